Context: an optimization exercise on an open-source flow, tuned for small area and a short achievable clock period. The choices shown serve that exercise and are no tape-out recipe.
RTL that was checked went through simulation tests only; none was proved equivalent to the original.
The runs stand in the order in which they began. Some may have run side by side, so a run need not build on the results above it, and the first need not be the original design.
The series may have gaps, and a smaller design here may also do less where the tests do not look.
Only the layout flow was run in runs 2 to 7, 10 to 14, 17, 19, 22, 24, 26 to 28, 30, 32, 33 and 36; the RTL was not checked for function there.
Power is estimated from default activity; no workload was simulated.

$ cat flow/design.v
module RF_ALU (input clk,
						input RegSet,	 
						input RegWrite,	 
						input [3:0] ALU_control,	 
						input [31:0] instr,	 
						input [31:0] Writedata,	 
						output reg[31:0] rd1,	 
						output reg[31:0] rd2,	 
						output reg[31:0] ALU_result,	 
						output reg  Zero);	 
reg [31:0] registers [31:0];
integer i;
reg [4:0] rs1;
reg [4:0] rs2;
reg [4:0] rd;
always @ (posedge clk) begin
	registers[0] = 0;	 
	rs1 = instr[19:15];	 
	rs2 = instr[24:20];	 
	rd = instr[11:7];		 
	rd1 = registers[rs1];	 
	rd2 = registers[rs2];	 
	if (RegSet)		 
		registers[rd] = Writedata;	 
	registers[0] = 0;	 
	if (ALU_control == 4'b0000)  
		ALU_result = rd1 & rd2;
	if (ALU_control == 4'b0001)	 
		ALU_result = rd1 | rd2;
	if (ALU_control == 4'b0010)	 
		ALU_result = rd1 + rd2;
	if (ALU_control == 4'b0110)	 
		ALU_result = rd1 - rd2;
	if ((rd1 - rd2) == 0)		 
		Zero = 1;
	else
		Zero = 0;
	if (RegWrite)	 
		registers[rd] = ALU_result;
end  
endmodule
$ cat flow/run.sh
#!/bin/bash
# synth_recipe.tcl (not shown) runs the flow's synth.tcl, then flattens the netlist and writes it again
# the make line also repeats each setting of config.mk as NAME=value (left out here)
make -C /OpenROAD-flow-scripts/flow DESIGN_CONFIG=/design/flow/config.mk WORK_HOME=/design/flow/orfs CLKGATE_MAP_FILE= SYNTH_SCRIPT=/design/flow/synth_recipe.tcl finish
$ cat flow/config.mk
export PLATFORM = sky130hd
export DESIGN_NAME = RF_ALU
export DESIGN_NICKNAME = RF_ALU
export VERILOG_FILES = /design/flow/design.v
export SDC_FILE = /design/flow/constraint.sdc
export NUM_CORES = 8
export LEC_CHECK = 0
export CAP_MARGIN = 20
export CORE_MARGIN = 2
export CORE_UTILIZATION = 40
export SLEW_MARGIN = 20
$ cat flow/constraint.sdc
create_clock -name core_clock -period 9.0 [get_ports {clk}]
set_input_delay 1.8000 -clock core_clock [delete_from_list [all_inputs] [get_ports {clk}]]
set_output_delay 1.8000 -clock core_clock [all_outputs]
set_load 0.01 [all_outputs]
==> impl_metrics.ini, run 1 <==
[outcome]
status = finished clean

[placed_design]
gp_congestion = 1.01
hpwl_microns = 215000
place_inst = 8947
io_buffers = 150

[floorplan]
pin_count = 168
initial_core_util_pct = 40.2
coreArea_sq_um = 150000
chipHeight_microns = 392
fp.dieArea_sq_um = 153000
std_cell_rows = 142
die_w_microns = 392

[logic_synthesis]
yosysTopAreaCellShare_pct = 36.3
yosys_warnings = 2
syn-cell-area_sq_um = 60100
synth-main-ff-cell = dfxtp_1
syn_avg_cell_area_sq_um = 8.40
yosysTopAreaCell = dfxtp_1
yosysUniqueCellTypes = 88
yosysSeqAreaShare_pct = 36.3
ys_ff_latch = 1089
synthTopCellsByArea = dfxtp_1, mux2i_1, a22oi_1, mux2_2, a21oi_1
synth_edf_count = 0
syn_inst = 7157
async_reset_ff_share_pct = 0

[timing]
fin_hold_ws_ps = 558
relSlewSlack_pct = 10.2
hold_viol_final = 0
tns_ps = 0
setup_viol = 0
period_minus_slack_ps = 7990
fmax_mhz = 125
worst_pin_slew_ps = 1350
rsz0062_at_grt = no
slew_violations = 0
skew_ps = 45.9
min_period_over_period_pct = 88.8

[drt]
drtIter0Drc = 14000
routed_via_density = 7.17
postRouteAntennaNets = 0
wirelength_microns = 365000
via_count = 66100
avgRoutedWirePerCell_microns = 39.6
drc_errors = 0
firstDrtPassIters = 14

[worst_setup_path]
timing.critical_path.to_type = flip-flop
ff2ff_path_depth = 17
rr_startpoint = registers[16][1]
cp.arrival_ps = 8610
crit_path_cell_trace = clkdlybuf4s50_1, or3b_2, nor2_4, buf_4, a22o_1, a221oi_1, nand3_1, nor4_1, buf_4, ha_1, clkinv_1, a21oi_1, nand2_1, nor3_2, buf_4, o31a_1, a21oi_1, mux2i_1, xnor2_1, a21oi_2, buf_12, o21ai_0
crit_end = registers[4][27]
worstSetupStartpoint = instr[18]
crit_path_start_kind = input pin
crit_path_max_fanout = 32
r2r-end = registers[6][28]
crit_path_top_delay_cell = nor2_4
cp_common_cell = buf_4
crit_type = in2reg
reg2reg_slack_ps = 3350
critPathMaxStageDelay_ps = 940
critPathRequiredTime_ps = 9620

[power_and_ir_drop]
vdd_drop_max_v = 0.000179
p_per_area_nw_per_um2 = 302
p_leak_nw = 29.7

[clock_network]
hold_buffers = 0
clk_pin_slew_worst_paths_ps = 70
cts_resized = 0
cts_htree_levels = 3
clockRootBuffer = clkbuf_16
post_cts_buffers = 0
tritoncts = yes
cts_buffers = 121
max-clock-path-buffers = 3
worstSkewPairLatency_ps = 800
cts.sinks = 1089

[grt]
grt_pass1_vias = 58900
track_usage_pct = 45.7
overflow = 0
grt_pass1_wl_microns = 488000
antenna_found_initial = 34
grt_max_degree = 64

[flow_run]
cap_violations = 0

[cells_and_area]
final_util_pct = 47.0
n_fill_cell = 14300
drive_gt1_share_pct = 16.4
fin_nets = 7228
syn_to_final_growth_pct = 16.9
fin_cells = 9215

[hold_path]
hold_class = reg2reg
-- cells by family (layout without fill, tap and decap cells) --
logic type,after synthesis,after routing,share of synthesized area (%)
adders and majority gates,97,97,2.04
DFF,1089,1089,36.3
buffers and inverters,887,894,5.78
muxes,893,893,15.5
xor gates and xnor gates,42,42,0.612
other,0,35,0
and+or+nand+nor,1747,1747,13.4
AOI/OAI and AO/OA,2402,2402,26.4
-- report_power, final --
group / internal [W] / leakage [nW] / switching, W / total (W)
clock: 0.00302 / 2.09 / 0.00234 / 0.00536
combinational: 0.00308 / 18.5 / 0.00462 / 0.00770
sequential: 0.00655 / 9.15 / 0.00161 / 0.00816
-- registers in the layout, summed over array words and instances (netlist names) --
name / cells
rd2: 32
rd1: 32
ALU_result: 32
Zero: 1
registers: 992
-- how the worst min path moves through the flow --
stage,startpoint,endpoint,cells past startpoint
2_1_floorplan,registers[11][30],registers[11][30],2
3_3_place_gp,registers[23][3],registers[23][3],2
3_5_place_dp,registers[23][3],registers[23][3],2
4_1_cts,registers[7][20],registers[7][20],2
5_1_grt,registers[23][3],registers[23][3],2
6_report,registers[7][20],registers[7][20],2
-- critical path: cells and delay by family --
kind,cells,cell delay (ps)
buf+inv,6,2060
simple gates,6,2400
compound gates,7,1440
mux,1,240
xor+xnor,1,160
fa+ha+maj,1,440
-- cell usage after synthesis (22+ instances only) --
cell      number
a22o_1       144
a211oi_1     191
a222oi_1      64
o211ai_1      22
a22oi_1      612
buf_2         35
o21ai_0      500
nand2_1      584
nor4_1        72
dfxtp_1     1089
buf_1         91
o21ai_1       38
nor3_1        49
inv_1        124
nand4_1       59
mux2i_1      573
ha_1          95
nor2b_1      178
nand3_1      229
a221oi_1     146
mux2_2       320
nor2_1       483
clkbuf_1     617
a21oi_1      578
xnor2_1       37
-- cells in the final DEF, fill, tap and decap left out, drive strengths merged, types with 229 or more instances in the layout --
cell	count
mux2i	573
o21ai	538
dfxtp	1089
a22oi	612
nand3	229
a21oi	581
nand2	584
mux2	320
nor2	483
buf	410
-- area by class of cell --
type	count	area [sq um]	share of cell area, %
sequential	1089	21800	31.0
multi-input combinational	5181	36100	51.4
clock buffer	166	3590	5.11
antenna	35	87.6	0.125
clock inverter	61	626	0.890
inverter	131	497	0.707
tap	2016	2520	3.59
timing repair buffer	536	5060	7.20
-- stage by stage --
| step | worst slack, ps | power [W] | area, sq um |
|---|---|---|---|
| 2_1_floorplan | 2530 | 0.0122 | 60100 |
| 5_1_grt | 911 | 0.0219 | 70200 |
| 3_3_place_gp | 263 | 0.0154 | 65900 |
| 6_report | 1010 | 0.0212 | 70300 |
| 4_1_cts | 1050 | 0.0208 | 70100 |
| 3_5_place_dp | 278 | 0.0155 | 65900 |
-- metal layers --
metal | vias to the layer above | wire length, microns | track usage [%] | part of all wire [%]
met2 | 6573 | 141000 | 62.4 | 39
li1 | 26300 | - | - | -
met1 | 31100 | 126000 | 54.0 | 34
met5 | - | 275 | 0.191 | 0.075
met3 | 2100 | 62600 | 23.0 | 17
met4 | 38 | 35100 | 34.9 | 9.6
==> run 2: changes to the inputs <==
==> flow/design.v (replaced) <==
module RF_ALU (input clk,
               input RegSet,
               input RegWrite,
               input [3:0] ALU_control,
               input [31:0] instr,
               input [31:0] Writedata,
               output reg [31:0] rd1,
               output reg [31:0] rd2,
               output [31:0] ALU_result,
               output reg Zero);
localparam CUT = 3;    
wire [4:0] rs1 = instr[19:15];
wire [4:0] rs2 = instr[24:20];
wire [4:0] rd  = instr[11:7];
reg        pend_v, pend_vn;
reg        pend_alu;
reg [4:0]  pend_rd, pend_rdn;
reg [31:0] pend_wd;
reg [31:0] regs [1:31];
wire [31:0] wdata = pend_alu ? ALU_result : pend_wd;
wire [31:0] stale;         
assign stale[0] = 1'b0;
wire [32*32-1:0] rows;     
assign rows[31:0] = wdata;
genvar r, k;
generate
    for (r = 1; r < 32; r = r + 1) begin : row
        wire we   = pend_v && (pend_rd == r);
        wire hold = pend_vn || (pend_rdn != ~r[4:0]);
        wire [31:0] d;
        assign stale[r] = we;
        assign rows[32*r +: 32] = regs[r];
        for (k = 0; k < 32; k = k + 1) begin : bt
            g_ao22 wc (.a1(regs[r][k]), .a2(hold), .b1(wdata[k]), .b2(we), .y(d[k]));
        end
        always @(posedge clk) regs[r] <= d;
    end
endgenerate
function [31:0] selects(input [4:0] rs, input [31:0] stl, input pv, input [4:0] prd);
    integer j;
    begin
        selects[0] = pv && (rs == prd) && (rs != 5'd0);
        for (j = 1; j < 32; j = j + 1)
            selects[j] = (rs == j) && !stl[j];
    end
endfunction
wire [31:0] sel1 = selects(rs1, stale, pend_v, pend_rd);
wire [31:0] sel2 = selects(rs2, stale, pend_v, pend_rd);
wire [31:0] a, b;
generate
    for (k = 0; k < 32; k = k + 1) begin : rdbit
        wire [31:0] col;
        for (r = 0; r < 32; r = r + 1) begin : c
            assign col[r] = rows[32*r + k];
        end
        rf_mux32 m1 (.sel(sel1), .d(col), .q(a[k]));
        rf_mux32 m2 (.sel(sel2), .d(col), .q(b[k]));
    end
endgenerate
wire op_and   = (ALU_control == 4'b0000);
wire op_or    = (ALU_control == 4'b0001);
wire op_sub   = (ALU_control == 4'b0110);
wire op_arith = (ALU_control == 4'b0010) || op_sub;
wire [31:0] bb, g0, p0;
generate
    for (k = 0; k < 32; k = k + 1) begin : pg
        g_xor2 x1 (.a(b[k]), .b(op_sub), .y(bb[k]));
        g_and2 ga (.a(a[k]), .b(bb[k]), .y(g0[k]));
        g_xor2 x2 (.a(a[k]), .b(bb[k]), .y(p0[k]));
    end
endgenerate
wire g0c;
g_ao21 cin0 (.a1(p0[0]), .a2(op_sub), .b1(g0[0]), .y(g0c));
wire [32*6-1:0] gv, tv;
assign gv[31:0] = {g0[31:1], g0c};
assign tv[31:0] = p0;
reg [31:0] alu_p;            
reg [31:0] alu_gn, alu_tn;   
genvar l;
generate
    for (l = 0; l < 5; l = l + 1) begin : lvl
        wire [31:0] gi = (l == CUT) ? ~alu_gn : gv[32*l +: 32];
        wire [31:0] ti = (l == CUT) ? ~alu_tn : tv[32*l +: 32];
        wire [31:0] giv = (l == CUT) ? alu_gn : gv[32*l +: 32];
        wire [31:0] tiv = (l == CUT) ? alu_tn : tv[32*l +: 32];
        ks_level #(.L(l), .INV_IN(l % 2)) u (.gi(giv), .ti(tiv),
            .go(gv[32*(l+1) +: 32]), .to(tv[32*(l+1) +: 32]));
    end
endgenerate
wire [31:0] cn = {gv[32*5 +: 31], 1'b1};    
generate
    for (k = 0; k < 32; k = k + 1) begin : sm
        g_xnor2 s (.a(alu_p[k]), .b(cn[k]), .y(ALU_result[k]));
    end
endgenerate
always @(posedge clk) begin
    rd1 <= a;
    rd2 <= b;
    Zero <= (a == b);
    if (op_arith) begin
        alu_p  <= {p0[31:1], p0[0] ^ op_sub};    
        alu_gn <= gv[32*CUT +: 32];
        alu_tn <= tv[32*CUT +: 32];
    end else begin
        alu_p  <= op_and ? (a & b) : op_or ? (a | b) : ALU_result;
        alu_gn <= 32'hffffffff;    
        alu_tn <= 32'hffffffff;
    end
    pend_v   <= (RegWrite || RegSet) && (rd != 5'd0);
    pend_vn  <= !((RegWrite || RegSet) && (rd != 5'd0));
    pend_alu <= RegWrite;
    pend_rd  <= rd;
    pend_rdn <= ~rd;
    pend_wd  <= Writedata;
end
endmodule
module rf_mux32 (input [31:0] sel, input [31:0] d, output q);
wire [15:0] t;
wire [3:0] u;
wire [1:0] v;
genvar j;
generate
    for (j = 0; j < 16; j = j + 1) begin : l1
        g_aoi22 x (.a1(sel[2*j]), .a2(d[2*j]), .b1(sel[2*j+1]), .b2(d[2*j+1]), .y(t[j]));
    end
    for (j = 0; j < 4; j = j + 1) begin : l2
        g_nand4 x (.a(t[4*j]), .b(t[4*j+1]), .c(t[4*j+2]), .d(t[4*j+3]), .y(u[j]));
    end
endgenerate
g_nor2 v0 (.a(u[0]), .b(u[1]), .y(v[0]));
g_nor2 v1 (.a(u[2]), .b(u[3]), .y(v[1]));
g_nand2 o (.a(v[0]), .b(v[1]), .y(q));
endmodule
module ks_level #(parameter L = 0, parameter INV_IN = 0)
                 (input [31:0] gi, input [31:0] ti, output [31:0] go, output [31:0] to);
genvar k;
generate
    for (k = 0; k < 32; k = k + 1) begin : bt
        if (k >= (1 << L)) begin : m
            if (INV_IN == 0) begin : p
                g_aoi21 g (.a1(ti[k]), .a2(gi[k-(1<<L)]), .b1(gi[k]), .y(go[k]));
                g_nand2 t (.a(ti[k]), .b(ti[k-(1<<L)]), .y(to[k]));
            end else begin : n
                g_oai21 g (.a1(ti[k]), .a2(gi[k-(1<<L)]), .b1(gi[k]), .y(go[k]));
                g_nor2 t (.a(ti[k]), .b(ti[k-(1<<L)]), .y(to[k]));
            end
        end else begin : t
            g_inv g (.a(gi[k]), .y(go[k]));
            g_inv t (.a(ti[k]), .y(to[k]));
        end
    end
endgenerate
endmodule
module g_aoi22 (input a1, input a2, input b1, input b2, output y);
assign y = ~((a1 & a2) | (b1 & b2));
endmodule
module g_ao22 (input a1, input a2, input b1, input b2, output y);
assign y = (a1 & a2) | (b1 & b2);
endmodule
module g_aoi21 (input a1, input a2, input b1, output y);
assign y = ~((a1 & a2) | b1);
endmodule
module g_oai21 (input a1, input a2, input b1, output y);
assign y = ~((a1 | a2) & b1);
endmodule
module g_ao21 (input a1, input a2, input b1, output y);
assign y = (a1 & a2) | b1;
endmodule
module g_nand4 (input a, input b, input c, input d, output y);
assign y = ~(a & b & c & d);
endmodule
module g_nand2 (input a, input b, output y);
assign y = ~(a & b);
endmodule
module g_nor2 (input a, input b, output y);
assign y = ~(a | b);
endmodule
module g_and2 (input a, input b, output y);
assign y = a & b;
endmodule
module g_xor2 (input a, input b, output y);
assign y = a ^ b;
endmodule
module g_xnor2 (input a, input b, output y);
assign y = ~(a ^ b);
endmodule
module g_inv (input a, output y);
assign y = ~a;
endmodule
--- a/flow/config.mk
+++ b/flow/config.mk
@@ -9,3 +9,5 @@
 export CORE_MARGIN = 2
 export CORE_UTILIZATION = 40
+export SETUP_SLACK_MARGIN = 5
 export SLEW_MARGIN = 20
+export SYNTH_HIERARCHICAL = 1
==> run 2 against run 1 <==
Against the previous run: maximum frequency is 88% higher; global-route usage down 12 points; clock skew fell by 3.7 ps; critical path depth shrank 3; first-iteration DRC count shrank 57%; critical endpoint is now alu_gn[13]; synthesized cell count shrank 35%; largest power group unchanged; count of clock-buffer cells in the layout increased by 26; largest cell class unchanged; final cell count down 22%; sequential power up 2%; core utilization rose by 5.7 points.
==> impl_metrics.ini, run 2 <==
[worst_setup_path]
worstSetupStartpoint = instr[21]
crit_path_max_fanout = 8
critPathRequiredTime_ps = 9620
cpLargestDelayFamily = simple AND/OR/NAND/NOR gates
crit_type = in2reg
crit_buf_inv = 6
cp.arrival_ps = 4870
crit_path_start_kind = input pin
timing.critical_path.to_type = flip-flop
crit_path_top_delay_cell = nand4_1
critPathMaxStageDelay_ps = 350
rr_startpoint = pend_rd[4]
crit_path_cell_trace = buf_16, nand2b_4, or2_4, nor4_4, buf_6, buf_8, buf_12, buf_16, a22oi_2, nand4_1, nor2_2, nand2_2, xor2_2, xor2_2, buf_6, a21oi_4, o21ai_4, a21oi_2, nand2b_1

[timing]
worst_pin_slew_ps = 1150
slew_violations = 0
setup_viol = 0
fmax_mhz = 235
tns_ps = 0
rsz0062_at_grt = yes
hold_viol_final = 0
period_minus_slack_ps = 4260
relSlewSlack_pct = 23.5
fin_ws_ps = 4740
skew_ps = 42.2
min_period_over_period_pct = 47.3

[floorplan]
pin_count = 168
fp.dieArea_sq_um = 138000
die_w_microns = 371
coreArea_sq_um = 134000
std_cell_rows = 134
initial_core_util_pct = 40.4
chipHeight_microns = 371

[drt]
via_count = 48600
wirelength_microns = 242000
routed_via_density = 6.79
wl_met2_microns = 104000
avgRoutedWirePerCell_microns = 33.8
drtIter0Drc = 6059
drc_errors = 0
met3_length_microns = 25400
dr.max_layer_used = met4
firstDrtPassIters = 6
postRouteAntennaNets = 0
wl_met1_microns = 96300

[clock_network]
cts_htree_levels = 4
max-clock-path-buffers = 3
cts_buffers = 132
hold_buffers = 0
tritoncts = yes
clk_pin_slew_worst_paths_ps = 60
clockRootBuffer = clkbuf_16
cts.sinks = 1188
worstSkewPairLatency_ps = 790

[grt]
grt_pass1_vias = 45900
overflow = 0
track_usage_pct = 33.5
grt_max_degree = 74
grt_pass1_wl_microns = 337000
antenna_found_initial = 1

[cells_and_area]
seqCellArea_sq_um = 23800
n_fill_cell = 11300
layout_commonest_cell = dfxtp_1
final_cell_mix = dfxtp_1, a22oi_2, a22o_1
fin_cells = 7157
drive_gt1_share_pct = 41.6
multi_input_area_sq_um = 33500
syn_to_final_growth_pct = 30.5
largest_reg_flops = 992
fin_nets = 5425

[power_and_ir_drop]
p_leak_nw = 24.5
p_per_area_nw_per_um2 = 277
vdd_drop_max_v = 0.000202

[logic_synthesis]
syn_avg_cell_area_sq_um = 11.6
syn_inst = 4651
syn-cell-area_sq_um = 54000
yosys_warnings = 9

[placed_design]
place_inst = 6692
place_ws_ps = 1990
hpwl_microns = 139000
io_buffers = 150
gp_congestion = 0.920

[flow_run]
cap_violations = 0

[hold_path]
hp-start = regs[23][22]
hold_class = reg2reg

[outcome]
status = finished clean
-- run 2: cell type report --
class	count	share of cell area, %
clock buffers	192	5.54
flip-flops and latches	1188	33.8
inverters	101	0.538
well taps	1768	3.14
diodes	2	0.00710
repair buffers	551	8.66
clock inverters	39	0.793
multi-input cells	3316	47.6
-- run 2: repair_timing --
item	CTS	global route
cloned	19	3
endpoints found under the setup margin	182	76
setup buffers	172	38
pin swaps	223	92
gates resized for setup	781	147
-- run 2: final timing paths --
kind	slack (ps)	depth (start not counted)	to
max reg2reg	4820	15	Zero
min	550	1	regs[23][22]
max	4740	19	alu_gn[13]
min reg2reg	550	1	regs[23][22]
-- run 2: routing by layer --
layer / vias up / track usage, %
li1: 20300 / -
met4: 0 / 21.1
met2: 2984 / 49.4
met1: 24600 / 43.4
met3: 632 / 8.75
met5: - / 0
-- run 2: report_power, final --
group,switching [W],internal [W],total [W]
logic,0.00293,0.00264,0.00557
registers,0.00154,0.00675,0.00830
clock network,0.00232,0.00333,0.00566
-- run 2: worst register-to-register path: stages, from the launching register on --
cell and delay, ps:
dfxtp_2 490, nand4b_1 190, buf_4 200, nor2_4 230, buf_4 350, nor4_4 110
bufbuf_16 330, a22oi_2 220, nand4_1 430, nor2_2 400, nand2_2 160, inv_1 130
ha_4 230, nor4_2 210, nand4_1 270, nor2_1 160
-- run 2: per-stage QoR --
step           utilization, %  instance area [sq um]  power [W]  hold slack (ps)
3_5_place_dp             44.6                  59700     0.0126              533
2_1_floorplan               -                  54300     0.0108              514
3_3_place_gp             44.6                  59700     0.0124              524
5_1_grt                  52.7                  70500     0.0201              556
4_1_cts                  51.8                  69300     0.0190              548
6_report                 52.7                  70500     0.0195              547
==> run 3: changes to the inputs <==
--- a/flow/config.mk
+++ b/flow/config.mk
@@ -9,5 +9,5 @@
 export CORE_MARGIN = 2
 export CORE_UTILIZATION = 40
-export SETUP_SLACK_MARGIN = 5
+export SETUP_SLACK_MARGIN = 4.6
 export SLEW_MARGIN = 20
 export SYNTH_HIERARCHICAL = 1
==> run 3 against run 2 <==
Against the previous run: synthesized cell count did not move; die area is the same; highest routed layer is now met5; maximum frequency decreased by 5.0%; critical path depth shrank 3; global-route usage shrank 1.3 points; setup slack lost 220 ps; still clean on timing, DRC and antenna.
==> impl_metrics.ini, run 3 <==
[cells_and_area]
largest_reg_flops = 992
drive_gt1_share_pct = 37.9
fin_nets = 5279
final_cell_mix = dfxtp_1, a22oi_2, a22o_1
layout_commonest_cell = dfxtp_1
syn_to_final_growth_pct = 23.8
fin_area_sq_um = 66900

[timing]
hold_viol_final = 0
skew_ps = 34.5
tns_ps = 0
slew_violations = 0
worst_pin_slew_ps = 1140
rsz0062_at_grt = no
fmax_mhz = 223
relSlewSlack_pct = 24.3
period_minus_slack_ps = 4480
min_period_over_period_pct = 49.8
setup_viol = 0

[clock_network]
worstSkewPairLatency_ps = 790
clk_pin_slew_worst_paths_ps = 60
cts_buffers = 132
max-clock-path-buffers = 3
cts_htree_levels = 4
cts.sinks = 1188
tritoncts = yes
clockRootBuffer = clkbuf_16

[power_and_ir_drop]
p_total_w = 0.0187
vdd_drop_max_v = 0.000207
p_leak_nw = 22.9
p_per_area_nw_per_um2 = 280

[floorplan]
chipHeight_microns = 371
pin_count = 168
die_w_microns = 371
coreArea_sq_um = 134000
fp.dieArea_sq_um = 138000
std_cell_rows = 134
initial_core_util_pct = 40.4

[worst_setup_path]
critPathMaxStageDelay_ps = 320
cp.arrival_ps = 5110
r2r-end = alu_gn[13]
crit_path_start_kind = input pin
critPathRequiredTime_ps = 9620
reg2reg_slack_ps = 4580
crit_path_cell_trace = buf_4, nand2b_2, or2_4, nor4_4, buf_4, buf_12, a22oi_2, nand4_1, nor2_1, nand2_2, xor2_2, buf_4, nand2_2, nor2_2, a21oi_2, nand2b_1
rr_startpoint = pend_rd[3]
crit_type = in2reg
crit_path_top_delay_cell = or2_4
ff2ff_path_depth = 15
cp_common_cell = buf_4
timing.critical_path.to_type = flip-flop
crit_path_max_fanout = 16

[placed_design]
hpwl_microns = 139000
io_buffers = 150
dpl-instance-area_sq_um = 59700
gp_congestion = 0.920

[hold_path]
whs_endpoint = regs[21][20]
hp-start = regs[21][20]
hold_class = reg2reg
whs_path_depth = 1

[logic_synthesis]
syn_inst = 4651
yosys_warnings = 9
syn_avg_cell_area_sq_um = 11.6
syn-cell-area_sq_um = 54000

[outcome]
status = finished clean

[drt]
via_count = 47500
avgRoutedWirePerCell_microns = 33.2
firstDrtPassIters = 11
drtIter0Drc = 5930
routed_via_density = 6.77
postRouteAntennaNets = 0
wirelength_microns = 233000
drc_errors = 0

[grt]
grt_pass1_wl_microns = 325000
overflow = 0
grt_max_degree = 74
track_usage_pct = 32.2
antenna_found_initial = 6
grt_pass1_vias = 44300

[flow_run]
cap_violations = 0
[run 3: repair_timing]
item | CTS | global route
resized for setup | 328 | 176
hold buffers | 0 | 0
buffers inserted | 39 | 36
pin swaps | 49 | 54
cloned | 6 | 5
endpoints found under the hold margin | 0 | 0
endpoints found under the setup margin | 147 | 63
[run 3: worst max-delay path, delay by kind of cell]
family | cells | cell delay (ps)
xor gates and xnor gates | 1 | 300
buffers and inverters | 4 | 880
AOI/OAI and AO/OA | 2 | 140
and+or+nand+nor | 9 | 1980
[run 3: worst max path at each step]
stage                     from          to  slack [ps]
finish               instr[16]  alu_gn[13]        4520
global route         instr[16]  alu_gn[11]        4560
CTS                 pend_rd[4]  alu_tn[25]        4580
detailed placement   instr[17]  alu_gn[15]        1990
global placement     instr[16]        Zero        2010
floorplan            instr[20]  alu_gn[28]         850
[run 3: per-layer routing]
layer  global-route usage, %  vias up  wire length, microns  part of all wire, %
met5                       0        -                    31                0.013
met1                    42.9    24100                 95600                   41
met4                    18.7        6                 14400                  6.2
li1                        -    20000                     -                    -
met2                    47.7     2771                100000                   43
met3                    7.46      557                 22900                  9.8
[run 3: report_power, final]
group	internal [W]	switching, W	total, W
logic	0.00223	0.00257	0.00480
registers	0.00675	0.00151	0.00826
clock network	0.00333	0.00231	0.00565
total	0.0123	0.00639	0.0187
[run 3: per-stage QoR]
stage | std cells | hold WS, ps | utilization [%] | setup WS (ps)
after CTS | 6968 | 548 | 49.2 | 4580
after global placement | 6690 | 524 | 44.6 | 2010
final | 7013 | 546 | 50.0 | 4520
after floorplan | 4651 | 514 | - | 852
after global routing | 7010 | 556 | 50.0 | 4560
after detailed placement | 6692 | 533 | 44.6 | 1990
[run 3: area by class of cell]
type | count | area [sq um]
inverter | 101 | 379
clock buffer | 192 | 3910
antenna | 4 | 10.0
sequential | 1188 | 23800
multi-input combinational | 3316 | 31800
fill | 11900 | 66900
timing repair buffer | 405 | 4220
clock inverter | 39 | 559
tap | 1768 | 2210
==> run 4: changes to the inputs <==
--- a/flow/config.mk
+++ b/flow/config.mk
@@ -9,5 +9,5 @@
 export CORE_MARGIN = 2
 export CORE_UTILIZATION = 40
-export SETUP_SLACK_MARGIN = 4.6
+export SETUP_SLACK_MARGIN = 4.0
 export SLEW_MARGIN = 20
 export SYNTH_HIERARCHICAL = 1
==> run 4 against run 3 <==
Against the previous run: non-clock buffer count fell by 68; maximum frequency fell by 10%; first-iteration DRC count fell by 4.7%; design area fell by 2.9%; still clean; global-route usage fell by 0.38 points; area after synthesis did not move; sequential share of layout area rose by 1.1 points; critical path depth fell by 3; setup slack got worse by 520 ps.
==> impl_metrics.ini, run 4 <==
[outcome]
status = finished clean

[worst_setup_path]
crit_path_cell_trace = clkdlybuf4s15_1, or2_2, nor4_2, bufbuf_16, a22oi_2, nand4_1, nor2_1, nand2_1, inv_1, ha_1, nor4_1, nand4_1, nor2_1
crit_type = in2reg
crit_path_start_kind = input pin
timing.critical_path.to_type = flip-flop
cp.arrival_ps = 5700
crit_path_top_delay_cell = or2_2
critPathRequiredTime_ps = 9700
critPathMaxStageDelay_ps = 550
crit_path_max_fanout = 32

[clock_network]
clk_pin_slew_worst_paths_ps = 60
cts.sinks = 1188
clockRootBuffer = clkbuf_16
cts_buffers = 132
worstSkewPairLatency_ps = 790
max-clock-path-buffers = 3
cts_htree_levels = 4
tritoncts = yes
hold_buffers = 0

[grt]
overflow = 0
track_usage_pct = 31.8
grt_pass1_vias = 44100
grt_pass1_wl_microns = 322000
antenna_found_initial = 8
grt_max_degree = 74

[timing]
tns_ps = 0
rsz0062_at_grt = yes
setup_viol = 0
skew_ps = 34.5
fmax_mhz = 200
period_minus_slack_ps = 5000
slew_violations = 0
fin_hold_ws_ps = 545
relSlewSlack_pct = 25.0
worst_pin_slew_ps = 1120
hold_viol_final = 0
min_period_over_period_pct = 55.6

[floorplan]
fp.dieArea_sq_um = 138000
die_w_microns = 371
pin_count = 168
std_cell_rows = 134
initial_core_util_pct = 40.4
coreArea_sq_um = 134000
chipHeight_microns = 371

[drt]
firstDrtPassIters = 9
wirelength_microns = 229000
via_count = 46800
routed_via_density = 6.74
postRouteAntennaNets = 0
drc_errors = 0
drtIter0Drc = 5650
avgRoutedWirePerCell_microns = 33.0

[placed_design]
gp_congestion = 0.920
io_buffers = 150
place_inst = 6692
dpl-instance-area_sq_um = 59700
hpwl_microns = 139000

[cells_and_area]
n_fill_cell = 12100
largest_reg_flops = 992
fin_nets = 5211
layout_commonest_cell = dfxtp_1
fin_area_sq_um = 64900
final_util_pct = 48.5
syn_to_final_growth_pct = 20.2
final_cell_mix = dfxtp_1, a22oi_2, a22o_1
drive_gt1_share_pct = 34.0
fin_cells = 6945

[power_and_ir_drop]
p_leak_nw = 22.2
vdd_drop_max_v = 0.000203
p_per_area_nw_per_um2 = 283

[logic_synthesis]
yosys_warnings = 9
syn-cell-area_sq_um = 54000
syn_inst = 4651
syn_avg_cell_area_sq_um = 11.6

[hold_path]
hold_class = reg2reg

[flow_run]
cap_violations = 0
[run 4: cell count changes in the layout (fill, tap and decap cells not counted), moves of 10 or more]
cell | before | now
xor2_2 | 46 | 25
buf_6 | 47 | 28
nor2_1 | 116 | 146
buf_12 | 28 | 12
buf_4 | 164 | 139
xnor2_1 | 30 | 40
nand2_1 | 86 | 149
nand2_2 | 77 | 23
nor2_4 | 71 | 48
xor2_1 | 11 | 40
[run 4: final timing paths]
| kind | from | to | slack, ps | cells after the start |
|---|---|---|---|---|
| max | instr[19] | Zero | 4000 | 13 |
| min | regs[13][2] | regs[13][2] | 550 | 1 |
| max reg2reg | pend_v | Zero | 4130 | 14 |
| min reg2reg | regs[13][2] | regs[13][2] | 550 | 1 |
[run 4: worst max-delay path: cells and delay by family]
family                     cells  cell delay (ps)
and+or+nand+nor                8             2370
buffers and inverters          3             1010
adders and majority gates      1              340
AOI/OAI and AO/OA              1               90
[run 4: cell type report]
class	count	area (sq um)	area share [%]
antenna	4	10.0	0.0154
clock buffer	192	3910	6.02
clock inverter	39	559	0.861
inverter	101	379	0.584
multi-input combinational	3316	30900	47.5
sequential	1188	23800	36.6
tap	1768	2210	3.41
timing repair buffer	337	3210	4.95
[run 4: metrics by stage]
stage / total power, W / setup slack [ps]
final: 0.0184 / 4000
after global routing: 0.0190 / 3950
after CTS: 0.0182 / 4040
after detailed placement: 0.0126 / 1990
after global placement: 0.0124 / 2010
after floorplan: 0.0108 / 852
[run 4: timing repair]
item,4_1_cts,5_1_grt
cloned,0,1
resized for setup,100,91
endpoints found under the setup margin,91,55
buffers inserted,13,4
pin swaps,8,7
[run 4: metal layers]
metal / GRT usage, % / part of all wire [%]
met5: 0 / 0.0066
met4: 18.0 / 5.8
met3: 7.99 / 9.8
met2: 46.9 / 43
met1: 42.3 / 42
[run 4: where the power goes]
group | internal, W | switching, W | leakage [nW]
Sequential | 0.00675 | 0.00150 | 9.89
Clock | 0.00333 | 0.00231 | 2.19
Combinational | 0.00204 | 0.00242 | 10.2
Total | 0.0121 | 0.00623 | 22.2
==> run 5: changes to the inputs <==
==> flow/design.v (replaced) <==
module RF_ALU (input clk,
               input RegSet,
               input RegWrite,
               input [3:0] ALU_control,
               input [31:0] instr,
               input [31:0] Writedata,
               output reg [31:0] rd1,
               output reg [31:0] rd2,
               output [31:0] ALU_result,
               output reg Zero);
wire [4:0] rs1 = instr[19:15];
wire [4:0] rs2 = instr[24:20];
wire [4:0] rd  = instr[11:7];
reg        pend_v;
reg        pend_alu;
reg [4:0]  pend_rd;
reg [31:0] pend_wd;
reg [31:0] regs [1:31];
wire [31:0] wdata = pend_alu ? ALU_result : pend_wd;
wire [31:0] stale;         
assign stale[0] = 1'b0;
wire [32*32-1:0] rows;     
assign rows[31:0] = wdata;
genvar r, k;
generate
    for (r = 1; r < 32; r = r + 1) begin : row
        wire we   = pend_v && (pend_rd == r);
        wire hold = !we;
        wire [31:0] d;
        assign stale[r] = we;
        assign rows[32*r +: 32] = regs[r];
        for (k = 0; k < 32; k = k + 1) begin : bt
            g_ao22 wc (.a1(regs[r][k]), .a2(hold), .b1(wdata[k]), .b2(we), .y(d[k]));
        end
        always @(posedge clk) regs[r] <= d;
    end
endgenerate
function [31:0] selects(input [4:0] rs, input [31:0] stl, input pv, input [4:0] prd);
    integer j;
    begin
        selects[0] = pv && (rs == prd) && (rs != 5'd0);
        for (j = 1; j < 32; j = j + 1)
            selects[j] = (rs == j) && !stl[j];
    end
endfunction
wire [31:0] sel1 = selects(rs1, stale, pend_v, pend_rd);
wire [31:0] sel2 = selects(rs2, stale, pend_v, pend_rd);
wire [31:0] a, b;
generate
    for (k = 0; k < 32; k = k + 1) begin : rdbit
        wire [31:0] col;
        for (r = 0; r < 32; r = r + 1) begin : c
            assign col[r] = rows[32*r + k];
        end
        rf_mux32 m1 (.sel(sel1), .d(col), .q(a[k]));
        rf_mux32 m2 (.sel(sel2), .d(col), .q(b[k]));
    end
endgenerate
wire op_and   = (ALU_control == 4'b0000);
wire op_or    = (ALU_control == 4'b0001);
wire op_sub   = (ALU_control == 4'b0110);
wire op_arith = (ALU_control == 4'b0010) || op_sub;
wire [31:0] aa, g0n, t0n;
generate
    for (k = 0; k < 32; k = k + 1) begin : pg
        g_xor2  x (.a(a[k]), .b(op_sub), .y(aa[k]));
        g_nand3 g (.a(aa[k]), .b(b[k]), .c(op_arith), .y(g0n[k]));
        g_nor2  t (.a(aa[k]), .b(b[k]), .y(t0n[k]));
    end
endgenerate
reg [31:0] alu_p;    
reg [31:0] alu_g;    
reg [31:8] alu_t;    
wire l1g_1;
wire l1g_2;
wire l1t_2;
wire l1g_3;
wire l1t_3;
wire l1g_4;
wire l1t_4;
wire l1g_5;
wire l1t_5;
wire l1g_6;
wire l1t_6;
wire l1g_7;
wire l1t_7;
wire l1g_8;
wire l1t_8;
wire l1g_9;
wire l1t_9;
wire l1g_10;
wire l1t_10;
wire l1g_11;
wire l1t_11;
wire l1g_12;
wire l1t_12;
wire l1g_13;
wire l1t_13;
wire l1g_14;
wire l1t_14;
wire l1g_15;
wire l1t_15;
wire l1g_16;
wire l1t_16;
wire l1g_17;
wire l1t_17;
wire l1g_18;
wire l1t_18;
wire l1g_19;
wire l1t_19;
wire l1g_20;
wire l1t_20;
wire l1g_21;
wire l1t_21;
wire l1g_22;
wire l1t_22;
wire l1g_23;
wire l1t_23;
wire l1g_24;
wire l1t_24;
wire l1g_25;
wire l1t_25;
wire l1g_26;
wire l1t_26;
wire l1g_27;
wire l1t_27;
wire l1g_28;
wire l1t_28;
wire l1g_29;
wire l1t_29;
wire l1g_30;
wire l1t_30;
wire l1g_31;
wire l1t_31;
wire n_g0n_0;
wire l2g_2;
wire l2g_3;
wire l2g_4;
wire l2t_4;
wire l2g_5;
wire l2t_5;
wire l2g_6;
wire l2t_6;
wire l2g_7;
wire l2t_7;
wire l2g_8;
wire l2t_8;
wire l2g_9;
wire l2t_9;
wire l2g_10;
wire l2t_10;
wire l2g_11;
wire l2t_11;
wire l2g_12;
wire l2t_12;
wire l2g_13;
wire l2t_13;
wire l2g_14;
wire l2t_14;
wire l2g_15;
wire l2t_15;
wire l2g_16;
wire l2t_16;
wire l2g_17;
wire l2t_17;
wire l2g_18;
wire l2t_18;
wire l2g_19;
wire l2t_19;
wire l2g_20;
wire l2t_20;
wire l2g_21;
wire l2t_21;
wire l2g_22;
wire l2t_22;
wire l2g_23;
wire l2t_23;
wire l2g_24;
wire l2t_24;
wire l2g_25;
wire l2t_25;
wire l2g_26;
wire l2t_26;
wire l2g_27;
wire l2t_27;
wire l2g_28;
wire l2t_28;
wire l2g_29;
wire l2t_29;
wire l2g_30;
wire l2t_30;
wire l2g_31;
wire l2t_31;
wire l3g_4;
wire n_l1g_1;
wire l3g_5;
wire l3g_6;
wire l3g_7;
wire l3g_8;
wire l3t_8;
wire l3g_9;
wire l3t_9;
wire l3g_10;
wire l3t_10;
wire l3g_11;
wire l3t_11;
wire l3g_12;
wire l3t_12;
wire l3g_13;
wire l3t_13;
wire l3g_14;
wire l3t_14;
wire l3g_15;
wire l3t_15;
wire l3g_16;
wire l3t_16;
wire l3g_17;
wire l3t_17;
wire l3g_18;
wire l3t_18;
wire l3g_19;
wire l3t_19;
wire l3g_20;
wire l3t_20;
wire l3g_21;
wire l3t_21;
wire l3g_22;
wire l3t_22;
wire l3g_23;
wire l3t_23;
wire l3g_24;
wire l3t_24;
wire l3g_25;
wire l3t_25;
wire l3g_26;
wire l3t_26;
wire l3g_27;
wire l3t_27;
wire l3g_28;
wire l3t_28;
wire l3g_29;
wire l3t_29;
wire l3g_30;
wire l3t_30;
wire l3g_31;
wire l3t_31;
wire n_alu_g_0;
wire l4g_8;
wire l4g_9;
wire n_alu_g_2;
wire l4g_10;
wire n_alu_g_3;
wire l4g_11;
wire l4g_12;
wire l4g_13;
wire l4g_14;
wire l4g_15;
wire l4g_16;
wire l4t_16;
wire l4g_17;
wire l4t_17;
wire l4g_18;
wire l4t_18;
wire l4g_19;
wire l4t_19;
wire l4g_20;
wire l4t_20;
wire l4g_21;
wire l4t_21;
wire l4g_22;
wire l4t_22;
wire l4g_23;
wire l4t_23;
wire l4g_24;
wire l4t_24;
wire l4g_25;
wire l4t_25;
wire l4g_26;
wire l4t_26;
wire l4g_27;
wire l4t_27;
wire l4g_28;
wire l4t_28;
wire l4g_29;
wire l4t_29;
wire l4g_30;
wire l4t_30;
wire l4g_31;
wire l4t_31;
wire l5g_16;
wire n_alu_g_1;
wire l5g_17;
wire l5g_18;
wire l5g_19;
wire n_alu_g_4;
wire l5g_20;
wire n_alu_g_5;
wire l5g_21;
wire n_alu_g_6;
wire l5g_22;
wire n_alu_g_7;
wire l5g_23;
wire l5g_24;
wire l5g_25;
wire l5g_26;
wire l5g_27;
wire l5g_28;
wire l5g_29;
wire l5g_30;
wire l5g_31;
g_oai21 p0g1 (.a1(t0n[1]), .a2(g0n[0]), .b1(g0n[1]), .y(l1g_1));
g_oai21 p0g2 (.a1(t0n[2]), .a2(g0n[1]), .b1(g0n[2]), .y(l1g_2));
g_nor2 p0t2 (.a(t0n[2]), .b(t0n[1]), .y(l1t_2));
g_oai21 p0g3 (.a1(t0n[3]), .a2(g0n[2]), .b1(g0n[3]), .y(l1g_3));
g_nor2 p0t3 (.a(t0n[3]), .b(t0n[2]), .y(l1t_3));
g_oai21 p0g4 (.a1(t0n[4]), .a2(g0n[3]), .b1(g0n[4]), .y(l1g_4));
g_nor2 p0t4 (.a(t0n[4]), .b(t0n[3]), .y(l1t_4));
g_oai21 p0g5 (.a1(t0n[5]), .a2(g0n[4]), .b1(g0n[5]), .y(l1g_5));
g_nor2 p0t5 (.a(t0n[5]), .b(t0n[4]), .y(l1t_5));
g_oai21 p0g6 (.a1(t0n[6]), .a2(g0n[5]), .b1(g0n[6]), .y(l1g_6));
g_nor2 p0t6 (.a(t0n[6]), .b(t0n[5]), .y(l1t_6));
g_oai21 p0g7 (.a1(t0n[7]), .a2(g0n[6]), .b1(g0n[7]), .y(l1g_7));
g_nor2 p0t7 (.a(t0n[7]), .b(t0n[6]), .y(l1t_7));
g_oai21 p0g8 (.a1(t0n[8]), .a2(g0n[7]), .b1(g0n[8]), .y(l1g_8));
g_nor2 p0t8 (.a(t0n[8]), .b(t0n[7]), .y(l1t_8));
g_oai21 p0g9 (.a1(t0n[9]), .a2(g0n[8]), .b1(g0n[9]), .y(l1g_9));
g_nor2 p0t9 (.a(t0n[9]), .b(t0n[8]), .y(l1t_9));
g_oai21 p0g10 (.a1(t0n[10]), .a2(g0n[9]), .b1(g0n[10]), .y(l1g_10));
g_nor2 p0t10 (.a(t0n[10]), .b(t0n[9]), .y(l1t_10));
g_oai21 p0g11 (.a1(t0n[11]), .a2(g0n[10]), .b1(g0n[11]), .y(l1g_11));
g_nor2 p0t11 (.a(t0n[11]), .b(t0n[10]), .y(l1t_11));
g_oai21 p0g12 (.a1(t0n[12]), .a2(g0n[11]), .b1(g0n[12]), .y(l1g_12));
g_nor2 p0t12 (.a(t0n[12]), .b(t0n[11]), .y(l1t_12));
g_oai21 p0g13 (.a1(t0n[13]), .a2(g0n[12]), .b1(g0n[13]), .y(l1g_13));
g_nor2 p0t13 (.a(t0n[13]), .b(t0n[12]), .y(l1t_13));
g_oai21 p0g14 (.a1(t0n[14]), .a2(g0n[13]), .b1(g0n[14]), .y(l1g_14));
g_nor2 p0t14 (.a(t0n[14]), .b(t0n[13]), .y(l1t_14));
g_oai21 p0g15 (.a1(t0n[15]), .a2(g0n[14]), .b1(g0n[15]), .y(l1g_15));
g_nor2 p0t15 (.a(t0n[15]), .b(t0n[14]), .y(l1t_15));
g_oai21 p0g16 (.a1(t0n[16]), .a2(g0n[15]), .b1(g0n[16]), .y(l1g_16));
g_nor2 p0t16 (.a(t0n[16]), .b(t0n[15]), .y(l1t_16));
g_oai21 p0g17 (.a1(t0n[17]), .a2(g0n[16]), .b1(g0n[17]), .y(l1g_17));
g_nor2 p0t17 (.a(t0n[17]), .b(t0n[16]), .y(l1t_17));
g_oai21 p0g18 (.a1(t0n[18]), .a2(g0n[17]), .b1(g0n[18]), .y(l1g_18));
g_nor2 p0t18 (.a(t0n[18]), .b(t0n[17]), .y(l1t_18));
g_oai21 p0g19 (.a1(t0n[19]), .a2(g0n[18]), .b1(g0n[19]), .y(l1g_19));
g_nor2 p0t19 (.a(t0n[19]), .b(t0n[18]), .y(l1t_19));
g_oai21 p0g20 (.a1(t0n[20]), .a2(g0n[19]), .b1(g0n[20]), .y(l1g_20));
g_nor2 p0t20 (.a(t0n[20]), .b(t0n[19]), .y(l1t_20));
g_oai21 p0g21 (.a1(t0n[21]), .a2(g0n[20]), .b1(g0n[21]), .y(l1g_21));
g_nor2 p0t21 (.a(t0n[21]), .b(t0n[20]), .y(l1t_21));
g_oai21 p0g22 (.a1(t0n[22]), .a2(g0n[21]), .b1(g0n[22]), .y(l1g_22));
g_nor2 p0t22 (.a(t0n[22]), .b(t0n[21]), .y(l1t_22));
g_oai21 p0g23 (.a1(t0n[23]), .a2(g0n[22]), .b1(g0n[23]), .y(l1g_23));
g_nor2 p0t23 (.a(t0n[23]), .b(t0n[22]), .y(l1t_23));
g_oai21 p0g24 (.a1(t0n[24]), .a2(g0n[23]), .b1(g0n[24]), .y(l1g_24));
g_nor2 p0t24 (.a(t0n[24]), .b(t0n[23]), .y(l1t_24));
g_oai21 p0g25 (.a1(t0n[25]), .a2(g0n[24]), .b1(g0n[25]), .y(l1g_25));
g_nor2 p0t25 (.a(t0n[25]), .b(t0n[24]), .y(l1t_25));
g_oai21 p0g26 (.a1(t0n[26]), .a2(g0n[25]), .b1(g0n[26]), .y(l1g_26));
g_nor2 p0t26 (.a(t0n[26]), .b(t0n[25]), .y(l1t_26));
g_oai21 p0g27 (.a1(t0n[27]), .a2(g0n[26]), .b1(g0n[27]), .y(l1g_27));
g_nor2 p0t27 (.a(t0n[27]), .b(t0n[26]), .y(l1t_27));
g_oai21 p0g28 (.a1(t0n[28]), .a2(g0n[27]), .b1(g0n[28]), .y(l1g_28));
g_nor2 p0t28 (.a(t0n[28]), .b(t0n[27]), .y(l1t_28));
g_oai21 p0g29 (.a1(t0n[29]), .a2(g0n[28]), .b1(g0n[29]), .y(l1g_29));
g_nor2 p0t29 (.a(t0n[29]), .b(t0n[28]), .y(l1t_29));
g_oai21 p0g30 (.a1(t0n[30]), .a2(g0n[29]), .b1(g0n[30]), .y(l1g_30));
g_nor2 p0t30 (.a(t0n[30]), .b(t0n[29]), .y(l1t_30));
g_oai21 p0g31 (.a1(t0n[31]), .a2(g0n[30]), .b1(g0n[31]), .y(l1g_31));
g_nor2 p0t31 (.a(t0n[31]), .b(t0n[30]), .y(l1t_31));
g_inv i_n_g0n_0 (.a(g0n[0]), .y(n_g0n_0));
g_aoi21 p1g2 (.a1(l1t_2), .a2(n_g0n_0), .b1(l1g_2), .y(l2g_2));
g_aoi21 p1g3 (.a1(l1t_3), .a2(l1g_1), .b1(l1g_3), .y(l2g_3));
g_aoi21 p1g4 (.a1(l1t_4), .a2(l1g_2), .b1(l1g_4), .y(l2g_4));
g_nand2 p1t4 (.a(l1t_4), .b(l1t_2), .y(l2t_4));
g_aoi21 p1g5 (.a1(l1t_5), .a2(l1g_3), .b1(l1g_5), .y(l2g_5));
g_nand2 p1t5 (.a(l1t_5), .b(l1t_3), .y(l2t_5));
g_aoi21 p1g6 (.a1(l1t_6), .a2(l1g_4), .b1(l1g_6), .y(l2g_6));
g_nand2 p1t6 (.a(l1t_6), .b(l1t_4), .y(l2t_6));
g_aoi21 p1g7 (.a1(l1t_7), .a2(l1g_5), .b1(l1g_7), .y(l2g_7));
g_nand2 p1t7 (.a(l1t_7), .b(l1t_5), .y(l2t_7));
g_aoi21 p1g8 (.a1(l1t_8), .a2(l1g_6), .b1(l1g_8), .y(l2g_8));
g_nand2 p1t8 (.a(l1t_8), .b(l1t_6), .y(l2t_8));
g_aoi21 p1g9 (.a1(l1t_9), .a2(l1g_7), .b1(l1g_9), .y(l2g_9));
g_nand2 p1t9 (.a(l1t_9), .b(l1t_7), .y(l2t_9));
g_aoi21 p1g10 (.a1(l1t_10), .a2(l1g_8), .b1(l1g_10), .y(l2g_10));
g_nand2 p1t10 (.a(l1t_10), .b(l1t_8), .y(l2t_10));
g_aoi21 p1g11 (.a1(l1t_11), .a2(l1g_9), .b1(l1g_11), .y(l2g_11));
g_nand2 p1t11 (.a(l1t_11), .b(l1t_9), .y(l2t_11));
g_aoi21 p1g12 (.a1(l1t_12), .a2(l1g_10), .b1(l1g_12), .y(l2g_12));
g_nand2 p1t12 (.a(l1t_12), .b(l1t_10), .y(l2t_12));
g_aoi21 p1g13 (.a1(l1t_13), .a2(l1g_11), .b1(l1g_13), .y(l2g_13));
g_nand2 p1t13 (.a(l1t_13), .b(l1t_11), .y(l2t_13));
g_aoi21 p1g14 (.a1(l1t_14), .a2(l1g_12), .b1(l1g_14), .y(l2g_14));
g_nand2 p1t14 (.a(l1t_14), .b(l1t_12), .y(l2t_14));
g_aoi21 p1g15 (.a1(l1t_15), .a2(l1g_13), .b1(l1g_15), .y(l2g_15));
g_nand2 p1t15 (.a(l1t_15), .b(l1t_13), .y(l2t_15));
g_aoi21 p1g16 (.a1(l1t_16), .a2(l1g_14), .b1(l1g_16), .y(l2g_16));
g_nand2 p1t16 (.a(l1t_16), .b(l1t_14), .y(l2t_16));
g_aoi21 p1g17 (.a1(l1t_17), .a2(l1g_15), .b1(l1g_17), .y(l2g_17));
g_nand2 p1t17 (.a(l1t_17), .b(l1t_15), .y(l2t_17));
g_aoi21 p1g18 (.a1(l1t_18), .a2(l1g_16), .b1(l1g_18), .y(l2g_18));
g_nand2 p1t18 (.a(l1t_18), .b(l1t_16), .y(l2t_18));
g_aoi21 p1g19 (.a1(l1t_19), .a2(l1g_17), .b1(l1g_19), .y(l2g_19));
g_nand2 p1t19 (.a(l1t_19), .b(l1t_17), .y(l2t_19));
g_aoi21 p1g20 (.a1(l1t_20), .a2(l1g_18), .b1(l1g_20), .y(l2g_20));
g_nand2 p1t20 (.a(l1t_20), .b(l1t_18), .y(l2t_20));
g_aoi21 p1g21 (.a1(l1t_21), .a2(l1g_19), .b1(l1g_21), .y(l2g_21));
g_nand2 p1t21 (.a(l1t_21), .b(l1t_19), .y(l2t_21));
g_aoi21 p1g22 (.a1(l1t_22), .a2(l1g_20), .b1(l1g_22), .y(l2g_22));
g_nand2 p1t22 (.a(l1t_22), .b(l1t_20), .y(l2t_22));
g_aoi21 p1g23 (.a1(l1t_23), .a2(l1g_21), .b1(l1g_23), .y(l2g_23));
g_nand2 p1t23 (.a(l1t_23), .b(l1t_21), .y(l2t_23));
g_aoi21 p1g24 (.a1(l1t_24), .a2(l1g_22), .b1(l1g_24), .y(l2g_24));
g_nand2 p1t24 (.a(l1t_24), .b(l1t_22), .y(l2t_24));
g_aoi21 p1g25 (.a1(l1t_25), .a2(l1g_23), .b1(l1g_25), .y(l2g_25));
g_nand2 p1t25 (.a(l1t_25), .b(l1t_23), .y(l2t_25));
g_aoi21 p1g26 (.a1(l1t_26), .a2(l1g_24), .b1(l1g_26), .y(l2g_26));
g_nand2 p1t26 (.a(l1t_26), .b(l1t_24), .y(l2t_26));
g_aoi21 p1g27 (.a1(l1t_27), .a2(l1g_25), .b1(l1g_27), .y(l2g_27));
g_nand2 p1t27 (.a(l1t_27), .b(l1t_25), .y(l2t_27));
g_aoi21 p1g28 (.a1(l1t_28), .a2(l1g_26), .b1(l1g_28), .y(l2g_28));
g_nand2 p1t28 (.a(l1t_28), .b(l1t_26), .y(l2t_28));
g_aoi21 p1g29 (.a1(l1t_29), .a2(l1g_27), .b1(l1g_29), .y(l2g_29));
g_nand2 p1t29 (.a(l1t_29), .b(l1t_27), .y(l2t_29));
g_aoi21 p1g30 (.a1(l1t_30), .a2(l1g_28), .b1(l1g_30), .y(l2g_30));
g_nand2 p1t30 (.a(l1t_30), .b(l1t_28), .y(l2t_30));
g_aoi21 p1g31 (.a1(l1t_31), .a2(l1g_29), .b1(l1g_31), .y(l2g_31));
g_nand2 p1t31 (.a(l1t_31), .b(l1t_29), .y(l2t_31));
g_oai21 p2g4 (.a1(l2t_4), .a2(g0n[0]), .b1(l2g_4), .y(l3g_4));
g_inv i_n_l1g_1 (.a(l1g_1), .y(n_l1g_1));
g_oai21 p2g5 (.a1(l2t_5), .a2(n_l1g_1), .b1(l2g_5), .y(l3g_5));
g_oai21 p2g6 (.a1(l2t_6), .a2(l2g_2), .b1(l2g_6), .y(l3g_6));
g_oai21 p2g7 (.a1(l2t_7), .a2(l2g_3), .b1(l2g_7), .y(l3g_7));
g_oai21 p2g8 (.a1(l2t_8), .a2(l2g_4), .b1(l2g_8), .y(l3g_8));
g_nor2 p2t8 (.a(l2t_8), .b(l2t_4), .y(l3t_8));
g_oai21 p2g9 (.a1(l2t_9), .a2(l2g_5), .b1(l2g_9), .y(l3g_9));
g_nor2 p2t9 (.a(l2t_9), .b(l2t_5), .y(l3t_9));
g_oai21 p2g10 (.a1(l2t_10), .a2(l2g_6), .b1(l2g_10), .y(l3g_10));
g_nor2 p2t10 (.a(l2t_10), .b(l2t_6), .y(l3t_10));
g_oai21 p2g11 (.a1(l2t_11), .a2(l2g_7), .b1(l2g_11), .y(l3g_11));
g_nor2 p2t11 (.a(l2t_11), .b(l2t_7), .y(l3t_11));
g_oai21 p2g12 (.a1(l2t_12), .a2(l2g_8), .b1(l2g_12), .y(l3g_12));
g_nor2 p2t12 (.a(l2t_12), .b(l2t_8), .y(l3t_12));
g_oai21 p2g13 (.a1(l2t_13), .a2(l2g_9), .b1(l2g_13), .y(l3g_13));
g_nor2 p2t13 (.a(l2t_13), .b(l2t_9), .y(l3t_13));
g_oai21 p2g14 (.a1(l2t_14), .a2(l2g_10), .b1(l2g_14), .y(l3g_14));
g_nor2 p2t14 (.a(l2t_14), .b(l2t_10), .y(l3t_14));
g_oai21 p2g15 (.a1(l2t_15), .a2(l2g_11), .b1(l2g_15), .y(l3g_15));
g_nor2 p2t15 (.a(l2t_15), .b(l2t_11), .y(l3t_15));
g_oai21 p2g16 (.a1(l2t_16), .a2(l2g_12), .b1(l2g_16), .y(l3g_16));
g_nor2 p2t16 (.a(l2t_16), .b(l2t_12), .y(l3t_16));
g_oai21 p2g17 (.a1(l2t_17), .a2(l2g_13), .b1(l2g_17), .y(l3g_17));
g_nor2 p2t17 (.a(l2t_17), .b(l2t_13), .y(l3t_17));
g_oai21 p2g18 (.a1(l2t_18), .a2(l2g_14), .b1(l2g_18), .y(l3g_18));
g_nor2 p2t18 (.a(l2t_18), .b(l2t_14), .y(l3t_18));
g_oai21 p2g19 (.a1(l2t_19), .a2(l2g_15), .b1(l2g_19), .y(l3g_19));
g_nor2 p2t19 (.a(l2t_19), .b(l2t_15), .y(l3t_19));
g_oai21 p2g20 (.a1(l2t_20), .a2(l2g_16), .b1(l2g_20), .y(l3g_20));
g_nor2 p2t20 (.a(l2t_20), .b(l2t_16), .y(l3t_20));
g_oai21 p2g21 (.a1(l2t_21), .a2(l2g_17), .b1(l2g_21), .y(l3g_21));
g_nor2 p2t21 (.a(l2t_21), .b(l2t_17), .y(l3t_21));
g_oai21 p2g22 (.a1(l2t_22), .a2(l2g_18), .b1(l2g_22), .y(l3g_22));
g_nor2 p2t22 (.a(l2t_22), .b(l2t_18), .y(l3t_22));
g_oai21 p2g23 (.a1(l2t_23), .a2(l2g_19), .b1(l2g_23), .y(l3g_23));
g_nor2 p2t23 (.a(l2t_23), .b(l2t_19), .y(l3t_23));
g_oai21 p2g24 (.a1(l2t_24), .a2(l2g_20), .b1(l2g_24), .y(l3g_24));
g_nor2 p2t24 (.a(l2t_24), .b(l2t_20), .y(l3t_24));
g_oai21 p2g25 (.a1(l2t_25), .a2(l2g_21), .b1(l2g_25), .y(l3g_25));
g_nor2 p2t25 (.a(l2t_25), .b(l2t_21), .y(l3t_25));
g_oai21 p2g26 (.a1(l2t_26), .a2(l2g_22), .b1(l2g_26), .y(l3g_26));
g_nor2 p2t26 (.a(l2t_26), .b(l2t_22), .y(l3t_26));
g_oai21 p2g27 (.a1(l2t_27), .a2(l2g_23), .b1(l2g_27), .y(l3g_27));
g_nor2 p2t27 (.a(l2t_27), .b(l2t_23), .y(l3t_27));
g_oai21 p2g28 (.a1(l2t_28), .a2(l2g_24), .b1(l2g_28), .y(l3g_28));
g_nor2 p2t28 (.a(l2t_28), .b(l2t_24), .y(l3t_28));
g_oai21 p2g29 (.a1(l2t_29), .a2(l2g_25), .b1(l2g_29), .y(l3g_29));
g_nor2 p2t29 (.a(l2t_29), .b(l2t_25), .y(l3t_29));
g_oai21 p2g30 (.a1(l2t_30), .a2(l2g_26), .b1(l2g_30), .y(l3g_30));
g_nor2 p2t30 (.a(l2t_30), .b(l2t_26), .y(l3t_30));
g_oai21 p2g31 (.a1(l2t_31), .a2(l2g_27), .b1(l2g_31), .y(l3g_31));
g_nor2 p2t31 (.a(l2t_31), .b(l2t_27), .y(l3t_31));
g_inv i_n_alu_g_0 (.a(alu_g[0]), .y(n_alu_g_0));
g_aoi21 p3g8 (.a1(alu_t[8]), .a2(n_alu_g_0), .b1(alu_g[8]), .y(l4g_8));
g_aoi21 p3g9 (.a1(alu_t[9]), .a2(alu_g[1]), .b1(alu_g[9]), .y(l4g_9));
g_inv i_n_alu_g_2 (.a(alu_g[2]), .y(n_alu_g_2));
g_aoi21 p3g10 (.a1(alu_t[10]), .a2(n_alu_g_2), .b1(alu_g[10]), .y(l4g_10));
g_inv i_n_alu_g_3 (.a(alu_g[3]), .y(n_alu_g_3));
g_aoi21 p3g11 (.a1(alu_t[11]), .a2(n_alu_g_3), .b1(alu_g[11]), .y(l4g_11));
g_aoi21 p3g12 (.a1(alu_t[12]), .a2(alu_g[4]), .b1(alu_g[12]), .y(l4g_12));
g_aoi21 p3g13 (.a1(alu_t[13]), .a2(alu_g[5]), .b1(alu_g[13]), .y(l4g_13));
g_aoi21 p3g14 (.a1(alu_t[14]), .a2(alu_g[6]), .b1(alu_g[14]), .y(l4g_14));
g_aoi21 p3g15 (.a1(alu_t[15]), .a2(alu_g[7]), .b1(alu_g[15]), .y(l4g_15));
g_aoi21 p3g16 (.a1(alu_t[16]), .a2(alu_g[8]), .b1(alu_g[16]), .y(l4g_16));
g_nand2 p3t16 (.a(alu_t[16]), .b(alu_t[8]), .y(l4t_16));
g_aoi21 p3g17 (.a1(alu_t[17]), .a2(alu_g[9]), .b1(alu_g[17]), .y(l4g_17));
g_nand2 p3t17 (.a(alu_t[17]), .b(alu_t[9]), .y(l4t_17));
g_aoi21 p3g18 (.a1(alu_t[18]), .a2(alu_g[10]), .b1(alu_g[18]), .y(l4g_18));
g_nand2 p3t18 (.a(alu_t[18]), .b(alu_t[10]), .y(l4t_18));
g_aoi21 p3g19 (.a1(alu_t[19]), .a2(alu_g[11]), .b1(alu_g[19]), .y(l4g_19));
g_nand2 p3t19 (.a(alu_t[19]), .b(alu_t[11]), .y(l4t_19));
g_aoi21 p3g20 (.a1(alu_t[20]), .a2(alu_g[12]), .b1(alu_g[20]), .y(l4g_20));
g_nand2 p3t20 (.a(alu_t[20]), .b(alu_t[12]), .y(l4t_20));
g_aoi21 p3g21 (.a1(alu_t[21]), .a2(alu_g[13]), .b1(alu_g[21]), .y(l4g_21));
g_nand2 p3t21 (.a(alu_t[21]), .b(alu_t[13]), .y(l4t_21));
g_aoi21 p3g22 (.a1(alu_t[22]), .a2(alu_g[14]), .b1(alu_g[22]), .y(l4g_22));
g_nand2 p3t22 (.a(alu_t[22]), .b(alu_t[14]), .y(l4t_22));
g_aoi21 p3g23 (.a1(alu_t[23]), .a2(alu_g[15]), .b1(alu_g[23]), .y(l4g_23));
g_nand2 p3t23 (.a(alu_t[23]), .b(alu_t[15]), .y(l4t_23));
g_aoi21 p3g24 (.a1(alu_t[24]), .a2(alu_g[16]), .b1(alu_g[24]), .y(l4g_24));
g_nand2 p3t24 (.a(alu_t[24]), .b(alu_t[16]), .y(l4t_24));
g_aoi21 p3g25 (.a1(alu_t[25]), .a2(alu_g[17]), .b1(alu_g[25]), .y(l4g_25));
g_nand2 p3t25 (.a(alu_t[25]), .b(alu_t[17]), .y(l4t_25));
g_aoi21 p3g26 (.a1(alu_t[26]), .a2(alu_g[18]), .b1(alu_g[26]), .y(l4g_26));
g_nand2 p3t26 (.a(alu_t[26]), .b(alu_t[18]), .y(l4t_26));
g_aoi21 p3g27 (.a1(alu_t[27]), .a2(alu_g[19]), .b1(alu_g[27]), .y(l4g_27));
g_nand2 p3t27 (.a(alu_t[27]), .b(alu_t[19]), .y(l4t_27));
g_aoi21 p3g28 (.a1(alu_t[28]), .a2(alu_g[20]), .b1(alu_g[28]), .y(l4g_28));
g_nand2 p3t28 (.a(alu_t[28]), .b(alu_t[20]), .y(l4t_28));
g_aoi21 p3g29 (.a1(alu_t[29]), .a2(alu_g[21]), .b1(alu_g[29]), .y(l4g_29));
g_nand2 p3t29 (.a(alu_t[29]), .b(alu_t[21]), .y(l4t_29));
g_aoi21 p3g30 (.a1(alu_t[30]), .a2(alu_g[22]), .b1(alu_g[30]), .y(l4g_30));
g_nand2 p3t30 (.a(alu_t[30]), .b(alu_t[22]), .y(l4t_30));
g_aoi21 p3g31 (.a1(alu_t[31]), .a2(alu_g[23]), .b1(alu_g[31]), .y(l4g_31));
g_nand2 p3t31 (.a(alu_t[31]), .b(alu_t[23]), .y(l4t_31));
g_oai21 p4g16 (.a1(l4t_16), .a2(alu_g[0]), .b1(l4g_16), .y(l5g_16));
g_inv i_n_alu_g_1 (.a(alu_g[1]), .y(n_alu_g_1));
g_oai21 p4g17 (.a1(l4t_17), .a2(n_alu_g_1), .b1(l4g_17), .y(l5g_17));
g_oai21 p4g18 (.a1(l4t_18), .a2(alu_g[2]), .b1(l4g_18), .y(l5g_18));
g_oai21 p4g19 (.a1(l4t_19), .a2(alu_g[3]), .b1(l4g_19), .y(l5g_19));
g_inv i_n_alu_g_4 (.a(alu_g[4]), .y(n_alu_g_4));
g_oai21 p4g20 (.a1(l4t_20), .a2(n_alu_g_4), .b1(l4g_20), .y(l5g_20));
g_inv i_n_alu_g_5 (.a(alu_g[5]), .y(n_alu_g_5));
g_oai21 p4g21 (.a1(l4t_21), .a2(n_alu_g_5), .b1(l4g_21), .y(l5g_21));
g_inv i_n_alu_g_6 (.a(alu_g[6]), .y(n_alu_g_6));
g_oai21 p4g22 (.a1(l4t_22), .a2(n_alu_g_6), .b1(l4g_22), .y(l5g_22));
g_inv i_n_alu_g_7 (.a(alu_g[7]), .y(n_alu_g_7));
g_oai21 p4g23 (.a1(l4t_23), .a2(n_alu_g_7), .b1(l4g_23), .y(l5g_23));
g_oai21 p4g24 (.a1(l4t_24), .a2(l4g_8), .b1(l4g_24), .y(l5g_24));
g_oai21 p4g25 (.a1(l4t_25), .a2(l4g_9), .b1(l4g_25), .y(l5g_25));
g_oai21 p4g26 (.a1(l4t_26), .a2(l4g_10), .b1(l4g_26), .y(l5g_26));
g_oai21 p4g27 (.a1(l4t_27), .a2(l4g_11), .b1(l4g_27), .y(l5g_27));
g_oai21 p4g28 (.a1(l4t_28), .a2(l4g_12), .b1(l4g_28), .y(l5g_28));
g_oai21 p4g29 (.a1(l4t_29), .a2(l4g_13), .b1(l4g_29), .y(l5g_29));
g_oai21 p4g30 (.a1(l4t_30), .a2(l4g_14), .b1(l4g_30), .y(l5g_30));
g_oai21 p4g31 (.a1(l4t_31), .a2(l4g_15), .b1(l4g_31), .y(l5g_31));
assign ALU_result[0] = alu_p[0];
g_xnor2 s1 (.a(alu_p[1]), .b(alu_g[0]), .y(ALU_result[1]));
g_xor2 s2 (.a(alu_p[2]), .b(alu_g[1]), .y(ALU_result[2]));
g_xnor2 s3 (.a(alu_p[3]), .b(alu_g[2]), .y(ALU_result[3]));
g_xnor2 s4 (.a(alu_p[4]), .b(alu_g[3]), .y(ALU_result[4]));
g_xor2 s5 (.a(alu_p[5]), .b(alu_g[4]), .y(ALU_result[5]));
g_xor2 s6 (.a(alu_p[6]), .b(alu_g[5]), .y(ALU_result[6]));
g_xor2 s7 (.a(alu_p[7]), .b(alu_g[6]), .y(ALU_result[7]));
g_xor2 s8 (.a(alu_p[8]), .b(alu_g[7]), .y(ALU_result[8]));
g_xnor2 s9 (.a(alu_p[9]), .b(l4g_8), .y(ALU_result[9]));
g_xnor2 s10 (.a(alu_p[10]), .b(l4g_9), .y(ALU_result[10]));
g_xnor2 s11 (.a(alu_p[11]), .b(l4g_10), .y(ALU_result[11]));
g_xnor2 s12 (.a(alu_p[12]), .b(l4g_11), .y(ALU_result[12]));
g_xnor2 s13 (.a(alu_p[13]), .b(l4g_12), .y(ALU_result[13]));
g_xnor2 s14 (.a(alu_p[14]), .b(l4g_13), .y(ALU_result[14]));
g_xnor2 s15 (.a(alu_p[15]), .b(l4g_14), .y(ALU_result[15]));
g_xnor2 s16 (.a(alu_p[16]), .b(l4g_15), .y(ALU_result[16]));
g_xor2 s17 (.a(alu_p[17]), .b(l5g_16), .y(ALU_result[17]));
g_xor2 s18 (.a(alu_p[18]), .b(l5g_17), .y(ALU_result[18]));
g_xor2 s19 (.a(alu_p[19]), .b(l5g_18), .y(ALU_result[19]));
g_xor2 s20 (.a(alu_p[20]), .b(l5g_19), .y(ALU_result[20]));
g_xor2 s21 (.a(alu_p[21]), .b(l5g_20), .y(ALU_result[21]));
g_xor2 s22 (.a(alu_p[22]), .b(l5g_21), .y(ALU_result[22]));
g_xor2 s23 (.a(alu_p[23]), .b(l5g_22), .y(ALU_result[23]));
g_xor2 s24 (.a(alu_p[24]), .b(l5g_23), .y(ALU_result[24]));
g_xor2 s25 (.a(alu_p[25]), .b(l5g_24), .y(ALU_result[25]));
g_xor2 s26 (.a(alu_p[26]), .b(l5g_25), .y(ALU_result[26]));
g_xor2 s27 (.a(alu_p[27]), .b(l5g_26), .y(ALU_result[27]));
g_xor2 s28 (.a(alu_p[28]), .b(l5g_27), .y(ALU_result[28]));
g_xor2 s29 (.a(alu_p[29]), .b(l5g_28), .y(ALU_result[29]));
g_xor2 s30 (.a(alu_p[30]), .b(l5g_29), .y(ALU_result[30]));
g_xor2 s31 (.a(alu_p[31]), .b(l5g_30), .y(ALU_result[31]));
always @(posedge clk) begin
    rd1 <= a;
    rd2 <= b;
    Zero <= (a == b);
    alu_p <= op_arith ? (a ^ b) : op_and ? (a & b) : op_or ? (a | b) : ALU_result;
    alu_g[0] <= g0n[0];
    alu_g[1] <= l1g_1;
    alu_g[2] <= l2g_2;
    alu_g[3] <= l2g_3;
    alu_g[4] <= l3g_4;
    alu_g[5] <= l3g_5;
    alu_g[6] <= l3g_6;
    alu_g[7] <= l3g_7;
    alu_g[8] <= l3g_8;
    alu_g[9] <= l3g_9;
    alu_g[10] <= l3g_10;
    alu_g[11] <= l3g_11;
    alu_g[12] <= l3g_12;
    alu_g[13] <= l3g_13;
    alu_g[14] <= l3g_14;
    alu_g[15] <= l3g_15;
    alu_g[16] <= l3g_16;
    alu_g[17] <= l3g_17;
    alu_g[18] <= l3g_18;
    alu_g[19] <= l3g_19;
    alu_g[20] <= l3g_20;
    alu_g[21] <= l3g_21;
    alu_g[22] <= l3g_22;
    alu_g[23] <= l3g_23;
    alu_g[24] <= l3g_24;
    alu_g[25] <= l3g_25;
    alu_g[26] <= l3g_26;
    alu_g[27] <= l3g_27;
    alu_g[28] <= l3g_28;
    alu_g[29] <= l3g_29;
    alu_g[30] <= l3g_30;
    alu_g[31] <= l3g_31;
    alu_t[8] <= l3t_8;
    alu_t[9] <= l3t_9;
    alu_t[10] <= l3t_10;
    alu_t[11] <= l3t_11;
    alu_t[12] <= l3t_12;
    alu_t[13] <= l3t_13;
    alu_t[14] <= l3t_14;
    alu_t[15] <= l3t_15;
    alu_t[16] <= l3t_16;
    alu_t[17] <= l3t_17;
    alu_t[18] <= l3t_18;
    alu_t[19] <= l3t_19;
    alu_t[20] <= l3t_20;
    alu_t[21] <= l3t_21;
    alu_t[22] <= l3t_22;
    alu_t[23] <= l3t_23;
    alu_t[24] <= l3t_24;
    alu_t[25] <= l3t_25;
    alu_t[26] <= l3t_26;
    alu_t[27] <= l3t_27;
    alu_t[28] <= l3t_28;
    alu_t[29] <= l3t_29;
    alu_t[30] <= l3t_30;
    alu_t[31] <= l3t_31;
    pend_v   <= (RegWrite || RegSet) && (rd != 5'd0);
    pend_alu <= RegWrite;
    pend_rd  <= rd;
    pend_wd  <= Writedata;
end
endmodule
module rf_mux32 (input [31:0] sel, input [31:0] d, output q);
wire [15:0] t;
wire [3:0] u;
wire [1:0] v;
genvar j;
generate
    for (j = 0; j < 16; j = j + 1) begin : l1
        g_aoi22 x (.a1(sel[2*j]), .a2(d[2*j]), .b1(sel[2*j+1]), .b2(d[2*j+1]), .y(t[j]));
    end
    for (j = 0; j < 4; j = j + 1) begin : l2
        g_nand4 x (.a(t[4*j]), .b(t[4*j+1]), .c(t[4*j+2]), .d(t[4*j+3]), .y(u[j]));
    end
endgenerate
g_nor2 v0 (.a(u[0]), .b(u[1]), .y(v[0]));
g_nor2 v1 (.a(u[2]), .b(u[3]), .y(v[1]));
g_nand2 o (.a(v[0]), .b(v[1]), .y(q));
endmodule
module g_aoi22 (input a1, input a2, input b1, input b2, output y);
assign y = ~((a1 & a2) | (b1 & b2));
endmodule
module g_ao22 (input a1, input a2, input b1, input b2, output y);
assign y = (a1 & a2) | (b1 & b2);
endmodule
module g_aoi21 (input a1, input a2, input b1, output y);
assign y = ~((a1 & a2) | b1);
endmodule
module g_oai21 (input a1, input a2, input b1, output y);
assign y = ~((a1 | a2) & b1);
endmodule
module g_nand4 (input a, input b, input c, input d, output y);
assign y = ~(a & b & c & d);
endmodule
module g_nand3 (input a, input b, input c, output y);
assign y = ~(a & b & c);
endmodule
module g_nand2 (input a, input b, output y);
assign y = ~(a & b);
endmodule
module g_nor2 (input a, input b, output y);
assign y = ~(a | b);
endmodule
module g_xor2 (input a, input b, output y);
assign y = a ^ b;
endmodule
module g_inv (input a, output y);
assign y = ~a;
endmodule
module g_xnor2 (input a, input b, output y);
assign y = ~(a ^ b);
endmodule
--- a/flow/config.mk
+++ b/flow/config.mk
@@ -9,5 +9,5 @@
 export CORE_MARGIN = 2
 export CORE_UTILIZATION = 40
-export SETUP_SLACK_MARGIN = 4.0
+export SETUP_SLACK_MARGIN = 4.6
 export SLEW_MARGIN = 20
 export SYNTH_HIERARCHICAL = 1
==> run 5 against run 4 <==
Against the previous run: sequential power about the same; die area decreased by 1.5%; clock skew decreased by 6.7 ps; area after synthesis decreased by 1.6%; register-to-register slack improved by 250 ps; core utilization increased by 2.2 points.
==> impl_metrics.ini, run 5 <==
[timing]
slew_violations = 0
fmax_mhz = 210
worst_pin_slew_ps = 1080
tns_ps = 0
setup_viol = 0
skew_ps = 27.8
period_minus_slack_ps = 4750
rsz0062_at_grt = yes
min_period_over_period_pct = 52.8
hold_viol_final = 0
fin_hold_ws_ps = 547
fin_ws_ps = 4250
relSlewSlack_pct = 28.0

[clock_network]
hold_buffers = 0
tritoncts = yes
clockRootBuffer = clkbuf_16
clk_pin_slew_worst_paths_ps = 60
max-clock-path-buffers = 3
worstSkewPairLatency_ps = 750
cts.sinks = 1182
cts_buffers = 121
cts_htree_levels = 3

[grt]
grt_pass1_vias = 44700
grt_pass1_wl_microns = 331000
grt_max_degree = 41
antenna_found_initial = 5
overflow = 0
track_usage_pct = 33.2

[logic_synthesis]
synth_most_common_cell = dfxtp_1
async_reset_ff_share_pct = 0
yosysSeqAreaShare_pct = 44.5
synth_edf_count = 1
synthTopCellsByCount = dfxtp_1, a22oi_2, a22o_1
ys_ff_latch = 1182
syn-cell-area_sq_um = 53200
synth-main-ff-cell = dfxtp_1
yosysTopAreaCell = dfxtp_1
yosysUniqueCellTypes = 50
syn_inst = 4533
synthTopCellsByArea = dfxtp_1, a22oi_2, a22o_1, nand4_1, nor2_1
syn_avg_cell_area_sq_um = 11.7
yosysTopAreaCellShare_pct = 44.5
yosys_warnings = 9

[floorplan]
coreArea_sq_um = 132000
initial_core_util_pct = 40.4
die_w_microns = 369
fp.dieArea_sq_um = 136000
std_cell_rows = 133
chipHeight_microns = 369
pin_count = 168

[placed_design]
place_ws_ps = 2260
gp_congestion = 0.968
dpl-instance-area_sq_um = 59000
hpwl_microns = 144000
io_buffers = 150

[worst_setup_path]
crit_buf_inv = 5
critPathRequiredTime_ps = 9670
crit_path_max_fanout = 8
reg2reg_slack_ps = 4380
critPathMaxStageDelay_ps = 500
crit_path_start_kind = input pin
timing.critical_path.to_type = flip-flop
crit_path_cell_trace = clkdlybuf4s50_1, buf_8, nand2b_4, or2_4, nor4_4, buf_4, clkbuf_16, a22oi_2, nand4_1, nor2_4, nand2_4, inv_2, ha_4, nor4_4, nand4_1, nor2_1
cpLargestDelayFamily = simple AND/OR/NAND/NOR gates
crit_type = in2reg
cp.arrival_ps = 5420
crit_path_top_delay_cell = clkdlybuf4s50_1

[drt]
wirelength_microns = 239000
firstDrtPassIters = 13
routed_via_density = 6.85
postRouteAntennaNets = 0
drc_errors = 0
avgRoutedWirePerCell_microns = 34.3
drtIter0Drc = 5917
via_count = 47700

[hold_path]
hold_class = reg2reg

[outcome]
status = finished clean

[power_and_ir_drop]
p_per_area_nw_per_um2 = 274
vdd_drop_max_v = 0.000198
p_leak_nw = 23.0

[cells_and_area]
largest_reg_flops = 992
final_cell_mix = dfxtp_1, a22oi_2, a22o_1
drive_gt1_share_pct = 39.4
syn_to_final_growth_pct = 25.5
n_fill_cell = 11700
final_util_pct = 50.7
fin_nets = 5246
fin_area_sq_um = 66700
layout_commonest_cell = dfxtp_1

[flow_run]
cap_violations = 0
run 5: layout make-up:
cell class / instances / area [sq um] / share of cell area, %
tap: 1755 / 2200 / 3.29
timing repair buffer: 490 / 5230 / 7.84
sequential: 1182 / 23700 / 35.5
multi-input combinational: 3209 / 31000 / 46.5
clock buffer: 183 / 3640 / 5.46
inverter: 107 / 403 / 0.604
clock inverter: 37 / 532 / 0.797
antenna: 1 / 2.50 / 0.00375
run 5: cells by family (layout without fill, tap and decap cells):
| group | count (synthesis) | count (layout) | share of synthesized area (%) |
|---|---|---|---|
| buf+inv | 145 | 817 | 1.17 |
| other cells | 0 | 1 | 0 |
| simple gates | 830 | 833 | 7.85 |
| fa+ha+maj | 64 | 64 | 1.51 |
| xor+xnor | 70 | 70 | 1.15 |
| mux | 33 | 33 | 0.697 |
| flops | 1182 | 1182 | 44.5 |
| compound gates | 2209 | 2209 | 43.1 |
run 5: metal layers:
layer	track usage, %	vias up	part of all wire, %
met2	48.8	3051	42
met4	16.9	8	6.2
met1	43.5	24000	40
met3	10.6	673	12
li1	-	19900	-
met5	0	-	0.027
run 5: per-module statistics from Yosys, one instance, submodules excluded, a selection:
module | cell area, sq um | flops+latches | cells inside
g_nand2 | 3.75 | 0 | 1
g_inv | 3.75 | 0 | 1
g_aoi21 | 8.76 | 0 | 1
RF_ALU | 27300 | 1182 | 1718
g_nand3 | 5.00 | 0 | 1
g_xor2 | 8.76 | 0 | 1
g_nor2 | 3.75 | 0 | 1
g_xnor2 | 8.76 | 0 | 1
g_aoi22 | 12.5 | 0 | 1
g_nand4 | 6.26 | 0 | 1
g_ao22 | 8.76 | 0 | 1
g_oai21 | 5.00 | 0 | 1
run 5: metrics by stage:
stage / total power [W] / std cells
after floorplan: 0.0107 / 4533
after global placement: 0.0123 / 6595
after detailed placement: 0.0125 / 6595
after CTS: 0.0179 / 6891
after global routing: 0.0188 / 6963
final: 0.0183 / 6964
run 5: power breakdown:
part           internal (W)  leakage [nW]  switching [W]
registers           0.00674          9.85        0.00152
clock network       0.00314          2.05        0.00222
logic               0.00217          11.1        0.00246
run 5: worst register-to-register path, cell delays in order, from the launching register on:
cell,delay [ps]
dfxtp_1,490
nand4bb_2,720
nor2_4,620
nor3_2,110
buf_6,280
a22oi_2,270
nand4_1,490
nor2_4,370
nand2_1,230
inv_1,160
ha_4,230
nor4_4,350
nand4_1,130
nor2_1,120
run 5: final timing paths:
check	end	depth (start not counted)	start
worst min register to register	regs[6][6]	1	regs[6][6]
worst max register to register	Zero	13	pend_rd[4]
worst min-delay path	regs[6][6]	1	regs[6][6]
worst max-delay path	Zero	16	instr[21]
run 5: timing repair:
| item | in CTS | in global routing |
|---|---|---|
| buffers inserted | 53 | 62 |
| pin swaps | 61 | 72 |
| cloned | 23 | 9 |
| resized for setup | 329 | 187 |
| endpoints found under the setup margin | 134 | 69 |
==> run 6: changes to the inputs <==
--- a/flow/config.mk
+++ b/flow/config.mk
@@ -9,5 +9,5 @@
 export CORE_MARGIN = 2
 export CORE_UTILIZATION = 40
-export SETUP_SLACK_MARGIN = 4.6
+export SETUP_SLACK_MARGIN = 5
 export SLEW_MARGIN = 20
 export SYNTH_HIERARCHICAL = 1
==> run 6 against run 5 <==
Against the previous run: area after synthesis is the same; first-iteration DRC count rose by 12%; synthesized cell count unchanged; critical path type unchanged; critical endpoint unchanged.
==> impl_metrics.ini, run 6 <==
[outcome]
status = finished clean

[power_and_ir_drop]
p_total_w = 0.0186
p_sw_share_pct = 34.4
vdd_drop_max_v = 0.000199
p_leak_nw = 24.0
pwr-share-seq_pct = 44.6
p_int_w = 0.0122
p_per_area_nw_per_um2 = 269
combPwrFrac_pct = 26.4
power.switching_w = 0.00640
p_clk_share_pct = 29.0

[logic_synthesis]
syn_avg_cell_area_sq_um = 11.7
yosys_warnings = 9
yosysUniqueCellTypes = 50
synthTopCellsByArea = dfxtp_1, a22oi_2, a22o_1, nand4_1, nor2_1
async_reset_ff_share_pct = 0
synth-main-ff-cell = dfxtp_1
yosysSeqAreaShare_pct = 44.5
ys_ff_latch = 1182
synthTopCellsByCount = dfxtp_1, a22oi_2, a22o_1
yosysTopAreaCell = dfxtp_1
syn-cell-area_sq_um = 53200
synth_most_common_cell = dfxtp_1
yosysTopAreaCellShare_pct = 44.5
synth_edf_count = 1
syn_inst = 4533

[worst_setup_path]
crit_path_start_kind = input pin
crit_buf_inv = 6
crit_type = in2reg
crit_path_max_fanout = 16
critPathRequiredTime_ps = 9670
timing.critical_path.to_type = flip-flop
cp.arrival_ps = 5080
crit_path_top_delay_cell = nand4_1
cpLargestDelayFamily = simple AND/OR/NAND/NOR gates
crit_path_cell_trace = buf_6, buf_12, buf_4, xnor2_1, nand3_1, a211oi_4, buf_4, buf_8, a22oi_2, nand4_1, nor2_4, nand2_2, inv_2, ha_4, nor4_4, nand4_1, nor2_1
critPathMaxStageDelay_ps = 420

[timing]
slew_violations = 0
period_minus_slack_ps = 4410
rsz0062_at_grt = yes
tns_ps = 0
hold_viol_final = 0
skew_ps = 36.4
fmax_mhz = 227
setup_viol = 0
worst_pin_slew_ps = 1230
min_period_over_period_pct = 48.9
relSlewSlack_pct = 18.0

[floorplan]
initial_core_util_pct = 40.4
std_cell_rows = 133
chipHeight_microns = 369
die_w_microns = 369
fp.dieArea_sq_um = 136000
pin_count = 168
coreArea_sq_um = 132000

[clock_network]
cts_buffers = 121
tritoncts = yes
worstSkewPairLatency_ps = 770
cts.sinks = 1182
max-clock-path-buffers = 3
clk_pin_slew_worst_paths_ps = 60
clockRootBuffer = clkbuf_16
cts_htree_levels = 3

[grt]
track_usage_pct = 34.4
overflow = 0
grt_max_degree = 41
grt_pass1_wl_microns = 341000
antenna_found_initial = 1
grt_pass1_vias = 45800

[hold_path]
hold_class = reg2reg

[cells_and_area]
final_cell_mix = dfxtp_1, a22oi_2, a22o_1
final_util_pct = 52.5
layout_commonest_cell = dfxtp_1
fin_nets = 5345
drive_gt1_share_pct = 42.2
largest_reg_flops = 992
syn_to_final_growth_pct = 29.9

[flow_run]
cap_violations = 0

[drt]
drc_errors = 0
wirelength_microns = 247000
postRouteAntennaNets = 0
avgRoutedWirePerCell_microns = 35.0
drtIter0Drc = 6612
firstDrtPassIters = 6
routed_via_density = 6.90
via_count = 48800

[placed_design]
hpwl_microns = 144000
gp_congestion = 0.968
io_buffers = 150
run 6: path summary, 6_finish.rpt:
check	start	endpoint	slack, ps	cells past startpoint
hold reg to reg	regs[17][28]	regs[17][28]	550	1
setup / recovery	instr[21]	Zero	4590	17
setup reg to reg	pend_rd[1]	Zero	4730	16
hold / removal	regs[17][28]	regs[17][28]	550	1
run 6: final cells by class:
type                            count  area (sq um)
Antenna cell                        1          2.50
Multi-Input combinational cell   3210         31900
Tap cell                         1755          2200
Timing Repair Buffer              588          6670
Fill cell                       11300         62600
Inverter                          107           403
Sequential cell                  1182         23700
Clock buffer                      183          3640
Clock inverter                     37           532
run 6: cell families (layout without fill, tap and decap cells):
group | Yosys count | after routing | share of synthesized area (%)
adder cells (fa/ha/maj) | 64 | 64 | 1.51
other | 0 | 1 | 0
multiplexers | 33 | 33 | 0.697
flip-flops | 1182 | 1182 | 44.5
XOR/XNOR | 70 | 70 | 1.15
buffers and inverters | 145 | 915 | 1.17
AO/OA/AOI/OAI | 2209 | 2209 | 43.1
AND/OR/NAND/NOR | 830 | 834 | 7.85
run 6: worst reg2reg max path, cell delays in order (launching register included):
cell      delay, ps
dfxtp_1         550
nand2_2         210
buf_4           300
nor2_4          150
clkbuf_8        400
nor3_4          120
buf_4           220
buf_12          190
a22oi_2         200
nand4_1         260
nor2_2          330
nand2_1         200
inv_1           130
ha_4            220
nor4_4          300
nand4_1         280
nor2_1          160
run 6: per-stage QoR:
step | area [sq um] | hold slack [ps] | std cells | setup WS [ps]
floorplan | 53500 | 514 | 4533 | 1100
global placement | 59000 | 525 | 6595 | 2310
detailed placement | 59000 | 533 | 6595 | 2260
finish | 69100 | 546 | 7063 | 4590
global route | 69100 | 559 | 7062 | 4640
CTS | 67500 | 549 | 6982 | 4780
run 6: routing by layer:
layer | GRT usage (%) | part of all wire (%) | up-vias
li1 | - | - | 20100
met1 | 44.5 | 39 | 24500
met2 | 51.0 | 42 | 3371
met5 | 0 | 0 | -
met4 | 18.1 | 6.4 | 0
met3 | 11.0 | 12 | 752
run 6: per-module statistics from Yosys, one instance, submodules excluded, a selection:
module   cells  copies in the design
g_nor2       1                   210
RF_ALU    1718                     1
g_nand3      1                    31
g_nand2      1                   106
g_ao22       1                   992
g_oai21      1                    72
g_xor2       1                    51
g_aoi22      1                  1024
g_aoi21      1                    52
g_inv        1                    10
g_xnor2      1                    11
g_nand4      1                   256
run 6: what timing repair did:
item,4_1_cts,5_1_grt
hold buffers,0,0
gates resized for setup,614,191
buffers inserted,128,72
pin swaps,145,122
setup endpoints to repair,179,83
cloned,39,8
run 6: power groups by stage:
stage | Sequential [W] | Clock, W | Combinational (W)
detailed placement | 0.00831 | 0 | 0.00417
CTS | 0.00822 | 0.00539 | 0.00456
finish | 0.00829 | 0.00538 | 0.00491
global route | 0.00845 | 0.00560 | 0.00507
floorplan | 0.00809 | 0 | 0.00263
global placement | 0.00824 | 0 | 0.00411
==> run 7: changes to the inputs <==
--- a/flow/design.v
+++ b/flow/design.v
@@ -646,14 +646,10 @@
 endmodule
 module rf_mux32 (input [31:0] sel, input [31:0] d, output q);
-wire [15:0] t;
 wire [3:0] u;
 wire [1:0] v;
 genvar j;
 generate
-    for (j = 0; j < 16; j = j + 1) begin : l1
-        g_aoi22 x (.a1(sel[2*j]), .a2(d[2*j]), .b1(sel[2*j+1]), .b2(d[2*j+1]), .y(t[j]));
-    end
-    for (j = 0; j < 4; j = j + 1) begin : l2
-        g_nand4 x (.a(t[4*j]), .b(t[4*j+1]), .c(t[4*j+2]), .d(t[4*j+3]), .y(u[j]));
+    for (j = 0; j < 4; j = j + 1) begin : l1
+        rf_mux8 x (.sel(sel[8*j +: 8]), .d(d[8*j +: 8]), .y(u[j]));
     end
 endgenerate
@@ -662,6 +658,6 @@
 g_nand2 o (.a(v[0]), .b(v[1]), .y(q));
 endmodule
-module g_aoi22 (input a1, input a2, input b1, input b2, output y);
-assign y = ~((a1 & a2) | (b1 & b2));
+module rf_mux8 (input [7:0] sel, input [7:0] d, output y);
+assign y = |(sel & d);
 endmodule
 module g_ao22 (input a1, input a2, input b1, input b2, output y);
==> run 7 against run 6 <==
Against the previous run: still clean; routed wire length shrank 6.2%; clock skew is 17 ps lower; clock power is 2% higher; global-route usage is 1.1 points higher; power is 2.0% lower; design area shrank 9.2%; die area fell by 9.5%; maximum frequency increased by 3.2%; final cell count down 3.6%; core utilization about the same; sequential share of layout area grew 3.5 points; non-clock buffer count decreased by 120.
==> impl_metrics.ini, run 7 <==
[drt]
via_count = 47600
firstDrtPassIters = 7
drc_errors = 0
drtIter0Drc = 7544
wirelength_microns = 231000
postRouteAntennaNets = 0
avgRoutedWirePerCell_microns = 34.0
routed_via_density = 6.99

[logic_synthesis]
synth_edf_count = 1
yosys_warnings = 9
synthTopCellsByCount = dfxtp_1, a22oi_1, a22o_1
yosysTopAreaCell = dfxtp_1
synth_most_common_cell = dfxtp_1
synth-main-ff-cell = dfxtp_1
syn_avg_cell_area_sq_um = 10.6
synthTopCellsByArea = dfxtp_1, a22o_1, a22oi_1, nand4_1, nor2_1
ys_ff_latch = 1182
async_reset_ff_share_pct = 0
syn-cell-area_sq_um = 48000
yosysUniqueCellTypes = 49
yosysSeqAreaShare_pct = 49.3
syn_inst = 4533
yosysTopAreaCellShare_pct = 49.2

[cells_and_area]
drive_gt1_share_pct = 22.4
fin_nets = 5231
fin_cells = 6809
fin_area_sq_um = 62700
final_cell_mix = dfxtp_1, a22oi_1, a22o_1
syn_to_final_growth_pct = 30.6
largest_reg_flops = 992
layout_commonest_cell = dfxtp_1

[placed_design]
dpl-instance-area_sq_um = 53500
hpwl_microns = 133000
gp_congestion = 0.971
io_buffers = 150
place_inst = 6424

[clock_network]
cts_htree_levels = 4
max-clock-path-buffers = 3
clk_pin_slew_worst_paths_ps = 60
clockRootBuffer = clkbuf_16
cts.sinks = 1182
tritoncts = yes
cts_buffers = 130
hold_buffers = 0
worstSkewPairLatency_ps = 770

[worst_setup_path]
rr_startpoint = pend_v
crit_path_start_kind = input pin
crit_path_max_fanout = 16
timing.critical_path.to_type = flip-flop
r2r-end = Zero
crit_type = in2reg
cp.arrival_ps = 4960
critPathRequiredTime_ps = 9690
worstSetupStartpoint = instr[22]
ff2ff_path_depth = 15
reg2reg_slack_ps = 4780

[power_and_ir_drop]
p_leak_nw = 23.0
vdd_drop_max_v = 0.000180
p_total_w = 0.0182
p_per_area_nw_per_um2 = 290

[grt]
grt_pass1_vias = 43500
grt_max_degree = 44
grt.busiest_layer = met2
use_met2_pct = 49.9
use_met3_pct = 14.1
grt_pass1_wl_microns = 318000
track_usage_pct = 35.5
use_met1_pct = 46.4
overflow = 0
antenna_found_initial = 4

[hold_path]
hp-start = regs[19][6]
whs_endpoint = regs[19][6]
whs_path_depth = 1
hold_class = reg2reg

[timing]
period_minus_slack_ps = 4270
skew_ps = 19.4
relSlewSlack_pct = 27.2
hold_viol_final = 0
rsz0062_at_grt = yes
slew_violations = 0
min_period_over_period_pct = 47.4
tns_ps = 0
fmax_mhz = 234
worst_pin_slew_ps = 1090
fin_hold_ws_ps = 511
setup_viol = 0

[floorplan]
coreArea_sq_um = 119000
fp.dieArea_sq_um = 123000
pin_count = 168
std_cell_rows = 127
initial_core_util_pct = 40.2
die_w_microns = 351
chipHeight_microns = 351

[flow_run]
cap_violations = 0

[outcome]
status = finished clean
[run 7: cell types whose count changed in the layout (fill, tap and decap cells not counted), sizes merged]
cell           delta
clkdlybuf4s50     -2
bufinv            -8
dlymetal6s2s      +1
bufbuf           -10
inv               -6
dlygate4sd2       -1
clkinv            +6
nor2              -3
buf             -113
clkdlybuf4s15     +2
clkbuf           +23
[run 7: area by class of cell]
| cell class | count | area (sq um) |
|---|---|---|
| tap | 1612 | 2020 |
| fill | 10500 | 56800 |
| antenna | 1 | 2.50 |
| inverter | 107 | 422 |
| multi-input combinational | 3207 | 27200 |
| clock inverter | 29 | 295 |
| timing repair buffer | 468 | 5080 |
| sequential | 1182 | 23700 |
| clock buffer | 203 | 4060 |
[run 7: modules after synthesis (local to each module, per instance), a selection]
module / copies in the design / flip-flops and latches / area, sq um / cells inside
g_nand3: 31 / 0 / 5.00 / 1
g_xnor2: 11 / 0 / 8.76 / 1
g_ao22: 992 / 0 / 8.76 / 1
rf_mux8: 256 / 0 / 36.3 / 5
g_aoi21: 52 / 0 / 8.76 / 1
g_nand2: 106 / 0 / 3.75 / 1
g_xor2: 51 / 0 / 8.76 / 1
g_inv: 10 / 0 / 3.75 / 1
g_oai21: 72 / 0 / 5.00 / 1
g_nor2: 210 / 0 / 3.75 / 1
RF_ALU: 1 / 1182 / 27300 / 1718
[run 7: where the power goes]
group | internal, W | switching [W]
Sequential | 0.00675 | 0.00116
Clock | 0.00324 | 0.00225
Combinational | 0.00219 | 0.00263
Total | 0.0122 | 0.00604
[run 7: per-stage QoR]
step	worst slack (ps)	util (%)
2_1_floorplan	2860	-
3_3_place_gp	2070	44.8
3_5_place_dp	2290	44.8
4_1_cts	4650	50.9
5_1_grt	4820	52.5
6_report	4730	52.5
[run 7: critical path, cell delays in order]
cell,delay [ps]
buf_6,150
nor2_2,150
a211o_1,180
a211oi_4,70
buf_4,170
clkbuf_16,200
a22oi_1,190
nand4_1,280
nor2_1,520
nand2_2,300
inv_1,130
ha_1,280
nor4_4,200
nand4_1,160
nor2_1,150
[run 7: how the worst max path moves through the flow]
stage	to	slack (ps)	cells after the start
3_5_place_dp	Zero	2290	14
4_1_cts	Zero	4650	14
2_1_floorplan	Zero	2860	13
5_1_grt	Zero	4820	16
6_report	Zero	4730	15
3_3_place_gp	Zero	2070	14
[run 7: metal layers]
metal  part of all wire [%]  routed length [microns]
met4                    6.1                    14100
met1                     39                    90600
met3                     14                    32300
met5                   0.13                      300
met2                     41                    94200
[run 7: timing repair]
item | CTS | global route
hold endpoints to repair | 0 | 0
buffers inserted | 86 | 48
pin swaps | 128 | 137
endpoints found under the setup margin | 177 | 92
gates resized for setup | 509 | 310
cloned | 11 | 7
[run 7: logic make-up after synthesis]
family                   count (synthesis)  share of synthesized area, %
XOR/XNOR                                70                          1.28
adder cells (fa/ha/maj)                 64                          1.67
buffers and inverters                  145                          1.30
flip-flops                            1182                          49.3
AO/OA/AOI/OAI                         2209                          37.0
multiplexers                            33                         0.771
AND/OR/NAND/NOR                        830                          8.69
==> run 8: changes to the inputs <==
--- a/flow/design.v
+++ b/flow/design.v
@@ -8,5 +8,5 @@
                output reg [31:0] rd2,
                output [31:0] ALU_result,
-               output reg Zero);
+               output Zero);
 wire [4:0] rs1 = instr[19:15];
 wire [4:0] rs2 = instr[24:20];
@@ -546,4 +546,5 @@
 g_oai21 p4g30 (.a1(l4t_30), .a2(l4g_14), .b1(l4g_30), .y(l5g_30));
 g_oai21 p4g31 (.a1(l4t_31), .a2(l4g_15), .b1(l4g_31), .y(l5g_31));
+assign Zero = (rd1 == rd2);
 assign ALU_result[0] = alu_p[0];
 g_xnor2 s1 (.a(alu_p[1]), .b(alu_g[0]), .y(ALU_result[1]));
@@ -581,5 +582,4 @@
     rd1 <= a;
     rd2 <= b;
-    Zero <= (a == b);
     alu_p <= op_arith ? (a ^ b) : op_and ? (a & b) : op_or ? (a | b) : ALU_result;
     alu_g[0] <= g0n[0];
==> run 8 against run 7 <==
Against the previous run: sequential share of layout area increased by 1.3 points; global-route usage decreased by 0.93 points; via count is 1.5% lower; power fell by 5.4%; final cell count decreased by 0.34%; count of clock-buffer cells in the layout is 20 lower; routed wire length shrank 2.6%; sequential cell count fell by 1; critical endpoint is now alu_g[30]; die area is 0.45% higher.
==> impl_metrics.ini, run 8 <==
[logic_synthesis]
synth-main-ff-cell = dfxtp_1
yosysTopAreaCell = dfxtp_1
yosysSeqAreaShare_pct = 49.0
synthTopCellsByCount = dfxtp_1, a22oi_1, a22o_1
yosysUniqueCellTypes = 35
synth_most_common_cell = dfxtp_1
async_reset_ff_share_pct = 0
syn_avg_cell_area_sq_um = 10.4
yosys_warnings = 9
synth_edf_count = 1
syn-cell-area_sq_um = 48300
synthTopCellsByArea = dfxtp_1, a22o_1, a22oi_1, nand4_1, nor2_1
ys_ff_latch = 1181
yosysTopAreaCellShare_pct = 48.9
syn_inst = 4621

[floorplan]
initial_core_util_pct = 40.3
pin_count = 168
die_w_microns = 351
chipHeight_microns = 351
coreArea_sq_um = 120000
std_cell_rows = 127
fp.dieArea_sq_um = 123000

[cells_and_area]
fin_cells = 6786
drive_gt1_share_pct = 19.0
largest_reg_flops = 992
layout_commonest_cell = dfxtp_1
final_cell_mix = dfxtp_1, a22oi_1, a22o_1
fin_nets = 5204
syn_to_final_growth_pct = 25.5
final_util_pct = 50.6

[clock_network]
max-clock-path-buffers = 3
cts_buffers = 121
cts.sinks = 1181
hold_buffers = 0
cts_htree_levels = 3
clk_pin_slew_worst_paths_ps = 60
worstSkewPairLatency_ps = 730
clockRootBuffer = clkbuf_16
tritoncts = yes

[timing]
slew_violations = 0
setup_viol = 0
min_period_over_period_pct = 45.4
fin_hold_ws_ps = 512
rsz0062_at_grt = yes
fmax_mhz = 245
hold_viol_final = 0
tns_ps = 0
period_minus_slack_ps = 4080
relSlewSlack_pct = 22.3
skew_ps = 24.9
worst_pin_slew_ps = 1160

[grt]
grt_pass1_vias = 42900
overflow = 0
grt_max_degree = 66
grt_pass1_wl_microns = 312000
antenna_found_initial = 10
track_usage_pct = 34.5

[worst_setup_path]
reg2reg_slack_ps = 4920
crit_path_top_delay_cell = nand4_1
crit_path_start_kind = flip-flop
ff2ff_path_depth = 16
critPathMaxStageDelay_ps = 490
crit_buf_inv = 3
cpLargestDelayFamily = simple AND/OR/NAND/NOR gates
timing.critical_path.to_type = flip-flop
crit_path_cell_trace = nor2b_2, nand3_2, nor2_4, buf_8, nor3_4, buf_6, buf_6, a22oi_1, nand4_1, nor2_4, nand2_4, xor2_1, nor2_2, o21ai_2, a21oi_2, o21ai_1
critPathRequiredTime_ps = 9610
crit_type = reg2reg
cp.arrival_ps = 4700
crit_path_max_fanout = 25
cp.depth = 16

[hold_path]
hold_class = reg2reg
whs_path_depth = 1

[drt]
via_count = 46900
firstDrtPassIters = 6
avgRoutedWirePerCell_microns = 33.2
wirelength_microns = 225000
drtIter0Drc = 7417
routed_via_density = 6.91
drc_errors = 0
postRouteAntennaNets = 0

[power_and_ir_drop]
p_per_area_nw_per_um2 = 284
pwr-share-seq_pct = 44.6
p_clk_share_pct = 30.6
p_sw_share_pct = 33.3
combPwrFrac_pct = 24.8
power.switching_w = 0.00573
p_int_w = 0.0115
p_leak_nw = 22.2
vdd_drop_max_v = 0.000194

[placed_design]
place_inst = 6498
io_buffers = 150
hpwl_microns = 132000
gp_congestion = 0.984

[outcome]
status = finished clean

[flow_run]
cap_violations = 0
-- run 8: logic make-up after synthesis --
family	count (synthesis)	synth area share, %
AO/OA/AOI/OAI	2238	36.7
flip-flops	1181	49.0
AND/OR/NAND/NOR	855	8.76
buffers and inverters	148	1.21
XOR/XNOR	102	1.85
adder cells (fa/ha/maj)	64	1.66
multiplexers	33	0.767
-- run 8: path summary, 6_finish.rpt --
path | start | endpoint
min | regs[25][25] | regs[25][25]
max | pend_rd[4] | alu_g[30]
min reg2reg | regs[25][25] | regs[25][25]
max reg2reg | pend_rd[4] | alu_g[30]
-- run 8: area by class of cell --
| cell class | count | area [sq um] |
|---|---|---|
| fill | 10900 | 59200 |
| multi-input combinational | 3293 | 26700 |
| sequential | 1181 | 23700 |
| timing repair buffer | 365 | 3660 |
| clock buffer | 183 | 3620 |
| tap | 1612 | 2020 |
| clock inverter | 42 | 502 |
| inverter | 107 | 404 |
| antenna | 3 | 7.51 |
-- run 8: modules after synthesis (local to each module, per instance), a selection --
module	times used	flip-flops and latches	area, sq um	cells inside
g_xor2	51	0	8.76	1
g_oai21	72	0	5.00	1
rf_mux8	256	0	36.3	5
g_nor2	210	0	3.75	1
g_xnor2	11	0	8.76	1
g_nand2	106	0	3.75	1
g_aoi21	52	0	8.76	1
-- run 8: timing repair --
action                                 CTS  global route
endpoints found under the hold margin    0             0
cloned                                   2             6
buffers inserted                        28            24
setup endpoints to repair              175            90
pin swaps                              102           122
resized for setup                      402           242
-- run 8: stage by stage --
stage / worst slack (ps) / cell area [sq um] / power [W]
2_1_floorplan: 2940 / 48500 / 0.00978
3_3_place_gp: 2520 / 53600 / 0.0114
3_5_place_dp: 2680 / 53600 / 0.0115
4_1_cts: 4810 / 59300 / 0.0169
5_1_grt: 4860 / 60600 / 0.0178
6_report: 4920 / 60600 / 0.0172
-- run 8: layer usage --
| metal | share of wire (%) | routed length [microns] | track usage [%] | vias up |
|---|---|---|---|---|
| met5 | 0.10 | 226 | 1.02 | - |
| met4 | 5.8 | 13100 | 18.4 | 10 |
| met3 | 14 | 31000 | 12.4 | 494 |
| met2 | 41 | 93500 | 49.9 | 3278 |
| met1 | 39 | 87600 | 44.7 | 23300 |
| li1 | - | - | - | 19800 |
-- run 8: power by group through the flow --
stage          logic [W]  clock network (W)  registers [W]
2_1_floorplan    0.00229                  0        0.00749
3_5_place_dp     0.00381                  0        0.00770
3_3_place_gp     0.00374                  0        0.00765
4_1_cts          0.00398            0.00527        0.00762
5_1_grt          0.00444            0.00549        0.00783
6_report         0.00427            0.00526        0.00769
==> run 9: changes to the inputs <==
--- a/flow/config.mk
+++ b/flow/config.mk
@@ -8,5 +8,5 @@
 export CAP_MARGIN = 20
 export CORE_MARGIN = 2
-export CORE_UTILIZATION = 40
+export CORE_UTILIZATION = 60
 export SETUP_SLACK_MARGIN = 5
 export SLEW_MARGIN = 20
==> run 9 against run 8 <==
Against the previous run: worst hold slack got worse by 0.59 ps; critical path type is now in2reg; highest routed layer unchanged; still clean; maximum frequency decreased by 1.7%; via count increased by 2.7%; critical endpoint is now alu_g[14].
==> impl_metrics.ini, run 9 <==
[floorplan]
chipHeight_microns = 288
pin_count = 168
die_w_microns = 288
fp.dieArea_sq_um = 82700
std_cell_rows = 104
initial_core_util_pct = 60.3
coreArea_sq_um = 80000

[timing]
period_minus_slack_ps = 4160
tns_ps = 0
setup_viol = 0
fmax_mhz = 241
hold_viol_final = 0
worst_pin_slew_ps = 1180
slew_violations = 0
relSlewSlack_pct = 21.7
skew_ps = 25.7
rsz0062_at_grt = yes
min_period_over_period_pct = 46.2

[logic_synthesis]
synth_most_common_cell = dfxtp_1
synth-main-ff-cell = dfxtp_1
syn_inst = 4621
yosysSeqAreaShare_pct = 49.0
synth_edf_count = 1
yosysTopAreaCell = dfxtp_1
synthTopCellsByCount = dfxtp_1, a22oi_1, a22o_1
yosysTopAreaCellShare_pct = 48.9
yosys_warnings = 9
async_reset_ff_share_pct = 0
syn-cell-area_sq_um = 48300
yosysUniqueCellTypes = 35
syn_avg_cell_area_sq_um = 10.4
ys_ff_latch = 1181
synthTopCellsByArea = dfxtp_1, a22o_1, a22oi_1, nand4_1, nor2_1

[clock_network]
cts_buffers = 121
worstSkewPairLatency_ps = 720
max-clock-path-buffers = 3
cts_htree_levels = 3
cts.sinks = 1181
clockRootBuffer = clkbuf_16
clk_pin_slew_worst_paths_ps = 60
tritoncts = yes

[worst_setup_path]
crit_path_max_fanout = 15
rr_startpoint = pend_rd[1]
critPathMaxStageDelay_ps = 460
crit_buf_inv = 4
crit_path_cell_trace = buf_8, nand3b_1, buf_4, nor4_4, buf_6, buf_12, a22oi_1, nand4_1, nor2_4, nand2_2, xor2_1, nand3_2, o21ai_2, a21oi_2, o21ai_1
crit_path_top_delay_cell = nand4_1
critPathRequiredTime_ps = 9630
cp.arrival_ps = 4790
reg2reg_slack_ps = 4930
cpLargestDelayFamily = simple AND/OR/NAND/NOR gates
worstSetupStartpoint = instr[18]
crit_path_start_kind = input pin
crit_end = alu_g[14]
timing.critical_path.to_type = flip-flop
ff2ff_path_depth = 14
cp.depth = 15
r2r-end = alu_g[14]
crit_type = in2reg

[drt]
postRouteAntennaNets = 0
via_count = 48200
drtIter0Drc = 8564
drc_errors = 0
routed_via_density = 7.74
wirelength_microns = 215000
avgRoutedWirePerCell_microns = 34.5
firstDrtPassIters = 10

[placed_design]
hpwl_microns = 122000
place_inst = 5955
io_buffers = 150
dpl-instance-area_sq_um = 53000
gp_congestion = 1.02

[cells_and_area]
final_cell_mix = dfxtp_1, a22oi_1, a22o_1
layout_commonest_cell = dfxtp_1
fin_cells = 6224
fin_nets = 5197
seqCellArea_sq_um = 23700
syn_to_final_growth_pct = 24.0
multi_input_area_sq_um = 26400
drive_gt1_share_pct = 18.4
n_fill_cell = 5705
fin_area_sq_um = 59900
largest_reg_flops = 992

[power_and_ir_drop]
p_int_w = 0.0118
pwr-share-seq_pct = 44.1
p_leak_nw = 22.3
p_clk_share_pct = 31.8
vdd_drop_max_v = 0.000203
p_sw_share_pct = 32.5
power.switching_w = 0.00568
p_per_area_nw_per_um2 = 292
combPwrFrac_pct = 24.1

[flow_run]
cap_violations = 0

[hold_path]
hp-start = regs[1][17]
hold_class = reg2reg

[outcome]
status = finished clean

[grt]
grt_pass1_wl_microns = 298000
antenna_found_initial = 2
grt_max_degree = 66
overflow = 0
grt_pass1_vias = 44000
track_usage_pct = 48.7
## run 9: kinds of logic (layout without fill, tap and decap cells)
group,after synthesis,count (layout),share of synthesized area [%]
other,0,2,0
buffers and inverters,148,689,1.21
flip-flops,1181,1181,49.0
multiplexers,33,33,0.767
AO/OA/AOI/OAI,2238,2238,36.7
XOR/XNOR,102,102,1.85
adder cells (fa/ha/maj),64,64,1.66
AND/OR/NAND/NOR,855,855,8.76
## run 9: how the worst min path moves through the flow
stage / endpoint / slack (ps) / cells after the start
finish: regs[1][17] / 510 / 1
global route: regs[6][27] / 520 / 1
CTS: regs[19][24] / 510 / 1
detailed placement: regs[9][8] / 500 / 1
global placement: regs[13][15] / 490 / 1
floorplan: regs[10][0] / 480 / 1
## run 9: layer usage
layer / GRT usage, % / routed length [microns]
met2: 66.1 / 84400
met3: 22.6 / 36500
met4: 29.7 / 16200
met1: 62.4 / 77700
met5: 0.640 / 205
## run 9: through the flow
stage          util [%]  hold slack [ps]  total power (W)  worst slack [ps]
3_3_place_gp       66.2              488           0.0113              2560
6_report           74.8              511           0.0175              4840
5_1_grt            74.8              523           0.0179              4750
4_1_cts            73.3              509           0.0170              4900
2_1_floorplan         -              478          0.00978              2940
3_5_place_dp       66.2              495           0.0114              2850
## run 9: final cells by class
class | count | share of cell area (%)
antenna | 2 | 0.00836
clock inverter | 58 | 1.59
inverter | 107 | 0.671
clock buffer | 165 | 5.75
timing repair buffer | 359 | 6.12
sequential | 1181 | 39.5
tap | 1060 | 2.22
multi-input combinational | 3292 | 44.1
## run 9: repair_timing
item	in CTS	in global routing
pin swaps	66	103
cloned	0	6
hold buffers	0	0
gates resized for setup	337	240
setup endpoints to repair	171	95
setup buffers	24	14
## run 9: worst register-to-register path: stages (launching register included)
cell and delay, ps:
dfxtp_1 500, nand2_2 370, nor2_4 220, buf_8 310, nor3_2 110, buf_6 240, a22oi_1 240, nand4_1 460
nor2_4 400, nand2_2 190, xor2_1 310, nand3_2 160, o21ai_2 220, a21oi_2 120, o21ai_1 140
## run 9: power groups by stage
| stage | registers [W] | clock network, W | logic, W |
|---|---|---|---|
| after floorplan | 0.00749 | 0 | 0.00229 |
| after global placement | 0.00765 | 0 | 0.00362 |
| after detailed placement | 0.00771 | 0 | 0.00370 |
| after CTS | 0.00763 | 0.00552 | 0.00385 |
| after global routing | 0.00783 | 0.00574 | 0.00434 |
| final | 0.00771 | 0.00555 | 0.00422 |
## run 9: per-module statistics from Yosys, one instance, submodules excluded, a selection
module,times used,cells inside
RF_ALU,1,1806
rf_mux8,256,5
g_ao22,992,1
g_aoi21,52,1
g_xnor2,11,1
g_xor2,51,1
g_nand3,31,1
g_oai21,72,1
g_inv,10,1
g_nand2,106,1
g_nor2,210,1
==> run 10: changes to the inputs <==
--- a/flow/design.v
+++ b/flow/design.v
@@ -36,14 +36,8 @@
     end
 endgenerate
-function [31:0] selects(input [4:0] rs, input [31:0] stl, input pv, input [4:0] prd);
-    integer j;
-    begin
-        selects[0] = pv && (rs == prd) && (rs != 5'd0);
-        for (j = 1; j < 32; j = j + 1)
-            selects[j] = (rs == j) && !stl[j];
-    end
-endfunction
-wire [31:0] sel1 = selects(rs1, stale, pend_v, pend_rd);
-wire [31:0] sel2 = selects(rs2, stale, pend_v, pend_rd);
+wire pend_nz = pend_v && (pend_rd != 5'd0);
+wire [31:0] sel1, sel2;
+rf_dec dec1 (.rs(rs1), .stale(stale), .pv(pend_nz), .prd(pend_rd), .sel(sel1));
+rf_dec dec2 (.rs(rs2), .stale(stale), .pv(pend_nz), .prd(pend_rd), .sel(sel2));
 wire [31:0] a, b;
 generate
@@ -645,4 +639,32 @@
 end
 endmodule
+module rf_dec (input [4:0] rs, input [31:0] stale, input pv, input [4:0] prd,
+               output [31:0] sel);
+wire [4:0] rn;
+wire [3:0] lo_n;
+wire [7:0] hi_n;
+wire [4:0] x;
+wire e0, e1;
+genvar j;
+generate
+    for (j = 0; j < 5; j = j + 1) begin : iv
+        g_inv i (.a(rs[j]), .y(rn[j]));
+        g_xnor2 c (.a(rs[j]), .b(prd[j]), .y(x[j]));
+    end
+    for (j = 0; j < 4; j = j + 1) begin : lo
+        g_nand2 n (.a(j & 1 ? rs[0] : rn[0]), .b(j & 2 ? rs[1] : rn[1]), .y(lo_n[j]));
+    end
+    for (j = 0; j < 8; j = j + 1) begin : hi
+        g_nand3 n (.a(j & 1 ? rs[2] : rn[2]), .b(j & 2 ? rs[3] : rn[3]),
+                   .c(j & 4 ? rs[4] : rn[4]), .y(hi_n[j]));
+    end
+    for (j = 1; j < 32; j = j + 1) begin : s
+        g_nor3 n (.a(lo_n[j % 4]), .b(hi_n[j / 4]), .c(stale[j]), .y(sel[j]));
+    end
+endgenerate
+g_nand3 c0 (.a(x[0]), .b(x[1]), .c(x[2]), .y(e0));
+g_nand3 c1 (.a(x[3]), .b(x[4]), .c(pv), .y(e1));
+g_nor2 c2 (.a(e0), .b(e1), .y(sel[0]));
+endmodule
 module rf_mux32 (input [31:0] sel, input [31:0] d, output q);
 wire [3:0] u;
@@ -676,4 +698,7 @@
 assign y = ~(a & b & c);
 endmodule
+module g_nor3 (input a, input b, input c, output y);
+assign y = ~(a | b | c);
+endmodule
 module g_nand2 (input a, input b, output y);
 assign y = ~(a & b);
--- a/flow/config.mk
+++ b/flow/config.mk
@@ -8,5 +8,5 @@
 export CAP_MARGIN = 20
 export CORE_MARGIN = 2
-export CORE_UTILIZATION = 60
+export CORE_UTILIZATION = 40
 export SETUP_SLACK_MARGIN = 5
 export SLEW_MARGIN = 20
==> run 10 against run 9 <==
Against the previous run: non-clock buffer count grew 79; critical path depth grew 3; critical path type unchanged; sequential share of layout area shrank 1.5 points; largest cell class unchanged; first-iteration DRC count shrank 5.7%; synthesized cell count shrank 0.22%; register-to-register slack lost 110 ps; still clean; final cell count grew 10%; core utilization shrank 23 points; largest power group unchanged; design area grew 4.1%.
==> impl_metrics.ini, run 10 <==
[outcome]
status = finished clean

[grt]
grt_max_degree = 66
antenna_found_initial = 4
track_usage_pct = 35.1
grt_pass1_wl_microns = 321000
overflow = 0
grt_pass1_vias = 43700

[worst_setup_path]
cp.arrival_ps = 4850
critPathRequiredTime_ps = 9610
timing.critical_path.to_type = flip-flop
rr_startpoint = pend_rd[1]
worstSetupStartpoint = instr[18]
crit_type = in2reg
crit_path_max_fanout = 8
crit_path_start_kind = input pin

[timing]
fin_ws_ps = 4770
hold_viol_final = 0
period_minus_slack_ps = 4230
skew_ps = 23.2
min_period_over_period_pct = 47.1
rsz0062_at_grt = yes
fin_hold_ws_ps = 512
worst_pin_slew_ps = 1110
tns_ps = 0
fmax_mhz = 236
slew_violations = 0
relSlewSlack_pct = 26.1
setup_viol = 0

[cells_and_area]
layout_commonest_cell = dfxtp_1
syn_to_final_growth_pct = 28.5
multi_input_area_sq_um = 27000
final_cell_mix = dfxtp_1, a22oi_1, a22o_1
drive_gt1_share_pct = 20.7
fin_area_sq_um = 62300
fin_nets = 5279
largest_reg_flops = 992
n_fill_cell = 10700
fin_cells = 6858
seqCellArea_sq_um = 23700

[clock_network]
max-clock-path-buffers = 3
tritoncts = yes
cts.sinks = 1181
hold_buffers = 0
clk_pin_slew_worst_paths_ps = 60
worstSkewPairLatency_ps = 750
cts_buffers = 119
cts_htree_levels = 3
clockRootBuffer = clkbuf_16

[placed_design]
dpl-instance-area_sq_um = 53900
place_ws_ps = 2540
place_inst = 6507
gp_congestion = 0.930
hpwl_microns = 132000
io_buffers = 150

[drt]
wirelength_microns = 232000
drc_errors = 0
via_count = 47800
drtIter0Drc = 8079
firstDrtPassIters = 9
avgRoutedWirePerCell_microns = 33.8
routed_via_density = 6.97
postRouteAntennaNets = 0

[logic_synthesis]
syn-cell-area_sq_um = 48500
syn_avg_cell_area_sq_um = 10.5
syn_inst = 4611
yosys_warnings = 9

[hold_path]
hp-start = regs[3][17]
hold_class = reg2reg

[power_and_ir_drop]
vdd_drop_max_v = 0.000194
p_leak_nw = 23.0
p_per_area_nw_per_um2 = 279

[floorplan]
coreArea_sq_um = 120000
std_cell_rows = 127
chipHeight_microns = 352
pin_count = 168
initial_core_util_pct = 40.4
fp.dieArea_sq_um = 124000
die_w_microns = 352

[flow_run]
cap_violations = 0
run 10: worst max-delay path, cell delays in order:
cell        delay, ps
buf_6              70
buf_8             120
clkinvlp_4        110
buf_6             130
nand3_4           100
buf_12            120
nor3_4             40
buf_6             160
buf_16            170
a22oi_2           180
nand4_1           450
nor2_4            440
nand2_4           140
xor2_2            190
nor2_2            230
o21ai_2           100
a21oi_2           170
o21ai_1            90
run 10: timing repair:
action,CTS,global route
buffers inserted,83,30
endpoints found under the setup margin,175,89
pin swaps,138,123
gates cloned,12,3
gates resized for setup,570,280
run 10: power breakdown:
part           switching [W]  total, W  internal [W]
Combinational        0.00247   0.00438       0.00191
Sequential           0.00111   0.00772       0.00661
Clock                0.00220   0.00531       0.00311
run 10: cell type report:
cell class / instances / share of cell area (%)
Multi-Input combinational cell: 3285 / 43.3
Sequential cell: 1181 / 38.0
Timing Repair Buffer: 438 / 7.88
Clock buffer: 176 / 5.69
Tap cell: 1612 / 3.24
Clock inverter: 45 / 0.950
Inverter: 117 / 0.892
Timing Repair inverter: 2 / 0.0161
Antenna cell: 2 / 0.00803
run 10: worst paths after layout:
| kind | slack [ps] | endpoint | depth (start not counted) |
|---|---|---|---|
| setup reg to reg | 4820 | alu_g[9] | 17 |
| setup / recovery | 4770 | alu_g[13] | 18 |
| hold reg to reg | 510 | regs[3][17] | 1 |
| hold / removal | 510 | regs[3][17] | 1 |
run 10: through the flow:
step                      power, W  util [%]
after floorplan            0.00978         -
after CTS                   0.0170      50.7
after detailed placement    0.0115      44.8
after global routing        0.0179      51.9
after global placement      0.0114      44.8
final                       0.0174      51.9
run 10: routing by layer:
layer / track usage, % / up-vias / part of all wire [%]
met2: 49.4 / 3582 / 41
met4: 21.4 / 6 / 6.7
li1: - / 20000 / -
met3: 12.5 / 600 / 14
met1: 45.7 / 23700 / 38
met5: 0 / - / 0.014
==> run 11: changes to the inputs <==
--- a/flow/design.v
+++ b/flow/design.v
@@ -13,4 +13,6 @@
 wire [4:0] rd  = instr[11:7];
 reg        pend_v;
+reg [3:0]  pend_lo;     
+reg [7:0]  pend_hi;     
 reg        pend_alu;
 reg [4:0]  pend_rd;
@@ -25,6 +27,7 @@
 generate
     for (r = 1; r < 32; r = r + 1) begin : row
-        wire we   = pend_v && (pend_rd == r);
-        wire hold = !we;
+        wire we, hold;
+        g_and2 w (.a(pend_lo[r % 4]), .b(pend_hi[r / 4]), .y(we));
+        g_inv h (.a(we), .y(hold));
         wire [31:0] d;
         assign stale[r] = we;
@@ -65,5 +68,5 @@
 reg [31:0] alu_p;    
 reg [31:0] alu_g;    
-reg [31:8] alu_t;    
+reg [31:4] alu_t;    
 wire l1g_1;
 wire l1g_2;
@@ -187,5 +190,5 @@
 wire l2t_31;
 wire l3g_4;
-wire n_l1g_1;
+wire n_alu_g_1;
 wire l3g_5;
 wire l3g_6;
@@ -283,15 +286,14 @@
 wire l4t_31;
 wire l5g_16;
-wire n_alu_g_1;
 wire l5g_17;
 wire l5g_18;
 wire l5g_19;
-wire n_alu_g_4;
+wire n_l3g_4;
 wire l5g_20;
-wire n_alu_g_5;
+wire n_l3g_5;
 wire l5g_21;
-wire n_alu_g_6;
+wire n_l3g_6;
 wire l5g_22;
-wire n_alu_g_7;
+wire n_l3g_7;
 wire l5g_23;
 wire l5g_24;
@@ -423,113 +425,112 @@
 g_aoi21 p1g31 (.a1(l1t_31), .a2(l1g_29), .b1(l1g_31), .y(l2g_31));
 g_nand2 p1t31 (.a(l1t_31), .b(l1t_29), .y(l2t_31));
-g_oai21 p2g4 (.a1(l2t_4), .a2(g0n[0]), .b1(l2g_4), .y(l3g_4));
-g_inv i_n_l1g_1 (.a(l1g_1), .y(n_l1g_1));
-g_oai21 p2g5 (.a1(l2t_5), .a2(n_l1g_1), .b1(l2g_5), .y(l3g_5));
-g_oai21 p2g6 (.a1(l2t_6), .a2(l2g_2), .b1(l2g_6), .y(l3g_6));
-g_oai21 p2g7 (.a1(l2t_7), .a2(l2g_3), .b1(l2g_7), .y(l3g_7));
-g_oai21 p2g8 (.a1(l2t_8), .a2(l2g_4), .b1(l2g_8), .y(l3g_8));
-g_nor2 p2t8 (.a(l2t_8), .b(l2t_4), .y(l3t_8));
-g_oai21 p2g9 (.a1(l2t_9), .a2(l2g_5), .b1(l2g_9), .y(l3g_9));
-g_nor2 p2t9 (.a(l2t_9), .b(l2t_5), .y(l3t_9));
-g_oai21 p2g10 (.a1(l2t_10), .a2(l2g_6), .b1(l2g_10), .y(l3g_10));
-g_nor2 p2t10 (.a(l2t_10), .b(l2t_6), .y(l3t_10));
-g_oai21 p2g11 (.a1(l2t_11), .a2(l2g_7), .b1(l2g_11), .y(l3g_11));
-g_nor2 p2t11 (.a(l2t_11), .b(l2t_7), .y(l3t_11));
-g_oai21 p2g12 (.a1(l2t_12), .a2(l2g_8), .b1(l2g_12), .y(l3g_12));
-g_nor2 p2t12 (.a(l2t_12), .b(l2t_8), .y(l3t_12));
-g_oai21 p2g13 (.a1(l2t_13), .a2(l2g_9), .b1(l2g_13), .y(l3g_13));
-g_nor2 p2t13 (.a(l2t_13), .b(l2t_9), .y(l3t_13));
-g_oai21 p2g14 (.a1(l2t_14), .a2(l2g_10), .b1(l2g_14), .y(l3g_14));
-g_nor2 p2t14 (.a(l2t_14), .b(l2t_10), .y(l3t_14));
-g_oai21 p2g15 (.a1(l2t_15), .a2(l2g_11), .b1(l2g_15), .y(l3g_15));
-g_nor2 p2t15 (.a(l2t_15), .b(l2t_11), .y(l3t_15));
-g_oai21 p2g16 (.a1(l2t_16), .a2(l2g_12), .b1(l2g_16), .y(l3g_16));
-g_nor2 p2t16 (.a(l2t_16), .b(l2t_12), .y(l3t_16));
-g_oai21 p2g17 (.a1(l2t_17), .a2(l2g_13), .b1(l2g_17), .y(l3g_17));
-g_nor2 p2t17 (.a(l2t_17), .b(l2t_13), .y(l3t_17));
-g_oai21 p2g18 (.a1(l2t_18), .a2(l2g_14), .b1(l2g_18), .y(l3g_18));
-g_nor2 p2t18 (.a(l2t_18), .b(l2t_14), .y(l3t_18));
-g_oai21 p2g19 (.a1(l2t_19), .a2(l2g_15), .b1(l2g_19), .y(l3g_19));
-g_nor2 p2t19 (.a(l2t_19), .b(l2t_15), .y(l3t_19));
-g_oai21 p2g20 (.a1(l2t_20), .a2(l2g_16), .b1(l2g_20), .y(l3g_20));
-g_nor2 p2t20 (.a(l2t_20), .b(l2t_16), .y(l3t_20));
-g_oai21 p2g21 (.a1(l2t_21), .a2(l2g_17), .b1(l2g_21), .y(l3g_21));
-g_nor2 p2t21 (.a(l2t_21), .b(l2t_17), .y(l3t_21));
-g_oai21 p2g22 (.a1(l2t_22), .a2(l2g_18), .b1(l2g_22), .y(l3g_22));
-g_nor2 p2t22 (.a(l2t_22), .b(l2t_18), .y(l3t_22));
-g_oai21 p2g23 (.a1(l2t_23), .a2(l2g_19), .b1(l2g_23), .y(l3g_23));
-g_nor2 p2t23 (.a(l2t_23), .b(l2t_19), .y(l3t_23));
-g_oai21 p2g24 (.a1(l2t_24), .a2(l2g_20), .b1(l2g_24), .y(l3g_24));
-g_nor2 p2t24 (.a(l2t_24), .b(l2t_20), .y(l3t_24));
-g_oai21 p2g25 (.a1(l2t_25), .a2(l2g_21), .b1(l2g_25), .y(l3g_25));
-g_nor2 p2t25 (.a(l2t_25), .b(l2t_21), .y(l3t_25));
-g_oai21 p2g26 (.a1(l2t_26), .a2(l2g_22), .b1(l2g_26), .y(l3g_26));
-g_nor2 p2t26 (.a(l2t_26), .b(l2t_22), .y(l3t_26));
-g_oai21 p2g27 (.a1(l2t_27), .a2(l2g_23), .b1(l2g_27), .y(l3g_27));
-g_nor2 p2t27 (.a(l2t_27), .b(l2t_23), .y(l3t_27));
-g_oai21 p2g28 (.a1(l2t_28), .a2(l2g_24), .b1(l2g_28), .y(l3g_28));
-g_nor2 p2t28 (.a(l2t_28), .b(l2t_24), .y(l3t_28));
-g_oai21 p2g29 (.a1(l2t_29), .a2(l2g_25), .b1(l2g_29), .y(l3g_29));
-g_nor2 p2t29 (.a(l2t_29), .b(l2t_25), .y(l3t_29));
-g_oai21 p2g30 (.a1(l2t_30), .a2(l2g_26), .b1(l2g_30), .y(l3g_30));
-g_nor2 p2t30 (.a(l2t_30), .b(l2t_26), .y(l3t_30));
-g_oai21 p2g31 (.a1(l2t_31), .a2(l2g_27), .b1(l2g_31), .y(l3g_31));
-g_nor2 p2t31 (.a(l2t_31), .b(l2t_27), .y(l3t_31));
+g_oai21 p2g4 (.a1(alu_t[4]), .a2(alu_g[0]), .b1(alu_g[4]), .y(l3g_4));
+g_inv i_n_alu_g_1 (.a(alu_g[1]), .y(n_alu_g_1));
+g_oai21 p2g5 (.a1(alu_t[5]), .a2(n_alu_g_1), .b1(alu_g[5]), .y(l3g_5));
+g_oai21 p2g6 (.a1(alu_t[6]), .a2(alu_g[2]), .b1(alu_g[6]), .y(l3g_6));
+g_oai21 p2g7 (.a1(alu_t[7]), .a2(alu_g[3]), .b1(alu_g[7]), .y(l3g_7));
+g_oai21 p2g8 (.a1(alu_t[8]), .a2(alu_g[4]), .b1(alu_g[8]), .y(l3g_8));
+g_nor2 p2t8 (.a(alu_t[8]), .b(alu_t[4]), .y(l3t_8));
+g_oai21 p2g9 (.a1(alu_t[9]), .a2(alu_g[5]), .b1(alu_g[9]), .y(l3g_9));
+g_nor2 p2t9 (.a(alu_t[9]), .b(alu_t[5]), .y(l3t_9));
+g_oai21 p2g10 (.a1(alu_t[10]), .a2(alu_g[6]), .b1(alu_g[10]), .y(l3g_10));
+g_nor2 p2t10 (.a(alu_t[10]), .b(alu_t[6]), .y(l3t_10));
+g_oai21 p2g11 (.a1(alu_t[11]), .a2(alu_g[7]), .b1(alu_g[11]), .y(l3g_11));
+g_nor2 p2t11 (.a(alu_t[11]), .b(alu_t[7]), .y(l3t_11));
+g_oai21 p2g12 (.a1(alu_t[12]), .a2(alu_g[8]), .b1(alu_g[12]), .y(l3g_12));
+g_nor2 p2t12 (.a(alu_t[12]), .b(alu_t[8]), .y(l3t_12));
+g_oai21 p2g13 (.a1(alu_t[13]), .a2(alu_g[9]), .b1(alu_g[13]), .y(l3g_13));
+g_nor2 p2t13 (.a(alu_t[13]), .b(alu_t[9]), .y(l3t_13));
+g_oai21 p2g14 (.a1(alu_t[14]), .a2(alu_g[10]), .b1(alu_g[14]), .y(l3g_14));
+g_nor2 p2t14 (.a(alu_t[14]), .b(alu_t[10]), .y(l3t_14));
+g_oai21 p2g15 (.a1(alu_t[15]), .a2(alu_g[11]), .b1(alu_g[15]), .y(l3g_15));
+g_nor2 p2t15 (.a(alu_t[15]), .b(alu_t[11]), .y(l3t_15));
+g_oai21 p2g16 (.a1(alu_t[16]), .a2(alu_g[12]), .b1(alu_g[16]), .y(l3g_16));
+g_nor2 p2t16 (.a(alu_t[16]), .b(alu_t[12]), .y(l3t_16));
+g_oai21 p2g17 (.a1(alu_t[17]), .a2(alu_g[13]), .b1(alu_g[17]), .y(l3g_17));
+g_nor2 p2t17 (.a(alu_t[17]), .b(alu_t[13]), .y(l3t_17));
+g_oai21 p2g18 (.a1(alu_t[18]), .a2(alu_g[14]), .b1(alu_g[18]), .y(l3g_18));
+g_nor2 p2t18 (.a(alu_t[18]), .b(alu_t[14]), .y(l3t_18));
+g_oai21 p2g19 (.a1(alu_t[19]), .a2(alu_g[15]), .b1(alu_g[19]), .y(l3g_19));
+g_nor2 p2t19 (.a(alu_t[19]), .b(alu_t[15]), .y(l3t_19));
+g_oai21 p2g20 (.a1(alu_t[20]), .a2(alu_g[16]), .b1(alu_g[20]), .y(l3g_20));
+g_nor2 p2t20 (.a(alu_t[20]), .b(alu_t[16]), .y(l3t_20));
+g_oai21 p2g21 (.a1(alu_t[21]), .a2(alu_g[17]), .b1(alu_g[21]), .y(l3g_21));
+g_nor2 p2t21 (.a(alu_t[21]), .b(alu_t[17]), .y(l3t_21));
+g_oai21 p2g22 (.a1(alu_t[22]), .a2(alu_g[18]), .b1(alu_g[22]), .y(l3g_22));
+g_nor2 p2t22 (.a(alu_t[22]), .b(alu_t[18]), .y(l3t_22));
+g_oai21 p2g23 (.a1(alu_t[23]), .a2(alu_g[19]), .b1(alu_g[23]), .y(l3g_23));
+g_nor2 p2t23 (.a(alu_t[23]), .b(alu_t[19]), .y(l3t_23));
+g_oai21 p2g24 (.a1(alu_t[24]), .a2(alu_g[20]), .b1(alu_g[24]), .y(l3g_24));
+g_nor2 p2t24 (.a(alu_t[24]), .b(alu_t[20]), .y(l3t_24));
+g_oai21 p2g25 (.a1(alu_t[25]), .a2(alu_g[21]), .b1(alu_g[25]), .y(l3g_25));
+g_nor2 p2t25 (.a(alu_t[25]), .b(alu_t[21]), .y(l3t_25));
+g_oai21 p2g26 (.a1(alu_t[26]), .a2(alu_g[22]), .b1(alu_g[26]), .y(l3g_26));
+g_nor2 p2t26 (.a(alu_t[26]), .b(alu_t[22]), .y(l3t_26));
+g_oai21 p2g27 (.a1(alu_t[27]), .a2(alu_g[23]), .b1(alu_g[27]), .y(l3g_27));
+g_nor2 p2t27 (.a(alu_t[27]), .b(alu_t[23]), .y(l3t_27));
+g_oai21 p2g28 (.a1(alu_t[28]), .a2(alu_g[24]), .b1(alu_g[28]), .y(l3g_28));
+g_nor2 p2t28 (.a(alu_t[28]), .b(alu_t[24]), .y(l3t_28));
+g_oai21 p2g29 (.a1(alu_t[29]), .a2(alu_g[25]), .b1(alu_g[29]), .y(l3g_29));
+g_nor2 p2t29 (.a(alu_t[29]), .b(alu_t[25]), .y(l3t_29));
+g_oai21 p2g30 (.a1(alu_t[30]), .a2(alu_g[26]), .b1(alu_g[30]), .y(l3g_30));
+g_nor2 p2t30 (.a(alu_t[30]), .b(alu_t[26]), .y(l3t_30));
+g_oai21 p2g31 (.a1(alu_t[31]), .a2(alu_g[27]), .b1(alu_g[31]), .y(l3g_31));
+g_nor2 p2t31 (.a(alu_t[31]), .b(alu_t[27]), .y(l3t_31));
 g_inv i_n_alu_g_0 (.a(alu_g[0]), .y(n_alu_g_0));
-g_aoi21 p3g8 (.a1(alu_t[8]), .a2(n_alu_g_0), .b1(alu_g[8]), .y(l4g_8));
-g_aoi21 p3g9 (.a1(alu_t[9]), .a2(alu_g[1]), .b1(alu_g[9]), .y(l4g_9));
+g_aoi21 p3g8 (.a1(l3t_8), .a2(n_alu_g_0), .b1(l3g_8), .y(l4g_8));
+g_aoi21 p3g9 (.a1(l3t_9), .a2(alu_g[1]), .b1(l3g_9), .y(l4g_9));
 g_inv i_n_alu_g_2 (.a(alu_g[2]), .y(n_alu_g_2));
-g_aoi21 p3g10 (.a1(alu_t[10]), .a2(n_alu_g_2), .b1(alu_g[10]), .y(l4g_10));
+g_aoi21 p3g10 (.a1(l3t_10), .a2(n_alu_g_2), .b1(l3g_10), .y(l4g_10));
 g_inv i_n_alu_g_3 (.a(alu_g[3]), .y(n_alu_g_3));
-g_aoi21 p3g11 (.a1(alu_t[11]), .a2(n_alu_g_3), .b1(alu_g[11]), .y(l4g_11));
-g_aoi21 p3g12 (.a1(alu_t[12]), .a2(alu_g[4]), .b1(alu_g[12]), .y(l4g_12));
-g_aoi21 p3g13 (.a1(alu_t[13]), .a2(alu_g[5]), .b1(alu_g[13]), .y(l4g_13));
-g_aoi21 p3g14 (.a1(alu_t[14]), .a2(alu_g[6]), .b1(alu_g[14]), .y(l4g_14));
-g_aoi21 p3g15 (.a1(alu_t[15]), .a2(alu_g[7]), .b1(alu_g[15]), .y(l4g_15));
-g_aoi21 p3g16 (.a1(alu_t[16]), .a2(alu_g[8]), .b1(alu_g[16]), .y(l4g_16));
-g_nand2 p3t16 (.a(alu_t[16]), .b(alu_t[8]), .y(l4t_16));
-g_aoi21 p3g17 (.a1(alu_t[17]), .a2(alu_g[9]), .b1(alu_g[17]), .y(l4g_17));
-g_nand2 p3t17 (.a(alu_t[17]), .b(alu_t[9]), .y(l4t_17));
-g_aoi21 p3g18 (.a1(alu_t[18]), .a2(alu_g[10]), .b1(alu_g[18]), .y(l4g_18));
-g_nand2 p3t18 (.a(alu_t[18]), .b(alu_t[10]), .y(l4t_18));
-g_aoi21 p3g19 (.a1(alu_t[19]), .a2(alu_g[11]), .b1(alu_g[19]), .y(l4g_19));
-g_nand2 p3t19 (.a(alu_t[19]), .b(alu_t[11]), .y(l4t_19));
-g_aoi21 p3g20 (.a1(alu_t[20]), .a2(alu_g[12]), .b1(alu_g[20]), .y(l4g_20));
-g_nand2 p3t20 (.a(alu_t[20]), .b(alu_t[12]), .y(l4t_20));
-g_aoi21 p3g21 (.a1(alu_t[21]), .a2(alu_g[13]), .b1(alu_g[21]), .y(l4g_21));
-g_nand2 p3t21 (.a(alu_t[21]), .b(alu_t[13]), .y(l4t_21));
-g_aoi21 p3g22 (.a1(alu_t[22]), .a2(alu_g[14]), .b1(alu_g[22]), .y(l4g_22));
-g_nand2 p3t22 (.a(alu_t[22]), .b(alu_t[14]), .y(l4t_22));
-g_aoi21 p3g23 (.a1(alu_t[23]), .a2(alu_g[15]), .b1(alu_g[23]), .y(l4g_23));
-g_nand2 p3t23 (.a(alu_t[23]), .b(alu_t[15]), .y(l4t_23));
-g_aoi21 p3g24 (.a1(alu_t[24]), .a2(alu_g[16]), .b1(alu_g[24]), .y(l4g_24));
-g_nand2 p3t24 (.a(alu_t[24]), .b(alu_t[16]), .y(l4t_24));
-g_aoi21 p3g25 (.a1(alu_t[25]), .a2(alu_g[17]), .b1(alu_g[25]), .y(l4g_25));
-g_nand2 p3t25 (.a(alu_t[25]), .b(alu_t[17]), .y(l4t_25));
-g_aoi21 p3g26 (.a1(alu_t[26]), .a2(alu_g[18]), .b1(alu_g[26]), .y(l4g_26));
-g_nand2 p3t26 (.a(alu_t[26]), .b(alu_t[18]), .y(l4t_26));
-g_aoi21 p3g27 (.a1(alu_t[27]), .a2(alu_g[19]), .b1(alu_g[27]), .y(l4g_27));
-g_nand2 p3t27 (.a(alu_t[27]), .b(alu_t[19]), .y(l4t_27));
-g_aoi21 p3g28 (.a1(alu_t[28]), .a2(alu_g[20]), .b1(alu_g[28]), .y(l4g_28));
-g_nand2 p3t28 (.a(alu_t[28]), .b(alu_t[20]), .y(l4t_28));
-g_aoi21 p3g29 (.a1(alu_t[29]), .a2(alu_g[21]), .b1(alu_g[29]), .y(l4g_29));
-g_nand2 p3t29 (.a(alu_t[29]), .b(alu_t[21]), .y(l4t_29));
-g_aoi21 p3g30 (.a1(alu_t[30]), .a2(alu_g[22]), .b1(alu_g[30]), .y(l4g_30));
-g_nand2 p3t30 (.a(alu_t[30]), .b(alu_t[22]), .y(l4t_30));
-g_aoi21 p3g31 (.a1(alu_t[31]), .a2(alu_g[23]), .b1(alu_g[31]), .y(l4g_31));
-g_nand2 p3t31 (.a(alu_t[31]), .b(alu_t[23]), .y(l4t_31));
+g_aoi21 p3g11 (.a1(l3t_11), .a2(n_alu_g_3), .b1(l3g_11), .y(l4g_11));
+g_aoi21 p3g12 (.a1(l3t_12), .a2(l3g_4), .b1(l3g_12), .y(l4g_12));
+g_aoi21 p3g13 (.a1(l3t_13), .a2(l3g_5), .b1(l3g_13), .y(l4g_13));
+g_aoi21 p3g14 (.a1(l3t_14), .a2(l3g_6), .b1(l3g_14), .y(l4g_14));
+g_aoi21 p3g15 (.a1(l3t_15), .a2(l3g_7), .b1(l3g_15), .y(l4g_15));
+g_aoi21 p3g16 (.a1(l3t_16), .a2(l3g_8), .b1(l3g_16), .y(l4g_16));
+g_nand2 p3t16 (.a(l3t_16), .b(l3t_8), .y(l4t_16));
+g_aoi21 p3g17 (.a1(l3t_17), .a2(l3g_9), .b1(l3g_17), .y(l4g_17));
+g_nand2 p3t17 (.a(l3t_17), .b(l3t_9), .y(l4t_17));
+g_aoi21 p3g18 (.a1(l3t_18), .a2(l3g_10), .b1(l3g_18), .y(l4g_18));
+g_nand2 p3t18 (.a(l3t_18), .b(l3t_10), .y(l4t_18));
+g_aoi21 p3g19 (.a1(l3t_19), .a2(l3g_11), .b1(l3g_19), .y(l4g_19));
+g_nand2 p3t19 (.a(l3t_19), .b(l3t_11), .y(l4t_19));
+g_aoi21 p3g20 (.a1(l3t_20), .a2(l3g_12), .b1(l3g_20), .y(l4g_20));
+g_nand2 p3t20 (.a(l3t_20), .b(l3t_12), .y(l4t_20));
+g_aoi21 p3g21 (.a1(l3t_21), .a2(l3g_13), .b1(l3g_21), .y(l4g_21));
+g_nand2 p3t21 (.a(l3t_21), .b(l3t_13), .y(l4t_21));
+g_aoi21 p3g22 (.a1(l3t_22), .a2(l3g_14), .b1(l3g_22), .y(l4g_22));
+g_nand2 p3t22 (.a(l3t_22), .b(l3t_14), .y(l4t_22));
+g_aoi21 p3g23 (.a1(l3t_23), .a2(l3g_15), .b1(l3g_23), .y(l4g_23));
+g_nand2 p3t23 (.a(l3t_23), .b(l3t_15), .y(l4t_23));
+g_aoi21 p3g24 (.a1(l3t_24), .a2(l3g_16), .b1(l3g_24), .y(l4g_24));
+g_nand2 p3t24 (.a(l3t_24), .b(l3t_16), .y(l4t_24));
+g_aoi21 p3g25 (.a1(l3t_25), .a2(l3g_17), .b1(l3g_25), .y(l4g_25));
+g_nand2 p3t25 (.a(l3t_25), .b(l3t_17), .y(l4t_25));
+g_aoi21 p3g26 (.a1(l3t_26), .a2(l3g_18), .b1(l3g_26), .y(l4g_26));
+g_nand2 p3t26 (.a(l3t_26), .b(l3t_18), .y(l4t_26));
+g_aoi21 p3g27 (.a1(l3t_27), .a2(l3g_19), .b1(l3g_27), .y(l4g_27));
+g_nand2 p3t27 (.a(l3t_27), .b(l3t_19), .y(l4t_27));
+g_aoi21 p3g28 (.a1(l3t_28), .a2(l3g_20), .b1(l3g_28), .y(l4g_28));
+g_nand2 p3t28 (.a(l3t_28), .b(l3t_20), .y(l4t_28));
+g_aoi21 p3g29 (.a1(l3t_29), .a2(l3g_21), .b1(l3g_29), .y(l4g_29));
+g_nand2 p3t29 (.a(l3t_29), .b(l3t_21), .y(l4t_29));
+g_aoi21 p3g30 (.a1(l3t_30), .a2(l3g_22), .b1(l3g_30), .y(l4g_30));
+g_nand2 p3t30 (.a(l3t_30), .b(l3t_22), .y(l4t_30));
+g_aoi21 p3g31 (.a1(l3t_31), .a2(l3g_23), .b1(l3g_31), .y(l4g_31));
+g_nand2 p3t31 (.a(l3t_31), .b(l3t_23), .y(l4t_31));
 g_oai21 p4g16 (.a1(l4t_16), .a2(alu_g[0]), .b1(l4g_16), .y(l5g_16));
-g_inv i_n_alu_g_1 (.a(alu_g[1]), .y(n_alu_g_1));
 g_oai21 p4g17 (.a1(l4t_17), .a2(n_alu_g_1), .b1(l4g_17), .y(l5g_17));
 g_oai21 p4g18 (.a1(l4t_18), .a2(alu_g[2]), .b1(l4g_18), .y(l5g_18));
 g_oai21 p4g19 (.a1(l4t_19), .a2(alu_g[3]), .b1(l4g_19), .y(l5g_19));
-g_inv i_n_alu_g_4 (.a(alu_g[4]), .y(n_alu_g_4));
-g_oai21 p4g20 (.a1(l4t_20), .a2(n_alu_g_4), .b1(l4g_20), .y(l5g_20));
-g_inv i_n_alu_g_5 (.a(alu_g[5]), .y(n_alu_g_5));
-g_oai21 p4g21 (.a1(l4t_21), .a2(n_alu_g_5), .b1(l4g_21), .y(l5g_21));
-g_inv i_n_alu_g_6 (.a(alu_g[6]), .y(n_alu_g_6));
-g_oai21 p4g22 (.a1(l4t_22), .a2(n_alu_g_6), .b1(l4g_22), .y(l5g_22));
-g_inv i_n_alu_g_7 (.a(alu_g[7]), .y(n_alu_g_7));
-g_oai21 p4g23 (.a1(l4t_23), .a2(n_alu_g_7), .b1(l4g_23), .y(l5g_23));
+g_inv i_n_l3g_4 (.a(l3g_4), .y(n_l3g_4));
+g_oai21 p4g20 (.a1(l4t_20), .a2(n_l3g_4), .b1(l4g_20), .y(l5g_20));
+g_inv i_n_l3g_5 (.a(l3g_5), .y(n_l3g_5));
+g_oai21 p4g21 (.a1(l4t_21), .a2(n_l3g_5), .b1(l4g_21), .y(l5g_21));
+g_inv i_n_l3g_6 (.a(l3g_6), .y(n_l3g_6));
+g_oai21 p4g22 (.a1(l4t_22), .a2(n_l3g_6), .b1(l4g_22), .y(l5g_22));
+g_inv i_n_l3g_7 (.a(l3g_7), .y(n_l3g_7));
+g_oai21 p4g23 (.a1(l4t_23), .a2(n_l3g_7), .b1(l4g_23), .y(l5g_23));
 g_oai21 p4g24 (.a1(l4t_24), .a2(l4g_8), .b1(l4g_24), .y(l5g_24));
 g_oai21 p4g25 (.a1(l4t_25), .a2(l4g_9), .b1(l4g_25), .y(l5g_25));
@@ -546,8 +547,8 @@
 g_xnor2 s3 (.a(alu_p[3]), .b(alu_g[2]), .y(ALU_result[3]));
 g_xnor2 s4 (.a(alu_p[4]), .b(alu_g[3]), .y(ALU_result[4]));
-g_xor2 s5 (.a(alu_p[5]), .b(alu_g[4]), .y(ALU_result[5]));
-g_xor2 s6 (.a(alu_p[6]), .b(alu_g[5]), .y(ALU_result[6]));
-g_xor2 s7 (.a(alu_p[7]), .b(alu_g[6]), .y(ALU_result[7]));
-g_xor2 s8 (.a(alu_p[8]), .b(alu_g[7]), .y(ALU_result[8]));
+g_xor2 s5 (.a(alu_p[5]), .b(l3g_4), .y(ALU_result[5]));
+g_xor2 s6 (.a(alu_p[6]), .b(l3g_5), .y(ALU_result[6]));
+g_xor2 s7 (.a(alu_p[7]), .b(l3g_6), .y(ALU_result[7]));
+g_xor2 s8 (.a(alu_p[8]), .b(l3g_7), .y(ALU_result[8]));
 g_xnor2 s9 (.a(alu_p[9]), .b(l4g_8), .y(ALU_result[9]));
 g_xnor2 s10 (.a(alu_p[10]), .b(l4g_9), .y(ALU_result[10]));
@@ -581,57 +582,63 @@
     alu_g[2] <= l2g_2;
     alu_g[3] <= l2g_3;
-    alu_g[4] <= l3g_4;
-    alu_g[5] <= l3g_5;
-    alu_g[6] <= l3g_6;
-    alu_g[7] <= l3g_7;
-    alu_g[8] <= l3g_8;
-    alu_g[9] <= l3g_9;
-    alu_g[10] <= l3g_10;
-    alu_g[11] <= l3g_11;
-    alu_g[12] <= l3g_12;
-    alu_g[13] <= l3g_13;
-    alu_g[14] <= l3g_14;
-    alu_g[15] <= l3g_15;
-    alu_g[16] <= l3g_16;
-    alu_g[17] <= l3g_17;
-    alu_g[18] <= l3g_18;
-    alu_g[19] <= l3g_19;
-    alu_g[20] <= l3g_20;
-    alu_g[21] <= l3g_21;
-    alu_g[22] <= l3g_22;
-    alu_g[23] <= l3g_23;
-    alu_g[24] <= l3g_24;
-    alu_g[25] <= l3g_25;
-    alu_g[26] <= l3g_26;
-    alu_g[27] <= l3g_27;
-    alu_g[28] <= l3g_28;
-    alu_g[29] <= l3g_29;
-    alu_g[30] <= l3g_30;
-    alu_g[31] <= l3g_31;
-    alu_t[8] <= l3t_8;
-    alu_t[9] <= l3t_9;
-    alu_t[10] <= l3t_10;
-    alu_t[11] <= l3t_11;
-    alu_t[12] <= l3t_12;
-    alu_t[13] <= l3t_13;
-    alu_t[14] <= l3t_14;
-    alu_t[15] <= l3t_15;
-    alu_t[16] <= l3t_16;
-    alu_t[17] <= l3t_17;
-    alu_t[18] <= l3t_18;
-    alu_t[19] <= l3t_19;
-    alu_t[20] <= l3t_20;
-    alu_t[21] <= l3t_21;
-    alu_t[22] <= l3t_22;
-    alu_t[23] <= l3t_23;
-    alu_t[24] <= l3t_24;
-    alu_t[25] <= l3t_25;
-    alu_t[26] <= l3t_26;
-    alu_t[27] <= l3t_27;
-    alu_t[28] <= l3t_28;
-    alu_t[29] <= l3t_29;
-    alu_t[30] <= l3t_30;
-    alu_t[31] <= l3t_31;
+    alu_g[4] <= l2g_4;
+    alu_g[5] <= l2g_5;
+    alu_g[6] <= l2g_6;
+    alu_g[7] <= l2g_7;
+    alu_g[8] <= l2g_8;
+    alu_g[9] <= l2g_9;
+    alu_g[10] <= l2g_10;
+    alu_g[11] <= l2g_11;
+    alu_g[12] <= l2g_12;
+    alu_g[13] <= l2g_13;
+    alu_g[14] <= l2g_14;
+    alu_g[15] <= l2g_15;
+    alu_g[16] <= l2g_16;
+    alu_g[17] <= l2g_17;
+    alu_g[18] <= l2g_18;
+    alu_g[19] <= l2g_19;
+    alu_g[20] <= l2g_20;
+    alu_g[21] <= l2g_21;
+    alu_g[22] <= l2g_22;
+    alu_g[23] <= l2g_23;
+    alu_g[24] <= l2g_24;
+    alu_g[25] <= l2g_25;
+    alu_g[26] <= l2g_26;
+    alu_g[27] <= l2g_27;
+    alu_g[28] <= l2g_28;
+    alu_g[29] <= l2g_29;
+    alu_g[30] <= l2g_30;
+    alu_g[31] <= l2g_31;
+    alu_t[4] <= l2t_4;
+    alu_t[5] <= l2t_5;
+    alu_t[6] <= l2t_6;
+    alu_t[7] <= l2t_7;
+    alu_t[8] <= l2t_8;
+    alu_t[9] <= l2t_9;
+    alu_t[10] <= l2t_10;
+    alu_t[11] <= l2t_11;
+    alu_t[12] <= l2t_12;
+    alu_t[13] <= l2t_13;
+    alu_t[14] <= l2t_14;
+    alu_t[15] <= l2t_15;
+    alu_t[16] <= l2t_16;
+    alu_t[17] <= l2t_17;
+    alu_t[18] <= l2t_18;
+    alu_t[19] <= l2t_19;
+    alu_t[20] <= l2t_20;
+    alu_t[21] <= l2t_21;
+    alu_t[22] <= l2t_22;
+    alu_t[23] <= l2t_23;
+    alu_t[24] <= l2t_24;
+    alu_t[25] <= l2t_25;
+    alu_t[26] <= l2t_26;
+    alu_t[27] <= l2t_27;
+    alu_t[28] <= l2t_28;
+    alu_t[29] <= l2t_29;
+    alu_t[30] <= l2t_30;
+    alu_t[31] <= l2t_31;
     pend_v   <= (RegWrite || RegSet) && (rd != 5'd0);
+    pend_lo  <= ((RegWrite || RegSet) && (rd != 5'd0)) ? (4'd1 << rd[1:0]) : 4'd0;
+    pend_hi  <= 8'd1 << rd[4:2];
     pend_alu <= RegWrite;
     pend_rd  <= rd;
@@ -701,4 +708,7 @@
 assign y = ~(a | b | c);
 endmodule
+module g_and2 (input a, input b, output y);
+assign y = a & b;
+endmodule
 module g_nand2 (input a, input b, output y);
 assign y = ~(a & b);
==> run 11 against run 10 <==
Against the previous run: worst hold slack got worse by 2.4 ps; critical endpoint is now alu_g[15]; still clean on timing, DRC and antenna; clock power rose by 11%; design area fell by 0.87%; combinational power fell by 1%; first-iteration DRC count fell by 11%; die area rose by 0.78%; count of clock-buffer cells in the layout rose by 11; area after synthesis rose by 0.79%; critical path depth fell by 3; largest cell class unchanged; critical path type unchanged.
==> impl_metrics.ini, run 11 <==
[worst_setup_path]
timing.critical_path.to_type = flip-flop
crit_path_max_fanout = 13
crit_path_cell_trace = buf_6, clkinvlp_4, buf_4, nand3_4, nor3_4, buf_4, buf_4, a22oi_1, nand4_1, nor2_2, nand2_4, xor2_2, nand3_1, o21ai_2, a21oi_2
critPathMaxStageDelay_ps = 500
cp_common_cell = buf_4
crit_type = in2reg
critPathRequiredTime_ps = 9650
cp.arrival_ps = 4830
crit_path_start_kind = input pin
crit_path_top_delay_cell = nand4_1

[logic_synthesis]
yosys_warnings = 9
syn_avg_cell_area_sq_um = 10.6
syn_inst = 4620
syn-cell-area_sq_um = 48900

[placed_design]
place_inst = 6528
gp_congestion = 0.968
hpwl_microns = 141000
io_buffers = 150
dpl-instance-area_sq_um = 54300

[clock_network]
hold_buffers = 0
tritoncts = yes
worstSkewPairLatency_ps = 790
cts_htree_levels = 4
clk_pin_slew_worst_paths_ps = 60
cts.sinks = 1197
clockRootBuffer = clkbuf_16
cts_buffers = 130
max-clock-path-buffers = 3

[drt]
firstDrtPassIters = 8
drtIter0Drc = 7162
wirelength_microns = 233000
routed_via_density = 6.90
postRouteAntennaNets = 0
drc_errors = 0
via_count = 47300
avgRoutedWirePerCell_microns = 34.0

[timing]
period_minus_slack_ps = 4180
setup_viol = 0
worst_pin_slew_ps = 1310
rsz0062_at_grt = yes
hold_viol_final = 0
skew_ps = 32.1
tns_ps = 0
fmax_mhz = 239
min_period_over_period_pct = 46.5
slew_violations = 0
relSlewSlack_pct = 12.5

[cells_and_area]
layout_commonest_cell = dfxtp_1
fin_area_sq_um = 61800
fin_nets = 5267
drive_gt1_share_pct = 19.4
final_cell_mix = dfxtp_1, a22oi_1, a22o_1
n_fill_cell = 11000
syn_to_final_growth_pct = 26.4
largest_reg_flops = 992
fin_cells = 6864
final_util_pct = 50.8

[hold_path]
hold_class = reg2reg

[grt]
antenna_found_initial = 6
grt_max_degree = 66
grt_pass1_wl_microns = 326000
track_usage_pct = 35.7
grt_pass1_vias = 44500
overflow = 0

[flow_run]
cap_violations = 0

[power_and_ir_drop]
pwr-share-seq_pct = 43.3
p_sw_share_pct = 33.0
p_int_w = 0.0121
p_clk_share_pct = 32.7
combPwrFrac_pct = 24.0
power.switching_w = 0.00594
p_per_area_nw_per_um2 = 291
p_leak_nw = 23.0
vdd_drop_max_v = 0.000222

[floorplan]
pin_count = 168
coreArea_sq_um = 122000
initial_core_util_pct = 40.2
chipHeight_microns = 354
std_cell_rows = 128
die_w_microns = 354
fp.dieArea_sq_um = 125000

[outcome]
status = finished clean
run 11: cell types whose count changed in the layout (fill, tap and decap cells not counted), moves of 21 or more:
cell / before / now
a22oi_1: 996 / 1018
buf_4: 139 / 199
nand2_1: 105 / 74
nor2_2: 71 / 50
clkinvlp_4: 34 / 9
and2_2: 1 / 31
nor2_1: 87 / 114
a22oi_2: 28 / 6
buf_12: 46 / 10
buf_6: 75 / 35
run 11: power by group through the flow:
stage	Clock, W	Sequential, W	Combinational [W]
floorplan	0	0.00758	0.00226
global route	0.00613	0.00794	0.00449
detailed placement	0	0.00778	0.00390
finish	0.00589	0.00778	0.00432
CTS	0.00592	0.00772	0.00405
global placement	0	0.00773	0.00384
run 11: final timing paths:
check        cells after the start  slack (ps)        start          end
max                             15        4820    instr[17]    alu_g[15]
min                              1         510  regs[22][3]  regs[22][3]
max reg2reg                     16        4950     alu_t[0]    alu_g[20]
min reg2reg                      1         510  regs[22][3]  regs[22][3]
run 11: layout make-up:
type	count	area (sq um)	area share, %
timing repair buffer	402	3690	5.98
clock buffer	187	3870	6.27
sequential	1197	24000	38.9
antenna	2	5.00	0.00810
multi-input combinational	3285	26900	43.5
clock inverter	50	817	1.32
tap	1625	2030	3.29
inverter	116	465	0.754
run 11: stage by stage:
step / hold slack, ps / total power, W / setup WS, ps
2_1_floorplan: 478 / 0.00984 / 4990
3_3_place_gp: 488 / 0.0116 / 2540
3_5_place_dp: 495 / 0.0117 / 2530
4_1_cts: 510 / 0.0177 / 4770
5_1_grt: 515 / 0.0186 / 4800
6_report: 509 / 0.0180 / 4820
run 11: critical path, delay by kind of cell:
| family | cells | cell delay (ps) |
|---|---|---|
| XOR/XNOR | 1 | 190 |
| buffers and inverters | 5 | 870 |
| AND/OR/NAND/NOR | 6 | 1330 |
| AO/OA/AOI/OAI | 3 | 600 |
run 11: timing repair:
item                       4_1_cts  5_1_grt
setup buffers                   62       32
pin swaps                      102      130
resized for setup              421      217
setup endpoints to repair      184      110
gates cloned                     3        0
run 11: layer usage:
| metal | part of all wire, % | vias to the layer above | global-route usage, % |
|---|---|---|---|
| met3 | 13 | 650 | 14.1 |
| li1 | - | 20000 | - |
| met5 | 0.041 | - | 0 |
| met1 | 37 | 23400 | 43.7 |
| met2 | 41 | 3325 | 50.7 |
| met4 | 8.3 | 6 | 26.0 |
==> run 12: too many edits to list; what changed since run 11 <==
flow/design.v: 727 -> 727 lines; modules unchanged: 15
  RF_ALU: edited, 647 -> 647 lines, not shown
==> run 12 against run 11 <==
Against the previous run: still clean on timing, DRC and antenna; maximum frequency increased by 1.2%; clock power decreased by 7.5%; via count increased by 0.83%; final cell count decreased by 0.32%; routed wire length decreased by 4.4%; sequential power increased by 1%; register-to-register slack improved by 190 ps; design area decreased by 1.0%; non-clock buffer count decreased by 6; power decreased by 3.9%; clock skew decreased by 1.4 ps; critical path type is now reg2out; critical endpoint is now Zero; highest routed layer unchanged.
==> impl_metrics.ini, run 12 <==
[outcome]
status = finished clean

[placed_design]
io_buffers = 150
hpwl_microns = 131000
gp_congestion = 0.910

[logic_synthesis]
yosys_warnings = 9
syn_avg_cell_area_sq_um = 10.6
syn-cell-area_sq_um = 48900
syn_inst = 4621

[floorplan]
fp.dieArea_sq_um = 125000
chipHeight_microns = 354
pin_count = 168
coreArea_sq_um = 122000
die_w_microns = 354
std_cell_rows = 128
initial_core_util_pct = 40.2

[clock_network]
cts_htree_levels = 3
tritoncts = yes
clk_pin_slew_worst_paths_ps = 60
hold_buffers = 0
worstSkewPairLatency_ps = 740
max-clock-path-buffers = 3
clockRootBuffer = clkbuf_16
cts.sinks = 1199
cts_buffers = 121

[power_and_ir_drop]
p_clk_share_pct = 31.5
p_per_area_nw_per_um2 = 283
p_int_w = 0.0118
combPwrFrac_pct = 22.9
p_sw_share_pct = 32.0
p_leak_nw = 22.7
pwr-share-seq_pct = 45.6
power.switching_w = 0.00554
p_total_w = 0.0173
vdd_drop_max_v = 0.000173

[drt]
routed_via_density = 6.98
via_count = 47700
avgRoutedWirePerCell_microns = 32.6
drc_errors = 0
postRouteAntennaNets = 0
wirelength_microns = 223000
firstDrtPassIters = 9
drtIter0Drc = 6739

[worst_setup_path]
crit_path_start_kind = flip-flop
crit_path_max_fanout = 2
crit_type = reg2out
cp.arrival_ps = 2330
timing.critical_path.to_type = output port
critPathRequiredTime_ps = 7200

[cells_and_area]
largest_reg_flops = 992
layout_commonest_cell = dfxtp_1
fin_nets = 5250
syn_to_final_growth_pct = 25.0
final_cell_mix = dfxtp_1, a22oi_1, a22o_1
drive_gt1_share_pct = 18.9

[timing]
fmax_mhz = 242
worst_pin_slew_ps = 1110
relSlewSlack_pct = 26.0
period_minus_slack_ps = 4130
rsz0062_at_grt = yes
slew_violations = 0
setup_viol = 0
min_period_over_period_pct = 45.9
skew_ps = 30.7
tns_ps = 0
hold_viol_final = 0

[grt]
overflow = 0
grt_pass1_vias = 44800
grt_max_degree = 79
track_usage_pct = 33.7
antenna_found_initial = 4
grt_pass1_wl_microns = 314000

[flow_run]
cap_violations = 0

[hold_path]
hold_class = reg2reg
-- run 12: critical path, cell delays in order (launching register included) --
cell,delay (ps)
dfxtp_1,310
xor2_1,180
nor4_4,470
nand4_1,280
nor2_2,190
buf_2,170
-- run 12: final cells by class --
type | count | area, sq um
Timing Repair Buffer | 396 | 3700
Clock buffer | 175 | 3560
Multi-Input combinational cell | 3282 | 26600
Fill cell | 10900 | 60400
Inverter | 115 | 460
Tap cell | 1625 | 2030
Sequential cell | 1199 | 24100
Antenna cell | 1 | 2.50
Clock inverter | 49 | 691
-- run 12: repair_timing --
item | 4_1_cts | 5_1_grt
pin swaps | 79 | 84
buffers inserted | 74 | 29
cloned | 0 | 1
resized for setup | 498 | 172
setup endpoints to repair | 186 | 108
-- run 12: power groups by stage --
stage                     clock network [W]  registers (W)  logic [W]
after floorplan                           0        0.00765    0.00222
after global placement                    0        0.00781    0.00356
after detailed placement                  0        0.00786    0.00362
after CTS                           0.00547        0.00780    0.00379
after global routing                0.00568        0.00803    0.00417
final                               0.00545        0.00788    0.00397
-- run 12: layer usage --
layer | share of wire [%] | global-route usage (%)
met1 | 39 | 43.8
met3 | 13 | 10.3
met2 | 43 | 50.7
met4 | 5.0 | 16.5
met5 | 0.081 | 0
-- run 12: path summary, 6_finish.rpt --
path / to / start / slack [ps] / cells past startpoint
worst max-delay path: Zero / rd2[27] / 4870 / 5
worst max register to register: alu_p[31] / alu_g[0] / 5140 / 19
worst min register to register: regs[7][29] / regs[7][29] / 510 / 1
worst min-delay path: regs[7][29] / regs[7][29] / 510 / 1
-- run 12: through the flow --
stage	area [sq um]	instances	setup WS (ps)	hold slack [ps]	util (%)
2_1_floorplan	49500	4621	5010	478	-
3_3_place_gp	54100	6512	2630	489	44.5
3_5_place_dp	54100	6512	2570	495	44.5
4_1_cts	60300	6810	4810	509	49.6
5_1_grt	61100	6841	4850	523	50.3
6_report	61100	6842	4870	510	50.3
==> run 13: changes to the inputs <==
--- a/flow/design.v
+++ b/flow/design.v
@@ -539,5 +539,6 @@
 g_oai21 p4g30 (.a1(l4t_30), .a2(l4g_14), .b1(l4g_30), .y(l5g_30));
 g_oai21 p4g31 (.a1(l4t_31), .a2(l4g_15), .b1(l4g_31), .y(l5g_31));
-assign Zero = (rd1 == rd2);
+reg [1:0] zq;
+assign Zero = zq[0] & zq[1];
 assign ALU_result[0] = alu_p[0];
 g_xnor2 s1 (.a(alu_p[1]), .b(alu_g[0]), .y(ALU_result[1]));
@@ -575,4 +576,6 @@
     rd1 <= a;
     rd2 <= b;
+    zq[0] <= (a[15:0] == b[15:0]);
+    zq[1] <= (a[31:16] == b[31:16]);
     alu_p <= op_arith ? (a ^ b) : op_and ? (a & b) : op_or ? (a | b) : ALU_result;
     alu_g[0] <= g0n[0];
==> run 13 against run 12 <==
Against the previous run: largest power group unchanged; sequential cell count grew 2; synthesized cell count shrank 1.2%; final cell count shrank 0.54%; still clean; core utilization grew 0.63 points; count of clock-buffer cells in the layout grew 19; highest routed layer unchanged; largest cell class unchanged; maximum frequency grew 1.2%; register-to-register slack lost 230 ps; global-route usage shrank 0.56 points; design area grew 0.20%; die area shrank 0.44%; area after synthesis shrank 0.45%; sequential share of layout area is essentially flat.
==> impl_metrics.ini, run 13 <==
[drt]
drc_errors = 0
routed_via_density = 6.90
avgRoutedWirePerCell_microns = 32.1
via_count = 47000
wirelength_microns = 218000
drtIter0Drc = 7667
firstDrtPassIters = 6
postRouteAntennaNets = 0

[hold_path]
hold_class = reg2reg
whs_path_depth = 1
whs_endpoint = regs[5][20]
hp-start = regs[5][20]

[cells_and_area]
layout_commonest_cell = dfxtp_1
fin_area_sq_um = 61300
drive_gt1_share_pct = 19.6
largest_reg_flops = 992
final_cell_mix = dfxtp_1, a22oi_1, a22o_1
syn_to_final_growth_pct = 25.8
fin_nets = 5220

[grt]
grt_pass1_vias = 43400
grt_max_degree = 96
antenna_found_initial = 7
grt_pass1_wl_microns = 308000
track_usage_pct = 33.2
overflow = 0

[timing]
setup_viol = 0
worst_pin_slew_ps = 1010
fmax_mhz = 245
relSlewSlack_pct = 32.5
hold_viol_final = 0
tns_ps = 0
skew_ps = 35.7
period_minus_slack_ps = 4090
min_period_over_period_pct = 45.4
slew_violations = 0
fin_ws_ps = 4910
rsz0062_at_grt = yes

[power_and_ir_drop]
combPwrFrac_pct = 23.3
power.switching_w = 0.00569
p_leak_nw = 22.9
p_sw_share_pct = 32.3
p_int_w = 0.0119
pwr-share-seq_pct = 45.6
vdd_drop_max_v = 0.000184
p_per_area_nw_per_um2 = 288
p_clk_share_pct = 31.2

[placed_design]
gp_congestion = 0.929
dpl-instance-area_sq_um = 53900
place_ws_ps = 2420
hpwl_microns = 129000
io_buffers = 150

[floorplan]
initial_core_util_pct = 40.5
coreArea_sq_um = 120000
fp.dieArea_sq_um = 125000
chipHeight_microns = 353
std_cell_rows = 127
die_w_microns = 353
pin_count = 168

[logic_synthesis]
yosys_warnings = 9
syn_avg_cell_area_sq_um = 10.7
syn-cell-area_sq_um = 48700
syn_inst = 4565

[worst_setup_path]
crit_path_start_kind = flip-flop
cpLargestDelayFamily = simple AND/OR/NAND/NOR gates
r2r-end = zq[1]
cp.arrival_ps = 4780
rr_startpoint = alu_g[3]
crit_path_max_fanout = 33
reg2reg_slack_ps = 4910
crit_path_cell_trace = a21oi_4, buf_6, o21ai_4, a21oi_4, o21ai_4, xor2_4, buf_4, mux2_1, buf_4, a22oi_1, nand4_1, nor2_2, nand2_2, inv_1, ha_1, nor4_2, and4_1
worstSetupStartpoint = alu_g[3]
crit_buf_inv = 4
timing.critical_path.to_type = flip-flop
critPathMaxStageDelay_ps = 350
crit_path_top_delay_cell = dfxtp_2
ff2ff_path_depth = 17
critPathRequiredTime_ps = 9700
crit_type = reg2reg

[clock_network]
max-clock-path-buffers = 3
cts.sinks = 1201
worstSkewPairLatency_ps = 780
clk_pin_slew_worst_paths_ps = 60
cts_buffers = 133
clockRootBuffer = clkbuf_16
cts_htree_levels = 4
tritoncts = yes
hold_buffers = 0

[flow_run]
cap_violations = 0

[outcome]
status = finished clean
run 13: power by group through the flow:
stage | logic (W) | registers, W | clock network (W)
6_report | 0.00410 | 0.00803 | 0.00550
5_1_grt | 0.00427 | 0.00819 | 0.00575
3_5_place_dp | 0.00367 | 0.00800 | 0
4_1_cts | 0.00386 | 0.00795 | 0.00553
3_3_place_gp | 0.00360 | 0.00795 | 0
2_1_floorplan | 0.00228 | 0.00779 | 0
run 13: what timing repair did:
item / 4_1_cts / 5_1_grt
pin swaps: 96 / 101
gates cloned: 0 / 1
endpoints found under the setup margin: 188 / 59
resized for setup: 505 / 187
setup buffers: 81 / 27
run 13: worst reg2reg max path: stages, from the launching register on:
cell     delay, ps
dfxtp_2        350
a21oi_4        210
buf_6          130
o21ai_4         60
a21oi_4        230
o21ai_4        110
xor2_4         190
buf_4          180
mux2_1         290
buf_4          280
a22oi_1        280
nand4_1        280
nor2_2         360
nand2_2        210
inv_1          100
ha_1           250
nor4_2         280
and4_1         200
run 13: area by class of cell:
type	count	area, sq um
Sequential cell	1201	24100
Antenna cell	4	10.0
Fill cell	10700	59000
Multi-Input combinational cell	3225	26400
Clock inverter	45	410
Inverter	114	468
Timing Repair Buffer	410	3880
Clock buffer	194	3980
Tap cell	1612	2020
run 13: per-layer routing:
layer	global-route usage [%]	part of all wire, %	up-vias
li1	-	-	19900
met1	43.8	40	23300
met2	48.1	42	3255
met3	10.3	12	561
met4	18.1	6.1	6
met5	0	0.068	-
run 13: worst max path at each step:
stage                                 to  slack, ps  cells after the start
after floorplan                    zq[0]       4940                     11
after global placement             zq[1]       2440                     13
after detailed placement           zq[1]       2420                     13
after CTS                 ALU_result[30]       4800                      6
after global routing      ALU_result[24]       4860                      6
final                              zq[1]       4910                     17
run 13: through the flow:
stage / hold slack (ps) / instances / utilization [%] / power, W
4_1_cts: 509 / 6773 / 50.2 / 0.0173
3_5_place_dp: 495 / 6453 / 44.8 / 0.0117
5_1_grt: 524 / 6803 / 50.9 / 0.0182
2_1_floorplan: 478 / 4565 / - / 0.0101
6_report: 509 / 6805 / 50.9 / 0.0176
3_3_place_gp: 489 / 6453 / 44.8 / 0.0116
==> run 14: changes to the inputs <==
==> flow/flow/run.sh (new file) <==
#!/bin/bash
set -euo pipefail
export SETUP_SLACK_MARGIN=6
# let timing repair change a cell's footprint (drive strength) in every step
sed 's|"\${@:-finish}"|MATCH_CELL_FOOTPRINT=0 "${@:-finish}"|' standard.sh > standard_own.sh
grep -q 'MATCH_CELL_FOOTPRINT=0' standard_own.sh
bash standard_own.sh > standard_flow.log 2>&1
==> flow/standard.sh (new file) <==
#!/bin/bash
# synth_recipe.tcl (not shown) runs the flow's synth.tcl, then flattens the netlist and writes it again
# the make line also repeats each setting of config.mk as NAME=value (left out here)
make -C /OpenROAD-flow-scripts/flow DESIGN_CONFIG=/design/flow/config.mk WORK_HOME=/design/flow/orfs CLKGATE_MAP_FILE= SYNTH_SCRIPT=/design/flow/synth_recipe.tcl "${@:-finish}"
--- a/flow/config.mk
+++ b/flow/config.mk
@@ -9,5 +9,4 @@
 export CORE_MARGIN = 2
 export CORE_UTILIZATION = 40
-export SETUP_SLACK_MARGIN = 5
 export SLEW_MARGIN = 20
 export SYNTH_HIERARCHICAL = 1
removed: flow/run.sh
==> run 14 against run 13 <==
Against the previous run: critical path type is now reg2out; largest power group unchanged; highest routed layer unchanged; maximum frequency is 6.5% lower; worst hold slack improved by 4.0 ps; via count rose by 12%; sequential share of layout area down 4.7 points; design area grew 14%; sequential cell count unchanged.
==> impl_metrics.ini, run 14 <==
[worst_setup_path]
rr_startpoint = alu_t[5]
r2r-end = zq[1]
cp_common_cell = nand2_1
cp.arrival_ps = 2570
critPathMaxStageDelay_ps = 390
crit_path_start_kind = flip-flop
crit_path_top_delay_cell = dfxtp_1
critPathRequiredTime_ps = 7200
timing.critical_path.to_type = output port
crit_path_cell_trace = nand2_1, nor2_1, nand2_1, o21ai_4, xor2_2, buf_2
reg2reg_slack_ps = 4890
ff2ff_path_depth = 16
crit_type = reg2out
crit_path_max_fanout = 2

[clock_network]
hold_buffers = 0
cts.sinks = 1201
clockRootBuffer = clkbuf_16
cts_buffers = 132
clk_pin_slew_worst_paths_ps = 70
cts_htree_levels = 4
tritoncts = yes
worstSkewPairLatency_ps = 800
max-clock-path-buffers = 3

[timing]
skew_ps = 39.1
rsz0062_at_grt = yes
tns_ps = 0
hold_viol_final = 0
min_period_over_period_pct = 48.6
fin_hold_ws_ps = 513
setup_viol = 0
period_minus_slack_ps = 4370
relSlewSlack_pct = 23.1
worst_pin_slew_ps = 1150
fmax_mhz = 229
fin_ws_ps = 4630
slew_violations = 0

[logic_synthesis]
syn_avg_cell_area_sq_um = 10.7
syn_inst = 4565
syn-cell-area_sq_um = 48700
yosys_warnings = 9

[power_and_ir_drop]
p_sw_share_pct = 34.2
p_leak_nw = 26.0
combPwrFrac_pct = 28.1
pwr-share-seq_pct = 42.8
vdd_drop_max_v = 0.000205
p_clk_share_pct = 29.1
p_per_area_nw_per_um2 = 274
p_int_w = 0.0126
power.switching_w = 0.00656

[drt]
met3_length_microns = 42200
firstDrtPassIters = 9
drtIter0Drc = 9564
via_count = 52700
wirelength_microns = 269000
drc_errors = 0
avgRoutedWirePerCell_microns = 37.7
postRouteAntennaNets = 0
routed_via_density = 7.39
wl_met2_microns = 107000
dr.max_layer_used = met5
wl_met1_microns = 95500

[placed_design]
hpwl_microns = 127000
gp_congestion = 0.894
place_ws_ps = 2410
io_buffers = 150

[floorplan]
chipHeight_microns = 353
coreArea_sq_um = 120000
die_w_microns = 353
pin_count = 168
fp.dieArea_sq_um = 125000
std_cell_rows = 127
initial_core_util_pct = 40.5

[grt]
grt_max_degree = 93
overflow = 0
track_usage_pct = 38.4
antenna_found_initial = 7
grt_pass1_wl_microns = 351000
grt_pass1_vias = 48100

[cells_and_area]
layout_commonest_cell = dfxtp_1
drive_gt1_share_pct = 35.9
fin_nets = 5552
largest_reg_flops = 992
final_cell_mix = dfxtp_1, a22o_1, a22oi_1
syn_to_final_growth_pct = 43.5

[hold_path]
whs_path_depth = 1
whs_endpoint = regs[7][11]
hp-start = regs[7][11]
hold_class = reg2reg

[outcome]
status = finished clean

[flow_run]
cap_violations = 0
## run 14: cell count changes in the layout (fill, tap and decap cells not counted), moves of 48 or more
| cell | change |
|---|---|
| buf_6 | +190 |
| a22oi_1 | -170 |
| a22oi_2 | +170 |
| nor2_1 | -107 |
| buf_12 | +98 |
| nor2_4 | +80 |
| clkdlybuf4s50_1 | -68 |
| ha_1 | -56 |
| dfxtp_1 | -52 |
| buf_4 | +50 |
| inv_1 | -50 |
| inv_2 | +50 |
| nand2_4 | +48 |
## run 14: final cells by class
| class | instances | area, sq um |
|---|---|---|
| Fill cell | 9329 | 50400 |
| Sequential cell | 1201 | 24200 |
| Antenna cell | 4 | 10.0 |
| Timing Repair Buffer | 740 | 8790 |
| Inverter | 114 | 483 |
| Tap cell | 1612 | 2020 |
| Clock buffer | 195 | 3930 |
| Multi-Input combinational cell | 3228 | 29900 |
| Clock inverter | 42 | 485 |
## run 14: worst max-delay path by stage
stage,from,to,slack (ps),cells after the start
6_report,alu_t[27],ALU_result[30],4630,6
3_3_place_gp,instr[22],zq[1],2440,13
5_1_grt,alu_g[5],ALU_result[28],4590,6
2_1_floorplan,instr[17],zq[0],4940,11
4_1_cts,alu_t[3],ALU_result[30],4970,7
3_5_place_dp,instr[22],zq[1],2410,13
## run 14: per-layer routing
| metal | vias up | GRT usage (%) |
|---|---|---|
| met4 | 10 | 26.3 |
| met5 | - | 0.792 |
| li1 | 20500 | - |
| met3 | 1385 | 14.9 |
| met1 | 25600 | 48.5 |
| met2 | 5146 | 53.7 |
## run 14: timing repair
action,CTS,global route
setup buffers,275,141
pin swaps,427,402
endpoints found under the setup margin,255,250
gates cloned,39,17
resized for setup,1512,527
## run 14: per-stage QoR
| stage | instance area (sq um) | cells | util [%] | power, W |
|---|---|---|---|---|
| floorplan | 49400 | 4565 | - | 0.0101 |
| global placement | 53800 | 6423 | 44.7 | 0.0115 |
| detailed placement | 53800 | 6423 | 44.7 | 0.0116 |
| CTS | 65800 | 6974 | 54.7 | 0.0179 |
| global route | 69800 | 7133 | 58.1 | 0.0196 |
| finish | 69900 | 7136 | 58.1 | 0.0192 |
## run 14: power groups by stage
stage / Combinational [W] / Clock (W) / Sequential (W)
CTS: 0.00439 / 0.00552 / 0.00801
floorplan: 0.00228 / 0 / 0.00779
global placement: 0.00356 / 0 / 0.00794
global route: 0.00548 / 0.00578 / 0.00835
finish: 0.00539 / 0.00557 / 0.00820
detailed placement: 0.00363 / 0 / 0.00799
## run 14: critical path: cells and delay by family (launching register included)
kind / cells / cell delay, ps
AO/OA/AOI/OAI: 1 / 270
XOR/XNOR: 1 / 230
AND/OR/NAND/NOR: 3 / 730
flip-flops: 1 / 390
buffers and inverters: 1 / 170
==> run 15: changes to the inputs <==
==> flow/design.v: back to that of run 8 <==
==> flow/run.sh (new file) <==
#!/bin/bash
# synth_recipe.tcl (not shown) runs the flow's synth.tcl, then flattens the netlist and writes it again
# the make line also repeats each setting of config.mk as NAME=value (left out here)
make -C /OpenROAD-flow-scripts/flow DESIGN_CONFIG=/design/flow/config.mk WORK_HOME=/design/flow/orfs CLKGATE_MAP_FILE= SYNTH_SCRIPT=/design/flow/synth_recipe.tcl finish
--- a/flow/config.mk
+++ b/flow/config.mk
@@ -9,4 +9,7 @@
 export CORE_MARGIN = 2
 export CORE_UTILIZATION = 40
+export CTS_CLUSTER_DIAMETER = 100
+export CTS_CLUSTER_SIZE = 30
+export SETUP_SLACK_MARGIN = 5
 export SLEW_MARGIN = 20
 export SYNTH_HIERARCHICAL = 1
removed: flow/flow/run.sh
removed: flow/standard.sh
==> run 15 against run 14 <==
Against the previous run: register-to-register slack improved by 70 ps; worst hold slack improved by 8.6 ps; count of clock-buffer cells in the layout is 144 lower; largest power group unchanged.
==> impl_metrics.ini, run 15 <==
[cells_and_area]
multi_input_area_sq_um = 26800
largest_reg_flops = 992
fin_nets = 5139
n_fill_cell = 11100
seqCellArea_sq_um = 23700
drive_gt1_share_pct = 17.0
final_cell_mix = dfxtp_1, a22oi_1, a22o_1
layout_commonest_cell = dfxtp_1
syn_to_final_growth_pct = 20.3

[timing]
min_period_over_period_pct = 45.4
rsz0062_at_grt = yes
fmax_mhz = 245
fin_ws_ps = 4910
skew_ps = 41.7
tns_ps = 0
slew_violations = 0
hold_viol_final = 0
worst_pin_slew_ps = 1160
setup_viol = 0
period_minus_slack_ps = 4090
relSlewSlack_pct = 22.5

[drt]
drc_errors = 0
via_count = 46500
routed_via_density = 7.02
avgRoutedWirePerCell_microns = 33.8
firstDrtPassIters = 13
postRouteAntennaNets = 0
wirelength_microns = 224000
drtIter0Drc = 7316

[floorplan]
die_w_microns = 351
chipHeight_microns = 351
pin_count = 168
fp.dieArea_sq_um = 123000
std_cell_rows = 127
initial_core_util_pct = 40.3
coreArea_sq_um = 120000

[logic_synthesis]
synth_most_common_cell = dfxtp_1
synth-main-ff-cell = dfxtp_1
synthTopCellsByArea = dfxtp_1, a22o_1, a22oi_1, nand4_1, nor2_1
yosysSeqAreaShare_pct = 49.0
yosys_warnings = 9
yosysTopAreaCellShare_pct = 48.9
ys_ff_latch = 1181
syn-cell-area_sq_um = 48300
yosysUniqueCellTypes = 35
syn_avg_cell_area_sq_um = 10.4
synth_edf_count = 1
yosysTopAreaCell = dfxtp_1
syn_inst = 4621
async_reset_ff_share_pct = 0
synthTopCellsByCount = dfxtp_1, a22oi_1, a22o_1

[grt]
overflow = 0
grt_pass1_wl_microns = 310000
grt_pass1_vias = 42100
track_usage_pct = 34.3
grt_max_degree = 66
antenna_found_initial = 5

[clock_network]
clockRootBuffer = clkbuf_16
max-clock-path-buffers = 3
tritoncts = yes
cts_htree_levels = 2
clk_pin_slew_worst_paths_ps = 110
cts_buffers = 46
cts.sinks = 1181
worstSkewPairLatency_ps = 710

[flow_run]
cap_violations = 0

[worst_setup_path]
ff2ff_path_depth = 16
critPathRequiredTime_ps = 9630
crit_path_start_kind = input pin
crit_type = in2reg
timing.critical_path.to_type = flip-flop
cp.arrival_ps = 4720
crit_path_max_fanout = 16

[placed_design]
hpwl_microns = 132000
gp_congestion = 0.984
place_ws_ps = 2680
io_buffers = 150

[power_and_ir_drop]
p_leak_nw = 20.9
p_per_area_nw_per_um2 = 254
vdd_drop_max_v = 0.000145

[hold_path]
hold_class = reg2reg
whs_path_depth = 1

[outcome]
status = finished clean
run 15: cell type report:
type	instances	area share, %
Multi-Input combinational cell	3293	46.1
Sequential cell	1181	40.8
Timing Repair Buffer	375	6.66
Tap cell	1612	3.48
Clock buffer	51	2.05
Inverter	107	0.696
Clock inverter	8	0.201
Antenna cell	2	0.00862
run 15: repair_timing:
| action | CTS | global route |
|---|---|---|
| pin swaps | 117 | 138 |
| setup buffers | 32 | 28 |
| hold buffers | 0 | 0 |
| cloned | 3 | 7 |
| setup endpoints to repair | 173 | 90 |
| resized for setup | 432 | 244 |
run 15: cell families (layout without fill, tap and decap cells):
group | Yosys count | in the layout | share of synthesized area, %
xor+xnor | 102 | 102 | 1.85
fa+ha+maj | 64 | 64 | 1.66
simple gates | 855 | 856 | 8.76
other cells | 0 | 2 | 0
buf+inv | 148 | 541 | 1.21
mux | 33 | 33 | 0.767
flops | 1181 | 1181 | 49.0
compound gates | 2238 | 2238 | 36.7
run 15: worst paths after layout:
check             slack, ps   startpoint          end
setup / recovery       4910    instr[18]    alu_g[21]
hold / removal          520  regs[22][1]  regs[22][1]
setup reg to reg       4960   pend_rd[4]    alu_g[30]
hold reg to reg         520  regs[22][1]  regs[22][1]
run 15: worst max-delay path, cell delays in order:
cell       delay (ps)
buf_8             140
nand3b_1          140
buf_6             150
nor4_4             60
bufbuf_16         320
a22oi_1           180
nand4_1           420
nor2_4            420
nand2_4           170
xor2_1            230
nand3_1           170
o21ai_2           260
a21oi_2           100
o21ai_1           140
run 15: metal layers:
metal	wire length, microns	global-route usage [%]	up-vias
met5	34	0	-
met4	13300	17.1	4
met3	29300	10.5	493
met2	93900	50.3	3201
met1	87700	45.6	23200
li1	-	-	19600
run 15: through the flow:
step	util (%)	power [W]	hold WS (ps)	cells	area, sq um
6_report	48.4	0.0147	522	6629	58000
5_1_grt	48.4	0.0152	536	6628	58000
4_1_cts	47.3	0.0144	521	6592	56700
3_5_place_dp	44.7	0.0115	495	6498	53600
3_3_place_gp	44.7	0.0114	489	6497	53600
2_1_floorplan	-	0.00978	478	4621	48500
run 15: Yosys stat by module, one instance, submodules excluded, a selection:
module / times used / flops+latches
g_inv: 10 / 0
g_nand2: 106 / 0
g_xnor2: 11 / 0
g_xor2: 51 / 0
RF_ALU: 1 / 1181
g_oai21: 72 / 0
g_ao22: 992 / 0
g_aoi21: 52 / 0
run 15: power by group:
part           total, W  leakage, nW  internal [W]  switching, W
Sequential      0.00767         9.80       0.00659       0.00108
Clock           0.00275        0.641       0.00103       0.00173
Combinational   0.00429         10.5       0.00187       0.00243
Total            0.0147         20.9       0.00949       0.00523
==> run 16: changes to the inputs <==
--- a/flow/config.mk
+++ b/flow/config.mk
@@ -9,6 +9,6 @@
 export CORE_MARGIN = 2
 export CORE_UTILIZATION = 40
-export CTS_CLUSTER_DIAMETER = 100
-export CTS_CLUSTER_SIZE = 30
+export CTS_BUF_LIST = sky130_fd_sc_hd__clkbuf_8
+export CTS_CLUSTER_SIZE = 20
 export SETUP_SLACK_MARGIN = 5
 export SLEW_MARGIN = 20
==> run 16 against run 15 <==
Against the previous run: largest power group unchanged; critical path depth fell by 9; routed wire length rose by 0.57%; core utilization rose by 1.7 points; highest routed layer unchanged.
==> impl_metrics.ini, run 16 <==
[placed_design]
io_buffers = 150
hpwl_microns = 132000
gp_congestion = 0.984

[timing]
hold_viol_final = 0
period_minus_slack_ps = 4200
tns_ps = 0
skew_ps = 49.5
fmax_mhz = 238
min_period_over_period_pct = 46.7
relSlewSlack_pct = 11.7
fin_hold_ws_ps = 510
rsz0062_at_grt = yes
worst_pin_slew_ps = 1320
slew_violations = 0
setup_viol = 0

[floorplan]
pin_count = 168
chipHeight_microns = 351
coreArea_sq_um = 120000
fp.dieArea_sq_um = 123000
die_w_microns = 351
std_cell_rows = 127
initial_core_util_pct = 40.3

[worst_setup_path]
crit_path_max_fanout = 2
r2r-end = alu_g[25]
rr_startpoint = pend_v
reg2reg_slack_ps = 4970
crit_type = reg2out
crit_path_start_kind = flip-flop
cp.arrival_ps = 2400
critPathRequiredTime_ps = 7200
timing.critical_path.to_type = output port
ff2ff_path_depth = 15

[logic_synthesis]
yosysTopAreaCell = dfxtp_1
yosysUniqueCellTypes = 35
synthTopCellsByArea = dfxtp_1, a22o_1, a22oi_1, nand4_1, nor2_1
syn-cell-area_sq_um = 48300
yosysTopAreaCellShare_pct = 48.9
synth_most_common_cell = dfxtp_1
async_reset_ff_share_pct = 0
yosysSeqAreaShare_pct = 49.0
syn_avg_cell_area_sq_um = 10.4
synth_edf_count = 1
syn_inst = 4621
synthTopCellsByCount = dfxtp_1, a22oi_1, a22o_1
ys_ff_latch = 1181
synth-main-ff-cell = dfxtp_1
yosys_warnings = 9

[drt]
routed_via_density = 6.88
wirelength_microns = 226000
via_count = 47400
avgRoutedWirePerCell_microns = 32.7
drc_errors = 0
postRouteAntennaNets = 0
firstDrtPassIters = 7
drtIter0Drc = 7252

[clock_network]
cts_htree_levels = 4
tritoncts = yes
clockRootBuffer = clkbuf_8
cts_buffers = 195
clk_pin_slew_worst_paths_ps = 60
max-clock-path-buffers = 3
hold_buffers = 0
worstSkewPairLatency_ps = 950
cts.sinks = 1181

[power_and_ir_drop]
vdd_drop_max_v = 0.000131
p_leak_nw = 22.4
p_total_w = 0.0169
p_per_area_nw_per_um2 = 281

[grt]
track_usage_pct = 34.8
overflow = 0
antenna_found_initial = 11
grt_pass1_wl_microns = 313000
grt_pass1_vias = 43800
grt_max_degree = 66

[hold_path]
hp-start = regs[25][25]
whs_endpoint = regs[25][25]
hold_class = reg2reg
whs_path_depth = 1

[cells_and_area]
final_cell_mix = dfxtp_1, a22oi_1, a22o_1
n_fill_cell = 10900
fin_nets = 5261
layout_commonest_cell = dfxtp_1
drive_gt1_share_pct = 19.3
largest_reg_flops = 992
syn_to_final_growth_pct = 24.4

[flow_run]
cap_violations = 0

[outcome]
status = finished clean
run 16: stage by stage:
stage,worst slack (ps),instances,area [sq um],util [%]
after floorplan,2940,4621,48500,-
after global placement,2520,6497,53600,44.7
after detailed placement,2680,6498,53600,44.7
after CTS,4730,6875,59300,49.5
after global routing,4740,6891,60000,50.1
final,4800,6891,60000,50.1
run 16: logic make-up (layout without fill, tap and decap cells):
family | Yosys count | count (layout) | synth area share, %
AO/OA/AOI/OAI | 2238 | 2238 | 36.7
XOR/XNOR | 102 | 102 | 1.85
adder cells (fa/ha/maj) | 64 | 64 | 1.66
buffers and inverters | 148 | 803 | 1.21
flip-flops | 1181 | 1181 | 49.0
multiplexers | 33 | 33 | 0.767
other | 0 | 2 | 0
AND/OR/NAND/NOR | 855 | 856 | 8.76
run 16: what timing repair did:
item	4_1_cts	5_1_grt
setup buffers	28	11
endpoints found under the setup margin	182	98
pin swaps	91	79
resized for setup	413	164
cloned	1	3
run 16: per-module statistics from Yosys, one instance, submodules excluded, excerpt:
module	cell area (sq um)	cells	flops+latches	copies in the design
RF_ALU	27500	1806	1181	1
g_ao22	8.76	1	0	992
g_aoi21	8.76	1	0	52
g_inv	3.75	1	0	10
g_nand2	3.75	1	0	106
g_oai21	5.00	1	0	72
g_xnor2	8.76	1	0	11
g_xor2	8.76	1	0	51
run 16: metal layers:
| layer | wire length [microns] | global-route usage [%] |
|---|---|---|
| met1 | 87300 | 44.6 |
| met2 | 93400 | 49.5 |
| met4 | 14200 | 20.6 |
| met5 | 287 | 1.22 |
| met3 | 30300 | 13.0 |
run 16: area by class of cell:
class	instances	area, sq um	share of cell area (%)
clock buffers	254	3500	5.82
multi-input cells	3293	26300	43.9
diodes	2	5.00	0.00834
well taps	1612	2020	3.36
clock inverters	94	618	1.03
inverters	107	404	0.673
flip-flops and latches	1181	23700	39.5
repair buffers	348	3430	5.72
run 16: how the worst max path moves through the flow:
| stage | startpoint | endpoint | slack, ps | cells past startpoint |
|---|---|---|---|---|
| final | rd1[25] | Zero | 4800 | 5 |
| after global placement | instr[15] | alu_g[23] | 2520 | 14 |
| after CTS | rd2[0] | Zero | 4730 | 6 |
| after global routing | rd2[0] | Zero | 4740 | 6 |
| after floorplan | instr[15] | alu_g[14] | 2940 | 13 |
| after detailed placement | instr[21] | alu_p[9] | 2680 | 14 |
run 16: critical path, cell delays in order, from the launching register on:
cell and delay, ps:
dfxtp_1 380, xor2_1 640, nor4_1 150, nand4_1 110, nor2_1 60, buf_2 140
run 16: report_power, final:
group          leakage [nW]  switching [W]  internal [W]  total, W
sequential             9.80        0.00109       0.00661   0.00770
clock                  2.35        0.00231       0.00270   0.00500
combinational          10.2        0.00237       0.00181   0.00418
## Run 17: large edit since run 16, in outline
flow/design.v: 692 -> 740 lines; modules unchanged: 12
  RF_ALU: edited, 646 -> 657 lines, shown in part
  rf_dec: new, 28 lines, not shown
  g_nor3: new, 3 lines
  g_mux2: new, 3 lines
  g_and2: new, 3 lines
==> module RF_ALU, changes in run 17, first 14 of 498 lines <==
@@ -13,18 +13,28 @@
 wire [4:0] rd  = instr[11:7];
 reg        pend_v;
+reg [3:0]  pend_lo;     
+reg [7:0]  pend_hi;     
 reg        pend_alu;
 reg [4:0]  pend_rd;
 reg [31:0] pend_wd;
 reg [31:0] regs [1:31];
-wire [31:0] wdata = pend_alu ? ALU_result : pend_wd;
+wire [31:0] wdata, fwd;
+genvar m;
+generate
+    for (m = 0; m < 32; m = m + 1) begin : wd
==> module g_nor3 as of run 17 <==
module g_nor3 (input a, input b, input c, output y);
assign y = ~(a | b | c);
endmodule
==> module g_mux2 as of run 17 <==
module g_mux2 (input s, input a, input b, output y);
assign y = s ? b : a;
endmodule
==> module g_and2 as of run 17 <==
module g_and2 (input a, input b, output y);
assign y = a & b;
endmodule
==> run 17 against run 16 <==
Against the previous run: design area is 2.4% higher; via count is 0.78% higher; setup slack worse by 43 ps; area after synthesis is 2.1% higher; global-route usage is 0.25 points lower; synthesized cell count is 0.61% lower; sequential share of layout area is 0.23 points lower.
==> impl_metrics.ini, run 17 <==
[grt]
grt_max_degree = 96
grt_pass1_wl_microns = 320000
grt_pass1_vias = 44200
overflow = 0
track_usage_pct = 34.6
antenna_found_initial = 9

[logic_synthesis]
yosys_warnings = 9
syn-cell-area_sq_um = 49300
syn_inst = 4593
syn_avg_cell_area_sq_um = 10.7

[timing]
min_period_over_period_pct = 47.2
setup_viol = 0
fmax_mhz = 236
worst_pin_slew_ps = 1030
slew_violations = 0
relSlewSlack_pct = 31.2
period_minus_slack_ps = 4240
skew_ps = 47.3
rsz0062_at_grt = yes
hold_viol_final = 0
tns_ps = 0

[worst_setup_path]
timing.critical_path.to_type = flip-flop
crit_path_cell_trace = clkbuf_4, clkinvlp_4, nand2_8, nor3_4, buf_6, a22oi_1, nand4_1, nor2_2, nand2_1, inv_1, ha_1, nor4_2, and4_1
crit_type = in2reg
crit_path_top_delay_cell = nor2_2
cp.arrival_ps = 5090
crit_path_start_kind = input pin
critPathMaxStageDelay_ps = 440
crit_path_max_fanout = 32
critPathRequiredTime_ps = 9840

[drt]
drc_errors = 0
firstDrtPassIters = 7
drtIter0Drc = 7324
met3_length_microns = 32000
postRouteAntennaNets = 0
wl_met2_microns = 93200
routed_via_density = 6.87
wl_met1_microns = 89600
via_count = 47800
dr.max_layer_used = met5
avgRoutedWirePerCell_microns = 32.8
wirelength_microns = 228000

[floorplan]
pin_count = 168
fp.dieArea_sq_um = 126000
chipHeight_microns = 355
coreArea_sq_um = 122000
initial_core_util_pct = 40.4
die_w_microns = 355
std_cell_rows = 128

[outcome]
status = finished clean

[cells_and_area]
multi_input_area_sq_um = 27000
largest_reg_flops = 992
fin_nets = 5314
layout_commonest_cell = dfxtp_1
drive_gt1_share_pct = 20.6
n_fill_cell = 11000
seqCellArea_sq_um = 24100
syn_to_final_growth_pct = 24.8
final_cell_mix = dfxtp_1, a22oi_1, a22o_1
final_util_pct = 50.4

[clock_network]
max-clock-path-buffers = 3
worstSkewPairLatency_ps = 920
clk_pin_slew_worst_paths_ps = 60
cts_htree_levels = 4
hold_buffers = 0
tritoncts = yes
cts.sinks = 1201
clockRootBuffer = clkbuf_8
cts_buffers = 200

[placed_design]
io_buffers = 150
gp_congestion = 0.991
hpwl_microns = 134000

[power_and_ir_drop]
vdd_drop_max_v = 0.000168
p_per_area_nw_per_um2 = 283
p_total_w = 0.0174
p_leak_nw = 23.5

[hold_path]
hold_class = reg2reg

[flow_run]
cap_violations = 0
-- run 17: worst paths after layout --
kind / startpoint / to / slack, ps / cells after the start
max reg2reg: pend_lo[0] / zq[1] / 4900 / 13
min: regs[23][27] / regs[23][27] / 510 / 1
max: instr[21] / zq[1] / 4760 / 13
min reg2reg: regs[23][27] / regs[23][27] / 510 / 1
-- run 17: report_power, final --
| part | switching [W] | leakage (nW) | internal, W | total, W |
|---|---|---|---|---|
| Combinational | 0.00229 | 11.1 | 0.00197 | 0.00426 |
| Sequential | 0.00121 | 10.0 | 0.00685 | 0.00806 |
| Clock | 0.00233 | 2.34 | 0.00272 | 0.00506 |
| Total | 0.00582 | 23.5 | 0.0115 | 0.0174 |
-- run 17: stage by stage --
stage               instances  setup slack (ps)  hold WS, ps  cell area (sq um)
CTS                      6911              4740          509              60700
floorplan                4593              4940          478              49900
global placement         6485              2420          489              54400
finish                   6957              4760          510              61500
detailed placement       6485              2340          495              54400
global route             6954              4690          523              61500
-- run 17: area by class of cell --
| cell class | count | area share [%] |
|---|---|---|
| tap | 1625 | 3.31 |
| sequential | 1201 | 39.3 |
| inverter | 114 | 0.770 |
| multi-input combinational | 3257 | 43.9 |
| timing repair buffer | 405 | 5.99 |
| clock inverter | 103 | 1.19 |
| antenna | 5 | 0.0204 |
| clock buffer | 247 | 5.53 |
-- run 17: worst max-delay path: cells and delay by family --
family / cells / cell delay, ps
adder cells (fa/ha/maj): 1 / 260
AND/OR/NAND/NOR: 7 / 1920
buffers and inverters: 4 / 810
AO/OA/AOI/OAI: 1 / 250
-- run 17: routing by layer --
| metal | vias up | global-route usage, % |
|---|---|---|
| met1 | 23700 | 45.2 |
| met4 | 2 | 19.5 |
| li1 | 20200 | - |
| met2 | 3349 | 48.0 |
| met3 | 591 | 14.0 |
| met5 | - | 0 |
-- run 17: repair_timing --
item	CTS	global route
resized for setup	564	102
buffers inserted	76	41
setup endpoints to repair	189	113
pin swaps	108	82
==> run 18: changes to the inputs <==
==> flow/design.v: back to that of run 8 <==
--- a/flow/config.mk
+++ b/flow/config.mk
@@ -9,6 +9,6 @@
 export CORE_MARGIN = 2
 export CORE_UTILIZATION = 40
-export CTS_BUF_LIST = sky130_fd_sc_hd__clkbuf_8
-export CTS_CLUSTER_SIZE = 20
+export CTS_CLUSTER_DIAMETER = 80
+export CTS_CLUSTER_SIZE = 24
 export SETUP_SLACK_MARGIN = 5
 export SLEW_MARGIN = 20
==> run 18 against run 17 <==
Against the previous run: still clean on timing, DRC and antenna; worst hold slack improved by 9.0 ps; design area down 5.0%; register-to-register slack improved by 40 ps; count of clock-buffer cells in the layout fell by 180; area after synthesis fell by 2.0%; power decreased by 13%; first-iteration DRC count is 7.9% higher; sequential cell count decreased by 20; largest cell class unchanged; highest routed layer unchanged.
==> impl_metrics.ini, run 18 <==
[outcome]
status = finished clean

[grt]
grt_pass1_vias = 42100
overflow = 0
grt_pass1_wl_microns = 309000
grt_max_degree = 66
antenna_found_initial = 7
track_usage_pct = 34.2

[cells_and_area]
drive_gt1_share_pct = 17.3
fin_nets = 5151
fin_cells = 6650
final_cell_mix = dfxtp_1, a22oi_1, a22o_1
final_util_pct = 48.7
layout_commonest_cell = dfxtp_1
syn_to_final_growth_pct = 21.0
fin_area_sq_um = 58400
largest_reg_flops = 992
n_fill_cell = 11000

[clock_network]
max-clock-path-buffers = 3
clockRootBuffer = clkbuf_16
cts_htree_levels = 2
clk_pin_slew_worst_paths_ps = 100
cts.sinks = 1181
cts_buffers = 58
tritoncts = yes
hold_buffers = 0
worstSkewPairLatency_ps = 740

[logic_synthesis]
yosysTopAreaCell = dfxtp_1
ys_ff_latch = 1181
yosysSeqAreaShare_pct = 49.0
yosys_warnings = 9
yosysTopAreaCellShare_pct = 48.9
synthTopCellsByArea = dfxtp_1, a22o_1, a22oi_1, nand4_1, nor2_1
async_reset_ff_share_pct = 0
yosysUniqueCellTypes = 35
syn_avg_cell_area_sq_um = 10.4
syn-cell-area_sq_um = 48300
syn_inst = 4621
synthTopCellsByCount = dfxtp_1, a22oi_1, a22o_1
synth_most_common_cell = dfxtp_1
synth_edf_count = 1
synth-main-ff-cell = dfxtp_1

[worst_setup_path]
crit_path_start_kind = input pin
cp.arrival_ps = 4760
critPathRequiredTime_ps = 9670
crit_type = in2reg
reg2reg_slack_ps = 4940
crit_path_max_fanout = 16
ff2ff_path_depth = 16
timing.critical_path.to_type = flip-flop

[floorplan]
chipHeight_microns = 351
fp.dieArea_sq_um = 123000
coreArea_sq_um = 120000
pin_count = 168
std_cell_rows = 127
initial_core_util_pct = 40.3
die_w_microns = 351

[power_and_ir_drop]
p_leak_nw = 21.1
p_per_area_nw_per_um2 = 259
vdd_drop_max_v = 0.000154
p_total_w = 0.0151

[placed_design]
hpwl_microns = 132000
io_buffers = 150
dpl-instance-area_sq_um = 53600
place_inst = 6498
gp_congestion = 0.984

[timing]
worst_pin_slew_ps = 1140
relSlewSlack_pct = 24.0
tns_ps = 0
setup_viol = 0
fmax_mhz = 245
rsz0062_at_grt = yes
skew_ps = 37.2
min_period_over_period_pct = 45.4
hold_viol_final = 0
period_minus_slack_ps = 4090
slew_violations = 0

[hold_path]
whs_path_depth = 1
hold_class = reg2reg

[drt]
avgRoutedWirePerCell_microns = 33.8
postRouteAntennaNets = 0
drc_errors = 0
firstDrtPassIters = 7
wirelength_microns = 225000
routed_via_density = 7.03
via_count = 46700
drtIter0Drc = 7900

[flow_run]
cap_violations = 0
==> run 18: per-layer routing <==
metal	GRT usage, %	part of all wire (%)	up-vias
li1	-	-	19600
met1	44.8	39	23200
met2	49.2	42	3368
met3	11.5	14	529
met4	18.4	6.0	10
met5	1.81	0.16	-
==> run 18: kinds of logic (layout without fill, tap and decap cells) <==
| group | count (synthesis) | count (layout) | share of synthesized area [%] |
|---|---|---|---|
| AO/OA/AOI/OAI | 2238 | 2238 | 36.7 |
| flip-flops | 1181 | 1181 | 49.0 |
| AND/OR/NAND/NOR | 855 | 856 | 8.76 |
| buffers and inverters | 148 | 561 | 1.21 |
| XOR/XNOR | 102 | 102 | 1.85 |
| adder cells (fa/ha/maj) | 64 | 64 | 1.66 |
| multiplexers | 33 | 33 | 0.767 |
| other | 0 | 3 | 0 |
==> run 18: worst paths after layout <==
path                     start            to
hold / removal    regs[20][19]  regs[20][19]
setup reg to reg    pend_rd[4]     alu_g[30]
hold reg to reg   regs[20][19]  regs[20][19]
setup / recovery     instr[16]     alu_g[30]
==> run 18: area by class of cell <==
class | instances | area [sq um] | area share (%)
Clock inverter | 12 | 183 | 0.313
Sequential cell | 1181 | 23700 | 40.5
Multi-Input combinational cell | 3293 | 26700 | 45.7
Antenna cell | 3 | 7.51 | 0.0129
Inverter | 107 | 404 | 0.692
Tap cell | 1612 | 2020 | 3.45
Timing Repair Buffer | 375 | 3870 | 6.63
Clock buffer | 67 | 1550 | 2.65
==> run 18: what timing repair did <==
item                       4_1_cts  5_1_grt
buffers inserted                33       26
setup endpoints to repair      173       90
gates resized for setup        427      237
pin swaps                      118      115
cloned                           2        9
==> run 18: power by group <==
| part | switching, W | internal [W] |
|---|---|---|
| clock network | 0.00182 | 0.00132 |
| registers | 0.00108 | 0.00659 |
| logic | 0.00242 | 0.00186 |
| total | 0.00532 | 0.00978 |
==> run 18: per-stage QoR <==
stage / setup WS (ps) / hold WS (ps)
detailed placement: 2680 / 495
CTS: 4960 / 518
finish: 4910 / 519
global placement: 2520 / 489
floorplan: 2940 / 478
global route: 4820 / 531
==> run 18: Yosys stat by module (local to each module, per instance), a selection <==
module | flip-flops and latches | area [sq um] | cells
g_nor2 | 0 | 3.75 | 1
rf_mux8 | 0 | 36.3 | 5
g_nand3 | 0 | 5.00 | 1
g_ao22 | 0 | 8.76 | 1
g_oai21 | 0 | 5.00 | 1
g_aoi21 | 0 | 8.76 | 1
==> run 18: worst max-delay path, cell delays in order <==
cell and delay [ps]:
buf_6 180, nand2b_4 230, or2_4 190, nor4_4 50, buf_4 180, buf_6 190
a22oi_1 190, nand4_1 400, nor2_2 280, nand2_4 120, xor2_2 240, nand3_1 190
o21ai_2 240, a21oi_2 110, o21ai_1 140
==> run 19: changes to the inputs <==
--- a/flow/design.v
+++ b/flow/design.v
@@ -13,18 +13,28 @@
 wire [4:0] rd  = instr[11:7];
 reg        pend_v;
+reg [3:0]  pend_lo;     
+reg [7:0]  pend_hi;     
 reg        pend_alu;
 reg [4:0]  pend_rd;
 reg [31:0] pend_wd;
 reg [31:0] regs [1:31];
-wire [31:0] wdata = pend_alu ? ALU_result : pend_wd;
+wire [31:0] wdata, fwd;
+genvar m;
+generate
+    for (m = 0; m < 32; m = m + 1) begin : wd
+        g_mux2 w (.s(pend_alu), .a(pend_wd[m]), .b(ALU_result[m]), .y(wdata[m]));
+        g_mux2 f (.s(pend_alu), .a(pend_wd[m]), .b(ALU_result[m]), .y(fwd[m]));
+    end
+endgenerate
 wire [31:0] stale;         
 assign stale[0] = 1'b0;
 wire [32*32-1:0] rows;     
-assign rows[31:0] = wdata;
+assign rows[31:0] = fwd;
 genvar r, k;
 generate
     for (r = 1; r < 32; r = r + 1) begin : row
-        wire we   = pend_v && (pend_rd == r);
-        wire hold = !we;
+        wire we, hold;
+        g_and2 w (.a(pend_lo[r % 4]), .b(pend_hi[r / 4]), .y(we));
+        g_inv h (.a(we), .y(hold));
         wire [31:0] d;
         assign stale[r] = we;
@@ -36,14 +46,8 @@
     end
 endgenerate
-function [31:0] selects(input [4:0] rs, input [31:0] stl, input pv, input [4:0] prd);
-    integer j;
-    begin
-        selects[0] = pv && (rs == prd) && (rs != 5'd0);
-        for (j = 1; j < 32; j = j + 1)
-            selects[j] = (rs == j) && !stl[j];
-    end
-endfunction
-wire [31:0] sel1 = selects(rs1, stale, pend_v, pend_rd);
-wire [31:0] sel2 = selects(rs2, stale, pend_v, pend_rd);
+wire pend_nz = pend_v && (pend_rd != 5'd0);
+wire [31:0] sel1, sel2;
+rf_dec dec1 (.rs(rs1), .stale(stale), .pv(pend_nz), .prd(pend_rd), .sel(sel1));
+rf_dec dec2 (.rs(rs2), .stale(stale), .pv(pend_nz), .prd(pend_rd), .sel(sel2));
 wire [31:0] a, b;
 generate
@@ -546,5 +550,27 @@
 g_oai21 p4g30 (.a1(l4t_30), .a2(l4g_14), .b1(l4g_30), .y(l5g_30));
 g_oai21 p4g31 (.a1(l4t_31), .a2(l4g_15), .b1(l4g_31), .y(l5g_31));
-assign Zero = (rd1 == rd2);
+reg [1:0] nzq;
+g_nor2 zr (.a(nzq[0]), .b(nzq[1]), .y(Zero));
+wire [31:0] ab_x;
+wire [15:0] ab_o1;
+wire [7:0] ab_o2;
+wire [3:0] ab_o3;
+wire ne_lo, ne_hi;
+generate
+    for (k = 0; k < 32; k = k + 1) begin : zx
+        g_xor2 x (.a(a[k]), .b(b[k]), .y(ab_x[k]));
+    end
+    for (k = 0; k < 16; k = k + 1) begin : z1
+        g_nor2 o (.a(ab_x[2*k]), .b(ab_x[2*k+1]), .y(ab_o1[k]));
+    end
+    for (k = 0; k < 8; k = k + 1) begin : z2
+        g_nand2 o (.a(ab_o1[2*k]), .b(ab_o1[2*k+1]), .y(ab_o2[k]));
+    end
+    for (k = 0; k < 4; k = k + 1) begin : z3
+        g_nor2 o (.a(ab_o2[2*k]), .b(ab_o2[2*k+1]), .y(ab_o3[k]));
+    end
+endgenerate
+g_nand2 z4l (.a(ab_o3[0]), .b(ab_o3[1]), .y(ne_lo));
+g_nand2 z4h (.a(ab_o3[2]), .b(ab_o3[3]), .y(ne_hi));
 assign ALU_result[0] = alu_p[0];
 g_xnor2 s1 (.a(alu_p[1]), .b(alu_g[0]), .y(ALU_result[1]));
@@ -582,4 +608,5 @@
     rd1 <= a;
     rd2 <= b;
+    nzq <= {ne_hi, ne_lo};
     alu_p <= op_arith ? (a ^ b) : op_and ? (a & b) : op_or ? (a | b) : ALU_result;
     alu_g[0] <= g0n[0];
@@ -640,4 +667,6 @@
     alu_t[31] <= l3t_31;
     pend_v   <= (RegWrite || RegSet) && (rd != 5'd0);
+    pend_lo  <= ((RegWrite || RegSet) && (rd != 5'd0)) ? (4'd1 << rd[1:0]) : 4'd0;
+    pend_hi  <= 8'd1 << rd[4:2];
     pend_alu <= RegWrite;
     pend_rd  <= rd;
@@ -645,4 +674,32 @@
 end
 endmodule
+module rf_dec (input [4:0] rs, input [31:0] stale, input pv, input [4:0] prd,
+               output [31:0] sel);
+wire [4:0] rn;
+wire [3:0] lo_n;
+wire [7:0] hi_n;
+wire [4:0] x;
+wire e0, e1;
+genvar j;
+generate
+    for (j = 0; j < 5; j = j + 1) begin : iv
+        g_inv i (.a(rs[j]), .y(rn[j]));
+        g_xnor2 c (.a(rs[j]), .b(prd[j]), .y(x[j]));
+    end
+    for (j = 0; j < 4; j = j + 1) begin : lo
+        g_nand2 n (.a(j & 1 ? rs[0] : rn[0]), .b(j & 2 ? rs[1] : rn[1]), .y(lo_n[j]));
+    end
+    for (j = 0; j < 8; j = j + 1) begin : hi
+        g_nand3 n (.a(j & 1 ? rs[2] : rn[2]), .b(j & 2 ? rs[3] : rn[3]),
+                   .c(j & 4 ? rs[4] : rn[4]), .y(hi_n[j]));
+    end
+    for (j = 1; j < 32; j = j + 1) begin : s
+        g_nor3 n (.a(lo_n[j % 4]), .b(hi_n[j / 4]), .c(stale[j]), .y(sel[j]));
+    end
+endgenerate
+g_nand3 c0 (.a(x[0]), .b(x[1]), .c(x[2]), .y(e0));
+g_nand3 c1 (.a(x[3]), .b(x[4]), .c(pv), .y(e1));
+g_nor2 c2 (.a(e0), .b(e1), .y(sel[0]));
+endmodule
 module rf_mux32 (input [31:0] sel, input [31:0] d, output q);
 wire [3:0] u;
@@ -676,4 +733,13 @@
 assign y = ~(a & b & c);
 endmodule
+module g_nor3 (input a, input b, input c, output y);
+assign y = ~(a | b | c);
+endmodule
+module g_mux2 (input s, input a, input b, output y);
+assign y = s ? b : a;
+endmodule
+module g_and2 (input a, input b, output y);
+assign y = a & b;
+endmodule
 module g_nand2 (input a, input b, output y);
 assign y = ~(a & b);
--- a/flow/config.mk
+++ b/flow/config.mk
@@ -9,6 +9,6 @@
 export CORE_MARGIN = 2
 export CORE_UTILIZATION = 40
-export CTS_CLUSTER_DIAMETER = 80
-export CTS_CLUSTER_SIZE = 24
+export CTS_CLUSTER_DIAMETER = 100
+export CTS_CLUSTER_SIZE = 30
 export SETUP_SLACK_MARGIN = 5
 export SLEW_MARGIN = 20
==> run 19 against run 18 <==
Against the previous run: via count barely moved; final cell count up 0.96%; core utilization rose by 0.11 points; routed wire length rose by 1.3%; count of clock-buffer cells in the layout decreased by 13; worst hold slack better by 5.8 ps; global-route usage fell by 0.33 points; non-clock buffer count grew 17; sequential cell count up 14; critical endpoint unchanged; sequential share of layout area decreased by 0.70 points; setup slack got worse by 17 ps.
==> impl_metrics.ini, run 19 <==
[drt]
avgRoutedWirePerCell_microns = 33.9
postRouteAntennaNets = 0
via_count = 46800
routed_via_density = 6.96
drtIter0Drc = 6739
drc_errors = 0
firstDrtPassIters = 7
wirelength_microns = 228000

[cells_and_area]
syn_to_final_growth_pct = 21.6
fin_cells = 6714
drive_gt1_share_pct = 18.3
fin_nets = 5198
antenna_cells = 0
layout_commonest_cell = dfxtp_1
largest_reg_flops = 992
final_cell_mix = dfxtp_1, a22oi_1, a22o_1

[logic_synthesis]
syn_inst = 4641
syn-cell-area_sq_um = 49500
syn_avg_cell_area_sq_um = 10.7
yosys_warnings = 9

[timing]
slew_violations = 0
rsz0062_at_grt = yes
tns_ps = 0
worst_pin_slew_ps = 1210
skew_ps = 30.5
setup_viol = 0
fmax_mhz = 244
min_period_over_period_pct = 45.6
relSlewSlack_pct = 19.6
hold_viol_final = 0
period_minus_slack_ps = 4110

[placed_design]
gp_congestion = 0.926
io_buffers = 150
hpwl_microns = 129000
place_inst = 6538

[hold_path]
hp-start = regs[17][5]
hold_class = reg2reg
whs_path_depth = 1
whs_endpoint = regs[17][5]

[floorplan]
std_cell_rows = 129
coreArea_sq_um = 123000
initial_core_util_pct = 40.2
chipHeight_microns = 356
die_w_microns = 356
pin_count = 168
fp.dieArea_sq_um = 127000

[clock_network]
cts_htree_levels = 2
tritoncts = yes
hold_buffers = 0
max-clock-path-buffers = 3
worstSkewPairLatency_ps = 710
clockRootBuffer = clkbuf_16
cts_buffers = 48
clk_pin_slew_worst_paths_ps = 110
cts.sinks = 1195

[grt]
grt.busiest_layer = met2
use_met1_pct = 45.4
track_usage_pct = 33.9
grt_pass1_wl_microns = 315000
use_met2_pct = 47.2
grt_max_degree = 73
use_met3_pct = 11.9
grt_pass1_vias = 42900
overflow = 0
antenna_found_initial = 4

[worst_setup_path]
r2r-end = alu_g[30]
crit_type = in2reg
timing.critical_path.to_type = flip-flop
critPathRequiredTime_ps = 9640
crit_path_cell_trace = buf_12, clkinvlp_4, nand2_8, buf_12, nor3_4, clkbuf_16, a22oi_1, nand4_1, nor2_4, nand2_4, xor2_4, nand3_1, o21ai_2, a21oi_2, o21ai_1
reg2reg_slack_ps = 5030
crit_path_top_delay_cell = nor2_4
cp.arrival_ps = 4740
ff2ff_path_depth = 13
crit_path_max_fanout = 16
crit_path_start_kind = input pin
critPathMaxStageDelay_ps = 440
rr_startpoint = pend_lo[3]
cp_common_cell = buf_12

[power_and_ir_drop]
p_per_area_nw_per_um2 = 254
p_leak_nw = 22.2
vdd_drop_max_v = 0.000151

[outcome]
status = finished clean

[flow_run]
cap_violations = 0
[run 19: worst max path at each step]
stage | startpoint | end | slack (ps) | depth (start not counted)
3_3_place_gp | instr[17] | alu_g[21] | 2600 | 14
5_1_grt | instr[15] | alu_g[20] | 4870 | 15
3_5_place_dp | instr[17] | alu_g[21] | 2560 | 14
6_report | instr[15] | alu_g[30] | 4890 | 15
4_1_cts | alu_g[6] | ALU_result[15] | 4930 | 3
2_1_floorplan | instr[24] | alu_p[0] | 4990 | 10
[run 19: layer usage]
metal / wire length [microns] / up-vias
met5: 44 / -
met4: 14400 / 6
met3: 30200 / 537
met2: 92000 / 3184
met1: 90900 / 23200
li1: - / 19800
[run 19: worst max-delay path: cells and delay by family]
kind            cells  cell delay (ps)
compound gates      4              620
xor+xnor            1              210
buf+inv             4              640
simple gates        6             1430
[run 19: metrics by stage]
stage               utilization (%)  hold WS (ps)  instance area (sq um)  total power, W  setup slack, ps
finish                         48.9           524                  60200          0.0153             4890
global route                   48.9           535                  60200          0.0158             4870
CTS                            47.5           522                  58500          0.0149             4930
detailed placement             44.5           495                  54800          0.0118             2560
global placement               44.5           489                  54800          0.0117             2600
floorplan                         -           478                  50400          0.0102             4990
[run 19: where the power goes]
group	leakage [nW]	internal (W)	switching, W
clock network	0.683	0.00106	0.00180
registers	9.95	0.00675	0.00112
logic	11.6	0.00205	0.00253
total	22.2	0.00986	0.00545
[run 19: repair_timing]
action / CTS / global route
pin swaps: 143 / 133
buffers inserted: 48 / 45
setup endpoints to repair: 181 / 91
gates resized for setup: 505 / 182
gates cloned: 4 / 15
[run 19: layout make-up]
type | instances | area [sq um]
fillers | 11100 | 63000
multi-input cells | 3310 | 28100
flip-flops and latches | 1195 | 24000
repair buffers | 392 | 4240
well taps | 1637 | 2050
clock buffers | 54 | 1250
inverters | 116 | 473
clock inverters | 10 | 140
==> run 20: changes to the inputs <==
==> flow/design.v: back to that of run 8 <==
--- a/flow/config.mk
+++ b/flow/config.mk
@@ -9,7 +9,8 @@
 export CORE_MARGIN = 2
 export CORE_UTILIZATION = 40
-export CTS_CLUSTER_DIAMETER = 100
-export CTS_CLUSTER_SIZE = 30
+export CTS_CLUSTER_DIAMETER = 80
+export CTS_CLUSTER_SIZE = 24
 export SETUP_SLACK_MARGIN = 5
 export SLEW_MARGIN = 20
 export SYNTH_HIERARCHICAL = 1
+export TNS_END_PERCENT = 10
==> run 20 against run 19 <==
Against the previous run: critical path type unchanged; largest power group unchanged; core utilization increased by 0.56 points; register-to-register slack got worse by 220 ps; sequential share of layout area increased by 0.13 points; non-clock buffer count increased by 27; highest routed layer unchanged; global-route usage increased by 2.1 points; setup slack got worse by 170 ps.
==> impl_metrics.ini, run 20 <==
[worst_setup_path]
reg2reg_slack_ps = 4810
crit_path_start_kind = input pin
rr_startpoint = pend_rd[4]
crit_path_cell_trace = buf_16, buf_4, nor4_4, nor3_2, a21oi_2, nor3_4, clkbuf_16, a22oi_1, nand4_1, nor2_4, nand2_4, xor2_1, nor2_2, nor2_1, nand2_1, nor2_1
critPathMaxStageDelay_ps = 520
crit_path_top_delay_cell = nor3_4
crit_type = in2reg
ff2ff_path_depth = 15
timing.critical_path.to_type = flip-flop
cp_common_cell = nor2_1
crit_path_max_fanout = 8
critPathRequiredTime_ps = 9600
r2r-end = alu_g[9]
cp.arrival_ps = 4880

[clock_network]
cts_buffers = 66
hold_buffers = 0
max-clock-path-buffers = 3
clockRootBuffer = clkbuf_16
clk_pin_slew_worst_paths_ps = 80
worstSkewPairLatency_ps = 700
tritoncts = yes
cts_htree_levels = 3
cts.sinks = 1181

[power_and_ir_drop]
p_sw_share_pct = 35.6
p_clk_share_pct = 22.5
combPwrFrac_pct = 28.4
p_int_w = 0.0101
power.switching_w = 0.00556
vdd_drop_max_v = 0.000190
p_leak_nw = 21.5
pwr-share-seq_pct = 49.0
p_per_area_nw_per_um2 = 264

[hold_path]
whs_endpoint = regs[16][12]
whs_path_depth = 1
hold_class = reg2reg
hp-start = regs[16][12]

[logic_synthesis]
syn_avg_cell_area_sq_um = 10.4
syn_inst = 4621
yosysTopAreaCellShare_pct = 48.9
synth-main-ff-cell = dfxtp_1
synthTopCellsByArea = dfxtp_1, a22o_1, a22oi_1, nand4_1, nor2_1
yosys_warnings = 9
synth_most_common_cell = dfxtp_1
synth_edf_count = 1
async_reset_ff_share_pct = 0
yosysTopAreaCell = dfxtp_1
ys_ff_latch = 1181
yosysSeqAreaShare_pct = 49.0
syn-cell-area_sq_um = 48300
synthTopCellsByCount = dfxtp_1, a22oi_1, a22o_1
yosysUniqueCellTypes = 35

[flow_run]
cap_violations = 0

[cells_and_area]
largest_reg_flops = 992
fin_area_sq_um = 59200
drive_gt1_share_pct = 17.4
layout_commonest_cell = dfxtp_1
syn_to_final_growth_pct = 22.7
fin_nets = 5205
final_cell_mix = dfxtp_1, a22oi_1, a22o_1

[timing]
period_minus_slack_ps = 4270
fin_hold_ws_ps = 517
skew_ps = 42.6
rsz0062_at_grt = yes
min_period_over_period_pct = 47.5
hold_viol_final = 0
fin_ws_ps = 4730
slew_violations = 0
tns_ps = 0
worst_pin_slew_ps = 1120
setup_viol = 0
relSlewSlack_pct = 25.4
fmax_mhz = 234

[placed_design]
hpwl_microns = 138000
io_buffers = 150
place_ws_ps = 2370
gp_congestion = 0.989
dpl-instance-area_sq_um = 53500

[floorplan]
fp.dieArea_sq_um = 123000
std_cell_rows = 127
pin_count = 168
initial_core_util_pct = 40.3
coreArea_sq_um = 120000
die_w_microns = 351
chipHeight_microns = 351

[grt]
grt_pass1_vias = 42900
antenna_found_initial = 4
grt_max_degree = 66
overflow = 0
track_usage_pct = 36.0
grt_pass1_wl_microns = 320000

[drt]
drtIter0Drc = 7220
wirelength_microns = 235000
avgRoutedWirePerCell_microns = 34.9
firstDrtPassIters = 7
drc_errors = 0
postRouteAntennaNets = 0
via_count = 46900
routed_via_density = 6.98

[outcome]
status = finished clean
run 20: per-stage QoR:
step / util (%) / instances / total power [W]
detailed placement: 44.7 / 6508 / 0.0116
global placement: 44.7 / 6508 / 0.0115
floorplan: - / 4621 / 0.00974
global route: 49.4 / 6712 / 0.0161
finish: 49.4 / 6716 / 0.0156
CTS: 48.0 / 6654 / 0.0152
run 20: cell families after synthesis:
| group | count (synthesis) | synth area share [%] |
|---|---|---|
| buf+inv | 148 | 1.21 |
| compound gates | 2238 | 36.7 |
| mux | 33 | 0.767 |
| xor+xnor | 102 | 1.85 |
| flops | 1181 | 49.0 |
| simple gates | 855 | 8.76 |
| fa+ha+maj | 64 | 1.66 |
run 20: metal layers:
layer	GRT usage (%)	part of all wire, %	up-vias
li1	-	-	19800
met1	44.2	37	23200
met2	51.7	41	3243
met3	13.4	14	668
met4	25.2	8.3	4
met5	0.0785	0.012	-
run 20: how the worst max path moves through the flow:
stage / start / endpoint / slack [ps]
2_1_floorplan: instr[15] / alu_g[14] / 2930
3_3_place_gp: instr[20] / alu_p[20] / 2180
3_5_place_dp: instr[20] / alu_p[20] / 2370
4_1_cts: alu_g[1] / ALU_result[26] / 4780
5_1_grt: instr[16] / alu_g[9] / 4750
6_report: instr[15] / alu_t[9] / 4730
run 20: per-module statistics from Yosys, one instance, submodules excluded, a selection:
module   cell area, sq um  flip-flops and latches
RF_ALU              27500                    1181
rf_mux8              36.3                       0
g_ao22               8.76                       0
g_aoi21              8.76                       0
g_xnor2              8.76                       0
g_xor2               8.76                       0
g_nand3              5.00                       0
g_oai21              5.00                       0
g_inv                3.75                       0
g_nand2              3.75                       0
g_nor2               3.75                       0
run 20: worst max-delay path, delay by kind of cell:
family / cells / cell delay (ps)
AO/OA/AOI/OAI: 2 / 180
XOR/XNOR: 1 / 250
buffers and inverters: 3 / 550
AND/OR/NAND/NOR: 10 / 2070
run 20: power by group through the flow:
stage / Combinational (W) / Sequential, W / Clock (W)
final: 0.00444 / 0.00766 / 0.00352
after global routing: 0.00461 / 0.00781 / 0.00372
after CTS: 0.00410 / 0.00759 / 0.00354
after detailed placement: 0.00390 / 0.00769 / 0
after global placement: 0.00383 / 0.00764 / 0
after floorplan: 0.00225 / 0.00749 / 0
run 20: area by class of cell:
type	count	area, sq um
repair buffers	419	4270
flip-flops and latches	1181	23700
clock inverters	22	309
multi-input cells	3295	26700
well taps	1612	2020
fillers	10900	60600
clock buffers	76	1820
inverters	107	402
diodes	4	10.0
run 20: what timing repair did:
item	in CTS	in global routing
buffers inserted	43	47
gates resized for setup	425	256
endpoints found under the setup margin	175	107
pin swaps	132	109
cloned	5	11
==> run 21: changes to the inputs <==
--- a/flow/config.mk
+++ b/flow/config.mk
@@ -11,6 +11,5 @@
 export CTS_CLUSTER_DIAMETER = 80
 export CTS_CLUSTER_SIZE = 24
-export SETUP_SLACK_MARGIN = 5
+export SETUP_SLACK_MARGIN = 4.8
 export SLEW_MARGIN = 20
 export SYNTH_HIERARCHICAL = 1
-export TNS_END_PERCENT = 10
==> run 21 against run 20 <==
Against the previous run: still clean on timing, DRC and antenna; die area did not move; synthesized cell count did not move; sequential cell count did not move; area after synthesis did not move; largest power group unchanged.
==> impl_metrics.ini, run 21 <==
[drt]
avgRoutedWirePerCell_microns = 33.6
drtIter0Drc = 7356
firstDrtPassIters = 7
wirelength_microns = 222000
via_count = 46400
drc_errors = 0
postRouteAntennaNets = 0
routed_via_density = 7.01

[cells_and_area]
multi_input_area_sq_um = 26000
drive_gt1_share_pct = 15.1
syn_to_final_growth_pct = 18.5
n_fill_cell = 11200
final_util_pct = 47.7
final_cell_mix = dfxtp_1, a22oi_1, a22o_1
fin_nets = 5119
seqCellArea_sq_um = 23700
largest_reg_flops = 992
fin_cells = 6619
layout_commonest_cell = dfxtp_1

[timing]
setup_viol = 0
relSlewSlack_pct = 10.7
tns_ps = 0
hold_viol_final = 0
fin_ws_ps = 4750
worst_pin_slew_ps = 1340
period_minus_slack_ps = 4250
skew_ps = 34.4
rsz0062_at_grt = yes
fmax_mhz = 235
slew_violations = 0
min_period_over_period_pct = 47.2

[clock_network]
hold_buffers = 0
clockRootBuffer = clkbuf_16
tritoncts = yes
max-clock-path-buffers = 3
worstSkewPairLatency_ps = 730
cts_htree_levels = 2
cts_buffers = 58
clk_pin_slew_worst_paths_ps = 100
cts.sinks = 1181

[logic_synthesis]
syn_avg_cell_area_sq_um = 10.4
yosysUniqueCellTypes = 35
synthTopCellsByCount = dfxtp_1, a22oi_1, a22o_1
yosys_warnings = 9
async_reset_ff_share_pct = 0
yosysTopAreaCell = dfxtp_1
synthTopCellsByArea = dfxtp_1, a22o_1, a22oi_1, nand4_1, nor2_1
yosysTopAreaCellShare_pct = 48.9
syn-cell-area_sq_um = 48300
ys_ff_latch = 1181
syn_inst = 4621
yosysSeqAreaShare_pct = 49.0
synth_edf_count = 1
synth-main-ff-cell = dfxtp_1
synth_most_common_cell = dfxtp_1

[floorplan]
die_w_microns = 351
fp.dieArea_sq_um = 123000
std_cell_rows = 127
pin_count = 168
chipHeight_microns = 351
initial_core_util_pct = 40.3
coreArea_sq_um = 120000

[worst_setup_path]
crit_path_max_fanout = 25
crit_path_start_kind = flip-flop
crit_type = reg2reg
critPathRequiredTime_ps = 9610
critPathMaxStageDelay_ps = 490
crit_path_cell_trace = nor2b_2, nand3_2, nor2_4, buf_6, nor3_4, buf_6, buf_4, a22oi_1, nand4_1, nor2_4, nand2_4, xor2_2, nor2_2, nor2_1, a21oi_2, o21ai_1
crit_path_top_delay_cell = dfxtp_1
timing.critical_path.to_type = flip-flop
cpLargestDelayFamily = simple AND/OR/NAND/NOR gates
crit_buf_inv = 3
cp.arrival_ps = 4860

[power_and_ir_drop]
p_sw_share_pct = 35.0
p_int_w = 0.00972
power.switching_w = 0.00524
combPwrFrac_pct = 27.8
vdd_drop_max_v = 0.000154
p_total_w = 0.0150
p_per_area_nw_per_um2 = 262
p_leak_nw = 20.7
pwr-share-seq_pct = 51.2
p_clk_share_pct = 21.0

[outcome]
status = finished clean

[hold_path]
hold_class = reg2reg

[placed_design]
gp_congestion = 0.984
io_buffers = 150
place_inst = 6498
place_ws_ps = 2680
hpwl_microns = 132000

[flow_run]
cap_violations = 0

[grt]
grt_max_degree = 66
antenna_found_initial = 9
track_usage_pct = 34.1
grt_pass1_wl_microns = 307000
grt_pass1_vias = 41900
overflow = 0
==> run 21: cell type report <==
cell class                      count  area share (%)
Sequential cell                  1181            41.4
Clock inverter                     12           0.320
Clock buffer                       67            2.71
Antenna cell                        4          0.0175
Inverter                          107           0.707
Tap cell                         1612            3.53
Timing Repair Buffer              343            5.81
Multi-Input combinational cell   3293            45.5
==> run 21: worst paths after layout <==
check | startpoint | end | slack [ps] | depth (start not counted)
worst max-delay path | pend_rd[3] | alu_g[10] | 4750 | 16
worst max register to register | pend_rd[3] | alu_g[10] | 4750 | 16
worst min register to register | regs[12][3] | regs[12][3] | 520 | 1
worst min-delay path | regs[12][3] | regs[12][3] | 520 | 1
==> run 21: cell families after synthesis <==
family	count (synthesis)	share of synthesized area, %
AO/OA/AOI/OAI	2238	36.7
adder cells (fa/ha/maj)	64	1.66
multiplexers	33	0.767
flip-flops	1181	49.0
buffers and inverters	148	1.21
AND/OR/NAND/NOR	855	8.76
XOR/XNOR	102	1.85
==> run 21: worst register-to-register path, cell delays in order, from the launching register on <==
cell     delay, ps
dfxtp_1        490
nor2b_2        250
nand3_2        240
nor2_4         260
buf_6          310
nor3_4         100
buf_6          180
buf_4          230
a22oi_1        230
nand4_1        440
nor2_4         420
nand2_4        150
xor2_2         190
nor2_2         250
nor2_1         120
a21oi_2        200
o21ai_1         90
==> run 21: modules after synthesis, one instance, submodules excluded, excerpt <==
module | cell area, sq um | flops+latches | times used
g_oai21 | 5.00 | 0 | 72
g_inv | 3.75 | 0 | 10
g_nor2 | 3.75 | 0 | 210
g_xor2 | 8.76 | 0 | 51
g_xnor2 | 8.76 | 0 | 11
g_nand3 | 5.00 | 0 | 31
g_nand2 | 3.75 | 0 | 106
rf_mux8 | 36.3 | 0 | 256
g_ao22 | 8.76 | 0 | 992
RF_ALU | 27500 | 1181 | 1
==> run 21: power groups by stage <==
stage | registers, W | logic (W) | clock network, W
final | 0.00767 | 0.00416 | 0.00314
after floorplan | 0.00749 | 0.00229 | 0
after detailed placement | 0.00770 | 0.00381 | 0
after global placement | 0.00765 | 0.00374 | 0
after global routing | 0.00781 | 0.00432 | 0.00333
after CTS | 0.00760 | 0.00395 | 0.00316
==> run 21: what timing repair did <==
action / CTS / global route
endpoints found under the setup margin: 169 / 96
gates resized for setup: 288 / 143
pin swaps: 69 / 71
cloned: 1 / 4
setup buffers: 19 / 14
==> run 21: per-stage QoR <==
step                cell area (sq um)  hold slack, ps
floorplan                       48500             478
detailed placement              53600             495
global route                    57200             531
global placement                53600             489
CTS                             56500             518
finish                          57200             521
==> run 21: per-layer routing <==
layer | wire length, microns | vias to the layer above | track usage (%)
li1 | - | 19600 | -
met1 | 86400 | 23100 | 44.7
met2 | 92400 | 3270 | 49.2
met3 | 29900 | 456 | 11.7
met4 | 13100 | 12 | 17.7
met5 | 257 | - | 1.02
## Run 22: large edit since run 21, in outline
flow/design.v: 692 -> 718 lines; modules unchanged: 12
  RF_ALU: edited, 646 -> 672 lines, not shown
--- a/flow/config.mk
+++ b/flow/config.mk
@@ -11,5 +11,5 @@
 export CTS_CLUSTER_DIAMETER = 80
 export CTS_CLUSTER_SIZE = 24
-export SETUP_SLACK_MARGIN = 4.8
+export SETUP_SLACK_MARGIN = 5
 export SLEW_MARGIN = 20
 export SYNTH_HIERARCHICAL = 1
==> run 22 against run 21 <==
Against the previous run: routed wire length is 2.4% higher; core utilization is 1.4 points higher; power is 4.5% higher; first-iteration DRC count is 4.6% higher; maximum frequency is 0.78% higher; global-route usage is 0.25 points lower; critical path type is now reg2out; highest routed layer unchanged.
==> impl_metrics.ini, run 22 <==
[grt]
grt.busiest_layer = met2
use_met2_pct = 47.1
grt_pass1_vias = 42800
grt_max_degree = 95
grt_pass1_wl_microns = 312000
overflow = 0
use_met3_pct = 12.7
use_met1_pct = 44.9
track_usage_pct = 33.8
antenna_found_initial = 5

[drt]
via_count = 47100
drc_errors = 0
postRouteAntennaNets = 0
firstDrtPassIters = 7
drtIter0Drc = 7697
wirelength_microns = 227000
avgRoutedWirePerCell_microns = 33.9
routed_via_density = 7.02

[timing]
min_period_over_period_pct = 46.9
relSlewSlack_pct = 23.0
fin_hold_ws_ps = 520
hold_viol_final = 0
setup_viol = 0
tns_ps = 0
slew_violations = 0
period_minus_slack_ps = 4220
fmax_mhz = 237
worst_pin_slew_ps = 1160
rsz0062_at_grt = yes
skew_ps = 26.6

[logic_synthesis]
synthTopCellsByArea = dfxtp_1, a22o_1, a22oi_1, nand4_1, nor2_1
ys_ff_latch = 1190
syn-cell-area_sq_um = 48500
synth_most_common_cell = dfxtp_1
synth_edf_count = 1
synthTopCellsByCount = dfxtp_1, a22oi_1, a22o_1
yosysTopAreaCellShare_pct = 49.0
syn_inst = 4621
yosysSeqAreaShare_pct = 49.1
yosys_warnings = 9
synth-main-ff-cell = dfxtp_1
async_reset_ff_share_pct = 0
yosysUniqueCellTypes = 43
yosysTopAreaCell = dfxtp_1
syn_avg_cell_area_sq_um = 10.5

[worst_setup_path]
crit_path_top_delay_cell = dfxtp_4
cp.arrival_ps = 2420
r2r-end = nzq[1]
crit_type = reg2out
crit_buf_inv = 1
timing.critical_path.to_type = output port
critPathRequiredTime_ps = 7200
critPathMaxStageDelay_ps = 380
cp_common_cell = nor2_4
crit_path_cell_trace = nor2_4, nand2_4, nor2_4, nand2_1, o21ai_4, xor2_2, buf_2
reg2reg_slack_ps = 4940
crit_path_start_kind = flip-flop
rr_startpoint = alu_t[6]
crit_path_max_fanout = 3
cpLargestDelayFamily = simple AND/OR/NAND/NOR gates
ff2ff_path_depth = 19

[power_and_ir_drop]
vdd_drop_max_v = 0.000184
p_total_w = 0.0156
p_per_area_nw_per_um2 = 265
p_leak_nw = 21.7

[clock_network]
cts_buffers = 61
hold_buffers = 0
tritoncts = yes
clk_pin_slew_worst_paths_ps = 100
cts.sinks = 1190
max-clock-path-buffers = 3
cts_htree_levels = 2
clockRootBuffer = clkbuf_16
worstSkewPairLatency_ps = 740

[hold_path]
hp-start = regs[21][27]
whs_endpoint = regs[21][27]
hold_class = reg2reg
whs_path_depth = 1

[cells_and_area]
fin_cells = 6706
largest_reg_flops = 992
drive_gt1_share_pct = 19.6
syn_to_final_growth_pct = 21.6
layout_commonest_cell = dfxtp_1
multi_input_area_sq_um = 26700
seqCellArea_sq_um = 23900
fin_area_sq_um = 59000
final_cell_mix = dfxtp_1, a22oi_1, a22o_1
n_fill_cell = 11000
fin_nets = 5202

[outcome]
status = finished clean

[floorplan]
fp.dieArea_sq_um = 124000
initial_core_util_pct = 40.4
pin_count = 168
chipHeight_microns = 352
die_w_microns = 352
std_cell_rows = 127
coreArea_sq_um = 120000

[placed_design]
gp_congestion = 0.952
io_buffers = 150
hpwl_microns = 130000
dpl-instance-area_sq_um = 53900
place_inst = 6497

[flow_run]
cap_violations = 0
==> run 22: cell count changes in the layout (fill, tap and decap cells not counted), moves of 24 or more <==
cell / previous run / this run
a21oi_1: 64 / 0
and3_1: 0 / 24
buf_4: 134 / 195
clkdlybuf4s50_1: 134 / 110
inv_1: 96 / 55
inv_2: 1 / 35
nand2_2: 40 / 72
nand2b_1: 50 / 7
nor2_1: 108 / 175
o21ai_4: 5 / 31
==> run 22: logic make-up after synthesis <==
logic type                 count (synthesis)  share of synthesized area (%)
adders and majority gates                 64                           1.65
xor gates and xnor gates                 102                           1.84
and+or+nand+nor                          909                           9.16
DFF                                     1190                           49.1
muxes                                     33                          0.763
buffers and inverters                    145                           1.28
AOI/OAI and AO/OA                       2178                           36.2
==> run 22: layout make-up <==
type	count	share of cell area [%]
multi-input combinational	3286	45.2
sequential	1190	40.5
timing repair buffer	424	6.88
tap	1612	3.42
clock buffer	68	2.75
inverter	104	0.678
clock inverter	19	0.471
antenna	3	0.0127
==> run 22: layer usage <==
layer  wire length, microns  up-vias
met1                  88500    23400
met2                  92800     3342
li1                       -    19800
met4                  13700        6
met3                  32200      562
met5                    166        -
==> run 22: metrics by stage <==
| step | setup slack (ps) | util (%) |
|---|---|---|
| finish | 4780 | 49.1 |
| global route | 4720 | 49.1 |
| CTS | 4770 | 48.1 |
| detailed placement | 2820 | 44.9 |
| global placement | 2900 | 44.9 |
| floorplan | 2940 | - |
==> run 22: how the worst max path moves through the flow <==
stage	end	depth (start not counted)	slack (ps)	startpoint
final	ALU_result[17]	7	4780	alu_t[8]
after global routing	ALU_result[28]	7	4720	alu_t[11]
after CTS	ALU_result[22]	8	4770	alu_t[0]
after detailed placement	alu_p[31]	12	2820	instr[20]
after global placement	alu_p[31]	13	2900	instr[17]
after floorplan	alu_p[0]	11	2940	instr[15]
==> run 22: where the power goes <==
part / internal, W / switching, W / leakage (nW) / total, W
clock network: 0.00141 / 0.00190 / 0.929 / 0.00331
logic: 0.00196 / 0.00230 / 10.9 / 0.00426
registers: 0.00682 / 0.00125 / 9.91 / 0.00807
==> run 22: what timing repair did <==
action                     4_1_cts  5_1_grt
gates resized for setup        537      210
gates cloned                     1       10
pin swaps                       84      117
setup buffers                   57       50
setup endpoints to repair      189       85
==> run 22: modules after synthesis (local to each module, per instance), a selection <==
| module | flops+latches | area, sq um | times used | cells inside |
|---|---|---|---|---|
| RF_ALU | 1190 | 27400 | 1 | 1745 |
| g_ao22 | 0 | 8.76 | 992 | 1 |
| g_inv | 0 | 3.75 | 8 | 1 |
| g_nand2 | 0 | 3.75 | 116 | 1 |
| g_nand3 | 0 | 5.00 | 31 | 1 |
| g_nor2 | 0 | 3.75 | 231 | 1 |
## Run 23: large edit since run 22, in outline
flow/design.v: 718 -> 717 lines; modules unchanged: 12
  RF_ALU: edited, 672 -> 671 lines, not shown
removed: flow/run.sh
==> flow/flow/run.sh (new file) <==
#!/bin/bash
set -euo pipefail
export SETUP_SLACK_MARGIN=5
# let timing repair change a cell's footprint (drive strength) in every step
sed 's|"\${@:-finish}"|MATCH_CELL_FOOTPRINT=0 "${@:-finish}"|' standard.sh > standard_own.sh
grep -q 'MATCH_CELL_FOOTPRINT=0' standard_own.sh
bash standard_own.sh > standard_flow.log 2>&1
==> flow/standard.sh (new file) <==
#!/bin/bash
# synth_recipe.tcl (not shown) runs the flow's synth.tcl, then flattens the netlist and writes it again
# the make line also repeats each setting of config.mk as NAME=value (left out here)
make -C /OpenROAD-flow-scripts/flow DESIGN_CONFIG=/design/flow/config.mk WORK_HOME=/design/flow/orfs CLKGATE_MAP_FILE= SYNTH_SCRIPT=/design/flow/synth_recipe.tcl "${@:-finish}"
--- a/flow/config.mk
+++ b/flow/config.mk
@@ -11,5 +11,4 @@
 export CTS_CLUSTER_DIAMETER = 80
 export CTS_CLUSTER_SIZE = 24
-export SETUP_SLACK_MARGIN = 5
 export SLEW_MARGIN = 20
 export SYNTH_HIERARCHICAL = 1
==> run 23 against run 22 <==
Against the previous run: still clean on timing, DRC and antenna; via count fell by 0.87%; synthesized cell count barely moved; core utilization fell by 1.0 points; routed wire length fell by 1.6%; sequential power fell by 1%; sequential share of layout area rose by 0.78 points; clock skew rose by 29 ps; highest routed layer unchanged; clock power fell by 6%.
==> impl_metrics.ini, run 23 <==
[outcome]
status = finished clean

[drt]
firstDrtPassIters = 7
routed_via_density = 7.01
drc_errors = 0
via_count = 46700
postRouteAntennaNets = 0
drtIter0Drc = 7866
wirelength_microns = 224000
avgRoutedWirePerCell_microns = 33.6

[timing]
skew_ps = 55.9
relSlewSlack_pct = 23.3
min_period_over_period_pct = 45.5
slew_violations = 0
setup_viol = 0
tns_ps = 0
worst_pin_slew_ps = 1150
fmax_mhz = 244
rsz0062_at_grt = yes
period_minus_slack_ps = 4090
hold_viol_final = 0

[worst_setup_path]
crit_path_start_kind = flip-flop
cpLargestDelayFamily = compound AO/OA/AOI/OAI gates
crit_path_top_delay_cell = dfxtp_2
critPathRequiredTime_ps = 7200
crit_path_max_fanout = 3
crit_type = reg2out
cp_common_cell = o21ai_4
timing.critical_path.to_type = output port
crit_path_cell_trace = nand2_4, o21ai_4, a21oi_4, buf_6, o21ai_4, xor2_2, buf_2
crit_buf_inv = 2
cp.arrival_ps = 2290
critPathMaxStageDelay_ps = 410

[cells_and_area]
drive_gt1_share_pct = 17.3
layout_commonest_cell = dfxtp_1
n_fill_cell = 11200
largest_reg_flops = 992
final_cell_mix = dfxtp_1, a22oi_1, a22o_1
syn_to_final_growth_pct = 19.1
fin_area_sq_um = 57800
fin_nets = 5161

[placed_design]
dpl-instance-area_sq_um = 53900
gp_congestion = 0.943
io_buffers = 150
hpwl_microns = 131000

[logic_synthesis]
synth_most_common_cell = dfxtp_1
yosysTopAreaCellShare_pct = 49.0
synthTopCellsByCount = dfxtp_1, a22oi_1, a22o_1
synth_edf_count = 1
syn-cell-area_sq_um = 48500
yosys_warnings = 9
syn_inst = 4620
synth-main-ff-cell = dfxtp_1
synthTopCellsByArea = dfxtp_1, a22o_1, a22oi_1, nand4_1, nor2_1
yosysTopAreaCell = dfxtp_1
ys_ff_latch = 1189
yosysSeqAreaShare_pct = 49.1
yosysUniqueCellTypes = 43
syn_avg_cell_area_sq_um = 10.5
async_reset_ff_share_pct = 0

[grt]
overflow = 0
grt_max_degree = 95
grt_pass1_wl_microns = 311000
track_usage_pct = 33.8
antenna_found_initial = 10
grt_pass1_vias = 42200

[power_and_ir_drop]
p_per_area_nw_per_um2 = 263
p_leak_nw = 21.3
vdd_drop_max_v = 0.000179

[floorplan]
chipHeight_microns = 352
std_cell_rows = 127
die_w_microns = 352
fp.dieArea_sq_um = 124000
initial_core_util_pct = 40.4
coreArea_sq_um = 120000
pin_count = 168

[clock_network]
worstSkewPairLatency_ps = 740
cts_htree_levels = 2
clockRootBuffer = clkbuf_16
max-clock-path-buffers = 3
tritoncts = yes
cts_buffers = 59
cts.sinks = 1189
clk_pin_slew_worst_paths_ps = 90

[flow_run]
cap_violations = 0

[hold_path]
hold_class = reg2reg
[run 23: layout make-up]
class                      instances  area, sq um  share of cell area (%)
inverter                         104          395                   0.684
tap                             1612         2020                    3.49
multi-input combinational       3288        26200                    45.3
clock inverter                    14          186                   0.323
antenna                            5         12.5                  0.0217
sequential                      1189        23900                    41.3
timing repair buffer             384         3600                    6.23
clock buffer                      64         1500                    2.59
[run 23: what timing repair did]
item,CTS,global route
buffers inserted,40,33
resized for setup,300,199
endpoints found under the hold margin,0,0
cloned,3,3
hold buffers,0,0
endpoints found under the setup margin,188,114
pin swaps,48,80
[run 23: cells by family after synthesis]
group | Yosys count | share of synthesized area (%)
AOI/OAI and AO/OA | 2178 | 36.2
xor gates and xnor gates | 102 | 1.84
adders and majority gates | 64 | 1.65
buffers and inverters | 145 | 1.28
DFF | 1189 | 49.1
muxes | 33 | 0.763
and+or+nand+nor | 909 | 9.16
[run 23: Yosys stat by module, one instance, submodules excluded, a selection]
module	area, sq um	flops+latches	copies in the design	cells
RF_ALU	27400	1189	1	1744
g_ao22	8.76	0	992	1
g_aoi21	8.76	0	52	1
g_inv	3.75	0	8	1
g_nand2	3.75	0	116	1
g_nand3	5.00	0	31	1
g_nor2	3.75	0	231	1
g_oai21	5.00	0	72	1
g_xnor2	8.76	0	11	1
g_xor2	8.76	0	83	1
rf_mux8	36.3	0	256	5
[run 23: stage by stage]
stage / utilization [%] / std cells / hold WS, ps / setup slack [ps] / total power [W]
global placement: 44.9 / 6498 / 488 / 3070 / 0.0117
finish: 48.1 / 6660 / 514 / 4910 / 0.0152
CTS: 47.3 / 6619 / 517 / 4810 / 0.0149
detailed placement: 44.9 / 6498 / 495 / 3070 / 0.0118
floorplan: - / 4620 / 478 / 2940 / 0.0101
global route: 48.1 / 6656 / 530 / 4820 / 0.0158
[run 23: power breakdown]
group	switching (W)	internal [W]	total, W
sequential	0.00119	0.00679	0.00797
clock	0.00185	0.00127	0.00312
combinational	0.00223	0.00187	0.00410
total	0.00527	0.00993	0.0152
[run 23: worst paths after layout]
kind | start | to | slack [ps] | cells past startpoint
min | regs[5][3] | regs[5][3] | 510 | 1
max | alu_t[0] | ALU_result[29] | 4910 | 7
min reg2reg | regs[5][3] | regs[5][3] | 510 | 1
max reg2reg | pend_rd[0] | nzq[0] | 4920 | 15
[run 23: per-layer routing]
metal | global-route usage, % | wire [microns]
met5 | 0 | 186
met3 | 11.5 | 30000
met4 | 17.2 | 12900
met2 | 46.2 | 89800
met1 | 46.7 | 90700
==> run 24: changes to the inputs <==
--- a/flow/design.v
+++ b/flow/design.v
@@ -36,14 +36,9 @@
     end
 endgenerate
-function [31:0] selects(input [4:0] rs, input [31:0] stl, input pv, input [4:0] prd);
-    integer j;
-    begin
-        selects[0] = pv && (rs == prd) && (rs != 5'd0);
-        for (j = 1; j < 32; j = j + 1)
-            selects[j] = (rs == j) && !stl[j];
-    end
-endfunction
-wire [31:0] sel1 = selects(rs1, stale, pend_v, pend_rd);
-wire [31:0] sel2 = selects(rs2, stale, pend_v, pend_rd);
+wire [31:0] sel1l, sel1h, sel2l, sel2h;
+rf_dec d1l (.rs(rs1), .stale(stale), .pv(pend_v), .prd(pend_rd), .sel(sel1l));
+rf_dec d1h (.rs(rs1), .stale(stale), .pv(pend_v), .prd(pend_rd), .sel(sel1h));
+rf_dec d2l (.rs(rs2), .stale(stale), .pv(pend_v), .prd(pend_rd), .sel(sel2l));
+rf_dec d2h (.rs(rs2), .stale(stale), .pv(pend_v), .prd(pend_rd), .sel(sel2h));
 wire [31:0] a, b;
 generate
@@ -53,6 +48,6 @@
             assign col[r] = rows[32*r + k];
         end
-        rf_mux32 m1 (.sel(sel1), .d(col), .q(a[k]));
-        rf_mux32 m2 (.sel(sel2), .d(col), .q(b[k]));
+        rf_mux32 m1 (.sel(k < 16 ? sel1l : sel1h), .d(col), .q(a[k]));
+        rf_mux32 m2 (.sel(k < 16 ? sel2l : sel2h), .d(col), .q(b[k]));
     end
 endgenerate
@@ -565,4 +560,16 @@
 g_nand2 z4l (.a(ab_o3[0]), .b(ab_o3[1]), .y(ne_lo));
 g_nand2 z4h (.a(ab_o3[2]), .b(ab_o3[3]), .y(ne_hi));
+wire sp_x = op_arith || op_or;
+wire sp_t = op_and || op_or;
+wire sp_h = !(op_arith || op_and || op_or);
+wire [31:0] alu_pd;
+generate
+    for (k = 0; k < 32; k = k + 1) begin : pn
+        wire x, tn;
+        g_xor2 x0 (.a(a[k]), .b(b[k]), .y(x));
+        g_nand2 t0 (.a(a[k]), .b(b[k]), .y(tn));
+        g_psel s (.x(x), .tn(tn), .r(ALU_result[k]), .sx(sp_x), .st(sp_t), .sh(sp_h), .y(alu_pd[k]));
+    end
+endgenerate
 assign ALU_result[0] = alu_p[0];
 g_xnor2 s1 (.a(alu_p[1]), .b(alu_g[0]), .y(ALU_result[1]));
@@ -601,5 +608,5 @@
     rd2 <= b;
     nzq <= {ne_hi, ne_lo};
-    alu_p <= op_arith ? (a ^ b) : op_and ? (a & b) : op_or ? (a | b) : ALU_result;
+    alu_p <= alu_pd;
     alu_g[0] <= g0n[0];
     alu_g[1] <= l1g_1;
@@ -670,4 +677,16 @@
 end
 endmodule
+module rf_dec (input [4:0] rs, input [31:0] stale, input pv, input [4:0] prd,
+               output reg [31:0] sel);
+integer j;
+always @* begin
+    sel[0] = pv && (rs == prd) && (rs != 5'd0);
+    for (j = 1; j < 32; j = j + 1)
+        sel[j] = (rs == j) && !stale[j];
+end
+endmodule
+module g_psel (input x, input tn, input r, input sx, input st, input sh, output y);
+assign y = (x & sx) | (~tn & st) | (r & sh);
+endmodule
 module rf_mux32 (input [31:0] sel, input [31:0] d, output q);
 wire [3:0] u;
==> flow/run.sh (new file) <==
#!/bin/bash
# synth_recipe.tcl (not shown) runs the flow's synth.tcl, then flattens the netlist and writes it again
# the make line also repeats each setting of config.mk as NAME=value (left out here)
make -C /OpenROAD-flow-scripts/flow DESIGN_CONFIG=/design/flow/config.mk WORK_HOME=/design/flow/orfs CLKGATE_MAP_FILE= SYNTH_SCRIPT=/design/flow/synth_recipe.tcl finish
--- a/flow/config.mk
+++ b/flow/config.mk
@@ -11,4 +11,5 @@
 export CTS_CLUSTER_DIAMETER = 80
 export CTS_CLUSTER_SIZE = 24
+export SETUP_SLACK_MARGIN = 5
 export SLEW_MARGIN = 20
 export SYNTH_HIERARCHICAL = 1
removed: flow/flow/run.sh
removed: flow/standard.sh
==> run 24 against run 23 <==
Against the previous run: clock power grew 2%; sequential share of layout area shrank 0.85 points; still clean; die area shrank 0.24%; sequential cell count is the same; setup slack lost 78 ps; highest routed layer unchanged; core utilization grew 1.1 points; maximum frequency shrank 1.9%; register-to-register slack lost 40 ps; synthesized cell count shrank 0.32%; non-clock buffer count grew 93.
==> impl_metrics.ini, run 24 <==
[drt]
drtIter0Drc = 7107
via_count = 46900
wirelength_microns = 222000
drc_errors = 0
avgRoutedWirePerCell_microns = 32.9
postRouteAntennaNets = 0
firstDrtPassIters = 6
routed_via_density = 6.96

[worst_setup_path]
crit_type = reg2out
crit_path_cell_trace = nand2_4, nor2_2, buf_4, a21oi_4, buf_6, o21ai_4, xor2_2, buf_2
crit_path_max_fanout = 3
crit_path_start_kind = flip-flop
crit_path_top_delay_cell = dfxtp_4
cp.arrival_ps = 2370
critPathMaxStageDelay_ps = 390
timing.critical_path.to_type = output port
critPathRequiredTime_ps = 7200
reg2reg_slack_ps = 4880

[cells_and_area]
seqCellArea_sq_um = 23900
n_fill_cell = 11000
layout_commonest_cell = dfxtp_1
largest_reg_flops = 992
fin_nets = 5176
drive_gt1_share_pct = 20.3
final_cell_mix = dfxtp_1, a22oi_1, a22o_1
syn_to_final_growth_pct = 21.9
multi_input_area_sq_um = 26900

[logic_synthesis]
syn-cell-area_sq_um = 48400
syn_inst = 4605
yosys_warnings = 10
syn_avg_cell_area_sq_um = 10.5

[clock_network]
worstSkewPairLatency_ps = 740
cts_htree_levels = 2
tritoncts = yes
clockRootBuffer = clkbuf_16
max-clock-path-buffers = 3
cts.sinks = 1189
cts_buffers = 60
hold_buffers = 0
clk_pin_slew_worst_paths_ps = 110

[floorplan]
fp.dieArea_sq_um = 124000
coreArea_sq_um = 120000
die_w_microns = 352
initial_core_util_pct = 40.3
std_cell_rows = 127
pin_count = 168
chipHeight_microns = 352

[grt]
track_usage_pct = 34.0
grt_pass1_vias = 42900
grt_pass1_wl_microns = 309000
grt_max_degree = 37
antenna_found_initial = 8
overflow = 0

[timing]
relSlewSlack_pct = 18.8
rsz0062_at_grt = yes
skew_ps = 32.7
hold_viol_final = 0
period_minus_slack_ps = 4170
tns_ps = 0
fmax_mhz = 240
setup_viol = 0
min_period_over_period_pct = 46.4
slew_violations = 0
worst_pin_slew_ps = 1210

[placed_design]
hpwl_microns = 133000
gp_congestion = 0.983
io_buffers = 150

[power_and_ir_drop]
p_leak_nw = 21.4
vdd_drop_max_v = 0.000179
p_total_w = 0.0151
p_per_area_nw_per_um2 = 257

[flow_run]
cap_violations = 0

[outcome]
status = finished clean

[hold_path]
hold_class = reg2reg
[run 24: path summary, 6_finish.rpt]
check / startpoint / to / depth (start not counted)
hold reg to reg: regs[5][18] / regs[5][18] / 1
setup / recovery: alu_t[9] / ALU_result[28] / 8
setup reg to reg: pend_rd[0] / nzq[1] / 14
hold / removal: regs[5][18] / regs[5][18] / 1
[run 24: final cells by class]
| cell class | count | share of cell area [%] |
|---|---|---|
| Multi-Input combinational cell | 3337 | 45.5 |
| Antenna cell | 2 | 0.00848 |
| Timing Repair Buffer | 477 | 7.31 |
| Inverter | 40 | 0.267 |
| Tap cell | 1612 | 3.42 |
| Clock inverter | 14 | 0.257 |
| Sequential cell | 1189 | 40.5 |
| Clock buffer | 68 | 2.73 |
[run 24: routing by layer]
layer,global-route usage [%],up-vias,routed length [microns]
met1,45.5,23100,88600
met5,0,-,61
met2,50.0,3296,93900
met4,17.4,10,11700
met3,9.38,535,27400
li1,-,19900,-
[run 24: power breakdown]
group | total, W | internal, W | switching, W
logic | 0.00414 | 0.00187 | 0.00227
clock network | 0.00318 | 0.00130 | 0.00188
registers | 0.00783 | 0.00668 | 0.00115
[run 24: metrics by stage]
step,worst slack [ps],cell area (sq um),utilization (%),hold WS [ps],instances
final,4830,59000,49.2,519,6739
after detailed placement,3100,54100,45.1,495,6526
after CTS,4780,57900,48.2,518,6692
after global placement,3110,54100,45.1,489,6526
after floorplan,4880,48600,-,472,4605
after global routing,4810,59000,49.2,532,6738
[run 24: worst max-delay path: cells and delay by family, from the launching register on]
family / cells / cell delay (ps)
AOI/OAI and AO/OA: 2 / 340
xor gates and xnor gates: 1 / 250
buffers and inverters: 3 / 430
DFF: 1 / 390
and+or+nand+nor: 2 / 200
[run 24: timing repair]
action	in CTS	in global routing
pin swaps	70	97
setup endpoints to repair	184	120
gates resized for setup	411	234
cloned	0	1
setup buffers	84	44
==> run 25: changes to the inputs <==
==> flow/design.v: back to that of run 23 <==
==> flow/flow/run.sh (new file) <==
#!/bin/bash
# Own layout flow: the standard flow (standard.sh, standard synthesis
# unchanged) with two changes to how the layout is made:
#  - port buffers are sky130_fd_sc_hd__buf_2 (timing repair resizes them),
#  - timing repair may change a cell's footprint in every step.
set -euo pipefail
export SETUP_SLACK_MARGIN=5
export BUFFER_PORTS_ARGS="-buffer_cell sky130_fd_sc_hd__buf_2"
sed 's|"\${@:-finish}"|MATCH_CELL_FOOTPRINT=0 "${@:-finish}"|' standard.sh > standard_own.sh
grep -q 'MATCH_CELL_FOOTPRINT=0' standard_own.sh
bash standard_own.sh > standard_flow.log 2>&1
==> flow/standard.sh (new file) <==
#!/bin/bash
# synth_recipe.tcl (not shown) runs the flow's synth.tcl, then flattens the netlist and writes it again
# the make line also repeats each setting of config.mk as NAME=value (left out here)
make -C /OpenROAD-flow-scripts/flow DESIGN_CONFIG=/design/flow/config.mk WORK_HOME=/design/flow/orfs CLKGATE_MAP_FILE= SYNTH_SCRIPT=/design/flow/synth_recipe.tcl "${@:-finish}"
--- a/flow/config.mk
+++ b/flow/config.mk
@@ -11,5 +11,4 @@
 export CTS_CLUSTER_DIAMETER = 80
 export CTS_CLUSTER_SIZE = 24
-export SETUP_SLACK_MARGIN = 5
 export SLEW_MARGIN = 20
 export SYNTH_HIERARCHICAL = 1
removed: flow/run.sh
==> run 25 against run 24 <==
Against the previous run: first-iteration DRC count is 8.5% higher; area after synthesis grew 0.25%; clock power grew 3%; die area increased by 0.24%; largest power group unchanged.
==> impl_metrics.ini, run 25 <==
[floorplan]
initial_core_util_pct = 40.4
chipHeight_microns = 352
pin_count = 168
fp.dieArea_sq_um = 124000
std_cell_rows = 127
coreArea_sq_um = 120000
die_w_microns = 352

[cells_and_area]
n_fill_cell = 11100
largest_reg_flops = 992
layout_commonest_cell = dfxtp_1
final_cell_mix = dfxtp_1, a22oi_1, a22o_1
drive_gt1_share_pct = 19.7
syn_to_final_growth_pct = 17.8
fin_nets = 5150
fin_area_sq_um = 57200

[grt]
antenna_found_initial = 8
grt_max_degree = 72
track_usage_pct = 33.1
grt_pass1_wl_microns = 306000
grt_pass1_vias = 42700
overflow = 0

[timing]
period_minus_slack_ps = 4090
fmax_mhz = 245
relSlewSlack_pct = 23.7
rsz0062_at_grt = yes
worst_pin_slew_ps = 1140
min_period_over_period_pct = 45.4
hold_viol_final = 0
setup_viol = 0
slew_violations = 0
skew_ps = 47.5
tns_ps = 0

[hold_path]
whs_path_depth = 1
hp-start = regs[23][7]
hold_class = reg2reg
whs_endpoint = regs[23][7]

[power_and_ir_drop]
p_leak_nw = 21.3
vdd_drop_max_v = 0.000187
p_per_area_nw_per_um2 = 265

[clock_network]
cts.sinks = 1189
cts_htree_levels = 2
worstSkewPairLatency_ps = 740
cts_buffers = 61
tritoncts = yes
max-clock-path-buffers = 3
clk_pin_slew_worst_paths_ps = 90
clockRootBuffer = clkbuf_16

[worst_setup_path]
timing.critical_path.to_type = flip-flop
critPathRequiredTime_ps = 9630
cpLargestDelayFamily = simple AND/OR/NAND/NOR gates
critPathMaxStageDelay_ps = 400
cp.arrival_ps = 4720
crit_path_start_kind = input pin
r2r-end = nzq[1]
rr_startpoint = alu_g[0]
crit_path_top_delay_cell = nand4_1
crit_buf_inv = 4
ff2ff_path_depth = 19
crit_path_max_fanout = 16
crit_type = in2reg
reg2reg_slack_ps = 4950
crit_path_cell_trace = clkbuf_4, nand2b_4, or2_4, nor4_4, buf_4, buf_12, a22oi_1, nand4_1, nor2_1, nand2_2, inv_2, ha_2, and3_1, o41ai_1

[logic_synthesis]
ys_ff_latch = 1189
syn-cell-area_sq_um = 48500
syn_inst = 4620
synthTopCellsByArea = dfxtp_1, a22o_1, a22oi_1, nand4_1, nor2_1
yosysTopAreaCellShare_pct = 49.0
synthTopCellsByCount = dfxtp_1, a22oi_1, a22o_1
yosysTopAreaCell = dfxtp_1
yosysUniqueCellTypes = 43
synth_most_common_cell = dfxtp_1
async_reset_ff_share_pct = 0
synth_edf_count = 1
syn_avg_cell_area_sq_um = 10.5
synth-main-ff-cell = dfxtp_1
yosysSeqAreaShare_pct = 49.1
yosys_warnings = 9

[flow_run]
cap_violations = 0

[placed_design]
gp_congestion = 0.946
io_buffers = 150
hpwl_microns = 128000
dpl-instance-area_sq_um = 53200

[drt]
wirelength_microns = 221000
avgRoutedWirePerCell_microns = 33.2
drc_errors = 0
routed_via_density = 6.97
via_count = 46400
postRouteAntennaNets = 0
firstDrtPassIters = 9
drtIter0Drc = 7708

[outcome]
status = finished clean
run 25: cell types whose count changed in the layout (fill, tap and decap cells not counted), sizes merged, moves of 31 or more:
cell,change
ha,+64
nand2,-37
a22oi,-32
inv,+59
nor2,+49
o41ai,+31
nor3,-69
and3,+31
clkdlybuf4s50,-112
o21ai,-36
xor2,-32
run 25: cell type report:
cell class	count	area, sq um	share of cell area, %
clock inverters	20	248	0.433
diodes	1	2.50	0.00438
inverters	104	393	0.687
multi-input cells	3286	26100	45.7
clock buffers	66	1610	2.81
repair buffers	373	2900	5.07
flip-flops and latches	1189	23900	41.8
well taps	1612	2020	3.53
run 25: worst reg2reg max path, cell delays in order (launching register included):
cell and delay (ps):
dfxtp_4 390, inv_4 40, a21oi_4 260, inv_2 80, a21oi_4 250, o21ai_4 100
xor2_2 160, buf_4 160, mux2_2 300, buf_8 220, a22oi_1 240, nand4_1 520
nor2_1 300, nand2_2 210, buf_4 200, xor2_1 150, nor2_1 110, nand2_1 70
nor2_1 120, nand2_1 60
run 25: worst max path at each step:
stage / slack (ps) / cells after the start / startpoint / endpoint
after global placement: 3990 / 14 / instr[17] / nzq[1]
after global routing: 4930 / 7 / alu_g[0] / ALU_result[31]
final: 4910 / 14 / instr[16] / alu_p[22]
after detailed placement: 3940 / 13 / instr[15] / alu_p[30]
after floorplan: 2940 / 11 / instr[15] / alu_p[0]
after CTS: 4890 / 6 / alu_g[8] / ALU_result[31]
run 25: kinds of logic after synthesis:
logic type | share of synthesized area [%]
adders and majority gates | 1.65
buffers and inverters | 1.28
and+or+nand+nor | 9.16
DFF | 49.1
AOI/OAI and AO/OA | 36.2
muxes | 0.763
xor gates and xnor gates | 1.84
run 25: power by group:
part | total (W) | internal, W | switching, W
logic | 0.00395 | 0.00175 | 0.00220
registers | 0.00796 | 0.00679 | 0.00117
clock network | 0.00326 | 0.00137 | 0.00189
run 25: modules after synthesis, one instance, submodules excluded, excerpt:
module   cell area, sq um  cells  times used
g_ao22               8.76      1         992
RF_ALU              27400   1744           1
g_oai21              5.00      1          72
rf_mux8              36.3      5         256
g_aoi21              8.76      1          52
g_nor2               3.75      1         231
run 25: repair_timing:
item / 4_1_cts / 5_1_grt
hold buffers: 0 / 0
gates resized for setup: 228 / 178
buffers inserted: 27 / 29
setup endpoints to repair: 176 / 113
cloned: 0 / 8
pin swaps: 39 / 84
run 25: metal layers:
metal | global-route usage [%] | vias to the layer above | share of wire, %
met5 | 0 | - | 0.027
met4 | 18.3 | 10 | 5.8
met3 | 13.7 | 512 | 14
met2 | 45.0 | 3152 | 40
met1 | 43.7 | 23000 | 40
li1 | - | 19600 | -
run 25: per-stage QoR:
step | setup WS [ps] | cells | total power [W] | hold slack (ps) | util (%)
after floorplan | 2940 | 4620 | 0.0101 | 478 | -
after global placement | 3990 | 6500 | 0.0115 | 489 | 44.2
after detailed placement | 3940 | 6500 | 0.0116 | 495 | 44.2
after CTS | 4890 | 6613 | 0.0149 | 517 | 46.7
after global routing | 4930 | 6650 | 0.0157 | 530 | 47.6
final | 4910 | 6651 | 0.0152 | 515 | 47.6
==> run 26: changes to the inputs <==
==> flow/design.v: back to that of run 24 <==
==> run 26 against run 25 <==
Against the previous run: still clean on timing, DRC and antenna; global-route usage rose by 0.27 points; clock skew fell by 19 ps; design area barely moved; synthesized cell count fell by 0.32%; register-to-register slack got worse by 40 ps; setup slack got worse by 63 ps; highest routed layer is now met4.
==> impl_metrics.ini, run 26 <==
[power_and_ir_drop]
vdd_drop_max_v = 0.000245
p_total_w = 0.0147
p_per_area_nw_per_um2 = 258
p_leak_nw = 21.1

[cells_and_area]
seqCellArea_sq_um = 23900
fin_area_sq_um = 57200
syn_to_final_growth_pct = 18.2
fin_cells = 6721
multi_input_area_sq_um = 26200
layout_commonest_cell = dfxtp_1
largest_reg_flops = 992
fin_nets = 5157
drive_gt1_share_pct = 20.7
final_cell_mix = dfxtp_1, a22oi_1, a22o_1
n_fill_cell = 11200

[clock_network]
clockRootBuffer = clkbuf_16
hold_buffers = 0
worstSkewPairLatency_ps = 720
cts.sinks = 1189
tritoncts = yes
max-clock-path-buffers = 3
clk_pin_slew_worst_paths_ps = 90
cts_buffers = 57
cts_htree_levels = 2

[drt]
routed_via_density = 6.93
drtIter0Drc = 7617
drc_errors = 0
avgRoutedWirePerCell_microns = 32.3
postRouteAntennaNets = 0
via_count = 46600
wirelength_microns = 217000
firstDrtPassIters = 10

[worst_setup_path]
crit_type = in2reg
cp.arrival_ps = 4740
critPathRequiredTime_ps = 9590
rr_startpoint = alu_g[1]
crit_path_start_kind = input pin
crit_path_max_fanout = 18
timing.critical_path.to_type = flip-flop
worstSetupStartpoint = instr[20]

[floorplan]
die_w_microns = 352
coreArea_sq_um = 120000
chipHeight_microns = 352
fp.dieArea_sq_um = 124000
initial_core_util_pct = 40.3
pin_count = 168
std_cell_rows = 127

[grt]
grt_pass1_wl_microns = 304000
antenna_found_initial = 6
grt_pass1_vias = 42100
overflow = 0
grt_max_degree = 37
track_usage_pct = 33.3

[timing]
min_period_over_period_pct = 46.1
relSlewSlack_pct = 19.6
tns_ps = 0
setup_viol = 0
rsz0062_at_grt = yes
fmax_mhz = 241
slew_violations = 0
period_minus_slack_ps = 4150
worst_pin_slew_ps = 1200
skew_ps = 29.0
hold_viol_final = 0

[placed_design]
hpwl_microns = 133000
dpl-instance-area_sq_um = 53400
gp_congestion = 1.01
place_inst = 6538
io_buffers = 150

[flow_run]
cap_violations = 0

[outcome]
status = finished clean

[logic_synthesis]
syn_avg_cell_area_sq_um = 10.5
syn-cell-area_sq_um = 48400
yosys_warnings = 10
syn_inst = 4605

[hold_path]
hp-start = regs[6][6]
hold_class = reg2reg
## run 26: power breakdown
part           internal (W)  switching (W)  leakage, nW
Sequential          0.00668        0.00113         9.86
Clock               0.00122        0.00180        0.783
Combinational       0.00171        0.00220         10.4
Total               0.00961        0.00513         21.1
## run 26: path summary, 6_finish.rpt
| kind | endpoint | slack, ps | cells after the start |
|---|---|---|---|
| worst max-delay path | nzq[0] | 4850 | 13 |
| worst min-delay path | regs[6][6] | 520 | 1 |
| worst max register to register | nzq[1] | 4910 | 17 |
| worst min register to register | regs[6][6] | 520 | 1 |
## run 26: routing by layer
| metal | part of all wire [%] | GRT usage (%) |
|---|---|---|
| met5 | 0 | 0 |
| met2 | 42 | 48.4 |
| met1 | 40 | 45.6 |
| met3 | 13 | 8.94 |
| met4 | 5.3 | 15.9 |
## run 26: metrics by stage
stage	util (%)	hold WS (ps)	worst slack [ps]
after floorplan	-	472	4880
after global placement	44.5	488	3920
after detailed placement	44.5	495	3890
after CTS	47.0	518	4920
after global routing	47.7	535	4880
final	47.7	520	4850
## run 26: repair_timing
| item | 4_1_cts | 5_1_grt |
|---|---|---|
| setup endpoints to repair | 180 | 101 |
| gates resized for setup | 224 | 114 |
| buffers inserted | 59 | 42 |
| pin swaps | 71 | 53 |
## run 26: cell type report
type	instances	share of cell area [%]
well taps	1612	3.53
multi-input cells	3337	45.8
clock buffers	66	2.64
diodes	7	0.0306
clock inverters	9	0.151
inverters	40	0.271
repair buffers	461	5.83
flip-flops and latches	1189	41.8
## run 26: worst max-delay path, cell delays in order
cell and delay (ps):
clkbuf_4 280, nand3b_1 460, nor3_2 80, buf_4 220
a22oi_1 240, nand4_1 250, nor2_1 440, nand2_2 230
xor2_1 210, nor2_1 90, nand2_1 60, nor2_1 240
nand2_1 100
==> run 27: changes to the inputs <==
--- a/flow/design.v
+++ b/flow/design.v
@@ -36,9 +36,14 @@
     end
 endgenerate
-wire [31:0] sel1l, sel1h, sel2l, sel2h;
-rf_dec d1l (.rs(rs1), .stale(stale), .pv(pend_v), .prd(pend_rd), .sel(sel1l));
-rf_dec d1h (.rs(rs1), .stale(stale), .pv(pend_v), .prd(pend_rd), .sel(sel1h));
-rf_dec d2l (.rs(rs2), .stale(stale), .pv(pend_v), .prd(pend_rd), .sel(sel2l));
-rf_dec d2h (.rs(rs2), .stale(stale), .pv(pend_v), .prd(pend_rd), .sel(sel2h));
+function [31:0] selects(input [4:0] rs, input [31:0] stl, input pv, input [4:0] prd);
+    integer j;
+    begin
+        selects[0] = pv && (rs == prd) && (rs != 5'd0);
+        for (j = 1; j < 32; j = j + 1)
+            selects[j] = (rs == j) && !stl[j];
+    end
+endfunction
+wire [31:0] sel1 = selects(rs1, stale, pend_v, pend_rd);
+wire [31:0] sel2 = selects(rs2, stale, pend_v, pend_rd);
 wire [31:0] a, b;
 generate
@@ -48,6 +53,6 @@
             assign col[r] = rows[32*r + k];
         end
-        rf_mux32 m1 (.sel(k < 16 ? sel1l : sel1h), .d(col), .q(a[k]));
-        rf_mux32 m2 (.sel(k < 16 ? sel2l : sel2h), .d(col), .q(b[k]));
+        rf_mux32 m1 (.sel(sel1), .d(col), .q(a[k]));
+        rf_mux32 m2 (.sel(sel2), .d(col), .q(b[k]));
     end
 endgenerate
@@ -560,16 +565,4 @@
 g_nand2 z4l (.a(ab_o3[0]), .b(ab_o3[1]), .y(ne_lo));
 g_nand2 z4h (.a(ab_o3[2]), .b(ab_o3[3]), .y(ne_hi));
-wire sp_x = op_arith || op_or;
-wire sp_t = op_and || op_or;
-wire sp_h = !(op_arith || op_and || op_or);
-wire [31:0] alu_pd;
-generate
-    for (k = 0; k < 32; k = k + 1) begin : pn
-        wire x, tn;
-        g_xor2 x0 (.a(a[k]), .b(b[k]), .y(x));
-        g_nand2 t0 (.a(a[k]), .b(b[k]), .y(tn));
-        g_psel s (.x(x), .tn(tn), .r(ALU_result[k]), .sx(sp_x), .st(sp_t), .sh(sp_h), .y(alu_pd[k]));
-    end
-endgenerate
 assign ALU_result[0] = alu_p[0];
 g_xnor2 s1 (.a(alu_p[1]), .b(alu_g[0]), .y(ALU_result[1]));
@@ -608,5 +601,5 @@
     rd2 <= b;
     nzq <= {ne_hi, ne_lo};
-    alu_p <= alu_pd;
+    alu_p <= op_arith ? (a ^ b) : op_and ? (a & b) : op_or ? (a | b) : ALU_result;
     alu_g[0] <= g0n[0];
     alu_g[1] <= l1g_1;
@@ -677,30 +670,26 @@
 end
 endmodule
-module rf_dec (input [4:0] rs, input [31:0] stale, input pv, input [4:0] prd,
-               output reg [31:0] sel);
-integer j;
-always @* begin
-    sel[0] = pv && (rs == prd) && (rs != 5'd0);
-    for (j = 1; j < 32; j = j + 1)
-        sel[j] = (rs == j) && !stale[j];
-end
-endmodule
-module g_psel (input x, input tn, input r, input sx, input st, input sh, output y);
-assign y = (x & sx) | (~tn & st) | (r & sh);
-endmodule
 module rf_mux32 (input [31:0] sel, input [31:0] d, output q);
-wire [3:0] u;
-wire [1:0] v;
+wire [15:0] t;
+wire [7:0] u;
+wire [3:0] v;
+wire [1:0] w;
+wire qn;
 genvar j;
 generate
-    for (j = 0; j < 4; j = j + 1) begin : l1
-        rf_mux8 x (.sel(sel[8*j +: 8]), .d(d[8*j +: 8]), .y(u[j]));
+    for (j = 0; j < 8; j = j + 1) begin : l1
+        rf_mux4 x (.sel(sel[4*j +: 4]), .d(d[4*j +: 4]), .y(u[j]));
+    end
+    for (j = 0; j < 4; j = j + 1) begin : l2
+        g_nor2 x (.a(u[2*j]), .b(u[2*j+1]), .y(v[j]));
+    end
+    for (j = 0; j < 2; j = j + 1) begin : l3
+        g_nand2 x (.a(v[2*j]), .b(v[2*j+1]), .y(w[j]));
     end
 endgenerate
-g_nor2 v0 (.a(u[0]), .b(u[1]), .y(v[0]));
-g_nor2 v1 (.a(u[2]), .b(u[3]), .y(v[1]));
-g_nand2 o (.a(v[0]), .b(v[1]), .y(q));
+g_nor2 o (.a(w[0]), .b(w[1]), .y(qn));
+g_inv i (.a(qn), .y(q));
 endmodule
-module rf_mux8 (input [7:0] sel, input [7:0] d, output y);
+module rf_mux4 (input [3:0] sel, input [3:0] d, output y);
 assign y = |(sel & d);
 endmodule
==> run 27 against run 26 <==
Against the previous run: still clean; via count rose by 2.0%; register-to-register slack improved by 20 ps; sequential power rose by 2%; design area rose by 1.8%; sequential share of layout area fell by 0.73 points; sequential cell count did not move; synthesized cell count rose by 13%; global-route usage fell by 1.5 points; core utilization fell by 0.70 points; die area rose by 3.4%; critical path depth rose by 3; largest cell class unchanged; highest routed layer is now met5.
==> impl_metrics.ini, run 27 <==
[outcome]
status = finished clean

[placed_design]
dpl-instance-area_sq_um = 54500
gp_congestion = 0.907
place_ws_ps = 3470
place_inst = 7104
hpwl_microns = 134000
io_buffers = 150

[cells_and_area]
layout_commonest_cell = dfxtp_1
syn_to_final_growth_pct = 16.4
final_cell_mix = dfxtp_1, a22oi_1, a22o_1
n_fill_cell = 11800
fin_nets = 5712
largest_reg_flops = 992
fin_area_sq_um = 58200
fin_cells = 7244
drive_gt1_share_pct = 18.3

[logic_synthesis]
synthSimpleGateAreaFrac_pct = 11.4
async_reset_ff_share_pct = 0
yosysUniqueCellTypes = 43
ys_ff_latch = 1189
synthTopCellsByArea = dfxtp_1, a22o_1, a22oi_1, nand2_1, nor2_1
synthAdderAreaFrac_pct = 1.60
synth_edf_count = 1
synthTopCellsByCount = dfxtp_1, a22oi_1, a22o_1
synth_most_common_cell = dfxtp_1
syn_avg_cell_area_sq_um = 9.63
syn_inst = 5196
synth.area.mux_share_pct = 0.740
yosysSeqAreaShare_pct = 47.6
yosysTopAreaCell = dfxtp_1
synth-xor-area-share_pct = 1.79
yosysTopAreaCellShare_pct = 47.5
synth_compound_gate_area_share_pct = 35.1
yosys_warnings = 9
synth_top_family_by_area = compound AO/OA/AOI/OAI gates
synth-main-ff-cell = dfxtp_1
syn-cell-area_sq_um = 50000

[timing]
fin_ws_ps = 4880
relSlewSlack_pct = 23.8
fin_hold_ws_ps = 517
rsz0062_at_grt = yes
skew_ps = 59.0
worst_pin_slew_ps = 1140
setup_viol = 0
hold_viol_final = 0
slew_violations = 0
period_minus_slack_ps = 4120
tns_ps = 0
min_period_over_period_pct = 45.7
fmax_mhz = 243

[power_and_ir_drop]
p_clk_share_pct = 21.7
power.switching_w = 0.00525
pwr-share-seq_pct = 52.5
combPwrFrac_pct = 25.9
p_int_w = 0.00990
p_sw_share_pct = 34.7
vdd_drop_max_v = 0.000175
p_leak_nw = 24.6
p_per_area_nw_per_um2 = 260

[grt]
grt_pass1_wl_microns = 302000
antenna_found_initial = 11
grt_max_degree = 64
overflow = 0
track_usage_pct = 31.8
grt_pass1_vias = 42600

[floorplan]
initial_core_util_pct = 40.4
std_cell_rows = 129
chipHeight_microns = 358
fp.dieArea_sq_um = 128000
coreArea_sq_um = 124000
pin_count = 168
die_w_microns = 358

[drt]
routed_via_density = 6.56
wirelength_microns = 216000
avgRoutedWirePerCell_microns = 29.8
via_count = 47500
drc_errors = 0
drtIter0Drc = 7027
firstDrtPassIters = 6
postRouteAntennaNets = 0

[clock_network]
cts.sinks = 1189
hold_buffers = 0
worstSkewPairLatency_ps = 740
cts_buffers = 60
clockRootBuffer = clkbuf_16
cts_htree_levels = 2
tritoncts = yes
clk_pin_slew_worst_paths_ps = 100
max-clock-path-buffers = 3

[worst_setup_path]
critPathRequiredTime_ps = 9640
crit_type = in2reg
timing.critical_path.to_type = flip-flop
crit_path_max_fanout = 32
cp.arrival_ps = 4750
crit_path_start_kind = input pin

[hold_path]
hold_class = reg2reg

[flow_run]
cap_violations = 0
run 27: cell types whose count changed in the layout (fill, tap and decap cells not counted), sizes merged, moves of 32 or more:
| cell | delta |
|---|---|
| nand2 | +539 |
| nor2 | +241 |
| a22oi | -32 |
| ha | +64 |
| nor3 | -69 |
| o21ai | -36 |
| nand4 | -256 |
| xor2 | -32 |
| inv | +127 |
| buf | -107 |
run 27: cells by family (layout without fill, tap and decap cells):
group                      Yosys count  after routing
DFF                               1189           1189
other                                0              3
buffers and inverters              209            617
and+or+nand+nor                   1421           1421
muxes                               33             33
adders and majority gates           64             64
AOI/OAI and AO/OA                 2178           2178
xor gates and xnor gates           102            102
run 27: routing by layer:
| layer | GRT usage [%] | share of wire [%] |
|---|---|---|
| met1 | 44.3 | 41 |
| met2 | 46.0 | 42 |
| met3 | 8.11 | 11 |
| met4 | 14.3 | 5.1 |
| met5 | 0 | 0.045 |
run 27: modules after synthesis (local to each module, per instance), excerpt:
module,flops+latches,cells
g_inv,0,1
g_nor2,0,1
g_xor2,0,1
rf_mux4,0,3
g_oai21,0,1
g_ao22,0,1
g_xnor2,0,1
run 27: path summary, 6_finish.rpt:
check	from	end	slack (ps)	depth (start not counted)
setup / recovery	instr[18]	nzq[0]	4880	16
hold / removal	regs[18][8]	regs[18][8]	520	1
setup reg to reg	pend_v	nzq[0]	4930	16
hold reg to reg	regs[18][8]	regs[18][8]	520	1
run 27: per-stage QoR:
step	utilization (%)	total power [W]
4_1_cts	46.2	0.0149
3_3_place_gp	44.0	0.0115
2_1_floorplan	-	0.0101
5_1_grt	47.0	0.0157
3_5_place_dp	44.0	0.0116
6_report	47.0	0.0152
run 27: cell type report:
type | instances | area, sq um | share of cell area (%)
diodes | 3 | 7.51 | 0.0129
clock buffers | 72 | 1630 | 2.80
clock inverters | 17 | 240 | 0.413
inverters | 168 | 633 | 1.09
multi-input cells | 3798 | 27000 | 46.4
flip-flops and latches | 1189 | 23900 | 41.0
well taps | 1637 | 2050 | 3.52
repair buffers | 360 | 2760 | 4.74
run 27: timing repair:
action / CTS / global route
setup endpoints to repair: 132 / 116
gates cloned: 0 / 3
buffers inserted: 26 / 19
pin swaps: 38 / 39
gates resized for setup: 158 / 219
run 27: worst max-delay path, stage by stage:
cell	delay [ps]
buf_2	290
nor2_1	110
nand2_2	170
nor3_2	50
buf_4	280
a22oi_1	230
nand2_1	230
nor2_2	290
nand2_1	240
nor2_1	300
inv_2	150
xor2_1	170
nor2_1	90
nand2_1	150
nor2_1	120
nand2_1	50
run 27: power by group through the flow:
| stage | Clock (W) | Combinational (W) | Sequential, W |
|---|---|---|---|
| CTS | 0.00331 | 0.00375 | 0.00788 |
| global route | 0.00348 | 0.00413 | 0.00811 |
| global placement | 0 | 0.00359 | 0.00790 |
| floorplan | 0 | 0.00240 | 0.00772 |
| detailed placement | 0 | 0.00367 | 0.00796 |
| finish | 0.00328 | 0.00392 | 0.00795 |
==> run 28: changes to the inputs <==
--- a/flow/design.v
+++ b/flow/design.v
@@ -71,5 +71,5 @@
 reg [31:0] alu_p;    
 reg [31:0] alu_g;    
-reg [31:2] alu_t;    
+reg [31:4] alu_t;    
 wire l1g_1;
 wire l1g_2;
@@ -133,5 +133,5 @@
 wire l1g_31;
 wire l1t_31;
-wire n_alu_g_0;
+wire n_g0n_0;
 wire l2g_2;
 wire l2g_3;
@@ -245,9 +245,10 @@
 wire l3g_31;
 wire l3t_31;
+wire n_alu_g_0;
 wire l4g_8;
 wire l4g_9;
-wire n_l2g_2;
+wire n_alu_g_2;
 wire l4g_10;
-wire n_l2g_3;
+wire n_alu_g_3;
 wire l4g_11;
 wire l4g_12;
@@ -368,122 +369,123 @@
 g_oai21 p0g31 (.a1(t0n[31]), .a2(g0n[30]), .b1(g0n[31]), .y(l1g_31));
 g_nor2 p0t31 (.a(t0n[31]), .b(t0n[30]), .y(l1t_31));
-g_inv i_n_alu_g_0 (.a(alu_g[0]), .y(n_alu_g_0));
-g_aoi21 p1g2 (.a1(alu_t[2]), .a2(n_alu_g_0), .b1(alu_g[2]), .y(l2g_2));
-g_aoi21 p1g3 (.a1(alu_t[3]), .a2(alu_g[1]), .b1(alu_g[3]), .y(l2g_3));
-g_aoi21 p1g4 (.a1(alu_t[4]), .a2(alu_g[2]), .b1(alu_g[4]), .y(l2g_4));
-g_nand2 p1t4 (.a(alu_t[4]), .b(alu_t[2]), .y(l2t_4));
-g_aoi21 p1g5 (.a1(alu_t[5]), .a2(alu_g[3]), .b1(alu_g[5]), .y(l2g_5));
-g_nand2 p1t5 (.a(alu_t[5]), .b(alu_t[3]), .y(l2t_5));
-g_aoi21 p1g6 (.a1(alu_t[6]), .a2(alu_g[4]), .b1(alu_g[6]), .y(l2g_6));
-g_nand2 p1t6 (.a(alu_t[6]), .b(alu_t[4]), .y(l2t_6));
-g_aoi21 p1g7 (.a1(alu_t[7]), .a2(alu_g[5]), .b1(alu_g[7]), .y(l2g_7));
-g_nand2 p1t7 (.a(alu_t[7]), .b(alu_t[5]), .y(l2t_7));
-g_aoi21 p1g8 (.a1(alu_t[8]), .a2(alu_g[6]), .b1(alu_g[8]), .y(l2g_8));
-g_nand2 p1t8 (.a(alu_t[8]), .b(alu_t[6]), .y(l2t_8));
-g_aoi21 p1g9 (.a1(alu_t[9]), .a2(alu_g[7]), .b1(alu_g[9]), .y(l2g_9));
-g_nand2 p1t9 (.a(alu_t[9]), .b(alu_t[7]), .y(l2t_9));
-g_aoi21 p1g10 (.a1(alu_t[10]), .a2(alu_g[8]), .b1(alu_g[10]), .y(l2g_10));
-g_nand2 p1t10 (.a(alu_t[10]), .b(alu_t[8]), .y(l2t_10));
-g_aoi21 p1g11 (.a1(alu_t[11]), .a2(alu_g[9]), .b1(alu_g[11]), .y(l2g_11));
-g_nand2 p1t11 (.a(alu_t[11]), .b(alu_t[9]), .y(l2t_11));
-g_aoi21 p1g12 (.a1(alu_t[12]), .a2(alu_g[10]), .b1(alu_g[12]), .y(l2g_12));
-g_nand2 p1t12 (.a(alu_t[12]), .b(alu_t[10]), .y(l2t_12));
-g_aoi21 p1g13 (.a1(alu_t[13]), .a2(alu_g[11]), .b1(alu_g[13]), .y(l2g_13));
-g_nand2 p1t13 (.a(alu_t[13]), .b(alu_t[11]), .y(l2t_13));
-g_aoi21 p1g14 (.a1(alu_t[14]), .a2(alu_g[12]), .b1(alu_g[14]), .y(l2g_14));
-g_nand2 p1t14 (.a(alu_t[14]), .b(alu_t[12]), .y(l2t_14));
-g_aoi21 p1g15 (.a1(alu_t[15]), .a2(alu_g[13]), .b1(alu_g[15]), .y(l2g_15));
-g_nand2 p1t15 (.a(alu_t[15]), .b(alu_t[13]), .y(l2t_15));
-g_aoi21 p1g16 (.a1(alu_t[16]), .a2(alu_g[14]), .b1(alu_g[16]), .y(l2g_16));
-g_nand2 p1t16 (.a(alu_t[16]), .b(alu_t[14]), .y(l2t_16));
-g_aoi21 p1g17 (.a1(alu_t[17]), .a2(alu_g[15]), .b1(alu_g[17]), .y(l2g_17));
-g_nand2 p1t17 (.a(alu_t[17]), .b(alu_t[15]), .y(l2t_17));
-g_aoi21 p1g18 (.a1(alu_t[18]), .a2(alu_g[16]), .b1(alu_g[18]), .y(l2g_18));
-g_nand2 p1t18 (.a(alu_t[18]), .b(alu_t[16]), .y(l2t_18));
-g_aoi21 p1g19 (.a1(alu_t[19]), .a2(alu_g[17]), .b1(alu_g[19]), .y(l2g_19));
-g_nand2 p1t19 (.a(alu_t[19]), .b(alu_t[17]), .y(l2t_19));
-g_aoi21 p1g20 (.a1(alu_t[20]), .a2(alu_g[18]), .b1(alu_g[20]), .y(l2g_20));
-g_nand2 p1t20 (.a(alu_t[20]), .b(alu_t[18]), .y(l2t_20));
-g_aoi21 p1g21 (.a1(alu_t[21]), .a2(alu_g[19]), .b1(alu_g[21]), .y(l2g_21));
-g_nand2 p1t21 (.a(alu_t[21]), .b(alu_t[19]), .y(l2t_21));
-g_aoi21 p1g22 (.a1(alu_t[22]), .a2(alu_g[20]), .b1(alu_g[22]), .y(l2g_22));
-g_nand2 p1t22 (.a(alu_t[22]), .b(alu_t[20]), .y(l2t_22));
-g_aoi21 p1g23 (.a1(alu_t[23]), .a2(alu_g[21]), .b1(alu_g[23]), .y(l2g_23));
-g_nand2 p1t23 (.a(alu_t[23]), .b(alu_t[21]), .y(l2t_23));
-g_aoi21 p1g24 (.a1(alu_t[24]), .a2(alu_g[22]), .b1(alu_g[24]), .y(l2g_24));
-g_nand2 p1t24 (.a(alu_t[24]), .b(alu_t[22]), .y(l2t_24));
-g_aoi21 p1g25 (.a1(alu_t[25]), .a2(alu_g[23]), .b1(alu_g[25]), .y(l2g_25));
-g_nand2 p1t25 (.a(alu_t[25]), .b(alu_t[23]), .y(l2t_25));
-g_aoi21 p1g26 (.a1(alu_t[26]), .a2(alu_g[24]), .b1(alu_g[26]), .y(l2g_26));
-g_nand2 p1t26 (.a(alu_t[26]), .b(alu_t[24]), .y(l2t_26));
-g_aoi21 p1g27 (.a1(alu_t[27]), .a2(alu_g[25]), .b1(alu_g[27]), .y(l2g_27));
-g_nand2 p1t27 (.a(alu_t[27]), .b(alu_t[25]), .y(l2t_27));
-g_aoi21 p1g28 (.a1(alu_t[28]), .a2(alu_g[26]), .b1(alu_g[28]), .y(l2g_28));
-g_nand2 p1t28 (.a(alu_t[28]), .b(alu_t[26]), .y(l2t_28));
-g_aoi21 p1g29 (.a1(alu_t[29]), .a2(alu_g[27]), .b1(alu_g[29]), .y(l2g_29));
-g_nand2 p1t29 (.a(alu_t[29]), .b(alu_t[27]), .y(l2t_29));
-g_aoi21 p1g30 (.a1(alu_t[30]), .a2(alu_g[28]), .b1(alu_g[30]), .y(l2g_30));
-g_nand2 p1t30 (.a(alu_t[30]), .b(alu_t[28]), .y(l2t_30));
-g_aoi21 p1g31 (.a1(alu_t[31]), .a2(alu_g[29]), .b1(alu_g[31]), .y(l2g_31));
-g_nand2 p1t31 (.a(alu_t[31]), .b(alu_t[29]), .y(l2t_31));
-g_oai21 p2g4 (.a1(l2t_4), .a2(alu_g[0]), .b1(l2g_4), .y(l3g_4));
+g_inv i_n_g0n_0 (.a(g0n[0]), .y(n_g0n_0));
+g_aoi21 p1g2 (.a1(l1t_2), .a2(n_g0n_0), .b1(l1g_2), .y(l2g_2));
+g_aoi21 p1g3 (.a1(l1t_3), .a2(l1g_1), .b1(l1g_3), .y(l2g_3));
+g_aoi21 p1g4 (.a1(l1t_4), .a2(l1g_2), .b1(l1g_4), .y(l2g_4));
+g_nand2 p1t4 (.a(l1t_4), .b(l1t_2), .y(l2t_4));
+g_aoi21 p1g5 (.a1(l1t_5), .a2(l1g_3), .b1(l1g_5), .y(l2g_5));
+g_nand2 p1t5 (.a(l1t_5), .b(l1t_3), .y(l2t_5));
+g_aoi21 p1g6 (.a1(l1t_6), .a2(l1g_4), .b1(l1g_6), .y(l2g_6));
+g_nand2 p1t6 (.a(l1t_6), .b(l1t_4), .y(l2t_6));
+g_aoi21 p1g7 (.a1(l1t_7), .a2(l1g_5), .b1(l1g_7), .y(l2g_7));
+g_nand2 p1t7 (.a(l1t_7), .b(l1t_5), .y(l2t_7));
+g_aoi21 p1g8 (.a1(l1t_8), .a2(l1g_6), .b1(l1g_8), .y(l2g_8));
+g_nand2 p1t8 (.a(l1t_8), .b(l1t_6), .y(l2t_8));
+g_aoi21 p1g9 (.a1(l1t_9), .a2(l1g_7), .b1(l1g_9), .y(l2g_9));
+g_nand2 p1t9 (.a(l1t_9), .b(l1t_7), .y(l2t_9));
+g_aoi21 p1g10 (.a1(l1t_10), .a2(l1g_8), .b1(l1g_10), .y(l2g_10));
+g_nand2 p1t10 (.a(l1t_10), .b(l1t_8), .y(l2t_10));
+g_aoi21 p1g11 (.a1(l1t_11), .a2(l1g_9), .b1(l1g_11), .y(l2g_11));
+g_nand2 p1t11 (.a(l1t_11), .b(l1t_9), .y(l2t_11));
+g_aoi21 p1g12 (.a1(l1t_12), .a2(l1g_10), .b1(l1g_12), .y(l2g_12));
+g_nand2 p1t12 (.a(l1t_12), .b(l1t_10), .y(l2t_12));
+g_aoi21 p1g13 (.a1(l1t_13), .a2(l1g_11), .b1(l1g_13), .y(l2g_13));
+g_nand2 p1t13 (.a(l1t_13), .b(l1t_11), .y(l2t_13));
+g_aoi21 p1g14 (.a1(l1t_14), .a2(l1g_12), .b1(l1g_14), .y(l2g_14));
+g_nand2 p1t14 (.a(l1t_14), .b(l1t_12), .y(l2t_14));
+g_aoi21 p1g15 (.a1(l1t_15), .a2(l1g_13), .b1(l1g_15), .y(l2g_15));
+g_nand2 p1t15 (.a(l1t_15), .b(l1t_13), .y(l2t_15));
+g_aoi21 p1g16 (.a1(l1t_16), .a2(l1g_14), .b1(l1g_16), .y(l2g_16));
+g_nand2 p1t16 (.a(l1t_16), .b(l1t_14), .y(l2t_16));
+g_aoi21 p1g17 (.a1(l1t_17), .a2(l1g_15), .b1(l1g_17), .y(l2g_17));
+g_nand2 p1t17 (.a(l1t_17), .b(l1t_15), .y(l2t_17));
+g_aoi21 p1g18 (.a1(l1t_18), .a2(l1g_16), .b1(l1g_18), .y(l2g_18));
+g_nand2 p1t18 (.a(l1t_18), .b(l1t_16), .y(l2t_18));
+g_aoi21 p1g19 (.a1(l1t_19), .a2(l1g_17), .b1(l1g_19), .y(l2g_19));
+g_nand2 p1t19 (.a(l1t_19), .b(l1t_17), .y(l2t_19));
+g_aoi21 p1g20 (.a1(l1t_20), .a2(l1g_18), .b1(l1g_20), .y(l2g_20));
+g_nand2 p1t20 (.a(l1t_20), .b(l1t_18), .y(l2t_20));
+g_aoi21 p1g21 (.a1(l1t_21), .a2(l1g_19), .b1(l1g_21), .y(l2g_21));
+g_nand2 p1t21 (.a(l1t_21), .b(l1t_19), .y(l2t_21));
+g_aoi21 p1g22 (.a1(l1t_22), .a2(l1g_20), .b1(l1g_22), .y(l2g_22));
+g_nand2 p1t22 (.a(l1t_22), .b(l1t_20), .y(l2t_22));
+g_aoi21 p1g23 (.a1(l1t_23), .a2(l1g_21), .b1(l1g_23), .y(l2g_23));
+g_nand2 p1t23 (.a(l1t_23), .b(l1t_21), .y(l2t_23));
+g_aoi21 p1g24 (.a1(l1t_24), .a2(l1g_22), .b1(l1g_24), .y(l2g_24));
+g_nand2 p1t24 (.a(l1t_24), .b(l1t_22), .y(l2t_24));
+g_aoi21 p1g25 (.a1(l1t_25), .a2(l1g_23), .b1(l1g_25), .y(l2g_25));
+g_nand2 p1t25 (.a(l1t_25), .b(l1t_23), .y(l2t_25));
+g_aoi21 p1g26 (.a1(l1t_26), .a2(l1g_24), .b1(l1g_26), .y(l2g_26));
+g_nand2 p1t26 (.a(l1t_26), .b(l1t_24), .y(l2t_26));
+g_aoi21 p1g27 (.a1(l1t_27), .a2(l1g_25), .b1(l1g_27), .y(l2g_27));
+g_nand2 p1t27 (.a(l1t_27), .b(l1t_25), .y(l2t_27));
+g_aoi21 p1g28 (.a1(l1t_28), .a2(l1g_26), .b1(l1g_28), .y(l2g_28));
+g_nand2 p1t28 (.a(l1t_28), .b(l1t_26), .y(l2t_28));
+g_aoi21 p1g29 (.a1(l1t_29), .a2(l1g_27), .b1(l1g_29), .y(l2g_29));
+g_nand2 p1t29 (.a(l1t_29), .b(l1t_27), .y(l2t_29));
+g_aoi21 p1g30 (.a1(l1t_30), .a2(l1g_28), .b1(l1g_30), .y(l2g_30));
+g_nand2 p1t30 (.a(l1t_30), .b(l1t_28), .y(l2t_30));
+g_aoi21 p1g31 (.a1(l1t_31), .a2(l1g_29), .b1(l1g_31), .y(l2g_31));
+g_nand2 p1t31 (.a(l1t_31), .b(l1t_29), .y(l2t_31));
+g_oai21 p2g4 (.a1(alu_t[4]), .a2(alu_g[0]), .b1(alu_g[4]), .y(l3g_4));
 g_inv i_n_alu_g_1 (.a(alu_g[1]), .y(n_alu_g_1));
-g_oai21 p2g5 (.a1(l2t_5), .a2(n_alu_g_1), .b1(l2g_5), .y(l3g_5));
-g_oai21 p2g6 (.a1(l2t_6), .a2(l2g_2), .b1(l2g_6), .y(l3g_6));
-g_oai21 p2g7 (.a1(l2t_7), .a2(l2g_3), .b1(l2g_7), .y(l3g_7));
-g_oai21 p2g8 (.a1(l2t_8), .a2(l2g_4), .b1(l2g_8), .y(l3g_8));
-g_nor2 p2t8 (.a(l2t_8), .b(l2t_4), .y(l3t_8));
-g_oai21 p2g9 (.a1(l2t_9), .a2(l2g_5), .b1(l2g_9), .y(l3g_9));
-g_nor2 p2t9 (.a(l2t_9), .b(l2t_5), .y(l3t_9));
-g_oai21 p2g10 (.a1(l2t_10), .a2(l2g_6), .b1(l2g_10), .y(l3g_10));
-g_nor2 p2t10 (.a(l2t_10), .b(l2t_6), .y(l3t_10));
-g_oai21 p2g11 (.a1(l2t_11), .a2(l2g_7), .b1(l2g_11), .y(l3g_11));
-g_nor2 p2t11 (.a(l2t_11), .b(l2t_7), .y(l3t_11));
-g_oai21 p2g12 (.a1(l2t_12), .a2(l2g_8), .b1(l2g_12), .y(l3g_12));
-g_nor2 p2t12 (.a(l2t_12), .b(l2t_8), .y(l3t_12));
-g_oai21 p2g13 (.a1(l2t_13), .a2(l2g_9), .b1(l2g_13), .y(l3g_13));
-g_nor2 p2t13 (.a(l2t_13), .b(l2t_9), .y(l3t_13));
-g_oai21 p2g14 (.a1(l2t_14), .a2(l2g_10), .b1(l2g_14), .y(l3g_14));
-g_nor2 p2t14 (.a(l2t_14), .b(l2t_10), .y(l3t_14));
-g_oai21 p2g15 (.a1(l2t_15), .a2(l2g_11), .b1(l2g_15), .y(l3g_15));
-g_nor2 p2t15 (.a(l2t_15), .b(l2t_11), .y(l3t_15));
-g_oai21 p2g16 (.a1(l2t_16), .a2(l2g_12), .b1(l2g_16), .y(l3g_16));
-g_nor2 p2t16 (.a(l2t_16), .b(l2t_12), .y(l3t_16));
-g_oai21 p2g17 (.a1(l2t_17), .a2(l2g_13), .b1(l2g_17), .y(l3g_17));
-g_nor2 p2t17 (.a(l2t_17), .b(l2t_13), .y(l3t_17));
-g_oai21 p2g18 (.a1(l2t_18), .a2(l2g_14), .b1(l2g_18), .y(l3g_18));
-g_nor2 p2t18 (.a(l2t_18), .b(l2t_14), .y(l3t_18));
-g_oai21 p2g19 (.a1(l2t_19), .a2(l2g_15), .b1(l2g_19), .y(l3g_19));
-g_nor2 p2t19 (.a(l2t_19), .b(l2t_15), .y(l3t_19));
-g_oai21 p2g20 (.a1(l2t_20), .a2(l2g_16), .b1(l2g_20), .y(l3g_20));
-g_nor2 p2t20 (.a(l2t_20), .b(l2t_16), .y(l3t_20));
-g_oai21 p2g21 (.a1(l2t_21), .a2(l2g_17), .b1(l2g_21), .y(l3g_21));
-g_nor2 p2t21 (.a(l2t_21), .b(l2t_17), .y(l3t_21));
-g_oai21 p2g22 (.a1(l2t_22), .a2(l2g_18), .b1(l2g_22), .y(l3g_22));
-g_nor2 p2t22 (.a(l2t_22), .b(l2t_18), .y(l3t_22));
-g_oai21 p2g23 (.a1(l2t_23), .a2(l2g_19), .b1(l2g_23), .y(l3g_23));
-g_nor2 p2t23 (.a(l2t_23), .b(l2t_19), .y(l3t_23));
-g_oai21 p2g24 (.a1(l2t_24), .a2(l2g_20), .b1(l2g_24), .y(l3g_24));
-g_nor2 p2t24 (.a(l2t_24), .b(l2t_20), .y(l3t_24));
-g_oai21 p2g25 (.a1(l2t_25), .a2(l2g_21), .b1(l2g_25), .y(l3g_25));
-g_nor2 p2t25 (.a(l2t_25), .b(l2t_21), .y(l3t_25));
-g_oai21 p2g26 (.a1(l2t_26), .a2(l2g_22), .b1(l2g_26), .y(l3g_26));
-g_nor2 p2t26 (.a(l2t_26), .b(l2t_22), .y(l3t_26));
-g_oai21 p2g27 (.a1(l2t_27), .a2(l2g_23), .b1(l2g_27), .y(l3g_27));
-g_nor2 p2t27 (.a(l2t_27), .b(l2t_23), .y(l3t_27));
-g_oai21 p2g28 (.a1(l2t_28), .a2(l2g_24), .b1(l2g_28), .y(l3g_28));
-g_nor2 p2t28 (.a(l2t_28), .b(l2t_24), .y(l3t_28));
-g_oai21 p2g29 (.a1(l2t_29), .a2(l2g_25), .b1(l2g_29), .y(l3g_29));
-g_nor2 p2t29 (.a(l2t_29), .b(l2t_25), .y(l3t_29));
-g_oai21 p2g30 (.a1(l2t_30), .a2(l2g_26), .b1(l2g_30), .y(l3g_30));
-g_nor2 p2t30 (.a(l2t_30), .b(l2t_26), .y(l3t_30));
-g_oai21 p2g31 (.a1(l2t_31), .a2(l2g_27), .b1(l2g_31), .y(l3g_31));
-g_nor2 p2t31 (.a(l2t_31), .b(l2t_27), .y(l3t_31));
+g_oai21 p2g5 (.a1(alu_t[5]), .a2(n_alu_g_1), .b1(alu_g[5]), .y(l3g_5));
+g_oai21 p2g6 (.a1(alu_t[6]), .a2(alu_g[2]), .b1(alu_g[6]), .y(l3g_6));
+g_oai21 p2g7 (.a1(alu_t[7]), .a2(alu_g[3]), .b1(alu_g[7]), .y(l3g_7));
+g_oai21 p2g8 (.a1(alu_t[8]), .a2(alu_g[4]), .b1(alu_g[8]), .y(l3g_8));
+g_nor2 p2t8 (.a(alu_t[8]), .b(alu_t[4]), .y(l3t_8));
+g_oai21 p2g9 (.a1(alu_t[9]), .a2(alu_g[5]), .b1(alu_g[9]), .y(l3g_9));
+g_nor2 p2t9 (.a(alu_t[9]), .b(alu_t[5]), .y(l3t_9));
+g_oai21 p2g10 (.a1(alu_t[10]), .a2(alu_g[6]), .b1(alu_g[10]), .y(l3g_10));
+g_nor2 p2t10 (.a(alu_t[10]), .b(alu_t[6]), .y(l3t_10));
+g_oai21 p2g11 (.a1(alu_t[11]), .a2(alu_g[7]), .b1(alu_g[11]), .y(l3g_11));
+g_nor2 p2t11 (.a(alu_t[11]), .b(alu_t[7]), .y(l3t_11));
+g_oai21 p2g12 (.a1(alu_t[12]), .a2(alu_g[8]), .b1(alu_g[12]), .y(l3g_12));
+g_nor2 p2t12 (.a(alu_t[12]), .b(alu_t[8]), .y(l3t_12));
+g_oai21 p2g13 (.a1(alu_t[13]), .a2(alu_g[9]), .b1(alu_g[13]), .y(l3g_13));
+g_nor2 p2t13 (.a(alu_t[13]), .b(alu_t[9]), .y(l3t_13));
+g_oai21 p2g14 (.a1(alu_t[14]), .a2(alu_g[10]), .b1(alu_g[14]), .y(l3g_14));
+g_nor2 p2t14 (.a(alu_t[14]), .b(alu_t[10]), .y(l3t_14));
+g_oai21 p2g15 (.a1(alu_t[15]), .a2(alu_g[11]), .b1(alu_g[15]), .y(l3g_15));
+g_nor2 p2t15 (.a(alu_t[15]), .b(alu_t[11]), .y(l3t_15));
+g_oai21 p2g16 (.a1(alu_t[16]), .a2(alu_g[12]), .b1(alu_g[16]), .y(l3g_16));
+g_nor2 p2t16 (.a(alu_t[16]), .b(alu_t[12]), .y(l3t_16));
+g_oai21 p2g17 (.a1(alu_t[17]), .a2(alu_g[13]), .b1(alu_g[17]), .y(l3g_17));
+g_nor2 p2t17 (.a(alu_t[17]), .b(alu_t[13]), .y(l3t_17));
+g_oai21 p2g18 (.a1(alu_t[18]), .a2(alu_g[14]), .b1(alu_g[18]), .y(l3g_18));
+g_nor2 p2t18 (.a(alu_t[18]), .b(alu_t[14]), .y(l3t_18));
+g_oai21 p2g19 (.a1(alu_t[19]), .a2(alu_g[15]), .b1(alu_g[19]), .y(l3g_19));
+g_nor2 p2t19 (.a(alu_t[19]), .b(alu_t[15]), .y(l3t_19));
+g_oai21 p2g20 (.a1(alu_t[20]), .a2(alu_g[16]), .b1(alu_g[20]), .y(l3g_20));
+g_nor2 p2t20 (.a(alu_t[20]), .b(alu_t[16]), .y(l3t_20));
+g_oai21 p2g21 (.a1(alu_t[21]), .a2(alu_g[17]), .b1(alu_g[21]), .y(l3g_21));
+g_nor2 p2t21 (.a(alu_t[21]), .b(alu_t[17]), .y(l3t_21));
+g_oai21 p2g22 (.a1(alu_t[22]), .a2(alu_g[18]), .b1(alu_g[22]), .y(l3g_22));
+g_nor2 p2t22 (.a(alu_t[22]), .b(alu_t[18]), .y(l3t_22));
+g_oai21 p2g23 (.a1(alu_t[23]), .a2(alu_g[19]), .b1(alu_g[23]), .y(l3g_23));
+g_nor2 p2t23 (.a(alu_t[23]), .b(alu_t[19]), .y(l3t_23));
+g_oai21 p2g24 (.a1(alu_t[24]), .a2(alu_g[20]), .b1(alu_g[24]), .y(l3g_24));
+g_nor2 p2t24 (.a(alu_t[24]), .b(alu_t[20]), .y(l3t_24));
+g_oai21 p2g25 (.a1(alu_t[25]), .a2(alu_g[21]), .b1(alu_g[25]), .y(l3g_25));
+g_nor2 p2t25 (.a(alu_t[25]), .b(alu_t[21]), .y(l3t_25));
+g_oai21 p2g26 (.a1(alu_t[26]), .a2(alu_g[22]), .b1(alu_g[26]), .y(l3g_26));
+g_nor2 p2t26 (.a(alu_t[26]), .b(alu_t[22]), .y(l3t_26));
+g_oai21 p2g27 (.a1(alu_t[27]), .a2(alu_g[23]), .b1(alu_g[27]), .y(l3g_27));
+g_nor2 p2t27 (.a(alu_t[27]), .b(alu_t[23]), .y(l3t_27));
+g_oai21 p2g28 (.a1(alu_t[28]), .a2(alu_g[24]), .b1(alu_g[28]), .y(l3g_28));
+g_nor2 p2t28 (.a(alu_t[28]), .b(alu_t[24]), .y(l3t_28));
+g_oai21 p2g29 (.a1(alu_t[29]), .a2(alu_g[25]), .b1(alu_g[29]), .y(l3g_29));
+g_nor2 p2t29 (.a(alu_t[29]), .b(alu_t[25]), .y(l3t_29));
+g_oai21 p2g30 (.a1(alu_t[30]), .a2(alu_g[26]), .b1(alu_g[30]), .y(l3g_30));
+g_nor2 p2t30 (.a(alu_t[30]), .b(alu_t[26]), .y(l3t_30));
+g_oai21 p2g31 (.a1(alu_t[31]), .a2(alu_g[27]), .b1(alu_g[31]), .y(l3g_31));
+g_nor2 p2t31 (.a(alu_t[31]), .b(alu_t[27]), .y(l3t_31));
+g_inv i_n_alu_g_0 (.a(alu_g[0]), .y(n_alu_g_0));
 g_aoi21 p3g8 (.a1(l3t_8), .a2(n_alu_g_0), .b1(l3g_8), .y(l4g_8));
 g_aoi21 p3g9 (.a1(l3t_9), .a2(alu_g[1]), .b1(l3g_9), .y(l4g_9));
-g_inv i_n_l2g_2 (.a(l2g_2), .y(n_l2g_2));
-g_aoi21 p3g10 (.a1(l3t_10), .a2(n_l2g_2), .b1(l3g_10), .y(l4g_10));
-g_inv i_n_l2g_3 (.a(l2g_3), .y(n_l2g_3));
-g_aoi21 p3g11 (.a1(l3t_11), .a2(n_l2g_3), .b1(l3g_11), .y(l4g_11));
+g_inv i_n_alu_g_2 (.a(alu_g[2]), .y(n_alu_g_2));
+g_aoi21 p3g10 (.a1(l3t_10), .a2(n_alu_g_2), .b1(l3g_10), .y(l4g_10));
+g_inv i_n_alu_g_3 (.a(alu_g[3]), .y(n_alu_g_3));
+g_aoi21 p3g11 (.a1(l3t_11), .a2(n_alu_g_3), .b1(l3g_11), .y(l4g_11));
 g_aoi21 p3g12 (.a1(l3t_12), .a2(l3g_4), .b1(l3g_12), .y(l4g_12));
 g_aoi21 p3g13 (.a1(l3t_13), .a2(l3g_5), .b1(l3g_13), .y(l4g_13));
@@ -524,6 +526,6 @@
 g_oai21 p4g16 (.a1(l4t_16), .a2(alu_g[0]), .b1(l4g_16), .y(l5g_16));
 g_oai21 p4g17 (.a1(l4t_17), .a2(n_alu_g_1), .b1(l4g_17), .y(l5g_17));
-g_oai21 p4g18 (.a1(l4t_18), .a2(l2g_2), .b1(l4g_18), .y(l5g_18));
-g_oai21 p4g19 (.a1(l4t_19), .a2(l2g_3), .b1(l4g_19), .y(l5g_19));
+g_oai21 p4g18 (.a1(l4t_18), .a2(alu_g[2]), .b1(l4g_18), .y(l5g_18));
+g_oai21 p4g19 (.a1(l4t_19), .a2(alu_g[3]), .b1(l4g_19), .y(l5g_19));
 g_inv i_n_l3g_4 (.a(l3g_4), .y(n_l3g_4));
 g_oai21 p4g20 (.a1(l4t_20), .a2(n_l3g_4), .b1(l4g_20), .y(l5g_20));
@@ -568,6 +570,6 @@
 g_xnor2 s1 (.a(alu_p[1]), .b(alu_g[0]), .y(ALU_result[1]));
 g_xor2 s2 (.a(alu_p[2]), .b(alu_g[1]), .y(ALU_result[2]));
-g_xnor2 s3 (.a(alu_p[3]), .b(l2g_2), .y(ALU_result[3]));
-g_xnor2 s4 (.a(alu_p[4]), .b(l2g_3), .y(ALU_result[4]));
+g_xnor2 s3 (.a(alu_p[3]), .b(alu_g[2]), .y(ALU_result[3]));
+g_xnor2 s4 (.a(alu_p[4]), .b(alu_g[3]), .y(ALU_result[4]));
 g_xor2 s5 (.a(alu_p[5]), .b(l3g_4), .y(ALU_result[5]));
 g_xor2 s6 (.a(alu_p[6]), .b(l3g_5), .y(ALU_result[6]));
@@ -604,64 +606,62 @@
     alu_g[0] <= g0n[0];
     alu_g[1] <= l1g_1;
-    alu_g[2] <= l1g_2;
-    alu_g[3] <= l1g_3;
-    alu_g[4] <= l1g_4;
-    alu_g[5] <= l1g_5;
-    alu_g[6] <= l1g_6;
-    alu_g[7] <= l1g_7;
-    alu_g[8] <= l1g_8;
-    alu_g[9] <= l1g_9;
-    alu_g[10] <= l1g_10;
-    alu_g[11] <= l1g_11;
-    alu_g[12] <= l1g_12;
-    alu_g[13] <= l1g_13;
-    alu_g[14] <= l1g_14;
-    alu_g[15] <= l1g_15;
-    alu_g[16] <= l1g_16;
-    alu_g[17] <= l1g_17;
-    alu_g[18] <= l1g_18;
-    alu_g[19] <= l1g_19;
-    alu_g[20] <= l1g_20;
-    alu_g[21] <= l1g_21;
-    alu_g[22] <= l1g_22;
-    alu_g[23] <= l1g_23;
-    alu_g[24] <= l1g_24;
-    alu_g[25] <= l1g_25;
-    alu_g[26] <= l1g_26;
-    alu_g[27] <= l1g_27;
-    alu_g[28] <= l1g_28;
-    alu_g[29] <= l1g_29;
-    alu_g[30] <= l1g_30;
-    alu_g[31] <= l1g_31;
-    alu_t[2] <= l1t_2;
-    alu_t[3] <= l1t_3;
-    alu_t[4] <= l1t_4;
-    alu_t[5] <= l1t_5;
-    alu_t[6] <= l1t_6;
-    alu_t[7] <= l1t_7;
-    alu_t[8] <= l1t_8;
-    alu_t[9] <= l1t_9;
-    alu_t[10] <= l1t_10;
-    alu_t[11] <= l1t_11;
-    alu_t[12] <= l1t_12;
-    alu_t[13] <= l1t_13;
-    alu_t[14] <= l1t_14;
-    alu_t[15] <= l1t_15;
-    alu_t[16] <= l1t_16;
-    alu_t[17] <= l1t_17;
-    alu_t[18] <= l1t_18;
-    alu_t[19] <= l1t_19;
-    alu_t[20] <= l1t_20;
-    alu_t[21] <= l1t_21;
-    alu_t[22] <= l1t_22;
-    alu_t[23] <= l1t_23;
-    alu_t[24] <= l1t_24;
-    alu_t[25] <= l1t_25;
-    alu_t[26] <= l1t_26;
-    alu_t[27] <= l1t_27;
-    alu_t[28] <= l1t_28;
-    alu_t[29] <= l1t_29;
-    alu_t[30] <= l1t_30;
-    alu_t[31] <= l1t_31;
+    alu_g[2] <= l2g_2;
+    alu_g[3] <= l2g_3;
+    alu_g[4] <= l2g_4;
+    alu_g[5] <= l2g_5;
+    alu_g[6] <= l2g_6;
+    alu_g[7] <= l2g_7;
+    alu_g[8] <= l2g_8;
+    alu_g[9] <= l2g_9;
+    alu_g[10] <= l2g_10;
+    alu_g[11] <= l2g_11;
+    alu_g[12] <= l2g_12;
+    alu_g[13] <= l2g_13;
+    alu_g[14] <= l2g_14;
+    alu_g[15] <= l2g_15;
+    alu_g[16] <= l2g_16;
+    alu_g[17] <= l2g_17;
+    alu_g[18] <= l2g_18;
+    alu_g[19] <= l2g_19;
+    alu_g[20] <= l2g_20;
+    alu_g[21] <= l2g_21;
+    alu_g[22] <= l2g_22;
+    alu_g[23] <= l2g_23;
+    alu_g[24] <= l2g_24;
+    alu_g[25] <= l2g_25;
+    alu_g[26] <= l2g_26;
+    alu_g[27] <= l2g_27;
+    alu_g[28] <= l2g_28;
+    alu_g[29] <= l2g_29;
+    alu_g[30] <= l2g_30;
+    alu_g[31] <= l2g_31;
+    alu_t[4] <= l2t_4;
+    alu_t[5] <= l2t_5;
+    alu_t[6] <= l2t_6;
+    alu_t[7] <= l2t_7;
+    alu_t[8] <= l2t_8;
+    alu_t[9] <= l2t_9;
+    alu_t[10] <= l2t_10;
+    alu_t[11] <= l2t_11;
+    alu_t[12] <= l2t_12;
+    alu_t[13] <= l2t_13;
+    alu_t[14] <= l2t_14;
+    alu_t[15] <= l2t_15;
+    alu_t[16] <= l2t_16;
+    alu_t[17] <= l2t_17;
+    alu_t[18] <= l2t_18;
+    alu_t[19] <= l2t_19;
+    alu_t[20] <= l2t_20;
+    alu_t[21] <= l2t_21;
+    alu_t[22] <= l2t_22;
+    alu_t[23] <= l2t_23;
+    alu_t[24] <= l2t_24;
+    alu_t[25] <= l2t_25;
+    alu_t[26] <= l2t_26;
+    alu_t[27] <= l2t_27;
+    alu_t[28] <= l2t_28;
+    alu_t[29] <= l2t_29;
+    alu_t[30] <= l2t_30;
+    alu_t[31] <= l2t_31;
     pend_v   <= (RegWrite || RegSet) && (rd != 5'd0);
     pend_alu <= RegWrite;
==> run 28 against run 27 <==
Against the previous run: critical path depth fell by 1; synthesized cell count barely moved; worst hold slack improved by 1.1 ps; die area barely moved; via count rose by 0.26%; first-iteration DRC count fell by 2.9%; combinational power rose by 3%; routed wire length rose by 2.8%; register-to-register slack improved by 70 ps; design area barely moved.
==> impl_metrics.ini, run 28 <==
[grt]
grt_pass1_wl_microns = 309000
antenna_found_initial = 15
grt_max_degree = 96
overflow = 0
grt_pass1_vias = 42800
track_usage_pct = 32.8

[worst_setup_path]
cp_common_cell = nand2_1
crit_type = in2reg
cp.arrival_ps = 4690
crit_buf_inv = 3
cpLargestDelayFamily = simple AND/OR/NAND/NOR gates
critPathRequiredTime_ps = 9610
crit_path_max_fanout = 32
crit_path_start_kind = input pin
rr_startpoint = pend_rd[2]
crit_path_top_delay_cell = or2_4
critPathMaxStageDelay_ps = 320
ff2ff_path_depth = 16
timing.critical_path.to_type = flip-flop
crit_path_cell_trace = clkbuf_4, nand2b_4, or2_4, nor3_2, buf_12, a22oi_1, nand2_1, nor2_2, nand2_1, nor2_1, inv_2, xor2_2, nand3_1, o21ai_2, a21oi_2
r2r-end = alu_g[15]
reg2reg_slack_ps = 5000

[timing]
tns_ps = 0
relSlewSlack_pct = 40.6
rsz0062_at_grt = yes
worst_pin_slew_ps = 890
period_minus_slack_ps = 4090
setup_viol = 0
min_period_over_period_pct = 45.4
slew_violations = 0
hold_viol_final = 0
fmax_mhz = 245
skew_ps = 40.0

[logic_synthesis]
yosysTopAreaCellShare_pct = 47.5
synth_most_common_cell = dfxtp_1
synth_edf_count = 1
yosysUniqueCellTypes = 43
syn-cell-area_sq_um = 50000
yosysTopAreaCell = dfxtp_1
yosys_warnings = 9
yosysSeqAreaShare_pct = 47.5
syn_inst = 5195
synthTopCellsByCount = dfxtp_1, a22oi_1, a22o_1
syn_avg_cell_area_sq_um = 9.62
synthTopCellsByArea = dfxtp_1, a22o_1, a22oi_1, nand2_1, nor2_1
ys_ff_latch = 1187
async_reset_ff_share_pct = 0
synth-main-ff-cell = dfxtp_1

[clock_network]
clk_pin_slew_worst_paths_ps = 100
max-clock-path-buffers = 3
tritoncts = yes
hold_buffers = 0
worstSkewPairLatency_ps = 750
clockRootBuffer = clkbuf_16
cts_buffers = 59
cts_htree_levels = 2
cts.sinks = 1187

[placed_design]
place_inst = 7102
gp_congestion = 0.961
io_buffers = 150
hpwl_microns = 132000

[floorplan]
initial_core_util_pct = 40.4
chipHeight_microns = 358
fp.dieArea_sq_um = 128000
die_w_microns = 358
std_cell_rows = 129
pin_count = 168
coreArea_sq_um = 124000

[outcome]
status = finished clean

[drt]
wirelength_microns = 222000
wl_met2_microns = 94800
met3_length_microns = 24600
wl_met1_microns = 86500
postRouteAntennaNets = 0
dr.max_layer_used = met5
avgRoutedWirePerCell_microns = 30.8
routed_via_density = 6.60
firstDrtPassIters = 9
via_count = 47600
drtIter0Drc = 6823
drc_errors = 0

[cells_and_area]
n_fill_cell = 11700
final_util_pct = 47.1
layout_commonest_cell = dfxtp_1
drive_gt1_share_pct = 19.3
fin_nets = 5697
final_cell_mix = dfxtp_1, a22oi_1, a22o_1
fin_cells = 7222
syn_to_final_growth_pct = 16.6
largest_reg_flops = 992

[hold_path]
whs_endpoint = regs[5][21]
hp-start = regs[5][21]
whs_path_depth = 1
hold_class = reg2reg

[power_and_ir_drop]
p_total_w = 0.0150
p_leak_nw = 24.4
p_per_area_nw_per_um2 = 257
vdd_drop_max_v = 0.000164

[flow_run]
cap_violations = 0
==> run 28: changes by cell type after synthesis, sizes merged <==
cell | before | now
dfxtp | 1188 | 1186
inv | 168 | 169
==> run 28: modules after synthesis, one instance, submodules excluded, excerpt <==
module,copies in the design,flip-flops and latches,cell area (sq um)
g_xor2,83,0,8.76
RF_ALU,1,1187,27400
g_nand3,31,0,5.00
rf_mux4,512,0,18.8
g_oai21,72,0,5.00
g_nor2,423,0,3.75
g_ao22,992,0,8.76
g_xnor2,11,0,8.76
g_nand2,180,0,3.75
g_aoi21,52,0,8.76
==> run 28: worst max-delay path by stage <==
stage / slack [ps] / from / endpoint / depth (start not counted)
after global routing: 4920 / instr[15] / alu_g[15] / 15
after detailed placement: 3660 / instr[21] / alu_p[14] / 15
final: 4910 / instr[15] / alu_g[15] / 15
after global placement: 3720 / instr[21] / alu_p[14] / 15
after floorplan: 2930 / instr[20] / alu_p[0] / 13
after CTS: 4990 / instr[20] / alu_p[14] / 15
==> run 28: layout make-up <==
type / instances / area [sq um] / share of cell area, %
Tap cell: 1637 / 2050 / 3.51
Inverter: 169 / 634 / 1.09
Timing Repair Buffer: 347 / 2730 / 4.69
Clock inverter: 15 / 158 / 0.270
Sequential cell: 1187 / 23800 / 40.8
Clock buffer: 65 / 1500 / 2.57
Antenna cell: 4 / 10.0 / 0.0172
Multi-Input combinational cell: 3798 / 27400 / 47.0
==> run 28: power breakdown <==
group	total [W]	internal [W]	leakage (nW)	switching (W)
logic	0.00405	0.00173	13.8	0.00232
registers	0.00783	0.00672	9.88	0.00111
clock network	0.00308	0.00122	0.813	0.00186
total	0.0150	0.00968	24.4	0.00529
==> run 28: repair_timing <==
| item | 4_1_cts | 5_1_grt |
|---|---|---|
| endpoints found under the setup margin | 122 | 99 |
| cloned | 2 | 7 |
| setup buffers | 10 | 17 |
| pin swaps | 19 | 17 |
| resized for setup | 212 | 224 |
==> run 28: metrics by stage <==
stage          instance area (sq um)  setup slack [ps]  hold slack (ps)
6_report                       58300              4910              518
5_1_grt                        58300              4920              529
4_1_cts                        57200              4990              517
3_5_place_dp                   54700              3660              495
3_3_place_gp                   54700              3720              489
2_1_floorplan                  50400              2930              478
==> run 28: kinds of logic after synthesis <==
group	share of synthesized area (%)
adders and majority gates	1.60
buffers and inverters	1.73
AOI/OAI and AO/OA	35.1
DFF	47.5
and+or+nand+nor	11.5
xor gates and xnor gates	1.79
muxes	0.741
==> run 28: per-layer routing <==
metal  GRT usage (%)  vias to the layer above
met2            48.2                     2780
met1            42.0                    23600
met3            9.44                      542
met4            21.3                       12
li1                -                    20800
met5               0                        -
==> run 29: changes to the inputs <==
==> flow/design.v: back to that of run 23 <==
==> flow/run.sh (new file) <==
#!/bin/bash
# synth_recipe.tcl (not shown) runs the flow's synth.tcl, then flattens the netlist and writes it again
# the make line also repeats each setting of config.mk as NAME=value (left out here)
make -C /OpenROAD-flow-scripts/flow DESIGN_CONFIG=/design/flow/config.mk WORK_HOME=/design/flow/orfs CLKGATE_MAP_FILE= SYNTH_SCRIPT=/design/flow/synth_recipe.tcl finish
--- a/flow/config.mk
+++ b/flow/config.mk
@@ -11,4 +11,5 @@
 export CTS_CLUSTER_DIAMETER = 80
 export CTS_CLUSTER_SIZE = 24
+export SETUP_SLACK_MARGIN = 5
 export SLEW_MARGIN = 20
 export SYNTH_HIERARCHICAL = 1
removed: flow/flow/run.sh
removed: flow/standard.sh
==> run 29 against run 28 <==
Against the previous run: still clean; count of clock-buffer cells in the layout rose by 6; area after synthesis fell by 3.0%; design area barely moved; routed wire length rose by 1.3%; critical path depth shrank 6; first-iteration DRC count up 10%; core utilization increased by 1.4 points; global-route usage grew 1.2 points; clock skew fell by 9.1 ps; setup slack improved by 32 ps; die area shrank 2.9%; sequential share of layout area rose by 0.21 points; critical path type is now reg2out; critical endpoint is now ALU_result[24].
==> impl_metrics.ini, run 29 <==
[timing]
tns_ps = 0
setup_viol = 0
period_minus_slack_ps = 4050
fin_ws_ps = 4950
fmax_mhz = 247
skew_ps = 30.9
min_period_over_period_pct = 45.0
hold_viol_final = 0
worst_pin_slew_ps = 1130
rsz0062_at_grt = yes
slew_violations = 0
fin_hold_ws_ps = 513
relSlewSlack_pct = 24.7

[logic_synthesis]
synthTopCellsByArea = dfxtp_1, a22o_1, a22oi_1, nand4_1, nor2_1
yosysUniqueCellTypes = 43
syn_inst = 4620
synth_edf_count = 1
syn_avg_cell_area_sq_um = 10.5
ys_ff_latch = 1189
yosysSeqAreaShare_pct = 49.1
synth_most_common_cell = dfxtp_1
synth-main-ff-cell = dfxtp_1
syn-cell-area_sq_um = 48500
yosysTopAreaCell = dfxtp_1
async_reset_ff_share_pct = 0
yosys_warnings = 9
yosysTopAreaCellShare_pct = 49.0
synthTopCellsByCount = dfxtp_1, a22oi_1, a22o_1

[clock_network]
cts_buffers = 59
cts.sinks = 1189
worstSkewPairLatency_ps = 730
clockRootBuffer = clkbuf_16
tritoncts = yes
cts_htree_levels = 2
max-clock-path-buffers = 3
clk_pin_slew_worst_paths_ps = 100

[worst_setup_path]
rr_startpoint = pend_rd[2]
crit_path_max_fanout = 3
ff2ff_path_depth = 12
crit_path_start_kind = flip-flop
crit_path_cell_trace = a21oi_4, buf_6, o21ai_4, buf_6, buf_6, inv_4, o21ai_4, xor2_2, buf_2
cp_common_cell = buf_6
timing.critical_path.to_type = output port
crit_path_top_delay_cell = dfxtp_2
r2r-end = alu_g[10]
crit_type = reg2out
reg2reg_slack_ps = 4950
critPathMaxStageDelay_ps = 390
critPathRequiredTime_ps = 7200
cp.arrival_ps = 2250

[hold_path]
whs_endpoint = regs[21][2]
whs_path_depth = 1
hold_class = reg2reg
hp-start = regs[21][2]

[drt]
via_count = 46900
avgRoutedWirePerCell_microns = 33.6
postRouteAntennaNets = 0
drtIter0Drc = 7538
firstDrtPassIters = 9
drc_errors = 0
wirelength_microns = 225000
routed_via_density = 7.01

[grt]
antenna_found_initial = 9
grt_pass1_vias = 43300
grt_max_degree = 96
grt_pass1_wl_microns = 313000
track_usage_pct = 34.0
overflow = 0

[outcome]
status = finished clean

[floorplan]
coreArea_sq_um = 120000
std_cell_rows = 127
die_w_microns = 352
pin_count = 168
fp.dieArea_sq_um = 124000
initial_core_util_pct = 40.4
chipHeight_microns = 352

[power_and_ir_drop]
vdd_drop_max_v = 0.000185
p_total_w = 0.0153
p_leak_nw = 21.5
p_per_area_nw_per_um2 = 263

[placed_design]
place_ws_ps = 3030
place_inst = 6497
gp_congestion = 0.945
hpwl_microns = 131000
io_buffers = 150

[cells_and_area]
fin_nets = 5188
layout_commonest_cell = dfxtp_1
fin_cells = 6690
drive_gt1_share_pct = 18.0
final_cell_mix = dfxtp_1, a22oi_1, a22o_1
syn_to_final_growth_pct = 20.0
largest_reg_flops = 992

[flow_run]
cap_violations = 0
-- run 29: cell types whose count changed after synthesis, sizes merged --
cell / delta
nand2: -576
nand4: +256
nor2: -192
inv: -65
dfxtp: +2
-- run 29: cells by family after synthesis --
group	synth area share [%]
AOI/OAI and AO/OA	36.2
DFF	49.1
and+or+nand+nor	9.16
buffers and inverters	1.28
xor gates and xnor gates	1.84
adders and majority gates	1.65
muxes	0.763
-- run 29: final cells by class --
| class | count | area, sq um |
|---|---|---|
| fill | 11100 | 61900 |
| multi-input combinational | 3288 | 26300 |
| sequential | 1189 | 23900 |
| timing repair buffer | 411 | 3870 |
| tap | 1612 | 2020 |
| clock buffer | 71 | 1590 |
| inverter | 104 | 400 |
| clock inverter | 12 | 168 |
| antenna | 3 | 7.51 |
-- run 29: where the power goes --
part           total, W  switching [W]  internal, W
sequential      0.00798        0.00119      0.00679
clock           0.00319        0.00186      0.00133
combinational   0.00412        0.00224      0.00187
total            0.0153        0.00530       0.0100
-- run 29: metal layers --
| layer | vias to the layer above | part of all wire (%) | track usage [%] |
|---|---|---|---|
| met2 | 3327 | 41 | 47.4 |
| met1 | 23300 | 39 | 44.6 |
| met3 | 535 | 14 | 12.6 |
| met4 | 12 | 6.3 | 20.0 |
| li1 | 19800 | - | - |
| met5 | - | 0.19 | 0 |
-- run 29: stage by stage --
| step | utilization (%) | instance area, sq um |
|---|---|---|
| 6_report | 48.5 | 58200 |
| 5_1_grt | 48.5 | 58200 |
| 4_1_cts | 47.7 | 57400 |
| 3_5_place_dp | 44.9 | 53900 |
| 3_3_place_gp | 44.8 | 53900 |
| 2_1_floorplan | - | 48900 |
-- run 29: worst max path at each step --
stage          slack [ps]              to  cells past startpoint      start
2_1_floorplan        2940        alu_p[0]                     11  instr[15]
3_3_place_gp         2690        alu_p[0]                     11  instr[23]
3_5_place_dp         3030        alu_p[0]                     11  instr[23]
4_1_cts              4800  ALU_result[31]                      6   alu_g[8]
5_1_grt              4890  ALU_result[24]                      9   alu_g[1]
6_report             4950  ALU_result[24]                      9   alu_t[1]
-- run 29: modules after synthesis (local to each module, per instance), excerpt --
| module | copies in the design | flops+latches |
|---|---|---|
| g_ao22 | 992 | 0 |
| g_nand2 | 116 | 0 |
| g_nand3 | 31 | 0 |
| g_nor2 | 231 | 0 |
| g_oai21 | 72 | 0 |
| rf_mux8 | 256 | 0 |
-- run 29: repair_timing --
item / 4_1_cts / 5_1_grt
endpoints found under the setup margin: 187 / 117
cloned: 4 / 5
gates resized for setup: 424 / 167
hold buffers: 0 / 0
buffers inserted: 66 / 32
pin swaps: 76 / 84
-- run 29: worst max-delay path: cells and delay by family (launching register included) --
kind            cells  cell delay, ps
buf+inv             5             530
flops               1             390
xor+xnor            1             160
compound gates      3             460
==> run 30: changes to the inputs <==
--- a/flow/design.v
+++ b/flow/design.v
@@ -71,5 +71,5 @@
 reg [31:0] alu_p;    
 reg [31:0] alu_g;    
-reg [31:2] alu_t;    
+reg [31:4] alu_t;    
 wire l1g_1;
 wire l1g_2;
@@ -133,5 +133,5 @@
 wire l1g_31;
 wire l1t_31;
-wire n_alu_g_0;
+wire n_g0n_0;
 wire l2g_2;
 wire l2g_3;
@@ -245,9 +245,10 @@
 wire l3g_31;
 wire l3t_31;
+wire n_alu_g_0;
 wire l4g_8;
 wire l4g_9;
-wire n_l2g_2;
+wire n_alu_g_2;
 wire l4g_10;
-wire n_l2g_3;
+wire n_alu_g_3;
 wire l4g_11;
 wire l4g_12;
@@ -368,122 +369,123 @@
 g_oai21 p0g31 (.a1(t0n[31]), .a2(g0n[30]), .b1(g0n[31]), .y(l1g_31));
 g_nor2 p0t31 (.a(t0n[31]), .b(t0n[30]), .y(l1t_31));
-g_inv i_n_alu_g_0 (.a(alu_g[0]), .y(n_alu_g_0));
-g_aoi21 p1g2 (.a1(alu_t[2]), .a2(n_alu_g_0), .b1(alu_g[2]), .y(l2g_2));
-g_aoi21 p1g3 (.a1(alu_t[3]), .a2(alu_g[1]), .b1(alu_g[3]), .y(l2g_3));
-g_aoi21 p1g4 (.a1(alu_t[4]), .a2(alu_g[2]), .b1(alu_g[4]), .y(l2g_4));
-g_nand2 p1t4 (.a(alu_t[4]), .b(alu_t[2]), .y(l2t_4));
-g_aoi21 p1g5 (.a1(alu_t[5]), .a2(alu_g[3]), .b1(alu_g[5]), .y(l2g_5));
-g_nand2 p1t5 (.a(alu_t[5]), .b(alu_t[3]), .y(l2t_5));
-g_aoi21 p1g6 (.a1(alu_t[6]), .a2(alu_g[4]), .b1(alu_g[6]), .y(l2g_6));
-g_nand2 p1t6 (.a(alu_t[6]), .b(alu_t[4]), .y(l2t_6));
-g_aoi21 p1g7 (.a1(alu_t[7]), .a2(alu_g[5]), .b1(alu_g[7]), .y(l2g_7));
-g_nand2 p1t7 (.a(alu_t[7]), .b(alu_t[5]), .y(l2t_7));
-g_aoi21 p1g8 (.a1(alu_t[8]), .a2(alu_g[6]), .b1(alu_g[8]), .y(l2g_8));
-g_nand2 p1t8 (.a(alu_t[8]), .b(alu_t[6]), .y(l2t_8));
-g_aoi21 p1g9 (.a1(alu_t[9]), .a2(alu_g[7]), .b1(alu_g[9]), .y(l2g_9));
-g_nand2 p1t9 (.a(alu_t[9]), .b(alu_t[7]), .y(l2t_9));
-g_aoi21 p1g10 (.a1(alu_t[10]), .a2(alu_g[8]), .b1(alu_g[10]), .y(l2g_10));
-g_nand2 p1t10 (.a(alu_t[10]), .b(alu_t[8]), .y(l2t_10));
-g_aoi21 p1g11 (.a1(alu_t[11]), .a2(alu_g[9]), .b1(alu_g[11]), .y(l2g_11));
-g_nand2 p1t11 (.a(alu_t[11]), .b(alu_t[9]), .y(l2t_11));
-g_aoi21 p1g12 (.a1(alu_t[12]), .a2(alu_g[10]), .b1(alu_g[12]), .y(l2g_12));
-g_nand2 p1t12 (.a(alu_t[12]), .b(alu_t[10]), .y(l2t_12));
-g_aoi21 p1g13 (.a1(alu_t[13]), .a2(alu_g[11]), .b1(alu_g[13]), .y(l2g_13));
-g_nand2 p1t13 (.a(alu_t[13]), .b(alu_t[11]), .y(l2t_13));
-g_aoi21 p1g14 (.a1(alu_t[14]), .a2(alu_g[12]), .b1(alu_g[14]), .y(l2g_14));
-g_nand2 p1t14 (.a(alu_t[14]), .b(alu_t[12]), .y(l2t_14));
-g_aoi21 p1g15 (.a1(alu_t[15]), .a2(alu_g[13]), .b1(alu_g[15]), .y(l2g_15));
-g_nand2 p1t15 (.a(alu_t[15]), .b(alu_t[13]), .y(l2t_15));
-g_aoi21 p1g16 (.a1(alu_t[16]), .a2(alu_g[14]), .b1(alu_g[16]), .y(l2g_16));
-g_nand2 p1t16 (.a(alu_t[16]), .b(alu_t[14]), .y(l2t_16));
-g_aoi21 p1g17 (.a1(alu_t[17]), .a2(alu_g[15]), .b1(alu_g[17]), .y(l2g_17));
-g_nand2 p1t17 (.a(alu_t[17]), .b(alu_t[15]), .y(l2t_17));
-g_aoi21 p1g18 (.a1(alu_t[18]), .a2(alu_g[16]), .b1(alu_g[18]), .y(l2g_18));
-g_nand2 p1t18 (.a(alu_t[18]), .b(alu_t[16]), .y(l2t_18));
-g_aoi21 p1g19 (.a1(alu_t[19]), .a2(alu_g[17]), .b1(alu_g[19]), .y(l2g_19));
-g_nand2 p1t19 (.a(alu_t[19]), .b(alu_t[17]), .y(l2t_19));
-g_aoi21 p1g20 (.a1(alu_t[20]), .a2(alu_g[18]), .b1(alu_g[20]), .y(l2g_20));
-g_nand2 p1t20 (.a(alu_t[20]), .b(alu_t[18]), .y(l2t_20));
-g_aoi21 p1g21 (.a1(alu_t[21]), .a2(alu_g[19]), .b1(alu_g[21]), .y(l2g_21));
-g_nand2 p1t21 (.a(alu_t[21]), .b(alu_t[19]), .y(l2t_21));
-g_aoi21 p1g22 (.a1(alu_t[22]), .a2(alu_g[20]), .b1(alu_g[22]), .y(l2g_22));
-g_nand2 p1t22 (.a(alu_t[22]), .b(alu_t[20]), .y(l2t_22));
-g_aoi21 p1g23 (.a1(alu_t[23]), .a2(alu_g[21]), .b1(alu_g[23]), .y(l2g_23));
-g_nand2 p1t23 (.a(alu_t[23]), .b(alu_t[21]), .y(l2t_23));
-g_aoi21 p1g24 (.a1(alu_t[24]), .a2(alu_g[22]), .b1(alu_g[24]), .y(l2g_24));
-g_nand2 p1t24 (.a(alu_t[24]), .b(alu_t[22]), .y(l2t_24));
-g_aoi21 p1g25 (.a1(alu_t[25]), .a2(alu_g[23]), .b1(alu_g[25]), .y(l2g_25));
-g_nand2 p1t25 (.a(alu_t[25]), .b(alu_t[23]), .y(l2t_25));
-g_aoi21 p1g26 (.a1(alu_t[26]), .a2(alu_g[24]), .b1(alu_g[26]), .y(l2g_26));
-g_nand2 p1t26 (.a(alu_t[26]), .b(alu_t[24]), .y(l2t_26));
-g_aoi21 p1g27 (.a1(alu_t[27]), .a2(alu_g[25]), .b1(alu_g[27]), .y(l2g_27));
-g_nand2 p1t27 (.a(alu_t[27]), .b(alu_t[25]), .y(l2t_27));
-g_aoi21 p1g28 (.a1(alu_t[28]), .a2(alu_g[26]), .b1(alu_g[28]), .y(l2g_28));
-g_nand2 p1t28 (.a(alu_t[28]), .b(alu_t[26]), .y(l2t_28));
-g_aoi21 p1g29 (.a1(alu_t[29]), .a2(alu_g[27]), .b1(alu_g[29]), .y(l2g_29));
-g_nand2 p1t29 (.a(alu_t[29]), .b(alu_t[27]), .y(l2t_29));
-g_aoi21 p1g30 (.a1(alu_t[30]), .a2(alu_g[28]), .b1(alu_g[30]), .y(l2g_30));
-g_nand2 p1t30 (.a(alu_t[30]), .b(alu_t[28]), .y(l2t_30));
-g_aoi21 p1g31 (.a1(alu_t[31]), .a2(alu_g[29]), .b1(alu_g[31]), .y(l2g_31));
-g_nand2 p1t31 (.a(alu_t[31]), .b(alu_t[29]), .y(l2t_31));
-g_oai21 p2g4 (.a1(l2t_4), .a2(alu_g[0]), .b1(l2g_4), .y(l3g_4));
+g_inv i_n_g0n_0 (.a(g0n[0]), .y(n_g0n_0));
+g_aoi21 p1g2 (.a1(l1t_2), .a2(n_g0n_0), .b1(l1g_2), .y(l2g_2));
+g_aoi21 p1g3 (.a1(l1t_3), .a2(l1g_1), .b1(l1g_3), .y(l2g_3));
+g_aoi21 p1g4 (.a1(l1t_4), .a2(l1g_2), .b1(l1g_4), .y(l2g_4));
+g_nand2 p1t4 (.a(l1t_4), .b(l1t_2), .y(l2t_4));
+g_aoi21 p1g5 (.a1(l1t_5), .a2(l1g_3), .b1(l1g_5), .y(l2g_5));
+g_nand2 p1t5 (.a(l1t_5), .b(l1t_3), .y(l2t_5));
+g_aoi21 p1g6 (.a1(l1t_6), .a2(l1g_4), .b1(l1g_6), .y(l2g_6));
+g_nand2 p1t6 (.a(l1t_6), .b(l1t_4), .y(l2t_6));
+g_aoi21 p1g7 (.a1(l1t_7), .a2(l1g_5), .b1(l1g_7), .y(l2g_7));
+g_nand2 p1t7 (.a(l1t_7), .b(l1t_5), .y(l2t_7));
+g_aoi21 p1g8 (.a1(l1t_8), .a2(l1g_6), .b1(l1g_8), .y(l2g_8));
+g_nand2 p1t8 (.a(l1t_8), .b(l1t_6), .y(l2t_8));
+g_aoi21 p1g9 (.a1(l1t_9), .a2(l1g_7), .b1(l1g_9), .y(l2g_9));
+g_nand2 p1t9 (.a(l1t_9), .b(l1t_7), .y(l2t_9));
+g_aoi21 p1g10 (.a1(l1t_10), .a2(l1g_8), .b1(l1g_10), .y(l2g_10));
+g_nand2 p1t10 (.a(l1t_10), .b(l1t_8), .y(l2t_10));
+g_aoi21 p1g11 (.a1(l1t_11), .a2(l1g_9), .b1(l1g_11), .y(l2g_11));
+g_nand2 p1t11 (.a(l1t_11), .b(l1t_9), .y(l2t_11));
+g_aoi21 p1g12 (.a1(l1t_12), .a2(l1g_10), .b1(l1g_12), .y(l2g_12));
+g_nand2 p1t12 (.a(l1t_12), .b(l1t_10), .y(l2t_12));
+g_aoi21 p1g13 (.a1(l1t_13), .a2(l1g_11), .b1(l1g_13), .y(l2g_13));
+g_nand2 p1t13 (.a(l1t_13), .b(l1t_11), .y(l2t_13));
+g_aoi21 p1g14 (.a1(l1t_14), .a2(l1g_12), .b1(l1g_14), .y(l2g_14));
+g_nand2 p1t14 (.a(l1t_14), .b(l1t_12), .y(l2t_14));
+g_aoi21 p1g15 (.a1(l1t_15), .a2(l1g_13), .b1(l1g_15), .y(l2g_15));
+g_nand2 p1t15 (.a(l1t_15), .b(l1t_13), .y(l2t_15));
+g_aoi21 p1g16 (.a1(l1t_16), .a2(l1g_14), .b1(l1g_16), .y(l2g_16));
+g_nand2 p1t16 (.a(l1t_16), .b(l1t_14), .y(l2t_16));
+g_aoi21 p1g17 (.a1(l1t_17), .a2(l1g_15), .b1(l1g_17), .y(l2g_17));
+g_nand2 p1t17 (.a(l1t_17), .b(l1t_15), .y(l2t_17));
+g_aoi21 p1g18 (.a1(l1t_18), .a2(l1g_16), .b1(l1g_18), .y(l2g_18));
+g_nand2 p1t18 (.a(l1t_18), .b(l1t_16), .y(l2t_18));
+g_aoi21 p1g19 (.a1(l1t_19), .a2(l1g_17), .b1(l1g_19), .y(l2g_19));
+g_nand2 p1t19 (.a(l1t_19), .b(l1t_17), .y(l2t_19));
+g_aoi21 p1g20 (.a1(l1t_20), .a2(l1g_18), .b1(l1g_20), .y(l2g_20));
+g_nand2 p1t20 (.a(l1t_20), .b(l1t_18), .y(l2t_20));
+g_aoi21 p1g21 (.a1(l1t_21), .a2(l1g_19), .b1(l1g_21), .y(l2g_21));
+g_nand2 p1t21 (.a(l1t_21), .b(l1t_19), .y(l2t_21));
+g_aoi21 p1g22 (.a1(l1t_22), .a2(l1g_20), .b1(l1g_22), .y(l2g_22));
+g_nand2 p1t22 (.a(l1t_22), .b(l1t_20), .y(l2t_22));
+g_aoi21 p1g23 (.a1(l1t_23), .a2(l1g_21), .b1(l1g_23), .y(l2g_23));
+g_nand2 p1t23 (.a(l1t_23), .b(l1t_21), .y(l2t_23));
+g_aoi21 p1g24 (.a1(l1t_24), .a2(l1g_22), .b1(l1g_24), .y(l2g_24));
+g_nand2 p1t24 (.a(l1t_24), .b(l1t_22), .y(l2t_24));
+g_aoi21 p1g25 (.a1(l1t_25), .a2(l1g_23), .b1(l1g_25), .y(l2g_25));
+g_nand2 p1t25 (.a(l1t_25), .b(l1t_23), .y(l2t_25));
+g_aoi21 p1g26 (.a1(l1t_26), .a2(l1g_24), .b1(l1g_26), .y(l2g_26));
+g_nand2 p1t26 (.a(l1t_26), .b(l1t_24), .y(l2t_26));
+g_aoi21 p1g27 (.a1(l1t_27), .a2(l1g_25), .b1(l1g_27), .y(l2g_27));
+g_nand2 p1t27 (.a(l1t_27), .b(l1t_25), .y(l2t_27));
+g_aoi21 p1g28 (.a1(l1t_28), .a2(l1g_26), .b1(l1g_28), .y(l2g_28));
+g_nand2 p1t28 (.a(l1t_28), .b(l1t_26), .y(l2t_28));
+g_aoi21 p1g29 (.a1(l1t_29), .a2(l1g_27), .b1(l1g_29), .y(l2g_29));
+g_nand2 p1t29 (.a(l1t_29), .b(l1t_27), .y(l2t_29));
+g_aoi21 p1g30 (.a1(l1t_30), .a2(l1g_28), .b1(l1g_30), .y(l2g_30));
+g_nand2 p1t30 (.a(l1t_30), .b(l1t_28), .y(l2t_30));
+g_aoi21 p1g31 (.a1(l1t_31), .a2(l1g_29), .b1(l1g_31), .y(l2g_31));
+g_nand2 p1t31 (.a(l1t_31), .b(l1t_29), .y(l2t_31));
+g_oai21 p2g4 (.a1(alu_t[4]), .a2(alu_g[0]), .b1(alu_g[4]), .y(l3g_4));
 g_inv i_n_alu_g_1 (.a(alu_g[1]), .y(n_alu_g_1));
-g_oai21 p2g5 (.a1(l2t_5), .a2(n_alu_g_1), .b1(l2g_5), .y(l3g_5));
-g_oai21 p2g6 (.a1(l2t_6), .a2(l2g_2), .b1(l2g_6), .y(l3g_6));
-g_oai21 p2g7 (.a1(l2t_7), .a2(l2g_3), .b1(l2g_7), .y(l3g_7));
-g_oai21 p2g8 (.a1(l2t_8), .a2(l2g_4), .b1(l2g_8), .y(l3g_8));
-g_nor2 p2t8 (.a(l2t_8), .b(l2t_4), .y(l3t_8));
-g_oai21 p2g9 (.a1(l2t_9), .a2(l2g_5), .b1(l2g_9), .y(l3g_9));
-g_nor2 p2t9 (.a(l2t_9), .b(l2t_5), .y(l3t_9));
-g_oai21 p2g10 (.a1(l2t_10), .a2(l2g_6), .b1(l2g_10), .y(l3g_10));
-g_nor2 p2t10 (.a(l2t_10), .b(l2t_6), .y(l3t_10));
-g_oai21 p2g11 (.a1(l2t_11), .a2(l2g_7), .b1(l2g_11), .y(l3g_11));
-g_nor2 p2t11 (.a(l2t_11), .b(l2t_7), .y(l3t_11));
-g_oai21 p2g12 (.a1(l2t_12), .a2(l2g_8), .b1(l2g_12), .y(l3g_12));
-g_nor2 p2t12 (.a(l2t_12), .b(l2t_8), .y(l3t_12));
-g_oai21 p2g13 (.a1(l2t_13), .a2(l2g_9), .b1(l2g_13), .y(l3g_13));
-g_nor2 p2t13 (.a(l2t_13), .b(l2t_9), .y(l3t_13));
-g_oai21 p2g14 (.a1(l2t_14), .a2(l2g_10), .b1(l2g_14), .y(l3g_14));
-g_nor2 p2t14 (.a(l2t_14), .b(l2t_10), .y(l3t_14));
-g_oai21 p2g15 (.a1(l2t_15), .a2(l2g_11), .b1(l2g_15), .y(l3g_15));
-g_nor2 p2t15 (.a(l2t_15), .b(l2t_11), .y(l3t_15));
-g_oai21 p2g16 (.a1(l2t_16), .a2(l2g_12), .b1(l2g_16), .y(l3g_16));
-g_nor2 p2t16 (.a(l2t_16), .b(l2t_12), .y(l3t_16));
-g_oai21 p2g17 (.a1(l2t_17), .a2(l2g_13), .b1(l2g_17), .y(l3g_17));
-g_nor2 p2t17 (.a(l2t_17), .b(l2t_13), .y(l3t_17));
-g_oai21 p2g18 (.a1(l2t_18), .a2(l2g_14), .b1(l2g_18), .y(l3g_18));
-g_nor2 p2t18 (.a(l2t_18), .b(l2t_14), .y(l3t_18));
-g_oai21 p2g19 (.a1(l2t_19), .a2(l2g_15), .b1(l2g_19), .y(l3g_19));
-g_nor2 p2t19 (.a(l2t_19), .b(l2t_15), .y(l3t_19));
-g_oai21 p2g20 (.a1(l2t_20), .a2(l2g_16), .b1(l2g_20), .y(l3g_20));
-g_nor2 p2t20 (.a(l2t_20), .b(l2t_16), .y(l3t_20));
-g_oai21 p2g21 (.a1(l2t_21), .a2(l2g_17), .b1(l2g_21), .y(l3g_21));
-g_nor2 p2t21 (.a(l2t_21), .b(l2t_17), .y(l3t_21));
-g_oai21 p2g22 (.a1(l2t_22), .a2(l2g_18), .b1(l2g_22), .y(l3g_22));
-g_nor2 p2t22 (.a(l2t_22), .b(l2t_18), .y(l3t_22));
-g_oai21 p2g23 (.a1(l2t_23), .a2(l2g_19), .b1(l2g_23), .y(l3g_23));
-g_nor2 p2t23 (.a(l2t_23), .b(l2t_19), .y(l3t_23));
-g_oai21 p2g24 (.a1(l2t_24), .a2(l2g_20), .b1(l2g_24), .y(l3g_24));
-g_nor2 p2t24 (.a(l2t_24), .b(l2t_20), .y(l3t_24));
-g_oai21 p2g25 (.a1(l2t_25), .a2(l2g_21), .b1(l2g_25), .y(l3g_25));
-g_nor2 p2t25 (.a(l2t_25), .b(l2t_21), .y(l3t_25));
-g_oai21 p2g26 (.a1(l2t_26), .a2(l2g_22), .b1(l2g_26), .y(l3g_26));
-g_nor2 p2t26 (.a(l2t_26), .b(l2t_22), .y(l3t_26));
-g_oai21 p2g27 (.a1(l2t_27), .a2(l2g_23), .b1(l2g_27), .y(l3g_27));
-g_nor2 p2t27 (.a(l2t_27), .b(l2t_23), .y(l3t_27));
-g_oai21 p2g28 (.a1(l2t_28), .a2(l2g_24), .b1(l2g_28), .y(l3g_28));
-g_nor2 p2t28 (.a(l2t_28), .b(l2t_24), .y(l3t_28));
-g_oai21 p2g29 (.a1(l2t_29), .a2(l2g_25), .b1(l2g_29), .y(l3g_29));
-g_nor2 p2t29 (.a(l2t_29), .b(l2t_25), .y(l3t_29));
-g_oai21 p2g30 (.a1(l2t_30), .a2(l2g_26), .b1(l2g_30), .y(l3g_30));
-g_nor2 p2t30 (.a(l2t_30), .b(l2t_26), .y(l3t_30));
-g_oai21 p2g31 (.a1(l2t_31), .a2(l2g_27), .b1(l2g_31), .y(l3g_31));
-g_nor2 p2t31 (.a(l2t_31), .b(l2t_27), .y(l3t_31));
+g_oai21 p2g5 (.a1(alu_t[5]), .a2(n_alu_g_1), .b1(alu_g[5]), .y(l3g_5));
+g_oai21 p2g6 (.a1(alu_t[6]), .a2(alu_g[2]), .b1(alu_g[6]), .y(l3g_6));
+g_oai21 p2g7 (.a1(alu_t[7]), .a2(alu_g[3]), .b1(alu_g[7]), .y(l3g_7));
+g_oai21 p2g8 (.a1(alu_t[8]), .a2(alu_g[4]), .b1(alu_g[8]), .y(l3g_8));
+g_nor2 p2t8 (.a(alu_t[8]), .b(alu_t[4]), .y(l3t_8));
+g_oai21 p2g9 (.a1(alu_t[9]), .a2(alu_g[5]), .b1(alu_g[9]), .y(l3g_9));
+g_nor2 p2t9 (.a(alu_t[9]), .b(alu_t[5]), .y(l3t_9));
+g_oai21 p2g10 (.a1(alu_t[10]), .a2(alu_g[6]), .b1(alu_g[10]), .y(l3g_10));
+g_nor2 p2t10 (.a(alu_t[10]), .b(alu_t[6]), .y(l3t_10));
+g_oai21 p2g11 (.a1(alu_t[11]), .a2(alu_g[7]), .b1(alu_g[11]), .y(l3g_11));
+g_nor2 p2t11 (.a(alu_t[11]), .b(alu_t[7]), .y(l3t_11));
+g_oai21 p2g12 (.a1(alu_t[12]), .a2(alu_g[8]), .b1(alu_g[12]), .y(l3g_12));
+g_nor2 p2t12 (.a(alu_t[12]), .b(alu_t[8]), .y(l3t_12));
+g_oai21 p2g13 (.a1(alu_t[13]), .a2(alu_g[9]), .b1(alu_g[13]), .y(l3g_13));
+g_nor2 p2t13 (.a(alu_t[13]), .b(alu_t[9]), .y(l3t_13));
+g_oai21 p2g14 (.a1(alu_t[14]), .a2(alu_g[10]), .b1(alu_g[14]), .y(l3g_14));
+g_nor2 p2t14 (.a(alu_t[14]), .b(alu_t[10]), .y(l3t_14));
+g_oai21 p2g15 (.a1(alu_t[15]), .a2(alu_g[11]), .b1(alu_g[15]), .y(l3g_15));
+g_nor2 p2t15 (.a(alu_t[15]), .b(alu_t[11]), .y(l3t_15));
+g_oai21 p2g16 (.a1(alu_t[16]), .a2(alu_g[12]), .b1(alu_g[16]), .y(l3g_16));
+g_nor2 p2t16 (.a(alu_t[16]), .b(alu_t[12]), .y(l3t_16));
+g_oai21 p2g17 (.a1(alu_t[17]), .a2(alu_g[13]), .b1(alu_g[17]), .y(l3g_17));
+g_nor2 p2t17 (.a(alu_t[17]), .b(alu_t[13]), .y(l3t_17));
+g_oai21 p2g18 (.a1(alu_t[18]), .a2(alu_g[14]), .b1(alu_g[18]), .y(l3g_18));
+g_nor2 p2t18 (.a(alu_t[18]), .b(alu_t[14]), .y(l3t_18));
+g_oai21 p2g19 (.a1(alu_t[19]), .a2(alu_g[15]), .b1(alu_g[19]), .y(l3g_19));
+g_nor2 p2t19 (.a(alu_t[19]), .b(alu_t[15]), .y(l3t_19));
+g_oai21 p2g20 (.a1(alu_t[20]), .a2(alu_g[16]), .b1(alu_g[20]), .y(l3g_20));
+g_nor2 p2t20 (.a(alu_t[20]), .b(alu_t[16]), .y(l3t_20));
+g_oai21 p2g21 (.a1(alu_t[21]), .a2(alu_g[17]), .b1(alu_g[21]), .y(l3g_21));
+g_nor2 p2t21 (.a(alu_t[21]), .b(alu_t[17]), .y(l3t_21));
+g_oai21 p2g22 (.a1(alu_t[22]), .a2(alu_g[18]), .b1(alu_g[22]), .y(l3g_22));
+g_nor2 p2t22 (.a(alu_t[22]), .b(alu_t[18]), .y(l3t_22));
+g_oai21 p2g23 (.a1(alu_t[23]), .a2(alu_g[19]), .b1(alu_g[23]), .y(l3g_23));
+g_nor2 p2t23 (.a(alu_t[23]), .b(alu_t[19]), .y(l3t_23));
+g_oai21 p2g24 (.a1(alu_t[24]), .a2(alu_g[20]), .b1(alu_g[24]), .y(l3g_24));
+g_nor2 p2t24 (.a(alu_t[24]), .b(alu_t[20]), .y(l3t_24));
+g_oai21 p2g25 (.a1(alu_t[25]), .a2(alu_g[21]), .b1(alu_g[25]), .y(l3g_25));
+g_nor2 p2t25 (.a(alu_t[25]), .b(alu_t[21]), .y(l3t_25));
+g_oai21 p2g26 (.a1(alu_t[26]), .a2(alu_g[22]), .b1(alu_g[26]), .y(l3g_26));
+g_nor2 p2t26 (.a(alu_t[26]), .b(alu_t[22]), .y(l3t_26));
+g_oai21 p2g27 (.a1(alu_t[27]), .a2(alu_g[23]), .b1(alu_g[27]), .y(l3g_27));
+g_nor2 p2t27 (.a(alu_t[27]), .b(alu_t[23]), .y(l3t_27));
+g_oai21 p2g28 (.a1(alu_t[28]), .a2(alu_g[24]), .b1(alu_g[28]), .y(l3g_28));
+g_nor2 p2t28 (.a(alu_t[28]), .b(alu_t[24]), .y(l3t_28));
+g_oai21 p2g29 (.a1(alu_t[29]), .a2(alu_g[25]), .b1(alu_g[29]), .y(l3g_29));
+g_nor2 p2t29 (.a(alu_t[29]), .b(alu_t[25]), .y(l3t_29));
+g_oai21 p2g30 (.a1(alu_t[30]), .a2(alu_g[26]), .b1(alu_g[30]), .y(l3g_30));
+g_nor2 p2t30 (.a(alu_t[30]), .b(alu_t[26]), .y(l3t_30));
+g_oai21 p2g31 (.a1(alu_t[31]), .a2(alu_g[27]), .b1(alu_g[31]), .y(l3g_31));
+g_nor2 p2t31 (.a(alu_t[31]), .b(alu_t[27]), .y(l3t_31));
+g_inv i_n_alu_g_0 (.a(alu_g[0]), .y(n_alu_g_0));
 g_aoi21 p3g8 (.a1(l3t_8), .a2(n_alu_g_0), .b1(l3g_8), .y(l4g_8));
 g_aoi21 p3g9 (.a1(l3t_9), .a2(alu_g[1]), .b1(l3g_9), .y(l4g_9));
-g_inv i_n_l2g_2 (.a(l2g_2), .y(n_l2g_2));
-g_aoi21 p3g10 (.a1(l3t_10), .a2(n_l2g_2), .b1(l3g_10), .y(l4g_10));
-g_inv i_n_l2g_3 (.a(l2g_3), .y(n_l2g_3));
-g_aoi21 p3g11 (.a1(l3t_11), .a2(n_l2g_3), .b1(l3g_11), .y(l4g_11));
+g_inv i_n_alu_g_2 (.a(alu_g[2]), .y(n_alu_g_2));
+g_aoi21 p3g10 (.a1(l3t_10), .a2(n_alu_g_2), .b1(l3g_10), .y(l4g_10));
+g_inv i_n_alu_g_3 (.a(alu_g[3]), .y(n_alu_g_3));
+g_aoi21 p3g11 (.a1(l3t_11), .a2(n_alu_g_3), .b1(l3g_11), .y(l4g_11));
 g_aoi21 p3g12 (.a1(l3t_12), .a2(l3g_4), .b1(l3g_12), .y(l4g_12));
 g_aoi21 p3g13 (.a1(l3t_13), .a2(l3g_5), .b1(l3g_13), .y(l4g_13));
@@ -524,6 +526,6 @@
 g_oai21 p4g16 (.a1(l4t_16), .a2(alu_g[0]), .b1(l4g_16), .y(l5g_16));
 g_oai21 p4g17 (.a1(l4t_17), .a2(n_alu_g_1), .b1(l4g_17), .y(l5g_17));
-g_oai21 p4g18 (.a1(l4t_18), .a2(l2g_2), .b1(l4g_18), .y(l5g_18));
-g_oai21 p4g19 (.a1(l4t_19), .a2(l2g_3), .b1(l4g_19), .y(l5g_19));
+g_oai21 p4g18 (.a1(l4t_18), .a2(alu_g[2]), .b1(l4g_18), .y(l5g_18));
+g_oai21 p4g19 (.a1(l4t_19), .a2(alu_g[3]), .b1(l4g_19), .y(l5g_19));
 g_inv i_n_l3g_4 (.a(l3g_4), .y(n_l3g_4));
 g_oai21 p4g20 (.a1(l4t_20), .a2(n_l3g_4), .b1(l4g_20), .y(l5g_20));
@@ -568,6 +570,6 @@
 g_xnor2 s1 (.a(alu_p[1]), .b(alu_g[0]), .y(ALU_result[1]));
 g_xor2 s2 (.a(alu_p[2]), .b(alu_g[1]), .y(ALU_result[2]));
-g_xnor2 s3 (.a(alu_p[3]), .b(l2g_2), .y(ALU_result[3]));
-g_xnor2 s4 (.a(alu_p[4]), .b(l2g_3), .y(ALU_result[4]));
+g_xnor2 s3 (.a(alu_p[3]), .b(alu_g[2]), .y(ALU_result[3]));
+g_xnor2 s4 (.a(alu_p[4]), .b(alu_g[3]), .y(ALU_result[4]));
 g_xor2 s5 (.a(alu_p[5]), .b(l3g_4), .y(ALU_result[5]));
 g_xor2 s6 (.a(alu_p[6]), .b(l3g_5), .y(ALU_result[6]));
@@ -604,64 +606,62 @@
     alu_g[0] <= g0n[0];
     alu_g[1] <= l1g_1;
-    alu_g[2] <= l1g_2;
-    alu_g[3] <= l1g_3;
-    alu_g[4] <= l1g_4;
-    alu_g[5] <= l1g_5;
-    alu_g[6] <= l1g_6;
-    alu_g[7] <= l1g_7;
-    alu_g[8] <= l1g_8;
-    alu_g[9] <= l1g_9;
-    alu_g[10] <= l1g_10;
-    alu_g[11] <= l1g_11;
-    alu_g[12] <= l1g_12;
-    alu_g[13] <= l1g_13;
-    alu_g[14] <= l1g_14;
-    alu_g[15] <= l1g_15;
-    alu_g[16] <= l1g_16;
-    alu_g[17] <= l1g_17;
-    alu_g[18] <= l1g_18;
-    alu_g[19] <= l1g_19;
-    alu_g[20] <= l1g_20;
-    alu_g[21] <= l1g_21;
-    alu_g[22] <= l1g_22;
-    alu_g[23] <= l1g_23;
-    alu_g[24] <= l1g_24;
-    alu_g[25] <= l1g_25;
-    alu_g[26] <= l1g_26;
-    alu_g[27] <= l1g_27;
-    alu_g[28] <= l1g_28;
-    alu_g[29] <= l1g_29;
-    alu_g[30] <= l1g_30;
-    alu_g[31] <= l1g_31;
-    alu_t[2] <= l1t_2;
-    alu_t[3] <= l1t_3;
-    alu_t[4] <= l1t_4;
-    alu_t[5] <= l1t_5;
-    alu_t[6] <= l1t_6;
-    alu_t[7] <= l1t_7;
-    alu_t[8] <= l1t_8;
-    alu_t[9] <= l1t_9;
-    alu_t[10] <= l1t_10;
-    alu_t[11] <= l1t_11;
-    alu_t[12] <= l1t_12;
-    alu_t[13] <= l1t_13;
-    alu_t[14] <= l1t_14;
-    alu_t[15] <= l1t_15;
-    alu_t[16] <= l1t_16;
-    alu_t[17] <= l1t_17;
-    alu_t[18] <= l1t_18;
-    alu_t[19] <= l1t_19;
-    alu_t[20] <= l1t_20;
-    alu_t[21] <= l1t_21;
-    alu_t[22] <= l1t_22;
-    alu_t[23] <= l1t_23;
-    alu_t[24] <= l1t_24;
-    alu_t[25] <= l1t_25;
-    alu_t[26] <= l1t_26;
-    alu_t[27] <= l1t_27;
-    alu_t[28] <= l1t_28;
-    alu_t[29] <= l1t_29;
-    alu_t[30] <= l1t_30;
-    alu_t[31] <= l1t_31;
+    alu_g[2] <= l2g_2;
+    alu_g[3] <= l2g_3;
+    alu_g[4] <= l2g_4;
+    alu_g[5] <= l2g_5;
+    alu_g[6] <= l2g_6;
+    alu_g[7] <= l2g_7;
+    alu_g[8] <= l2g_8;
+    alu_g[9] <= l2g_9;
+    alu_g[10] <= l2g_10;
+    alu_g[11] <= l2g_11;
+    alu_g[12] <= l2g_12;
+    alu_g[13] <= l2g_13;
+    alu_g[14] <= l2g_14;
+    alu_g[15] <= l2g_15;
+    alu_g[16] <= l2g_16;
+    alu_g[17] <= l2g_17;
+    alu_g[18] <= l2g_18;
+    alu_g[19] <= l2g_19;
+    alu_g[20] <= l2g_20;
+    alu_g[21] <= l2g_21;
+    alu_g[22] <= l2g_22;
+    alu_g[23] <= l2g_23;
+    alu_g[24] <= l2g_24;
+    alu_g[25] <= l2g_25;
+    alu_g[26] <= l2g_26;
+    alu_g[27] <= l2g_27;
+    alu_g[28] <= l2g_28;
+    alu_g[29] <= l2g_29;
+    alu_g[30] <= l2g_30;
+    alu_g[31] <= l2g_31;
+    alu_t[4] <= l2t_4;
+    alu_t[5] <= l2t_5;
+    alu_t[6] <= l2t_6;
+    alu_t[7] <= l2t_7;
+    alu_t[8] <= l2t_8;
+    alu_t[9] <= l2t_9;
+    alu_t[10] <= l2t_10;
+    alu_t[11] <= l2t_11;
+    alu_t[12] <= l2t_12;
+    alu_t[13] <= l2t_13;
+    alu_t[14] <= l2t_14;
+    alu_t[15] <= l2t_15;
+    alu_t[16] <= l2t_16;
+    alu_t[17] <= l2t_17;
+    alu_t[18] <= l2t_18;
+    alu_t[19] <= l2t_19;
+    alu_t[20] <= l2t_20;
+    alu_t[21] <= l2t_21;
+    alu_t[22] <= l2t_22;
+    alu_t[23] <= l2t_23;
+    alu_t[24] <= l2t_24;
+    alu_t[25] <= l2t_25;
+    alu_t[26] <= l2t_26;
+    alu_t[27] <= l2t_27;
+    alu_t[28] <= l2t_28;
+    alu_t[29] <= l2t_29;
+    alu_t[30] <= l2t_30;
+    alu_t[31] <= l2t_31;
     pend_v   <= (RegWrite || RegSet) && (rd != 5'd0);
     pend_alu <= RegWrite;
==> run 30 against run 29 <==
Against the previous run: sequential cell count shrank 2; setup slack lost 37 ps; clock power shrank 1%; die area is essentially flat; synthesized cell count is essentially flat; global-route usage grew 0.48 points; highest routed layer unchanged.
==> impl_metrics.ini, run 30 <==
[outcome]
status = finished clean

[drt]
routed_via_density = 7.00
drc_errors = 0
drtIter0Drc = 7629
via_count = 46600
wirelength_microns = 227000
postRouteAntennaNets = 0
firstDrtPassIters = 6
avgRoutedWirePerCell_microns = 34.1

[clock_network]
max-clock-path-buffers = 3
cts_buffers = 59
worstSkewPairLatency_ps = 750
cts.sinks = 1187
clk_pin_slew_worst_paths_ps = 100
cts_htree_levels = 2
tritoncts = yes
clockRootBuffer = clkbuf_16

[logic_synthesis]
syn-cell-area_sq_um = 48500
yosysSeqAreaShare_pct = 49.0
yosys_warnings = 9
synth_edf_count = 1
synth-main-ff-cell = dfxtp_1
yosysTopAreaCell = dfxtp_1
synthTopCellsByCount = dfxtp_1, a22oi_1, a22o_1
synthTopCellsByArea = dfxtp_1, a22o_1, a22oi_1, nand4_1, nor2_1
async_reset_ff_share_pct = 0
ys_ff_latch = 1187
yosysTopAreaCellShare_pct = 49.0
yosysUniqueCellTypes = 43
synth_most_common_cell = dfxtp_1
syn_avg_cell_area_sq_um = 10.5
syn_inst = 4619

[power_and_ir_drop]
power.switching_w = 0.00534
p_total_w = 0.0153
p_int_w = 0.00992
p_sw_share_pct = 35.0
p_per_area_nw_per_um2 = 262
p_clk_share_pct = 20.6
p_leak_nw = 21.3
pwr-share-seq_pct = 51.6
combPwrFrac_pct = 27.8
vdd_drop_max_v = 0.000169

[timing]
tns_ps = 0
relSlewSlack_pct = 27.0
period_minus_slack_ps = 4090
rsz0062_at_grt = yes
min_period_over_period_pct = 45.5
worst_pin_slew_ps = 1090
slew_violations = 0
fin_hold_ws_ps = 515
skew_ps = 62.6
setup_viol = 0
hold_viol_final = 0
fmax_mhz = 244

[grt]
overflow = 0
grt_max_degree = 73
track_usage_pct = 34.5
antenna_found_initial = 7
grt_pass1_vias = 42900
grt_pass1_wl_microns = 317000

[worst_setup_path]
crit_path_start_kind = input pin
timing.critical_path.to_type = flip-flop
critPathRequiredTime_ps = 9630
crit_type = in2reg
crit_path_max_fanout = 16
reg2reg_slack_ps = 5000
cp.arrival_ps = 4720

[cells_and_area]
antenna_cells = 0
seqCellArea_sq_um = 23800
syn_to_final_growth_pct = 19.9
n_fill_cell = 11100
layout_commonest_cell = dfxtp_1
largest_reg_flops = 992
multi_input_area_sq_um = 26400
drive_gt1_share_pct = 18.4
final_cell_mix = dfxtp_1, a22oi_1, a22o_1
fin_nets = 5157

[floorplan]
fp.dieArea_sq_um = 124000
pin_count = 168
die_w_microns = 352
coreArea_sq_um = 120000
initial_core_util_pct = 40.4
std_cell_rows = 127
chipHeight_microns = 352

[placed_design]
hpwl_microns = 130000
gp_congestion = 0.945
io_buffers = 150

[flow_run]
cap_violations = 0

[hold_path]
hold_class = reg2reg
## run 30: what timing repair did
| action | in CTS | in global routing |
|---|---|---|
| endpoints found under the setup margin | 184 | 101 |
| pin swaps | 61 | 72 |
| hold endpoints to repair | 0 | 0 |
| buffers inserted | 43 | 30 |
| gates cloned | 4 | 6 |
| hold buffers | 0 | 0 |
| resized for setup | 325 | 159 |
## run 30: area by class of cell
class / count / area share, %
clock buffer: 66 / 2.66
inverter: 105 / 0.678
timing repair buffer: 382 / 6.49
sequential: 1187 / 41.0
multi-input combinational: 3287 / 45.5
tap: 1612 / 3.47
clock inverter: 14 / 0.299
## run 30: critical path, cell delays in order
cell,delay [ps]
buf_4,230
nor2_2,90
a211o_1,330
a211oi_4,270
buf_4,160
buf_12,170
a22oi_1,110
nand4_1,520
nor2_1,130
nand2_2,270
inv_1,80
ha_2,180
and3_1,140
o41ai_1,220
## run 30: worst paths after layout
| check | endpoint | cells after the start | from |
|---|---|---|---|
| min | regs[17][12] | 1 | regs[17][12] |
| min reg2reg | regs[17][12] | 1 | regs[17][12] |
| max | alu_p[23] | 14 | instr[22] |
| max reg2reg | alu_g[24] | 14 | alu_t[0] |
## run 30: kinds of logic after synthesis
kind of cell / Yosys count / share of synthesized area [%]
AOI/OAI and AO/OA: 2178 / 36.2
DFF: 1187 / 49.0
and+or+nand+nor: 909 / 9.17
buffers and inverters: 146 / 1.29
xor gates and xnor gates: 102 / 1.84
adders and majority gates: 64 / 1.65
muxes: 33 / 0.764
## run 30: modules after synthesis, one instance, submodules excluded, a selection
module / cells / area [sq um] / copies in the design / flip-flops and latches
RF_ALU: 1742 / 27400 / 1 / 1187
g_ao22: 1 / 8.76 / 992 / 0
g_aoi21: 1 / 8.76 / 52 / 0
g_inv: 1 / 3.75 / 9 / 0
g_nand2: 1 / 3.75 / 116 / 0
g_nand3: 1 / 5.00 / 31 / 0
g_nor2: 1 / 3.75 / 231 / 0
g_oai21: 1 / 5.00 / 72 / 0
g_xnor2: 1 / 8.76 / 11 / 0
g_xor2: 1 / 8.76 / 83 / 0
rf_mux8: 5 / 36.3 / 256 / 0
## run 30: power groups by stage
stage          clock network, W  logic [W]  registers, W
6_report                0.00315    0.00424       0.00787
3_3_place_gp                  0    0.00387       0.00783
3_5_place_dp                  0    0.00393       0.00789
4_1_cts                 0.00315    0.00403       0.00780
2_1_floorplan                 0    0.00249       0.00767
5_1_grt                 0.00333    0.00445       0.00804
## run 30: through the flow
step                      utilization, %  setup WS, ps  instance area (sq um)  cells
final                               48.4          4910                  58100   6653
after floorplan                        -          2940                  49100   4619
after global routing                48.4          4900                  58100   6653
after CTS                           47.6          4910                  57100   6617
after global placement              45.0          3000                  54100   6490
after detailed placement            45.0          3060                  54100   6490
## run 30: metal layers
layer  global-route usage, %  wire length (microns)
met5                    1.19                    276
met4                    18.5                  13200
met3                    13.6                  32100
met2                    47.5                  91600
met1                    45.7                  89900
==> run 31: changes to the inputs <==
==> flow/design.v: back to that of run 23 <==
--- a/flow/config.mk
+++ b/flow/config.mk
@@ -8,5 +8,5 @@
 export CAP_MARGIN = 20
 export CORE_MARGIN = 2
-export CORE_UTILIZATION = 40
+export CORE_UTILIZATION = 55
 export CTS_CLUSTER_DIAMETER = 80
 export CTS_CLUSTER_SIZE = 24
==> run 31 against run 30 <==
Against the previous run: sequential share of layout area is 0.84 points higher; sequential power is 1% higher; clock skew is 16 ps lower; maximum frequency is 1.7% lower; via count is 1.9% higher; global-route usage is 11 points higher; sequential cell count is 2 higher; highest routed layer unchanged; register-to-register slack worse by 160 ps; clock power is 6.3% lower; core utilization is 17 points higher; setup slack worse by 70 ps.
==> impl_metrics.ini, run 31 <==
[drt]
firstDrtPassIters = 7
via_count = 47500
postRouteAntennaNets = 0
routed_via_density = 7.65
drtIter0Drc = 8132
wirelength_microns = 220000
avgRoutedWirePerCell_microns = 35.4
drc_errors = 0

[grt]
antenna_found_initial = 7
grt_pass1_wl_microns = 303000
grt_max_degree = 96
track_usage_pct = 45.5
grt_pass1_vias = 43100
overflow = 0

[timing]
relSlewSlack_pct = 18.3
slew_violations = 0
hold_viol_final = 0
fmax_mhz = 240
setup_viol = 0
rsz0062_at_grt = yes
skew_ps = 46.7
period_minus_slack_ps = 4160
min_period_over_period_pct = 46.2
tns_ps = 0
worst_pin_slew_ps = 1230

[clock_network]
clockRootBuffer = clkbuf_16
hold_buffers = 0
cts.sinks = 1189
max-clock-path-buffers = 3
clk_pin_slew_worst_paths_ps = 100
tritoncts = yes
cts_htree_levels = 2
worstSkewPairLatency_ps = 720
cts_buffers = 56

[cells_and_area]
drive_gt1_share_pct = 17.4
fin_area_sq_um = 57100
fin_nets = 5166
syn_to_final_growth_pct = 17.8
largest_reg_flops = 992
layout_commonest_cell = dfxtp_1
fin_cells = 6204
final_cell_mix = dfxtp_1, a22oi_1, a22o_1

[logic_synthesis]
synth-main-ff-cell = dfxtp_1
syn-cell-area_sq_um = 48500
synth_edf_count = 1
yosysTopAreaCell = dfxtp_1
async_reset_ff_share_pct = 0
ys_ff_latch = 1189
yosys_warnings = 9
yosysTopAreaCellShare_pct = 49.0
synth_most_common_cell = dfxtp_1
yosysUniqueCellTypes = 43
syn_inst = 4620
yosysSeqAreaShare_pct = 49.1
synthTopCellsByArea = dfxtp_1, a22o_1, a22oi_1, nand4_1, nor2_1
synthTopCellsByCount = dfxtp_1, a22oi_1, a22o_1
syn_avg_cell_area_sq_um = 10.5

[power_and_ir_drop]
p_int_w = 0.00985
p_leak_nw = 21.2
combPwrFrac_pct = 27.3
pwr-share-seq_pct = 53.1
vdd_drop_max_v = 0.000222
p_clk_share_pct = 19.6
power.switching_w = 0.00519
p_per_area_nw_per_um2 = 263
p_sw_share_pct = 34.5

[floorplan]
initial_core_util_pct = 55.7
coreArea_sq_um = 87200
chipHeight_microns = 301
std_cell_rows = 108
pin_count = 168
fp.dieArea_sq_um = 90600
die_w_microns = 301

[placed_design]
hpwl_microns = 126000
io_buffers = 150
dpl-instance-area_sq_um = 53300
place_inst = 6041
gp_congestion = 0.966

[worst_setup_path]
cp_common_cell = buf_4
crit_path_cell_trace = nand2_1, o21ai_4, buf_4, inv_1, o21ai_2, xor2_2, buf_4, buf_4, mux2_1, buf_6, a22oi_1, nand4_1, nor2_1, nand2_2, inv_1, ha_2, nand2_1, o41ai_2
timing.critical_path.to_type = flip-flop
critPathMaxStageDelay_ps = 490
crit_path_max_fanout = 33
crit_path_top_delay_cell = nand4_1
crit_buf_inv = 6
crit_type = reg2reg
crit_path_start_kind = flip-flop
critPathRequiredTime_ps = 9560
cp.arrival_ps = 4720
cpLargestDelayFamily = simple AND/OR/NAND/NOR gates

[flow_run]
cap_violations = 0

[hold_path]
hold_class = reg2reg

[outcome]
status = finished clean
run 31: layer usage:
| layer | GRT usage, % | share of wire, % | vias to the layer above |
|---|---|---|---|
| met1 | 59.5 | 37 | 23300 |
| met3 | 20.1 | 16 | 667 |
| met5 | 0.582 | 0.061 | - |
| met2 | 61.2 | 39 | 3825 |
| li1 | - | - | 19700 |
| met4 | 27.4 | 7.2 | 8 |
run 31: area by class of cell:
| class | instances | area, sq um |
|---|---|---|
| Tap cell | 1155 | 1450 |
| Antenna cell | 4 | 10.0 |
| Clock buffer | 64 | 1480 |
| Sequential cell | 1189 | 23900 |
| Clock inverter | 8 | 82.6 |
| Fill cell | 7074 | 30000 |
| Timing Repair Buffer | 393 | 3740 |
| Inverter | 104 | 395 |
| Multi-Input combinational cell | 3287 | 26100 |
run 31: Yosys stat by module, one instance, submodules excluded, excerpt:
module	cell area (sq um)	flip-flops and latches	cells
g_xnor2	8.76	0	1
g_nand2	3.75	0	1
g_ao22	8.76	0	1
g_oai21	5.00	0	1
g_xor2	8.76	0	1
rf_mux8	36.3	0	5
g_inv	3.75	0	1
RF_ALU	27400	1189	1744
g_nor2	3.75	0	1
g_nand3	5.00	0	1
g_aoi21	8.76	0	1
run 31: final timing paths:
check	end	slack (ps)	cells past startpoint	start
min reg2reg	regs[23][9]	520	1	regs[23][9]
max	alu_p[21]	4840	18	alu_t[2]
max reg2reg	alu_p[21]	4840	18	alu_t[2]
min	regs[23][9]	520	1	regs[23][9]
run 31: kinds of logic after synthesis:
| logic type | share of synthesized area, % |
|---|---|
| compound gates | 36.2 |
| xor+xnor | 1.84 |
| fa+ha+maj | 1.65 |
| buf+inv | 1.28 |
| flops | 49.1 |
| mux | 0.763 |
| simple gates | 9.16 |
run 31: power by group through the flow:
stage | sequential (W) | clock, W | combinational [W]
after floorplan | 0.00775 | 0 | 0.00240
after global routing | 0.00814 | 0.00312 | 0.00426
after detailed placement | 0.00796 | 0 | 0.00380
after global placement | 0.00791 | 0 | 0.00372
after CTS | 0.00789 | 0.00294 | 0.00387
final | 0.00798 | 0.00295 | 0.00410
run 31: what timing repair did:
| item | in CTS | in global routing |
|---|---|---|
| pin swaps | 53 | 69 |
| cloned | 2 | 6 |
| buffers inserted | 40 | 39 |
| endpoints found under the hold margin | 0 | 0 |
| gates resized for setup | 383 | 175 |
| endpoints found under the setup margin | 187 | 119 |
run 31: per-stage QoR:
| step | total power (W) | setup WS, ps | util [%] | hold slack, ps |
|---|---|---|---|---|
| after floorplan | 0.0101 | 2940 | - | 478 |
| after global placement | 0.0116 | 3020 | 61.2 | 489 |
| after detailed placement | 0.0118 | 2980 | 61.2 | 495 |
| after CTS | 0.0147 | 4910 | 64.5 | 518 |
| after global routing | 0.0155 | 4890 | 65.6 | 531 |
| final | 0.0150 | 4840 | 65.6 | 518 |
run 31: worst register-to-register path: cells and delay by family, from the launching register on:
kind            cells  cell delay, ps
mux                 1             310
compound gates      4             780
flops               1             390
xor+xnor            1             160
buf+inv             6             890
simple gates        5            1220
fa+ha+maj           1             260
==> run 32: changes to the inputs <==
--- a/flow/design.v
+++ b/flow/design.v
@@ -671,18 +671,27 @@
 endmodule
 module rf_mux32 (input [31:0] sel, input [31:0] d, output q);
-wire [3:0] u;
-wire [1:0] v;
+wire [32:0] s = {1'b0, sel};
+wire [32:0] e = {1'b0, d};
+wire [10:0] t;
+wire [2:0] u;
+wire qn;
 genvar j;
 generate
-    for (j = 0; j < 4; j = j + 1) begin : l1
-        rf_mux8 x (.sel(sel[8*j +: 8]), .d(d[8*j +: 8]), .y(u[j]));
+    for (j = 0; j < 11; j = j + 1) begin : l1
+        g_aoi222 x (.a1(s[3*j]), .a2(e[3*j]), .b1(s[3*j+1]), .b2(e[3*j+1]),
+                    .c1(s[3*j+2]), .c2(e[3*j+2]), .y(t[j]));
     end
 endgenerate
-g_nor2 v0 (.a(u[0]), .b(u[1]), .y(v[0]));
-g_nor2 v1 (.a(u[2]), .b(u[3]), .y(v[1]));
-g_nand2 o (.a(v[0]), .b(v[1]), .y(q));
+g_nand4 n0 (.a(t[0]), .b(t[1]), .c(t[2]), .d(t[3]), .y(u[0]));
+g_nand4 n1 (.a(t[4]), .b(t[5]), .c(t[6]), .d(t[7]), .y(u[1]));
+g_nand3 n2 (.a(t[8]), .b(t[9]), .c(t[10]), .y(u[2]));
+g_nor3 o (.a(u[0]), .b(u[1]), .c(u[2]), .y(qn));
+g_inv i (.a(qn), .y(q));
 endmodule
-module rf_mux8 (input [7:0] sel, input [7:0] d, output y);
-assign y = |(sel & d);
+module g_aoi222 (input a1, input a2, input b1, input b2, input c1, input c2, output y);
+assign y = ~((a1 & a2) | (b1 & b2) | (c1 & c2));
+endmodule
+module g_nor3 (input a, input b, input c, output y);
+assign y = ~(a | b | c);
 endmodule
 module g_ao22 (input a1, input a2, input b1, input b2, output y);
--- a/flow/config.mk
+++ b/flow/config.mk
@@ -8,5 +8,5 @@
 export CAP_MARGIN = 20
 export CORE_MARGIN = 2
-export CORE_UTILIZATION = 55
+export CORE_UTILIZATION = 40
 export CTS_CLUSTER_DIAMETER = 80
 export CTS_CLUSTER_SIZE = 24
==> run 32 against run 31 <==
Against the previous run: still clean on timing, DRC and antenna; register-to-register slack about the same; power increased by 10%; via count decreased by 2.3%; non-clock buffer count increased by 80; sequential share of layout area decreased by 1.1 points; critical path type is now in2reg; largest cell class unchanged.
==> impl_metrics.ini, run 32 <==
[outcome]
status = finished clean

[worst_setup_path]
critPathRequiredTime_ps = 9630
cp.depth = 16
critPathMaxStageDelay_ps = 520
timing.critical_path.to_type = flip-flop
crit_path_start_kind = input pin
reg2reg_slack_ps = 4850
rr_startpoint = pend_rd[0]
crit_path_max_fanout = 9
cpLargestDelayFamily = simple AND/OR/NAND/NOR gates
r2r-end = nzq[1]
crit_buf_inv = 5
crit_type = in2reg
cp_common_cell = nand2_1
crit_path_top_delay_cell = nand4_1
crit_path_cell_trace = buf_16, buf_4, xnor2_1, nand2_1, a211oi_4, buf_12, buf_6, a222oi_1, nand4_1, nor3_2, inv_2, xor2_1, nor2_1, nand2_1, nor2_2, nand2_1
ff2ff_path_depth = 14
cp.arrival_ps = 4790

[timing]
relSlewSlack_pct = 15.6
fin_hold_ws_ps = 517
worst_pin_slew_ps = 1270
period_minus_slack_ps = 4160
slew_violations = 0
skew_ps = 49.1
fmax_mhz = 241
fin_ws_ps = 4840
min_period_over_period_pct = 46.2
hold_viol_final = 0
setup_viol = 0
rsz0062_at_grt = yes
tns_ps = 0

[drt]
drtIter0Drc = 10200
drc_errors = 0
via_count = 46400
firstDrtPassIters = 22
routed_via_density = 7.30
postRouteAntennaNets = 0
avgRoutedWirePerCell_microns = 35.3
wirelength_microns = 224000

[power_and_ir_drop]
vdd_drop_max_v = 0.000192
p_clk_share_pct = 19.2
p_per_area_nw_per_um2 = 283
p_int_w = 0.0107
combPwrFrac_pct = 30.0
pwr-share-seq_pct = 50.8
p_leak_nw = 22.2
p_sw_share_pct = 35.8
power.switching_w = 0.00594

[floorplan]
coreArea_sq_um = 118000
initial_core_util_pct = 40.4
chipHeight_microns = 350
die_w_microns = 350
std_cell_rows = 126
pin_count = 168
fp.dieArea_sq_um = 122000

[grt]
track_usage_pct = 34.1
overflow = 0
grt_max_degree = 95
antenna_found_initial = 4
grt_pass1_wl_microns = 306000
grt_pass1_vias = 42600

[flow_run]
cap_violations = 0

[logic_synthesis]
yosysTopAreaCellShare_pct = 49.8
syn_inst = 4236
yosysTopAreaCell = dfxtp_1
ys_ff_latch = 1189
async_reset_ff_share_pct = 0
yosys_warnings = 9
synthTopCellsByCount = dfxtp_1, a22o_1, a222oi_1
synth-main-ff-cell = dfxtp_1
syn-cell-area_sq_um = 47800
synthTopCellsByArea = dfxtp_1, a22o_1, a222oi_1, nand4_1, ha_1
synth_most_common_cell = dfxtp_1
yosysSeqAreaShare_pct = 49.8
syn_avg_cell_area_sq_um = 11.3
yosysUniqueCellTypes = 45
synth_edf_count = 1

[hold_path]
whs_path_depth = 1
hp-start = regs[25][0]
hold_class = reg2reg
whs_endpoint = regs[25][0]

[cells_and_area]
fin_nets = 4930
drive_gt1_share_pct = 21.5
final_util_pct = 49.7
final_cell_mix = dfxtp_1, a22o_1, a222oi_1
n_fill_cell = 10500
largest_reg_flops = 992
layout_commonest_cell = dfxtp_1
fin_area_sq_um = 58800
syn_to_final_growth_pct = 22.9

[clock_network]
clockRootBuffer = clkbuf_16
cts_htree_levels = 2
max-clock-path-buffers = 3
clk_pin_slew_worst_paths_ps = 100
tritoncts = yes
cts.sinks = 1189
worstSkewPairLatency_ps = 750
cts_buffers = 60

[placed_design]
place_ws_ps = 2470
hpwl_microns = 127000
gp_congestion = 0.968
io_buffers = 150
dpl-instance-area_sq_um = 53200
## run 32: layout make-up
cell class	count	area [sq um]	share of cell area, %
antenna	3	7.51	0.0128
clock buffer	65	1560	2.66
clock inverter	17	206	0.351
inverter	168	677	1.15
multi-input combinational	2903	25600	43.5
sequential	1189	23900	40.7
tap	1536	1920	3.27
timing repair buffer	473	4910	8.35
## run 32: power by group through the flow
stage / Clock (W) / Sequential (W) / Combinational (W)
5_1_grt: 0.00336 / 0.00861 / 0.00520
6_report: 0.00318 / 0.00843 / 0.00499
2_1_floorplan: 0 / 0.00810 / 0.00284
3_3_place_gp: 0 / 0.00832 / 0.00432
4_1_cts: 0.00319 / 0.00834 / 0.00460
3_5_place_dp: 0 / 0.00839 / 0.00440
## run 32: through the flow
| stage | std cells | power, W |
|---|---|---|
| global route | 6351 | 0.0172 |
| global placement | 6100 | 0.0126 |
| floorplan | 4300 | 0.0109 |
| CTS | 6276 | 0.0161 |
| finish | 6354 | 0.0166 |
| detailed placement | 6100 | 0.0128 |
## run 32: cell families (layout without fill, tap and decap cells)
group,Yosys count,count (layout),synth area share [%]
AND/OR/NAND/NOR,717,717,8.13
flip-flops,1189,1189,49.8
other,64,131,0.503
buffers and inverters,209,723,1.80
XOR/XNOR,102,102,1.87
AO/OA/AOI/OAI,1858,1858,35.4
multiplexers,33,34,0.775
adder cells (fa/ha/maj),64,64,1.68
## run 32: modules after synthesis, one instance, submodules excluded, a selection
module | cell area [sq um] | copies in the design | flops+latches
RF_ALU | 27400 | 1 | 1189
g_aoi21 | 8.76 | 52 | 0
g_aoi222 | 10.0 | 704 | 0
g_inv | 3.75 | 72 | 0
g_nand2 | 3.75 | 52 | 0
g_nand3 | 5.00 | 95 | 0
g_nand4 | 6.26 | 128 | 0
g_nor2 | 3.75 | 103 | 0
g_nor3 | 10.0 | 64 | 0
g_oai21 | 5.00 | 72 | 0
g_xnor2 | 8.76 | 11 | 0
rf_mux32 | 3.75 | 64 | 0
## run 32: worst max path at each step
stage | start | endpoint | slack, ps
2_1_floorplan | instr[21] | alu_p[0] | 3030
3_3_place_gp | instr[21] | alu_p[0] | 2530
3_5_place_dp | instr[20] | alu_p[0] | 2470
4_1_cts | alu_g[7] | ALU_result[30] | 4910
5_1_grt | alu_g[2] | nzq[1] | 4810
6_report | instr[20] | nzq[1] | 4840
## run 32: routing by layer
layer	routed length (microns)	share of wire, %	global-route usage, %	vias up
met5	362	0.16	0	-
met4	15700	7.0	21.6	10
met3	31000	14	10.8	659
met2	92700	41	49.6	3678
met1	84700	38	43.5	22800
li1	-	-	-	19300
## run 32: timing repair
item | CTS | global route
resized for setup | 427 | 266
setup endpoints to repair | 188 | 109
hold buffers | 0 | 0
pin swaps | 103 | 170
gates cloned | 7 | 11
setup buffers | 87 | 64
==> run 33: changes to the inputs <==
--- a/flow/design.v
+++ b/flow/design.v
@@ -71,5 +71,5 @@
 reg [31:0] alu_p;    
 reg [31:0] alu_g;    
-reg [31:2] alu_t;    
+reg [31:4] alu_t;    
 wire l1g_1;
 wire l1g_2;
@@ -133,5 +133,5 @@
 wire l1g_31;
 wire l1t_31;
-wire n_alu_g_0;
+wire n_g0n_0;
 wire l2g_2;
 wire l2g_3;
@@ -245,9 +245,10 @@
 wire l3g_31;
 wire l3t_31;
+wire n_alu_g_0;
 wire l4g_8;
 wire l4g_9;
-wire n_l2g_2;
+wire n_alu_g_2;
 wire l4g_10;
-wire n_l2g_3;
+wire n_alu_g_3;
 wire l4g_11;
 wire l4g_12;
@@ -368,122 +369,123 @@
 g_oai21 p0g31 (.a1(t0n[31]), .a2(g0n[30]), .b1(g0n[31]), .y(l1g_31));
 g_nor2 p0t31 (.a(t0n[31]), .b(t0n[30]), .y(l1t_31));
-g_inv i_n_alu_g_0 (.a(alu_g[0]), .y(n_alu_g_0));
-g_aoi21 p1g2 (.a1(alu_t[2]), .a2(n_alu_g_0), .b1(alu_g[2]), .y(l2g_2));
-g_aoi21 p1g3 (.a1(alu_t[3]), .a2(alu_g[1]), .b1(alu_g[3]), .y(l2g_3));
-g_aoi21 p1g4 (.a1(alu_t[4]), .a2(alu_g[2]), .b1(alu_g[4]), .y(l2g_4));
-g_nand2 p1t4 (.a(alu_t[4]), .b(alu_t[2]), .y(l2t_4));
-g_aoi21 p1g5 (.a1(alu_t[5]), .a2(alu_g[3]), .b1(alu_g[5]), .y(l2g_5));
-g_nand2 p1t5 (.a(alu_t[5]), .b(alu_t[3]), .y(l2t_5));
-g_aoi21 p1g6 (.a1(alu_t[6]), .a2(alu_g[4]), .b1(alu_g[6]), .y(l2g_6));
-g_nand2 p1t6 (.a(alu_t[6]), .b(alu_t[4]), .y(l2t_6));
-g_aoi21 p1g7 (.a1(alu_t[7]), .a2(alu_g[5]), .b1(alu_g[7]), .y(l2g_7));
-g_nand2 p1t7 (.a(alu_t[7]), .b(alu_t[5]), .y(l2t_7));
-g_aoi21 p1g8 (.a1(alu_t[8]), .a2(alu_g[6]), .b1(alu_g[8]), .y(l2g_8));
-g_nand2 p1t8 (.a(alu_t[8]), .b(alu_t[6]), .y(l2t_8));
-g_aoi21 p1g9 (.a1(alu_t[9]), .a2(alu_g[7]), .b1(alu_g[9]), .y(l2g_9));
-g_nand2 p1t9 (.a(alu_t[9]), .b(alu_t[7]), .y(l2t_9));
-g_aoi21 p1g10 (.a1(alu_t[10]), .a2(alu_g[8]), .b1(alu_g[10]), .y(l2g_10));
-g_nand2 p1t10 (.a(alu_t[10]), .b(alu_t[8]), .y(l2t_10));
-g_aoi21 p1g11 (.a1(alu_t[11]), .a2(alu_g[9]), .b1(alu_g[11]), .y(l2g_11));
-g_nand2 p1t11 (.a(alu_t[11]), .b(alu_t[9]), .y(l2t_11));
-g_aoi21 p1g12 (.a1(alu_t[12]), .a2(alu_g[10]), .b1(alu_g[12]), .y(l2g_12));
-g_nand2 p1t12 (.a(alu_t[12]), .b(alu_t[10]), .y(l2t_12));
-g_aoi21 p1g13 (.a1(alu_t[13]), .a2(alu_g[11]), .b1(alu_g[13]), .y(l2g_13));
-g_nand2 p1t13 (.a(alu_t[13]), .b(alu_t[11]), .y(l2t_13));
-g_aoi21 p1g14 (.a1(alu_t[14]), .a2(alu_g[12]), .b1(alu_g[14]), .y(l2g_14));
-g_nand2 p1t14 (.a(alu_t[14]), .b(alu_t[12]), .y(l2t_14));
-g_aoi21 p1g15 (.a1(alu_t[15]), .a2(alu_g[13]), .b1(alu_g[15]), .y(l2g_15));
-g_nand2 p1t15 (.a(alu_t[15]), .b(alu_t[13]), .y(l2t_15));
-g_aoi21 p1g16 (.a1(alu_t[16]), .a2(alu_g[14]), .b1(alu_g[16]), .y(l2g_16));
-g_nand2 p1t16 (.a(alu_t[16]), .b(alu_t[14]), .y(l2t_16));
-g_aoi21 p1g17 (.a1(alu_t[17]), .a2(alu_g[15]), .b1(alu_g[17]), .y(l2g_17));
-g_nand2 p1t17 (.a(alu_t[17]), .b(alu_t[15]), .y(l2t_17));
-g_aoi21 p1g18 (.a1(alu_t[18]), .a2(alu_g[16]), .b1(alu_g[18]), .y(l2g_18));
-g_nand2 p1t18 (.a(alu_t[18]), .b(alu_t[16]), .y(l2t_18));
-g_aoi21 p1g19 (.a1(alu_t[19]), .a2(alu_g[17]), .b1(alu_g[19]), .y(l2g_19));
-g_nand2 p1t19 (.a(alu_t[19]), .b(alu_t[17]), .y(l2t_19));
-g_aoi21 p1g20 (.a1(alu_t[20]), .a2(alu_g[18]), .b1(alu_g[20]), .y(l2g_20));
-g_nand2 p1t20 (.a(alu_t[20]), .b(alu_t[18]), .y(l2t_20));
-g_aoi21 p1g21 (.a1(alu_t[21]), .a2(alu_g[19]), .b1(alu_g[21]), .y(l2g_21));
-g_nand2 p1t21 (.a(alu_t[21]), .b(alu_t[19]), .y(l2t_21));
-g_aoi21 p1g22 (.a1(alu_t[22]), .a2(alu_g[20]), .b1(alu_g[22]), .y(l2g_22));
-g_nand2 p1t22 (.a(alu_t[22]), .b(alu_t[20]), .y(l2t_22));
-g_aoi21 p1g23 (.a1(alu_t[23]), .a2(alu_g[21]), .b1(alu_g[23]), .y(l2g_23));
-g_nand2 p1t23 (.a(alu_t[23]), .b(alu_t[21]), .y(l2t_23));
-g_aoi21 p1g24 (.a1(alu_t[24]), .a2(alu_g[22]), .b1(alu_g[24]), .y(l2g_24));
-g_nand2 p1t24 (.a(alu_t[24]), .b(alu_t[22]), .y(l2t_24));
-g_aoi21 p1g25 (.a1(alu_t[25]), .a2(alu_g[23]), .b1(alu_g[25]), .y(l2g_25));
-g_nand2 p1t25 (.a(alu_t[25]), .b(alu_t[23]), .y(l2t_25));
-g_aoi21 p1g26 (.a1(alu_t[26]), .a2(alu_g[24]), .b1(alu_g[26]), .y(l2g_26));
-g_nand2 p1t26 (.a(alu_t[26]), .b(alu_t[24]), .y(l2t_26));
-g_aoi21 p1g27 (.a1(alu_t[27]), .a2(alu_g[25]), .b1(alu_g[27]), .y(l2g_27));
-g_nand2 p1t27 (.a(alu_t[27]), .b(alu_t[25]), .y(l2t_27));
-g_aoi21 p1g28 (.a1(alu_t[28]), .a2(alu_g[26]), .b1(alu_g[28]), .y(l2g_28));
-g_nand2 p1t28 (.a(alu_t[28]), .b(alu_t[26]), .y(l2t_28));
-g_aoi21 p1g29 (.a1(alu_t[29]), .a2(alu_g[27]), .b1(alu_g[29]), .y(l2g_29));
-g_nand2 p1t29 (.a(alu_t[29]), .b(alu_t[27]), .y(l2t_29));
-g_aoi21 p1g30 (.a1(alu_t[30]), .a2(alu_g[28]), .b1(alu_g[30]), .y(l2g_30));
-g_nand2 p1t30 (.a(alu_t[30]), .b(alu_t[28]), .y(l2t_30));
-g_aoi21 p1g31 (.a1(alu_t[31]), .a2(alu_g[29]), .b1(alu_g[31]), .y(l2g_31));
-g_nand2 p1t31 (.a(alu_t[31]), .b(alu_t[29]), .y(l2t_31));
-g_oai21 p2g4 (.a1(l2t_4), .a2(alu_g[0]), .b1(l2g_4), .y(l3g_4));
+g_inv i_n_g0n_0 (.a(g0n[0]), .y(n_g0n_0));
+g_aoi21 p1g2 (.a1(l1t_2), .a2(n_g0n_0), .b1(l1g_2), .y(l2g_2));
+g_aoi21 p1g3 (.a1(l1t_3), .a2(l1g_1), .b1(l1g_3), .y(l2g_3));
+g_aoi21 p1g4 (.a1(l1t_4), .a2(l1g_2), .b1(l1g_4), .y(l2g_4));
+g_nand2 p1t4 (.a(l1t_4), .b(l1t_2), .y(l2t_4));
+g_aoi21 p1g5 (.a1(l1t_5), .a2(l1g_3), .b1(l1g_5), .y(l2g_5));
+g_nand2 p1t5 (.a(l1t_5), .b(l1t_3), .y(l2t_5));
+g_aoi21 p1g6 (.a1(l1t_6), .a2(l1g_4), .b1(l1g_6), .y(l2g_6));
+g_nand2 p1t6 (.a(l1t_6), .b(l1t_4), .y(l2t_6));
+g_aoi21 p1g7 (.a1(l1t_7), .a2(l1g_5), .b1(l1g_7), .y(l2g_7));
+g_nand2 p1t7 (.a(l1t_7), .b(l1t_5), .y(l2t_7));
+g_aoi21 p1g8 (.a1(l1t_8), .a2(l1g_6), .b1(l1g_8), .y(l2g_8));
+g_nand2 p1t8 (.a(l1t_8), .b(l1t_6), .y(l2t_8));
+g_aoi21 p1g9 (.a1(l1t_9), .a2(l1g_7), .b1(l1g_9), .y(l2g_9));
+g_nand2 p1t9 (.a(l1t_9), .b(l1t_7), .y(l2t_9));
+g_aoi21 p1g10 (.a1(l1t_10), .a2(l1g_8), .b1(l1g_10), .y(l2g_10));
+g_nand2 p1t10 (.a(l1t_10), .b(l1t_8), .y(l2t_10));
+g_aoi21 p1g11 (.a1(l1t_11), .a2(l1g_9), .b1(l1g_11), .y(l2g_11));
+g_nand2 p1t11 (.a(l1t_11), .b(l1t_9), .y(l2t_11));
+g_aoi21 p1g12 (.a1(l1t_12), .a2(l1g_10), .b1(l1g_12), .y(l2g_12));
+g_nand2 p1t12 (.a(l1t_12), .b(l1t_10), .y(l2t_12));
+g_aoi21 p1g13 (.a1(l1t_13), .a2(l1g_11), .b1(l1g_13), .y(l2g_13));
+g_nand2 p1t13 (.a(l1t_13), .b(l1t_11), .y(l2t_13));
+g_aoi21 p1g14 (.a1(l1t_14), .a2(l1g_12), .b1(l1g_14), .y(l2g_14));
+g_nand2 p1t14 (.a(l1t_14), .b(l1t_12), .y(l2t_14));
+g_aoi21 p1g15 (.a1(l1t_15), .a2(l1g_13), .b1(l1g_15), .y(l2g_15));
+g_nand2 p1t15 (.a(l1t_15), .b(l1t_13), .y(l2t_15));
+g_aoi21 p1g16 (.a1(l1t_16), .a2(l1g_14), .b1(l1g_16), .y(l2g_16));
+g_nand2 p1t16 (.a(l1t_16), .b(l1t_14), .y(l2t_16));
+g_aoi21 p1g17 (.a1(l1t_17), .a2(l1g_15), .b1(l1g_17), .y(l2g_17));
+g_nand2 p1t17 (.a(l1t_17), .b(l1t_15), .y(l2t_17));
+g_aoi21 p1g18 (.a1(l1t_18), .a2(l1g_16), .b1(l1g_18), .y(l2g_18));
+g_nand2 p1t18 (.a(l1t_18), .b(l1t_16), .y(l2t_18));
+g_aoi21 p1g19 (.a1(l1t_19), .a2(l1g_17), .b1(l1g_19), .y(l2g_19));
+g_nand2 p1t19 (.a(l1t_19), .b(l1t_17), .y(l2t_19));
+g_aoi21 p1g20 (.a1(l1t_20), .a2(l1g_18), .b1(l1g_20), .y(l2g_20));
+g_nand2 p1t20 (.a(l1t_20), .b(l1t_18), .y(l2t_20));
+g_aoi21 p1g21 (.a1(l1t_21), .a2(l1g_19), .b1(l1g_21), .y(l2g_21));
+g_nand2 p1t21 (.a(l1t_21), .b(l1t_19), .y(l2t_21));
+g_aoi21 p1g22 (.a1(l1t_22), .a2(l1g_20), .b1(l1g_22), .y(l2g_22));
+g_nand2 p1t22 (.a(l1t_22), .b(l1t_20), .y(l2t_22));
+g_aoi21 p1g23 (.a1(l1t_23), .a2(l1g_21), .b1(l1g_23), .y(l2g_23));
+g_nand2 p1t23 (.a(l1t_23), .b(l1t_21), .y(l2t_23));
+g_aoi21 p1g24 (.a1(l1t_24), .a2(l1g_22), .b1(l1g_24), .y(l2g_24));
+g_nand2 p1t24 (.a(l1t_24), .b(l1t_22), .y(l2t_24));
+g_aoi21 p1g25 (.a1(l1t_25), .a2(l1g_23), .b1(l1g_25), .y(l2g_25));
+g_nand2 p1t25 (.a(l1t_25), .b(l1t_23), .y(l2t_25));
+g_aoi21 p1g26 (.a1(l1t_26), .a2(l1g_24), .b1(l1g_26), .y(l2g_26));
+g_nand2 p1t26 (.a(l1t_26), .b(l1t_24), .y(l2t_26));
+g_aoi21 p1g27 (.a1(l1t_27), .a2(l1g_25), .b1(l1g_27), .y(l2g_27));
+g_nand2 p1t27 (.a(l1t_27), .b(l1t_25), .y(l2t_27));
+g_aoi21 p1g28 (.a1(l1t_28), .a2(l1g_26), .b1(l1g_28), .y(l2g_28));
+g_nand2 p1t28 (.a(l1t_28), .b(l1t_26), .y(l2t_28));
+g_aoi21 p1g29 (.a1(l1t_29), .a2(l1g_27), .b1(l1g_29), .y(l2g_29));
+g_nand2 p1t29 (.a(l1t_29), .b(l1t_27), .y(l2t_29));
+g_aoi21 p1g30 (.a1(l1t_30), .a2(l1g_28), .b1(l1g_30), .y(l2g_30));
+g_nand2 p1t30 (.a(l1t_30), .b(l1t_28), .y(l2t_30));
+g_aoi21 p1g31 (.a1(l1t_31), .a2(l1g_29), .b1(l1g_31), .y(l2g_31));
+g_nand2 p1t31 (.a(l1t_31), .b(l1t_29), .y(l2t_31));
+g_oai21 p2g4 (.a1(alu_t[4]), .a2(alu_g[0]), .b1(alu_g[4]), .y(l3g_4));
 g_inv i_n_alu_g_1 (.a(alu_g[1]), .y(n_alu_g_1));
-g_oai21 p2g5 (.a1(l2t_5), .a2(n_alu_g_1), .b1(l2g_5), .y(l3g_5));
-g_oai21 p2g6 (.a1(l2t_6), .a2(l2g_2), .b1(l2g_6), .y(l3g_6));
-g_oai21 p2g7 (.a1(l2t_7), .a2(l2g_3), .b1(l2g_7), .y(l3g_7));
-g_oai21 p2g8 (.a1(l2t_8), .a2(l2g_4), .b1(l2g_8), .y(l3g_8));
-g_nor2 p2t8 (.a(l2t_8), .b(l2t_4), .y(l3t_8));
-g_oai21 p2g9 (.a1(l2t_9), .a2(l2g_5), .b1(l2g_9), .y(l3g_9));
-g_nor2 p2t9 (.a(l2t_9), .b(l2t_5), .y(l3t_9));
-g_oai21 p2g10 (.a1(l2t_10), .a2(l2g_6), .b1(l2g_10), .y(l3g_10));
-g_nor2 p2t10 (.a(l2t_10), .b(l2t_6), .y(l3t_10));
-g_oai21 p2g11 (.a1(l2t_11), .a2(l2g_7), .b1(l2g_11), .y(l3g_11));
-g_nor2 p2t11 (.a(l2t_11), .b(l2t_7), .y(l3t_11));
-g_oai21 p2g12 (.a1(l2t_12), .a2(l2g_8), .b1(l2g_12), .y(l3g_12));
-g_nor2 p2t12 (.a(l2t_12), .b(l2t_8), .y(l3t_12));
-g_oai21 p2g13 (.a1(l2t_13), .a2(l2g_9), .b1(l2g_13), .y(l3g_13));
-g_nor2 p2t13 (.a(l2t_13), .b(l2t_9), .y(l3t_13));
-g_oai21 p2g14 (.a1(l2t_14), .a2(l2g_10), .b1(l2g_14), .y(l3g_14));
-g_nor2 p2t14 (.a(l2t_14), .b(l2t_10), .y(l3t_14));
-g_oai21 p2g15 (.a1(l2t_15), .a2(l2g_11), .b1(l2g_15), .y(l3g_15));
-g_nor2 p2t15 (.a(l2t_15), .b(l2t_11), .y(l3t_15));
-g_oai21 p2g16 (.a1(l2t_16), .a2(l2g_12), .b1(l2g_16), .y(l3g_16));
-g_nor2 p2t16 (.a(l2t_16), .b(l2t_12), .y(l3t_16));
-g_oai21 p2g17 (.a1(l2t_17), .a2(l2g_13), .b1(l2g_17), .y(l3g_17));
-g_nor2 p2t17 (.a(l2t_17), .b(l2t_13), .y(l3t_17));
-g_oai21 p2g18 (.a1(l2t_18), .a2(l2g_14), .b1(l2g_18), .y(l3g_18));
-g_nor2 p2t18 (.a(l2t_18), .b(l2t_14), .y(l3t_18));
-g_oai21 p2g19 (.a1(l2t_19), .a2(l2g_15), .b1(l2g_19), .y(l3g_19));
-g_nor2 p2t19 (.a(l2t_19), .b(l2t_15), .y(l3t_19));
-g_oai21 p2g20 (.a1(l2t_20), .a2(l2g_16), .b1(l2g_20), .y(l3g_20));
-g_nor2 p2t20 (.a(l2t_20), .b(l2t_16), .y(l3t_20));
-g_oai21 p2g21 (.a1(l2t_21), .a2(l2g_17), .b1(l2g_21), .y(l3g_21));
-g_nor2 p2t21 (.a(l2t_21), .b(l2t_17), .y(l3t_21));
-g_oai21 p2g22 (.a1(l2t_22), .a2(l2g_18), .b1(l2g_22), .y(l3g_22));
-g_nor2 p2t22 (.a(l2t_22), .b(l2t_18), .y(l3t_22));
-g_oai21 p2g23 (.a1(l2t_23), .a2(l2g_19), .b1(l2g_23), .y(l3g_23));
-g_nor2 p2t23 (.a(l2t_23), .b(l2t_19), .y(l3t_23));
-g_oai21 p2g24 (.a1(l2t_24), .a2(l2g_20), .b1(l2g_24), .y(l3g_24));
-g_nor2 p2t24 (.a(l2t_24), .b(l2t_20), .y(l3t_24));
-g_oai21 p2g25 (.a1(l2t_25), .a2(l2g_21), .b1(l2g_25), .y(l3g_25));
-g_nor2 p2t25 (.a(l2t_25), .b(l2t_21), .y(l3t_25));
-g_oai21 p2g26 (.a1(l2t_26), .a2(l2g_22), .b1(l2g_26), .y(l3g_26));
-g_nor2 p2t26 (.a(l2t_26), .b(l2t_22), .y(l3t_26));
-g_oai21 p2g27 (.a1(l2t_27), .a2(l2g_23), .b1(l2g_27), .y(l3g_27));
-g_nor2 p2t27 (.a(l2t_27), .b(l2t_23), .y(l3t_27));
-g_oai21 p2g28 (.a1(l2t_28), .a2(l2g_24), .b1(l2g_28), .y(l3g_28));
-g_nor2 p2t28 (.a(l2t_28), .b(l2t_24), .y(l3t_28));
-g_oai21 p2g29 (.a1(l2t_29), .a2(l2g_25), .b1(l2g_29), .y(l3g_29));
-g_nor2 p2t29 (.a(l2t_29), .b(l2t_25), .y(l3t_29));
-g_oai21 p2g30 (.a1(l2t_30), .a2(l2g_26), .b1(l2g_30), .y(l3g_30));
-g_nor2 p2t30 (.a(l2t_30), .b(l2t_26), .y(l3t_30));
-g_oai21 p2g31 (.a1(l2t_31), .a2(l2g_27), .b1(l2g_31), .y(l3g_31));
-g_nor2 p2t31 (.a(l2t_31), .b(l2t_27), .y(l3t_31));
+g_oai21 p2g5 (.a1(alu_t[5]), .a2(n_alu_g_1), .b1(alu_g[5]), .y(l3g_5));
+g_oai21 p2g6 (.a1(alu_t[6]), .a2(alu_g[2]), .b1(alu_g[6]), .y(l3g_6));
+g_oai21 p2g7 (.a1(alu_t[7]), .a2(alu_g[3]), .b1(alu_g[7]), .y(l3g_7));
+g_oai21 p2g8 (.a1(alu_t[8]), .a2(alu_g[4]), .b1(alu_g[8]), .y(l3g_8));
+g_nor2 p2t8 (.a(alu_t[8]), .b(alu_t[4]), .y(l3t_8));
+g_oai21 p2g9 (.a1(alu_t[9]), .a2(alu_g[5]), .b1(alu_g[9]), .y(l3g_9));
+g_nor2 p2t9 (.a(alu_t[9]), .b(alu_t[5]), .y(l3t_9));
+g_oai21 p2g10 (.a1(alu_t[10]), .a2(alu_g[6]), .b1(alu_g[10]), .y(l3g_10));
+g_nor2 p2t10 (.a(alu_t[10]), .b(alu_t[6]), .y(l3t_10));
+g_oai21 p2g11 (.a1(alu_t[11]), .a2(alu_g[7]), .b1(alu_g[11]), .y(l3g_11));
+g_nor2 p2t11 (.a(alu_t[11]), .b(alu_t[7]), .y(l3t_11));
+g_oai21 p2g12 (.a1(alu_t[12]), .a2(alu_g[8]), .b1(alu_g[12]), .y(l3g_12));
+g_nor2 p2t12 (.a(alu_t[12]), .b(alu_t[8]), .y(l3t_12));
+g_oai21 p2g13 (.a1(alu_t[13]), .a2(alu_g[9]), .b1(alu_g[13]), .y(l3g_13));
+g_nor2 p2t13 (.a(alu_t[13]), .b(alu_t[9]), .y(l3t_13));
+g_oai21 p2g14 (.a1(alu_t[14]), .a2(alu_g[10]), .b1(alu_g[14]), .y(l3g_14));
+g_nor2 p2t14 (.a(alu_t[14]), .b(alu_t[10]), .y(l3t_14));
+g_oai21 p2g15 (.a1(alu_t[15]), .a2(alu_g[11]), .b1(alu_g[15]), .y(l3g_15));
+g_nor2 p2t15 (.a(alu_t[15]), .b(alu_t[11]), .y(l3t_15));
+g_oai21 p2g16 (.a1(alu_t[16]), .a2(alu_g[12]), .b1(alu_g[16]), .y(l3g_16));
+g_nor2 p2t16 (.a(alu_t[16]), .b(alu_t[12]), .y(l3t_16));
+g_oai21 p2g17 (.a1(alu_t[17]), .a2(alu_g[13]), .b1(alu_g[17]), .y(l3g_17));
+g_nor2 p2t17 (.a(alu_t[17]), .b(alu_t[13]), .y(l3t_17));
+g_oai21 p2g18 (.a1(alu_t[18]), .a2(alu_g[14]), .b1(alu_g[18]), .y(l3g_18));
+g_nor2 p2t18 (.a(alu_t[18]), .b(alu_t[14]), .y(l3t_18));
+g_oai21 p2g19 (.a1(alu_t[19]), .a2(alu_g[15]), .b1(alu_g[19]), .y(l3g_19));
+g_nor2 p2t19 (.a(alu_t[19]), .b(alu_t[15]), .y(l3t_19));
+g_oai21 p2g20 (.a1(alu_t[20]), .a2(alu_g[16]), .b1(alu_g[20]), .y(l3g_20));
+g_nor2 p2t20 (.a(alu_t[20]), .b(alu_t[16]), .y(l3t_20));
+g_oai21 p2g21 (.a1(alu_t[21]), .a2(alu_g[17]), .b1(alu_g[21]), .y(l3g_21));
+g_nor2 p2t21 (.a(alu_t[21]), .b(alu_t[17]), .y(l3t_21));
+g_oai21 p2g22 (.a1(alu_t[22]), .a2(alu_g[18]), .b1(alu_g[22]), .y(l3g_22));
+g_nor2 p2t22 (.a(alu_t[22]), .b(alu_t[18]), .y(l3t_22));
+g_oai21 p2g23 (.a1(alu_t[23]), .a2(alu_g[19]), .b1(alu_g[23]), .y(l3g_23));
+g_nor2 p2t23 (.a(alu_t[23]), .b(alu_t[19]), .y(l3t_23));
+g_oai21 p2g24 (.a1(alu_t[24]), .a2(alu_g[20]), .b1(alu_g[24]), .y(l3g_24));
+g_nor2 p2t24 (.a(alu_t[24]), .b(alu_t[20]), .y(l3t_24));
+g_oai21 p2g25 (.a1(alu_t[25]), .a2(alu_g[21]), .b1(alu_g[25]), .y(l3g_25));
+g_nor2 p2t25 (.a(alu_t[25]), .b(alu_t[21]), .y(l3t_25));
+g_oai21 p2g26 (.a1(alu_t[26]), .a2(alu_g[22]), .b1(alu_g[26]), .y(l3g_26));
+g_nor2 p2t26 (.a(alu_t[26]), .b(alu_t[22]), .y(l3t_26));
+g_oai21 p2g27 (.a1(alu_t[27]), .a2(alu_g[23]), .b1(alu_g[27]), .y(l3g_27));
+g_nor2 p2t27 (.a(alu_t[27]), .b(alu_t[23]), .y(l3t_27));
+g_oai21 p2g28 (.a1(alu_t[28]), .a2(alu_g[24]), .b1(alu_g[28]), .y(l3g_28));
+g_nor2 p2t28 (.a(alu_t[28]), .b(alu_t[24]), .y(l3t_28));
+g_oai21 p2g29 (.a1(alu_t[29]), .a2(alu_g[25]), .b1(alu_g[29]), .y(l3g_29));
+g_nor2 p2t29 (.a(alu_t[29]), .b(alu_t[25]), .y(l3t_29));
+g_oai21 p2g30 (.a1(alu_t[30]), .a2(alu_g[26]), .b1(alu_g[30]), .y(l3g_30));
+g_nor2 p2t30 (.a(alu_t[30]), .b(alu_t[26]), .y(l3t_30));
+g_oai21 p2g31 (.a1(alu_t[31]), .a2(alu_g[27]), .b1(alu_g[31]), .y(l3g_31));
+g_nor2 p2t31 (.a(alu_t[31]), .b(alu_t[27]), .y(l3t_31));
+g_inv i_n_alu_g_0 (.a(alu_g[0]), .y(n_alu_g_0));
 g_aoi21 p3g8 (.a1(l3t_8), .a2(n_alu_g_0), .b1(l3g_8), .y(l4g_8));
 g_aoi21 p3g9 (.a1(l3t_9), .a2(alu_g[1]), .b1(l3g_9), .y(l4g_9));
-g_inv i_n_l2g_2 (.a(l2g_2), .y(n_l2g_2));
-g_aoi21 p3g10 (.a1(l3t_10), .a2(n_l2g_2), .b1(l3g_10), .y(l4g_10));
-g_inv i_n_l2g_3 (.a(l2g_3), .y(n_l2g_3));
-g_aoi21 p3g11 (.a1(l3t_11), .a2(n_l2g_3), .b1(l3g_11), .y(l4g_11));
+g_inv i_n_alu_g_2 (.a(alu_g[2]), .y(n_alu_g_2));
+g_aoi21 p3g10 (.a1(l3t_10), .a2(n_alu_g_2), .b1(l3g_10), .y(l4g_10));
+g_inv i_n_alu_g_3 (.a(alu_g[3]), .y(n_alu_g_3));
+g_aoi21 p3g11 (.a1(l3t_11), .a2(n_alu_g_3), .b1(l3g_11), .y(l4g_11));
 g_aoi21 p3g12 (.a1(l3t_12), .a2(l3g_4), .b1(l3g_12), .y(l4g_12));
 g_aoi21 p3g13 (.a1(l3t_13), .a2(l3g_5), .b1(l3g_13), .y(l4g_13));
@@ -524,6 +526,6 @@
 g_oai21 p4g16 (.a1(l4t_16), .a2(alu_g[0]), .b1(l4g_16), .y(l5g_16));
 g_oai21 p4g17 (.a1(l4t_17), .a2(n_alu_g_1), .b1(l4g_17), .y(l5g_17));
-g_oai21 p4g18 (.a1(l4t_18), .a2(l2g_2), .b1(l4g_18), .y(l5g_18));
-g_oai21 p4g19 (.a1(l4t_19), .a2(l2g_3), .b1(l4g_19), .y(l5g_19));
+g_oai21 p4g18 (.a1(l4t_18), .a2(alu_g[2]), .b1(l4g_18), .y(l5g_18));
+g_oai21 p4g19 (.a1(l4t_19), .a2(alu_g[3]), .b1(l4g_19), .y(l5g_19));
 g_inv i_n_l3g_4 (.a(l3g_4), .y(n_l3g_4));
 g_oai21 p4g20 (.a1(l4t_20), .a2(n_l3g_4), .b1(l4g_20), .y(l5g_20));
@@ -568,6 +570,6 @@
 g_xnor2 s1 (.a(alu_p[1]), .b(alu_g[0]), .y(ALU_result[1]));
 g_xor2 s2 (.a(alu_p[2]), .b(alu_g[1]), .y(ALU_result[2]));
-g_xnor2 s3 (.a(alu_p[3]), .b(l2g_2), .y(ALU_result[3]));
-g_xnor2 s4 (.a(alu_p[4]), .b(l2g_3), .y(ALU_result[4]));
+g_xnor2 s3 (.a(alu_p[3]), .b(alu_g[2]), .y(ALU_result[3]));
+g_xnor2 s4 (.a(alu_p[4]), .b(alu_g[3]), .y(ALU_result[4]));
 g_xor2 s5 (.a(alu_p[5]), .b(l3g_4), .y(ALU_result[5]));
 g_xor2 s6 (.a(alu_p[6]), .b(l3g_5), .y(ALU_result[6]));
@@ -604,64 +606,62 @@
     alu_g[0] <= g0n[0];
     alu_g[1] <= l1g_1;
-    alu_g[2] <= l1g_2;
-    alu_g[3] <= l1g_3;
-    alu_g[4] <= l1g_4;
-    alu_g[5] <= l1g_5;
-    alu_g[6] <= l1g_6;
-    alu_g[7] <= l1g_7;
-    alu_g[8] <= l1g_8;
-    alu_g[9] <= l1g_9;
-    alu_g[10] <= l1g_10;
-    alu_g[11] <= l1g_11;
-    alu_g[12] <= l1g_12;
-    alu_g[13] <= l1g_13;
-    alu_g[14] <= l1g_14;
-    alu_g[15] <= l1g_15;
-    alu_g[16] <= l1g_16;
-    alu_g[17] <= l1g_17;
-    alu_g[18] <= l1g_18;
-    alu_g[19] <= l1g_19;
-    alu_g[20] <= l1g_20;
-    alu_g[21] <= l1g_21;
-    alu_g[22] <= l1g_22;
-    alu_g[23] <= l1g_23;
-    alu_g[24] <= l1g_24;
-    alu_g[25] <= l1g_25;
-    alu_g[26] <= l1g_26;
-    alu_g[27] <= l1g_27;
-    alu_g[28] <= l1g_28;
-    alu_g[29] <= l1g_29;
-    alu_g[30] <= l1g_30;
-    alu_g[31] <= l1g_31;
-    alu_t[2] <= l1t_2;
-    alu_t[3] <= l1t_3;
-    alu_t[4] <= l1t_4;
-    alu_t[5] <= l1t_5;
-    alu_t[6] <= l1t_6;
-    alu_t[7] <= l1t_7;
-    alu_t[8] <= l1t_8;
-    alu_t[9] <= l1t_9;
-    alu_t[10] <= l1t_10;
-    alu_t[11] <= l1t_11;
-    alu_t[12] <= l1t_12;
-    alu_t[13] <= l1t_13;
-    alu_t[14] <= l1t_14;
-    alu_t[15] <= l1t_15;
-    alu_t[16] <= l1t_16;
-    alu_t[17] <= l1t_17;
-    alu_t[18] <= l1t_18;
-    alu_t[19] <= l1t_19;
-    alu_t[20] <= l1t_20;
-    alu_t[21] <= l1t_21;
-    alu_t[22] <= l1t_22;
-    alu_t[23] <= l1t_23;
-    alu_t[24] <= l1t_24;
-    alu_t[25] <= l1t_25;
-    alu_t[26] <= l1t_26;
-    alu_t[27] <= l1t_27;
-    alu_t[28] <= l1t_28;
-    alu_t[29] <= l1t_29;
-    alu_t[30] <= l1t_30;
-    alu_t[31] <= l1t_31;
+    alu_g[2] <= l2g_2;
+    alu_g[3] <= l2g_3;
+    alu_g[4] <= l2g_4;
+    alu_g[5] <= l2g_5;
+    alu_g[6] <= l2g_6;
+    alu_g[7] <= l2g_7;
+    alu_g[8] <= l2g_8;
+    alu_g[9] <= l2g_9;
+    alu_g[10] <= l2g_10;
+    alu_g[11] <= l2g_11;
+    alu_g[12] <= l2g_12;
+    alu_g[13] <= l2g_13;
+    alu_g[14] <= l2g_14;
+    alu_g[15] <= l2g_15;
+    alu_g[16] <= l2g_16;
+    alu_g[17] <= l2g_17;
+    alu_g[18] <= l2g_18;
+    alu_g[19] <= l2g_19;
+    alu_g[20] <= l2g_20;
+    alu_g[21] <= l2g_21;
+    alu_g[22] <= l2g_22;
+    alu_g[23] <= l2g_23;
+    alu_g[24] <= l2g_24;
+    alu_g[25] <= l2g_25;
+    alu_g[26] <= l2g_26;
+    alu_g[27] <= l2g_27;
+    alu_g[28] <= l2g_28;
+    alu_g[29] <= l2g_29;
+    alu_g[30] <= l2g_30;
+    alu_g[31] <= l2g_31;
+    alu_t[4] <= l2t_4;
+    alu_t[5] <= l2t_5;
+    alu_t[6] <= l2t_6;
+    alu_t[7] <= l2t_7;
+    alu_t[8] <= l2t_8;
+    alu_t[9] <= l2t_9;
+    alu_t[10] <= l2t_10;
+    alu_t[11] <= l2t_11;
+    alu_t[12] <= l2t_12;
+    alu_t[13] <= l2t_13;
+    alu_t[14] <= l2t_14;
+    alu_t[15] <= l2t_15;
+    alu_t[16] <= l2t_16;
+    alu_t[17] <= l2t_17;
+    alu_t[18] <= l2t_18;
+    alu_t[19] <= l2t_19;
+    alu_t[20] <= l2t_20;
+    alu_t[21] <= l2t_21;
+    alu_t[22] <= l2t_22;
+    alu_t[23] <= l2t_23;
+    alu_t[24] <= l2t_24;
+    alu_t[25] <= l2t_25;
+    alu_t[26] <= l2t_26;
+    alu_t[27] <= l2t_27;
+    alu_t[28] <= l2t_28;
+    alu_t[29] <= l2t_29;
+    alu_t[30] <= l2t_30;
+    alu_t[31] <= l2t_31;
     pend_v   <= (RegWrite || RegSet) && (rd != 5'd0);
     pend_alu <= RegWrite;
==> run 33 against run 32 <==
Against the previous run: core utilization rose by 1.5 points; maximum frequency down 4.0%; critical path depth shrank 1; count of clock-buffer cells in the layout rose by 4; non-clock buffer count up 44; sequential share of layout area shrank 1.3 points; clock power grew 3%; routed wire length increased by 2.5%; first-iteration DRC count rose by 6.6%; sequential power fell by 0.7%; area after synthesis hardly changed; setup slack worse by 170 ps; largest power group unchanged.
==> impl_metrics.ini, run 33 <==
[floorplan]
die_w_microns = 350
coreArea_sq_um = 118000
initial_core_util_pct = 40.4
chipHeight_microns = 350
fp.dieArea_sq_um = 122000
std_cell_rows = 126
pin_count = 168

[placed_design]
hpwl_microns = 128000
io_buffers = 150
place_inst = 6099
gp_congestion = 1.00
place_ws_ps = 2720

[drt]
routed_via_density = 7.36
drc_errors = 0
via_count = 47200
firstDrtPassIters = 15
wirelength_microns = 230000
drtIter0Drc = 10900
postRouteAntennaNets = 0
avgRoutedWirePerCell_microns = 35.9

[outcome]
status = finished clean

[clock_network]
clockRootBuffer = clkbuf_16
worstSkewPairLatency_ps = 750
tritoncts = yes
cts.sinks = 1187
hold_buffers = 0
cts_htree_levels = 2
clk_pin_slew_worst_paths_ps = 100
max-clock-path-buffers = 3
cts_buffers = 60

[logic_synthesis]
synth_most_common_cell = dfxtp_1
yosysUniqueCellTypes = 45
synth-main-ff-cell = dfxtp_1
synth_edf_count = 1
async_reset_ff_share_pct = 0
yosys_warnings = 9
syn-cell-area_sq_um = 47800
synthTopCellsByCount = dfxtp_1, a22o_1, a222oi_1
syn_inst = 4235
syn_avg_cell_area_sq_um = 11.3
yosysTopAreaCellShare_pct = 49.7
yosysTopAreaCell = dfxtp_1
yosysSeqAreaShare_pct = 49.8
synthTopCellsByArea = dfxtp_1, a22o_1, a222oi_1, nand4_1, ha_1
ys_ff_latch = 1187

[flow_run]
cap_violations = 0

[timing]
fmax_mhz = 231
slew_violations = 0
relSlewSlack_pct = 28.8
min_period_over_period_pct = 48.1
skew_ps = 47.1
hold_viol_final = 0
rsz0062_at_grt = yes
fin_hold_ws_ps = 515
fin_ws_ps = 4670
period_minus_slack_ps = 4330
setup_viol = 0
tns_ps = 0
worst_pin_slew_ps = 1070

[worst_setup_path]
crit_path_max_fanout = 8
timing.critical_path.to_type = flip-flop
crit_path_start_kind = input pin
crit_type = in2reg
critPathRequiredTime_ps = 9620
cp.arrival_ps = 4950

[cells_and_area]
drive_gt1_share_pct = 24.5
largest_reg_flops = 992
n_fill_cell = 10300
layout_commonest_cell = dfxtp_1
syn_to_final_growth_pct = 26.7
final_cell_mix = dfxtp_1, a22o_1, a222oi_1
fin_cells = 6404
fin_nets = 4975

[grt]
antenna_found_initial = 1
track_usage_pct = 34.4
grt_max_degree = 81
grt_pass1_wl_microns = 309000
grt_pass1_vias = 43000
overflow = 0

[power_and_ir_drop]
p_per_area_nw_per_um2 = 278
p_total_w = 0.0168
p_leak_nw = 22.7
vdd_drop_max_v = 0.000193

[hold_path]
hold_class = reg2reg
run 33: cell types whose count changed after synthesis:
cell / before / now
dfxtp_1: 1188 / 1186
inv_1: 168 / 169
run 33: metrics by stage:
stage	util [%]	instance area, sq um
CTS	48.8	57600
finish	51.2	60500
floorplan	-	48400
global placement	45.1	53300
detailed placement	45.1	53400
global route	51.2	60500
run 33: Yosys stat by module (local to each module, per instance), a selection:
module    cells  copies in the design
g_oai21       1                    72
g_xnor2       1                    11
g_nand3       1                    95
RF_ALU     1742                     1
g_nand4       1                   128
g_ao22        1                   992
g_aoi222      1                   704
rf_mux32      1                    64
run 33: worst paths after layout:
kind / slack [ps] / end / depth (start not counted) / startpoint
max reg2reg: 4740 / alu_g[5] / 15 / pend_rd[3]
max: 4670 / alu_g[30] / 15 / instr[16]
min: 520 / regs[13][2] / 1 / regs[13][2]
min reg2reg: 520 / regs[13][2] / 1 / regs[13][2]
run 33: kinds of logic after synthesis:
kind of cell / Yosys count / share of synthesized area [%]
DFF: 1187 / 49.8
buffers and inverters: 210 / 1.81
xor gates and xnor gates: 102 / 1.87
muxes: 33 / 0.775
AOI/OAI and AO/OA: 1858 / 35.5
other: 64 / 0.503
adders and majority gates: 64 / 1.68
and+or+nand+nor: 717 / 8.13
run 33: area by class of cell:
cell class	count	area (sq um)	area share [%]
diodes	1	2.50	0.00414
clock buffers	69	1590	2.62
clock inverters	20	262	0.432
inverters	169	707	1.17
multi-input cells	2905	26700	44.1
flip-flops and latches	1187	23800	39.4
well taps	1536	1920	3.18
repair buffers	517	5530	9.14
run 33: per-layer routing:
layer | share of wire [%] | track usage (%) | vias up
li1 | - | - | 19300
met2 | 41 | 49.9 | 3758
met3 | 14 | 11.5 | 735
met1 | 37 | 44.4 | 23400
met5 | 0 | 0 | -
met4 | 7.0 | 20.0 | 0
run 33: where the power goes:
group / internal [W] / total [W] / switching, W
sequential: 0.00701 / 0.00837 / 0.00136
clock: 0.00137 / 0.00326 / 0.00189
combinational: 0.00241 / 0.00522 / 0.00281
run 33: what timing repair did:
| action | CTS | global route |
|---|---|---|
| endpoints found under the setup margin | 183 | 103 |
| resized for setup | 432 | 377 |
| setup buffers | 85 | 102 |
| pin swaps | 163 | 264 |
| hold endpoints to repair | 0 | 0 |
| gates cloned | 12 | 16 |
run 33: critical path, stage by stage:
cell and delay [ps]:
buf_16 130, nand2b_4 160, buf_4 110, buf_6 90, buf_6 90, nor3_4 60, clkbuf_16 190, a222oi_1 460
nand4_1 490, nor3_4 520, inv_4 130, xor2_4 210, nand3_2 140, o21ai_2 250, a21oi_2 70
--- run 34: outline of the changes from run 33 ---
flow/design.v: 726 -> 742 lines; modules unchanged: 11
  RF_ALU: edited, 671 -> 665 lines, not shown
  rf_dec: new, 28 lines, not shown
  rf_mux32: edited, 19 -> 13 lines, not shown
  rf_mux8: new, 3 lines, not shown
  removed: g_aoi222
removed: flow/run.sh
==> flow/flow/run.sh (new file) <==
#!/bin/bash
# Own layout flow: the standard flow (standard.sh, standard synthesis
# unchanged) with two changes to how the layout is made:
#  - port buffers are sky130_fd_sc_hd__buf_2 (timing repair resizes them),
#  - timing repair may change a cell's footprint in every step.
set -euo pipefail
export SETUP_SLACK_MARGIN=5
export BUFFER_PORTS_ARGS="-buffer_cell sky130_fd_sc_hd__buf_2"
sed 's|"\${@:-finish}"|MATCH_CELL_FOOTPRINT=0 "${@:-finish}"|' standard.sh > standard_own.sh
grep -q 'MATCH_CELL_FOOTPRINT=0' standard_own.sh
bash standard_own.sh > standard_flow.log 2>&1
==> flow/standard.sh (new file) <==
#!/bin/bash
# synth_recipe.tcl (not shown) runs the flow's synth.tcl, then flattens the netlist and writes it again
# the make line also repeats each setting of config.mk as NAME=value (left out here)
make -C /OpenROAD-flow-scripts/flow DESIGN_CONFIG=/design/flow/config.mk WORK_HOME=/design/flow/orfs CLKGATE_MAP_FILE= SYNTH_SCRIPT=/design/flow/synth_recipe.tcl "${@:-finish}"
--- a/flow/config.mk
+++ b/flow/config.mk
@@ -11,5 +11,4 @@
 export CTS_CLUSTER_DIAMETER = 80
 export CTS_CLUSTER_SIZE = 24
-export SETUP_SLACK_MARGIN = 5
 export SLEW_MARGIN = 20
 export SYNTH_HIERARCHICAL = 1
==> run 34 against run 33 <==
Against the previous run: clock power down 5%; setup slack gained 250 ps; clock skew decreased by 6.9 ps; combinational power is 27% lower; critical path type unchanged; worst hold slack about the same; synthesized cell count grew 9.3%; sequential power down 4.9%; register-to-register slack improved by 220 ps; maximum frequency rose by 6.2%; count of clock-buffer cells in the layout decreased by 4; global-route usage decreased by 0.17 points; largest power group unchanged; design area shrank 5.1%.
==> impl_metrics.ini, run 34 <==
[timing]
worst_pin_slew_ps = 1190
period_minus_slack_ps = 4080
fin_ws_ps = 4920
relSlewSlack_pct = 20.7
min_period_over_period_pct = 45.3
hold_viol_final = 0
tns_ps = 0
skew_ps = 40.2
setup_viol = 0
slew_violations = 0
rsz0062_at_grt = yes
fmax_mhz = 245

[worst_setup_path]
ff2ff_path_depth = 14
r2r-end = alu_p[23]
crit_path_start_kind = input pin
reg2reg_slack_ps = 4960
crit_path_max_fanout = 27
crit_type = in2reg
timing.critical_path.to_type = flip-flop
rr_startpoint = pend_v
critPathRequiredTime_ps = 9550
worstSetupStartpoint = instr[15]
cp.arrival_ps = 4630

[hold_path]
hold_class = reg2reg
whs_path_depth = 1
whs_endpoint = regs[4][2]
hp-start = regs[4][2]

[clock_network]
max-clock-path-buffers = 3
clk_pin_slew_worst_paths_ps = 90
cts.sinks = 1189
worstSkewPairLatency_ps = 740
cts_htree_levels = 2
clockRootBuffer = clkbuf_16
hold_buffers = 0
cts_buffers = 58
tritoncts = yes

[cells_and_area]
n_fill_cell = 11400
multi_input_area_sq_um = 26400
seqCellArea_sq_um = 23900
layout_commonest_cell = dfxtp_1
syn_to_final_growth_pct = 17.7
drive_gt1_share_pct = 18.6
final_cell_mix = dfxtp_1, a22oi_1, a22o_1
largest_reg_flops = 992
fin_nets = 5180

[placed_design]
gp_congestion = 0.909
hpwl_microns = 128000
io_buffers = 150
place_ws_ps = 3560

[power_and_ir_drop]
combPwrFrac_pct = 25.7
p_clk_share_pct = 20.8
p_per_area_nw_per_um2 = 259
p_sw_share_pct = 34.4
pwr-share-seq_pct = 53.5
vdd_drop_max_v = 0.000186
p_leak_nw = 21.4
p_int_w = 0.00977
power.switching_w = 0.00512

[logic_synthesis]
syn_inst = 4629
syn_avg_cell_area_sq_um = 10.5
yosys_warnings = 9
syn-cell-area_sq_um = 48800

[drt]
routed_via_density = 7.14
wirelength_microns = 226000
drtIter0Drc = 7583
postRouteAntennaNets = 0
via_count = 47800
drc_errors = 0
avgRoutedWirePerCell_microns = 33.7
firstDrtPassIters = 7

[flow_run]
cap_violations = 0

[floorplan]
initial_core_util_pct = 40.2
chipHeight_microns = 353
die_w_microns = 353
pin_count = 168
fp.dieArea_sq_um = 125000
std_cell_rows = 128
coreArea_sq_um = 121000

[grt]
grt_pass1_wl_microns = 317000
track_usage_pct = 34.2
overflow = 0
grt_max_degree = 95
antenna_found_initial = 6
grt_pass1_vias = 44800

[outcome]
status = finished clean
-- run 34: metrics by stage --
step,hold WS (ps),utilization [%],power (W),instances,instance area (sq um)
2_1_floorplan,478,-,0.0101,4629,49100
3_3_place_gp,489,44.1,0.0114,6531,53500
3_5_place_dp,495,44.1,0.0115,6531,53500
4_1_cts,518,46.5,0.0146,6664,56500
5_1_grt,534,47.3,0.0154,6685,57400
6_report,515,47.3,0.0149,6689,57400
-- run 34: metal layers --
| metal | GRT usage, % | up-vias | wire length, microns |
|---|---|---|---|
| met1 | 44.7 | 23500 | 87100 |
| met5 | 0.189 | - | 241 |
| met4 | 16.9 | 12 | 11900 |
| met2 | 49.8 | 3745 | 94600 |
| li1 | - | 19700 | - |
| met3 | 12.3 | 817 | 31800 |
-- run 34: area by class of cell --
cell class,count,area share (%)
flip-flops and latches,1189,41.6
clock buffers,65,2.74
clock inverters,10,0.179
repair buffers,387,5.37
well taps,1625,3.54
diodes,4,0.0174
multi-input cells,3322,45.9
inverters,87,0.639
-- run 34: what timing repair did --
item                                    in CTS  in global routing
pin swaps                                   55                 46
endpoints found under the setup margin     182                114
resized for setup                          199                194
buffers inserted                            58                 21
-- run 34: how the worst max path moves through the flow --
stage	end
3_3_place_gp	alu_p[11]
6_report	alu_p[23]
4_1_cts	nzq[1]
5_1_grt	nzq[1]
3_5_place_dp	alu_p[11]
2_1_floorplan	alu_p[0]
-- run 34: critical path, stage by stage --
cell	delay [ps]
buf_2	280
clkinvlp_4	250
nand2_4	260
nor3_4	100
buf_8	220
a22oi_1	190
nand4_1	250
nor2_2	500
nand2_2	250
inv_1	110
ha_1	230
nand2_1	60
o41ai_1	100
-- run 34: power groups by stage --
stage,registers [W],clock network [W],logic [W]
2_1_floorplan,0.00775,0,0.00238
3_3_place_gp,0.00791,0,0.00350
3_5_place_dp,0.00796,0,0.00357
4_1_cts,0.00787,0.00309,0.00366
5_1_grt,0.00812,0.00327,0.00404
6_report,0.00796,0.00310,0.00383
==> run 35: changes to the inputs <==
==> flow/run.sh (new file) <==
#!/bin/bash
# synth_recipe.tcl (not shown) runs the flow's synth.tcl, then flattens the netlist and writes it again
# the make line also repeats each setting of config.mk as NAME=value (left out here)
make -C /OpenROAD-flow-scripts/flow DESIGN_CONFIG=/design/flow/config.mk WORK_HOME=/design/flow/orfs CLKGATE_MAP_FILE= SYNTH_SCRIPT=/design/flow/synth_recipe.tcl finish
--- a/flow/config.mk
+++ b/flow/config.mk
@@ -11,4 +11,5 @@
 export CTS_CLUSTER_DIAMETER = 80
 export CTS_CLUSTER_SIZE = 24
+export SETUP_SLACK_MARGIN = 5
 export SLEW_MARGIN = 20
 export SYNTH_HIERARCHICAL = 1
removed: flow/flow/run.sh
removed: flow/standard.sh
==> run 35 against run 34 <==
Against the previous run: register-to-register slack better by 90 ps; power rose by 1.2%; critical path depth down 7; maximum frequency grew 0.60%; sequential power about the same.
==> impl_metrics.ini, run 35 <==
[cells_and_area]
final_cell_mix = dfxtp_1, a22oi_1, a22o_1
layout_commonest_cell = dfxtp_1
drive_gt1_share_pct = 16.5
syn_to_final_growth_pct = 19.5
largest_reg_flops = 992
antenna_cells = 0
n_fill_cell = 11400
fin_nets = 5177

[worst_setup_path]
crit_type = reg2out
ff2ff_path_depth = 14
critPathRequiredTime_ps = 7200
cp_common_cell = buf_4
cp.arrival_ps = 2260
critPathMaxStageDelay_ps = 400
crit_path_max_fanout = 4
cp.depth = 6
crit_path_top_delay_cell = xnor2_1
crit_path_start_kind = flip-flop
crit_path_cell_trace = inv_4, a21oi_4, buf_4, buf_4, xnor2_1, dlygate4sd2_1
cpLargestDelayFamily = buffers and inverters
crit_buf_inv = 4
timing.critical_path.to_type = output port

[timing]
worst_pin_slew_ps = 1100
skew_ps = 42.1
relSlewSlack_pct = 26.7
slew_violations = 0
rsz0062_at_grt = yes
tns_ps = 0
fmax_mhz = 247
hold_viol_final = 0
period_minus_slack_ps = 4060
setup_viol = 0
min_period_over_period_pct = 45.1

[placed_design]
hpwl_microns = 129000
gp_congestion = 0.930
io_buffers = 150

[clock_network]
worstSkewPairLatency_ps = 730
cts_buffers = 59
clockRootBuffer = clkbuf_16
cts.sinks = 1189
max-clock-path-buffers = 3
tritoncts = yes
cts_htree_levels = 2
clk_pin_slew_worst_paths_ps = 100

[drt]
avgRoutedWirePerCell_microns = 33.6
drtIter0Drc = 7003
wirelength_microns = 224000
firstDrtPassIters = 7
drc_errors = 0
via_count = 47500
postRouteAntennaNets = 0
routed_via_density = 7.11

[logic_synthesis]
yosys_warnings = 9
syn-cell-area_sq_um = 48800
syn_inst = 4629
syn_avg_cell_area_sq_um = 10.5

[grt]
grt_max_degree = 75
overflow = 0
antenna_found_initial = 2
use_met3_pct = 10.7
grt.busiest_layer = met2
grt_pass1_wl_microns = 317000
use_met2_pct = 50.9
use_met1_pct = 44.7
track_usage_pct = 34.1
grt_pass1_vias = 45100

[hold_path]
hold_class = reg2reg
whs_path_depth = 1

[power_and_ir_drop]
p_per_area_nw_per_um2 = 259
vdd_drop_max_v = 0.000185
p_leak_nw = 21.4
p_total_w = 0.0151

[floorplan]
die_w_microns = 353
std_cell_rows = 128
initial_core_util_pct = 40.2
coreArea_sq_um = 121000
chipHeight_microns = 353
pin_count = 168
fp.dieArea_sq_um = 125000

[outcome]
status = finished clean

[flow_run]
cap_violations = 0
## run 35: final timing paths
check                   start             to  slack (ps)
setup / recovery     alu_g[0]  ALU_result[3]        4940
hold reg to reg   regs[7][14]    regs[7][14]         520
setup reg to reg   pend_rd[0]       alu_p[0]        5050
hold / removal    regs[7][14]    regs[7][14]         520
## run 35: where the power goes
part	leakage (nW)	total (W)	internal [W]	switching, W
registers	9.91	0.00798	0.00679	0.00119
clock network	0.817	0.00310	0.00124	0.00185
logic	10.7	0.00400	0.00187	0.00213
total	21.4	0.0151	0.00990	0.00517
## run 35: per-layer routing
metal  wire length, microns  up-vias
met2                  96200     3548
met4                   9990        0
met3                  29900      705
li1                       -    19800
met5                      0        -
met1                  88300    23500
## run 35: through the flow
stage / area [sq um] / util [%] / worst slack (ps) / hold slack (ps) / cells
6_report: 58300 / 48.0 / 4940 / 519 / 6680
5_1_grt: 58300 / 48.0 / 4910 / 532 / 6680
4_1_cts: 57600 / 47.5 / 4870 / 518 / 6666
3_5_place_dp: 54300 / 44.7 / 2800 / 495 / 6532
3_3_place_gp: 54300 / 44.7 / 2810 / 489 / 6532
2_1_floorplan: 49100 / - / 4680 / 478 / 4629
## run 35: timing repair
action	4_1_cts	5_1_grt
gates resized for setup	424	173
setup buffers	60	14
endpoints found under the setup margin	189	113
pin swaps	75	44
hold buffers	0	0
gates cloned	0	0
## run 35: area by class of cell
class,instances,area [sq um],share of cell area [%]
clock inverter,10,136,0.234
multi-input combinational,3322,26700,45.8
sequential,1189,23900,41.0
inverter,87,367,0.629
clock buffer,64,1540,2.64
timing repair buffer,383,3640,6.25
tap,1625,2030,3.49
==> run 36: changes to the inputs <==
--- a/flow/design.v
+++ b/flow/design.v
@@ -666,5 +666,4 @@
 module rf_dec (input [4:0] rs, input [31:0] stale, input pv, input [4:0] prd,
                output [31:0] sel);
-wire [4:0] rn;
 wire [3:0] lo_n;
 wire [7:0] hi_n;
@@ -674,13 +673,11 @@
 generate
     for (j = 0; j < 5; j = j + 1) begin : iv
-        g_inv i (.a(rs[j]), .y(rn[j]));
         g_xnor2 c (.a(rs[j]), .b(prd[j]), .y(x[j]));
     end
     for (j = 0; j < 4; j = j + 1) begin : lo
-        g_nand2 n (.a(j & 1 ? rs[0] : rn[0]), .b(j & 2 ? rs[1] : rn[1]), .y(lo_n[j]));
+        g_ndec2 #(.V(j)) n (.x(rs[1:0]), .y(lo_n[j]));
     end
     for (j = 0; j < 8; j = j + 1) begin : hi
-        g_nand3 n (.a(j & 1 ? rs[2] : rn[2]), .b(j & 2 ? rs[3] : rn[3]),
-                   .c(j & 4 ? rs[4] : rn[4]), .y(hi_n[j]));
+        g_ndec3 #(.V(j)) n (.x(rs[4:2]), .y(hi_n[j]));
     end
     for (j = 1; j < 32; j = j + 1) begin : s
@@ -692,4 +689,10 @@
 g_nor2 c2 (.a(e0), .b(e1), .y(sel[0]));
 endmodule
+module g_ndec2 #(parameter V = 0) (input [1:0] x, output y);
+assign y = ~(x == V);
+endmodule
+module g_ndec3 #(parameter V = 0) (input [2:0] x, output y);
+assign y = ~(x == V);
+endmodule
 module rf_mux32 (input [31:0] sel, input [31:0] d, output q);
 wire [3:0] u;
==> run 36 against run 35 <==
Against the previous run: power up 0.88%; count of clock-buffer cells in the layout is the same; combinational power up 3%; maximum frequency fell by 0.18%; critical path depth up 7; routed wire length decreased by 0.95%; design area grew 0.21%; final cell count rose by 0.37%; still clean; critical endpoint is now alu_g[27]; synthesized cell count down 0.22%; sequential power is essentially flat; via count decreased by 1.9%; highest routed layer is now met5; largest power group unchanged; global-route usage is 0.36 points lower; largest cell class unchanged.
==> impl_metrics.ini, run 36 <==
[placed_design]
dpl-instance-area_sq_um = 54200
io_buffers = 150
hpwl_microns = 127000
place_ws_ps = 2640
gp_congestion = 1.01

[drt]
drc_errors = 0
avgRoutedWirePerCell_microns = 33.1
via_count = 46600
postRouteAntennaNets = 0
drtIter0Drc = 6910
routed_via_density = 6.95
wirelength_microns = 222000
firstDrtPassIters = 7

[worst_setup_path]
cpLargestDelayFamily = simple AND/OR/NAND/NOR gates
r2r-end = alu_g[27]
critPathMaxStageDelay_ps = 480
rr_startpoint = pend_rd[0]
crit_type = reg2reg
ff2ff_path_depth = 13
cp_common_cell = nor2_4
crit_buf_inv = 2
crit_path_max_fanout = 25
timing.critical_path.to_type = flip-flop
crit_path_top_delay_cell = dfxtp_4
cp.arrival_ps = 4660
crit_path_cell_trace = nor2b_1, nand3_2, nor2_4, buf_6, nor3_4, buf_4, a22oi_1, nand4_1, nor2_4, nand2_2, xor2_1, nor2_1, o21ai_1
reg2reg_slack_ps = 4940
crit_path_start_kind = flip-flop
critPathRequiredTime_ps = 9600

[cells_and_area]
final_util_pct = 48.1
largest_reg_flops = 992
fin_nets = 5199
drive_gt1_share_pct = 18.8
layout_commonest_cell = dfxtp_1
final_cell_mix = dfxtp_1, a22oi_1, a22o_1
fin_area_sq_um = 58400
syn_to_final_growth_pct = 19.7

[power_and_ir_drop]
vdd_drop_max_v = 0.000182
combPwrFrac_pct = 27.1
p_int_w = 0.00994
p_clk_share_pct = 20.5
p_per_area_nw_per_um2 = 260
power.switching_w = 0.00527
p_leak_nw = 21.6
pwr-share-seq_pct = 52.4
p_sw_share_pct = 34.6

[clock_network]
cts_buffers = 58
hold_buffers = 0
worstSkewPairLatency_ps = 720
tritoncts = yes
cts.sinks = 1189
clockRootBuffer = clkbuf_16
max-clock-path-buffers = 3
cts_htree_levels = 2
clk_pin_slew_worst_paths_ps = 100

[floorplan]
die_w_microns = 353
chipHeight_microns = 353
initial_core_util_pct = 40.2
pin_count = 168
fp.dieArea_sq_um = 125000
std_cell_rows = 128
coreArea_sq_um = 121000

[timing]
min_period_over_period_pct = 45.1
hold_viol_final = 0
relSlewSlack_pct = 24.1
period_minus_slack_ps = 4060
slew_violations = 0
tns_ps = 0
rsz0062_at_grt = yes
fmax_mhz = 246
fin_ws_ps = 4940
setup_viol = 0
skew_ps = 27.7
worst_pin_slew_ps = 1140

[grt]
grt_max_degree = 82
overflow = 0
grt_pass1_wl_microns = 312000
grt_pass1_vias = 43300
track_usage_pct = 33.7
antenna_found_initial = 3

[hold_path]
hold_class = reg2reg
whs_endpoint = regs[13][30]
whs_path_depth = 1
hp-start = regs[13][30]

[logic_synthesis]
yosys_warnings = 9
syn_inst = 4619
syn_avg_cell_area_sq_um = 10.6
syn-cell-area_sq_um = 48800

[outcome]
status = finished clean

[flow_run]
cap_violations = 0
## run 36: layout make-up
class | count | area, sq um
tap | 1625 | 2030
inverter | 77 | 292
clock buffer | 64 | 1530
timing repair buffer | 414 | 3780
multi-input combinational | 3324 | 26800
sequential | 1189 | 23900
fill | 11400 | 63000
antenna | 1 | 2.50
clock inverter | 11 | 155
## run 36: worst max-delay path by stage
stage	depth (start not counted)	slack [ps]	startpoint	endpoint
floorplan	9	4510	instr[23]	alu_p[0]
global placement	13	2630	instr[21]	nzq[1]
detailed placement	13	2640	instr[21]	nzq[1]
CTS	6	4890	alu_g[6]	ALU_result[29]
global route	8	4890	alu_g[0]	ALU_result[31]
finish	13	4940	pend_rd[0]	alu_g[27]
## run 36: metrics by stage
stage	instances	hold WS [ps]	power, W
finish	6705	519	0.0152
global placement	6507	489	0.0117
floorplan	4619	478	0.0102
detailed placement	6509	495	0.0118
CTS	6686	518	0.0150
global route	6704	529	0.0157
## run 36: what timing repair did
action | CTS | global route
cloned | 2 | 0
pin swaps | 77 | 53
setup buffers | 100 | 18
gates resized for setup | 447 | 128
setup endpoints to repair | 187 | 120
## run 36: power by group through the flow
stage                     Sequential (W)  Combinational (W)  Clock, W
after floorplan                  0.00775            0.00241         0
after global placement           0.00790            0.00375         0
after detailed placement         0.00796            0.00382         0
after CTS                        0.00788            0.00395   0.00312
after global routing             0.00813            0.00431   0.00330
final                            0.00797            0.00412   0.00312
## run 36: metal layers
metal	share of wire, %	vias up	GRT usage [%]
li1	-	19800	-
met1	38	23100	42.6
met2	41	3152	47.7
met3	13	607	11.7
met4	7.7	6	23.4
met5	0.14	-	1.74
## run 36: worst register-to-register path, delay by kind of cell, from the launching register on
family	cells	cell delay (ps)
AOI/OAI and AO/OA	2	390
xor gates and xnor gates	1	200
buffers and inverters	2	580
DFF	1	480
and+or+nand+nor	8	2310
==> run 37: changes to the inputs <==
--- a/flow/design.v
+++ b/flow/design.v
@@ -666,4 +666,5 @@
 module rf_dec (input [4:0] rs, input [31:0] stale, input pv, input [4:0] prd,
                output [31:0] sel);
+wire [4:0] rn;
 wire [3:0] lo_n;
 wire [7:0] hi_n;
@@ -673,11 +674,13 @@
 generate
     for (j = 0; j < 5; j = j + 1) begin : iv
+        g_inv i (.a(rs[j]), .y(rn[j]));
         g_xnor2 c (.a(rs[j]), .b(prd[j]), .y(x[j]));
     end
     for (j = 0; j < 4; j = j + 1) begin : lo
-        g_ndec2 #(.V(j)) n (.x(rs[1:0]), .y(lo_n[j]));
+        g_nand2 n (.a(j & 1 ? rs[0] : rn[0]), .b(j & 2 ? rs[1] : rn[1]), .y(lo_n[j]));
     end
     for (j = 0; j < 8; j = j + 1) begin : hi
-        g_ndec3 #(.V(j)) n (.x(rs[4:2]), .y(hi_n[j]));
+        g_nand3 n (.a(j & 1 ? rs[2] : rn[2]), .b(j & 2 ? rs[3] : rn[3]),
+                   .c(j & 4 ? rs[4] : rn[4]), .y(hi_n[j]));
     end
     for (j = 1; j < 32; j = j + 1) begin : s
@@ -689,10 +692,4 @@
 g_nor2 c2 (.a(e0), .b(e1), .y(sel[0]));
 endmodule
-module g_ndec2 #(parameter V = 0) (input [1:0] x, output y);
-assign y = ~(x == V);
-endmodule
-module g_ndec3 #(parameter V = 0) (input [2:0] x, output y);
-assign y = ~(x == V);
-endmodule
 module rf_mux32 (input [31:0] sel, input [31:0] d, output q);
 wire [3:0] u;
--- a/flow/config.mk
+++ b/flow/config.mk
@@ -9,6 +9,6 @@
 export CORE_MARGIN = 2
 export CORE_UTILIZATION = 40
-export CTS_CLUSTER_DIAMETER = 80
-export CTS_CLUSTER_SIZE = 24
+export CTS_CLUSTER_DIAMETER = 90
+export CTS_CLUSTER_SIZE = 28
 export SETUP_SLACK_MARGIN = 5
 export SLEW_MARGIN = 20
==> run 37 against run 36 <==
Against the previous run: still clean on timing, DRC and antenna; sequential power about the same; design area decreased by 0.31%; first-iteration DRC count is 6.9% higher; critical path depth shrank 6; count of clock-buffer cells in the layout shrank 4; sequential share of layout area grew 0.15 points; maximum frequency is 0.77% higher; register-to-register slack better by 80 ps; power shrank 1.2%; combinational power decreased by 3%; largest power group unchanged; highest routed layer is now met4.
==> impl_metrics.ini, run 37 <==
[outcome]
status = finished clean

[logic_synthesis]
syn_avg_cell_area_sq_um = 10.5
syn_inst = 4629
syn-cell-area_sq_um = 48800
yosys_warnings = 9

[clock_network]
cts_buffers = 51
tritoncts = yes
max-clock-path-buffers = 3
cts_htree_levels = 2
cts.sinks = 1189
hold_buffers = 0
clk_pin_slew_worst_paths_ps = 110
clockRootBuffer = clkbuf_16
worstSkewPairLatency_ps = 730

[grt]
use_met2_pct = 51.1
overflow = 0
use_met1_pct = 44.5
grt_max_degree = 75
grt_pass1_wl_microns = 318000
antenna_found_initial = 4
grt_pass1_vias = 45000
use_met3_pct = 11.2
grt.busiest_layer = met2
track_usage_pct = 34.2

[worst_setup_path]
cp.arrival_ps = 2230
timing.critical_path.to_type = output port
crit_path_cell_trace = nand2_2, o21ai_4, a21oi_4, buf_6, o21ai_4, xor2_2, buf_2
crit_path_top_delay_cell = dfxtp_2
cp_common_cell = o21ai_4
crit_path_start_kind = flip-flop
ff2ff_path_depth = 13
critPathRequiredTime_ps = 7200
cp.depth = 7
crit_buf_inv = 2
critPathMaxStageDelay_ps = 390
crit_path_max_fanout = 3
cpLargestDelayFamily = compound AO/OA/AOI/OAI gates
crit_type = reg2out

[power_and_ir_drop]
p_int_w = 0.00987
vdd_drop_max_v = 0.000183
p_leak_nw = 21.4
pwr-share-seq_pct = 53.1
combPwrFrac_pct = 26.7
p_per_area_nw_per_um2 = 258
p_sw_share_pct = 34.3
p_clk_share_pct = 20.2
power.switching_w = 0.00514

[placed_design]
hpwl_microns = 129000
io_buffers = 150
gp_congestion = 0.930
place_ws_ps = 2800

[timing]
hold_viol_final = 0
skew_ps = 27.7
worst_pin_slew_ps = 1090
fmax_mhz = 248
min_period_over_period_pct = 44.8
fin_ws_ps = 4970
setup_viol = 0
rsz0062_at_grt = yes
relSlewSlack_pct = 27.4
tns_ps = 0
slew_violations = 0
period_minus_slack_ps = 4030

[drt]
firstDrtPassIters = 9
postRouteAntennaNets = 0
drc_errors = 0
via_count = 47500
routed_via_density = 7.11
avgRoutedWirePerCell_microns = 33.7
drtIter0Drc = 7390
wirelength_microns = 226000

[floorplan]
coreArea_sq_um = 121000
fp.dieArea_sq_um = 125000
pin_count = 168
die_w_microns = 353
initial_core_util_pct = 40.2
chipHeight_microns = 353
std_cell_rows = 128

[cells_and_area]
syn_to_final_growth_pct = 19.4
drive_gt1_share_pct = 16.6
final_cell_mix = dfxtp_1, a22oi_1, a22o_1
layout_commonest_cell = dfxtp_1
largest_reg_flops = 992
fin_nets = 5176

[hold_path]
hold_class = reg2reg
whs_path_depth = 1

[flow_run]
cap_violations = 0
[run 37: changes by cell type in the layout (fill, tap and decap cells not counted), sizes merged, moves of 3 or more]
cell      previous run  this run
nand3               41        55
nand2b               9         5
nand3b               6         0
clkinv               5         2
nand2              182       188
or3b                 6         0
clkinvlp             0        11
clkbuf              74        79
buf                284       251
[run 37: final cells by class]
class	count	area, sq um
Timing Repair Buffer	390	3790
Clock buffer	60	1390
Fill cell	11400	63100
Antenna cell	1	2.50
Sequential cell	1189	23900
Inverter	87	367
Clock inverter	11	180
Tap cell	1625	2030
Multi-Input combinational cell	3322	26600
[run 37: repair_timing]
item	CTS	global route
resized for setup	410	198
setup endpoints to repair	189	117
setup buffers	64	16
gates cloned	0	1
pin swaps	69	46
[run 37: per-layer routing]
metal | share of wire (%) | wire length, microns | vias up
li1 | - | - | 19700
met1 | 39 | 87600 | 23400
met2 | 42 | 95800 | 3637
met3 | 14 | 31100 | 768
met4 | 4.9 | 11100 | 0
met5 | 0 | 0 | -
[run 37: worst reg2reg max path, stage by stage (launching register included)]
cell and delay (ps):
dfxtp_2 530, nor2b_2 350, nand2_1 300, nor2_4 330, buf_6 340, nor3_4 100
buf_12 190, a22oi_1 230, nand4_1 220, nor2_2 450, nand2_2 250, xor2_1 210
nor2_1 250, o21ai_1 110
[run 37: power by group through the flow]
| stage | Sequential [W] | Clock (W) | Combinational (W) |
|---|---|---|---|
| 6_report | 0.00798 | 0.00303 | 0.00401 |
| 5_1_grt | 0.00814 | 0.00321 | 0.00423 |
| 4_1_cts | 0.00789 | 0.00304 | 0.00383 |
| 3_5_place_dp | 0.00796 | 0 | 0.00374 |
| 3_3_place_gp | 0.00791 | 0 | 0.00367 |
| 2_1_floorplan | 0.00775 | 0 | 0.00238 |
[run 37: final timing paths]
path,slack (ps),endpoint,from
max,4970,ALU_result[29],alu_t[0]
max reg2reg,5020,alu_g[22],pend_v
min,520,regs[7][14],regs[7][14]
min reg2reg,520,regs[7][14],regs[7][14]
[run 37: stage by stage]
stage	hold WS [ps]	total power [W]	utilization (%)	cells	cell area [sq um]
after floorplan	478	0.0101	-	4629	49100
after global placement	489	0.0116	44.7	6532	54300
after detailed placement	495	0.0117	44.7	6532	54300
after CTS	521	0.0148	47.4	6667	57500
after global routing	535	0.0156	48.0	6684	58200
final	521	0.0150	48.0	6685	58200
==> run 38: changes to the inputs <==
--- a/flow/config.mk
+++ b/flow/config.mk
@@ -9,6 +9,6 @@
 export CORE_MARGIN = 2
 export CORE_UTILIZATION = 40
-export CTS_CLUSTER_DIAMETER = 90
-export CTS_CLUSTER_SIZE = 28
+export CTS_CLUSTER_DIAMETER = 70
+export CTS_CLUSTER_SIZE = 20
 export SETUP_SLACK_MARGIN = 5
 export SLEW_MARGIN = 20
==> run 38 against run 37 <==
Against the previous run: design area up 2.0%; synthesized cell count unchanged; die area unchanged; sequential share of layout area down 0.82 points; largest power group unchanged; non-clock buffer count up 12.
==> impl_metrics.ini, run 38 <==
[outcome]
status = finished clean

[timing]
period_minus_slack_ps = 4090
min_period_over_period_pct = 45.4
rsz0062_at_grt = yes
setup_viol = 0
fin_hold_ws_ps = 514
slew_violations = 0
hold_viol_final = 0
worst_pin_slew_ps = 1120
tns_ps = 0
relSlewSlack_pct = 25.1
fmax_mhz = 245
skew_ps = 32.8

[hold_path]
hold_class = reg2reg

[drt]
drtIter0Drc = 7533
postRouteAntennaNets = 0
routed_via_density = 7.09
avgRoutedWirePerCell_microns = 33.6
via_count = 47900
firstDrtPassIters = 9
wirelength_microns = 227000
drc_errors = 0

[flow_run]
cap_violations = 0

[power_and_ir_drop]
combPwrFrac_pct = 25.2
p_sw_share_pct = 33.9
pwr-share-seq_pct = 50.0
p_per_area_nw_per_um2 = 269
power.switching_w = 0.00542
p_int_w = 0.0106
p_total_w = 0.0160
p_leak_nw = 22.0
vdd_drop_max_v = 0.000187
p_clk_share_pct = 24.9

[grt]
grt_max_degree = 75
grt_pass1_wl_microns = 320000
overflow = 0
grt_pass1_vias = 45400
track_usage_pct = 34.4
antenna_found_initial = 3

[worst_setup_path]
crit_buf_inv = 4
crit_path_top_delay_cell = nor2_2
crit_path_max_fanout = 16
cpLargestDelayFamily = simple AND/OR/NAND/NOR gates
crit_path_start_kind = input pin
timing.critical_path.to_type = flip-flop
critPathRequiredTime_ps = 9620
critPathMaxStageDelay_ps = 360
crit_type = in2reg
cp.arrival_ps = 4710
crit_path_cell_trace = buf_2, clkinvlp_4, nand3_4, nor3_4, buf_12, buf_4, a22oi_1, nand4_1, nor2_2, nand2_2, xor2_1, nand3_1, o21ai_1

[cells_and_area]
n_fill_cell = 11300
seqCellArea_sq_um = 23900
layout_commonest_cell = dfxtp_1
fin_nets = 5219
fin_area_sq_um = 59400
multi_input_area_sq_um = 26600
largest_reg_flops = 992
syn_to_final_growth_pct = 21.8
final_cell_mix = dfxtp_1, a22oi_1, a22o_1
drive_gt1_share_pct = 17.6

[floorplan]
initial_core_util_pct = 40.2
chipHeight_microns = 353
fp.dieArea_sq_um = 125000
coreArea_sq_um = 121000
std_cell_rows = 128
die_w_microns = 353
pin_count = 168

[logic_synthesis]
syn_inst = 4629
yosys_warnings = 9
syn-cell-area_sq_um = 48800
syn_avg_cell_area_sq_um = 10.5

[placed_design]
gp_congestion = 0.930
hpwl_microns = 129000
dpl-instance-area_sq_um = 54300
io_buffers = 150

[clock_network]
max-clock-path-buffers = 3
clockRootBuffer = clkbuf_16
tritoncts = yes
clk_pin_slew_worst_paths_ps = 70
cts_buffers = 82
cts_htree_levels = 3
worstSkewPairLatency_ps = 720
cts.sinks = 1189
==> run 38: worst paths after layout <==
check              startpoint           to  slack, ps  depth (start not counted)
setup reg to reg   pend_rd[1]    alu_g[12]       4970                         13
hold / removal    regs[13][2]  regs[13][2]        510                          1
setup / recovery    instr[18]     alu_g[9]       4910                         13
hold reg to reg   regs[13][2]  regs[13][2]        510                          1
==> run 38: power groups by stage <==
stage	sequential [W]	combinational, W	clock (W)
floorplan	0.00775	0.00238	0
detailed placement	0.00796	0.00374	0
CTS	0.00789	0.00383	0.00398
finish	0.00799	0.00402	0.00397
global placement	0.00791	0.00367	0
global route	0.00815	0.00423	0.00418
==> run 38: metal layers <==
layer | wire length (microns) | vias to the layer above | global-route usage, % | part of all wire, %
met5 | 12 | - | 0 | 0.0053
met4 | 11700 | 2 | 16.5 | 5.1
met3 | 30400 | 806 | 10.9 | 13
met2 | 96700 | 3693 | 51.1 | 43
met1 | 88500 | 23500 | 45.3 | 39
li1 | - | 19900 | - | -
==> run 38: final cells by class <==
type,instances,area share (%)
Timing Repair Buffer,402,6.56
Antenna cell,1,0.00421
Clock buffer,91,3.67
Sequential cell,1189,40.2
Multi-Input combinational cell,3322,44.8
Clock inverter,37,0.707
Inverter,87,0.617
Tap cell,1625,3.42
==> run 38: repair_timing <==
item / 4_1_cts / 5_1_grt
setup buffers: 67 / 23
endpoints found under the setup margin: 188 / 117
cloned: 0 / 3
hold buffers: 0 / 0
resized for setup: 418 / 177
pin swaps: 71 / 56
==> run 38: through the flow <==
| step | util, % | instances | worst slack [ps] |
|---|---|---|---|
| finish | 48.9 | 6754 | 4910 |
| global route | 48.9 | 6753 | 4850 |
| CTS | 48.3 | 6727 | 4820 |
| detailed placement | 44.7 | 6532 | 2800 |
| global placement | 44.7 | 6532 | 2810 |
| floorplan | - | 4629 | 4680 |

==> separate check: timing with driven ports <==
The flow's constraints put no driver on any port. The routed layouts listed below were extracted and timed again, unchanged, in two steps. Step 1 assumes that a clkbuf_16 drives the clock port and a buf_2 every other input. Step 2 times the ports against the registers' clock, not the clock port: input delays grow and output delays shrink by t, the midpoint of the rising clock arrivals with the driver on. a / b / c = no drivers / after step 1 / after step 2; a / b = the first two.
run	t (ns)	setup WS [ns]	clock arrival spread, ns	worst register clock-pin slew, ns	worst data-port slew with drivers (ns)
run 1	0.864	1.010 / 1.057 / 0.193	0.046 / 0.046	0.07 / 0.07	0.22
run 2	0.843	4.744 / 4.570 / 3.727	0.043 / 0.044	0.07 / 0.07	0.26
run 3	0.847	4.520 / 4.429 / 3.582	0.039 / 0.038	0.06 / 0.06	0.23
run 4	0.851	4.000 / 3.911 / 3.059	0.039 / 0.039	0.06 / 0.06	0.21
run 5	0.819	4.249 / 4.292 / 3.474	0.029 / 0.029	0.07 / 0.07	0.06
run 6	0.829	4.595 / 4.632 / 3.803	0.036 / 0.036	0.07 / 0.07	0.21
run 7	0.839	4.732 / 4.763 / 3.924	0.023 / 0.023	0.07 / 0.07	0.08
run 8	0.795	4.916 / 4.820 / 4.025	0.029 / 0.030	0.07 / 0.07	0.21
run 9	0.786	4.845 / 4.799 / 4.013	0.025 / 0.026	0.07 / 0.07	0.16
run 10	0.810	4.765 / 4.800 / 3.990	0.026 / 0.026	0.07 / 0.07	0.09
run 11	0.857	4.819 / 4.793 / 4.001	0.036 / 0.035	0.07 / 0.07	0.08
run 12	0.796	4.867 / 4.793 / 4.251	0.031 / 0.031	0.07 / 0.07	0.08
run 13	0.839	4.914 / 4.841 / 4.023	0.038 / 0.038	0.06 / 0.06	0.14
run 14	0.855	4.628 / 4.553 / 4.131	0.039 / 0.039	0.07 / 0.07	0.17
run 15	0.764	4.914 / 4.819 / 4.055	0.045 / 0.045	0.12 / 0.12	0.18
run 16	1.005	4.798 / 4.723 / 3.890	0.054 / 0.054	0.08 / 0.08	0.18
run 17	0.976	4.755 / 4.689 / 3.823	0.053 / 0.053	0.07 / 0.07	0.14
run 18	0.790	4.911 / 4.836 / 4.045	0.039 / 0.039	0.10 / 0.10	0.18
run 19	0.776	4.894 / 4.904 / 4.128	0.034 / 0.034	0.12 / 0.12	0.07
run 20	0.754	4.725 / 4.710 / 3.956	0.043 / 0.044	0.11 / 0.11	0.09
run 21	0.786	4.748 / 4.667 / 3.881	0.036 / 0.036	0.11 / 0.11	0.20
run 22	0.794	4.781 / 4.709 / 3.920	0.031 / 0.031	0.11 / 0.11	0.22
run 23	0.788	4.906 / 4.790 / 4.001	0.058 / 0.059	0.11 / 0.11	0.21
run 24	0.795	4.828 / 4.756 / 4.113	0.035 / 0.035	0.11 / 0.11	0.14
run 25	0.798	4.914 / 4.856 / 4.058	0.054 / 0.054	0.10 / 0.10	0.18
run 26	0.788	4.851 / 4.793 / 4.033	0.031 / 0.031	0.11 / 0.11	0.13
run 27	0.786	4.885 / 4.829 / 4.043	0.067 / 0.067	0.11 / 0.11	0.23
run 28	0.812	4.914 / 4.837 / 4.025	0.051 / 0.051	0.11 / 0.11	0.21
run 29	0.786	4.946 / 4.874 / 4.204	0.036 / 0.035	0.11 / 0.11	0.11
run 30	0.793	4.909 / 4.831 / 4.038	0.066 / 0.066	0.11 / 0.11	0.19
run 31	0.764	4.839 / 4.782 / 4.128	0.051 / 0.051	0.11 / 0.11	0.13
run 32	0.795	4.842 / 4.809 / 4.014	0.054 / 0.054	0.10 / 0.10	0.16
run 33	0.803	4.669 / 4.562 / 3.759	0.051 / 0.051	0.10 / 0.10	0.22
run 34	0.796	4.920 / 4.847 / 4.050	0.041 / 0.041	0.11 / 0.11	0.23
run 35	0.784	4.944 / 4.872 / 4.245	0.048 / 0.049	0.11 / 0.11	0.08
run 36	0.780	4.937 / 4.868 / 4.216	0.033 / 0.034	0.11 / 0.11	0.07
run 37	0.794	4.968 / 4.896 / 4.231	0.037 / 0.036	0.12 / 0.12	0.10
run 38	0.784	4.911 / 4.846 / 4.158	0.035 / 0.034	0.09 / 0.09	0.08
After both steps every run listed still meets setup and hold. The setup slack of run 2, which loses most, moves by -0.174 ns with the drivers and by -1.017 ns with both steps.
